Source: an optimization exercise on an open RTL-to-GDS flow (aim: small area, a short achievable clock period and few clock cycles). Production flows keep margins and buffers that such runs may drop. RTL that was checked went through simulation tests only; none was proved equivalent to the original. The runs stand in the order in which they began. Some may have run side by side, so a run need not build on the results above it, and the first need not be the original design. The series may have gaps, and a smaller design here may also do less where the tests do not look. Only the layout flow was run in runs 2 to 4, 6, 9 to 12 and 16 to 18; the RTL was not checked for function there. Power is estimated from default activity; no workload was simulated.

==> flow/design.v <==
`timescale 1ns / 1ps
module levinson_top(clock, reset, start, done,
	scratch_mem_read_addr, scratch_mem_in,
	scratch_mem_write_addr, scratch_mem_out, scratch_mem_write_en);
	input clock, reset, start;
	output done;
	output [11:0] scratch_mem_read_addr;
	input [31:0] scratch_mem_in;
	output [11:0] scratch_mem_write_addr;
	output [31:0] scratch_mem_out;
	output scratch_mem_write_en;
	localparam [31:0] MAX32 = 32'h7fff_ffff;
	localparam [31:0] MIN32 = 32'h8000_0000;
	localparam [2:0] T_NONE = 3'd0, T_KK = 3'd1, T_AL = 3'd2, T_I1 = 3'd3,
	                 T_I2 = 3'd4, T_FI = 3'd5, T_U = 3'd6, T_S = 3'd7;
	localparam [2:0] C_NONE = 3'd0, C_AL = 3'd2, C_I1 = 3'd3, C_I2 = 3'd4,
	                 C_FI = 3'd5, C_NXT = 3'd6;
	localparam [1:0] M_IDLE = 2'd0, M_RUN = 2'd1, M_RST = 2'd2;
	function [31:0] sadd;    
		input [31:0] a, b;
		reg [31:0] s;
		begin
			s = a + b;
			if (a[31] == b[31] && s[31] != a[31])
				sadd = a[31] ? MIN32 : MAX32;
			else
				sadd = s;
		end
	endfunction
	function [31:0] fmt;     
		input [31:0] x;
		fmt = {x[31:16], 1'b0, x[15:1]};
	endfunction
	function [31:0] comp;    
		input [31:0] x;
		comp = {x[31:16], x[14:0], 1'b0};
	endfunction
	function [4:0] nrm;      
		input [31:0] x;
		reg [30:0] z;
		integer i;
		reg f;
		begin
			z = x[31:1] ^ x[30:0];
			nrm = x[31] ? 5'd31 : 5'd0;
			f = 1'b0;
			for (i = 30; i >= 0; i = i - 1)
				if (!f && z[i]) begin
					nrm = 30 - i;
					f = 1'b1;
				end
		end
	endfunction
	reg [1:0] mode;
	reg [1:0] ph;             
	reg pro;                  
	reg [3:0] it;             
	reg [2:0] jat, jbt, jct, jrt;
	reg [3:0] jak, jbk, jck, jrk;
	reg [2:0] ch;             
	reg [1:0] chw;            
	reg [3:0] nu, ns;         
	reg uf1, uf2, sf1, sf2;   
	reg [2:0] fin;            
	reg [2:0] tl;             
	reg unst;
	reg [2:0] dcnt;           
	reg [15:0] rem;
	reg [5:0] ec;             
	reg [3:0] rcn;            
	reg [3:0] wm;
	reg [31:0] X, Y, H, P, acc, sum, W, K, alp, inv, MI;
	reg [4:0] ex;
	reg [11:0] ra, wa;
	reg [31:0] wd;
	reg we, done_r;
	assign scratch_mem_read_addr = ra;
	assign scratch_mem_write_addr = wa;
	assign scratch_mem_out = wd;
	assign scratch_mem_write_en = we;
	assign done = done_r;
	function [11:0] bufa;
		input b;
		input [3:0] idx;
		bufa = {4'h1, b ? 4'h5 : 4'h3, idx};
	endfunction
	wire signed [15:0] ma = (ph == 2'd2) ? X[15:0] : X[31:16];
	wire signed [15:0] mb = (ph == 2'd1) ? Y[15:0] : Y[31:16];
	wire signed [31:0] mp = ma * mb;
	wire p_big = (P == 32'h4000_0000);
	wire p_small = (P[31:3] == 29'd0) && (P[2:0] != 3'd0);
	wire [15:0] mq = p_small ? P[15:0] : (p_big ? 16'h7fff : P[30:15]);
	wire [31:0] acc_lm = p_big ? MAX32 : {P[30:0], 1'b0};
	wire [31:0] acc_mq = sadd(acc, {{15{mq[15]}}, mq, 1'b0});
	reg [31:0] sh_in;
	reg [4:0] sh_n;
	wire [4:0] sh_norm = nrm(sh_in);
	wire [4:0] sh_s = (sh_n < sh_norm) ? sh_n : sh_norm;
	wire [31:0] sh_out = sh_in << sh_s;
	reg [31:0] ng_in;
	wire [31:0] ng_out = (ng_in == MIN32) ? MAX32 : (~ng_in + 32'd1);
	reg [31:0] oa, ob;
	wire [31:0] o_sum = sadd(oa, ob);
	wire last_it = (it == 4'd10);
	wire acc_neg = acc[31];
	wire sum_neg = sum[31];
	always @(*) begin
		sh_in = acc;
		sh_n = 5'd31;
		ng_in = acc;
		oa = sum;
		ob = acc;
		case (ph)
			2'd1: begin
				if (jrt == T_FI) sh_n = 5'd2;
				if (jrt == T_KK) ng_in = acc;
				else ng_in = sum;        
				if (jrt == T_U) begin
					oa = acc;
					ob = comp(MI);
				end else begin
					oa = (jrk == 4'd0) ? 32'd0 : sum;
					ob = acc;
				end
			end
			2'd2: begin
				ng_in = W;
				if (last_it) begin
					sh_in = {sum[31:1], 1'b0};
					sh_n = 5'd1;
				end else begin
					sh_in = sum;
					sh_n = 5'd4;
				end
				oa = sh_out;
				ob = 32'h0000_8000;
			end
			default: begin
				sh_in = W;
				sh_n = ex;
				oa = sum;
				ob = comp(MI);
			end
		endcase
	end
	wire [3:0] nU = (it == 4'd0) ? 4'd0 : (last_it ? 4'd9 : it - 4'd1);
	wire [3:0] nS = (it == 4'd0 || last_it) ? 4'd0 : it;
	wire [3:0] nu_ok = nu - {3'd0, uf1} - {3'd0, uf2};
	wire s_ready = (ns < nS) && (ns == 4'd0 || ns <= nu_ok);
	wire fin_ok = (ns == nS) && !sf1 && !sf2;
	wire u_avail = (nu < nU);
	reg [2:0] dt;
	reg [3:0] dk;
	always @(*) begin
		dt = T_NONE;
		dk = 4'd0;
		if (ch == C_NXT) begin
			if (chw == 2'd0) begin
				dt = (it == 4'd9) ? T_U : T_KK;
			end
		end else if (ch != C_NONE && chw == 2'd0 && (ch != C_FI || fin_ok)) begin
			dt = ch;
		end else if (u_avail && (nu - ns < 4'd2)) begin
			dt = T_U; dk = nu;
		end else if (s_ready) begin
			dt = T_S; dk = ns;
		end else if (u_avail) begin
			dt = T_U; dk = nu;
		end
	end
	wire signed [15:0] kh = K[31:16];
	wire k_unst = (kh > 16'sd32750) || (kh < -16'sd32750);
	wire [15:0] den = alp[31:16];
	wire [16:0] d1a = {rem, 1'b0};
	wire q1 = (d1a >= {1'b0, den});
	wire [15:0] r1 = q1 ? (d1a - {1'b0, den}) : d1a[15:0];
	wire [16:0] d2a = {r1, 1'b0};
	wire q2 = (d2a >= {1'b0, den});
	wire [15:0] r2 = q2 ? (d2a - {1'b0, den}) : d2a[15:0];
	wire [16:0] d3a = {r2, 1'b0};
	wire q3 = (d3a >= {1'b0, den});
	wire [15:0] r3 = q3 ? (d3a - {1'b0, den}) : d3a[15:0];
	wire [3:0] um = it - 4'd1 - jck;    
	wire [3:0] rm = it - 4'd1 - jrk;    
	always @(posedge clock) begin
		P <= mp;
		MI <= scratch_mem_in;
		if (ph == 2'd1) acc <= acc_lm;
		else acc <= acc_mq;
		we <= 1'b0;
		done_r <= 1'b0;
		if (reset) begin
			mode <= M_IDLE;
			ph <= 2'd0;
			pro <= 1'b0;
			ra <= 12'd272;
			jat <= T_NONE; jbt <= T_NONE; jct <= T_NONE; jrt <= T_NONE;
			ch <= C_NONE;
			chw <= 2'd0;
			fin <= 3'd0;
			tl <= 3'd0;
			dcnt <= 3'd0;
			unst <= 1'b0;
			ec <= 6'd0;
			rcn <= 4'd0;
			it <= 4'd0;
		end else begin
			if (dcnt != 3'd0) begin
				rem <= r3;
				inv[31:16] <= {inv[28:16], q1, q2, q3};
				dcnt <= dcnt - 3'd1;
			end
			case (mode)
			M_IDLE: begin
				ra <= 12'd272;
				if (start) begin
					mode <= M_RUN;
					ph <= 2'd1;
					pro <= 1'b1;
					ra <= 12'd273;            
					it <= 4'd0;
					ch <= C_I1;
					chw <= 2'd0;
					nu <= 4'd0; ns <= 4'd0;
					uf1 <= 1'b0; uf2 <= 1'b0; sf1 <= 1'b0; sf2 <= 1'b0;
					jat <= T_NONE; jbt <= T_NONE; jct <= T_NONE; jrt <= T_NONE;
					fin <= 3'd0;
					tl <= 3'd0;
					ec <= 6'd0;
				end
			end
			M_RST: begin
				rcn <= rcn + 4'd1;
				if (rcn < 4'd10) ra <= 12'd321 + {8'd0, rcn};
				else ra <= 12'd358 + {8'd0, rcn};      
				if (rcn == 4'd0) begin
					we <= 1'b1; wa <= 12'd784; wd <= 32'd4096;
				end else if (rcn >= 4'd3 && rcn <= 4'd12) begin
					we <= 1'b1; wa <= 12'd782 + {8'd0, rcn}; wd <= MI;
				end else if (rcn >= 4'd13) begin
					we <= 1'b1; wa <= 12'd339 + {8'd0, rcn}; wd <= MI;
				end
				if (rcn == 4'd14) done_r <= 1'b1;
				if (rcn == 4'd15) begin
					mode <= M_IDLE;
					ra <= 12'd272;
				end
			end
			default: begin    
				ph <= (ph == 2'd2) ? 2'd0 : ph + 2'd1;
				if (last_it) ec <= ec + 6'd1;
				if (pro) begin
					if (ph == 2'd1) begin
						sum <= 32'd0;
						tl <= 3'd1;
					end else begin
						alp <= MI;           
						ex <= 5'd0;
						dcnt <= 3'd5;
						rem <= 16'h3fff;
						inv <= 32'd0;
						pro <= 1'b0;
					end
				end
				case (ph)
				2'd0: begin
					if (jat == T_S) ra <= 12'd273 + {8'd0, jak};
					else if (jrt == T_S && jrk == it - 4'd1) ra <= 12'd273 + {8'd0, it};
					if (jbt == T_S) H <= MI;
					if (tl == 3'd2) begin
						sum <= o_sum;
						tl <= 3'd3;
					end
					if (fin == 3'd2) begin
						W <= sh_out;
						K <= fmt(sh_out);
						fin <= 3'd3;
					end
					if (last_it && ec >= 6'd10 && ec <= 6'd37) begin
						we <= 1'b1;
						wa <= {4'h3, 4'h1, wm};       
						wd <= {{16{sum[31]}}, sum[31:16]};
					end
					if (last_it && (ec == 6'd10 || ec == 6'd13))
						ra <= (ec == 6'd10) ? 12'd352 : 12'd353;
					if (last_it && (ec == 6'd13 || ec == 6'd16)) H <= MI;
				end
				2'd1: begin
					if (jct == T_U) ra <= bufa(~it[0], um);
					case (jrt)
					T_U: begin
						if (last_it) begin
							sum <= o_sum;
							wm <= 4'd9 - jrk;
						end else begin
							we <= 1'b1;
							wa <= bufa(it[0], rm);
							wd <= fmt(o_sum);
						end
					end
					T_S: begin
						sum <= o_sum;
						if (jrk == it - 4'd1) tl <= 3'd1;
					end
					T_KK: begin
						W <= {1'b0, ~(acc_neg ? ng_out[30:0] : acc[30:0])};
					end
					T_AL: begin
						alp <= fmt(sh_out);
						ex <= ({1'b0, ex} + {1'b0, sh_s} > 6'd31) ? 5'd31 : ex + sh_s;
						dcnt <= 3'd5;
						rem <= 16'h3fff;
						inv <= 32'd0;
					end
					T_I1: begin
						if (acc == MIN32) W <= 32'hffff_ffff;
						else if (acc_neg) W <= MAX32;
						else W <= {1'b0, ~acc[30:0]};
					end
					T_I2: begin
						inv <= fmt(acc);
					end
					T_FI: begin
						W <= sh_out;
						fin <= 3'd1;
					end
					default: ;
					endcase
					if (tl == 3'd3) begin
						H <= fmt(sum_neg ? ng_out : sum);
						tl <= 3'd0;
					end
					if (fin == 3'd3) begin
						we <= 1'b1;
						wa <= bufa(it[0], it);
						wd <= fmt({{4{W[31]}}, W[31:4]});
						unst <= (it >= 4'd2) && k_unst;
						fin <= 3'd4;
					end
					if (last_it && ec == 6'd8) begin
						sum <= {{4{K[31]}}, K[31:16], K[14:4], 1'b0};
						wm <= 4'd10;
					end
					if (last_it && ec >= 6'd11 && ec <= 6'd38) begin
						we <= 1'b1;
						wa <= {4'h1, 4'h4, wm};       
						wd <= {{16{sum[31]}}, sum[31:16]};
					end
					if (last_it && ec == 6'd38) done_r <= 1'b1;
				end
				default: begin    
					if (jat == T_U) ra <= bufa(~it[0], jak + 4'd1);
					else if (jat == T_S) ra <= bufa(it[0], it - jak);
					case (jbt)
					T_KK: begin X <= K; Y <= K; end
					T_AL: begin X <= alp; Y <= fmt(W); end
					T_I1: begin X <= alp; Y <= inv; end
					T_I2: begin X <= fmt(W); Y <= inv; end
					T_FI: begin X <= H; Y <= inv; end
					T_U: begin X <= K; Y <= MI; end
					T_S: begin X <= H; Y <= MI; end
					default: ;
					endcase
					if (tl == 3'd1) begin
						sum <= sh_out;
						tl <= 3'd2;
					end
					if (last_it && ec >= 6'd9)
						sum <= o_sum;
					if (fin == 3'd1) begin
						if (!sum_neg && sum != 32'd0) W <= ng_out;
						fin <= 3'd2;
					end
					if (last_it && (ec == 6'd15 || ec == 6'd18)) begin
						we <= 1'b1;
						wa <= (ec == 6'd15) ? 12'd368 : 12'd369;
						wd <= H;
					end
					if (last_it && ec == 6'd21) begin
						we <= 1'b1;
						wa <= 12'd784;
						wd <= 32'd4096;
					end
					if (last_it && ec == 6'd39) begin
						mode <= M_IDLE;
						ra <= 12'd272;
					end
					if (fin == 3'd4) begin
						we <= 1'b1;
						wa <= 12'd351 + {8'd0, it};
						wd <= {{16{K[31]}}, K[31:16]};
						fin <= 3'd0;
						if (unst) begin
							mode <= M_RST;
							rcn <= 4'd0;
							ec <= 6'd0;
							dcnt <= 3'd0;
						end
					end
					jrt <= jct; jrk <= jck;
					jct <= jbt; jck <= jbk;
					jbt <= jat; jbk <= jak;
					jat <= dt; jak <= dk;
					uf2 <= uf1; uf1 <= (dt == T_U);
					sf2 <= sf1; sf1 <= (dt == T_S);
					if (ch == C_NXT) begin
						if (chw == 2'd0) begin
							it <= it + 4'd1;
							ns <= 4'd0;
							if (it == 4'd9) begin
								nu <= 4'd1;
								ch <= C_NONE;
								ec <= 6'd1;
							end else begin
								nu <= 4'd0;
								ch <= C_AL;
								chw <= 2'd1;
							end
						end else
							chw <= chw - 2'd1;
					end else if (dt == ch && ch != C_NONE) begin
						case (ch)
						C_AL: begin ch <= C_I1; chw <= 2'd3; end
						C_I1: begin ch <= C_I2; chw <= 2'd1; end
						C_I2: begin ch <= C_FI; chw <= 2'd1; end
						default: begin ch <= C_NXT; chw <= 2'd2; end
						endcase
					end else begin
						if (chw != 2'd0) chw <= chw - 2'd1;
						if (dt == T_U) nu <= nu + 4'd1;
						if (dt == T_S) ns <= ns + 4'd1;
					end
				end
				endcase
			end
			endcase
		end
	end
endmodule
==> flow/run.sh <==
#!/bin/bash
# synth_recipe.tcl (not shown) runs the flow's synth.tcl, then flattens the netlist and writes it again
# the make line also repeats each setting of config.mk as NAME=value (left out here)
make -C /OpenROAD-flow-scripts/flow DESIGN_CONFIG=/design/flow/config.mk WORK_HOME=/design/flow/orfs CLKGATE_MAP_FILE= SYNTH_SCRIPT=/design/flow/synth_recipe.tcl finish
==> flow/config.mk <==
export PLATFORM = sky130hd
export DESIGN_NAME = levinson_top
export DESIGN_NICKNAME = levinson_top
export VERILOG_FILES = /design/flow/design.v
export SDC_FILE = /design/flow/constraint.sdc
export NUM_CORES = 8
export LEC_CHECK = 0
export CAP_MARGIN = 20
export CORE_MARGIN = 2
export CORE_UTILIZATION = 30
export PLACE_DENSITY = 0.5
export SLEW_MARGIN = 20
==> flow/constraint.sdc <==
create_clock -name core_clock -period 20.0 [get_ports {clock}]
set_input_delay 4.0000 -clock core_clock [delete_from_list [all_inputs] [get_ports {clock}]]
set_output_delay 4.0000 -clock core_clock [all_outputs]
set_load 0.01 [all_outputs]
==> flow_summary.yaml, run 1 <==
die:
  design.die.area_mm2: 0.1717
  start_util: 0.3021
  placementRows: 150
  die_w_um: 414.4
  core_mm2: 0.1672
  ios: 93
  fp.dieH_um: 414.4
worst_setup_path:
  critPathMaxStageDelay_ps: 730
  worst-setup-path-type: "reg2reg"
  crit_required_ps: 20530
  cp.arrival_ps: 14670
  crit_fanout: 49
  cp_slowest_cell: "mux2_2"
  setup.worst_path.end_class: "flip-flop"
  crit_top_cell: "a21oi_1"
  r2r_slack_ps: 5860
  cp-start-kind: "flip-flop"
yosys:
  synth.most_common_cell: "nor2_1"
  synth_compound_area_frac: 0.2387
  yosys-top-cells-area: "edfxtp_1 21%, fa_1 11%, ha_1 6.3%"
  synth_area_mm2: 0.05052
  synth_cell_types: 108
  yosys.area_share.simple: 0.1614
  synth_xor_area_frac: 0.03173
  yosys.area.top_type_share: 0.2080
  synth-edff-count: 350
  yosys-top-cells-count: "669 x nor2_1, 611 x nand2_1, 476 x a21oi_1, 427 x inv_1, 350 x edfxtp_1"
  syn_inst: 5993
  ys_seq_area_frac: 0.2671
  synth-seq-cells: 499
  synth_top_family_by_area: "compound AO/OA/AOI/OAI gates"
  yosys.area.top_type: "edfxtp_1"
  synth-async-reset-ratio: 0
  synth_mux_area_frac: 0.05929
  synthAdderAreaFrac: 0.1713
  synth.yosys.warnings: 1
  avgSynthCellArea_um2: 8.429
  ys.flop_type: "edfxtp_1"
drt:
  wl_um: 245900
  via_per_inst: 6.078
  drt-pass1-iter-count: 10
  route.detailed.drc: 0
  final_antenna_net_count: 0
  wl_per_cell_um: 30.18
  vias: 49530
  drtIter0Drc: 6827
grt:
  grt_max_degree: 88
  antenna_found_initial: 18
  grt_pass1_wl_um: 349900
  overflow: 0
  grt_pass1_vias: 47180
  grt_usage: 0.2770
sta:
  hold_ws_ps: 418.7
  rsz0062_at_grt: "no"
  period_minus_slack_ps: 14140
  tightest_slew_ps: 1126
  relSlewSlack: 0.2494
  finalMaxSlewViolations: 0
  tns_ps: 0
  setup_viol: 0
  clock-skew-final_ps: 63.54
  fmax_mhz: 70.73
  fin_crit_sh: 0.7069
  hold_violations: 0
layout:
  area_growth_syn_to_layout_pct: 11.11
  design_area_mm2: 0.05613
  post-route-util: 0.3357
  final_layout_size_suffix_gt1_frac: 0.08962
  nFillCells: 17430
  fin_nets: 6448
clock_network:
  post_cts_buffers: 0
  cts_tree: "built"
  clk_transition_reported_paths_ps: 60
  cts-root-buf: "clkbuf_16"
  numCtsBuffers: 67
  htree_levels: 3
  holdBufCountCts: 0
  clock-sinks: 499
  clk_latency_ps: 700
  ctsResizeCount: 0
  clockBufferDepth: 3
placement:
  place_area_mm2: 0.05386
  gp_routability_congestion: 1.026
  port_buffers: 83
  dp_hpwl_um: 183800
power:
  vdd_drop_max_v: 0.0001388
  power.density_mw_per_mm2: 164.9
  p_leak_uw: 0.02169
  total_power_uw: 9258
outcome:
  outcome: "complete, no violations"
hold_path:
  hold_class: "reg2reg"
run:
  maxCapViolCount: 0
[placed cells by master, fill, tap and decap left out, drive strengths merged, types with 41 or more instances in the layout]
cell type        n
o22ai           98
o221ai          83
fa             273
a22o           113
a211oi          61
dfxtp          149
o21a            74
a21o            79
nor2b           51
ha             255
nand2          613
nand2b          41
o21ai          318
clkdlybuf4s50   82
nand3          119
inv            433
a21oi          480
a22oi           78
buf            189
xor2            48
nor2           671
edfxtp         350
clkbuf          82
nor4            58
xnor2          135
a221oi          50
a31oi           99
o211ai          50
mux2           112
mux2i           96
and2            46
nor3           100
[critical path, delay by kind of cell (launching register included)]
| family | cells | cell delay (ps) |
|---|---|---|
| AO/OA/AOI/OAI | 31 | 6760 |
| buffers and inverters | 6 | 2280 |
| AND/OR/NAND/NOR | 9 | 2140 |
| adder cells (fa/ha/maj) | 4 | 1590 |
| multiplexers | 1 | 730 |
| flip-flops | 1 | 380 |
[power by group]
group / internal [uW] / switching [uW]
combinational: 2430 / 4010
clock: 742 / 547
sequential: 1370 / 155
total: 4540 / 4720
[per-stage QoR]
step	worst slack, ps	instances
2_1_floorplan	8600	6000
3_3_place_gp	6410	8019
3_5_place_dp	6295	8019
4_1_cts	6228	8139
5_1_grt	4868	8142
6_report	5862	8148
[area by class of cell]
type	count	area [um2]	area share
multi-input cells	4613	33720	0.6008
flip-flops and latches	499	13500	0.2405
well taps	2204	2758	0.04913
repair buffers	272	2270	0.04044
clock buffers	81	1780	0.03172
inverters	432	1625	0.02896
clock inverters	39	454.2	0.008092
diodes	8	20.02	0.0003567
[flip-flops by register name (all words and copies together), names as in the netlist, 7 cells and up]
signal  cells
inv        32
Y          32
H          32
K          31
ra          7
wd         32
P          32
alp        32
acc        32
MI         32
sum        32
X          32
rem        16
wa          8
W          32
[layer usage]
layer	wire length, um	GRT usage	part of all wire	vias up
li1	-	-	-	21460
met1	100500	0.3662	0.41	24420
met2	106000	0.4162	0.43	2946
met3	23390	0.06080	0.095	693
met4	16020	0.1585	0.065	12
met5	68	0	0.00028	-
[kinds of logic (layout without fill, tap and decap cells)]
logic type / after synthesis / count (layout)
AO/OA/AOI/OAI: 1808 / 1808
XOR/XNOR: 183 / 183
adder cells (fa/ha/maj): 528 / 528
buffers and inverters: 888 / 824
flip-flops: 499 / 499
multiplexers: 242 / 242
other: 2 / 17
AND/OR/NAND/NOR: 1843 / 1843
[path summary, 6_finish.rpt]
check | start | endpoint | depth (start not counted)
setup / recovery | ph[0] | sum[27] | 51
hold / removal | jbk[1] | jck[1] | 0
setup reg to reg | ph[0] | sum[27] | 51
hold reg to reg | jbk[1] | jck[1] | 0
Testbench counts, summed over its fixed seeds: cycles 1,339,200.
==> run 2, diff against run 1 <==
==> flow/design.v (replaced) <==
module bmul16(a, b, s, c);
	input [15:0] a, b;
	output [31:0] s, c;
	wire one0 = b[0] ^ 1'b0;
	wire two0 = (b[1] & ~b[0] & ~1'b0) | (~b[1] & b[0] & 1'b0);
	wire neg0 = b[1];
	wire pp0_0 = ((one0 & a[0]) | (two0 & 1'b0)) ^ neg0;
	wire pp0_1 = ((one0 & a[1]) | (two0 & a[0])) ^ neg0;
	wire pp0_2 = ((one0 & a[2]) | (two0 & a[1])) ^ neg0;
	wire pp0_3 = ((one0 & a[3]) | (two0 & a[2])) ^ neg0;
	wire pp0_4 = ((one0 & a[4]) | (two0 & a[3])) ^ neg0;
	wire pp0_5 = ((one0 & a[5]) | (two0 & a[4])) ^ neg0;
	wire pp0_6 = ((one0 & a[6]) | (two0 & a[5])) ^ neg0;
	wire pp0_7 = ((one0 & a[7]) | (two0 & a[6])) ^ neg0;
	wire pp0_8 = ((one0 & a[8]) | (two0 & a[7])) ^ neg0;
	wire pp0_9 = ((one0 & a[9]) | (two0 & a[8])) ^ neg0;
	wire pp0_10 = ((one0 & a[10]) | (two0 & a[9])) ^ neg0;
	wire pp0_11 = ((one0 & a[11]) | (two0 & a[10])) ^ neg0;
	wire pp0_12 = ((one0 & a[12]) | (two0 & a[11])) ^ neg0;
	wire pp0_13 = ((one0 & a[13]) | (two0 & a[12])) ^ neg0;
	wire pp0_14 = ((one0 & a[14]) | (two0 & a[13])) ^ neg0;
	wire pp0_15 = ((one0 & a[15]) | (two0 & a[14])) ^ neg0;
	wire pp0_16 = ((one0 & a[15]) | (two0 & a[15])) ^ neg0;
	wire ne0 = ~pp0_16;
	wire one1 = b[2] ^ b[1];
	wire two1 = (b[3] & ~b[2] & ~b[1]) | (~b[3] & b[2] & b[1]);
	wire neg1 = b[3];
	wire pp1_0 = ((one1 & a[0]) | (two1 & 1'b0)) ^ neg1;
	wire pp1_1 = ((one1 & a[1]) | (two1 & a[0])) ^ neg1;
	wire pp1_2 = ((one1 & a[2]) | (two1 & a[1])) ^ neg1;
	wire pp1_3 = ((one1 & a[3]) | (two1 & a[2])) ^ neg1;
	wire pp1_4 = ((one1 & a[4]) | (two1 & a[3])) ^ neg1;
	wire pp1_5 = ((one1 & a[5]) | (two1 & a[4])) ^ neg1;
	wire pp1_6 = ((one1 & a[6]) | (two1 & a[5])) ^ neg1;
	wire pp1_7 = ((one1 & a[7]) | (two1 & a[6])) ^ neg1;
	wire pp1_8 = ((one1 & a[8]) | (two1 & a[7])) ^ neg1;
	wire pp1_9 = ((one1 & a[9]) | (two1 & a[8])) ^ neg1;
	wire pp1_10 = ((one1 & a[10]) | (two1 & a[9])) ^ neg1;
	wire pp1_11 = ((one1 & a[11]) | (two1 & a[10])) ^ neg1;
	wire pp1_12 = ((one1 & a[12]) | (two1 & a[11])) ^ neg1;
	wire pp1_13 = ((one1 & a[13]) | (two1 & a[12])) ^ neg1;
	wire pp1_14 = ((one1 & a[14]) | (two1 & a[13])) ^ neg1;
	wire pp1_15 = ((one1 & a[15]) | (two1 & a[14])) ^ neg1;
	wire pp1_16 = ((one1 & a[15]) | (two1 & a[15])) ^ neg1;
	wire ne1 = ~pp1_16;
	wire one2 = b[4] ^ b[3];
	wire two2 = (b[5] & ~b[4] & ~b[3]) | (~b[5] & b[4] & b[3]);
	wire neg2 = b[5];
	wire pp2_0 = ((one2 & a[0]) | (two2 & 1'b0)) ^ neg2;
	wire pp2_1 = ((one2 & a[1]) | (two2 & a[0])) ^ neg2;
	wire pp2_2 = ((one2 & a[2]) | (two2 & a[1])) ^ neg2;
	wire pp2_3 = ((one2 & a[3]) | (two2 & a[2])) ^ neg2;
	wire pp2_4 = ((one2 & a[4]) | (two2 & a[3])) ^ neg2;
	wire pp2_5 = ((one2 & a[5]) | (two2 & a[4])) ^ neg2;
	wire pp2_6 = ((one2 & a[6]) | (two2 & a[5])) ^ neg2;
	wire pp2_7 = ((one2 & a[7]) | (two2 & a[6])) ^ neg2;
	wire pp2_8 = ((one2 & a[8]) | (two2 & a[7])) ^ neg2;
	wire pp2_9 = ((one2 & a[9]) | (two2 & a[8])) ^ neg2;
	wire pp2_10 = ((one2 & a[10]) | (two2 & a[9])) ^ neg2;
	wire pp2_11 = ((one2 & a[11]) | (two2 & a[10])) ^ neg2;
	wire pp2_12 = ((one2 & a[12]) | (two2 & a[11])) ^ neg2;
	wire pp2_13 = ((one2 & a[13]) | (two2 & a[12])) ^ neg2;
	wire pp2_14 = ((one2 & a[14]) | (two2 & a[13])) ^ neg2;
	wire pp2_15 = ((one2 & a[15]) | (two2 & a[14])) ^ neg2;
	wire pp2_16 = ((one2 & a[15]) | (two2 & a[15])) ^ neg2;
	wire ne2 = ~pp2_16;
	wire one3 = b[6] ^ b[5];
	wire two3 = (b[7] & ~b[6] & ~b[5]) | (~b[7] & b[6] & b[5]);
	wire neg3 = b[7];
	wire pp3_0 = ((one3 & a[0]) | (two3 & 1'b0)) ^ neg3;
	wire pp3_1 = ((one3 & a[1]) | (two3 & a[0])) ^ neg3;
	wire pp3_2 = ((one3 & a[2]) | (two3 & a[1])) ^ neg3;
	wire pp3_3 = ((one3 & a[3]) | (two3 & a[2])) ^ neg3;
	wire pp3_4 = ((one3 & a[4]) | (two3 & a[3])) ^ neg3;
	wire pp3_5 = ((one3 & a[5]) | (two3 & a[4])) ^ neg3;
	wire pp3_6 = ((one3 & a[6]) | (two3 & a[5])) ^ neg3;
	wire pp3_7 = ((one3 & a[7]) | (two3 & a[6])) ^ neg3;
	wire pp3_8 = ((one3 & a[8]) | (two3 & a[7])) ^ neg3;
	wire pp3_9 = ((one3 & a[9]) | (two3 & a[8])) ^ neg3;
	wire pp3_10 = ((one3 & a[10]) | (two3 & a[9])) ^ neg3;
	wire pp3_11 = ((one3 & a[11]) | (two3 & a[10])) ^ neg3;
	wire pp3_12 = ((one3 & a[12]) | (two3 & a[11])) ^ neg3;
	wire pp3_13 = ((one3 & a[13]) | (two3 & a[12])) ^ neg3;
	wire pp3_14 = ((one3 & a[14]) | (two3 & a[13])) ^ neg3;
	wire pp3_15 = ((one3 & a[15]) | (two3 & a[14])) ^ neg3;
	wire pp3_16 = ((one3 & a[15]) | (two3 & a[15])) ^ neg3;
	wire ne3 = ~pp3_16;
	wire one4 = b[8] ^ b[7];
	wire two4 = (b[9] & ~b[8] & ~b[7]) | (~b[9] & b[8] & b[7]);
	wire neg4 = b[9];
	wire pp4_0 = ((one4 & a[0]) | (two4 & 1'b0)) ^ neg4;
	wire pp4_1 = ((one4 & a[1]) | (two4 & a[0])) ^ neg4;
	wire pp4_2 = ((one4 & a[2]) | (two4 & a[1])) ^ neg4;
	wire pp4_3 = ((one4 & a[3]) | (two4 & a[2])) ^ neg4;
	wire pp4_4 = ((one4 & a[4]) | (two4 & a[3])) ^ neg4;
	wire pp4_5 = ((one4 & a[5]) | (two4 & a[4])) ^ neg4;
	wire pp4_6 = ((one4 & a[6]) | (two4 & a[5])) ^ neg4;
	wire pp4_7 = ((one4 & a[7]) | (two4 & a[6])) ^ neg4;
	wire pp4_8 = ((one4 & a[8]) | (two4 & a[7])) ^ neg4;
	wire pp4_9 = ((one4 & a[9]) | (two4 & a[8])) ^ neg4;
	wire pp4_10 = ((one4 & a[10]) | (two4 & a[9])) ^ neg4;
	wire pp4_11 = ((one4 & a[11]) | (two4 & a[10])) ^ neg4;
	wire pp4_12 = ((one4 & a[12]) | (two4 & a[11])) ^ neg4;
	wire pp4_13 = ((one4 & a[13]) | (two4 & a[12])) ^ neg4;
	wire pp4_14 = ((one4 & a[14]) | (two4 & a[13])) ^ neg4;
	wire pp4_15 = ((one4 & a[15]) | (two4 & a[14])) ^ neg4;
	wire pp4_16 = ((one4 & a[15]) | (two4 & a[15])) ^ neg4;
	wire ne4 = ~pp4_16;
	wire one5 = b[10] ^ b[9];
	wire two5 = (b[11] & ~b[10] & ~b[9]) | (~b[11] & b[10] & b[9]);
	wire neg5 = b[11];
	wire pp5_0 = ((one5 & a[0]) | (two5 & 1'b0)) ^ neg5;
	wire pp5_1 = ((one5 & a[1]) | (two5 & a[0])) ^ neg5;
	wire pp5_2 = ((one5 & a[2]) | (two5 & a[1])) ^ neg5;
	wire pp5_3 = ((one5 & a[3]) | (two5 & a[2])) ^ neg5;
	wire pp5_4 = ((one5 & a[4]) | (two5 & a[3])) ^ neg5;
	wire pp5_5 = ((one5 & a[5]) | (two5 & a[4])) ^ neg5;
	wire pp5_6 = ((one5 & a[6]) | (two5 & a[5])) ^ neg5;
	wire pp5_7 = ((one5 & a[7]) | (two5 & a[6])) ^ neg5;
	wire pp5_8 = ((one5 & a[8]) | (two5 & a[7])) ^ neg5;
	wire pp5_9 = ((one5 & a[9]) | (two5 & a[8])) ^ neg5;
	wire pp5_10 = ((one5 & a[10]) | (two5 & a[9])) ^ neg5;
	wire pp5_11 = ((one5 & a[11]) | (two5 & a[10])) ^ neg5;
	wire pp5_12 = ((one5 & a[12]) | (two5 & a[11])) ^ neg5;
	wire pp5_13 = ((one5 & a[13]) | (two5 & a[12])) ^ neg5;
	wire pp5_14 = ((one5 & a[14]) | (two5 & a[13])) ^ neg5;
	wire pp5_15 = ((one5 & a[15]) | (two5 & a[14])) ^ neg5;
	wire pp5_16 = ((one5 & a[15]) | (two5 & a[15])) ^ neg5;
	wire ne5 = ~pp5_16;
	wire one6 = b[12] ^ b[11];
	wire two6 = (b[13] & ~b[12] & ~b[11]) | (~b[13] & b[12] & b[11]);
	wire neg6 = b[13];
	wire pp6_0 = ((one6 & a[0]) | (two6 & 1'b0)) ^ neg6;
	wire pp6_1 = ((one6 & a[1]) | (two6 & a[0])) ^ neg6;
	wire pp6_2 = ((one6 & a[2]) | (two6 & a[1])) ^ neg6;
	wire pp6_3 = ((one6 & a[3]) | (two6 & a[2])) ^ neg6;
	wire pp6_4 = ((one6 & a[4]) | (two6 & a[3])) ^ neg6;
	wire pp6_5 = ((one6 & a[5]) | (two6 & a[4])) ^ neg6;
	wire pp6_6 = ((one6 & a[6]) | (two6 & a[5])) ^ neg6;
	wire pp6_7 = ((one6 & a[7]) | (two6 & a[6])) ^ neg6;
	wire pp6_8 = ((one6 & a[8]) | (two6 & a[7])) ^ neg6;
	wire pp6_9 = ((one6 & a[9]) | (two6 & a[8])) ^ neg6;
	wire pp6_10 = ((one6 & a[10]) | (two6 & a[9])) ^ neg6;
	wire pp6_11 = ((one6 & a[11]) | (two6 & a[10])) ^ neg6;
	wire pp6_12 = ((one6 & a[12]) | (two6 & a[11])) ^ neg6;
	wire pp6_13 = ((one6 & a[13]) | (two6 & a[12])) ^ neg6;
	wire pp6_14 = ((one6 & a[14]) | (two6 & a[13])) ^ neg6;
	wire pp6_15 = ((one6 & a[15]) | (two6 & a[14])) ^ neg6;
	wire pp6_16 = ((one6 & a[15]) | (two6 & a[15])) ^ neg6;
	wire ne6 = ~pp6_16;
	wire one7 = b[14] ^ b[13];
	wire two7 = (b[15] & ~b[14] & ~b[13]) | (~b[15] & b[14] & b[13]);
	wire neg7 = b[15];
	wire pp7_0 = ((one7 & a[0]) | (two7 & 1'b0)) ^ neg7;
	wire pp7_1 = ((one7 & a[1]) | (two7 & a[0])) ^ neg7;
	wire pp7_2 = ((one7 & a[2]) | (two7 & a[1])) ^ neg7;
	wire pp7_3 = ((one7 & a[3]) | (two7 & a[2])) ^ neg7;
	wire pp7_4 = ((one7 & a[4]) | (two7 & a[3])) ^ neg7;
	wire pp7_5 = ((one7 & a[5]) | (two7 & a[4])) ^ neg7;
	wire pp7_6 = ((one7 & a[6]) | (two7 & a[5])) ^ neg7;
	wire pp7_7 = ((one7 & a[7]) | (two7 & a[6])) ^ neg7;
	wire pp7_8 = ((one7 & a[8]) | (two7 & a[7])) ^ neg7;
	wire pp7_9 = ((one7 & a[9]) | (two7 & a[8])) ^ neg7;
	wire pp7_10 = ((one7 & a[10]) | (two7 & a[9])) ^ neg7;
	wire pp7_11 = ((one7 & a[11]) | (two7 & a[10])) ^ neg7;
	wire pp7_12 = ((one7 & a[12]) | (two7 & a[11])) ^ neg7;
	wire pp7_13 = ((one7 & a[13]) | (two7 & a[12])) ^ neg7;
	wire pp7_14 = ((one7 & a[14]) | (two7 & a[13])) ^ neg7;
	wire pp7_15 = ((one7 & a[15]) | (two7 & a[14])) ^ neg7;
	wire pp7_16 = ((one7 & a[15]) | (two7 & a[15])) ^ neg7;
	wire ne7 = ~pp7_16;
	wire s1 = pp0_10 ^ pp1_8;
	wire c2 = pp0_10 & pp1_8;
	wire s3 = pp0_11 ^ pp1_9;
	wire c4 = pp0_11 & pp1_9;
	wire s5 = pp0_12 ^ pp1_10 ^ pp2_8;
	wire c6 = (pp0_12 & pp1_10) | (pp0_12 & pp2_8) | (pp1_10 & pp2_8);
	wire s7 = pp3_6 ^ pp4_4;
	wire c8 = pp3_6 & pp4_4;
	wire s9 = pp0_13 ^ pp1_11 ^ pp2_9;
	wire c10 = (pp0_13 & pp1_11) | (pp0_13 & pp2_9) | (pp1_11 & pp2_9);
	wire s11 = pp3_7 ^ pp4_5;
	wire c12 = pp3_7 & pp4_5;
	wire s13 = pp0_14 ^ pp1_12 ^ pp2_10;
	wire c14 = (pp0_14 & pp1_12) | (pp0_14 & pp2_10) | (pp1_12 & pp2_10);
	wire s15 = pp3_8 ^ pp4_6 ^ pp5_4;
	wire c16 = (pp3_8 & pp4_6) | (pp3_8 & pp5_4) | (pp4_6 & pp5_4);
	wire s17 = pp6_2 ^ pp7_0;
	wire c18 = pp6_2 & pp7_0;
	wire s19 = pp0_15 ^ pp1_13 ^ pp2_11;
	wire c20 = (pp0_15 & pp1_13) | (pp0_15 & pp2_11) | (pp1_13 & pp2_11);
	wire s21 = pp3_9 ^ pp4_7 ^ pp5_5;
	wire c22 = (pp3_9 & pp4_7) | (pp3_9 & pp5_5) | (pp4_7 & pp5_5);
	wire s23 = pp6_3 ^ pp7_1;
	wire c24 = pp6_3 & pp7_1;
	wire s25 = ne0 ^ pp1_14 ^ pp2_12;
	wire c26 = (ne0 & pp1_14) | (ne0 & pp2_12) | (pp1_14 & pp2_12);
	wire s27 = pp3_10 ^ pp4_8 ^ pp5_6;
	wire c28 = (pp3_10 & pp4_8) | (pp3_10 & pp5_6) | (pp4_8 & pp5_6);
	wire s29 = pp6_4 ^ pp7_2 ^ 1'b1;
	wire c30 = (pp6_4 & pp7_2) | (pp6_4 & 1'b1) | (pp7_2 & 1'b1);
	wire s31 = pp1_15 ^ pp2_13 ^ pp3_11;
	wire c32 = (pp1_15 & pp2_13) | (pp1_15 & pp3_11) | (pp2_13 & pp3_11);
	wire s33 = pp4_9 ^ pp5_7 ^ pp6_5;
	wire c34 = (pp4_9 & pp5_7) | (pp4_9 & pp6_5) | (pp5_7 & pp6_5);
	wire s35 = pp7_3 ^ 1'b1;
	wire c36 = pp7_3 & 1'b1;
	wire s37 = ne1 ^ pp2_14 ^ pp3_12;
	wire c38 = (ne1 & pp2_14) | (ne1 & pp3_12) | (pp2_14 & pp3_12);
	wire s39 = pp4_10 ^ pp5_8 ^ pp6_6;
	wire c40 = (pp4_10 & pp5_8) | (pp4_10 & pp6_6) | (pp5_8 & pp6_6);
	wire s41 = pp2_15 ^ pp3_13 ^ pp4_11;
	wire c42 = (pp2_15 & pp3_13) | (pp2_15 & pp4_11) | (pp3_13 & pp4_11);
	wire s43 = pp5_9 ^ pp6_7;
	wire c44 = pp5_9 & pp6_7;
	wire s45 = ne2 ^ pp3_14 ^ pp4_12;
	wire c46 = (ne2 & pp3_14) | (ne2 & pp4_12) | (pp3_14 & pp4_12);
	wire s47 = pp3_15 ^ pp4_13;
	wire c48 = pp3_15 & pp4_13;
	wire s49 = pp0_6 ^ pp1_4;
	wire c50 = pp0_6 & pp1_4;
	wire s51 = pp0_7 ^ pp1_5;
	wire c52 = pp0_7 & pp1_5;
	wire s53 = pp0_8 ^ pp1_6 ^ pp2_4;
	wire c54 = (pp0_8 & pp1_6) | (pp0_8 & pp2_4) | (pp1_6 & pp2_4);
	wire s55 = pp3_2 ^ pp4_0;
	wire c56 = pp3_2 & pp4_0;
	wire s57 = pp0_9 ^ pp1_7 ^ pp2_5;
	wire c58 = (pp0_9 & pp1_7) | (pp0_9 & pp2_5) | (pp1_7 & pp2_5);
	wire s59 = pp3_3 ^ pp4_1;
	wire c60 = pp3_3 & pp4_1;
	wire s61 = s1 ^ pp2_6 ^ pp3_4;
	wire c62 = (s1 & pp2_6) | (s1 & pp3_4) | (pp2_6 & pp3_4);
	wire s63 = pp4_2 ^ pp5_0 ^ neg5;
	wire c64 = (pp4_2 & pp5_0) | (pp4_2 & neg5) | (pp5_0 & neg5);
	wire s65 = c2 ^ s3 ^ pp2_7;
	wire c66 = (c2 & s3) | (c2 & pp2_7) | (s3 & pp2_7);
	wire s67 = pp3_5 ^ pp4_3 ^ pp5_1;
	wire c68 = (pp3_5 & pp4_3) | (pp3_5 & pp5_1) | (pp4_3 & pp5_1);
	wire s69 = c4 ^ s5 ^ s7;
	wire c70 = (c4 & s5) | (c4 & s7) | (s5 & s7);
	wire s71 = pp5_2 ^ pp6_0 ^ neg6;
	wire c72 = (pp5_2 & pp6_0) | (pp5_2 & neg6) | (pp6_0 & neg6);
	wire s73 = c6 ^ c8 ^ s9;
	wire c74 = (c6 & c8) | (c6 & s9) | (c8 & s9);
	wire s75 = s11 ^ pp5_3 ^ pp6_1;
	wire c76 = (s11 & pp5_3) | (s11 & pp6_1) | (pp5_3 & pp6_1);
	wire s77 = c10 ^ c12 ^ s13;
	wire c78 = (c10 & c12) | (c10 & s13) | (c12 & s13);
	wire s79 = s15 ^ s17 ^ neg7;
	wire c80 = (s15 & s17) | (s15 & neg7) | (s17 & neg7);
	wire s81 = c14 ^ c16 ^ c18;
	wire c82 = (c14 & c16) | (c14 & c18) | (c16 & c18);
	wire s83 = s19 ^ s21 ^ s23;
	wire c84 = (s19 & s21) | (s19 & s23) | (s21 & s23);
	wire s85 = c20 ^ c22 ^ c24;
	wire c86 = (c20 & c22) | (c20 & c24) | (c22 & c24);
	wire s87 = s25 ^ s27 ^ s29;
	wire c88 = (s25 & s27) | (s25 & s29) | (s27 & s29);
	wire s89 = c26 ^ c28 ^ c30;
	wire c90 = (c26 & c28) | (c26 & c30) | (c28 & c30);
	wire s91 = s31 ^ s33 ^ s35;
	wire c92 = (s31 & s33) | (s31 & s35) | (s33 & s35);
	wire s93 = c32 ^ c34 ^ c36;
	wire c94 = (c32 & c34) | (c32 & c36) | (c34 & c36);
	wire s95 = s37 ^ s39 ^ pp7_4;
	wire c96 = (s37 & s39) | (s37 & pp7_4) | (s39 & pp7_4);
	wire s97 = c38 ^ c40 ^ s41;
	wire c98 = (c38 & c40) | (c38 & s41) | (c40 & s41);
	wire s99 = s43 ^ pp7_5 ^ 1'b1;
	wire c100 = (s43 & pp7_5) | (s43 & 1'b1) | (pp7_5 & 1'b1);
	wire s101 = c42 ^ c44 ^ s45;
	wire c102 = (c42 & c44) | (c42 & s45) | (c44 & s45);
	wire s103 = pp5_10 ^ pp6_8 ^ pp7_6;
	wire c104 = (pp5_10 & pp6_8) | (pp5_10 & pp7_6) | (pp6_8 & pp7_6);
	wire s105 = c46 ^ s47 ^ pp5_11;
	wire c106 = (c46 & s47) | (c46 & pp5_11) | (s47 & pp5_11);
	wire s107 = pp6_9 ^ pp7_7 ^ 1'b1;
	wire c108 = (pp6_9 & pp7_7) | (pp6_9 & 1'b1) | (pp7_7 & 1'b1);
	wire s109 = c48 ^ ne3 ^ pp4_14;
	wire c110 = (c48 & ne3) | (c48 & pp4_14) | (ne3 & pp4_14);
	wire s111 = pp5_12 ^ pp6_10 ^ pp7_8;
	wire c112 = (pp5_12 & pp6_10) | (pp5_12 & pp7_8) | (pp6_10 & pp7_8);
	wire s113 = pp4_15 ^ pp5_13 ^ pp6_11;
	wire c114 = (pp4_15 & pp5_13) | (pp4_15 & pp6_11) | (pp5_13 & pp6_11);
	wire s115 = pp7_9 ^ 1'b1;
	wire c116 = pp7_9 & 1'b1;
	wire s117 = ne4 ^ pp5_14 ^ pp6_12;
	wire c118 = (ne4 & pp5_14) | (ne4 & pp6_12) | (pp5_14 & pp6_12);
	wire s119 = pp5_15 ^ pp6_13;
	wire c120 = pp5_15 & pp6_13;
	wire s121 = pp0_4 ^ pp1_2;
	wire c122 = pp0_4 & pp1_2;
	wire s123 = pp0_5 ^ pp1_3;
	wire c124 = pp0_5 & pp1_3;
	wire s125 = s49 ^ pp2_2 ^ pp3_0;
	wire c126 = (s49 & pp2_2) | (s49 & pp3_0) | (pp2_2 & pp3_0);
	wire s127 = c50 ^ s51 ^ pp2_3;
	wire c128 = (c50 & s51) | (c50 & pp2_3) | (s51 & pp2_3);
	wire s129 = c52 ^ s53 ^ s55;
	wire c130 = (c52 & s53) | (c52 & s55) | (s53 & s55);
	wire s131 = c54 ^ c56 ^ s57;
	wire c132 = (c54 & c56) | (c54 & s57) | (c56 & s57);
	wire s133 = c58 ^ c60 ^ s61;
	wire c134 = (c58 & c60) | (c58 & s61) | (c60 & s61);
	wire s135 = c62 ^ c64 ^ s65;
	wire c136 = (c62 & c64) | (c62 & s65) | (c64 & s65);
	wire s137 = c66 ^ c68 ^ s69;
	wire c138 = (c66 & c68) | (c66 & s69) | (c68 & s69);
	wire s139 = c70 ^ c72 ^ s73;
	wire c140 = (c70 & c72) | (c70 & s73) | (c72 & s73);
	wire s141 = c74 ^ c76 ^ s77;
	wire c142 = (c74 & c76) | (c74 & s77) | (c76 & s77);
	wire s143 = c78 ^ c80 ^ s81;
	wire c144 = (c78 & c80) | (c78 & s81) | (c80 & s81);
	wire s145 = c82 ^ c84 ^ s85;
	wire c146 = (c82 & c84) | (c82 & s85) | (c84 & s85);
	wire s147 = c86 ^ c88 ^ s89;
	wire c148 = (c86 & c88) | (c86 & s89) | (c88 & s89);
	wire s149 = c90 ^ c92 ^ s93;
	wire c150 = (c90 & c92) | (c90 & s93) | (c92 & s93);
	wire s151 = c94 ^ c96 ^ s97;
	wire c152 = (c94 & c96) | (c94 & s97) | (c96 & s97);
	wire s153 = c98 ^ c100 ^ s101;
	wire c154 = (c98 & c100) | (c98 & s101) | (c100 & s101);
	wire s155 = c102 ^ c104 ^ s105;
	wire c156 = (c102 & c104) | (c102 & s105) | (c104 & s105);
	wire s157 = c106 ^ c108 ^ s109;
	wire c158 = (c106 & c108) | (c106 & s109) | (c108 & s109);
	wire s159 = c110 ^ c112 ^ s113;
	wire c160 = (c110 & c112) | (c110 & s113) | (c112 & s113);
	wire s161 = c114 ^ c116 ^ s117;
	wire c162 = (c114 & c116) | (c114 & s117) | (c116 & s117);
	wire s163 = c118 ^ s119 ^ pp7_11;
	wire c164 = (c118 & s119) | (c118 & pp7_11) | (s119 & pp7_11);
	wire s165 = c120 ^ ne5 ^ pp6_14;
	wire c166 = (c120 & ne5) | (c120 & pp6_14) | (ne5 & pp6_14);
	wire s167 = pp6_15 ^ pp7_13;
	wire c168 = pp6_15 & pp7_13;
	wire s169 = pp0_2 ^ pp1_0;
	wire c170 = pp0_2 & pp1_0;
	wire s171 = pp0_3 ^ pp1_1;
	wire c172 = pp0_3 & pp1_1;
	wire s173 = s121 ^ pp2_0 ^ neg2;
	wire c174 = (s121 & pp2_0) | (s121 & neg2) | (pp2_0 & neg2);
	wire s175 = c122 ^ s123 ^ pp2_1;
	wire c176 = (c122 & s123) | (c122 & pp2_1) | (s123 & pp2_1);
	wire s177 = c124 ^ s125 ^ neg3;
	wire c178 = (c124 & s125) | (c124 & neg3) | (s125 & neg3);
	wire s179 = c126 ^ s127 ^ pp3_1;
	wire c180 = (c126 & s127) | (c126 & pp3_1) | (s127 & pp3_1);
	wire s181 = c128 ^ s129 ^ neg4;
	wire c182 = (c128 & s129) | (c128 & neg4) | (s129 & neg4);
	wire s183 = c130 ^ s131 ^ s59;
	wire c184 = (c130 & s131) | (c130 & s59) | (s131 & s59);
	wire s185 = c132 ^ s133 ^ s63;
	wire c186 = (c132 & s133) | (c132 & s63) | (s133 & s63);
	wire s187 = c134 ^ s135 ^ s67;
	wire c188 = (c134 & s135) | (c134 & s67) | (s135 & s67);
	wire s189 = c136 ^ s137 ^ s71;
	wire c190 = (c136 & s137) | (c136 & s71) | (s137 & s71);
	wire s191 = c138 ^ s139 ^ s75;
	wire c192 = (c138 & s139) | (c138 & s75) | (s139 & s75);
	wire s193 = c140 ^ s141 ^ s79;
	wire c194 = (c140 & s141) | (c140 & s79) | (s141 & s79);
	wire s195 = c142 ^ s143 ^ s83;
	wire c196 = (c142 & s143) | (c142 & s83) | (s143 & s83);
	wire s197 = c144 ^ s145 ^ s87;
	wire c198 = (c144 & s145) | (c144 & s87) | (s145 & s87);
	wire s199 = c146 ^ s147 ^ s91;
	wire c200 = (c146 & s147) | (c146 & s91) | (s147 & s91);
	wire s201 = c148 ^ s149 ^ s95;
	wire c202 = (c148 & s149) | (c148 & s95) | (s149 & s95);
	wire s203 = c150 ^ s151 ^ s99;
	wire c204 = (c150 & s151) | (c150 & s99) | (s151 & s99);
	wire s205 = c152 ^ s153 ^ s103;
	wire c206 = (c152 & s153) | (c152 & s103) | (s153 & s103);
	wire s207 = c154 ^ s155 ^ s107;
	wire c208 = (c154 & s155) | (c154 & s107) | (s155 & s107);
	wire s209 = c156 ^ s157 ^ s111;
	wire c210 = (c156 & s157) | (c156 & s111) | (s157 & s111);
	wire s211 = c158 ^ s159 ^ s115;
	wire c212 = (c158 & s159) | (c158 & s115) | (s159 & s115);
	wire s213 = c160 ^ s161 ^ pp7_10;
	wire c214 = (c160 & s161) | (c160 & pp7_10) | (s161 & pp7_10);
	wire s215 = c162 ^ s163 ^ 1'b1;
	wire c216 = (c162 & s163) | (c162 & 1'b1) | (s163 & 1'b1);
	wire s217 = c164 ^ s165 ^ pp7_12;
	wire c218 = (c164 & s165) | (c164 & pp7_12) | (s165 & pp7_12);
	wire s219 = c166 ^ s167 ^ 1'b1;
	wire c220 = (c166 & s167) | (c166 & 1'b1) | (s167 & 1'b1);
	wire s221 = c168 ^ ne6 ^ pp7_14;
	wire c222 = (c168 & ne6) | (c168 & pp7_14) | (ne6 & pp7_14);
	wire s223 = pp7_15 ^ 1'b1;
	wire c224 = pp7_15 & 1'b1;
	assign s = {1'b1, c224, c222, c220, c218, c216, c214, c212, c210, c208, c206, c204, c202, c200, c198, c196, c194, c192, c190, c188, c186, c184, c182, c180, c178, c176, c174, c172, c170, s169, pp0_1, pp0_0};
	assign c = {1'b0, ne7, s223, s221, s219, s217, s215, s213, s211, s209, s207, s205, s203, s201, s199, s197, s195, s193, s191, s189, s187, s185, s183, s181, s179, s177, s175, s173, s171, neg1, 1'b0, neg0};
endmodule
`timescale 1ns / 1ps
module levinson_top(clock, reset, start, done,
	scratch_mem_read_addr, scratch_mem_in,
	scratch_mem_write_addr, scratch_mem_out, scratch_mem_write_en);
	input clock, reset, start;
	output done;
	output [11:0] scratch_mem_read_addr;
	input [31:0] scratch_mem_in;
	output [11:0] scratch_mem_write_addr;
	output [31:0] scratch_mem_out;
	output scratch_mem_write_en;
	localparam [31:0] MAX32 = 32'h7fff_ffff;
	localparam [31:0] MIN32 = 32'h8000_0000;
	localparam [2:0] T_NONE = 3'd0, T_KK = 3'd1, T_AL = 3'd2, T_I1 = 3'd3,
	                 T_I2 = 3'd4, T_FI = 3'd5, T_U = 3'd6, T_S = 3'd7;
	localparam [2:0] C_NONE = 3'd0, C_AL = 3'd2, C_I1 = 3'd3, C_I2 = 3'd4,
	                 C_FI = 3'd5, C_NXT = 3'd6;
	localparam [1:0] M_IDLE = 2'd0, M_RUN = 2'd1, M_RST = 2'd2;
	function [31:0] sadd;    
		input [31:0] a, b;
		reg [31:0] s;
		begin
			s = a + b;
			if (a[31] == b[31] && s[31] != a[31])
				sadd = a[31] ? MIN32 : MAX32;
			else
				sadd = s;
		end
	endfunction
	function [31:0] fmt;     
		input [31:0] x;
		fmt = {x[31:16], 1'b0, x[15:1]};
	endfunction
	function [31:0] comp;    
		input [31:0] x;
		comp = {x[31:16], x[14:0], 1'b0};
	endfunction
	function [4:0] nrm;      
		input [31:0] x;
		reg [30:0] z;
		integer i;
		reg f;
		begin
			z = x[31:1] ^ x[30:0];
			nrm = x[31] ? 5'd31 : 5'd0;
			f = 1'b0;
			for (i = 30; i >= 0; i = i - 1)
				if (!f && z[i]) begin
					nrm = 30 - i;
					f = 1'b1;
				end
		end
	endfunction
	function [31:0] shl4;
		input [31:0] x;
		begin
			if (x[31] != x[30]) shl4 = x;
			else if (x[31] != x[29]) shl4 = {x[30:0], 1'b0};
			else if (x[31] != x[28]) shl4 = {x[29:0], 2'b0};
			else if (x[31] != x[27]) shl4 = {x[28:0], 3'b0};
			else shl4 = {x[27:0], 4'b0};
		end
	endfunction
	function [11:0] bufa;    
		input b;
		input [3:0] idx;
		bufa = {4'h1, b ? 4'h5 : 4'h3, idx};
	endfunction
	reg [1:0] mode;
	reg p0, p1, p2;           
	reg pro;                  
	reg [3:0] it;             
	reg [2:0] jat, jbt, jct, jrt;
	reg [3:0] jak, jbk, jck, jrk;
	reg [2:0] ch;             
	reg [1:0] chw;            
	reg [3:0] nu, ns;         
	reg uf1, uf2, uf3, sf1, sf2;
	reg young;                
	reg f1, f2, f3, f4;       
	reg t1, t2;               
	reg unst;
	reg [2:0] dcnt;           
	reg [15:0] rem;
	reg [5:0] ec;             
	reg [3:0] rcn;            
	reg [3:0] wm;
	reg rnd;
	reg [31:0] X, Y, H, AD, acc, sum, K, alp, inv, MI;
	reg [31:0] ms, mc, T;
	reg [4:0] ex;
	reg [11:0] ra, wa;
	reg [31:0] wd;
	reg we, done_r;
	assign scratch_mem_read_addr = ra;
	assign scratch_mem_write_addr = wa;
	assign scratch_mem_out = wd;
	assign scratch_mem_write_en = we;
	assign done = done_r;
	wire last_it = (it == 4'd10);
	wire [15:0] ma = p2 ? X[15:0] : X[31:16];
	wire [15:0] mb = p1 ? Y[15:0] : Y[31:16];
	wire [31:0] mps, mpc;
	bmul16 i_mul(.a(ma), .b(mb), .s(mps), .c(mpc));
	wire [31:0] P = ms + mc;
	wire p_big = (P == 32'h4000_0000);
	wire p_small = (P[31:3] == 29'd0) && (P[2:0] != 3'd0);
	wire [15:0] mq = p_small ? P[15:0] : (p_big ? 16'h7fff : P[30:15]);
	wire [31:0] t_next = p1 ? (p_big ? MAX32 : {P[30:0], 1'b0}) : {{15{mq[15]}}, mq, 1'b0};
	wire [31:0] acc_next = p2 ? T : sadd(acc, T);
	wire [31:0] sh_in = p1 ? K : acc;
	wire [4:0] sh_n = p1 ? ex : ((jrt == T_FI) ? 5'd2 : 5'd31);
	wire [4:0] sh_norm = nrm(sh_in);
	wire [4:0] sh_s = (sh_n < sh_norm) ? sh_n : sh_norm;
	wire [31:0] sh_out = sh_in << sh_s;
	wire [31:0] ng_in = p0 ? K : (p1 ? sum : acc);
	wire [31:0] ng_out = (ng_in == MIN32) ? MAX32 : (~ng_in + 32'd1);
	reg [31:0] oa, ob;
	always @(*) begin
		if (p2) begin
			if (jrt == T_U) begin
				oa = acc;                      
				ob = comp(AD);
			end else begin
				oa = (jrk == 4'd0) ? 32'd0 : sum;   
				ob = acc;
			end
		end else if (last_it) begin
			oa = (sum[31] == sum[30]) ? {sum[30:1], 2'b00} : {sum[31:1], 1'b0};
			ob = 32'h0000_8000;
		end else begin
			oa = sum;                          
			ob = comp(MI);
		end
	end
	wire [31:0] o_sum = sadd(oa, ob);
	wire [31:0] kk_post = {1'b0, ~(acc[31] ? ng_out[30:0] : acc[30:0])};    
	wire [31:0] i1_post = (acc == MIN32) ? 32'hffff_ffff :
	                      (acc[31] ? MAX32 : {1'b0, ~acc[30:0]});           
	wire [3:0] nU = (it == 4'd0) ? 4'd0 : (last_it ? 4'd9 : it - 4'd1);
	wire [3:0] nS = (it == 4'd0 || last_it) ? 4'd0 : it;
	wire [3:0] nu_ok = nu - {3'd0, uf1} - {3'd0, uf2} - {3'd0, uf3};
	wire s_ready = (ns < nS) && (ns == 4'd0 ? !young : (ns <= nu_ok));
	wire fin_ok = (ns == nS) && !sf1 && !sf2;
	wire u_avail = (nu < nU);
	reg [2:0] dt;
	reg [3:0] dk;
	always @(*) begin
		dt = T_NONE;
		dk = 4'd0;
		if (ch == C_NXT) begin
			if (chw == 2'd0)
				dt = (it == 4'd9) ? T_U : T_KK;
		end else if (ch != C_NONE && chw == 2'd0 && (ch != C_FI || fin_ok)) begin
			dt = ch;
		end else if (u_avail && (nu - ns < 4'd3)) begin
			dt = T_U; dk = nu;
		end else if (s_ready) begin
			dt = T_S; dk = ns;
		end else if (u_avail) begin
			dt = T_U; dk = nu;
		end
	end
	wire signed [15:0] kh = K[31:16];
	wire k_unst = (kh > 16'sd32750) || (kh < -16'sd32750);
	wire [15:0] den = alp[31:16];
	function [16:0] dstep;   
		input [15:0] r;
		input [15:0] d;
		reg [17:0] t;
		begin
			t = {1'b0, r, 1'b0} - {2'b0, d};
			dstep = t[17] ? {1'b0, r[14:0], 1'b0} : {1'b1, t[15:0]};
		end
	endfunction
	wire [16:0] s1 = dstep(rem, den);
	wire [16:0] s2a = dstep({rem[14:0], 1'b0}, den);           
	wire [16:0] s2b = dstep(s1[15:0], den);
	wire [16:0] s2 = s1[16] ? s2b : s2a;
	wire [16:0] s3 = dstep(s2[15:0], den);
	wire [3:0] um = it - 4'd1 - jck;    
	wire [3:0] rm = it - 4'd1 - jrk;    
	always @(posedge clock) begin
		ms <= mps;
		mc <= mpc;
		T <= t_next;
		acc <= acc_next;
		MI <= scratch_mem_in;
		we <= 1'b0;
		done_r <= 1'b0;
		if (dcnt != 3'd0) begin
			rem <= s3[15:0];
			inv[31:16] <= {inv[28:16], s1[16], s2[16], s3[16]};
			dcnt <= dcnt - 3'd1;
		end
		case (mode)
		M_IDLE: begin
			ra <= start ? 12'd273 : 12'd272;    
			mode <= start ? M_RUN : M_IDLE;
			pro <= start;
			p0 <= 1'b0; p1 <= 1'b1; p2 <= 1'b0;
			it <= 4'd0;
			ch <= C_I1;
			chw <= 2'd0;
			nu <= 4'd0; ns <= 4'd0;
			uf1 <= 1'b0; uf2 <= 1'b0; uf3 <= 1'b0; sf1 <= 1'b0; sf2 <= 1'b0;
			young <= 1'b0;
			jat <= T_NONE; jbt <= T_NONE; jct <= T_NONE; jrt <= T_NONE;
			f1 <= 1'b0; f2 <= 1'b0; f3 <= 1'b0; f4 <= 1'b0;
			t1 <= 1'b0; t2 <= 1'b0;
			ec <= 6'd0;
		end
		M_RST: begin
			rcn <= rcn + 4'd1;
			if (rcn < 4'd10) ra <= 12'd321 + {8'd0, rcn};
			else ra <= 12'd358 + {8'd0, rcn};      
			if (rcn == 4'd0) begin
				we <= 1'b1; wa <= 12'd784; wd <= 32'd4096;
			end else if (rcn >= 4'd3 && rcn <= 4'd12) begin
				we <= 1'b1; wa <= 12'd782 + {8'd0, rcn}; wd <= MI;
			end else if (rcn >= 4'd13) begin
				we <= 1'b1; wa <= 12'd339 + {8'd0, rcn}; wd <= MI;
			end
			if (rcn == 4'd14) done_r <= 1'b1;
			if (rcn == 4'd15) begin
				mode <= M_IDLE;
				ra <= 12'd272;
			end
		end
		default: begin    
			p0 <= p2; p1 <= p0; p2 <= p1;
			if (last_it) ec <= ec + 6'd1;
			if (p0) begin
				if (jat == T_S) ra <= 12'd273 + {8'd0, jak};
				if (jrt == T_S && jrk == it - 4'd1) ra <= 12'd273 + {8'd0, it};
				if (jbt == T_S) H <= MI;
				if (f1) begin
					if (!sum[31] && sum != 32'd0) K <= ng_out;
					f1 <= 1'b0;
					f2 <= 1'b1;
				end
				if (t1) begin
					sum <= o_sum;
					t1 <= 1'b0;
					t2 <= 1'b1;
				end
				if (f4) begin
					we <= 1'b1;
					wa <= 12'd351 + {8'd0, it};
					wd <= {{16{K[31]}}, K[31:16]};
					f4 <= 1'b0;
					if (unst) begin
						mode <= M_RST;
						rcn <= 4'd0;
						dcnt <= 3'd0;
					end
				end
				if (last_it) begin
					if (rnd) sum <= o_sum;
					rnd <= 1'b0;
					if (ec == 6'd7) ra <= 12'd352;
					if (ec == 6'd10) ra <= 12'd353;
					if (ec == 6'd10 || ec == 6'd13) begin
						we <= 1'b1;
						wa <= (ec == 6'd10) ? 12'd368 : 12'd369;
						wd <= MI;
					end
					if (ec == 6'd16) begin
						we <= 1'b1;
						wa <= 12'd784;
						wd <= 32'd4096;
					end
				end
			end
			if (p1) begin
				if (jct == T_U) ra <= bufa(~it[0], um);
				if (jrt == T_U) AD <= MI;
				if (t2) begin
					H <= fmt(sum[31] ? ng_out : sum);
					t2 <= 1'b0;
				end
				if (f2) begin
					K <= sh_out;
					f2 <= 1'b0;
					f3 <= 1'b1;
				end
				if (last_it) begin
					if (ec == 6'd8 || (ec >= 6'd14 && ec <= 6'd38)) begin
						we <= 1'b1;
						wa <= {4'h3, 4'h1, wm};       
						wd <= {{16{sum[31]}}, sum[31:16]};
					end
				end
				if (pro) begin
					sum <= 32'd0;
					t1 <= 1'b1;
				end
			end
			if (p2) begin
				if (jat == T_U) ra <= bufa(~it[0], jak + 4'd1);
				else if (jat == T_S) ra <= bufa(it[0], it - jak);
				case (jrt)
				T_U: begin
					if (last_it) begin
						sum <= o_sum;
						rnd <= 1'b1;
						wm <= 4'd9 - jrk;
					end else begin
						we <= 1'b1;
						wa <= bufa(it[0], rm);
						wd <= fmt(o_sum);
					end
				end
				T_S: begin
					if (jrk == it - 4'd1) begin
						sum <= shl4(o_sum);
						t1 <= 1'b1;
					end else
						sum <= o_sum;
				end
				T_AL: begin
					alp <= fmt(sh_out);
					ex <= ({1'b0, ex} + {1'b0, sh_s} > 6'd31) ? 5'd31 : ex + sh_s;
					dcnt <= 3'd5;
					rem <= 16'h3fff;
					inv <= 32'd0;
				end
				T_I2: inv <= fmt(acc);
				T_FI: begin
					K <= sh_out;
					f1 <= 1'b1;
				end
				default: ;
				endcase
				case (jbt)
				T_KK: begin X <= fmt(K); Y <= fmt(K); end
				T_AL: begin X <= alp; Y <= fmt(kk_post); end
				T_I1: begin X <= alp; Y <= inv; end
				T_I2: begin X <= fmt(i1_post); Y <= inv; end
				T_FI: begin X <= H; Y <= (jrt == T_I2) ? fmt(acc) : inv; end
				T_U: begin X <= fmt(K); Y <= MI; end
				T_S: begin X <= H; Y <= MI; end
				default: ;
				endcase
				if (f3) begin
					we <= 1'b1;
					wa <= bufa(it[0], it);
					wd <= fmt({{4{K[31]}}, K[31:4]});
					unst <= (it >= 4'd2) && k_unst;
					f3 <= 1'b0;
					f4 <= 1'b1;
				end
				if (pro) begin
					pro <= 1'b0;
					alp <= MI;           
					ex <= 5'd0;
					dcnt <= 3'd5;
					rem <= 16'h3fff;
					inv <= 32'd0;
				end
				if (last_it) begin
					if (ec == 6'd6) begin
						sum <= {{4{K[31]}}, K[31:5], 1'b0};
						rnd <= 1'b1;
						wm <= 4'd10;
					end
					if (ec == 6'd9 || (ec >= 6'd15 && ec <= 6'd39)) begin
						we <= 1'b1;
						wa <= {4'h1, 4'h4, wm};       
						wd <= {{16{sum[31]}}, sum[31:16]};
					end
					if (ec == 6'd39) done_r <= 1'b1;
				end
				jrt <= jct; jrk <= jck;
				jct <= jbt; jck <= jbk;
				jbt <= jat; jbk <= jak;
				jat <= dt; jak <= dk;
				uf3 <= uf2; uf2 <= uf1; uf1 <= (dt == T_U);
				sf2 <= sf1; sf1 <= (dt == T_S);
				young <= 1'b0;
				if (ch == C_NXT) begin
					if (chw == 2'd0) begin
						it <= it + 4'd1;
						ns <= 4'd0;
						young <= 1'b1;
						if (it == 4'd9) begin
							nu <= 4'd1;
							ch <= C_NONE;
							ec <= 6'd1;
						end else begin
							nu <= 4'd0;
							ch <= C_AL;
							chw <= 2'd1;
						end
					end else
						chw <= chw - 2'd1;
				end else if (dt == ch && ch != C_NONE) begin
					case (ch)
					C_AL: begin ch <= C_I1; chw <= 2'd3; end
					C_I1: begin ch <= C_I2; chw <= 2'd1; end
					C_I2: begin ch <= C_FI; chw <= 2'd1; end
					default: begin ch <= C_NXT; chw <= 2'd2; end
					endcase
				end else begin
					if (chw != 2'd0) chw <= chw - 2'd1;
					if (dt == T_U) nu <= nu + 4'd1;
					if (dt == T_S) ns <= ns + 4'd1;
				end
				if (last_it && ec == 6'd39) begin
					mode <= M_IDLE;
					ra <= 12'd272;
				end
			end
		end
		endcase
		if (reset) begin
			mode <= M_IDLE;
			ra <= 12'd272;
			we <= 1'b0;
			done_r <= 1'b0;
		end
	end
endmodule
==> flow_summary.yaml, run 2 <==
clock_network:
  numCtsBuffers: 74
  post_cts_buffers: 0
  clock-sinks: 572
  clockBufferDepth: 3
  holdBufCountCts: 0
  clk_latency_ps: 710
  cts_tree: "built"
  cts-root-buf: "clkbuf_16"
  ctsResizeCount: 0
  clk_transition_reported_paths_ps: 60
  htree_levels: 3
worst_setup_path:
  crit_top_cell: "a21oi_1"
  path_buf_inv: 2
  path_depth: 37
  r2r_cells: 37
  cp_slowest_cell: "a21boi_0"
  crit_required_ps: 20580
  critPathMaxStageDelay_ps: 720
  worst-setup-path-type: "reg2reg"
  crit_fanout: 27
  cp-start-kind: "flip-flop"
  setup.worst_path.end_class: "flip-flop"
  crit_family: "compound AO/OA/AOI/OAI gates"
  cp.arrival_ps: 9890
sta:
  finalMaxSlewViolations: 0
  tns_ps: 0
  fmax_mhz: 107.4
  period_minus_slack_ps: 9314
  clock-skew-final_ps: 47.56
  worst_slack_ps: 10690
  relSlewSlack: 0.1547
  rsz0062_at_grt: "no"
  tightest_slew_ps: 1266
  hold_violations: 0
  fin_crit_sh: 0.4657
  setup_viol: 0
hold_path:
  hold_class: "reg2reg"
  min_path_cells: 0
yosys:
  syn_inst: 6451
  yosys-top-cells-count: "652 x a21oi_1, 614 x nand2_1, 586 x nor2_1, 525 x o21ai_0, 430 x clkbuf_1"
  ys_seq_area_frac: 0.2859
  synth-seq-cells: 572
  synth_cell_types: 124
  synth-async-reset-ratio: 0
  synth.yosys.warnings: 1
  yosys.area.top_type_share: 0.2074
  synth.most_common_cell: "a21oi_1"
  yosys.area.top_type: "edfxtp_1"
  yosys-top-cells-area: "edfxtp_1 21%, dfxtp_1 7.8%, mux2i_1 6.3%"
  synth_area_mm2: 0.05284
  avgSynthCellArea_um2: 8.191
  ys.flop_type: "edfxtp_1"
  synth-edff-count: 365
power:
  pwr-share-comb: 0.661
  p_sw_frac: 0.5055
  power.density_mw_per_mm2: 161.5
  vdd_drop_max_v: 0.0001238
  p_leak_uw: 0.02252
  switchingPower_uw: 4813
  clkPwrFrac: 0.150
  intPower_uw: 4708
  seqPwrFrac: 0.189
drt:
  vias: 53000
  wl_per_cell_um: 28.15
  via_per_inst: 6.088
  final_antenna_net_count: 0
  route.detailed.drc: 0
  drt-pass1-iter-count: 9
  wl_um: 245000
  drtIter0Drc: 6812
placement:
  dp_hpwl_um: 174900
  dp_slack_ps: 10850
  placed_cells: 8561
  port_buffers: 92
  gp_routability_congestion: 0.9642
die:
  start_util: 0.3010
  design.die.area_mm2: 0.1795
  ios: 93
  die_w_um: 423.7
  placementRows: 154
  fp.dieH_um: 423.7
  core_mm2: 0.1755
layout:
  mostFrequentLayoutCell: "a21oi_1"
  final_cell_mix: "651 x a21oi_1, 613 x nand2_1, 578 x nor2_1, 523 x o21ai_0, 365 x edfxtp_1"
  layout.cells.non_filler: 8705
  fin_nets: 6667
  area_growth_syn_to_layout_pct: 11.58
  final_layout_size_suffix_gt1_frac: 0.09034
grt:
  grt_pass1_vias: 48890
  grt_pass1_wl_um: 350600
  grt_usage: 0.2618
  grt_use_met3: 0.06108
  overflow: 0
  busiest_layer: "met2"
  use_met1: 0.3404
  gr-usage-met2: 0.3962
  antenna_found_initial: 14
  grt_max_degree: 113
run:
  maxCapViolCount: 0
outcome:
  outcome: "complete, no violations"
run 2: changes by cell type after synthesis, moves of 35 or more:
cell	previous run	this run
a21oi_1	476	652
a221oi_1	47	83
a22o_1	112	19
a31oi_1	98	45
clkbuf_1	339	430
dfxtp_1	149	207
fa_1	273	95
inv_1	427	245
mux2i_1	95	330
nor2_1	669	586
o211ai_1	47	82
o21ai_0	263	525
o22ai_1	98	139
run 2: cell type report:
| cell class | instances | area [um2] |
|---|---|---|
| sequential | 572 | 15110 |
| clock buffer | 98 | 2077 |
| fill | 18320 | 116600 |
| timing repair buffer | 306 | 2552 |
| antenna | 11 | 27.53 |
| inverter | 253 | 952.2 |
| multi-input combinational | 5090 | 34880 |
| tap | 2340 | 2928 |
| clock inverter | 35 | 430.4 |
run 2: path summary, 6_finish.rpt:
path | start | endpoint | slack, ps
setup / recovery | alp[26] | rem[1] | 10690
hold reg to reg | jbk[0] | jck[0] | 420
hold / removal | jbk[0] | jck[0] | 420
setup reg to reg | alp[26] | rem[1] | 10690
run 2: stage by stage:
step | hold WS (ps) | total power, uW | util | area, um2
after floorplan | 400.3 | 6006 | - | 52840
after global placement | 400.6 | 7934 | 0.3212 | 56390
after detailed placement | 405.6 | 7945 | 0.3213 | 56400
after CTS | 419.7 | 9411 | 0.3356 | 58900
after global routing | 421.8 | 10120 | 0.3357 | 58930
final | 418.2 | 9521 | 0.3359 | 58960
run 2: cells by family after synthesis:
| family | Yosys count | share of synthesized area |
|---|---|---|
| AO/OA/AOI/OAI | 2244 | 0.2724 |
| XOR/XNOR | 222 | 0.03694 |
| adder cells (fa/ha/maj) | 335 | 0.09283 |
| buffers and inverters | 789 | 0.05970 |
| flip-flops | 572 | 0.2859 |
| multiplexers | 450 | 0.09330 |
| AND/OR/NAND/NOR | 1839 | 0.1589 |
run 2: per-layer routing:
layer  up-vias  part of all wire
li1      23660                 -
met4        10             0.065
met1     25750              0.41
met3       646             0.095
met2      2926              0.43
met5         -           0.00027
run 2: power groups by stage:
stage | combinational, uW | sequential, uW | clock, uW
floorplan | 4340 | 1670 | 0
global placement | 6120 | 1820 | 0
detailed placement | 6130 | 1810 | 0
global route | 6810 | 1820 | 1500
finish | 6290 | 1800 | 1430
CTS | 6170 | 1790 | 1450
==> run 3, diff against run 2 <==
--- a/flow/design.v
+++ b/flow/design.v
@@ -465,21 +465,29 @@
 		bufa = {4'h1, b ? 4'h5 : 4'h3, idx};
 	endfunction
 	reg [1:0] mode;
-	reg p0, p1, p2;           
+	reg p0, p1, p2;
+	reg ma_lo, mb_lo, t_lm, a_ld, sh_k, ng_k, ng_s;
 	reg pro;                  
 	reg [3:0] it;             
-	reg [2:0] jat, jbt, jct, jrt;
+	reg lit;                  
+	reg [2:0] jat, jbt, jct;
 	reg [3:0] jak, jbk, jck, jrk;
+	reg ja_l, jb_l, jc_l;     
+	reg r_u, r_s, r_s0, r_sl, r_al, r_i2, r_fi;
 	reg [2:0] ch;             
-	reg [1:0] chw;            
+	reg [2:0] chw;            
 	reg [3:0] nu, ns;         
+	reg [3:0] ul, sl;         
+	reg [3:0] du;             
+	reg sfirst;
 	reg uf1, uf2, uf3, sf1, sf2;
 	reg young;                
 	reg f1, f2, f3, f4;       
 	reg t1, t2;               
 	reg unst;
-	reg [2:0] dcnt;           
+	reg [3:0] dcnt;           
 	reg [15:0] rem;
+	reg [16:0] d3;            
 	reg [5:0] ec;             
 	reg [3:0] rcn;            
 	reg [3:0] wm;
@@ -495,63 +503,46 @@
 	assign scratch_mem_out = wd;
 	assign scratch_mem_write_en = we;
 	assign done = done_r;
-	wire last_it = (it == 4'd10);
-	wire [15:0] ma = p2 ? X[15:0] : X[31:16];
-	wire [15:0] mb = p1 ? Y[15:0] : Y[31:16];
+	wire [15:0] ma = ma_lo ? X[15:0] : X[31:16];
+	wire [15:0] mb = mb_lo ? Y[15:0] : Y[31:16];
 	wire [31:0] mps, mpc;
 	bmul16 i_mul(.a(ma), .b(mb), .s(mps), .c(mpc));
 	wire [31:0] P = ms + mc;
 	wire p_big = (P == 32'h4000_0000);
 	wire p_small = (P[31:3] == 29'd0) && (P[2:0] != 3'd0);
 	wire [15:0] mq = p_small ? P[15:0] : (p_big ? 16'h7fff : P[30:15]);
-	wire [31:0] t_next = p1 ? (p_big ? MAX32 : {P[30:0], 1'b0}) : {{15{mq[15]}}, mq, 1'b0};
-	wire [31:0] acc_next = p2 ? T : sadd(acc, T);
-	wire [31:0] sh_in = p1 ? K : acc;
-	wire [4:0] sh_n = p1 ? ex : ((jrt == T_FI) ? 5'd2 : 5'd31);
+	wire [31:0] t_next = t_lm ? (p_big ? MAX32 : {P[30:0], 1'b0}) : {{15{mq[15]}}, mq, 1'b0};
+	wire [31:0] acc_next = a_ld ? T : sadd(acc, T);
+	wire [31:0] sh_in = sh_k ? K : acc;
+	wire [4:0] sh_n = sh_k ? ex : (r_fi ? 5'd2 : 5'd31);
 	wire [4:0] sh_norm = nrm(sh_in);
 	wire [4:0] sh_s = (sh_n < sh_norm) ? sh_n : sh_norm;
 	wire [31:0] sh_out = sh_in << sh_s;
-	wire [31:0] ng_in = p0 ? K : (p1 ? sum : acc);
+	wire [31:0] ng_in = ng_k ? K : (ng_s ? sum : acc);
 	wire [31:0] ng_out = (ng_in == MIN32) ? MAX32 : (~ng_in + 32'd1);
-	reg [31:0] oa, ob;
-	always @(*) begin
-		if (p2) begin
-			if (jrt == T_U) begin
-				oa = acc;                      
-				ob = comp(AD);
-			end else begin
-				oa = (jrk == 4'd0) ? 32'd0 : sum;   
-				ob = acc;
-			end
-		end else if (last_it) begin
-			oa = (sum[31] == sum[30]) ? {sum[30:1], 2'b00} : {sum[31:1], 1'b0};
-			ob = 32'h0000_8000;
-		end else begin
-			oa = sum;                          
-			ob = comp(MI);
-		end
-	end
+	wire [31:0] oa = p2 ? (r_u ? acc : (r_s0 ? 32'd0 : sum)) :
+	                 (lit ? ((sum[31] == sum[30]) ? {sum[30:1], 2'b00} : {sum[31:1], 1'b0}) : sum);
+	wire [31:0] ob = p2 ? (r_u ? comp(AD) : acc) : (lit ? 32'h0000_8000 : comp(MI));
 	wire [31:0] o_sum = sadd(oa, ob);
 	wire [31:0] kk_post = {1'b0, ~(acc[31] ? ng_out[30:0] : acc[30:0])};    
 	wire [31:0] i1_post = (acc == MIN32) ? 32'hffff_ffff :
 	                      (acc[31] ? MAX32 : {1'b0, ~acc[30:0]});           
-	wire [3:0] nU = (it == 4'd0) ? 4'd0 : (last_it ? 4'd9 : it - 4'd1);
-	wire [3:0] nS = (it == 4'd0 || last_it) ? 4'd0 : it;
-	wire [3:0] nu_ok = nu - {3'd0, uf1} - {3'd0, uf2} - {3'd0, uf3};
-	wire s_ready = (ns < nS) && (ns == 4'd0 ? !young : (ns <= nu_ok));
-	wire fin_ok = (ns == nS) && !sf1 && !sf2;
-	wire u_avail = (nu < nU);
+	wire u_avail = (ul != 4'd0);
+	wire s_avail = (sl != 4'd0);
+	wire [1:0] recent = {1'b0, uf1} + {1'b0, uf2} + {1'b0, uf3};
+	wire s_ready = s_avail && (sfirst ? !young : (du >= {2'b0, recent}));
+	wire fin_ok = !s_avail && !sf1 && !sf2;
 	reg [2:0] dt;
 	reg [3:0] dk;
 	always @(*) begin
 		dt = T_NONE;
 		dk = 4'd0;
 		if (ch == C_NXT) begin
-			if (chw == 2'd0)
+			if (chw == 3'd0)
 				dt = (it == 4'd9) ? T_U : T_KK;
-		end else if (ch != C_NONE && chw == 2'd0 && (ch != C_FI || fin_ok)) begin
+		end else if (ch != C_NONE && chw == 3'd0 && (ch != C_FI || fin_ok)) begin
 			dt = ch;
-		end else if (u_avail && (nu - ns < 4'd3)) begin
+		end else if (u_avail && du < 4'd3) begin
 			dt = T_U; dk = nu;
 		end else if (s_ready) begin
 			dt = T_S; dk = ns;
@@ -562,20 +553,11 @@
 	wire signed [15:0] kh = K[31:16];
 	wire k_unst = (kh > 16'sd32750) || (kh < -16'sd32750);
 	wire [15:0] den = alp[31:16];
-	function [16:0] dstep;   
-		input [15:0] r;
-		input [15:0] d;
-		reg [17:0] t;
-		begin
-			t = {1'b0, r, 1'b0} - {2'b0, d};
-			dstep = t[17] ? {1'b0, r[14:0], 1'b0} : {1'b1, t[15:0]};
-		end
-	endfunction
-	wire [16:0] s1 = dstep(rem, den);
-	wire [16:0] s2a = dstep({rem[14:0], 1'b0}, den);           
-	wire [16:0] s2b = dstep(s1[15:0], den);
-	wire [16:0] s2 = s1[16] ? s2b : s2a;
-	wire [16:0] s3 = dstep(s2[15:0], den);
+	wire [17:0] rb = {rem, 2'b00};                          
+	wire [18:0] q1t = {1'b0, rb} - {3'b0, den};
+	wire [18:0] q2t = {1'b0, rb} - {2'b0, den, 1'b0};
+	wire [18:0] q3t = {1'b0, rb} - {2'b0, d3};
+	wire [16:0] r2t = {rem, 1'b0} - {1'b0, den};            
 	wire [3:0] um = it - 4'd1 - jck;    
 	wire [3:0] rm = it - 4'd1 - jrk;    
 	always @(posedge clock) begin
@@ -586,10 +568,19 @@
 		MI <= scratch_mem_in;
 		we <= 1'b0;
 		done_r <= 1'b0;
-		if (dcnt != 3'd0) begin
-			rem <= s3[15:0];
-			inv[31:16] <= {inv[28:16], s1[16], s2[16], s3[16]};
-			dcnt <= dcnt - 3'd1;
+		if (dcnt != 4'd0) begin
+			dcnt <= dcnt - 4'd1;
+			if (dcnt == 4'd8) begin
+				d3 <= {1'b0, den} + {den, 1'b0};
+				rem <= r2t[16] ? {rem[14:0], 1'b0} : r2t[15:0];
+				inv <= {15'd0, ~r2t[16], 16'd0};
+			end else begin
+				if (!q3t[18]) rem <= q3t[15:0];
+				else if (!q2t[18]) rem <= q2t[15:0];
+				else if (!q1t[18]) rem <= q1t[15:0];
+				else rem <= rb[15:0];
+				inv[31:16] <= {inv[29:16], !q3t[18] || !q2t[18], !q3t[18] || (q2t[18] && !q1t[18])};
+			end
 		end
 		case (mode)
 		M_IDLE: begin
@@ -597,13 +588,19 @@
 			mode <= start ? M_RUN : M_IDLE;
 			pro <= start;
 			p0 <= 1'b0; p1 <= 1'b1; p2 <= 1'b0;
+			ma_lo <= 1'b0; mb_lo <= 1'b1; t_lm <= 1'b1; a_ld <= 1'b0;
+			sh_k <= 1'b1; ng_k <= 1'b0; ng_s <= 1'b1;
 			it <= 4'd0;
+			lit <= 1'b0;
 			ch <= C_I1;
-			chw <= 2'd0;
-			nu <= 4'd0; ns <= 4'd0;
+			chw <= 3'd1;
+			nu <= 4'd0; ns <= 4'd0; ul <= 4'd0; sl <= 4'd0; du <= 4'd0;
+			sfirst <= 1'b1;
 			uf1 <= 1'b0; uf2 <= 1'b0; uf3 <= 1'b0; sf1 <= 1'b0; sf2 <= 1'b0;
 			young <= 1'b0;
-			jat <= T_NONE; jbt <= T_NONE; jct <= T_NONE; jrt <= T_NONE;
+			jat <= T_NONE; jbt <= T_NONE; jct <= T_NONE;
+			r_u <= 1'b0; r_s <= 1'b0; r_s0 <= 1'b0; r_sl <= 1'b0;
+			r_al <= 1'b0; r_i2 <= 1'b0; r_fi <= 1'b0;
 			f1 <= 1'b0; f2 <= 1'b0; f3 <= 1'b0; f4 <= 1'b0;
 			t1 <= 1'b0; t2 <= 1'b0;
 			ec <= 6'd0;
@@ -627,10 +624,13 @@
 		end
 		default: begin    
 			p0 <= p2; p1 <= p0; p2 <= p1;
-			if (last_it) ec <= ec + 6'd1;
+			ma_lo <= ~(p0 | p2); a_ld <= p1 & ~p0;
+			mb_lo <= ~(p1 | p2); t_lm <= p0 & ~p2; sh_k <= p0 & ~p1;
+			ng_s <= p0 | (p1 & p2); ng_k <= ~(p0 | p1);
+			if (lit) ec <= ec + 6'd1;
 			if (p0) begin
 				if (jat == T_S) ra <= 12'd273 + {8'd0, jak};
-				if (jrt == T_S && jrk == it - 4'd1) ra <= 12'd273 + {8'd0, it};
+				if (r_sl) ra <= 12'd273 + {8'd0, it};
 				if (jbt == T_S) H <= MI;
 				if (f1) begin
 					if (!sum[31] && sum != 32'd0) K <= ng_out;
@@ -650,10 +650,10 @@
 					if (unst) begin
 						mode <= M_RST;
 						rcn <= 4'd0;
-						dcnt <= 3'd0;
+						dcnt <= 4'd0;
 					end
 				end
-				if (last_it) begin
+				if (lit) begin
 					if (rnd) sum <= o_sum;
 					rnd <= 1'b0;
 					if (ec == 6'd7) ra <= 12'd352;
@@ -672,7 +672,7 @@
 			end
 			if (p1) begin
 				if (jct == T_U) ra <= bufa(~it[0], um);
-				if (jrt == T_U) AD <= MI;
+				if (r_u) AD <= MI;
 				if (t2) begin
 					H <= fmt(sum[31] ? ng_out : sum);
 					t2 <= 1'b0;
@@ -682,12 +682,10 @@
 					f2 <= 1'b0;
 					f3 <= 1'b1;
 				end
-				if (last_it) begin
-					if (ec == 6'd8 || (ec >= 6'd14 && ec <= 6'd38)) begin
-						we <= 1'b1;
-						wa <= {4'h3, 4'h1, wm};       
-						wd <= {{16{sum[31]}}, sum[31:16]};
-					end
+				if (lit && (ec == 6'd8 || (ec >= 6'd14 && ec <= 6'd38))) begin
+					we <= 1'b1;
+					wa <= {4'h3, 4'h1, wm};       
+					wd <= {{16{sum[31]}}, sum[31:16]};
 				end
 				if (pro) begin
 					sum <= 32'd0;
@@ -697,9 +695,8 @@
 			if (p2) begin
 				if (jat == T_U) ra <= bufa(~it[0], jak + 4'd1);
 				else if (jat == T_S) ra <= bufa(it[0], it - jak);
-				case (jrt)
-				T_U: begin
-					if (last_it) begin
+				if (r_u) begin
+					if (lit) begin
 						sum <= o_sum;
 						rnd <= 1'b1;
 						wm <= 4'd9 - jrk;
@@ -709,33 +706,30 @@
 						wd <= fmt(o_sum);
 					end
 				end
-				T_S: begin
-					if (jrk == it - 4'd1) begin
+				if (r_s) begin
+					if (r_sl) begin
 						sum <= shl4(o_sum);
 						t1 <= 1'b1;
 					end else
 						sum <= o_sum;
 				end
-				T_AL: begin
+				if (r_al) begin
 					alp <= fmt(sh_out);
 					ex <= ({1'b0, ex} + {1'b0, sh_s} > 6'd31) ? 5'd31 : ex + sh_s;
-					dcnt <= 3'd5;
+					dcnt <= 4'd8;
 					rem <= 16'h3fff;
-					inv <= 32'd0;
 				end
-				T_I2: inv <= fmt(acc);
-				T_FI: begin
+				if (r_i2) inv <= fmt(acc);
+				if (r_fi) begin
 					K <= sh_out;
 					f1 <= 1'b1;
 				end
-				default: ;
-				endcase
 				case (jbt)
 				T_KK: begin X <= fmt(K); Y <= fmt(K); end
 				T_AL: begin X <= alp; Y <= fmt(kk_post); end
 				T_I1: begin X <= alp; Y <= inv; end
 				T_I2: begin X <= fmt(i1_post); Y <= inv; end
-				T_FI: begin X <= H; Y <= (jrt == T_I2) ? fmt(acc) : inv; end
+				T_FI: begin X <= H; Y <= r_i2 ? fmt(acc) : inv; end
 				T_U: begin X <= fmt(K); Y <= MI; end
 				T_S: begin X <= H; Y <= MI; end
 				default: ;
@@ -752,11 +746,10 @@
 					pro <= 1'b0;
 					alp <= MI;           
 					ex <= 5'd0;
-					dcnt <= 3'd5;
+					dcnt <= 4'd8;
 					rem <= 16'h3fff;
-					inv <= 32'd0;
 				end
-				if (last_it) begin
+				if (lit) begin
 					if (ec == 6'd6) begin
 						sum <= {{4{K[31]}}, K[31:5], 1'b0};
 						rnd <= 1'b1;
@@ -769,42 +762,66 @@
 					end
 					if (ec == 6'd39) done_r <= 1'b1;
 				end
-				jrt <= jct; jrk <= jck;
-				jct <= jbt; jck <= jbk;
-				jbt <= jat; jbk <= jak;
-				jat <= dt; jak <= dk;
+				jrk <= jck;
+				r_u <= (jct == T_U);
+				r_s <= (jct == T_S);
+				r_s0 <= (jct == T_S) && (jck == 4'd0);
+				r_sl <= (jct == T_S) && jc_l;
+				r_al <= (jct == T_AL);
+				r_i2 <= (jct == T_I2);
+				r_fi <= (jct == T_FI);
+				jct <= jbt; jck <= jbk; jc_l <= jb_l;
+				jbt <= jat; jbk <= jak; jb_l <= ja_l;
+				jat <= dt; jak <= dk; ja_l <= (dt == T_S) && (sl == 4'd1);
 				uf3 <= uf2; uf2 <= uf1; uf1 <= (dt == T_U);
 				sf2 <= sf1; sf1 <= (dt == T_S);
 				young <= 1'b0;
 				if (ch == C_NXT) begin
-					if (chw == 2'd0) begin
+					if (chw == 3'd0) begin
 						it <= it + 4'd1;
 						ns <= 4'd0;
+						sfirst <= 1'b1;
 						young <= 1'b1;
 						if (it == 4'd9) begin
+							lit <= 1'b1;
 							nu <= 4'd1;
+							ul <= 4'd8;
+							sl <= 4'd0;
+							du <= 4'd1;
 							ch <= C_NONE;
 							ec <= 6'd1;
 						end else begin
 							nu <= 4'd0;
+							ul <= it;
+							sl <= it + 4'd1;
+							du <= 4'd0;
 							ch <= C_AL;
-							chw <= 2'd1;
+							chw <= 3'd1;
 						end
 					end else
-						chw <= chw - 2'd1;
+						chw <= chw - 3'd1;
 				end else if (dt == ch && ch != C_NONE) begin
 					case (ch)
-					C_AL: begin ch <= C_I1; chw <= 2'd3; end
-					C_I1: begin ch <= C_I2; chw <= 2'd1; end
-					C_I2: begin ch <= C_FI; chw <= 2'd1; end
-					default: begin ch <= C_NXT; chw <= 2'd2; end
+					C_AL: begin ch <= C_I1; chw <= 3'd4; end
+					C_I1: begin ch <= C_I2; chw <= 3'd1; end
+					C_I2: begin ch <= C_FI; chw <= 3'd1; end
+					default: begin ch <= C_NXT; chw <= 3'd2; end
 					endcase
 				end else begin
-					if (chw != 2'd0) chw <= chw - 2'd1;
-					if (dt == T_U) nu <= nu + 4'd1;
-					if (dt == T_S) ns <= ns + 4'd1;
+					if (chw != 3'd0) chw <= chw - 3'd1;
+					if (dt == T_U) begin
+						nu <= nu + 4'd1;
+						ul <= ul - 4'd1;
+						du <= du + 4'd1;
+					end
+					if (dt == T_S) begin
+						ns <= ns + 4'd1;
+						sl <= sl - 4'd1;
+						du <= du - 4'd1;
+						sfirst <= 1'b0;
+					end
 				end
-				if (last_it && ec == 6'd39) begin
+				if (lit && ec == 6'd39) begin
 					mode <= M_IDLE;
 					ra <= 12'd272;
 				end
==> flow_summary.yaml, run 3 <==
outcome:
  outcome: "complete, no violations"
worst_setup_path:
  path_buf_inv: 4
  crit_family: "compound AO/OA/AOI/OAI gates"
  cp_slowest_cell: "nor2_1"
  crit_required_ps: 20520
  cp-start-kind: "flip-flop"
  critPathMaxStageDelay_ps: 850
  worst-setup-path-type: "reg2reg"
  setup.worst_path.end_class: "flip-flop"
  cp.arrival_ps: 9520
  crit_fanout: 31
yosys:
  ys.flop_type: "edfxtp_1"
  synth_cell_types: 103
  yosys-top-cells-count: "685 x a21oi_1, 657 x nor2_1, 617 x nand2_1, 614 x o21ai_0, 484 x clkbuf_1"
  yosys.area.top_type: "edfxtp_1"
  synth-seq-cells: 620
  ys_seq_area_frac: 0.3027
  yosys-top-cells-area: "edfxtp_1 22%, dfxtp_1 8.3%, a21oi_1 6.3%"
  synth.most_common_cell: "a21oi_1"
  synth.yosys.warnings: 1
  synth-async-reset-ratio: 0
  synth-edff-count: 396
  yosys.area.top_type_share: 0.2198
  synth_area_mm2: 0.05410
  syn_inst: 6688
  avgSynthCellArea_um2: 8.089
die:
  placementRows: 155
  core_mm2: 0.1788
  die_w_um: 428.7
  fp.dieH_um: 428.7
  start_util: 0.3026
  design.die.area_mm2: 0.1838
  ios: 93
sta:
  worst_slack_ps: 11000
  fmax_mhz: 111.2
  finalMaxSlewViolations: 0
  period_minus_slack_ps: 8996
  fin_crit_sh: 0.4498
  tns_ps: 0
  rsz0062_at_grt: "no"
  clock-skew-final_ps: 39.60
  relSlewSlack: 0.1868
  setup_viol: 0
  tightest_slew_ps: 1215
  hold_violations: 0
grt:
  gr-usage-met2: 0.3972
  grt_usage: 0.2628
  grt_max_degree: 84
  busiest_layer: "met2"
  overflow: 0
  grt_use_met3: 0.06314
  grt_pass1_wl_um: 362800
  use_met1: 0.3436
  grt_pass1_vias: 50910
  antenna_found_initial: 22
clock_network:
  htree_levels: 3
  clock-sinks: 620
  ctsResizeCount: 0
  holdBufCountCts: 0
  clockBufferDepth: 3
  clk_transition_reported_paths_ps: 60
  post_cts_buffers: 0
  clk_latency_ps: 710
  cts_tree: "built"
  numCtsBuffers: 81
  cts-root-buf: "clkbuf_16"
layout:
  final_cell_mix: "683 x a21oi_1, 644 x nor2_1, 616 x nand2_1, 613 x o21ai_0, 396 x edfxtp_1"
  final_layout_size_suffix_gt1_frac: 0.09074
  post-route-util: 0.3389
  fin_nets: 6892
  area_growth_syn_to_layout_pct: 12.01
  mostFrequentLayoutCell: "a21oi_1"
drt:
  wl_per_cell_um: 28.14
  final_antenna_net_count: 0
  route.detailed.drc: 0
  wl_um: 252300
  drt-pass1-iter-count: 10
  via_per_inst: 6.091
  vias: 54610
  drtIter0Drc: 7299
power:
  power.density_mw_per_mm2: 159.4
  switchingPower_uw: 4920
  p_sw_frac: 0.5092
  pwr-share-comb: 0.638
  seqPwrFrac: 0.198
  vdd_drop_max_v: 0.00007555
  clkPwrFrac: 0.164
  intPower_uw: 4742
  p_leak_uw: 0.02344
hold_path:
  hold_class: "reg2reg"
placement:
  port_buffers: 92
  dp_slack_ps: 11170
  dp_hpwl_um: 178800
  gp_routability_congestion: 1.002
run:
  maxCapViolCount: 0
-- run 3: changes by cell type after synthesis, moves of 34 or more --
cell,delta
inv_1,+51
a221oi_1,+34
clkbuf_1,+54
nor2_1,+71
o21ai_0,+89
-- run 3: metrics by stage --
stage / instances / cell area, um2 / hold WS [ps] / total power [uW]
2_1_floorplan: 6688 / 54100 / 400.3 / 5929
6_report: 8966 / 60600 / 418.4 / 9662
3_5_place_dp: 8804 / 57740 / 405.7 / 7915
3_3_place_gp: 8804 / 57730 / 404.3 / 7890
5_1_grt: 8956 / 60580 / 426.2 / 10230
4_1_cts: 8956 / 60570 / 420.5 / 9541
-- run 3: final timing paths --
check                from  cells after the start  slack [ps]       to
setup / recovery  sum[30]                     29       11000  sum[17]
hold reg to reg    jbk[0]                      0         420   jck[0]
setup reg to reg  sum[30]                     29       11000  sum[17]
hold / removal     jbk[0]                      0         420   jck[0]
-- run 3: cells by family after synthesis --
logic type / synth area share
flip-flops: 0.3027
multiplexers: 0.07738
buffers and inverters: 0.06258
AND/OR/NAND/NOR: 0.1559
AO/OA/AOI/OAI: 0.2774
adder cells (fa/ha/maj): 0.08821
XOR/XNOR: 0.03585
-- run 3: cell type report --
cell class | instances | area (um2)
Tap cell | 2355 | 2947
Sequential cell | 620 | 16380
Inverter | 307 | 1154
Antenna cell | 10 | 25.02
Clock inverter | 50 | 560.5
Timing Repair Buffer | 325 | 2670
Fill cell | 18760 | 118200
Multi-Input combinational cell | 5197 | 34590
Clock buffer | 102 | 2272
-- run 3: worst register-to-register path, delay by kind of cell, from the launching register on --
kind,cells,cell delay (ps)
XOR/XNOR,1,210
AND/OR/NAND/NOR,8,2210
AO/OA/AOI/OAI,13,3600
adder cells (fa/ha/maj),3,1150
flip-flops,1,660
buffers and inverters,4,980
-- run 3: per-layer routing --
layer  vias up  share of wire
li1      24380              -
met1     26330           0.41
met2      3157           0.43
met3       727           0.11
met4        12          0.062
met5         -        0.00028
-- run 3: power by group through the flow --
stage	clock, uW	combinational [uW]	sequential, uW
2_1_floorplan	0	4110	1820
6_report	1590	6160	1910
3_5_place_dp	0	5980	1930
4_1_cts	1620	6020	1910
3_3_place_gp	0	5960	1930
5_1_grt	1660	6640	1930
==> run 4, diff against run 3 <==
--- a/flow/design.v
+++ b/flow/design.v
@@ -435,28 +435,42 @@
 	endfunction
 	function [4:0] nrm;      
 		input [31:0] x;
-		reg [30:0] z;
+		reg [31:0] v;
+		reg [15:0] a1;  reg [15:0] c1;         
+		reg [7:0] a2;   reg [15:0] c2;         
+		reg [3:0] a3;   reg [11:0] c3;         
+		reg [1:0] a4;   reg [7:0] c4;          
 		integer i;
-		reg f;
 		begin
-			z = x[31:1] ^ x[30:0];
-			nrm = x[31] ? 5'd31 : 5'd0;
-			f = 1'b0;
-			for (i = 30; i >= 0; i = i - 1)
-				if (!f && z[i]) begin
-					nrm = 30 - i;
-					f = 1'b1;
-				end
+			v = {x[31:1] ^ x[30:0], 1'b1};
+			for (i = 0; i < 16; i = i + 1) begin
+				a1[i] = v[2*i+1] | v[2*i];
+				c1[i] = ~v[2*i+1];
+			end
+			for (i = 0; i < 8; i = i + 1) begin
+				a2[i] = a1[2*i+1] | a1[2*i];
+				c2[2*i +: 2] = a1[2*i+1] ? {1'b0, c1[2*i+1]} : {1'b1, c1[2*i]};
+			end
+			for (i = 0; i < 4; i = i + 1) begin
+				a3[i] = a2[2*i+1] | a2[2*i];
+				c3[3*i +: 3] = a2[2*i+1] ? {1'b0, c2[4*i+2 +: 2]} : {1'b1, c2[4*i +: 2]};
+			end
+			for (i = 0; i < 2; i = i + 1) begin
+				a4[i] = a3[2*i+1] | a3[2*i];
+				c4[4*i +: 4] = a3[2*i+1] ? {1'b0, c3[6*i+3 +: 3]} : {1'b1, c3[6*i +: 3]};
+			end
+			nrm = a4[1] ? {1'b0, c4[7:4]} : {1'b1, c4[3:0]};
+			if (x == 32'd0) nrm = 5'd0;
 		end
 	endfunction
-	function [31:0] shl4;
+	function [4:0] shl4s;    
 		input [31:0] x;
 		begin
-			if (x[31] != x[30]) shl4 = x;
-			else if (x[31] != x[29]) shl4 = {x[30:0], 1'b0};
-			else if (x[31] != x[28]) shl4 = {x[29:0], 2'b0};
-			else if (x[31] != x[27]) shl4 = {x[28:0], 3'b0};
-			else shl4 = {x[27:0], 4'b0};
+			if (x[31] != x[30]) shl4s = 5'b00001;
+			else if (x[31] != x[29]) shl4s = 5'b00010;
+			else if (x[31] != x[28]) shl4s = 5'b00100;
+			else if (x[31] != x[27]) shl4s = 5'b01000;
+			else shl4s = 5'b10000;
 		end
 	endfunction
 	function [11:0] bufa;    
@@ -492,6 +506,8 @@
 	reg [3:0] rcn;            
 	reg [3:0] wm;
 	reg rnd;
+	reg [4:0] s4;
+	reg sa_acc, sa_sum, sa_sh4, sa_r1, sa_r0, sb_ad, sb_acc, sb_mi, sb_r;
 	reg [31:0] X, Y, H, AD, acc, sum, K, alp, inv, MI;
 	reg [31:0] ms, mc, T;
 	reg [4:0] ex;
@@ -520,9 +536,13 @@
 	wire [31:0] sh_out = sh_in << sh_s;
 	wire [31:0] ng_in = ng_k ? K : (ng_s ? sum : acc);
 	wire [31:0] ng_out = (ng_in == MIN32) ? MAX32 : (~ng_in + 32'd1);
-	wire [31:0] oa = p2 ? (r_u ? acc : (r_s0 ? 32'd0 : sum)) :
-	                 (lit ? ((sum[31] == sum[30]) ? {sum[30:1], 2'b00} : {sum[31:1], 1'b0}) : sum);
-	wire [31:0] ob = p2 ? (r_u ? comp(AD) : acc) : (lit ? 32'h0000_8000 : comp(MI));
+	wire [31:0] sh4 = ({32{s4[0]}} & sum) | ({32{s4[1]}} & {sum[30:0], 1'b0}) |
+	                  ({32{s4[2]}} & {sum[29:0], 2'b0}) | ({32{s4[3]}} & {sum[28:0], 3'b0}) |
+	                  ({32{s4[4]}} & {sum[27:0], 4'b0});
+	wire [31:0] oa = ({32{sa_acc}} & acc) | ({32{sa_sum}} & sum) | ({32{sa_sh4}} & sh4) |
+	                 ({32{sa_r1}} & {sum[30:1], 2'b00}) | ({32{sa_r0}} & {sum[31:1], 1'b0});
+	wire [31:0] ob = ({32{sb_ad}} & comp(AD)) | ({32{sb_acc}} & acc) | ({32{sb_mi}} & comp(MI)) |
+	                 {16'd0, sb_r, 15'd0};
 	wire [31:0] o_sum = sadd(oa, ob);
 	wire [31:0] kk_post = {1'b0, ~(acc[31] ? ng_out[30:0] : acc[30:0])};    
 	wire [31:0] i1_post = (acc == MIN32) ? 32'hffff_ffff :
@@ -604,6 +624,8 @@
 			f1 <= 1'b0; f2 <= 1'b0; f3 <= 1'b0; f4 <= 1'b0;
 			t1 <= 1'b0; t2 <= 1'b0;
 			ec <= 6'd0;
+			sa_acc <= 1'b0; sa_sum <= 1'b0; sa_sh4 <= 1'b0; sa_r1 <= 1'b0; sa_r0 <= 1'b0;
+			sb_ad <= 1'b0; sb_acc <= 1'b0; sb_mi <= 1'b0; sb_r <= 1'b0;
 		end
 		M_RST: begin
 			rcn <= rcn + 4'd1;
@@ -628,6 +650,15 @@
 			mb_lo <= ~(p1 | p2); t_lm <= p0 & ~p2; sh_k <= p0 & ~p1;
 			ng_s <= p0 | (p1 & p2); ng_k <= ~(p0 | p1);
 			if (lit) ec <= ec + 6'd1;
+			sa_acc <= p1 & r_u;
+			sa_sum <= p1 & r_s & ~r_s0;
+			sb_ad <= p1 & r_u;
+			sb_acc <= p1 & r_s;
+			sa_sh4 <= p2 & ~lit;
+			sb_mi <= p2 & ~lit;
+			sb_r <= p2 & lit;
+			sa_r1 <= p2 & lit & ((lit && ec == 6'd6) || (r_u ? (o_sum[31] == o_sum[30]) : (sum[31] == sum[30])));
+			sa_r0 <= p2 & lit & ~((lit && ec == 6'd6) || (r_u ? (o_sum[31] == o_sum[30]) : (sum[31] == sum[30])));
 			if (p0) begin
 				if (jat == T_S) ra <= 12'd273 + {8'd0, jak};
 				if (r_sl) ra <= 12'd273 + {8'd0, it};
@@ -689,6 +720,7 @@
 				end
 				if (pro) begin
 					sum <= 32'd0;
+					s4 <= 5'b00001;
 					t1 <= 1'b1;
 				end
 			end
@@ -707,15 +739,13 @@
 					end
 				end
 				if (r_s) begin
-					if (r_sl) begin
-						sum <= shl4(o_sum);
-						t1 <= 1'b1;
-					end else
-						sum <= o_sum;
+					sum <= o_sum;
+					s4 <= shl4s(o_sum);
+					if (r_sl) t1 <= 1'b1;
 				end
 				if (r_al) begin
 					alp <= fmt(sh_out);
-					ex <= ({1'b0, ex} + {1'b0, sh_s} > 6'd31) ? 5'd31 : ex + sh_s;
+					ex <= ({1'b0, ex} + {1'b0, sh_norm} > 6'd31) ? 5'd31 : ex + sh_norm;
 					dcnt <= 4'd8;
 					rem <= 16'h3fff;
 				end
==> flow_summary.yaml, run 4 <==
outcome:
  outcome: "complete, no violations"
die:
  design.die.area_mm2: 0.1766
  placementRows: 152
  fp.dieH_um: 420.3
  core_mm2: 0.1719
  ios: 93
  die_w_um: 420.3
  start_util: 0.3024
yosys:
  synth-async-reset-ratio: 0
  ys.flop_type: "edfxtp_1"
  synth.yosys.warnings: 1
  ys_seq_area_frac: 0.3219
  synth-edff-count: 408
  synth_compound_area_frac: 0.2622
  synth_cell_types: 96
  synth_area_mm2: 0.05198
  synth_mux_area_frac: 0.06835
  yosys.area.top_type_share: 0.2357
  synth-seq-cells: 632
  synth_xor_area_frac: 0.03803
  yosys-top-cells-area: "edfxtp_1 24%, dfxtp_1 8.6%, ha_1 5.9%"
  synthAdderAreaFrac: 0.09493
  syn_inst: 6194
  synth.most_common_cell: "nor2_1"
  yosys.area.top_type: "edfxtp_1"
  synth_top_family_by_area: "compound AO/OA/AOI/OAI gates"
  avgSynthCellArea_um2: 8.393
  yosys-top-cells-count: "614 x nor2_1, 588 x a21oi_1, 520 x nand2_1, 440 x o21ai_0, 418 x clkbuf_1"
  yosys.area_share.simple: 0.1510
power:
  vdd_drop_max_v: 0.00009007
  power.density_mw_per_mm2: 142.0
  p_leak_uw: 0.02300
  total_power_uw: 8268
sta:
  setup_viol: 0
  tightest_slew_ps: 1145
  finalMaxSlewViolations: 0
  fmax_mhz: 127.4
  relSlewSlack: 0.2288
  rsz0062_at_grt: "no"
  clock-skew-final_ps: 39.78
  period_minus_slack_ps: 7847
  fin_crit_sh: 0.3924
  tns_ps: 0
  hold_violations: 0
layout:
  nFillCells: 18050
  area_growth_syn_to_layout_pct: 12.03
  post-route-util: 0.3387
  final_layout_size_suffix_gt1_frac: 0.08318
  fin_nets: 6425
  mostFrequentLayoutCell: "nor2_1"
  final_cell_mix: "606 x nor2_1, 587 x a21oi_1, 519 x nand2_1, 436 x o21ai_0, 408 x edfxtp_1"
drt:
  drtIter0Drc: 6445
  wl_um: 230100
  route.detailed.drc: 0
  wl_per_cell_um: 27.28
  vias: 50590
  final_antenna_net_count: 0
  via_per_inst: 5.998
  drt-pass1-iter-count: 10
hold_path:
  hold_class: "reg2reg"
  min_path_cells: 0
clock_network:
  clockBufferDepth: 3
  clock-sinks: 632
  clk_transition_reported_paths_ps: 60
  cts_tree: "built"
  ctsResizeCount: 0
  post_cts_buffers: 0
  htree_levels: 3
  cts-root-buf: "clkbuf_16"
  clk_latency_ps: 720
  numCtsBuffers: 80
  holdBufCountCts: 0
grt:
  overflow: 0
  grt_pass1_wl_um: 332800
  grt_max_degree: 67
  antenna_found_initial: 9
  grt_usage: 0.2530
  grt_pass1_vias: 47250
worst_setup_path:
  worst-setup-path-type: "reg2reg"
  r2r_cells: 22
  setup.worst_path.end_class: "flip-flop"
  crit_fanout: 30
  cp.arrival_ps: 8310
  cp-start-kind: "flip-flop"
  crit_required_ps: 20460
placement:
  gp_routability_congestion: 1.017
  port_buffers: 92
  dp_hpwl_um: 165500
run:
  maxCapViolCount: 0
run 4: changes by cell type after synthesis, moves of 25 or more:
cell / previous run / this run
a221oi_1: 117 / 75
clkbuf_1: 484 / 418
o21ai_0: 614 / 440
o211ai_1: 92 / 67
a31oi_1: 52 / 77
nand2_1: 617 / 520
a222oi_1: 25 / 117
nor2_1: 657 / 614
a21oi_1: 685 / 588
mux2i_1: 307 / 250
run 4: metal layers:
| metal | routed length, um | track usage | vias up |
|---|---|---|---|
| li1 | - | - | 22680 |
| met1 | 95660 | 0.3395 | 24540 |
| met2 | 98940 | 0.3825 | 2782 |
| met3 | 21170 | 0.04719 | 570 |
| met4 | 14260 | 0.1380 | 12 |
| met5 | 69 | 0 | - |
run 4: layout make-up:
class	count	area, um2	area share
Antenna cell	5	12.51	0.0002148
Tap cell	2310	2890	0.04963
Inverter	328	1231	0.02114
Clock inverter	30	324.1	0.005565
Clock buffer	119	2395	0.04112
Multi-Input combinational cell	4718	32180	0.5526
Sequential cell	632	16740	0.2874
Timing Repair Buffer	292	2464	0.04230
run 4: worst paths after layout:
kind	startpoint	endpoint	slack, ps
max	s4[3]	s4[2]	12150
min	jbk[2]	jck[2]	420
min reg2reg	jbk[2]	jck[2]	420
max reg2reg	s4[3]	s4[2]	12150
run 4: stage by stage:
step	instance area (um2)	hold slack [ps]	instances	setup WS [ps]
after global placement	55430	401.6	8275	12130
after global routing	58220	423.6	8429	11570
after detailed placement	55480	404.5	8279	12310
after CTS	58200	418.3	8428	12260
final	58240	417.1	8434	12150
after floorplan	51980	400.3	6194	13530
run 4: worst max-delay path, stage by stage, from the launching register on:
cell,delay (ps)
edfxtp_1,810
a222oi_1,500
inv_1,70
a222oi_1,320
nand2_1,100
ha_1,360
a21o_1,180
a21o_1,180
a2111oi_0,620
o21bai_1,180
a21oi_1,200
o31a_1,150
and2_1,210
o21ai_0,160
o21a_1,210
o21ai_0,180
nor2b_1,230
fa_1,470
or3_1,720
a311oi_1,1030
or2_2,280
nor2_1,50
a221o_1,350
run 4: power breakdown:
part	internal [uW]	switching (uW)	total [uW]	leakage (uW)
clock network	865	655	1520	0.00133
logic	1770	2990	4760	0.0158
registers	1700	292	1990	0.00582
total	4330	3940	8270	0.0230
run 4: cell families after synthesis:
logic type | Yosys count
compound gates | 2088
simple gates | 1729
buf+inv | 844
flops | 632
mux | 342
fa+ha+maj | 338
xor+xnor | 221
==> run 5, diff against run 4 <==
--- a/flow/design.v
+++ b/flow/design.v
@@ -624,6 +624,7 @@
 			f1 <= 1'b0; f2 <= 1'b0; f3 <= 1'b0; f4 <= 1'b0;
 			t1 <= 1'b0; t2 <= 1'b0;
 			ec <= 6'd0;
+			rnd <= 1'b0;
 			sa_acc <= 1'b0; sa_sum <= 1'b0; sa_sh4 <= 1'b0; sa_r1 <= 1'b0; sa_r0 <= 1'b0;
 			sb_ad <= 1'b0; sb_acc <= 1'b0; sb_mi <= 1'b0; sb_r <= 1'b0;
 		end
==> flow_summary.yaml, run 5 <==
outcome:
  outcome: "complete, no violations"
power:
  pwr-share-comb: 0.574
  power.density_mw_per_mm2: 142.0
  seqPwrFrac: 0.235
  clkPwrFrac: 0.191
  switchingPower_uw: 3926
  intPower_uw: 4348
  p_leak_uw: 0.02283
  p_sw_frac: 0.4745
  vdd_drop_max_v: 0.00009070
clock_network:
  htree_levels: 3
  cts_tree: "built"
  clock-sinks: 632
  post_cts_buffers: 0
  holdBufCountCts: 0
  ctsResizeCount: 0
  clockBufferDepth: 3
  clk_latency_ps: 750
  cts-root-buf: "clkbuf_16"
  numCtsBuffers: 82
  clk_transition_reported_paths_ps: 70
sta:
  tightest_slew_ps: 1183
  clock-skew-final_ps: 67.13
  relSlewSlack: 0.2083
  worst_slack_ps: 11830
  period_minus_slack_ps: 8168
  hold_violations: 0
  finalMaxSlewViolations: 0
  setup_viol: 0
  rsz0062_at_grt: "no"
  fmax_mhz: 122.4
  fin_crit_sh: 0.4084
  tns_ps: 0
drt:
  wl_um: 223100
  final_antenna_net_count: 0
  route.detailed.drc: 0
  drt-pass1-iter-count: 11
  wl_per_cell_um: 26.46
  vias: 50120
  via_per_inst: 5.944
  drtIter0Drc: 7014
worst_setup_path:
  critPathMaxStageDelay_ps: 890
  cp-start-kind: "flip-flop"
  crit_family: "compound AO/OA/AOI/OAI gates"
  path_cells: "buf_4 -> a21o_1 -> or2_2 -> a221o_1 -> ha_1 -> a21o_1 -> a21oi_1 -> a31oi_1 -> o41ai_1 -> o21ai_0 -> a211oi_1 -> o21ai_0 -> a21o_1 -> a21oi_1 -> fa_1 -> or3_1 -> a31o_2 -> a21oi_1 -> xnor2_1 -> a211oi_1 -> nor2b_1"
  setup.worst_path.end_class: "flip-flop"
  path_buf_inv: 1
  crit_fanout: 65
  crit_required_ps: 20500
  worst-setup-path-type: "reg2reg"
  cp_slowest_cell: "o41ai_1"
  cp.arrival_ps: 8670
die:
  die_w_um: 420.7
  placementRows: 152
  start_util: 0.3027
  design.die.area_mm2: 0.1770
  core_mm2: 0.1721
  ios: 93
  fp.dieH_um: 420.7
grt:
  antenna_found_initial: 14
  gr-usage-met2: 0.3718
  grt_usage: 0.2443
  overflow: 0
  use_met1: 0.3338
  grt_max_degree: 75
  grt_pass1_wl_um: 324600
  grt_pass1_vias: 46940
  grt_use_met3: 0.04679
  busiest_layer: "met2"
placement:
  port_buffers: 92
  dp_hpwl_um: 159100
  place_area_mm2: 0.05540
  dp_slack_ps: 11980
  gp_routability_congestion: 0.9678
yosys:
  synth-async-reset-ratio: 0
  avgSynthCellArea_um2: 8.370
  synth-edff-count: 408
  yosys.area.top_type_share: 0.2351
  yosys-top-cells-area: "edfxtp_1 24%, dfxtp_1 8.6%, ha_1 5.9%"
  synth_area_mm2: 0.05210
  ys.flop_type: "edfxtp_1"
  ys_seq_area_frac: 0.3212
  syn_inst: 6225
  yosys.area.top_type: "edfxtp_1"
  synth.yosys.warnings: 1
  synth.most_common_cell: "a21oi_1"
  synth-seq-cells: 632
  synth_cell_types: 95
  yosys-top-cells-count: "571 x a21oi_1, 566 x nor2_1, 539 x o21ai_0, 528 x nand2_1, 450 x clkbuf_1"
hold_path:
  hold_class: "reg2reg"
run:
  maxCapViolCount: 0
layout:
  design_area_mm2: 0.05825
  area_growth_syn_to_layout_pct: 11.80
  final_layout_size_suffix_gt1_frac: 0.08302
  mostFrequentLayoutCell: "a21oi_1"
  post-route-util: 0.3384
  final_cell_mix: "570 x a21oi_1, 559 x nor2_1, 538 x o21ai_0, 527 x nand2_1, 408 x edfxtp_1"
  fin_nets: 6423
run 5: cell count changes in the layout (fill, tap and decap cells not counted), moves of 15 or more:
cell / before / now
o21ai_0: 436 / 538
nor2_1: 606 / 559
buf_4: 196 / 177
mux2i_1: 230 / 211
nand3_1: 98 / 79
xor2_1: 71 / 90
a21oi_1: 587 / 570
mux2_2: 89 / 104
run 5: power groups by stage:
stage / Combinational, uW / Clock, uW / Sequential [uW]
final: 4750 / 1580 / 1940
after global routing: 5160 / 1650 / 1960
after CTS: 4670 / 1610 / 1940
after detailed placement: 4630 / 0 / 1960
after global placement: 4600 / 0 / 1960
after floorplan: 3250 / 0 / 1830
run 5: cells by family after synthesis:
family | synth area share
flops | 0.3212
fa+ha+maj | 0.09471
simple gates | 0.1446
xor+xnor | 0.04102
compound gates | 0.2659
mux | 0.06830
buf+inv | 0.06426
run 5: cell type report:
| class | instances | area [um2] |
|---|---|---|
| Antenna cell | 3 | 7.507 |
| Clock buffer | 102 | 2187 |
| Clock inverter | 51 | 646.9 |
| Fill cell | 17910 | 113900 |
| Inverter | 336 | 1261 |
| Multi-Input combinational cell | 4728 | 32250 |
| Sequential cell | 632 | 16740 |
| Tap cell | 2310 | 2890 |
| Timing Repair Buffer | 270 | 2265 |
run 5: final timing paths:
kind / start / endpoint / slack [ps] / cells after the start
worst max-delay path: sb_mi / sa_r1 / 11830 / 21
worst min-delay path: jbk[3] / jck[3] / 420 / 0
worst max register to register: sb_mi / sa_r1 / 11830 / 21
worst min register to register: jbk[3] / jck[3] / 420 / 0
run 5: metal layers:
metal,wire length (um),vias to the layer above,share of wire
met5,31,-,0.00014
met4,11400,6,0.051
met3,20830,483,0.093
met2,96530,2660,0.43
met1,94300,24370,0.42
li1,-,22600,-
run 5: per-stage QoR:
step                instances  hold WS [ps]  power [uW]
finish                   8432         424.5        8273
global route             8429         436.5        8779
global placement         8275         403.6        6564
floorplan                6225         400.3        5073
CTS                      8428         427.2        8209
detailed placement       8275         413.7        6586
Testbench counts for the RTL of run 5, summed over its fixed seeds: cycles 1,370,400.
==> run 6, diff against run 5 <==
--- a/flow/design.v
+++ b/flow/design.v
@@ -480,7 +480,9 @@
 	endfunction
 	reg [1:0] mode;
 	reg p0, p1, p2;
-	reg ma_lo, mb_lo, t_lm, a_ld, sh_k, ng_k, ng_s;
+	reg ma_lo, mb_lo, t_lm, a_ld, sh_k, ng_k, ng_s, lz_k;
+	reg [4:0] amtk;           
+	reg t0pos;                
 	reg pro;                  
 	reg [3:0] it;             
 	reg lit;                  
@@ -529,11 +531,11 @@
 	wire [15:0] mq = p_small ? P[15:0] : (p_big ? 16'h7fff : P[30:15]);
 	wire [31:0] t_next = t_lm ? (p_big ? MAX32 : {P[30:0], 1'b0}) : {{15{mq[15]}}, mq, 1'b0};
 	wire [31:0] acc_next = a_ld ? T : sadd(acc, T);
-	wire [31:0] sh_in = sh_k ? K : acc;
-	wire [4:0] sh_n = sh_k ? ex : (r_fi ? 5'd2 : 5'd31);
-	wire [4:0] sh_norm = nrm(sh_in);
-	wire [4:0] sh_s = (sh_n < sh_norm) ? sh_n : sh_norm;
-	wire [31:0] sh_out = sh_in << sh_s;
+	wire [31:0] kneg = t0pos ? ng_out : K;
+	wire [4:0] lz = nrm(lz_k ? kneg : acc);
+	wire [31:0] sh_out = (sh_k ? K : acc) << (sh_k ? amtk : lz);
+	wire [31:0] shl2_acc = (acc[31] != acc[30]) ? acc :
+	                       ((acc[31] != acc[29]) ? {acc[30:0], 1'b0} : {acc[29:0], 2'b0});
 	wire [31:0] ng_in = ng_k ? K : (ng_s ? sum : acc);
 	wire [31:0] ng_out = (ng_in == MIN32) ? MAX32 : (~ng_in + 32'd1);
 	wire [31:0] sh4 = ({32{s4[0]}} & sum) | ({32{s4[1]}} & {sum[30:0], 1'b0}) |
@@ -609,7 +611,7 @@
 			pro <= start;
 			p0 <= 1'b0; p1 <= 1'b1; p2 <= 1'b0;
 			ma_lo <= 1'b0; mb_lo <= 1'b1; t_lm <= 1'b1; a_ld <= 1'b0;
-			sh_k <= 1'b1; ng_k <= 1'b0; ng_s <= 1'b1;
+			sh_k <= 1'b1; ng_k <= 1'b0; ng_s <= 1'b1; lz_k <= 1'b0;
 			it <= 4'd0;
 			lit <= 1'b0;
 			ch <= C_I1;
@@ -649,7 +651,7 @@
 			p0 <= p2; p1 <= p0; p2 <= p1;
 			ma_lo <= ~(p0 | p2); a_ld <= p1 & ~p0;
 			mb_lo <= ~(p1 | p2); t_lm <= p0 & ~p2; sh_k <= p0 & ~p1;
-			ng_s <= p0 | (p1 & p2); ng_k <= ~(p0 | p1);
+			ng_s <= p0 | (p1 & p2); ng_k <= ~(p0 | p1); lz_k <= p2 & ~p1;
 			if (lit) ec <= ec + 6'd1;
 			sa_acc <= p1 & r_u;
 			sa_sum <= p1 & r_s & ~r_s0;
@@ -665,12 +667,14 @@
 				if (r_sl) ra <= 12'd273 + {8'd0, it};
 				if (jbt == T_S) H <= MI;
 				if (f1) begin
-					if (!sum[31] && sum != 32'd0) K <= ng_out;
+					K <= kneg;
+					amtk <= (ex < lz) ? ex : lz;
 					f1 <= 1'b0;
 					f2 <= 1'b1;
 				end
 				if (t1) begin
 					sum <= o_sum;
+					t0pos <= !o_sum[31] && (o_sum != 32'd0);
 					t1 <= 1'b0;
 					t2 <= 1'b1;
 				end
@@ -746,13 +750,13 @@
 				end
 				if (r_al) begin
 					alp <= fmt(sh_out);
-					ex <= ({1'b0, ex} + {1'b0, sh_norm} > 6'd31) ? 5'd31 : ex + sh_norm;
+					ex <= ({1'b0, ex} + {1'b0, lz} > 6'd31) ? 5'd31 : ex + lz;
 					dcnt <= 4'd8;
 					rem <= 16'h3fff;
 				end
 				if (r_i2) inv <= fmt(acc);
 				if (r_fi) begin
-					K <= sh_out;
+					K <= shl2_acc;
 					f1 <= 1'b1;
 				end
 				case (jbt)
==> flow_summary.yaml, run 6 <==
worst_setup_path:
  cp-start-kind: "flip-flop"
  critPathMaxStageDelay_ps: 820
  setup.worst_path.end_class: "flip-flop"
  cp_slowest_cell: "a2111oi_1"
  cp.arrival_ps: 9790
  worst-setup-path-type: "reg2reg"
  crit_required_ps: 20480
  crit_fanout: 45
clock_network:
  htree_levels: 3
  clk_transition_reported_paths_ps: 60
  clockBufferDepth: 3
  ctsResizeCount: 0
  clock-sinks: 639
  numCtsBuffers: 86
  post_cts_buffers: 0
  holdBufCountCts: 0
  clk_latency_ps: 730
  cts-root-buf: "clkbuf_16"
  cts_tree: "built"
die:
  core_mm2: 0.1805
  design.die.area_mm2: 0.1848
  placementRows: 156
  ios: 93
  start_util: 0.3014
  die_w_um: 429.9
  fp.dieH_um: 429.9
yosys:
  synth-seq-cells: 639
  yosys.area_share.simple: 0.1565
  syn_inst: 6671
  synth_cell_types: 111
  yosys.area.top_type_share: 0.2290
  ys.flop_type: "edfxtp_1"
  synth_top_family_by_area: "compound AO/OA/AOI/OAI gates"
  yosys.area.top_type: "edfxtp_1"
  synth.most_common_cell: "a21oi_1"
  synth-edff-count: 415
  synth_area_mm2: 0.05441
  yosys-top-cells-area: "edfxtp_1 23%, dfxtp_1 8.2%, a21oi_1 6.1%"
  synth_mux_area_frac: 0.05947
  synth.yosys.warnings: 1
  ys_seq_area_frac: 0.3114
  avgSynthCellArea_um2: 8.156
  synthAdderAreaFrac: 0.09184
  synth_xor_area_frac: 0.03139
  synth-async-reset-ratio: 0
  yosys-top-cells-count: "666 x a21oi_1, 628 x nand2_1, 608 x nor2_1, 555 x o21ai_0, 517 x clkbuf_1"
  synth_compound_area_frac: 0.2825
sta:
  relSlewSlack: 0.2125
  hold_ws_ps: 416.3
  worst_slack_ps: 10690
  fmax_mhz: 107.4
  tightest_slew_ps: 1177
  setup_viol: 0
  clock-skew-final_ps: 33.19
  rsz0062_at_grt: "no"
  finalMaxSlewViolations: 0
  hold_violations: 0
  tns_ps: 0
  period_minus_slack_ps: 9311
  fin_crit_sh: 0.4655
layout:
  fin_nets: 6893
  final_cell_mix: "665 x a21oi_1, 626 x nand2_1, 598 x nor2_1, 554 x o21ai_0, 415 x edfxtp_1"
  area_growth_syn_to_layout_pct: 12.31
  layout.cells.non_filler: 8966
  final_layout_size_suffix_gt1_frac: 0.08986
  multi_input_area_mm2: 0.03411
  mostFrequentLayoutCell: "a21oi_1"
  nFillCells: 18800
  seq_area_mm2: 0.01695
placement:
  placed_cells: 8797
  dp_hpwl_um: 195800
  dp_slack_ps: 10810
  port_buffers: 92
  gp_routability_congestion: 0.9920
grt:
  grt_usage: 0.2872
  antenna_found_initial: 19
  grt_max_degree: 77
  grt_pass1_vias: 51590
  grt_pass1_wl_um: 388800
  overflow: 0
run:
  maxCapViolCount: 0
hold_path:
  hold_class: "reg2reg"
drt:
  drtIter0Drc: 8114
  via_per_inst: 6.207
  route.detailed.drc: 0
  final_antenna_net_count: 0
  wl_um: 275700
  wl_per_cell_um: 30.75
  vias: 55650
  drt-pass1-iter-count: 13
power:
  power.density_mw_per_mm2: 140.6
  p_leak_uw: 0.02386
  total_power_uw: 8590
  vdd_drop_max_v: 0.00009037
outcome:
  outcome: "complete, no violations"
run 6: cell types whose count changed after synthesis, sizes merged, moves of 27 or more:
cell and delta:
nor3 -28, a2bb2oi -27, xor2 -39, nand2 +100, nor2 +44, o22ai +32
a21oi +96, inv +32, a31oi +39, mux2 -30, clkbuf +67
run 6: cell type report:
| type | instances | area share |
|---|---|---|
| Inverter | 366 | 0.02248 |
| Antenna cell | 8 | 0.0003276 |
| Sequential cell | 639 | 0.2774 |
| Tap cell | 2370 | 0.04853 |
| Clock buffer | 112 | 0.03923 |
| Clock inverter | 49 | 0.008559 |
| Multi-Input combinational cell | 5084 | 0.5582 |
| Timing Repair Buffer | 338 | 0.04525 |
run 6: cells by family (layout without fill, tap and decap cells):
group	count (synthesis)	in the layout
other cells	0	8
mux	307	307
xor+xnor	195	195
flops	639	639
fa+ha+maj	343	343
buf+inv	948	865
compound gates	2388	2388
simple gates	1851	1851
run 6: final timing paths:
| path | start | end | slack [ps] | cells after the start |
|---|---|---|---|---|
| worst max register to register | ng_k | K[29] | 10690 | 30 |
| worst max-delay path | ng_k | K[29] | 10690 | 30 |
| worst min-delay path | jbk[3] | jck[3] | 420 | 0 |
| worst min register to register | jbk[3] | jck[3] | 420 | 0 |
run 6: per-layer routing:
layer,global-route usage,part of all wire,wire (um),vias up
li1,-,-,-,24420
met1,0.3772,0.41,112200,27130
met2,0.4255,0.42,116700,3331
met3,0.06433,0.098,27100,760
met4,0.1804,0.071,19630,12
met5,0,0.00024,67,-
run 6: where the power goes:
part	switching, uW	total, uW	internal (uW)
clock	694	1640	946
combinational	3280	4990	1710
sequential	247	1960	1710
total	4220	8590	4370
run 6: worst max-delay path, delay by kind of cell, from the launching register on:
kind                       cells  cell delay, ps
and+or+nand+nor                8            2040
muxes                          2             880
DFF                            1             370
adders and majority gates      2             750
AOI/OAI and AO/OA             13            3460
buffers and inverters          5            1480
run 6: stage by stage:
step	area, um2	util
after floorplan	54410	-
after global placement	58140	0.3220
after detailed placement	58170	0.3222
after CTS	61090	0.3383
after global routing	61090	0.3384
final	61110	0.3385
==> run 7, diff against run 6 <==
--- a/flow/design.v
+++ b/flow/design.v
@@ -507,9 +507,8 @@
 	reg [5:0] ec;             
 	reg [3:0] rcn;            
 	reg [3:0] wm;
-	reg rnd;
 	reg [4:0] s4;
-	reg sa_acc, sa_sum, sa_sh4, sa_r1, sa_r0, sb_ad, sb_acc, sb_mi, sb_r;
+	reg sa_acc, sa_sum, sa_sh4, sb_ad, sb_acc, sb_mi;
 	reg [31:0] X, Y, H, AD, acc, sum, K, alp, inv, MI;
 	reg [31:0] ms, mc, T;
 	reg [4:0] ex;
@@ -531,21 +530,22 @@
 	wire [15:0] mq = p_small ? P[15:0] : (p_big ? 16'h7fff : P[30:15]);
 	wire [31:0] t_next = t_lm ? (p_big ? MAX32 : {P[30:0], 1'b0}) : {{15{mq[15]}}, mq, 1'b0};
 	wire [31:0] acc_next = a_ld ? T : sadd(acc, T);
-	wire [31:0] kneg = t0pos ? ng_out : K;
-	wire [4:0] lz = nrm(lz_k ? kneg : acc);
+	wire [4:0] lz = nrm(lz_k ? K : acc);
 	wire [31:0] sh_out = (sh_k ? K : acc) << (sh_k ? amtk : lz);
 	wire [31:0] shl2_acc = (acc[31] != acc[30]) ? acc :
 	                       ((acc[31] != acc[29]) ? {acc[30:0], 1'b0} : {acc[29:0], 2'b0});
-	wire [31:0] ng_in = ng_k ? K : (ng_s ? sum : acc);
+	wire [31:0] ng_in = ng_s ? sum : (r_fi ? shl2_acc : acc);
 	wire [31:0] ng_out = (ng_in == MIN32) ? MAX32 : (~ng_in + 32'd1);
 	wire [31:0] sh4 = ({32{s4[0]}} & sum) | ({32{s4[1]}} & {sum[30:0], 1'b0}) |
 	                  ({32{s4[2]}} & {sum[29:0], 2'b0}) | ({32{s4[3]}} & {sum[28:0], 3'b0}) |
 	                  ({32{s4[4]}} & {sum[27:0], 4'b0});
-	wire [31:0] oa = ({32{sa_acc}} & acc) | ({32{sa_sum}} & sum) | ({32{sa_sh4}} & sh4) |
-	                 ({32{sa_r1}} & {sum[30:1], 2'b00}) | ({32{sa_r0}} & {sum[31:1], 1'b0});
-	wire [31:0] ob = ({32{sb_ad}} & comp(AD)) | ({32{sb_acc}} & acc) | ({32{sb_mi}} & comp(MI)) |
-	                 {16'd0, sb_r, 15'd0};
-	wire [31:0] o_sum = sadd(oa, ob);
+	wire [31:0] oa = ({32{sa_acc}} & acc) | ({32{sa_sum}} & sum) | ({32{sa_sh4}} & sh4);
+	wire [31:0] ob = ({32{sb_ad}} & comp(AD)) | ({32{sb_acc}} & acc) | ({32{sb_mi}} & comp(MI));
+	wire [31:0] o_raw = oa + ob;
+	wire o_ovf = (oa[31] == ob[31]) && (o_raw[31] != oa[31]);
+	wire [31:0] o_sum = o_ovf ? (oa[31] ? MIN32 : MAX32) : o_raw;
+	wire [16:0] rnd_y = (sum[31] == sum[30]) ? sum[30:14] : sum[31:15];    
+	wire [15:0] rnd_hi = (rnd_y[16:1] == 16'h7fff && rnd_y[0]) ? 16'h7fff : rnd_y[16:1] + {15'd0, rnd_y[0]};
 	wire [31:0] kk_post = {1'b0, ~(acc[31] ? ng_out[30:0] : acc[30:0])};    
 	wire [31:0] i1_post = (acc == MIN32) ? 32'hffff_ffff :
 	                      (acc[31] ? MAX32 : {1'b0, ~acc[30:0]});           
@@ -626,9 +626,8 @@
 			f1 <= 1'b0; f2 <= 1'b0; f3 <= 1'b0; f4 <= 1'b0;
 			t1 <= 1'b0; t2 <= 1'b0;
 			ec <= 6'd0;
-			rnd <= 1'b0;
-			sa_acc <= 1'b0; sa_sum <= 1'b0; sa_sh4 <= 1'b0; sa_r1 <= 1'b0; sa_r0 <= 1'b0;
-			sb_ad <= 1'b0; sb_acc <= 1'b0; sb_mi <= 1'b0; sb_r <= 1'b0;
+			sa_acc <= 1'b0; sa_sum <= 1'b0; sa_sh4 <= 1'b0;
+			sb_ad <= 1'b0; sb_acc <= 1'b0; sb_mi <= 1'b0;
 		end
 		M_RST: begin
 			rcn <= rcn + 4'd1;
@@ -659,22 +658,17 @@
 			sb_acc <= p1 & r_s;
 			sa_sh4 <= p2 & ~lit;
 			sb_mi <= p2 & ~lit;
-			sb_r <= p2 & lit;
-			sa_r1 <= p2 & lit & ((lit && ec == 6'd6) || (r_u ? (o_sum[31] == o_sum[30]) : (sum[31] == sum[30])));
-			sa_r0 <= p2 & lit & ~((lit && ec == 6'd6) || (r_u ? (o_sum[31] == o_sum[30]) : (sum[31] == sum[30])));
 			if (p0) begin
 				if (jat == T_S) ra <= 12'd273 + {8'd0, jak};
 				if (r_sl) ra <= 12'd273 + {8'd0, it};
 				if (jbt == T_S) H <= MI;
 				if (f1) begin
-					K <= kneg;
 					amtk <= (ex < lz) ? ex : lz;
 					f1 <= 1'b0;
 					f2 <= 1'b1;
 				end
 				if (t1) begin
 					sum <= o_sum;
-					t0pos <= !o_sum[31] && (o_sum != 32'd0);
 					t1 <= 1'b0;
 					t2 <= 1'b1;
 				end
@@ -690,8 +684,6 @@
 					end
 				end
 				if (lit) begin
-					if (rnd) sum <= o_sum;
-					rnd <= 1'b0;
 					if (ec == 6'd7) ra <= 12'd352;
 					if (ec == 6'd10) ra <= 12'd353;
 					if (ec == 6'd10 || ec == 6'd13) begin
@@ -711,6 +703,7 @@
 				if (r_u) AD <= MI;
 				if (t2) begin
 					H <= fmt(sum[31] ? ng_out : sum);
+					t0pos <= !sum[31] && (sum != 32'd0);
 					t2 <= 1'b0;
 				end
 				if (f2) begin
@@ -721,7 +714,7 @@
 				if (lit && (ec == 6'd8 || (ec >= 6'd14 && ec <= 6'd38))) begin
 					we <= 1'b1;
 					wa <= {4'h3, 4'h1, wm};       
-					wd <= {{16{sum[31]}}, sum[31:16]};
+					wd <= {{16{rnd_hi[15]}}, rnd_hi};
 				end
 				if (pro) begin
 					sum <= 32'd0;
@@ -735,7 +728,6 @@
 				if (r_u) begin
 					if (lit) begin
 						sum <= o_sum;
-						rnd <= 1'b1;
 						wm <= 4'd9 - jrk;
 					end else begin
 						we <= 1'b1;
@@ -745,7 +737,7 @@
 				end
 				if (r_s) begin
 					sum <= o_sum;
-					s4 <= shl4s(o_sum);
+					s4 <= o_ovf ? 5'b00001 : shl4s(o_raw);
 					if (r_sl) t1 <= 1'b1;
 				end
 				if (r_al) begin
@@ -756,7 +748,7 @@
 				end
 				if (r_i2) inv <= fmt(acc);
 				if (r_fi) begin
-					K <= shl2_acc;
+					K <= t0pos ? ng_out : shl2_acc;
 					f1 <= 1'b1;
 				end
 				case (jbt)
@@ -787,13 +779,12 @@
 				if (lit) begin
 					if (ec == 6'd6) begin
 						sum <= {{4{K[31]}}, K[31:5], 1'b0};
-						rnd <= 1'b1;
 						wm <= 4'd10;
 					end
 					if (ec == 6'd9 || (ec >= 6'd15 && ec <= 6'd39)) begin
 						we <= 1'b1;
 						wa <= {4'h1, 4'h4, wm};       
-						wd <= {{16{sum[31]}}, sum[31:16]};
+						wd <= {{16{rnd_hi[15]}}, rnd_hi};
 					end
 					if (ec == 6'd39) done_r <= 1'b1;
 				end
==> flow_summary.yaml, run 7 <==
clock_network:
  cts_tree: "built"
  clk_latency_ps: 740
  clockBufferDepth: 3
  post_cts_buffers: 0
  holdBufCountCts: 0
  cts-root-buf: "clkbuf_16"
  numCtsBuffers: 82
  ctsResizeCount: 0
  clock-sinks: 634
  htree_levels: 3
  clk_transition_reported_paths_ps: 60
worst_setup_path:
  r2r_cells: 16
  timing.rr.start: "lz_k"
  cp-start-kind: "flip-flop"
  crit_end: "alp[31]"
  crit_required_ps: 20450
  crit_fanout: 63
  setup.worst_path.end_class: "flip-flop"
  crit_start: "lz_k"
  r2r_slack_ps: 13780
  worst-setup-path-type: "reg2reg"
  r2r-end: "alp[31]"
  cp.arrival_ps: 6680
drt:
  final_antenna_net_count: 0
  drt-pass1-iter-count: 9
  wl_per_cell_um: 27.49
  via_per_inst: 6.051
  route.detailed.drc: 0
  drtIter0Drc: 6572
  wl_um: 247200
  vias: 54420
sta:
  tightest_slew_ps: 1198
  period_minus_slack_ps: 6222
  relSlewSlack: 0.2011
  setup_viol: 0
  hold_violations: 0
  clock-skew-final_ps: 81.20
  fmax_mhz: 160.7
  rsz0062_at_grt: "no"
  finalMaxSlewViolations: 0
  tns_ps: 0
  worst_slack_ps: 13780
  hold_ws_ps: 414.7
  fin_crit_sh: 0.3111
die:
  placementRows: 157
  ios: 93
  start_util: 0.3013
  design.die.area_mm2: 0.1869
  fp.dieH_um: 432.3
  core_mm2: 0.1827
  die_w_um: 432.3
layout:
  fin_nets: 6918
  final_cell_mix: "694 x a21oi_1, 650 x nand2_1, 565 x nor2_1, 437 x o21ai_0, 410 x edfxtp_1"
  layout.cells.non_filler: 8993
  nFillCells: 19180
  area_growth_syn_to_layout_pct: 11.53
  post-route-util: 0.3360
  final_layout_size_suffix_gt1_frac: 0.08491
  mostFrequentLayoutCell: "a21oi_1"
grt:
  grt_pass1_wl_um: 358100
  grt_pass1_vias: 50910
  antenna_found_initial: 14
  grt_usage: 0.2557
  grt_max_degree: 68
  overflow: 0
power:
  p_sw_frac: 0.4822
  p_leak_uw: 0.02402
  intPower_uw: 4453
  seqPwrFrac: 0.227
  vdd_drop_max_v: 0.00009015
  pwr-share-comb: 0.588
  clkPwrFrac: 0.185
  power.density_mw_per_mm2: 140.1
  switchingPower_uw: 4147
placement:
  dp_hpwl_um: 177600
  dp_slack_ps: 13850
  port_buffers: 92
  gp_routability_congestion: 0.9615
  placed_cells: 8837
yosys:
  synth-seq-cells: 634
  syn_inst: 6731
  yosys-top-cells-count: "696 x a21oi_1, 651 x nand2_1, 572 x nor2_1, 486 x clkbuf_1, 441 x o21ai_0"
  avgSynthCellArea_um2: 8.178
  yosys.area.top_type_share: 0.2237
  ys_seq_area_frac: 0.3051
  synth-async-reset-ratio: 0
  synth.yosys.warnings: 1
  synth_cell_types: 104
  yosys-top-cells-area: "edfxtp_1 22%, dfxtp_1 8.1%, a21oi_1 6.3%"
  synth.most_common_cell: "a21oi_1"
  synth-edff-count: 410
  ys.flop_type: "edfxtp_1"
  synth_area_mm2: 0.05504
  yosys.area.top_type: "edfxtp_1"
outcome:
  outcome: "complete, no violations"
run:
  maxCapViolCount: 0
hold_path:
  hold_class: "reg2reg"
## run 7: cell type report
type | instances | area (um2) | area share
inverters | 359 | 1348 | 0.02195
multi-input cells | 5159 | 34860 | 0.5678
well taps | 2385 | 2984 | 0.04861
clock buffers | 111 | 2367 | 0.03856
diodes | 1 | 2.502 | 0.00004076
clock inverters | 43 | 519.2 | 0.008459
repair buffers | 301 | 2510 | 0.04089
flip-flops and latches | 634 | 16800 | 0.2737
## run 7: routing by layer
| layer | part of all wire | global-route usage | up-vias | routed length [um] |
|---|---|---|---|---|
| met5 | 0.00033 | 0 | - | 81 |
| met4 | 0.059 | 0.1338 | 12 | 14650 |
| met3 | 0.088 | 0.04933 | 620 | 21740 |
| met2 | 0.43 | 0.3910 | 2908 | 107000 |
| met1 | 0.42 | 0.3407 | 26340 | 103700 |
| li1 | - | - | 24550 | - |
## run 7: per-stage QoR
step / instance area (um2) / power [uW]
final: 61390 / 8600
after global routing: 61390 / 9123
after CTS: 61350 / 8549
after detailed placement: 58460 / 6908
after global placement: 58460 / 6892
after floorplan: 55040 / 5276
## run 7: worst min-delay path by stage
stage	startpoint	to	slack (ps)	cells after the start
6_report	jbk[2]	jck[2]	410	0
3_3_place_gp	jbk[0]	jck[0]	400	0
4_1_cts	jbk[2]	jck[2]	420	0
3_5_place_dp	jb_l	jc_l	410	0
5_1_grt	jbk[2]	jck[2]	430	0
2_1_floorplan	ja_l	jb_l	400	0
## run 7: cell families (layout without fill, tap and decap cells)
group | count (synthesis) | in the layout | share of synthesized area
compound gates | 2408 | 2408 | 0.2859
simple gates | 1833 | 1833 | 0.1514
fa+ha+maj | 346 | 346 | 0.09133
buf+inv | 938 | 814 | 0.06553
xor+xnor | 252 | 252 | 0.04023
flops | 634 | 634 | 0.3051
mux | 320 | 320 | 0.06049
other cells | 0 | 1 | 0
## run 7: power by group through the flow
stage / logic [uW] / clock network [uW] / registers [uW]
floorplan: 3420 / 0 / 1850
global placement: 4920 / 0 / 1970
detailed placement: 4940 / 0 / 1970
CTS: 4980 / 1620 / 1950
global route: 5490 / 1660 / 1980
finish: 5050 / 1590 / 1950
## run 7: critical path, stage by stage (launching register included)
cell and delay, ps:
edfxtp_1 330, buf_4 650, mux2i_1 270, ha_1 340, nor2_1 200, nand4_1 210, a211oi_2 550, o21ai_1 470
a21oi_2 920, inv_2 170, a221o_1 410, a22oi_1 350, a22oi_1 260, mux2i_1 330, o22ai_1 190, nand2_1 170
o21ai_0 90
Testbench counts for the RTL of run 7, summed over its fixed seeds: cycles 1,370,400.
==> run 8, diff against run 7 <==
--- a/flow/config.mk
+++ b/flow/config.mk
@@ -5,8 +5,9 @@
 export SDC_FILE = /design/flow/constraint.sdc
 export NUM_CORES = 8
 export LEC_CHECK = 0
+export ABC_AREA = 1
 export CAP_MARGIN = 20
 export CORE_MARGIN = 2
-export CORE_UTILIZATION = 30
-export PLACE_DENSITY = 0.5
+export CORE_UTILIZATION = 50
+export PLACE_DENSITY = 0.7
 export SLEW_MARGIN = 20
==> flow_summary.yaml, run 8 <==
layout:
  layout.cells.non_filler: 8732
  mostFrequentLayoutCell: "nand2_1"
  area_growth_syn_to_layout_pct: 9.384
  final_layout_size_suffix_gt1_frac: 0.04934
  nFillCells: 10270
  fin_nets: 7652
  final_cell_mix: "1698 x nand2_1, 761 x inv_1, 744 x o21ai_0, 546 x a21oi_1, 460 x nor2_1"
yosys:
  yosys.area.top_type_share: 0.2327
  synth_area_mm2: 0.05290
  avgSynthCellArea_um2: 7.192
  ys.flop_type: "edfxtp_1"
  synth-edff-count: 410
  synth.yosys.warnings: 1
  syn_inst: 7356
  synth-async-reset-ratio: 0
  yosys-top-cells-count: "1699 x nand2_1, 767 x inv_1, 746 x o21ai_0, 550 x a21oi_1, 467 x nor2_1"
  ys_seq_area_frac: 0.3175
  synth.most_common_cell: "nand2_1"
  yosys-top-cells-area: "edfxtp_1 23%, nand2_1 12%, dfxtp_1 8.5%"
  synth-seq-cells: 634
  yosys.area.top_type: "edfxtp_1"
  synth_cell_types: 72
power:
  p_leak_uw: 0.02486
  vdd_drop_max_v: 0.0001337
  total_power_uw: 8868
  p_sw_frac: 0.5061
  clkPwrFrac: 0.180
  intPower_uw: 4380
  pwr-share-comb: 0.592
  seqPwrFrac: 0.228
  switchingPower_uw: 4488
  power.density_mw_per_mm2: 153.2
sta:
  worst_slack_ps: 14100
  relSlewSlack: 0.2045
  tightest_slew_ps: 1186
  clock-skew-final_ps: 32.61
  tns_ps: 0
  setup_viol: 0
  fmax_mhz: 169.4
  period_minus_slack_ps: 5903
  hold_violations: 0
  rsz0062_at_grt: "no"
  fin_crit_sh: 0.2952
  finalMaxSlewViolations: 0
grt:
  grt_max_degree: 73
  grt_pass1_vias: 52560
  grt_usage: 0.4239
  antenna_found_initial: 8
  grt_pass1_wl_um: 344500
  overflow: 0
clock_network:
  clk_transition_reported_paths_ps: 70
  clock-sinks: 634
  clockBufferDepth: 3
  cts-root-buf: "clkbuf_16"
  post_cts_buffers: 0
  numCtsBuffers: 79
  ctsResizeCount: 0
  htree_levels: 3
  clk_latency_ps: 690
  holdBufCountCts: 0
  cts_tree: "built"
drt:
  final_antenna_net_count: 0
  via_per_inst: 6.475
  wl_um: 235600
  drtIter0Drc: 8436
  drt-pass1-iter-count: 12
  vias: 56540
  route.detailed.drc: 0
  wl_per_cell_um: 26.98
die:
  ios: 93
  die_w_um: 329.3
  placementRows: 119
  fp.dieH_um: 329.3
  core_mm2: 0.1051
  start_util: 0.5033
  design.die.area_mm2: 0.1084
worst_setup_path:
  setup.worst_path.end_class: "output pin"
  cp_slowest_cell: "clkdlybuf4s50_1"
  crit_family: "buffers and inverters"
  cp-start-kind: "flip-flop"
  crit_fanout: 2
  path_cells: "clkdlybuf4s50_1"
  cp.arrival_ps: 1900
  worst-setup-path-type: "reg2out"
  path_buf_inv: 1
  crit_required_ps: 16000
  critPathMaxStageDelay_ps: 630
outcome:
  outcome: "complete, no violations"
placement:
  port_buffers: 92
  dp_hpwl_um: 177300
  gp_routability_congestion: 1.078
  dp_slack_ps: 14320
  placed_cells: 8578
hold_path:
  hold_class: "reg2reg"
run:
  maxCapViolCount: 0
-- run 8: changes by cell type after synthesis, moves of 100 or more --
cell and delta:
xor2_1 +156, nor2_1 -105, mux2i_1 -215, a21oi_1 -146
nand3_1 +349, nand2_1 +1048, xnor2_1 -100, a211oi_1 -120
inv_1 +416, o21ai_0 +305, clkbuf_1 -201
-- run 8: stage by stage --
step	area (um2)	utilization	hold WS [ps]
6_report	57870	0.5505	420.1
5_1_grt	57860	0.5504	427.1
4_1_cts	57790	0.5498	421.1
3_5_place_dp	54990	0.5231	407.0
3_3_place_gp	54950	0.5227	401.3
2_1_floorplan	52900	-	400.3
-- run 8: logic make-up after synthesis --
| kind of cell | share of synthesized area |
|---|---|
| compound gates | 0.2233 |
| xor+xnor | 0.05082 |
| fa+ha+maj | 0.09503 |
| buf+inv | 0.08736 |
| flops | 0.3175 |
| mux | 0.001324 |
| simple gates | 0.2247 |
-- run 8: metal layers --
layer | global-route usage | share of wire | vias up
met5 | 0.0008696 | 0.00015 | -
met4 | 0.2625 | 0.072 | 4
met2 | 0.6293 | 0.42 | 4088
met3 | 0.1011 | 0.13 | 796
met1 | 0.5567 | 0.38 | 26520
li1 | - | - | 25130
-- run 8: area by class of cell --
type,instances,area [um2],share of cell area
multi-input cells,5541,31580,0.5457
flip-flops and latches,634,16800,0.2903
inverters,795,2987,0.05161
clock buffers,94,2158,0.03730
repair buffers,220,1949,0.03369
well taps,1391,1740,0.03008
clock inverters,53,643.1,0.01111
diodes,4,10.01,0.0001730
-- run 8: worst paths after layout --
check / start / to / slack [ps] / depth (start not counted)
max: wd[16] / scratch_mem_out[16] / 14100 / 1
min: jb_l / jc_l / 420 / 0
max reg2reg: sum[31] / wd[22] / 14300 / 22
min reg2reg: jb_l / jc_l / 420 / 0
-- run 8: power groups by stage --
| stage | combinational (uW) | sequential, uW | clock [uW] |
|---|---|---|---|
| finish | 5250 | 2020 | 1600 |
| global route | 5780 | 2040 | 1640 |
| CTS | 5110 | 2010 | 1600 |
| detailed placement | 5070 | 2030 | 0 |
| global placement | 4990 | 2030 | 0 |
| floorplan | 3590 | 1920 | 0 |
==> run 9, diff against run 8 <==
--- a/flow/design.v
+++ b/flow/design.v
@@ -480,7 +480,7 @@
 	endfunction
 	reg [1:0] mode;
 	reg p0, p1, p2;
-	reg ma_lo, mb_lo, t_lm, a_ld, sh_k, ng_k, ng_s, lz_k;
+	reg ma_lo, mb_lo, t_lm, a_ld, sh_k, ng_s, lz_k;
 	reg [4:0] amtk;           
 	reg t0pos;                
 	reg pro;                  
@@ -544,6 +544,10 @@
 	wire [31:0] o_raw = oa + ob;
 	wire o_ovf = (oa[31] == ob[31]) && (o_raw[31] != oa[31]);
 	wire [31:0] o_sum = o_ovf ? (oa[31] ? MIN32 : MAX32) : o_raw;
+	wire [31:0] wd_v = f3 ? {{4{K[31]}}, K[31:4]} : o_sum;
+	wire [31:0] wd_f = fmt(wd_v);
+	wire [15:0] wd_hv = lit ? rnd_hi : K[31:16];
+	wire [31:0] wd_h = {{16{wd_hv[15]}}, wd_hv};
 	wire [16:0] rnd_y = (sum[31] == sum[30]) ? sum[30:14] : sum[31:15];    
 	wire [15:0] rnd_hi = (rnd_y[16:1] == 16'h7fff && rnd_y[0]) ? 16'h7fff : rnd_y[16:1] + {15'd0, rnd_y[0]};
 	wire [31:0] kk_post = {1'b0, ~(acc[31] ? ng_out[30:0] : acc[30:0])};    
@@ -611,7 +615,7 @@
 			pro <= start;
 			p0 <= 1'b0; p1 <= 1'b1; p2 <= 1'b0;
 			ma_lo <= 1'b0; mb_lo <= 1'b1; t_lm <= 1'b1; a_ld <= 1'b0;
-			sh_k <= 1'b1; ng_k <= 1'b0; ng_s <= 1'b1; lz_k <= 1'b0;
+			sh_k <= 1'b1; ng_s <= 1'b1; lz_k <= 1'b0;
 			it <= 4'd0;
 			lit <= 1'b0;
 			ch <= C_I1;
@@ -650,7 +654,7 @@
 			p0 <= p2; p1 <= p0; p2 <= p1;
 			ma_lo <= ~(p0 | p2); a_ld <= p1 & ~p0;
 			mb_lo <= ~(p1 | p2); t_lm <= p0 & ~p2; sh_k <= p0 & ~p1;
-			ng_s <= p0 | (p1 & p2); ng_k <= ~(p0 | p1); lz_k <= p2 & ~p1;
+			ng_s <= p0 | (p1 & p2); lz_k <= p2 & ~p1;
 			if (lit) ec <= ec + 6'd1;
 			sa_acc <= p1 & r_u;
 			sa_sum <= p1 & r_s & ~r_s0;
@@ -675,7 +679,7 @@
 				if (f4) begin
 					we <= 1'b1;
 					wa <= 12'd351 + {8'd0, it};
-					wd <= {{16{K[31]}}, K[31:16]};
+					wd <= wd_h;
 					f4 <= 1'b0;
 					if (unst) begin
 						mode <= M_RST;
@@ -714,7 +718,7 @@
 				if (lit && (ec == 6'd8 || (ec >= 6'd14 && ec <= 6'd38))) begin
 					we <= 1'b1;
 					wa <= {4'h3, 4'h1, wm};       
-					wd <= {{16{rnd_hi[15]}}, rnd_hi};
+					wd <= wd_h;
 				end
 				if (pro) begin
 					sum <= 32'd0;
@@ -732,7 +736,7 @@
 					end else begin
 						we <= 1'b1;
 						wa <= bufa(it[0], rm);
-						wd <= fmt(o_sum);
+						wd <= wd_f;
 					end
 				end
 				if (r_s) begin
@@ -764,7 +768,7 @@
 				if (f3) begin
 					we <= 1'b1;
 					wa <= bufa(it[0], it);
-					wd <= fmt({{4{K[31]}}, K[31:4]});
+					wd <= wd_f;
 					unst <= (it >= 4'd2) && k_unst;
 					f3 <= 1'b0;
 					f4 <= 1'b1;
@@ -784,7 +788,7 @@
 					if (ec == 6'd9 || (ec >= 6'd15 && ec <= 6'd39)) begin
 						we <= 1'b1;
 						wa <= {4'h1, 4'h4, wm};       
-						wd <= {{16{rnd_hi[15]}}, rnd_hi};
+						wd <= wd_h;
 					end
 					if (ec == 6'd39) done_r <= 1'b1;
 				end
--- a/flow/config.mk
+++ b/flow/config.mk
@@ -8,6 +8,6 @@
 export ABC_AREA = 1
 export CAP_MARGIN = 20
 export CORE_MARGIN = 2
-export CORE_UTILIZATION = 50
-export PLACE_DENSITY = 0.7
+export CORE_UTILIZATION = 40
+export PLACE_DENSITY = 0.6
 export SLEW_MARGIN = 20
==> flow_summary.yaml, run 9 <==
worst_setup_path:
  worst-setup-path-type: "reg2out"
  critPathMaxStageDelay_ps: 670
  cp_slowest_cell: "clkdlybuf4s50_1"
  r2r-end: "wd[16]"
  path_buf_inv: 1
  path_cells: "clkdlybuf4s50_1"
  crit_fanout: 3
  crit_family: "buffers and inverters"
  cp.arrival_ps: 1830
  r2r_slack_ps: 14220
  crit_required_ps: 16000
  cp-start-kind: "flip-flop"
  r2r_cells: 20
  setup.worst_path.end_class: "output pin"
  timing.rr.start: "s4[2]"
sta:
  worst_slack_ps: 14170
  fin_crit_sh: 0.2913
  finalMaxSlewViolations: 0
  setup_viol: 0
  period_minus_slack_ps: 5827
  hold_violations: 0
  tns_ps: 0
  rsz0062_at_grt: "no"
  relSlewSlack: 0.2483
  fmax_mhz: 171.6
  tightest_slew_ps: 1126
  clock-skew-final_ps: 48.88
yosys:
  synth_area_mm2: 0.05309
  synth_cell_types: 74
  synth.most_common_cell: "nand2_1"
  avgSynthCellArea_um2: 7.192
  synth-edff-count: 410
  synth.yosys.warnings: 1
  synth-async-reset-ratio: 0
  yosys-top-cells-area: "edfxtp_1 23%, nand2_1 12%, dfxtp_1 8.4%"
  yosys.area.top_type_share: 0.2319
  synth-seq-cells: 634
  yosys.area.top_type: "edfxtp_1"
  ys.flop_type: "edfxtp_1"
  ys_seq_area_frac: 0.3164
  syn_inst: 7382
  yosys-top-cells-count: "1665 x nand2_1, 782 x inv_1, 727 x o21ai_0, 622 x a21oi_1, 476 x nand3_1"
grt:
  grt_max_degree: 72
  grt_pass1_vias: 50780
  grt_usage: 0.3286
  grt_pass1_wl_um: 337300
  overflow: 0
  antenna_found_initial: 8
drt:
  via_per_inst: 6.059
  wl_per_cell_um: 25.30
  drtIter0Drc: 7414
  drt-pass1-iter-count: 7
  wl_um: 230500
  route.detailed.drc: 0
  vias: 55190
  final_antenna_net_count: 0
power:
  seqPwrFrac: 0.228
  power.density_mw_per_mm2: 147.2
  p_sw_frac: 0.4956
  intPower_uw: 4345
  vdd_drop_max_v: 0.00007377
  switchingPower_uw: 4269
  p_leak_uw: 0.02550
  clkPwrFrac: 0.190
  pwr-share-comb: 0.583
  total_power_uw: 8614
clock_network:
  clockBufferDepth: 3
  post_cts_buffers: 0
  cts-root-buf: "clkbuf_16"
  clk_transition_reported_paths_ps: 60
  numCtsBuffers: 82
  holdBufCountCts: 0
  htree_levels: 3
  clk_latency_ps: 720
  clock-sinks: 634
  ctsResizeCount: 0
  cts_tree: "built"
die:
  start_util: 0.4034
  placementRows: 133
  design.die.area_mm2: 0.1357
  ios: 93
  core_mm2: 0.1316
  die_w_um: 368.3
  fp.dieH_um: 368.3
layout:
  mostFrequentLayoutCell: "nand2_1"
  layout.cells.non_filler: 9109
  final_layout_size_suffix_gt1_frac: 0.05076
  final_cell_mix: "1664 x nand2_1, 778 x inv_1, 726 x o21ai_0, 619 x a21oi_1, 475 x nand3_1"
  fin_nets: 7659
  design_area_mm2: 0.05852
  area_growth_syn_to_layout_pct: 10.22
hold_path:
  min_path_cells: 0
  min_from: "jbk[3]"
  hold_path_end: "jck[3]"
  hold_class: "reg2reg"
placement:
  gp_routability_congestion: 1.024
  port_buffers: 92
  place_area_mm2: 0.05549
  placed_cells: 8946
  dp_slack_ps: 13990
  dp_hpwl_um: 177100
run:
  maxCapViolCount: 0
outcome:
  outcome: "complete, no violations"
-- run 9: changes by cell type in the layout (fill, tap and decap cells not counted), sizes merged, moves of 14 or more --
cell / change
clkbuf: +22
o21bai: -21
nand2: -30
a221oi: +32
a21oi: +73
o2111ai: -24
inv: +17
nand3: +24
o221ai: -14
nor2: -45
-- run 9: area by class of cell --
type	count	area (um2)
Fill cell	13570	73110
Antenna cell	6	15.01
Tap cell	1755	2196
Clock buffer	116	2415
Clock inverter	38	535.5
Multi-Input combinational cell	5529	31600
Timing Repair Buffer	218	1902
Inverter	813	3057
Sequential cell	634	16800
-- run 9: cells by family (layout without fill, tap and decap cells) --
logic type               count (synthesis)  count (layout)  share of synthesized area
XOR/XNOR                               303             303                    0.04998
multiplexers                             7               7                   0.001320
buffers and inverters                 1219            1185                    0.09012
AO/OA/AOI/OAI                         2070            2070                     0.2260
AND/OR/NAND/NOR                       2803            2803                     0.2216
adder cells (fa/ha/maj)                346             346                    0.09469
flip-flops                             634             634                     0.3164
other                                    0               6                          0
-- run 9: worst max-delay path by stage --
| stage | startpoint | endpoint | slack (ps) | cells after the start |
|---|---|---|---|---|
| 6_report | wd[6] | scratch_mem_out[6] | 14170 | 1 |
| 5_1_grt | s4[2] | wd[17] | 14140 | 20 |
| 4_1_cts | wd[1] | scratch_mem_out[1] | 14160 | 1 |
| 3_5_place_dp | reset | ra[8] | 13990 | 5 |
| 3_3_place_gp | reset | ra[8] | 14020 | 5 |
| 2_1_floorplan | reset | ra[8] | 14760 | 4 |
-- run 9: through the flow --
step	util	hold slack, ps
finish	0.4446	420.8
global route	0.4445	441.0
CTS	0.4440	424.3
detailed placement	0.4216	406.3
global placement	0.4216	403.4
floorplan	-	400.3
-- run 9: power groups by stage --
stage               registers [uW]  logic, uW  clock network (uW)
detailed placement            1970       4910                   0
global route                  1980       5560                1700
global placement              1980       4870                   0
finish                        1960       5020                1630
floorplan                     1880       3460                   0
CTS                           1950       4930                1650
-- run 9: per-layer routing --
| layer | global-route usage | part of all wire |
|---|---|---|
| met1 | 0.4409 | 0.41 |
| met2 | 0.4973 | 0.43 |
| met3 | 0.06367 | 0.095 |
| met4 | 0.1771 | 0.063 |
| met5 | 0 | 0.00018 |
==> run 10, diff against run 9 <==
--- a/flow/design.v
+++ b/flow/design.v
@@ -505,6 +505,8 @@
 	reg [15:0] rem;
 	reg [16:0] d3;            
 	reg [5:0] ec;             
+	wire [5:0] ecn = ec + 6'd1;
+	reg e6, e7, e10, e13, e16, e39, ew1, ew2;
 	reg [3:0] rcn;            
 	reg [3:0] wm;
 	reg [4:0] s4;
@@ -546,7 +548,7 @@
 	wire [31:0] o_sum = o_ovf ? (oa[31] ? MIN32 : MAX32) : o_raw;
 	wire [31:0] wd_v = f3 ? {{4{K[31]}}, K[31:4]} : o_sum;
 	wire [31:0] wd_f = fmt(wd_v);
-	wire [15:0] wd_hv = lit ? rnd_hi : K[31:16];
+	wire [15:0] wd_hv = lit ? inv[15:0] : K[31:16];
 	wire [31:0] wd_h = {{16{wd_hv[15]}}, wd_hv};
 	wire [16:0] rnd_y = (sum[31] == sum[30]) ? sum[30:14] : sum[31:15];    
 	wire [15:0] rnd_hi = (rnd_y[16:1] == 16'h7fff && rnd_y[0]) ? 16'h7fff : rnd_y[16:1] + {15'd0, rnd_y[0]};
@@ -592,19 +594,23 @@
 		T <= t_next;
 		acc <= acc_next;
 		MI <= scratch_mem_in;
+		AD <= MI;                 
 		we <= 1'b0;
 		done_r <= 1'b0;
+		wd <= wd_f;
+		wa <= bufa(it[0], rm);
+		ra <= bufa(~it[0], um);
+		if (dcnt == 4'd8) rem <= r2t[16] ? {rem[14:0], 1'b0} : r2t[15:0];
+		else if (!q3t[18]) rem <= q3t[15:0];
+		else if (!q2t[18]) rem <= q2t[15:0];
+		else if (!q1t[18]) rem <= q1t[15:0];
+		else rem <= rb[15:0];
 		if (dcnt != 4'd0) begin
 			dcnt <= dcnt - 4'd1;
 			if (dcnt == 4'd8) begin
 				d3 <= {1'b0, den} + {den, 1'b0};
-				rem <= r2t[16] ? {rem[14:0], 1'b0} : r2t[15:0];
 				inv <= {15'd0, ~r2t[16], 16'd0};
 			end else begin
-				if (!q3t[18]) rem <= q3t[15:0];
-				else if (!q2t[18]) rem <= q2t[15:0];
-				else if (!q1t[18]) rem <= q1t[15:0];
-				else rem <= rb[15:0];
 				inv[31:16] <= {inv[29:16], !q3t[18] || !q2t[18], !q3t[18] || (q2t[18] && !q1t[18])};
 			end
 		end
@@ -630,6 +636,8 @@
 			f1 <= 1'b0; f2 <= 1'b0; f3 <= 1'b0; f4 <= 1'b0;
 			t1 <= 1'b0; t2 <= 1'b0;
 			ec <= 6'd0;
+			e6 <= 1'b0; e7 <= 1'b0; e10 <= 1'b0; e13 <= 1'b0; e16 <= 1'b0; e39 <= 1'b0;
+			ew1 <= 1'b0; ew2 <= 1'b0;
 			sa_acc <= 1'b0; sa_sum <= 1'b0; sa_sh4 <= 1'b0;
 			sb_ad <= 1'b0; sb_acc <= 1'b0; sb_mi <= 1'b0;
 		end
@@ -655,7 +663,15 @@
 			ma_lo <= ~(p0 | p2); a_ld <= p1 & ~p0;
 			mb_lo <= ~(p1 | p2); t_lm <= p0 & ~p2; sh_k <= p0 & ~p1;
 			ng_s <= p0 | (p1 & p2); lz_k <= p2 & ~p1;
-			if (lit) ec <= ec + 6'd1;
+			if (lit) ec <= ecn;
+			e6 <= lit && ecn == 6'd6;
+			e7 <= lit && ecn == 6'd7;
+			e10 <= lit && ecn == 6'd10;
+			e13 <= lit && ecn == 6'd13;
+			e16 <= lit && ecn == 6'd16;
+			e39 <= lit && ecn == 6'd39;
+			ew1 <= lit && (ecn == 6'd8 || (ecn >= 6'd14 && ecn <= 6'd38));
+			ew2 <= lit && (ecn == 6'd9 || (ecn >= 6'd15 && ecn <= 6'd39));
 			sa_acc <= p1 & r_u;
 			sa_sum <= p1 & r_s & ~r_s0;
 			sb_ad <= p1 & r_u;
@@ -688,14 +704,15 @@
 					end
 				end
 				if (lit) begin
-					if (ec == 6'd7) ra <= 12'd352;
-					if (ec == 6'd10) ra <= 12'd353;
-					if (ec == 6'd10 || ec == 6'd13) begin
+					inv[15:0] <= rnd_hi;     
+					if (e7) ra <= 12'd352;
+					if (e10) ra <= 12'd353;
+					if (e10 || e13) begin
 						we <= 1'b1;
-						wa <= (ec == 6'd10) ? 12'd368 : 12'd369;
+						wa <= e10 ? 12'd368 : 12'd369;
 						wd <= MI;
 					end
-					if (ec == 6'd16) begin
+					if (e16) begin
 						we <= 1'b1;
 						wa <= 12'd784;
 						wd <= 32'd4096;
@@ -704,9 +721,8 @@
 			end
 			if (p1) begin
 				if (jct == T_U) ra <= bufa(~it[0], um);
-				if (r_u) AD <= MI;
 				if (t2) begin
-					H <= fmt(sum[31] ? ng_out : sum);
+					sum <= fmt(sum[31] ? ng_out : sum);
 					t0pos <= !sum[31] && (sum != 32'd0);
 					t2 <= 1'b0;
 				end
@@ -715,7 +731,7 @@
 					f2 <= 1'b0;
 					f3 <= 1'b1;
 				end
-				if (lit && (ec == 6'd8 || (ec >= 6'd14 && ec <= 6'd38))) begin
+				if (lit && ew1) begin
 					we <= 1'b1;
 					wa <= {4'h3, 4'h1, wm};       
 					wd <= wd_h;
@@ -760,7 +776,7 @@
 				T_AL: begin X <= alp; Y <= fmt(kk_post); end
 				T_I1: begin X <= alp; Y <= inv; end
 				T_I2: begin X <= fmt(i1_post); Y <= inv; end
-				T_FI: begin X <= H; Y <= r_i2 ? fmt(acc) : inv; end
+				T_FI: begin X <= sum; Y <= r_i2 ? fmt(acc) : inv; end
 				T_U: begin X <= fmt(K); Y <= MI; end
 				T_S: begin X <= H; Y <= MI; end
 				default: ;
@@ -781,16 +797,16 @@
 					rem <= 16'h3fff;
 				end
 				if (lit) begin
-					if (ec == 6'd6) begin
+					if (e6) begin
 						sum <= {{4{K[31]}}, K[31:5], 1'b0};
 						wm <= 4'd10;
 					end
-					if (ec == 6'd9 || (ec >= 6'd15 && ec <= 6'd39)) begin
+					if (ew2) begin
 						we <= 1'b1;
 						wa <= {4'h1, 4'h4, wm};       
 						wd <= wd_h;
 					end
-					if (ec == 6'd39) done_r <= 1'b1;
+					if (e39) done_r <= 1'b1;
 				end
 				jrk <= jck;
 				r_u <= (jct == T_U);
@@ -851,7 +867,7 @@
 						sfirst <= 1'b0;
 					end
 				end
-				if (lit && ec == 6'd39) begin
+				if (lit && e39) begin
 					mode <= M_IDLE;
 					ra <= 12'd272;
 				end
--- a/flow/config.mk
+++ b/flow/config.mk
@@ -9,5 +9,7 @@
 export CAP_MARGIN = 20
 export CORE_MARGIN = 2
 export CORE_UTILIZATION = 40
+export CTS_CLUSTER_DIAMETER = 120
+export CTS_CLUSTER_SIZE = 20
 export PLACE_DENSITY = 0.6
 export SLEW_MARGIN = 20
==> flow_summary.yaml, run 10 <==
die:
  ios: 93
  die_w_um: 370.7
  fp.dieH_um: 370.7
  design.die.area_mm2: 0.1374
  start_util: 0.4030
  core_mm2: 0.1335
  placementRows: 134
sta:
  rsz0062_at_grt: "no"
  tightest_slew_ps: 1416
  fmax_mhz: 155.5
  setup_viol: 0
  fin_crit_sh: 0.3215
  clock-skew-final_ps: 44.38
  tns_ps: 0
  period_minus_slack_ps: 6431
  relSlewSlack: 0.05592
  hold_violations: 0
  finalMaxSlewViolations: 0
drt:
  wl_per_cell_um: 30.43
  drtIter0Drc: 9449
  via_per_inst: 6.287
  route.detailed.drc: 0
  vias: 59310
  drt-pass1-iter-count: 9
  wl_um: 287100
  final_antenna_net_count: 0
worst_setup_path:
  crit_fanout: 24
  cp.arrival_ps: 6840
  r2r_slack_ps: 13570
  critPathMaxStageDelay_ps: 1040
  worst-setup-path-type: "reg2reg"
  path_cells: "buf_4 -> inv_2 -> ha_1 -> nand2_1 -> clkinv_1 -> o221ai_1 -> o21ai_0 -> ha_1 -> inv_1 -> nor2_1 -> nand2_2 -> nor2_2 -> nand3_2 -> buf_4 -> nand3_1 -> a221oi_1 -> a21oi_1"
  r2r-end: "K[16]"
  setup.worst_path.end_class: "flip-flop"
  cp_slowest_cell: "a221oi_1"
  timing.rr.start: "acc[30]"
  cp-start-kind: "flip-flop"
  r2r_cells: 17
  crit_required_ps: 20410
clock_network:
  cts-root-buf: "clkbuf_16"
  clk_latency_ps: 700
  cts_tree: "built"
  clk_transition_reported_paths_ps: 100
  numCtsBuffers: 42
  clock-sinks: 633
  holdBufCountCts: 0
  clockBufferDepth: 3
  ctsResizeCount: 0
  htree_levels: 2
  post_cts_buffers: 0
power:
  intPower_uw: 3841
  p_leak_uw: 0.02567
  switchingPower_uw: 4780
  p_sw_frac: 0.5545
  clkPwrFrac: 0.113
  power.density_mw_per_mm2: 149.2
  vdd_drop_max_v: 0.00009107
  seqPwrFrac: 0.230
  pwr-share-comb: 0.657
grt:
  grt_max_degree: 98
  grt_pass1_wl_um: 401700
  grt_usage: 0.4054
  grt_pass1_vias: 54520
  antenna_found_initial: 29
  overflow: 0
layout:
  fin_nets: 7986
  nFillCells: 14130
  area_growth_syn_to_layout_pct: 7.464
  final_cell_mix: "1903 x nand2_1, 758 x inv_1, 664 x o21ai_0, 611 x a21oi_1, 533 x nand3_1"
  design_area_mm2: 0.05779
  mostFrequentLayoutCell: "nand2_1"
  final_layout_size_suffix_gt1_frac: 0.04885
yosys:
  yosys-top-cells-count: "1904 x nand2_1, 759 x inv_1, 665 x o21ai_0, 615 x a21oi_1, 533 x nand3_1"
  syn_inst: 7728
  ys_seq_area_frac: 0.2995
  synth-edff-count: 343
  yosys-top-cells-area: "edfxtp_1 19%, nand2_1 13%, dfxtp_1 11%"
  synth_cell_types: 76
  avgSynthCellArea_um2: 6.959
  ys.flop_type: "edfxtp_1"
  synth.yosys.warnings: 1
  synth-seq-cells: 633
  synth-async-reset-ratio: 0
  synth_area_mm2: 0.05378
  yosys.area.top_type: "edfxtp_1"
  yosys.area.top_type_share: 0.1915
  synth.most_common_cell: "nand2_1"
placement:
  gp_routability_congestion: 1.122
  dp_hpwl_um: 213400
  port_buffers: 83
  place_area_mm2: 0.05634
hold_path:
  min_from: "jbk[1]"
  hold_path_end: "jck[1]"
  hold_class: "reg2reg"
  min_path_cells: 0
outcome:
  outcome: "complete, no violations"
run:
  maxCapViolCount: 0
-- run 10: cell count changes after synthesis, moves of 57 or more --
cell | before | now
o21ai_0 | 727 | 665
dfxtp_1 | 224 | 290
o22ai_1 | 178 | 238
edfxtp_1 | 410 | 343
nand2_1 | 1665 | 1904
nand3_1 | 476 | 533
-- run 10: area by class of cell --
| type | instances | area, um2 | area share |
|---|---|---|---|
| sequential | 633 | 16110 | 0.2788 |
| inverter | 813 | 3052 | 0.05280 |
| clock inverter | 12 | 132.6 | 0.002295 |
| tap | 1768 | 2212 | 0.03828 |
| multi-input combinational | 5859 | 32880 | 0.5689 |
| clock buffer | 63 | 1162 | 0.02011 |
| timing repair buffer | 255 | 2167 | 0.03750 |
| antenna | 31 | 77.57 | 0.001342 |
-- run 10: power by group through the flow --
stage                     combinational [uW]  clock, uW  sequential [uW]
after detailed placement                5440          0             1990
after floorplan                         3580          0             1880
final                                   5660        971             1990
after global routing                    6140       1020             2000
after global placement                  5410          0             2000
after CTS                               5470        979             1970
-- run 10: how the worst max path moves through the flow --
| stage | from | to |
|---|---|---|
| global route | lz_k | K[30] |
| detailed placement | lz_k | K[30] |
| global placement | sb_ad | wd[16] |
| CTS | lz_k | K[30] |
| finish | acc[30] | K[16] |
| floorplan | reset | ra[1] |
-- run 10: worst max-delay path, delay by kind of cell (launching register included) --
family,cells,cell delay (ps)
flops,1,320
buf+inv,5,1540
compound gates,4,1670
fa+ha+maj,2,920
simple gates,6,1690
-- run 10: per-layer routing --
metal / routed length [um] / vias to the layer above / global-route usage
met5: 148 / - / 0
met4: 23700 / 18 / 0.2769
met3: 36720 / 1003 / 0.1397
met2: 117500 / 4106 / 0.5855
met1: 109000 / 28050 / 0.5064
li1: - / 26130 / -
-- run 10: logic make-up (layout without fill, tap and decap cells) --
family	count (synthesis)	in the layout	synth area share
compound gates	2013	2013	0.2160
xor+xnor	307	307	0.05000
fa+ha+maj	347	347	0.09371
buf+inv	1243	1143	0.09171
flops	633	633	0.2995
mux	11	11	0.002047
other cells	2	40	0.0001396
simple gates	3172	3172	0.2469
-- run 10: per-stage QoR --
| step | util | std cells | setup WS (ps) | total power, uW | hold WS (ps) |
|---|---|---|---|---|---|
| 2_1_floorplan | - | 7735 | 15560 | 5463 | 360.9 |
| 3_3_place_gp | 0.4220 | 9321 | 14100 | 7402 | 401.0 |
| 3_5_place_dp | 0.4221 | 9322 | 14060 | 7434 | 406.2 |
| 4_1_cts | 0.4319 | 9397 | 14050 | 8417 | 428.9 |
| 5_1_grt | 0.4325 | 9403 | 13330 | 9160 | 435.0 |
| 6_report | 0.4330 | 9434 | 13570 | 8621 | 428.0 |
==> run 11, diff against run 10 <==
--- a/flow/config.mk
+++ b/flow/config.mk
@@ -9,7 +9,5 @@
 export CAP_MARGIN = 20
 export CORE_MARGIN = 2
 export CORE_UTILIZATION = 40
-export CTS_CLUSTER_DIAMETER = 120
-export CTS_CLUSTER_SIZE = 20
 export PLACE_DENSITY = 0.6
 export SLEW_MARGIN = 20
==> flow_summary.yaml, run 11 <==
worst_setup_path:
  worst-setup-path-type: "reg2reg"
  cp-start-kind: "flip-flop"
  crit_required_ps: 20580
  crit_top_cell: "nand2_1"
  crit_fanout: 33
  path_cells: "inv_1 -> nand2_1 -> inv_1 -> o221ai_1 -> ha_1 -> a21oi_1 -> nand2_1 -> nand2_1 -> nand3_1 -> a21oi_1 -> nand2_1 -> nand4_1 -> buf_4 -> inv_1 -> a21oi_1 -> o21ai_1 -> inv_1 -> o21ai_1 -> nand2_1 -> nand2_1 -> nand2_1 -> nand2_1 -> nand2_1 -> nand2_1"
  path_buf_inv: 5
  cp.arrival_ps: 7030
  critPathMaxStageDelay_ps: 1070
  setup.worst_path.end_class: "flip-flop"
  cp_slowest_cell: "a21oi_1"
  crit_family: "compound AO/OA/AOI/OAI gates"
die:
  design.die.area_mm2: 0.1374
  die_w_um: 370.7
  start_util: 0.4030
  ios: 93
  placementRows: 134
  fp.dieH_um: 370.7
  core_mm2: 0.1335
layout:
  design_area_mm2: 0.05935
  final_layout_size_suffix_gt1_frac: 0.05837
  mostFrequentLayoutCell: "nand2_1"
  area_growth_syn_to_layout_pct: 10.36
  fin_nets: 8025
  final_cell_mix: "1903 x nand2_1, 758 x inv_1, 664 x o21ai_0, 611 x a21oi_1, 533 x nand3_1"
  layout.cells.non_filler: 9507
run:
  maxCapViolCount: 0
grt:
  grt_pass1_vias: 55000
  antenna_found_initial: 25
  grt_usage: 0.4080
  grt_max_degree: 98
  busiest_layer: "met2"
  overflow: 0
  use_met1: 0.5067
  gr-usage-met2: 0.5844
  grt_pass1_wl_um: 403700
  grt_use_met3: 0.1454
clock_network:
  clock-sinks: 633
  clk_transition_reported_paths_ps: 60
  ctsResizeCount: 0
  cts-root-buf: "clkbuf_16"
  clk_latency_ps: 740
  clockBufferDepth: 3
  htree_levels: 3
  holdBufCountCts: 0
  cts_tree: "built"
  numCtsBuffers: 81
  post_cts_buffers: 0
sta:
  period_minus_slack_ps: 6447
  clock-skew-final_ps: 54.91
  rsz0062_at_grt: "no"
  hold_violations: 0
  fin_crit_sh: 0.3224
  relSlewSlack: 0.1130
  finalMaxSlewViolations: 0
  tightest_slew_ps: 1330
  fmax_mhz: 155.1
  tns_ps: 0
  hold_ws_ps: 417.4
  setup_viol: 0
yosys:
  synth-async-reset-ratio: 0
  yosys-top-cells-count: "1904 x nand2_1, 759 x inv_1, 665 x o21ai_0, 615 x a21oi_1, 533 x nand3_1"
  yosys.area.top_type_share: 0.1915
  synth_cell_types: 76
  yosys-top-cells-area: "edfxtp_1 19%, nand2_1 13%, dfxtp_1 11%"
  avgSynthCellArea_um2: 6.959
  synth_area_mm2: 0.05378
  synth.most_common_cell: "nand2_1"
  ys.flop_type: "edfxtp_1"
  synth.yosys.warnings: 1
  synth-seq-cells: 633
  syn_inst: 7728
  synth-edff-count: 343
  ys_seq_area_frac: 0.2995
  yosys.area.top_type: "edfxtp_1"
power:
  clkPwrFrac: 0.172
  total_power_uw: 9255
  intPower_uw: 4339
  p_sw_frac: 0.5312
  seqPwrFrac: 0.215
  pwr-share-comb: 0.613
  switchingPower_uw: 4917
  p_leak_uw: 0.02645
  vdd_drop_max_v: 0.0001091
  power.density_mw_per_mm2: 155.9
placement:
  gp_routability_congestion: 1.122
  dp_hpwl_um: 213400
  port_buffers: 83
  place_area_mm2: 0.05634
  placed_cells: 9322
drt:
  vias: 59850
  wl_per_cell_um: 30.38
  drt-pass1-iter-count: 9
  wl_um: 288800
  drtIter0Drc: 9185
  route.detailed.drc: 0
  final_antenna_net_count: 0
  via_per_inst: 6.295
hold_path:
  hold_class: "reg2reg"
outcome:
  outcome: "complete, no violations"
==> run 11: cell count changes in the layout (fill, tap and decap cells not counted), moves of 2 or more <==
cell       delta
clkbuf_16    +49
clkbuf_8     +15
clkinv_2      +5
inv_4         +5
clkbuf_1      -4
clkinv_4      +3
clkinv_1      +2
clkinv_16     +2
clkinv_8      +2
diode_2       -2
inv_8         -2
==> run 11: path summary, 6_finish.rpt <==
path	start	end	slack, ps	cells after the start
setup / recovery	sa_sum	wd[16]	13550	24
hold / removal	jbk[1]	jck[1]	420	0
setup reg to reg	sa_sum	wd[16]	13550	24
hold reg to reg	jbk[1]	jck[1]	420	0
==> run 11: final cells by class <==
type / instances / area, um2
repair buffers: 255 / 2167
clock inverters: 27 / 277.8
multi-input cells: 5859 / 32880
inverters: 813 / 3052
flip-flops and latches: 633 / 16110
clock buffers: 123 / 2580
well taps: 1768 / 2212
fillers: 14000 / 74110
diodes: 29 / 72.57
==> run 11: cell families (layout without fill, tap and decap cells) <==
logic type | Yosys count | after routing | synth area share
xor+xnor | 307 | 307 | 0.05000
mux | 11 | 11 | 0.002047
flops | 633 | 633 | 0.2995
fa+ha+maj | 347 | 347 | 0.09371
other cells | 2 | 38 | 0.0001396
buf+inv | 1243 | 1218 | 0.09171
simple gates | 3172 | 3172 | 0.2469
compound gates | 2013 | 2013 | 0.2160
==> run 11: power groups by stage <==
| stage | combinational (uW) | sequential, uW | clock [uW] |
|---|---|---|---|
| after floorplan | 3580 | 1880 | 0 |
| after global placement | 5410 | 2000 | 0 |
| after detailed placement | 5440 | 1990 | 0 |
| after CTS | 5470 | 1970 | 1600 |
| after global routing | 6140 | 2000 | 1650 |
| final | 5670 | 1990 | 1590 |
==> run 11: stage by stage <==
step	util	worst slack, ps
final	0.4447	13550
after global routing	0.4442	13330
after CTS	0.4436	14060
after detailed placement	0.4221	14060
after global placement	0.4220	14100
after floorplan	-	15560
==> run 11: per-layer routing <==
layer	routed length, um	vias up	share of wire
li1	-	26240	-
met1	109000	28230	0.38
met2	117200	4350	0.41
met3	38040	1012	0.13
met4	24450	13	0.085
met5	164	-	0.00057
==> run 11: worst reg2reg max path, cell delays in order (launching register included) <==
cell,delay (ps)
edfxtp_1,480
inv_1,140
nand2_1,120
inv_1,760
o221ai_1,470
ha_1,510
a21oi_1,210
nand2_1,120
nand2_1,70
nand3_1,100
a21oi_1,300
nand2_1,150
nand4_1,100
buf_4,410
inv_1,290
a21oi_1,1070
o21ai_1,330
inv_1,180
o21ai_1,70
nand2_1,90
nand2_1,50
nand2_1,50
nand2_1,50
nand2_1,60
nand2_1,90
==> run 12, diff against run 11 <==
--- a/flow/design.v
+++ b/flow/design.v
@@ -503,7 +503,6 @@
 	reg unst;
 	reg [3:0] dcnt;           
 	reg [15:0] rem;
-	reg [16:0] d3;            
 	reg [5:0] ec;             
 	wire [5:0] ecn = ec + 6'd1;
 	reg e6, e7, e10, e13, e16, e39, ew1, ew2;
@@ -584,7 +583,7 @@
 	wire [17:0] rb = {rem, 2'b00};                          
 	wire [18:0] q1t = {1'b0, rb} - {3'b0, den};
 	wire [18:0] q2t = {1'b0, rb} - {2'b0, den, 1'b0};
-	wire [18:0] q3t = {1'b0, rb} - {2'b0, d3};
+	wire [18:0] q3t = q1t - {2'b0, den, 1'b0};             
 	wire [16:0] r2t = {rem, 1'b0} - {1'b0, den};            
 	wire [3:0] um = it - 4'd1 - jck;    
 	wire [3:0] rm = it - 4'd1 - jrk;    
@@ -608,7 +607,6 @@
 		if (dcnt != 4'd0) begin
 			dcnt <= dcnt - 4'd1;
 			if (dcnt == 4'd8) begin
-				d3 <= {1'b0, den} + {den, 1'b0};
 				inv <= {15'd0, ~r2t[16], 16'd0};
 			end else begin
 				inv[31:16] <= {inv[29:16], !q3t[18] || !q2t[18], !q3t[18] || (q2t[18] && !q1t[18])};
==> flow_summary.yaml, run 12 <==
layout:
  final_layout_size_suffix_gt1_frac: 0.05991
  area_growth_syn_to_layout_pct: 10.37
  mostFrequentLayoutCell: "nand2_1"
  final_cell_mix: "1882 x nand2_1, 811 x inv_1, 641 x o21ai_0, 566 x a21oi_1, 552 x nand3_1"
  design_area_mm2: 0.05865
  nFillCells: 13740
  fin_nets: 7979
  post-route-util: 0.4456
placement:
  gp_routability_congestion: 1.082
  place_area_mm2: 0.05582
  dp_hpwl_um: 212000
  port_buffers: 83
  dp_slack_ps: 14110
sta:
  tightest_slew_ps: 1258
  rsz0062_at_grt: "no"
  worst_slack_ps: 13760
  period_minus_slack_ps: 6242
  clock-skew-final_ps: 34.54
  tns_ps: 0
  setup_viol: 0
  finalMaxSlewViolations: 0
  fmax_mhz: 160.2
  hold_violations: 0
  fin_crit_sh: 0.3121
  relSlewSlack: 0.1616
die:
  design.die.area_mm2: 0.1358
  fp.dieH_um: 368.5
  core_mm2: 0.1316
  ios: 93
  placementRows: 133
  start_util: 0.4037
  die_w_um: 368.5
clock_network:
  clk_latency_ps: 730
  cts_tree: "built"
  clk_transition_reported_paths_ps: 70
  post_cts_buffers: 0
  htree_levels: 3
  cts-root-buf: "clkbuf_16"
  clock-sinks: 616
  ctsResizeCount: 0
  holdBufCountCts: 0
  numCtsBuffers: 81
  clockBufferDepth: 3
yosys:
  avgSynthCellArea_um2: 6.916
  yosys.area.top_type_share: 0.1842
  synth-edff-count: 326
  synth-async-reset-ratio: 0
  ys_seq_area_frac: 0.2935
  ys.flop_type: "edfxtp_1"
  yosys-top-cells-area: "edfxtp_1 18%, nand2_1 13%, dfxtp_1 11%"
  synth_cell_types: 75
  synth.yosys.warnings: 1
  synth.most_common_cell: "nand2_1"
  syn_inst: 7683
  synth-seq-cells: 616
  yosys-top-cells-count: "1886 x nand2_1, 814 x inv_1, 643 x o21ai_0, 571 x a21oi_1, 552 x nand3_1"
  synth_area_mm2: 0.05314
  yosys.area.top_type: "edfxtp_1"
power:
  seqPwrFrac: 0.204
  total_power_uw: 9430
  power.density_mw_per_mm2: 160.8
  vdd_drop_max_v: 0.00009713
  clkPwrFrac: 0.162
  p_leak_uw: 0.02621
  intPower_uw: 4363
  p_sw_frac: 0.5374
  pwr-share-comb: 0.633
  switchingPower_uw: 5067
drt:
  vias: 59650
  drt-pass1-iter-count: 9
  via_per_inst: 6.310
  final_antenna_net_count: 0
  wl_um: 290400
  drtIter0Drc: 9829
  wl_per_cell_um: 30.72
  route.detailed.drc: 0
worst_setup_path:
  r2r_slack_ps: 13760
  worst-setup-path-type: "reg2reg"
  path_cells: "buf_4 -> nand2_1 -> nand2_1 -> inv_1 -> o221ai_1 -> ha_1 -> a21oi_1 -> a21boi_0 -> nand2_1 -> a21oi_1 -> nand2_1 -> nand2_1 -> nand2_1 -> nand2_1 -> buf_4 -> inv_1 -> a21oi_1 -> inv_1 -> a21oi_1 -> o21ai_0 -> nand3_1 -> o21ai_1 -> nand2_1 -> nand2_1"
  cp_slowest_cell: "inv_1"
  crit_top_cell: "nand2_1"
  critPathMaxStageDelay_ps: 800
  setup.worst_path.end_class: "flip-flop"
  cp.arrival_ps: 6700
  cp-start-kind: "flip-flop"
  crit_required_ps: 20460
  path_buf_inv: 5
  crit_fanout: 64
  crit_family: "compound AO/OA/AOI/OAI gates"
grt:
  grt_pass1_vias: 54010
  grt_usage: 0.4129
  antenna_found_initial: 24
  grt_pass1_wl_um: 404100
  overflow: 0
  grt_max_degree: 103
outcome:
  outcome: "complete, no violations"
run:
  maxCapViolCount: 0
hold_path:
  hold_class: "reg2reg"
==> run 12: cell count changes after synthesis, sizes merged, moves of 14 or more <==
cell / before / now
a21oi: 618 / 572
a221oi: 52 / 94
clkbuf: 321 / 300
edfxtp: 343 / 326
ha: 254 / 239
inv: 786 / 833
nand2: 1914 / 1900
nand3: 549 / 580
nor2: 484 / 466
o211ai: 83 / 115
o21ai: 750 / 728
o22ai: 238 / 173
or2: 38 / 53
xor2: 235 / 217
==> run 12: path summary, 6_finish.rpt <==
check	startpoint	endpoint	depth (start not counted)
min	jbk[3]	jck[3]	0
max	sb_mi	sum[11]	24
min reg2reg	jbk[3]	jck[3]	0
max reg2reg	sb_mi	sum[11]	24
==> run 12: cell type report <==
type | instances | area, um2 | area share
antenna | 21 | 52.55 | 0.0008960
clock buffer | 104 | 2183 | 0.03723
clock inverter | 45 | 511.7 | 0.008725
inverter | 855 | 3214 | 0.05480
multi-input combinational | 5798 | 32680 | 0.5572
sequential | 616 | 15600 | 0.2660
tap | 1755 | 2196 | 0.03744
timing repair buffer | 260 | 2215 | 0.03776
==> run 12: layer usage <==
metal | GRT usage | up-vias | part of all wire
met5 | 0.002493 | - | 0.00063
met4 | 0.2729 | 20 | 0.081
met3 | 0.1332 | 1042 | 0.13
met2 | 0.6022 | 4344 | 0.41
met1 | 0.5199 | 28170 | 0.38
li1 | - | 26080 | -
==> run 12: power by group through the flow <==
stage | clock network, uW | logic (uW) | registers [uW]
global placement | 0 | 5690 | 1940
CTS | 1540 | 5750 | 1910
floorplan | 0 | 3760 | 1850
finish | 1530 | 5970 | 1930
detailed placement | 0 | 5720 | 1930
global route | 1580 | 6460 | 1940
==> run 12: logic make-up after synthesis <==
logic type      share of synthesized area
compound gates                     0.2153
xor+xnor                          0.04780
fa+ha+maj                         0.09131
buf+inv                           0.09484
flops                              0.2935
mux                              0.001319
other cells                     0.0001413
simple gates                       0.2558
==> run 12: metrics by stage <==
step | hold WS, ps | instances
after floorplan | 360.9 | 7690
after global placement | 405.7 | 9277
after detailed placement | 411.5 | 9278
after CTS | 429.1 | 9427
after global routing | 429.8 | 9433
final | 426.1 | 9454
==> run 13, diff against run 12 <==
==> flow/design.v: back to that of run 7 <==
==> flow_summary.yaml, run 13 <==
worst_setup_path:
  path_cells: "clkdlybuf4s50_1"
  crit_start: "wd[1]"
  cp_slowest_cell: "clkdlybuf4s50_1"
  crit_family: "buffers and inverters"
  worst-setup-path-type: "reg2out"
  cp.arrival_ps: 1880
  crit_required_ps: 16000
  setup.worst_path.end_class: "output pin"
  cp-start-kind: "flip-flop"
  timing.rr.start: "sum[31]"
  r2r_cells: 21
  crit_fanout: 2
  path_buf_inv: 1
  path_depth: 1
  critPathMaxStageDelay_ps: 620
drt:
  via_per_inst: 6.096
  route.detailed.drc: 0
  drtIter0Drc: 7458
  wl_per_cell_um: 26.46
  wl_um: 241400
  drt-pass1-iter-count: 7
  final_antenna_net_count: 0
  vias: 55620
grt:
  grt_pass1_vias: 52020
  grt_pass1_wl_um: 350700
  grt_usage: 0.3450
  antenna_found_initial: 10
  grt_max_degree: 72
  overflow: 0
sta:
  rsz0062_at_grt: "no"
  finalMaxSlewViolations: 0
  period_minus_slack_ps: 5880
  fmax_mhz: 170.1
  relSlewSlack: 0.2566
  hold_ws_ps: 422.3
  fin_crit_sh: 0.2940
  tns_ps: 0
  clock-skew-final_ps: 67.27
  setup_viol: 0
  hold_violations: 0
  tightest_slew_ps: 1114
layout:
  layout.cells.non_filler: 9123
  final_layout_size_suffix_gt1_frac: 0.05217
  fin_nets: 7672
  mostFrequentLayoutCell: "nand2_1"
  area_growth_syn_to_layout_pct: 10.49
  final_cell_mix: "1698 x nand2_1, 763 x inv_1, 744 x o21ai_0, 545 x a21oi_1, 460 x nor2_1"
yosys:
  ys.flop_type: "edfxtp_1"
  yosys-top-cells-area: "edfxtp_1 23%, nand2_1 12%, dfxtp_1 8.5%"
  synth.most_common_cell: "nand2_1"
  syn_inst: 7356
  synth.yosys.warnings: 1
  yosys.area.top_type: "edfxtp_1"
  synth_cell_types: 72
  synth_area_mm2: 0.05290
  ys_seq_area_frac: 0.3175
  avgSynthCellArea_um2: 7.192
  yosys.area.top_type_share: 0.2327
  synth-async-reset-ratio: 0
  yosys-top-cells-count: "1699 x nand2_1, 767 x inv_1, 746 x o21ai_0, 550 x a21oi_1, 467 x nor2_1"
  synth-edff-count: 410
  synth-seq-cells: 634
clock_network:
  cts_tree: "built"
  clk_transition_reported_paths_ps: 60
  htree_levels: 3
  clockBufferDepth: 3
  post_cts_buffers: 0
  numCtsBuffers: 82
  clk_latency_ps: 730
  ctsResizeCount: 0
  clock-sinks: 634
  holdBufCountCts: 0
  cts-root-buf: "clkbuf_16"
power:
  seqPwrFrac: 0.225
  switchingPower_uw: 4514
  power.density_mw_per_mm2: 152.3
  clkPwrFrac: 0.179
  vdd_drop_max_v: 0.00007865
  intPower_uw: 4386
  p_leak_uw: 0.02497
  pwr-share-comb: 0.596
  p_sw_frac: 0.5072
  total_power_uw: 8901
outcome:
  outcome: "complete, no violations"
hold_path:
  min_from: "jb_l"
  min_path_cells: 0
  hold_class: "reg2reg"
die:
  design.die.area_mm2: 0.1352
  fp.dieH_um: 367.7
  die_w_um: 367.7
  placementRows: 133
  core_mm2: 0.1313
  ios: 93
  start_util: 0.4029
placement:
  dp_hpwl_um: 184100
  gp_routability_congestion: 1.023
  placed_cells: 8961
  port_buffers: 92
run:
  maxCapViolCount: 0
==> run 13: changes by cell type after synthesis, moves of 27 or more <==
cell       change
dfxtp_1       -66
o2111ai_1     +27
nand2_1      -187
nand4_1       -29
o21ai_0      +103
edfxtp_1      +84
o21ai_1       -50
inv_1         -47
o221ai_1      +49
a221oi_1      -71
nand3_1       -97
==> run 13: final cells by class <==
cell class | count | area [um2]
Fill cell | 13540 | 72840
Multi-Input combinational cell | 5541 | 31600
Sequential cell | 634 | 16800
Inverter | 795 | 2987
Clock buffer | 111 | 2356
Tap cell | 1755 | 2196
Timing Repair Buffer | 237 | 2017
Clock inverter | 42 | 476.7
Antenna cell | 8 | 20.02
==> run 13: per-stage QoR <==
step / util / setup WS, ps / area, um2
finish: 0.4452 / 14120 / 58450
global route: 0.4451 / 14010 / 58440
CTS: 0.4449 / 14100 / 58410
detailed placement: 0.4233 / 14330 / 55580
global placement: 0.4232 / 14400 / 55570
floorplan: - / 15120 / 52900
==> run 13: power groups by stage <==
stage	Combinational, uW	Clock, uW	Sequential, uW
final	5310	1590	2000
after global routing	5880	1650	2010
after CTS	5220	1610	1990
after detailed placement	5190	0	2010
after global placement	5160	0	2010
after floorplan	3590	0	1920
==> run 13: cell families after synthesis <==
group                    share of synthesized area
buffers and inverters                      0.08736
adder cells (fa/ha/maj)                    0.09503
AO/OA/AOI/OAI                               0.2233
flip-flops                                  0.3175
AND/OR/NAND/NOR                             0.2247
multiplexers                              0.001324
XOR/XNOR                                   0.05082
==> run 13: path summary, 6_finish.rpt <==
| kind | to | slack [ps] |
|---|---|---|
| max | scratch_mem_out[1] | 14120 |
| min | jc_l | 420 |
| max reg2reg | wd[29] | 14410 |
| min reg2reg | jc_l | 420 |
==> run 13: routing by layer <==
metal	GRT usage	share of wire	wire, um
met1	0.4510	0.40	96960
met3	0.07688	0.10	24620
met2	0.5297	0.44	105100
met4	0.1838	0.061	14630
met5	0	0.00039	93
Testbench counts for the RTL of run 13, summed over its fixed seeds: cycles 1,370,400.
==> run 14, diff against run 13 <==
--- a/flow/design.v
+++ b/flow/design.v
@@ -480,7 +480,7 @@
 	endfunction
 	reg [1:0] mode;
 	reg p0, p1, p2;
-	reg ma_lo, mb_lo, t_lm, a_ld, sh_k, ng_k, ng_s, lz_k;
+	reg ma_lo, mb_lo, t_lm, a_ld, sh_k, ng_s;
 	reg [4:0] amtk;           
 	reg t0pos;                
 	reg pro;                  
@@ -503,8 +503,9 @@
 	reg unst;
 	reg [3:0] dcnt;           
 	reg [15:0] rem;
-	reg [16:0] d3;            
 	reg [5:0] ec;             
+	wire [5:0] ecn = ec + 6'd1;
+	reg e6, e7, e10, e13, e16, e39, ew1, ew2;
 	reg [3:0] rcn;            
 	reg [3:0] wm;
 	reg [4:0] s4;
@@ -530,7 +531,8 @@
 	wire [15:0] mq = p_small ? P[15:0] : (p_big ? 16'h7fff : P[30:15]);
 	wire [31:0] t_next = t_lm ? (p_big ? MAX32 : {P[30:0], 1'b0}) : {{15{mq[15]}}, mq, 1'b0};
 	wire [31:0] acc_next = a_ld ? T : sadd(acc, T);
-	wire [4:0] lz = nrm(lz_k ? K : acc);
+	wire [4:0] lz = nrm(acc);
+	wire [4:0] lzk = nrm(K);
 	wire [31:0] sh_out = (sh_k ? K : acc) << (sh_k ? amtk : lz);
 	wire [31:0] shl2_acc = (acc[31] != acc[30]) ? acc :
 	                       ((acc[31] != acc[29]) ? {acc[30:0], 1'b0} : {acc[29:0], 2'b0});
@@ -578,29 +580,74 @@
 	wire [17:0] rb = {rem, 2'b00};                          
 	wire [18:0] q1t = {1'b0, rb} - {3'b0, den};
 	wire [18:0] q2t = {1'b0, rb} - {2'b0, den, 1'b0};
-	wire [18:0] q3t = {1'b0, rb} - {2'b0, d3};
+	wire [18:0] q3t = q1t - {2'b0, den, 1'b0};             
 	wire [16:0] r2t = {rem, 1'b0} - {1'b0, den};            
 	wire [3:0] um = it - 4'd1 - jck;    
 	wire [3:0] rm = it - 4'd1 - jrk;    
+	wire run = (mode == M_RUN);
+	wire rst_m = (mode == M_RST);
+	wire w_u = run & p2 & r_u & ~lit;                    
+	wire w_f3 = run & p2 & f3;                           
+	wire w_f4 = run & p0 & f4;                           
+	wire w_lw = run & lit & ((p1 & ew1) | (p2 & ew2));   
+	wire w_mi = (run & p0 & lit & (e10 | e13)) | (rst_m & rcn >= 4'd3);
+	wire w_4k = (run & p0 & lit & e16) | (rst_m & rcn == 4'd0);
+	always @(posedge clock)
+		wd <= ({32{w_u}} & fmt(o_sum)) | ({32{w_f3}} & fmt({{4{K[31]}}, K[31:4]})) |
+		      ({32{w_f4}} & {{16{K[31]}}, K[31:16]}) | ({32{w_lw}} & {{16{inv[15]}}, inv[15:0]}) |
+		      ({32{w_mi}} & MI) | {19'd0, w_4k, 12'd0};
+	wire s_os = run & ((p2 & r_s) | (p0 & t1) | (p2 & r_u & lit));
+	wire s_ab = run & p1 & t2;
+	wire s_10 = run & p2 & lit & e6;
+	wire s_0 = run & p1 & pro;
+	always @(posedge clock)
+		if (s_os | s_ab | s_10 | s_0)
+			sum <= ({32{s_os}} & o_sum) | ({32{s_ab}} & fmt(sum[31] ? ng_out : sum)) |
+			       ({32{s_10}} & {{4{K[31]}}, K[31:5], 1'b0});
+	wire k_fi = run & p2 & r_fi;
+	wire k_f2 = run & p1 & f2;
+	always @(posedge clock)
+		if (k_fi | k_f2)
+			K <= ({32{k_fi}} & (t0pos ? ng_out : shl2_acc)) | ({32{k_f2}} & sh_out);
+	wire ld = run & p2;
+	wire x_k = (jbt == T_KK) | (jbt == T_U);
+	wire x_a = (jbt == T_AL) | (jbt == T_I1);
+	wire x_i = (jbt == T_I2);
+	wire x_s = (jbt == T_FI);
+	wire x_h = (jbt == T_S);
+	wire y_k = (jbt == T_KK);
+	wire y_kk = (jbt == T_AL);
+	wire y_i = (jbt == T_I1) | (jbt == T_I2) | ((jbt == T_FI) & ~r_i2);
+	wire y_a = (jbt == T_FI) & r_i2;
+	wire y_m = (jbt == T_U) | (jbt == T_S);
+	always @(posedge clock)
+		if (ld & (jbt != T_NONE)) begin
+			X <= ({32{x_k}} & fmt(K)) | ({32{x_a}} & alp) | ({32{x_i}} & fmt(i1_post)) |
+			     ({32{x_s}} & sum) | ({32{x_h}} & H);
+			Y <= ({32{y_k}} & fmt(K)) | ({32{y_kk}} & fmt(kk_post)) | ({32{y_i}} & inv) |
+			     ({32{y_a}} & fmt(acc)) | ({32{y_m}} & MI);
+		end
 	always @(posedge clock) begin
 		ms <= mps;
 		mc <= mpc;
 		T <= t_next;
 		acc <= acc_next;
 		MI <= scratch_mem_in;
+		AD <= MI;                 
 		we <= 1'b0;
 		done_r <= 1'b0;
+		wa <= bufa(it[0], rm);
+		ra <= bufa(~it[0], um);
+		if (dcnt == 4'd8) rem <= r2t[16] ? {rem[14:0], 1'b0} : r2t[15:0];
+		else if (!q3t[18]) rem <= q3t[15:0];
+		else if (!q2t[18]) rem <= q2t[15:0];
+		else if (!q1t[18]) rem <= q1t[15:0];
+		else rem <= rb[15:0];
 		if (dcnt != 4'd0) begin
 			dcnt <= dcnt - 4'd1;
 			if (dcnt == 4'd8) begin
-				d3 <= {1'b0, den} + {den, 1'b0};
-				rem <= r2t[16] ? {rem[14:0], 1'b0} : r2t[15:0];
 				inv <= {15'd0, ~r2t[16], 16'd0};
 			end else begin
-				if (!q3t[18]) rem <= q3t[15:0];
-				else if (!q2t[18]) rem <= q2t[15:0];
-				else if (!q1t[18]) rem <= q1t[15:0];
-				else rem <= rb[15:0];
 				inv[31:16] <= {inv[29:16], !q3t[18] || !q2t[18], !q3t[18] || (q2t[18] && !q1t[18])};
 			end
 		end
@@ -611,7 +658,7 @@
 			pro <= start;
 			p0 <= 1'b0; p1 <= 1'b1; p2 <= 1'b0;
 			ma_lo <= 1'b0; mb_lo <= 1'b1; t_lm <= 1'b1; a_ld <= 1'b0;
-			sh_k <= 1'b1; ng_k <= 1'b0; ng_s <= 1'b1; lz_k <= 1'b0;
+			sh_k <= 1'b1; ng_s <= 1'b1;
 			it <= 4'd0;
 			lit <= 1'b0;
 			ch <= C_I1;
@@ -626,6 +673,8 @@
 			f1 <= 1'b0; f2 <= 1'b0; f3 <= 1'b0; f4 <= 1'b0;
 			t1 <= 1'b0; t2 <= 1'b0;
 			ec <= 6'd0;
+			e6 <= 1'b0; e7 <= 1'b0; e10 <= 1'b0; e13 <= 1'b0; e16 <= 1'b0; e39 <= 1'b0;
+			ew1 <= 1'b0; ew2 <= 1'b0;
 			sa_acc <= 1'b0; sa_sum <= 1'b0; sa_sh4 <= 1'b0;
 			sb_ad <= 1'b0; sb_acc <= 1'b0; sb_mi <= 1'b0;
 		end
@@ -634,11 +683,11 @@
 			if (rcn < 4'd10) ra <= 12'd321 + {8'd0, rcn};
 			else ra <= 12'd358 + {8'd0, rcn};      
 			if (rcn == 4'd0) begin
-				we <= 1'b1; wa <= 12'd784; wd <= 32'd4096;
+				we <= 1'b1; wa <= 12'd784;
 			end else if (rcn >= 4'd3 && rcn <= 4'd12) begin
-				we <= 1'b1; wa <= 12'd782 + {8'd0, rcn}; wd <= MI;
+				we <= 1'b1; wa <= 12'd782 + {8'd0, rcn};
 			end else if (rcn >= 4'd13) begin
-				we <= 1'b1; wa <= 12'd339 + {8'd0, rcn}; wd <= MI;
+				we <= 1'b1; wa <= 12'd339 + {8'd0, rcn};
 			end
 			if (rcn == 4'd14) done_r <= 1'b1;
 			if (rcn == 4'd15) begin
@@ -650,8 +699,16 @@
 			p0 <= p2; p1 <= p0; p2 <= p1;
 			ma_lo <= ~(p0 | p2); a_ld <= p1 & ~p0;
 			mb_lo <= ~(p1 | p2); t_lm <= p0 & ~p2; sh_k <= p0 & ~p1;
-			ng_s <= p0 | (p1 & p2); ng_k <= ~(p0 | p1); lz_k <= p2 & ~p1;
-			if (lit) ec <= ec + 6'd1;
+			ng_s <= p0 | (p1 & p2);
+			if (lit) ec <= ecn;
+			e6 <= lit && ecn == 6'd6;
+			e7 <= lit && ecn == 6'd7;
+			e10 <= lit && ecn == 6'd10;
+			e13 <= lit && ecn == 6'd13;
+			e16 <= lit && ecn == 6'd16;
+			e39 <= lit && ecn == 6'd39;
+			ew1 <= lit && (ecn == 6'd8 || (ecn >= 6'd14 && ecn <= 6'd38));
+			ew2 <= lit && (ecn == 6'd9 || (ecn >= 6'd15 && ecn <= 6'd39));
 			sa_acc <= p1 & r_u;
 			sa_sum <= p1 & r_s & ~r_s0;
 			sb_ad <= p1 & r_u;
@@ -663,19 +720,17 @@
 				if (r_sl) ra <= 12'd273 + {8'd0, it};
 				if (jbt == T_S) H <= MI;
 				if (f1) begin
-					amtk <= (ex < lz) ? ex : lz;
+					amtk <= (ex < lzk) ? ex : lzk;
 					f1 <= 1'b0;
 					f2 <= 1'b1;
 				end
 				if (t1) begin
-					sum <= o_sum;
 					t1 <= 1'b0;
 					t2 <= 1'b1;
 				end
 				if (f4) begin
 					we <= 1'b1;
 					wa <= 12'd351 + {8'd0, it};
-					wd <= {{16{K[31]}}, K[31:16]};
 					f4 <= 1'b0;
 					if (unst) begin
 						mode <= M_RST;
@@ -684,40 +739,34 @@
 					end
 				end
 				if (lit) begin
-					if (ec == 6'd7) ra <= 12'd352;
-					if (ec == 6'd10) ra <= 12'd353;
-					if (ec == 6'd10 || ec == 6'd13) begin
+					inv[15:0] <= rnd_hi;     
+					if (e7) ra <= 12'd352;
+					if (e10) ra <= 12'd353;
+					if (e10 || e13) begin
 						we <= 1'b1;
-						wa <= (ec == 6'd10) ? 12'd368 : 12'd369;
-						wd <= MI;
+						wa <= e10 ? 12'd368 : 12'd369;
 					end
-					if (ec == 6'd16) begin
+					if (e16) begin
 						we <= 1'b1;
 						wa <= 12'd784;
-						wd <= 32'd4096;
 					end
 				end
 			end
 			if (p1) begin
 				if (jct == T_U) ra <= bufa(~it[0], um);
-				if (r_u) AD <= MI;
 				if (t2) begin
-					H <= fmt(sum[31] ? ng_out : sum);
 					t0pos <= !sum[31] && (sum != 32'd0);
 					t2 <= 1'b0;
 				end
 				if (f2) begin
-					K <= sh_out;
 					f2 <= 1'b0;
 					f3 <= 1'b1;
 				end
-				if (lit && (ec == 6'd8 || (ec >= 6'd14 && ec <= 6'd38))) begin
+				if (lit && ew1) begin
 					we <= 1'b1;
 					wa <= {4'h3, 4'h1, wm};       
-					wd <= {{16{rnd_hi[15]}}, rnd_hi};
 				end
 				if (pro) begin
-					sum <= 32'd0;
 					s4 <= 5'b00001;
 					t1 <= 1'b1;
 				end
@@ -727,16 +776,13 @@
 				else if (jat == T_S) ra <= bufa(it[0], it - jak);
 				if (r_u) begin
 					if (lit) begin
-						sum <= o_sum;
 						wm <= 4'd9 - jrk;
 					end else begin
 						we <= 1'b1;
 						wa <= bufa(it[0], rm);
-						wd <= fmt(o_sum);
 					end
 				end
 				if (r_s) begin
-					sum <= o_sum;
 					s4 <= o_ovf ? 5'b00001 : shl4s(o_raw);
 					if (r_sl) t1 <= 1'b1;
 				end
@@ -748,23 +794,11 @@
 				end
 				if (r_i2) inv <= fmt(acc);
 				if (r_fi) begin
-					K <= t0pos ? ng_out : shl2_acc;
 					f1 <= 1'b1;
 				end
-				case (jbt)
-				T_KK: begin X <= fmt(K); Y <= fmt(K); end
-				T_AL: begin X <= alp; Y <= fmt(kk_post); end
-				T_I1: begin X <= alp; Y <= inv; end
-				T_I2: begin X <= fmt(i1_post); Y <= inv; end
-				T_FI: begin X <= H; Y <= r_i2 ? fmt(acc) : inv; end
-				T_U: begin X <= fmt(K); Y <= MI; end
-				T_S: begin X <= H; Y <= MI; end
-				default: ;
-				endcase
 				if (f3) begin
 					we <= 1'b1;
 					wa <= bufa(it[0], it);
-					wd <= fmt({{4{K[31]}}, K[31:4]});
 					unst <= (it >= 4'd2) && k_unst;
 					f3 <= 1'b0;
 					f4 <= 1'b1;
@@ -777,16 +811,14 @@
 					rem <= 16'h3fff;
 				end
 				if (lit) begin
-					if (ec == 6'd6) begin
-						sum <= {{4{K[31]}}, K[31:5], 1'b0};
+					if (e6) begin
 						wm <= 4'd10;
 					end
-					if (ec == 6'd9 || (ec >= 6'd15 && ec <= 6'd39)) begin
+					if (ew2) begin
 						we <= 1'b1;
 						wa <= {4'h1, 4'h4, wm};       
-						wd <= {{16{rnd_hi[15]}}, rnd_hi};
 					end
-					if (ec == 6'd39) done_r <= 1'b1;
+					if (e39) done_r <= 1'b1;
 				end
 				jrk <= jck;
 				r_u <= (jct == T_U);
@@ -847,7 +879,7 @@
 						sfirst <= 1'b0;
 					end
 				end
-				if (lit && ec == 6'd39) begin
+				if (lit && e39) begin
 					mode <= M_IDLE;
 					ra <= 12'd272;
 				end
==> flow_summary.yaml, run 14 <==
clock_network:
  cts_tree: "built"
  clk_transition_reported_paths_ps: 60
  clock-sinks: 615
  post_cts_buffers: 0
  cts-root-buf: "clkbuf_16"
  numCtsBuffers: 76
  clk_latency_ps: 710
  htree_levels: 3
  clockBufferDepth: 3
  holdBufCountCts: 0
  ctsResizeCount: 0
sta:
  hold_violations: 0
  tns_ps: 0
  period_minus_slack_ps: 6605
  fmax_mhz: 151.4
  finalMaxSlewViolations: 0
  hold_ws_ps: 402.2
  fin_crit_sh: 0.3303
  rsz0062_at_grt: "no"
  tightest_slew_ps: 1260
  setup_viol: 0
  clock-skew-final_ps: 32.21
  worst_slack_ps: 13390
  relSlewSlack: 0.1582
placement:
  dp_hpwl_um: 183300
  place_area_mm2: 0.05171
  port_buffers: 83
  gp_routability_congestion: 1.127
  dp_slack_ps: 13550
yosys:
  synthAdderAreaFrac: 0.1069
  synth_top_family_by_area: "simple AND/OR/NAND/NOR gates"
  ys.flop_type: "edfxtp_1"
  yosys-top-cells-count: "1588 x nand2_1, 696 x inv_1, 527 x nor2_1, 499 x o21ai_0, 488 x nand3_1"
  ys_seq_area_frac: 0.3171
  synth-edff-count: 325
  synth-seq-cells: 615
  syn_inst: 6782
  yosys-top-cells-area: "edfxtp_1 20%, nand2_1 12%, dfxtp_1 12%"
  synth_compound_area_frac: 0.1963
  synth-async-reset-ratio: 0
  synth.yosys.warnings: 1
  yosys.area.top_type_share: 0.1988
  avgSynthCellArea_um2: 7.238
  yosys.area_share.simple: 0.2429
  synth_area_mm2: 0.04909
  synth_cell_types: 66
  synth.most_common_cell: "nand2_1"
  yosys.area.top_type: "edfxtp_1"
  synth_xor_area_frac: 0.05139
  synth_mux_area_frac: 0.001427
run:
  maxCapViolCount: 0
worst_setup_path:
  r2r-end: "wd[10]"
  cp.arrival_ps: 7180
  crit_start: "sb_ad"
  crit_fanout: 33
  r2r_slack_ps: 13390
  timing.rr.start: "sb_ad"
  cp-start-kind: "flip-flop"
  setup.worst_path.end_class: "flip-flop"
  crit_required_ps: 20570
  worst-setup-path-type: "reg2reg"
  r2r_cells: 23
hold_path:
  min_path_cells: 0
  hold_path_end: "AD[3]"
  hold_class: "reg2reg"
  min_from: "MI[3]"
outcome:
  outcome: "complete, no violations"
drt:
  drtIter0Drc: 7137
  drt-pass1-iter-count: 12
  final_antenna_net_count: 0
  route.detailed.drc: 0
  wl_per_cell_um: 28.25
  via_per_inst: 6.129
  vias: 51980
  wl_um: 239500
die:
  die_w_um: 354.3
  placementRows: 128
  design.die.area_mm2: 0.1255
  core_mm2: 0.1217
  ios: 93
  start_util: 0.4033
  fp.dieH_um: 354.3
layout:
  area_growth_syn_to_layout_pct: 10.65
  final_layout_size_suffix_gt1_frac: 0.05615
  fin_nets: 7175
  design_area_mm2: 0.05432
  mostFrequentLayoutCell: "nand2_1"
  final_cell_mix: "1585 x nand2_1, 692 x inv_1, 522 x nor2_1, 496 x o21ai_0, 488 x nand3_1"
power:
  power.density_mw_per_mm2: 159.2
  p_leak_uw: 0.02387
  vdd_drop_max_v: 0.00009953
grt:
  grt_max_degree: 73
  grt_pass1_wl_um: 339500
  grt_usage: 0.3698
  grt_pass1_vias: 47810
  overflow: 0
  antenna_found_initial: 25
==> run 14: logic make-up (layout without fill, tap and decap cells) <==
kind of cell,Yosys count,count (layout)
multiplexers,7,7
buffers and inverters,1054,1104
AND/OR/NAND/NOR,2848,2848
adder cells (fa/ha/maj),363,363
flip-flops,615,615
XOR/XNOR,288,288
AO/OA/AOI/OAI,1605,1605
other,2,26
==> run 14: routing by layer <==
| metal | global-route usage | wire [um] | part of all wire |
|---|---|---|---|
| met5 | 0 | 91 | 0.00038 |
| met2 | 0.5243 | 96520 | 0.40 |
| met1 | 0.4867 | 94780 | 0.40 |
| met4 | 0.2271 | 17680 | 0.074 |
| met3 | 0.1178 | 30460 | 0.13 |
==> run 14: through the flow <==
stage | utilization | instances | power, uW
floorplan | - | 6789 | 5306
global placement | 0.4248 | 8323 | 6985
detailed placement | 0.4248 | 8323 | 7032
CTS | 0.4458 | 8463 | 8491
global route | 0.4459 | 8464 | 9200
finish | 0.4462 | 8481 | 8648
==> run 14: worst max-delay path by stage <==
stage,cells past startpoint,slack (ps),end
finish,23,13390,wd[10]
global route,23,12930,wd[10]
CTS,23,13550,wd[10]
detailed placement,23,13550,wd[10]
global placement,23,13520,wd[10]
floorplan,22,15450,sum[22]
==> run 14: final cells by class <==
type / instances / area (um2)
flip-flops and latches: 615 / 15560
clock buffers: 99 / 2103
repair buffers: 207 / 1769
fillers: 12590 / 67400
multi-input cells: 5120 / 29520
clock inverters: 41 / 445.4
diodes: 17 / 42.54
inverters: 757 / 2841
well taps: 1625 / 2033
==> run 14: critical path, cell delays in order (launching register included) <==
cell,delay [ps]
edfxtp_1,360
buf_4,280
inv_1,770
o221ai_1,330
ha_1,350
nand3_1,70
nand2_1,120
a21oi_1,120
o21ai_0,470
nand3_1,130
nand3_1,190
nand2_1,80
o211ai_1,130
a21oi_1,150
fa_1,730
nor2_1,80
nand2_1,600
nand2_1,410
inv_1,420
nand3_1,190
nand2_1,100
o221ai_1,110
a21oi_1,150
o21ai_0,100
==> run 14: power breakdown <==
group | switching (uW) | internal [uW]
sequential | 222 | 1640
combinational | 3680 | 1660
clock | 628 | 818
Testbench counts for the RTL of run 14, summed over its fixed seeds: cycles 1,370,400.
==> run 15, diff against run 14 <==
==> flow/flow/run.sh (new file) <==
#!/bin/bash
set -euo pipefail
bash standard.sh SETUP_SLACK_MARGIN=15 finish > standard.log 2>&1
==> flow/standard.sh (new file) <==
#!/bin/bash
# synth_recipe.tcl (not shown) runs the flow's synth.tcl, then flattens the netlist and writes it again
# the make line also repeats each setting of config.mk as NAME=value (left out here)
make -C /OpenROAD-flow-scripts/flow DESIGN_CONFIG=/design/flow/config.mk WORK_HOME=/design/flow/orfs CLKGATE_MAP_FILE= SYNTH_SCRIPT=/design/flow/synth_recipe.tcl "${@:-finish}"
removed: flow/run.sh
==> flow_summary.yaml, run 15 <==
worst_setup_path:
  crit_fanout: 1
  path_cells: "buf_6"
  cp_slowest_cell: "dfxtp_4"
  critPathMaxStageDelay_ps: 400
  cp-start-kind: "flip-flop"
  crit_required_ps: 16000
  crit_family: "flip-flops"
  worst-setup-path-type: "reg2out"
  path_buf_inv: 1
  setup.worst_path.end_class: "output pin"
  cp.arrival_ps: 1210
sta:
  hold_violations: 0
  rsz0062_at_grt: "yes"
  relSlewSlack: 0.1824
  tightest_slew_ps: 1223
  period_minus_slack_ps: 5210
  fmax_mhz: 191.9
  clock-skew-final_ps: 32.28
  tns_ps: 0
  setup_viol: 0
  fin_crit_sh: 0.2605
  finalMaxSlewViolations: 0
drt:
  vias: 52150
  wl_um: 241000
  wl_per_cell_um: 28.27
  via_per_inst: 6.118
  final_antenna_net_count: 0
  route.detailed.drc: 0
  drtIter0Drc: 7108
  drt-pass1-iter-count: 8
yosys:
  synth-async-reset-ratio: 0
  avgSynthCellArea_um2: 7.238
  synth_area_mm2: 0.04909
  syn_inst: 6782
  yosys-top-cells-area: "edfxtp_1 20%, nand2_1 12%, dfxtp_1 12%"
  yosys.area.top_type_share: 0.1988
  synth.yosys.warnings: 1
  ys_seq_area_frac: 0.3171
  synth_cell_types: 66
  synth-edff-count: 325
  ys.flop_type: "edfxtp_1"
  yosys-top-cells-count: "1588 x nand2_1, 696 x inv_1, 527 x nor2_1, 499 x o21ai_0, 488 x nand3_1"
  synth-seq-cells: 615
  synth.most_common_cell: "nand2_1"
  yosys.area.top_type: "edfxtp_1"
grt:
  overflow: 0
  antenna_found_initial: 28
  grt_pass1_wl_um: 340500
  grt_max_degree: 73
  grt_pass1_vias: 47920
  grt_usage: 0.3708
layout:
  final_layout_size_suffix_gt1_frac: 0.08112
  multi_input_area_mm2: 0.02971
  design_area_mm2: 0.05506
  area_growth_syn_to_layout_pct: 12.17
  post-route-util: 0.4524
  mostFrequentLayoutCell: "nand2_1"
  fin_nets: 7215
  nFillCells: 12560
  final_cell_mix: "1579 x nand2_1, 678 x inv_1, 517 x nor2_1, 485 x nand3_1, 484 x o21ai_0"
  seq_area_mm2: 0.01567
clock_network:
  holdBufCountCts: 0
  cts-root-buf: "clkbuf_16"
  numCtsBuffers: 76
  clockBufferDepth: 3
  clk_transition_reported_paths_ps: 60
  clock-sinks: 615
  cts_tree: "built"
  clk_latency_ps: 700
  htree_levels: 3
die:
  die_w_um: 354.3
  core_mm2: 0.1217
  placementRows: 128
  fp.dieH_um: 354.3
  start_util: 0.4033
  design.die.area_mm2: 0.1255
  ios: 93
hold_path:
  hold_class: "reg2reg"
placement:
  gp_routability_congestion: 1.127
  port_buffers: 83
  dp_hpwl_um: 183300
  place_area_mm2: 0.05171
power:
  power.density_mw_per_mm2: 157.8
  p_leak_uw: 0.02416
  vdd_drop_max_v: 0.00009893
run:
  maxCapViolCount: 0
outcome:
  outcome: "complete, no violations"
run 15: cell count changes in the layout (fill, tap and decap cells not counted), moves of 7 or more:
| cell | change |
|---|---|
| buf_6 | +41 |
| dfxtp_4 | +22 |
| dfxtp_1 | -41 |
| clkinvlp_4 | +19 |
| buf_4 | +27 |
| inv_1 | -14 |
| buf_2 | +10 |
| dfxtp_2 | +19 |
| clkdlybuf4s50_1 | -49 |
| o21ai_0 | -12 |
| o21ai_1 | +7 |
run 15: worst paths after layout:
check                                      endpoint  slack, ps  cells past startpoint    start
worst min-delay path                          AD[3]        400                      0    MI[3]
worst max-delay path            scratch_mem_out[27]      14790                      1   wd[27]
worst max register to register                K[28]      14850                     17  acc[31]
worst min register to register                AD[3]        400                      0    MI[3]
run 15: report_power, final:
part | internal (uW) | switching [uW]
Clock | 818 | 624
Combinational | 1680 | 3710
Sequential | 1640 | 220
Total | 4140 | 4550
run 15: layer usage:
metal	vias to the layer above	track usage	share of wire
met1	24650	0.4842	0.40
li1	23310	-	-
met5	-	0	0.00048
met4	18	0.2227	0.074
met2	3424	0.5300	0.41
met3	742	0.1215	0.12
run 15: area by class of cell:
type / instances / share of cell area
flip-flops and latches: 615 / 0.2846
diodes: 19 / 0.0008635
inverters: 757 / 0.05319
repair inverters: 3 / 0.0004090
multi-input cells: 5122 / 0.5396
well taps: 1625 / 0.03692
repair buffers: 242 / 0.03815
clock buffers: 99 / 0.03820
clock inverters: 41 / 0.008089
run 15: cells by family after synthesis:
logic type	after synthesis	synth area share
simple gates	2848	0.2429
compound gates	1605	0.1963
buf+inv	1054	0.08393
flops	615	0.3171
fa+ha+maj	363	0.1069
xor+xnor	288	0.05139
mux	7	0.001427
other cells	2	0.0001530
run 15: timing repair:
action / 4_1_cts / 5_1_grt
gates cloned: 3 / 2
endpoints found under the setup margin: 219 / 189
gates resized for setup: 330 / 74
pin swaps: 0 / 9
endpoints found under the hold margin: 0 / 0
setup buffers: 8 / 27
run 15: metrics by stage:
step	cells	total power (uW)	setup WS (ps)	hold slack, ps
after floorplan	6789	5306	15450	360.9
after global placement	8323	6985	13520	397.3
after detailed placement	8323	7032	13550	404.5
after CTS	8474	8504	14740	411.3
after global routing	8504	9250	14740	422.1
final	8523	8691	14790	401.6
==> run 16, diff against run 15 <==
--- a/flow/design.v
+++ b/flow/design.v
@@ -577,11 +577,10 @@
 	wire signed [15:0] kh = K[31:16];
 	wire k_unst = (kh > 16'sd32750) || (kh < -16'sd32750);
 	wire [15:0] den = alp[31:16];
-	wire [17:0] rb = {rem, 2'b00};                          
-	wire [18:0] q1t = {1'b0, rb} - {3'b0, den};
-	wire [18:0] q2t = {1'b0, rb} - {2'b0, den, 1'b0};
-	wire [18:0] q3t = q1t - {2'b0, den, 1'b0};             
-	wire [16:0] r2t = {rem, 1'b0} - {1'b0, den};            
+	wire [16:0] s1t = {rem, 1'b0} - {1'b0, den};
+	wire [15:0] s1r = s1t[16] ? {rem[14:0], 1'b0} : s1t[15:0];
+	wire [16:0] s2t = {s1r, 1'b0} - {1'b0, den};
+	wire [15:0] s2r = s2t[16] ? {s1r[14:0], 1'b0} : s2t[15:0];
 	wire [3:0] um = it - 4'd1 - jck;    
 	wire [3:0] rm = it - 4'd1 - jrk;    
 	wire run = (mode == M_RUN);
@@ -638,17 +637,13 @@
 		done_r <= 1'b0;
 		wa <= bufa(it[0], rm);
 		ra <= bufa(~it[0], um);
-		if (dcnt == 4'd8) rem <= r2t[16] ? {rem[14:0], 1'b0} : r2t[15:0];
-		else if (!q3t[18]) rem <= q3t[15:0];
-		else if (!q2t[18]) rem <= q2t[15:0];
-		else if (!q1t[18]) rem <= q1t[15:0];
-		else rem <= rb[15:0];
+		rem <= (dcnt == 4'd8) ? s1r : s2r;
 		if (dcnt != 4'd0) begin
 			dcnt <= dcnt - 4'd1;
 			if (dcnt == 4'd8) begin
-				inv <= {15'd0, ~r2t[16], 16'd0};
+				inv <= {15'd0, ~s1t[16], 16'd0};
 			end else begin
-				inv[31:16] <= {inv[29:16], !q3t[18] || !q2t[18], !q3t[18] || (q2t[18] && !q1t[18])};
+				inv[31:16] <= {inv[29:16], ~s1t[16], ~s2t[16]};
 			end
 		end
 		case (mode)
--- a/flow/config.mk
+++ b/flow/config.mk
@@ -9,5 +9,7 @@
 export CAP_MARGIN = 20
 export CORE_MARGIN = 2
 export CORE_UTILIZATION = 40
+export CTS_CLUSTER_DIAMETER = 120
+export CTS_CLUSTER_SIZE = 20
 export PLACE_DENSITY = 0.6
 export SLEW_MARGIN = 20
==> flow_summary.yaml, run 16 <==
worst_setup_path:
  path_cells: "buf_6"
  worst-setup-path-type: "reg2out"
  r2r_slack_ps: 15020
  crit_family: "flip-flops"
  cp_slowest_cell: "dfxtp_4"
  crit_fanout: 1
  cp-start-kind: "flip-flop"
  critPathMaxStageDelay_ps: 420
  path_buf_inv: 1
  cp.arrival_ps: 1230
  setup.worst_path.end_class: "output pin"
  crit_required_ps: 16000
sta:
  setup_viol: 0
  hold_violations: 0
  finalMaxSlewViolations: 0
  fin_crit_sh: 0.2615
  clock-skew-final_ps: 47.02
  rsz0062_at_grt: "yes"
  relSlewSlack: 0.1991
  tns_ps: 0
  tightest_slew_ps: 1201
  period_minus_slack_ps: 5230
  fmax_mhz: 191.2
grt:
  grt_pass1_vias: 45750
  grt_max_degree: 66
  grt_usage: 0.3820
  grt_pass1_wl_um: 337500
  overflow: 0
  antenna_found_initial: 20
yosys:
  synth_area_mm2: 0.04813
  synth.yosys.warnings: 1
  synth-seq-cells: 615
  synth-edff-count: 325
  ys_seq_area_frac: 0.3234
  synth_cell_types: 81
  yosys-top-cells-count: "1509 x nand2_1, 651 x inv_1, 547 x nor2_1, 442 x o21ai_0, 432 x nand3_1"
  ys.flop_type: "edfxtp_1"
  yosys.area.top_type_share: 0.2028
  synth.most_common_cell: "nand2_1"
  syn_inst: 6554
  avgSynthCellArea_um2: 7.344
  synth-async-reset-ratio: 0
  yosys-top-cells-area: "edfxtp_1 20%, dfxtp_1 12%, nand2_1 12%"
  yosys.area.top_type: "edfxtp_1"
clock_network:
  clock-sinks: 615
  cts_tree: "built"
  clk_latency_ps: 680
  clk_transition_reported_paths_ps: 120
  numCtsBuffers: 39
  holdBufCountCts: 0
  cts-root-buf: "clkbuf_16"
  clockBufferDepth: 3
  htree_levels: 2
layout:
  mostFrequentLayoutCell: "nand2_1"
  final_cell_mix: "1501 x nand2_1, 642 x inv_1, 537 x nor2_1, 421 x nand3_1, 418 x o21ai_0"
  final_layout_size_suffix_gt1_frac: 0.07582
  area_growth_syn_to_layout_pct: 9.805
  fin_nets: 6932
outcome:
  outcome: "complete, no violations"
drt:
  top_layer: "met5"
  drtIter0Drc: 6818
  wl_per_cell_um: 29.60
  drt-met1-wl_um: 98900
  final_antenna_net_count: 0
  via_per_inst: 6.114
  drt-pass1-iter-count: 9
  route.detailed.drc: 0
  vias: 50140
  dr_wl_met2_um: 97650
  wl_um: 242700
  met3WireLength_um: 32530
power:
  p_leak_uw: 0.02302
  total_power_uw: 8137
  power.density_mw_per_mm2: 154.0
  vdd_drop_max_v: 0.0001377
die:
  placementRows: 127
  core_mm2: 0.1197
  die_w_um: 350.9
  ios: 93
  start_util: 0.4023
  fp.dieH_um: 350.9
  design.die.area_mm2: 0.1231
placement:
  dp_hpwl_um: 187000
  gp_routability_congestion: 1.074
  port_buffers: 83
run:
  maxCapViolCount: 0
hold_path:
  hold_class: "reg2reg"
[run 16: path summary, 6_finish.rpt]
| check | from | to | cells after the start |
|---|---|---|---|
| worst min-delay path | MI[2] | AD[2] | 0 |
| worst max register to register | acc[1] | alp[11] | 14 |
| worst max-delay path | wd[12] | scratch_mem_out[12] | 1 |
| worst min register to register | MI[2] | AD[2] | 0 |
[run 16: timing repair]
action                     CTS  global route
pin swaps                    4            10
resized for setup          339            79
cloned                       5             3
setup buffers               11            17
setup endpoints to repair  230           217
[run 16: area by class of cell]
type	count	area [um2]
multi-input cells	4938	29040
fillers	12410	66800
inverters	718	2733
clock buffers	61	1090
repair inverters	3	23.77
diodes	8	20.02
flip-flops and latches	615	15650
clock inverters	10	157.7
repair buffers	236	2122
well taps	1612	2017
[run 16: metal layers]
layer	vias to the layer above	global-route usage
li1	22450	-
met3	528	0.1507
met2	3058	0.5418
met5	-	0.01531
met4	21	0.1681
met1	24080	0.5077
[run 16: cell families (layout without fill, tap and decap cells)]
group                    count (synthesis)  count (layout)  share of synthesized area
buffers and inverters                 1012            1028                    0.08321
AO/OA/AOI/OAI                         1565            1566                     0.1975
XOR/XNOR                               284             284                    0.05183
multiplexers                             8               8                   0.001664
AND/OR/NAND/NOR                       2722            2725                     0.2378
adder cells (fa/ha/maj)                346             346                     0.1044
other                                    2              17                  0.0001560
flip-flops                             615             615                     0.3234
[run 16: report_power, final]
| part | switching, uW | total [uW] | internal, uW |
|---|---|---|---|
| clock network | 525 | 928 | 403 |
| registers | 187 | 1820 | 1640 |
| logic | 3680 | 5390 | 1700 |
| total | 4390 | 8140 | 3740 |
[run 16: per-stage QoR]
step | instances | utilization | worst slack (ps) | instance area (um2) | hold WS (ps)
floorplan | 6561 | - | 15560 | 48160 | 346.7
global placement | 8084 | 0.4238 | 13160 | 50710 | 361.5
detailed placement | 8084 | 0.4238 | 13370 | 50710 | 369.2
CTS | 8171 | 0.4375 | 14780 | 52350 | 388.9
global route | 8195 | 0.4416 | 14770 | 52840 | 395.3
finish | 8201 | 0.4417 | 14770 | 52850 | 390.7
==> run 17, diff against run 16 <==
--- a/flow/config.mk
+++ b/flow/config.mk
@@ -9,7 +9,7 @@
 export CAP_MARGIN = 20
 export CORE_MARGIN = 2
 export CORE_UTILIZATION = 40
-export CTS_CLUSTER_DIAMETER = 120
-export CTS_CLUSTER_SIZE = 20
+export CTS_CLUSTER_DIAMETER = 110
+export CTS_CLUSTER_SIZE = 18
 export PLACE_DENSITY = 0.6
 export SLEW_MARGIN = 20
==> flow_summary.yaml, run 17 <==
outcome:
  outcome: "complete, no violations"
sta:
  hold_violations: 0
  finalMaxSlewViolations: 0
  fin_crit_sh: 0.2623
  hold_ws_ps: 381.5
  fmax_mhz: 190.7
  period_minus_slack_ps: 5245
  setup_viol: 0
  tns_ps: 0
  rsz0062_at_grt: "yes"
  clock-skew-final_ps: 53.76
  relSlewSlack: 0.1948
  tightest_slew_ps: 1208
clock_network:
  clockBufferDepth: 3
  cts-root-buf: "clkbuf_16"
  clk_latency_ps: 690
  clk_transition_reported_paths_ps: 110
  cts_tree: "built"
  numCtsBuffers: 43
  htree_levels: 2
  holdBufCountCts: 0
  clock-sinks: 615
yosys:
  syn_inst: 6554
  ys.flop_type: "edfxtp_1"
  synth.most_common_cell: "nand2_1"
  yosys-top-cells-count: "1509 x nand2_1, 651 x inv_1, 547 x nor2_1, 442 x o21ai_0, 432 x nand3_1"
  yosys-top-cells-area: "edfxtp_1 20%, dfxtp_1 12%, nand2_1 12%"
  synth_cell_types: 81
  synth-seq-cells: 615
  synth-edff-count: 325
  ys_seq_area_frac: 0.3234
  yosys.area.top_type_share: 0.2028
  synth.yosys.warnings: 1
  avgSynthCellArea_um2: 7.344
  synth-async-reset-ratio: 0
  synth_area_mm2: 0.04813
  yosys.area.top_type: "edfxtp_1"
drt:
  wl_um: 242600
  final_antenna_net_count: 0
  drtIter0Drc: 6805
  route.detailed.drc: 0
  drt-pass1-iter-count: 9
  vias: 50170
  via_per_inst: 6.108
  wl_per_cell_um: 29.54
layout:
  fin_nets: 6940
  layout.cells.non_filler: 8213
  mostFrequentLayoutCell: "nand2_1"
  area_growth_syn_to_layout_pct: 10.02
  final_layout_size_suffix_gt1_frac: 0.07797
  post-route-util: 0.4426
  final_cell_mix: "1500 x nand2_1, 642 x inv_1, 537 x nor2_1, 422 x o21ai_0, 420 x nand3_1"
grt:
  gr-usage-met2: 0.5435
  antenna_found_initial: 17
  grt_max_degree: 66
  grt_pass1_wl_um: 338100
  grt_pass1_vias: 45850
  busiest_layer: "met2"
  use_met1: 0.5088
  grt_usage: 0.3824
  overflow: 0
  grt_use_met3: 0.1493
worst_setup_path:
  setup.worst_path.end_class: "output pin"
  cp_slowest_cell: "dfxtp_4"
  worst-setup-path-type: "reg2out"
  path_buf_inv: 1
  critPathMaxStageDelay_ps: 430
  cp.arrival_ps: 1250
  crit_family: "flip-flops"
  crit_start: "wd[13]"
  crit_fanout: 1
  timing.rr.start: "acc[1]"
  cp-start-kind: "flip-flop"
  crit_required_ps: 16000
  path_cells: "buf_6"
power:
  power.density_mw_per_mm2: 153.8
  vdd_drop_max_v: 0.0001356
  total_power_uw: 8145
  p_leak_uw: 0.02308
hold_path:
  hold_class: "reg2reg"
  min_from: "MI[2]"
die:
  placementRows: 127
  die_w_um: 350.9
  ios: 93
  start_util: 0.4023
  core_mm2: 0.1197
  fp.dieH_um: 350.9
  design.die.area_mm2: 0.1231
run:
  maxCapViolCount: 0
placement:
  placed_cells: 8084
  dp_hpwl_um: 187000
  port_buffers: 83
  gp_routability_congestion: 1.074
==> run 17: cell counts after synthesis <==
Identical to the previous run, type by type.
==> run 17: cell type report <==
| cell class | count | area [um2] |
|---|---|---|
| Fill cell | 12400 | 66700 |
| Clock buffer | 67 | 1167 |
| Clock inverter | 11 | 140.1 |
| Timing Repair Buffer | 240 | 2157 |
| Multi-Input combinational cell | 4938 | 29040 |
| Timing Repair inverter | 3 | 23.77 |
| Antenna cell | 9 | 22.52 |
| Tap cell | 1612 | 2017 |
| Inverter | 718 | 2734 |
| Sequential cell | 615 | 15650 |
==> run 17: layer usage <==
metal	part of all wire	wire length, um
met5	0.00050	121
met4	0.055	13390
met1	0.41	98770
met3	0.14	32780
met2	0.40	97570
==> run 17: repair_timing <==
| item | in CTS | in global routing |
|---|---|---|
| gates cloned | 5 | 3 |
| resized for setup | 341 | 77 |
| endpoints found under the setup margin | 231 | 224 |
| pin swaps | 4 | 12 |
| endpoints found under the hold margin | 0 | 0 |
| setup buffers | 14 | 18 |
==> run 17: through the flow <==
step	setup slack (ps)	cell area, um2
global placement	13160	50710
global route	14760	52940
floorplan	15560	48160
detailed placement	13370	50710
CTS	14760	52440
finish	14750	52960
==> run 17: power breakdown <==
part / internal, uW / switching (uW)
clock: 417 / 536
sequential: 1640 / 187
combinational: 1700 / 3670
total: 3750 / 4390
==> run 17: cells by family (layout without fill, tap and decap cells) <==
group           Yosys count  in the layout  synth area share
other cells               2             18         0.0001560
flops                   615            615            0.3234
mux                       8              8          0.001664
simple gates           2722           2725            0.2378
xor+xnor                284            284           0.05183
buf+inv                1012           1039           0.08321
compound gates         1565           1566            0.1975
fa+ha+maj               346            346            0.1044
==> run 17: final timing paths <==
path                         endpoint  slack, ps  cells past startpoint
setup reg to reg               alp[8]      15020                     14
setup / recovery  scratch_mem_out[13]      14750                      1
hold / removal                  AD[2]        380                      0
hold reg to reg                 AD[2]        380                      0
==> run 17: worst reg2reg max path, delay by kind of cell, from the launching register on <==
kind	cells	cell delay (ps)
AOI/OAI and AO/OA	2	620
adders and majority gates	1	250
buffers and inverters	4	1250
DFF	1	300
and+or+nand+nor	7	2260
==> run 18, diff against run 17 <==
--- a/flow/config.mk
+++ b/flow/config.mk
@@ -9,7 +9,7 @@
 export CAP_MARGIN = 20
 export CORE_MARGIN = 2
 export CORE_UTILIZATION = 40
-export CTS_CLUSTER_DIAMETER = 110
-export CTS_CLUSTER_SIZE = 18
+export CTS_CLUSTER_DIAMETER = 100
+export CTS_CLUSTER_SIZE = 16
 export PLACE_DENSITY = 0.6
 export SLEW_MARGIN = 20
==> flow_summary.yaml, run 18 <==
power:
  total_power_uw: 8228
  p_leak_uw: 0.02314
  power.density_mw_per_mm2: 155.0
  vdd_drop_max_v: 0.0001377
sta:
  setup_viol: 0
  clock-skew-final_ps: 41.04
  period_minus_slack_ps: 5227
  fin_crit_sh: 0.2614
  relSlewSlack: 0.1953
  hold_violations: 0
  fmax_mhz: 191.3
  tightest_slew_ps: 1206
  tns_ps: 0
  rsz0062_at_grt: "yes"
  hold_ws_ps: 382.8
  finalMaxSlewViolations: 0
worst_setup_path:
  path_depth: 1
  cp_slowest_cell: "dfxtp_4"
  cp-start-kind: "flip-flop"
  crit_required_ps: 16000
  crit_family: "flip-flops"
  r2r_cells: 14
  setup.worst_path.end_class: "output pin"
  path_buf_inv: 1
  cp.arrival_ps: 1230
  path_cells: "buf_6"
  crit_fanout: 1
  critPathMaxStageDelay_ps: 410
  worst-setup-path-type: "reg2out"
  r2r_slack_ps: 14920
layout:
  mostFrequentLayoutCell: "nand2_1"
  final_layout_size_suffix_gt1_frac: 0.07758
  seq_area_mm2: 0.01565
  multi_input_area_mm2: 0.02902
  nFillCells: 12400
  design_area_mm2: 0.05310
  fin_nets: 6943
  post-route-util: 0.4438
  area_growth_syn_to_layout_pct: 10.31
  final_cell_mix: "1502 x nand2_1, 643 x inv_1, 537 x nor2_1, 422 x nand3_1, 419 x o21ai_0"
yosys:
  synth-edff-count: 325
  avgSynthCellArea_um2: 7.344
  yosys.area.top_type_share: 0.2028
  synth-async-reset-ratio: 0
  synth_area_mm2: 0.04813
  ys.flop_type: "edfxtp_1"
  synth-seq-cells: 615
  synth_cell_types: 81
  synth.yosys.warnings: 1
  syn_inst: 6554
  yosys-top-cells-count: "1509 x nand2_1, 651 x inv_1, 547 x nor2_1, 442 x o21ai_0, 432 x nand3_1"
  synth.most_common_cell: "nand2_1"
  yosys.area.top_type: "edfxtp_1"
  yosys-top-cells-area: "edfxtp_1 20%, dfxtp_1 12%, nand2_1 12%"
  ys_seq_area_frac: 0.3234
die:
  core_mm2: 0.1197
  placementRows: 127
  fp.dieH_um: 350.9
  start_util: 0.4023
  ios: 93
  design.die.area_mm2: 0.1231
  die_w_um: 350.9
grt:
  grt_pass1_wl_um: 338100
  grt_usage: 0.3827
  antenna_found_initial: 15
  overflow: 0
  grt_pass1_vias: 45800
  grt_max_degree: 66
clock_network:
  clk_transition_reported_paths_ps: 90
  clk_latency_ps: 700
  cts_tree: "built"
  htree_levels: 2
  numCtsBuffers: 48
  cts-root-buf: "clkbuf_16"
  clock-sinks: 615
  clockBufferDepth: 3
drt:
  drt-pass1-iter-count: 8
  wl_um: 242600
  vias: 50120
  route.detailed.drc: 0
  via_per_inst: 6.094
  wl_per_cell_um: 29.50
  drtIter0Drc: 6530
  final_antenna_net_count: 0
placement:
  gp_routability_congestion: 1.074
  port_buffers: 83
  dp_hpwl_um: 187000
  place_area_mm2: 0.05071
run:
  maxCapViolCount: 0
hold_path:
  hold_class: "reg2reg"
  min_path_cells: 0
outcome:
  outcome: "complete, no violations"
-- run 18: worst paths after layout --
path                from                  end
hold reg to reg    MI[2]                AD[2]
hold / removal     MI[2]                AD[2]
setup / recovery  wd[12]  scratch_mem_out[12]
setup reg to reg  acc[1]              alp[10]
-- run 18: metal layers --
layer  part of all wire  vias to the layer above  global-route usage  wire, um
li1                   -                    22480                   -         -
met4              0.055                       12              0.1753     13310
met5             0.0012                        -            0.005887       298
met1               0.41                    24120              0.5080     99300
met3               0.13                      537              0.1530     32310
met2               0.40                     2967              0.5399     97360
-- run 18: what timing repair did --
item,4_1_cts,5_1_grt
pin swaps,4,9
cloned,6,2
setup endpoints to repair,229,225
setup buffers,16,13
gates resized for setup,340,75
hold buffers,0,0
hold endpoints to repair,0,0
-- run 18: where the power goes --
group / internal (uW) / leakage, uW / switching (uW)
clock network: 480 / 0.000715 / 545
logic: 1700 / 0.0169 / 3680
registers: 1640 / 0.00557 / 187
-- run 18: layout make-up --
type / instances / share of cell area
multi-input combinational: 4938 / 0.5466
sequential: 615 / 0.2948
inverter: 718 / 0.05149
timing repair buffer: 238 / 0.04025
tap: 1612 / 0.03799
clock buffer: 75 / 0.02491
clock inverter: 13 / 0.003016
antenna: 12 / 0.0005655
timing repair inverter: 3 / 0.0004477
-- run 18: cells by family after synthesis --
group	share of synthesized area
xor+xnor	0.05183
fa+ha+maj	0.1044
buf+inv	0.08321
mux	0.001664
compound gates	0.1975
simple gates	0.2378
other cells	0.0001560
flops	0.3234
-- run 18: metrics by stage --
stage | worst slack [ps] | std cells
after floorplan | 15560 | 6561
after global placement | 13160 | 8084
after detailed placement | 13370 | 8084
after CTS | 14780 | 8194
after global routing | 14770 | 8214
final | 14770 | 8224
==> run 19, diff against run 18 <==
--- a/flow/design.v
+++ b/flow/design.v
@@ -536,8 +536,12 @@
 	wire [31:0] sh_out = (sh_k ? K : acc) << (sh_k ? amtk : lz);
 	wire [31:0] shl2_acc = (acc[31] != acc[30]) ? acc :
 	                       ((acc[31] != acc[29]) ? {acc[30:0], 1'b0} : {acc[29:0], 2'b0});
-	wire [31:0] ng_in = ng_s ? sum : (r_fi ? shl2_acc : acc);
-	wire [31:0] ng_out = (ng_in == MIN32) ? MAX32 : (~ng_in + 32'd1);
+	wire [31:0] ng_in = ng_s ? sum : acc;
+	wire [31:0] ng_raw = ~ng_in + 32'd1;
+	wire [31:0] ng_out = (ng_in == MIN32) ? MAX32 : ng_raw;
+	wire [1:0] s2 = (acc[31] != acc[30]) ? 2'd0 : ((acc[31] != acc[29]) ? 2'd1 : 2'd2);
+	wire [31:0] neg_shl2 = (shl2_acc == MIN32) ? MAX32 :
+	                       ((s2 == 2'd0) ? ng_raw : ((s2 == 2'd1) ? {ng_raw[30:0], 1'b0} : {ng_raw[29:0], 2'b0}));
 	wire [31:0] sh4 = ({32{s4[0]}} & sum) | ({32{s4[1]}} & {sum[30:0], 1'b0}) |
 	                  ({32{s4[2]}} & {sum[29:0], 2'b0}) | ({32{s4[3]}} & {sum[28:0], 3'b0}) |
 	                  ({32{s4[4]}} & {sum[27:0], 4'b0});
@@ -607,7 +611,7 @@
 	wire k_f2 = run & p1 & f2;
 	always @(posedge clock)
 		if (k_fi | k_f2)
-			K <= ({32{k_fi}} & (t0pos ? ng_out : shl2_acc)) | ({32{k_f2}} & sh_out);
+			K <= ({32{k_fi}} & (t0pos ? neg_shl2 : shl2_acc)) | ({32{k_f2}} & sh_out);
 	wire ld = run & p2;
 	wire x_k = (jbt == T_KK) | (jbt == T_U);
 	wire x_a = (jbt == T_AL) | (jbt == T_I1);
==> flow/flow/run.sh (replaced) <==
#!/bin/bash
set -euo pipefail
bash standard.sh SETUP_SLACK_MARGIN=14.8 finish > standard.log 2>&1
==> flow_summary.yaml, run 19 <==
outcome:
  outcome: "complete, no violations"
sta:
  tns_ps: 0
  tightest_slew_ps: 1325
  hold_ws_ps: 377.5
  fin_crit_sh: 0.2618
  hold_violations: 0
  finalMaxSlewViolations: 0
  relSlewSlack: 0.1164
  setup_viol: 0
  rsz0062_at_grt: "yes"
  period_minus_slack_ps: 5236
  clock-skew-final_ps: 40.81
  fmax_mhz: 191.0
drt:
  via_per_inst: 6.127
  vias: 50430
  wl_per_cell_um: 31.15
  wl_um: 256400
  drt-pass1-iter-count: 6
  final_antenna_net_count: 0
  route.detailed.drc: 0
  drtIter0Drc: 6570
power:
  power.density_mw_per_mm2: 157.3
  p_leak_uw: 0.02324
  vdd_drop_max_v: 0.00009596
worst_setup_path:
  path_cells: "inv_1 -> ha_1 -> inv_1 -> nand3_1 -> nor2_1 -> nand2_1 -> nor2_4 -> nand3_2 -> nand3_4 -> nand2_8 -> nor2_1 -> nand2_1 -> nand3_1 -> nand3_1 -> nand2_1 -> nand3_1 -> nand2_1"
  r2r_slack_ps: 14760
  setup.worst_path.end_class: "flip-flop"
  timing.rr.start: "acc[21]"
  worst-setup-path-type: "reg2reg"
  r2r-end: "K[22]"
  critPathMaxStageDelay_ps: 820
  cp.arrival_ps: 5780
  cp-start-kind: "flip-flop"
  cp_slowest_cell: "dfxtp_1"
  crit_fanout: 35
  crit_family: "simple AND/OR/NAND/NOR gates"
  crit_required_ps: 20550
  path_buf_inv: 2
  r2r_cells: 17
placement:
  placed_cells: 8100
  dp_hpwl_um: 198600
  port_buffers: 83
  gp_routability_congestion: 1.094
  place_area_mm2: 0.05085
layout:
  layout.cells.non_filler: 8231
  area_growth_syn_to_layout_pct: 9.634
  fin_nets: 6950
  final_cell_mix: "1490 x nand2_1, 691 x inv_1, 537 x nor2_1, 461 x nand3_1, 371 x o21ai_0"
  design_area_mm2: 0.05271
  final_layout_size_suffix_gt1_frac: 0.06798
  mostFrequentLayoutCell: "nand2_1"
die:
  ios: 93
  design.die.area_mm2: 0.1230
  core_mm2: 0.1197
  fp.dieH_um: 350.7
  die_w_um: 350.7
  start_util: 0.4018
  placementRows: 127
clock_network:
  clk_transition_reported_paths_ps: 90
  numCtsBuffers: 48
  clockBufferDepth: 3
  cts-root-buf: "clkbuf_16"
  htree_levels: 2
  holdBufCountCts: 0
  cts_tree: "built"
  clk_latency_ps: 700
  clock-sinks: 615
grt:
  grt_pass1_wl_um: 354600
  grt_pass1_vias: 46580
  grt_usage: 0.4069
  overflow: 0
  antenna_found_initial: 19
  grt_max_degree: 71
yosys:
  synth-seq-cells: 615
  ys_seq_area_frac: 0.3237
  synth-edff-count: 325
  synth.yosys.warnings: 1
  yosys.area.top_type_share: 0.2030
  yosys.area_share.simple: 0.2372
  synth_cell_types: 76
  syn_inst: 6549
  synth_top_family_by_area: "simple AND/OR/NAND/NOR gates"
  synth_mux_area_frac: 0.002290
  synth_xor_area_frac: 0.05374
  synthAdderAreaFrac: 0.1046
  synth.most_common_cell: "nand2_1"
  ys.flop_type: "edfxtp_1"
  yosys.area.top_type: "edfxtp_1"
  synth_compound_area_frac: 0.1930
  avgSynthCellArea_um2: 7.342
  synth_area_mm2: 0.04808
  synth-async-reset-ratio: 0
  yosys-top-cells-count: "1494 x nand2_1, 702 x inv_1, 545 x nor2_1, 464 x nand3_1, 386 x o21ai_0"
  yosys-top-cells-area: "edfxtp_1 20%, dfxtp_1 12%, nand2_1 12%"
hold_path:
  min_from: "MI[3]"
  min_path_cells: 0
  hold_path_end: "AD[3]"
  hold_class: "reg2reg"
run:
  maxCapViolCount: 0
[run 19: cell types whose count changed after synthesis, moves of 13 or more]
cell      previous run  this run
a21oi_1            374       345
nand3_1            432       464
o221ai_1            64        80
xor2_1             216       230
inv_2               41        26
o22ai_1            219       244
a221oi_1            46        63
o211ai_1           124       105
nor3_1              43        56
o21ai_1             47        60
nand2_1           1509      1494
inv_1              651       702
o21ai_0            442       386
[run 19: cell type report]
cell class	count	area, um2
timing repair buffer	258	2026
timing repair inverter	1	7.507
multi-input combinational	4899	28690
fill	12450	66940
clock inverter	13	180.2
antenna	14	35.03
clock buffer	73	1316
inverter	746	2853
sequential	615	15590
tap	1612	2017
[run 19: what timing repair did]
action                                  CTS  global route
cloned                                    1             1
gates resized for setup                 253            39
hold endpoints to repair                  0             0
pin swaps                                 3             6
endpoints found under the setup margin  139            93
setup buffers                            11            16
[run 19: worst max path at each step]
stage            start       to  slack [ps]  depth (start not counted)
4_1_cts          sb_ad  sum[21]       14790                         23
3_5_place_dp     s4[1]  sum[21]       12700                         23
3_3_place_gp     s4[1]  sum[21]       12530                         23
6_report       acc[21]    K[22]       14760                         17
2_1_floorplan    sb_ad   sum[7]       15550                         22
5_1_grt        sum[21]  sum[23]       14730                         20
[run 19: stage by stage]
step / power [uW] / utilization / setup slack (ps)
6_report: 8291 / 0.4405 / 14760
5_1_grt: 8828 / 0.4403 / 14730
4_1_cts: 8103 / 0.4378 / 14790
3_5_place_dp: 7072 / 0.4250 / 12700
3_3_place_gp: 7050 / 0.4250 / 12530
2_1_floorplan: 5296 / - / 15550
[run 19: metal layers]
metal  track usage  share of wire  vias up
met2        0.6133           0.43     3003
met1        0.5063           0.38    24240
met3       0.08593          0.095      716
met5             0        0.00018        -
met4        0.3197          0.095        6
li1              -              -    22470
[run 19: worst reg2reg max path: stages (launching register included)]
cell and delay [ps]:
dfxtp_1 820, inv_1 410, ha_1 380, inv_1 80
nand3_1 90, nor2_1 150, nand2_1 300, nor2_4 230
nand3_2 310, nand3_4 420, nand2_8 260, nor2_1 300
nand2_1 130, nand3_1 150, nand3_1 460, nand2_1 240
nand3_1 230, nand2_1 150
[run 19: cell families after synthesis]
family	Yosys count
XOR/XNOR	295
buffers and inverters	1043
flip-flops	615
AO/OA/AOI/OAI	1513
adder cells (fa/ha/maj)	346
AND/OR/NAND/NOR	2724
other	2
multiplexers	11
[run 19: where the power goes]
group / leakage, uW / switching, uW / internal (uW) / total [uW]
Sequential: 0.00556 / 168 / 1630 / 1800
Clock: 0.000722 / 540 / 479 / 1020
Combinational: 0.0170 / 3790 / 1690 / 5470
Total: 0.0232 / 4500 / 3800 / 8290
Testbench counts for the RTL of run 19, summed over its fixed seeds: cycles 1,370,400.
==> run 20, diff against run 19 <==
==> flow/flow/run.sh (replaced) <==
#!/bin/bash
set -euo pipefail
bash standard.sh SETUP_SLACK_MARGIN=15 finish > standard.log 2>&1
==> flow_summary.yaml, run 20 <==
yosys:
  yosys.area_share.simple: 0.2372
  ys.flop_type: "edfxtp_1"
  synth.most_common_cell: "nand2_1"
  synth_mux_area_frac: 0.002290
  syn_inst: 6549
  yosys-top-cells-area: "edfxtp_1 20%, dfxtp_1 12%, nand2_1 12%"
  synth-edff-count: 325
  yosys.area.top_type: "edfxtp_1"
  synthAdderAreaFrac: 0.1046
  avgSynthCellArea_um2: 7.342
  synth_area_mm2: 0.04808
  synth-seq-cells: 615
  synth_cell_types: 76
  synth_compound_area_frac: 0.1930
  ys_seq_area_frac: 0.3237
  yosys-top-cells-count: "1494 x nand2_1, 702 x inv_1, 545 x nor2_1, 464 x nand3_1, 386 x o21ai_0"
  synth_top_family_by_area: "simple AND/OR/NAND/NOR gates"
  synth_xor_area_frac: 0.05374
  yosys.area.top_type_share: 0.2030
  synth.yosys.warnings: 1
  synth-async-reset-ratio: 0
worst_setup_path:
  cp.arrival_ps: 1180
  timing.rr.start: "acc[30]"
  worst-setup-path-type: "reg2out"
  cp_slowest_cell: "dfxtp_4"
  path_cells: "buf_6"
  crit_fanout: 1
  crit_family: "flip-flops"
  cp-start-kind: "flip-flop"
  setup.worst_path.end_class: "output pin"
  crit_start: "wd[9]"
  critPathMaxStageDelay_ps: 390
  crit_required_ps: 16000
  path_buf_inv: 1
layout:
  seq_area_mm2: 0.01562
  final_layout_size_suffix_gt1_frac: 0.07621
  final_cell_mix: "1488 x nand2_1, 685 x inv_1, 537 x nor2_1, 456 x nand3_1, 365 x o21ai_0"
  nFillCells: 12400
  fin_nets: 6958
  design_area_mm2: 0.05304
  area_growth_syn_to_layout_pct: 10.31
  mostFrequentLayoutCell: "nand2_1"
  multi_input_area_mm2: 0.02874
sta:
  setup_viol: 0
  worst_slack_ps: 14820
  hold_ws_ps: 376.0
  tightest_slew_ps: 1294
  relSlewSlack: 0.1373
  rsz0062_at_grt: "yes"
  finalMaxSlewViolations: 0
  clock-skew-final_ps: 41.65
  fmax_mhz: 192.9
  period_minus_slack_ps: 5184
  hold_violations: 0
  fin_crit_sh: 0.2592
  tns_ps: 0
die:
  die_w_um: 350.7
  start_util: 0.4018
  core_mm2: 0.1197
  fp.dieH_um: 350.7
  ios: 93
  design.die.area_mm2: 0.1230
  placementRows: 127
power:
  vdd_drop_max_v: 0.00009566
  power.density_mw_per_mm2: 156.8
  p_leak_uw: 0.02332
  total_power_uw: 8317
clock_network:
  htree_levels: 2
  clk_transition_reported_paths_ps: 80
  clock-sinks: 615
  numCtsBuffers: 48
  cts-root-buf: "clkbuf_16"
  clockBufferDepth: 3
  holdBufCountCts: 0
  cts_tree: "built"
  clk_latency_ps: 710
grt:
  grt_pass1_wl_um: 355800
  grt_pass1_vias: 46620
  antenna_found_initial: 17
  grt_usage: 0.4082
  grt_max_degree: 71
  overflow: 0
placement:
  port_buffers: 83
  place_area_mm2: 0.05085
  gp_routability_congestion: 1.094
  dp_slack_ps: 12700
  dp_hpwl_um: 198600
drt:
  drtIter0Drc: 6634
  drt-pass1-iter-count: 6
  vias: 50470
  route.detailed.drc: 0
  wl_um: 257200
  wl_per_cell_um: 31.22
  via_per_inst: 6.128
  final_antenna_net_count: 0
run:
  maxCapViolCount: 0
hold_path:
  hold_class: "reg2reg"
  min_from: "MI[3]"
outcome:
  outcome: "complete, no violations"
==> run 20: cell types whose count changed in the layout (fill, tap and decap cells not counted), sizes merged <==
cell    previous run  this run
buf              224       231
diode             14        11
clkinv            24        26
bufinv             2         1
==> run 20: worst reg2reg max path: cells and delay by family, from the launching register on <==
family                     cells  cell delay [ps]
and+or+nand+nor                5              680
DFF                            1              310
AOI/OAI and AO/OA              3             1390
adders and majority gates      1              320
buffers and inverters          6             1920
==> run 20: stage by stage <==
| step | utilization | cells |
|---|---|---|
| floorplan | - | 6556 |
| global placement | 0.4250 | 8100 |
| detailed placement | 0.4250 | 8100 |
| CTS | 0.4395 | 8201 |
| global route | 0.4430 | 8226 |
| finish | 0.4432 | 8236 |
==> run 20: timing repair <==
item,4_1_cts,5_1_grt
gates resized for setup,310,74
pin swaps,4,7
cloned,2,1
setup buffers,13,21
endpoints found under the setup margin,156,176
==> run 20: power breakdown <==
part / total [uW] / leakage (uW) / internal, uW / switching (uW)
logic: 5500 / 0.0170 / 1700 / 3800
clock network: 1020 / 0.000722 / 479 / 538
registers: 1800 / 0.00557 / 1630 / 170
==> run 20: logic make-up after synthesis <==
logic type / count (synthesis)
and+or+nand+nor: 2724
AOI/OAI and AO/OA: 1513
buffers and inverters: 1043
DFF: 615
adders and majority gates: 346
xor gates and xnor gates: 295
muxes: 11
other: 2
==> run 20: layout make-up <==
cell class | instances | share of cell area
clock buffer | 73 | 0.02482
timing repair inverter | 2 | 0.0002595
multi-input combinational | 4899 | 0.5418
antenna | 11 | 0.0005190
inverter | 746 | 0.05339
sequential | 615 | 0.2946
tap | 1612 | 0.03803
clock inverter | 13 | 0.003397
timing repair buffer | 265 | 0.04320
==> run 20: worst paths after layout <==
check	cells past startpoint	endpoint	slack (ps)
max	1	scratch_mem_out[9]	14820
min reg2reg	0	AD[3]	380
max reg2reg	15	K[8]	15100
min	0	AD[3]	380
==> run 20: metal layers <==
| metal | wire, um | up-vias | global-route usage |
|---|---|---|---|
| met5 | 24 | - | 0 |
| met4 | 24330 | 4 | 0.3257 |
| met3 | 24640 | 717 | 0.09021 |
| met2 | 109600 | 3027 | 0.6124 |
| met1 | 98560 | 24250 | 0.5058 |
| li1 | - | 22470 | - |
==> run 21, diff against run 20 <==
--- a/flow/config.mk
+++ b/flow/config.mk
@@ -8,8 +8,8 @@
 export ABC_AREA = 1
 export CAP_MARGIN = 20
 export CORE_MARGIN = 2
-export CORE_UTILIZATION = 40
+export CORE_UTILIZATION = 45
 export CTS_CLUSTER_DIAMETER = 100
 export CTS_CLUSTER_SIZE = 16
-export PLACE_DENSITY = 0.6
+export PLACE_DENSITY = 0.65
 export SLEW_MARGIN = 20
==> flow_summary.yaml, run 21 <==
layout:
  final_cell_mix: "1485 x nand2_1, 686 x inv_1, 536 x nor2_1, 458 x nand3_1, 370 x o21ai_0"
  layout.cells.non_filler: 8038
  area_growth_syn_to_layout_pct: 10.36
  design_area_mm2: 0.05306
  final_layout_size_suffix_gt1_frac: 0.07931
  fin_nets: 6964
  mostFrequentLayoutCell: "nand2_1"
  post-route-util: 0.5026
grt:
  antenna_found_initial: 36
  overflow: 0
  grt_max_degree: 71
  grt_pass1_vias: 46830
  grt_pass1_wl_um: 349800
  grt_usage: 0.4507
yosys:
  synth-edff-count: 325
  synth_compound_area_frac: 0.1930
  synth_area_mm2: 0.04808
  synth-seq-cells: 615
  synth-async-reset-ratio: 0
  ys_seq_area_frac: 0.3237
  synth_top_family_by_area: "simple AND/OR/NAND/NOR gates"
  synth.most_common_cell: "nand2_1"
  yosys-top-cells-area: "edfxtp_1 20%, dfxtp_1 12%, nand2_1 12%"
  avgSynthCellArea_um2: 7.342
  yosys.area.top_type: "edfxtp_1"
  syn_inst: 6549
  yosys.area.top_type_share: 0.2030
  synth.yosys.warnings: 1
  yosys.area_share.simple: 0.2372
  yosys-top-cells-count: "1494 x nand2_1, 702 x inv_1, 545 x nor2_1, 464 x nand3_1, 386 x o21ai_0"
  synthAdderAreaFrac: 0.1046
  synth_cell_types: 76
  synth_xor_area_frac: 0.05374
  ys.flop_type: "edfxtp_1"
  synth_mux_area_frac: 0.002290
power:
  power.density_mw_per_mm2: 161.7
  vdd_drop_max_v: 0.0001253
  p_leak_uw: 0.02337
die:
  fp.dieH_um: 330.9
  ios: 93
  start_util: 0.4555
  die_w_um: 330.9
  placementRows: 119
  core_mm2: 0.1056
  design.die.area_mm2: 0.1095
drt:
  vias: 51960
  route.detailed.drc: 0
  wl_um: 254200
  final_antenna_net_count: 0
  wl_per_cell_um: 31.63
  drtIter0Drc: 7800
  via_per_inst: 6.464
  drt-pass1-iter-count: 7
worst_setup_path:
  crit_start: "wd[23]"
  cp-start-kind: "flip-flop"
  critPathMaxStageDelay_ps: 410
  setup.worst_path.end_class: "output pin"
  path_buf_inv: 1
  timing.rr.start: "acc[16]"
  crit_required_ps: 16000
  cp.arrival_ps: 1220
  crit_fanout: 1
  crit_family: "flip-flops"
  cp_slowest_cell: "dfxtp_4"
  r2r_cells: 18
  path_cells: "buf_6"
  worst-setup-path-type: "reg2out"
  path_depth: 1
sta:
  clock-skew-final_ps: 52.69
  relSlewSlack: 0.1022
  tns_ps: 0
  fin_crit_sh: 0.2611
  period_minus_slack_ps: 5223
  hold_violations: 0
  finalMaxSlewViolations: 0
  setup_viol: 0
  fmax_mhz: 191.5
  tightest_slew_ps: 1335
  rsz0062_at_grt: "yes"
  hold_ws_ps: 355.2
clock_network:
  clockBufferDepth: 3
  cts_tree: "built"
  numCtsBuffers: 50
  clock-sinks: 615
  clk_transition_reported_paths_ps: 90
  cts-root-buf: "clkbuf_16"
  htree_levels: 2
  clk_latency_ps: 700
run:
  maxCapViolCount: 0
placement:
  place_area_mm2: 0.05048
  gp_routability_congestion: 1.119
  placed_cells: 7866
  port_buffers: 83
  dp_hpwl_um: 190800
outcome:
  outcome: "complete, no violations"
hold_path:
  min_from: "MI[2]"
  hold_class: "reg2reg"
  min_path_cells: 0
-- run 21: cell counts after synthesis --
No cell type changed its count.
-- run 21: repair_timing --
item	in CTS	in global routing
gates resized for setup	376	62
pin swaps	4	24
setup endpoints to repair	198	179
hold buffers	0	0
cloned	7	2
setup buffers	16	29
-- run 21: path summary, 6_finish.rpt --
path | to | slack, ps
worst min-delay path | AD[2] | 360
worst min register to register | AD[2] | 360
worst max-delay path | scratch_mem_out[23] | 14780
worst max register to register | K[18] | 14960
-- run 21: area by class of cell --
class | count | area, um2
clock buffer | 74 | 1341
inverter | 746 | 2858
antenna | 27 | 67.56
timing repair inverter | 5 | 35.03
timing repair buffer | 264 | 2356
tap | 1391 | 1740
fill | 10600 | 52500
multi-input combinational | 4901 | 28790
clock inverter | 15 | 215.2
sequential | 615 | 15660
-- run 21: report_power, final --
group          internal [uW]  switching [uW]  total (uW)  leakage [uW]
registers               1630             175        1810       0.00557
logic                   1770            3960        5730        0.0170
clock network            503             539        1040      0.000746
total                   3900            4680        8580        0.0234
-- run 21: per-stage QoR --
| step | total power (uW) | setup WS [ps] |
|---|---|---|
| after global routing | 9059 | 14780 |
| after CTS | 8258 | 14780 |
| after floorplan | 5296 | 15550 |
| after detailed placement | 7156 | 12950 |
| after global placement | 7137 | 12930 |
| final | 8578 | 14780 |
-- run 21: metal layers --
| layer | GRT usage | wire [um] | up-vias |
|---|---|---|---|
| met5 | 0.006087 | 255 | - |
| met4 | 0.2807 | 19530 | 26 |
| met3 | 0.1834 | 35920 | 867 |
| met2 | 0.6271 | 101300 | 3734 |
| met1 | 0.5767 | 97230 | 24810 |
| li1 | - | - | 22520 |
-- run 21: kinds of logic after synthesis --
logic type,count (synthesis)
and+or+nand+nor,2724
buffers and inverters,1043
adders and majority gates,346
DFF,615
AOI/OAI and AO/OA,1513
muxes,11
other,2
xor gates and xnor gates,295
==> run 22, diff against run 21 <==
--- a/flow/config.mk
+++ b/flow/config.mk
@@ -8,8 +8,9 @@
 export ABC_AREA = 1
 export CAP_MARGIN = 20
 export CORE_MARGIN = 2
-export CORE_UTILIZATION = 45
+export CORE_UTILIZATION = 40
 export CTS_CLUSTER_DIAMETER = 100
 export CTS_CLUSTER_SIZE = 16
-export PLACE_DENSITY = 0.65
+export PLACE_DENSITY = 0.6
 export SLEW_MARGIN = 20
+export TNS_END_PERCENT = 20
==> flow_summary.yaml, run 22 <==
worst_setup_path:
  setup.worst_path.end_class: "output pin"
  crit_family: "flip-flops"
  timing.rr.start: "acc[30]"
  cp-start-kind: "flip-flop"
  path_buf_inv: 1
  path_depth: 1
  crit_fanout: 1
  crit_required_ps: 16000
  cp.arrival_ps: 1180
  crit_start: "wd[9]"
  path_cells: "buf_6"
  r2r_slack_ps: 14840
  r2r_cells: 17
  worst-setup-path-type: "reg2out"
  cp_slowest_cell: "dfxtp_4"
  r2r-end: "K[29]"
  critPathMaxStageDelay_ps: 380
yosys:
  ys_seq_area_frac: 0.3237
  yosys.area.top_type: "edfxtp_1"
  synth_cell_types: 76
  syn_inst: 6549
  synth_area_mm2: 0.04808
  yosys.area.top_type_share: 0.2030
  synth-async-reset-ratio: 0
  ys.flop_type: "edfxtp_1"
  synth.yosys.warnings: 1
  synth-seq-cells: 615
  yosys-top-cells-area: "edfxtp_1 20%, dfxtp_1 12%, nand2_1 12%"
  avgSynthCellArea_um2: 7.342
  yosys-top-cells-count: "1494 x nand2_1, 702 x inv_1, 545 x nor2_1, 464 x nand3_1, 386 x o21ai_0"
  synth-edff-count: 325
  synth.most_common_cell: "nand2_1"
drt:
  wl_um: 257200
  final_antenna_net_count: 0
  drtIter0Drc: 6458
  route.detailed.drc: 0
  vias: 50390
  wl_per_cell_um: 31.20
  via_per_inst: 6.113
  drt-pass1-iter-count: 14
hold_path:
  hold_path_end: "AD[3]"
  min_path_cells: 0
  min_from: "MI[3]"
  hold_class: "reg2reg"
grt:
  overflow: 0
  grt_usage: 0.4073
  grt_pass1_vias: 46580
  grt_pass1_wl_um: 355000
  antenna_found_initial: 17
  grt_max_degree: 71
layout:
  nFillCells: 12440
  multi_input_area_mm2: 0.02872
  final_layout_size_suffix_gt1_frac: 0.07238
  mostFrequentLayoutCell: "nand2_1"
  seq_area_mm2: 0.01559
  area_growth_syn_to_layout_pct: 9.949
  fin_nets: 6963
  final_cell_mix: "1489 x nand2_1, 686 x inv_1, 537 x nor2_1, 457 x nand3_1, 365 x o21ai_0"
sta:
  tns_ps: 0
  fin_crit_sh: 0.2590
  period_minus_slack_ps: 5180
  fmax_mhz: 193.1
  setup_viol: 0
  rsz0062_at_grt: "yes"
  hold_ws_ps: 378.8
  relSlewSlack: 0.1467
  hold_violations: 0
  clock-skew-final_ps: 34.74
  finalMaxSlewViolations: 0
  tightest_slew_ps: 1280
placement:
  dp_hpwl_um: 198600
  port_buffers: 83
  gp_routability_congestion: 1.094
clock_network:
  clockBufferDepth: 3
  numCtsBuffers: 48
  holdBufCountCts: 0
  cts_tree: "built"
  htree_levels: 2
  cts-root-buf: "clkbuf_16"
  clk_latency_ps: 690
  clock-sinks: 615
  clk_transition_reported_paths_ps: 80
die:
  die_w_um: 350.7
  core_mm2: 0.1197
  ios: 93
  fp.dieH_um: 350.7
  placementRows: 127
  start_util: 0.4018
  design.die.area_mm2: 0.1230
run:
  maxCapViolCount: 0
power:
  vdd_drop_max_v: 0.00009541
  power.density_mw_per_mm2: 157.3
  p_leak_uw: 0.02330
outcome:
  outcome: "complete, no violations"
[run 22: cell counts after synthesis]
No cell type changed its count.
[run 22: layout make-up]
type	count	area share
repair inverters	2	0.0003077
flip-flops and latches	615	0.2950
clock inverters	13	0.003408
repair buffers	270	0.04078
diodes	12	0.0005680
clock buffers	73	0.02490
multi-input cells	4899	0.5434
inverters	746	0.05356
well taps	1612	0.03815
[run 22: power by group]
| group | switching (uW) | leakage (uW) | internal (uW) | total, uW |
|---|---|---|---|---|
| logic | 3800 | 0.0170 | 1700 | 5500 |
| registers | 169 | 0.00556 | 1630 | 1800 |
| clock network | 534 | 0.000722 | 479 | 1010 |
| total | 4510 | 0.0233 | 3810 | 8310 |
[run 22: what timing repair did]
| action | 4_1_cts | 5_1_grt |
|---|---|---|
| buffers inserted | 12 | 27 |
| setup endpoints to repair | 156 | 178 |
| pin swaps | 3 | 9 |
| gates resized for setup | 256 | 64 |
| hold endpoints to repair | 0 | 0 |
| cloned | 1 | 2 |
[run 22: through the flow]
step	utilization	area, um2	power [uW]	cells	setup WS (ps)
floorplan	-	48110	5296	6556	15550
global placement	0.4250	50850	7050	8100	12530
detailed placement	0.4250	50850	7072	8100	12700
CTS	0.4379	52400	8104	8199	14800
global route	0.4416	52840	8853	8231	14820
finish	0.4418	52860	8314	8242	14820
[run 22: how the worst max path moves through the flow]
stage	end	slack, ps
after CTS	scratch_mem_out[9]	14800
final	scratch_mem_out[9]	14820
after global placement	sum[21]	12530
after floorplan	sum[7]	15550
after global routing	scratch_mem_out[14]	14820
after detailed placement	sum[21]	12700
[run 22: worst reg2reg max path, delay by kind of cell (launching register included)]
family | cells | cell delay (ps)
adders and majority gates | 1 | 310
DFF | 1 | 310
buffers and inverters | 7 | 2250
and+or+nand+nor | 6 | 840
AOI/OAI and AO/OA | 3 | 1220
[run 22: metal layers]
metal,vias to the layer above,GRT usage,wire (um)
met2,2773,0.6101,108600
met5,-,0,11
met4,2,0.3286,25020
met3,710,0.08889,23780
met1,24400,0.5048,99710
li1,22500,-,-
[run 22: cell families (layout without fill, tap and decap cells)]
group           Yosys count  after routing  share of synthesized area
xor+xnor                295            295                    0.05374
mux                      11             11                   0.002290
fa+ha+maj               346            346                     0.1046
simple gates           2724           2725                     0.2372
other cells               2             21                  0.0001562
buf+inv                1043           1104                    0.08538
compound gates         1513           1513                     0.1930
flops                   615            615                     0.3237
==> run 23, diff against run 22 <==
--- a/flow/design.v
+++ b/flow/design.v
@@ -560,6 +560,7 @@
 	wire [1:0] recent = {1'b0, uf1} + {1'b0, uf2} + {1'b0, uf3};
 	wire s_ready = s_avail && (sfirst ? !young : (du >= {2'b0, recent}));
 	wire fin_ok = !s_avail && !sf1 && !sf2;
+	wire few_left = (ul == 4'd0 && sl <= 4'd1) || (ul == 4'd1 && sl == 4'd0);
 	reg [2:0] dt;
 	reg [3:0] dk;
 	always @(*) begin
@@ -568,7 +569,7 @@
 		if (ch == C_NXT) begin
 			if (chw == 3'd0)
 				dt = (it == 4'd9) ? T_U : T_KK;
-		end else if (ch != C_NONE && chw == 3'd0 && (ch != C_FI || fin_ok)) begin
+		end else if (ch != C_NONE && chw == 3'd0 && (ch != C_FI || fin_ok) && (ch != C_I1 || few_left)) begin
 			dt = ch;
 		end else if (u_avail && du < 4'd3) begin
 			dt = T_U; dk = nu;
--- a/flow/config.mk
+++ b/flow/config.mk
@@ -13,4 +13,3 @@
 export CTS_CLUSTER_SIZE = 16
 export PLACE_DENSITY = 0.6
 export SLEW_MARGIN = 20
-export TNS_END_PERCENT = 20
==> flow_summary.yaml, run 23 <==
outcome:
  outcome: "complete, no violations"
grt:
  grt_usage: 0.3987
  use_met1: 0.5004
  antenna_found_initial: 16
  grt_pass1_wl_um: 348100
  gr-usage-met2: 0.5673
  grt_use_met3: 0.1529
  overflow: 0
  grt_pass1_vias: 46540
  busiest_layer: "met2"
  grt_max_degree: 69
worst_setup_path:
  path_buf_inv: 1
  cp.arrival_ps: 1220
  critPathMaxStageDelay_ps: 410
  setup.worst_path.end_class: "output pin"
  cp-start-kind: "flip-flop"
  cp_slowest_cell: "dfxtp_4"
  r2r_cells: 14
  worst-setup-path-type: "reg2out"
  crit_required_ps: 16000
  path_cells: "buf_6"
  crit_family: "flip-flops"
  timing.rr.start: "sum[30]"
  crit_fanout: 1
  crit_start: "wd[22]"
  path_depth: 1
layout:
  layout.cells.non_filler: 8222
  design_area_mm2: 0.05312
  mostFrequentLayoutCell: "nand2_1"
  final_cell_mix: "1443 x nand2_1, 687 x inv_1, 548 x nor2_1, 437 x o21ai_0, 422 x nand3_1"
  area_growth_syn_to_layout_pct: 10.74
  final_layout_size_suffix_gt1_frac: 0.07532
  fin_nets: 6926
sta:
  finalMaxSlewViolations: 0
  tightest_slew_ps: 1349
  fin_crit_sh: 0.2610
  setup_viol: 0
  hold_violations: 0
  clock-skew-final_ps: 36.75
  tns_ps: 0
  fmax_mhz: 191.6
  hold_ws_ps: 393.1
  relSlewSlack: 0.09088
  worst_slack_ps: 14780
  period_minus_slack_ps: 5220
  rsz0062_at_grt: "yes"
yosys:
  synth.yosys.warnings: 1
  synth_cell_types: 67
  synth.most_common_cell: "nand2_1"
  ys.flop_type: "edfxtp_1"
  syn_inst: 6526
  synth-seq-cells: 615
  synth-async-reset-ratio: 0
  yosys-top-cells-count: "1453 x nand2_1, 695 x inv_1, 559 x nor2_1, 457 x o21ai_0, 427 x nand3_1"
  avgSynthCellArea_um2: 7.350
  synth_area_mm2: 0.04797
  synth-edff-count: 325
  yosys.area.top_type: "edfxtp_1"
  ys_seq_area_frac: 0.3245
  yosys-top-cells-area: "edfxtp_1 20%, dfxtp_1 12%, nand2_1 11%"
  yosys.area.top_type_share: 0.2035
drt:
  vias: 51030
  via_per_inst: 6.206
  drt-pass1-iter-count: 7
  route.detailed.drc: 0
  final_antenna_net_count: 0
  wl_um: 251800
  drtIter0Drc: 7359
  wl_per_cell_um: 30.63
power:
  intPower_uw: 3923
  pwr-share-comb: 0.662
  p_sw_frac: 0.5445
  power.density_mw_per_mm2: 162.1
  p_leak_uw: 0.02320
  vdd_drop_max_v: 0.0001889
  switchingPower_uw: 4689
  seqPwrFrac: 0.212
  clkPwrFrac: 0.126
clock_network:
  clock-sinks: 615
  numCtsBuffers: 51
  clk_latency_ps: 710
  cts_tree: "built"
  htree_levels: 2
  cts-root-buf: "clkbuf_16"
  clk_transition_reported_paths_ps: 80
  clockBufferDepth: 3
  holdBufCountCts: 0
placement:
  placed_cells: 8073
  port_buffers: 83
  dp_slack_ps: 13460
  gp_routability_congestion: 1.118
  place_area_mm2: 0.05073
  dp_hpwl_um: 194000
run:
  maxCapViolCount: 0
hold_path:
  min_path_cells: 0
  min_from: "MI[11]"
  hold_class: "reg2reg"
die:
  design.die.area_mm2: 0.1227
  start_util: 0.4014
  die_w_um: 350.3
  core_mm2: 0.1195
  fp.dieH_um: 350.3
  placementRows: 127
  ios: 93
-- run 23: kinds of logic after synthesis --
kind of cell	share of synthesized area
AOI/OAI and AO/OA	0.1989
xor gates and xnor gates	0.05514
adders and majority gates	0.1048
buffers and inverters	0.08459
DFF	0.3245
muxes	0.001669
other	0.0001566
and+or+nand+nor	0.2302
-- run 23: final timing paths --
check / end / slack (ps)
worst max-delay path: scratch_mem_out[22] / 14780
worst min-delay path: AD[11] / 390
worst max register to register: inv[14] / 14980
worst min register to register: AD[11] / 390
-- run 23: layout make-up --
type	count	area, um2
multi-input cells	4879	28710
clock inverters	19	260.3
diodes	25	62.56
inverters	748	2858
repair buffers	249	2171
repair inverters	1	7.507
fillers	12370	66370
clock buffers	74	1384
well taps	1612	2017
flip-flops and latches	615	15660
-- run 23: timing repair --
item | CTS | global route
pin swaps | 2 | 8
gates cloned | 2 | 0
setup buffers | 12 | 14
endpoints found under the hold margin | 0 | 0
setup endpoints to repair | 196 | 220
resized for setup | 333 | 75
-- run 23: metrics by stage --
stage	utilization	total power [uW]
after floorplan	-	5290
after global placement	0.4244	7242
after detailed placement	0.4245	7248
after CTS	0.4409	8366
after global routing	0.4440	9118
final	0.4445	8613
-- run 23: power by group through the flow --
| stage | Sequential [uW] | Clock, uW | Combinational (uW) |
|---|---|---|---|
| after detailed placement | 1840 | 0 | 5410 |
| after global routing | 1840 | 1130 | 6150 |
| final | 1820 | 1080 | 5700 |
| after CTS | 1810 | 1080 | 5470 |
| after global placement | 1840 | 0 | 5400 |
| after floorplan | 1790 | 0 | 3500 |
-- run 23: layer usage --
layer,routed length [um],vias to the layer above,part of all wire
met5,574,-,0.0023
met4,19670,21,0.078
met3,32850,773,0.13
met2,101600,3359,0.40
met1,97120,24430,0.39
li1,-,22440,-
Testbench counts for the RTL of run 23, summed over its fixed seeds: cycles 1,327,200.
==> run 24, diff against run 23 <==
==> flow/flow/run.sh (replaced) <==
#!/bin/bash
set -euo pipefail
bash standard.sh SETUP_SLACK_MARGIN=15.2 finish > standard.log 2>&1
==> flow_summary.yaml, run 24 <==
outcome:
  outcome: "complete, no violations"
yosys:
  ys_seq_area_frac: 0.3245
  yosys.area.top_type_share: 0.2035
  synth_top_family_by_area: "simple AND/OR/NAND/NOR gates"
  synth.most_common_cell: "nand2_1"
  synth_compound_area_frac: 0.1989
  yosys-top-cells-area: "edfxtp_1 20%, dfxtp_1 12%, nand2_1 11%"
  synth_xor_area_frac: 0.05514
  syn_inst: 6526
  synth_mux_area_frac: 0.001669
  synth-async-reset-ratio: 0
  synthAdderAreaFrac: 0.1048
  synth-seq-cells: 615
  synth-edff-count: 325
  yosys.area_share.simple: 0.2302
  avgSynthCellArea_um2: 7.350
  yosys.area.top_type: "edfxtp_1"
  synth_cell_types: 67
  yosys-top-cells-count: "1453 x nand2_1, 695 x inv_1, 559 x nor2_1, 457 x o21ai_0, 427 x nand3_1"
  ys.flop_type: "edfxtp_1"
  synth.yosys.warnings: 1
  synth_area_mm2: 0.04797
hold_path:
  hold_class: "reg2reg"
  min_path_cells: 0
grt:
  gr-usage-met2: 0.5635
  grt_pass1_wl_um: 347700
  antenna_found_initial: 19
  grt_use_met3: 0.1456
  grt_usage: 0.3981
  use_met1: 0.5016
  grt_max_degree: 69
  overflow: 0
  grt_pass1_vias: 46590
  busiest_layer: "met2"
sta:
  relSlewSlack: 0.06066
  finalMaxSlewViolations: 0
  tightest_slew_ps: 1397
  rsz0062_at_grt: "yes"
  hold_violations: 0
  tns_ps: 0
  period_minus_slack_ps: 5220
  fin_crit_sh: 0.2610
  fmax_mhz: 191.6
  setup_viol: 0
  clock-skew-final_ps: 45.21
die:
  placementRows: 127
  start_util: 0.4014
  design.die.area_mm2: 0.1227
  ios: 93
  core_mm2: 0.1195
  fp.dieH_um: 350.3
  die_w_um: 350.3
drt:
  wl_um: 252600
  route.detailed.drc: 0
  drt-pass1-iter-count: 10
  drtIter0Drc: 7622
  via_per_inst: 6.241
  final_antenna_net_count: 0
  wl_per_cell_um: 30.61
  vias: 51510
worst_setup_path:
  r2r_cells: 17
  crit_family: "flip-flops"
  path_cells: "buf_6"
  crit_fanout: 1
  path_buf_inv: 1
  cp.arrival_ps: 1220
  crit_start: "wd[19]"
  r2r_slack_ps: 15240
  crit_end: "scratch_mem_out[19]"
  path_depth: 1
  r2r-end: "K[12]"
  cp-start-kind: "flip-flop"
  critPathMaxStageDelay_ps: 410
  worst-setup-path-type: "reg2out"
  setup.worst_path.end_class: "output pin"
  crit_required_ps: 16000
  cp_slowest_cell: "dfxtp_4"
  timing.rr.start: "acc[1]"
layout:
  final_cell_mix: "1433 x nand2_1, 682 x inv_1, 547 x nor2_1, 433 x o21ai_0, 421 x nand3_1"
  area_growth_syn_to_layout_pct: 11.66
  fin_nets: 6963
  final_layout_size_suffix_gt1_frac: 0.08426
  nFillCells: 12350
  mostFrequentLayoutCell: "nand2_1"
clock_network:
  cts-root-buf: "clkbuf_16"
  clk_latency_ps: 710
  cts_tree: "built"
  clk_transition_reported_paths_ps: 80
  clockBufferDepth: 3
  clock-sinks: 615
  numCtsBuffers: 51
  htree_levels: 2
power:
  p_leak_uw: 0.02341
  power.density_mw_per_mm2: 161.3
  total_power_uw: 8637
  vdd_drop_max_v: 0.0001568
placement:
  port_buffers: 83
  dp_hpwl_um: 194000
  gp_routability_congestion: 1.118
run:
  maxCapViolCount: 0
## run 24: cell counts after synthesis
Identical to the previous run, type by type.
## run 24: kinds of logic after synthesis
| group | Yosys count |
|---|---|
| AND/OR/NAND/NOR | 2652 |
| AO/OA/AOI/OAI | 1561 |
| buffers and inverters | 1040 |
| flip-flops | 615 |
| adder cells (fa/ha/maj) | 346 |
| XOR/XNOR | 302 |
| multiplexers | 8 |
| other | 2 |
## run 24: through the flow
| stage | instance area, um2 | instances | utilization | hold WS [ps] | worst slack [ps] |
|---|---|---|---|---|---|
| 4_1_cts | 52800 | 8184 | 0.4418 | 390.4 | 14780 |
| 3_3_place_gp | 50720 | 8072 | 0.4244 | 379.5 | 13420 |
| 2_1_floorplan | 47990 | 6533 | - | 346.7 | 15560 |
| 3_5_place_dp | 50730 | 8073 | 0.4245 | 381.0 | 13460 |
| 6_report | 53560 | 8253 | 0.4482 | 393.0 | 14780 |
| 5_1_grt | 53520 | 8236 | 0.4479 | 401.0 | 14760 |
## run 24: how the worst min path moves through the flow
stage,start,end,slack (ps)
after floorplan,MI[0],AD[0],350
after global placement,MI[2],AD[2],380
after detailed placement,MI[2],AD[2],380
after CTS,MI[2],AD[2],390
after global routing,MI[2],AD[2],400
final,MI[11],AD[11],390
## run 24: routing by layer
layer | routed length, um | part of all wire
met4 | 20520 | 0.081
met3 | 32900 | 0.13
met1 | 97270 | 0.39
met2 | 101400 | 0.40
met5 | 511 | 0.0020
## run 24: worst register-to-register path, cell delays in order (launching register included)
cell	delay (ps)
dfxtp_1	310
buf_4	220
clkinvlp_4	230
buf_4	290
ha_1	210
nand4_1	140
nor2_2	400
inv_1	100
nor3_1	400
or2_1	280
nor2_4	110
inv_1	90
o21ai_0	90
o21ai_2	460
nand2_2	490
inv_1	400
nand3_1	150
o21ai_0	170
## run 24: area by class of cell
cell class / instances / area (um2) / share of cell area
Antenna cell: 19 / 47.55 / 0.0008877
Multi-Input combinational cell: 4880 / 28830 / 0.5383
Clock inverter: 19 / 260.3 / 0.004859
Inverter: 748 / 2880 / 0.05378
Tap cell: 1612 / 2017 / 0.03766
Clock buffer: 74 / 1384 / 0.02584
Timing Repair Buffer: 285 / 2476 / 0.04623
Sequential cell: 615 / 15660 / 0.2923
Timing Repair inverter: 1 / 7.507 / 0.0001402
## run 24: where the power goes
group / leakage [uW] / internal [uW] / total [uW] / switching, uW
combinational: 0.0170 / 1770 / 5730 / 3960
clock: 0.000793 / 531 / 1080 / 551
sequential: 0.00557 / 1640 / 1830 / 187
## run 24: repair_timing
item / CTS / global route
buffers inserted: 16 / 46
gates cloned: 2 / 2
hold buffers: 0 / 0
pin swaps: 3 / 24
endpoints found under the setup margin: 215 / 216
resized for setup: 356 / 100
==> run 25, diff against run 24 <==
==> flow/run.sh (new file) <==
#!/bin/bash
# synth_recipe.tcl (not shown) runs the flow's synth.tcl, then flattens the netlist and writes it again
# the make line also repeats each setting of config.mk as NAME=value (left out here)
make -C /OpenROAD-flow-scripts/flow DESIGN_CONFIG=/design/flow/config.mk WORK_HOME=/design/flow/orfs CLKGATE_MAP_FILE= SYNTH_SCRIPT=/design/flow/synth_recipe.tcl finish
==> flow/config.mk (replaced) <==
export PLATFORM = sky130hd
export DESIGN_NAME = levinson_top
export DESIGN_NICKNAME = levinson_top
export VERILOG_FILES = /design/flow/design.v
export SDC_FILE = /design/flow/constraint.sdc
export NUM_CORES = 8
export LEC_CHECK = 0
export CAP_MARGIN = 20
export CORE_MARGIN = 2
export CORE_UTILIZATION = 40
export PLACE_DENSITY = 0.6
export SLEW_MARGIN = 20
removed: flow/flow/run.sh
removed: flow/standard.sh
==> flow_summary.yaml, run 25 <==
power:
  vdd_drop_max_v: 0.0001407
  clkPwrFrac: 0.171
  power.density_mw_per_mm2: 159.2
  total_power_uw: 8733
  pwr-share-comb: 0.618
  intPower_uw: 4391
  seqPwrFrac: 0.211
  p_leak_uw: 0.02203
  p_sw_frac: 0.4972
  switchingPower_uw: 4342
clock_network:
  htree_levels: 3
  clk_latency_ps: 740
  numCtsBuffers: 76
  clk_transition_reported_paths_ps: 70
  clockBufferDepth: 3
  clock-sinks: 615
  ctsResizeCount: 0
  holdBufCountCts: 0
  post_cts_buffers: 0
  cts-root-buf: "clkbuf_16"
  cts_tree: "built"
drt:
  wl_um: 224400
  vias: 49770
  final_antenna_net_count: 0
  wl_per_cell_um: 29.82
  drt-pass1-iter-count: 10
  route.detailed.drc: 0
  drtIter0Drc: 7915
  via_per_inst: 6.615
sta:
  finalMaxSlewViolations: 0
  worst_slack_ps: 13020
  clock-skew-final_ps: 81.30
  hold_ws_ps: 412.6
  fin_crit_sh: 0.3488
  tns_ps: 0
  period_minus_slack_ps: 6976
  setup_viol: 0
  fmax_mhz: 143.4
  hold_violations: 0
  relSlewSlack: 0.2222
  tightest_slew_ps: 1167
  rsz0062_at_grt: "no"
worst_setup_path:
  crit_top_cell: "nand2_1"
  r2r_cells: 20
  cp_slowest_cell: "inv_1"
  crit_required_ps: 20490
  cp.arrival_ps: 7470
  crit_fanout: 36
  path_cells: "buf_4 -> inv_1 -> a21oi_1 -> a221oi_1 -> inv_1 -> ha_1 -> o21ai_0 -> nand2b_1 -> a2111oi_1 -> nor3_1 -> o2111ai_1 -> nand3_1 -> nand2_1 -> nand2_1 -> a21o_1 -> a21oi_1 -> fa_1 -> nand3_1 -> nand2_1 -> o221ai_1"
  setup.worst_path.end_class: "flip-flop"
  worst-setup-path-type: "reg2reg"
  cp-start-kind: "flip-flop"
  critPathMaxStageDelay_ps: 750
yosys:
  synth-seq-cells: 615
  synth.yosys.warnings: 1
  yosys.area.top_type: "edfxtp_1"
  synth-async-reset-ratio: 0
  synth_area_mm2: 0.04975
  synth.most_common_cell: "nand2_1"
  ys.flop_type: "edfxtp_1"
  ys_seq_area_frac: 0.3129
  yosys-top-cells-count: "544 x nand2_1, 513 x a21oi_1, 474 x nor2_1, 457 x o21ai_0, 432 x clkbuf_1"
  avgSynthCellArea_um2: 8.325
  synth-edff-count: 325
  synth_cell_types: 121
  syn_inst: 5976
  yosys-top-cells-area: "edfxtp_1 20%, dfxtp_1 12%, ha_1 6.4%"
  yosys.area.top_type_share: 0.1962
die:
  ios: 93
  core_mm2: 0.1236
  placementRows: 129
  fp.dieH_um: 356.7
  design.die.area_mm2: 0.1272
  start_util: 0.4024
  die_w_um: 356.7
layout:
  area_growth_syn_to_layout_pct: 10.24
  final_layout_size_suffix_gt1_frac: 0.07928
  fin_nets: 6197
  final_cell_mix: "544 x nand2_1, 513 x a21oi_1, 471 x nor2_1, 455 x o21ai_0, 364 x inv_1"
  design_area_mm2: 0.05485
  mostFrequentLayoutCell: "nand2_1"
grt:
  antenna_found_initial: 21
  grt_pass1_wl_um: 320100
  grt_max_degree: 75
  grt_pass1_vias: 45510
  overflow: 0
  grt_usage: 0.3400
run:
  maxCapViolCount: 0
placement:
  port_buffers: 83
  place_area_mm2: 0.05211
  gp_routability_congestion: 1.049
  dp_slack_ps: 13390
  dp_hpwl_um: 166500
outcome:
  outcome: "complete, no violations"
hold_path:
  hold_class: "reg2reg"
  min_path_cells: 0
[run 25: logic make-up after synthesis]
kind of cell / Yosys count / share of synthesized area
other: 2 / 0.0001510
adder cells (fa/ha/maj): 346 / 0.1011
flip-flops: 615 / 0.3129
AO/OA/AOI/OAI: 2091 / 0.2793
multiplexers: 225 / 0.04708
buffers and inverters: 873 / 0.06833
AND/OR/NAND/NOR: 1575 / 0.1471
XOR/XNOR: 249 / 0.04414
[run 25: critical path, delay by kind of cell (launching register included)]
kind / cells / cell delay (ps)
buf+inv: 3 / 1110
simple gates: 7 / 1920
flops: 1 / 360
fa+ha+maj: 2 / 850
compound gates: 8 / 2460
[run 25: final timing paths]
path	from	endpoint	slack, ps
max	sb_mi	sum[14]	13020
min	jbk[1]	jck[1]	410
max reg2reg	sb_mi	sum[14]	13020
min reg2reg	jbk[1]	jck[1]	410
[run 25: layer usage]
metal / global-route usage / share of wire / vias to the layer above
li1: - / - / 21800
met1: 0.4256 / 0.38 / 23850
met2: 0.5016 / 0.42 / 3289
met3: 0.1075 / 0.12 / 817
met4: 0.2235 / 0.081 / 20
met5: 0.005926 / 0.0010 / -
[run 25: cell type report]
| cell class | count | area, um2 |
|---|---|---|
| fill | 12240 | 68790 |
| multi-input combinational | 4495 | 30980 |
| sequential | 615 | 15570 |
| timing repair buffer | 256 | 2130 |
| clock buffer | 98 | 2127 |
| tap | 1637 | 2048 |
| inverter | 372 | 1396 |
| clock inverter | 42 | 576.8 |
| antenna | 9 | 22.52 |
[run 25: metrics by stage]
step	utilization	instances
after floorplan	-	5983
after global placement	0.4215	7375
after detailed placement	0.4215	7375
after CTS	0.4433	7515
after global routing	0.4435	7518
final	0.4436	7524
[run 25: power groups by stage]
stage	Clock, uW	Sequential, uW	Combinational [uW]
detailed placement	0	1850	5190
CTS	1510	1830	5230
finish	1490	1840	5400
global route	1560	1860	5780
global placement	0	1850	5150
floorplan	0	1760	3620
==> run 26, diff against run 25 <==
--- a/flow/config.mk
+++ b/flow/config.mk
@@ -5,6 +5,7 @@
 export SDC_FILE = /design/flow/constraint.sdc
 export NUM_CORES = 8
 export LEC_CHECK = 0
+export ABC_AREA = 1
 export CAP_MARGIN = 20
 export CORE_MARGIN = 2
 export CORE_UTILIZATION = 40
==> flow_summary.yaml, run 26 <==
clock_network:
  post_cts_buffers: 0
  holdBufCountCts: 0
  clk_transition_reported_paths_ps: 60
  cts-root-buf: "clkbuf_16"
  htree_levels: 3
  ctsResizeCount: 0
  clk_latency_ps: 730
  clock-sinks: 615
  clockBufferDepth: 3
  cts_tree: "built"
  numCtsBuffers: 77
sta:
  finalMaxSlewViolations: 0
  period_minus_slack_ps: 6793
  clock-skew-final_ps: 54.04
  fin_crit_sh: 0.3396
  setup_viol: 0
  tns_ps: 0
  fmax_mhz: 147.2
  tightest_slew_ps: 1283
  rsz0062_at_grt: "no"
  hold_violations: 0
  relSlewSlack: 0.1359
placement:
  gp_routability_congestion: 1.118
  dp_hpwl_um: 194000
  port_buffers: 83
yosys:
  yosys.area.top_type_share: 0.2035
  synth_cell_types: 67
  ys_seq_area_frac: 0.3245
  ys.flop_type: "edfxtp_1"
  synth_area_mm2: 0.04797
  yosys-top-cells-area: "edfxtp_1 20%, dfxtp_1 12%, nand2_1 11%"
  synth-edff-count: 325
  yosys.area.top_type: "edfxtp_1"
  avgSynthCellArea_um2: 7.350
  yosys-top-cells-count: "1453 x nand2_1, 695 x inv_1, 559 x nor2_1, 457 x o21ai_0, 427 x nand3_1"
  synth-async-reset-ratio: 0
  synth.most_common_cell: "nand2_1"
  synth-seq-cells: 615
  syn_inst: 6526
  synth.yosys.warnings: 1
worst_setup_path:
  worst-setup-path-type: "reg2reg"
  setup.worst_path.end_class: "flip-flop"
  crit_required_ps: 20440
  cp.arrival_ps: 7230
  crit_fanout: 37
  cp-start-kind: "flip-flop"
  r2r_slack_ps: 13210
layout:
  mostFrequentLayoutCell: "nand2_1"
  final_cell_mix: "1451 x nand2_1, 694 x inv_1, 554 x nor2_1, 453 x o21ai_0, 427 x nand3_1"
  final_layout_size_suffix_gt1_frac: 0.05783
  area_growth_syn_to_layout_pct: 11.78
  fin_nets: 6925
grt:
  antenna_found_initial: 26
  overflow: 0
  grt_max_degree: 69
  grt_pass1_wl_um: 348400
  grt_pass1_vias: 46720
  grt_usage: 0.3993
power:
  p_sw_frac: 0.5264
  total_power_uw: 9026
  clkPwrFrac: 0.171
  intPower_uw: 4275
  power.density_mw_per_mm2: 168.3
  seqPwrFrac: 0.202
  pwr-share-comb: 0.627
  p_leak_uw: 0.02346
  vdd_drop_max_v: 0.0001716
  switchingPower_uw: 4752
outcome:
  outcome: "complete, no violations"
die:
  design.die.area_mm2: 0.1227
  core_mm2: 0.1195
  start_util: 0.4014
  die_w_um: 350.3
  ios: 93
  fp.dieH_um: 350.3
  placementRows: 127
drt:
  route.detailed.drc: 0
  drt-pass1-iter-count: 10
  vias: 51260
  via_per_inst: 6.215
  final_antenna_net_count: 0
  wl_per_cell_um: 30.50
  drtIter0Drc: 7380
  wl_um: 251600
run:
  maxCapViolCount: 0
hold_path:
  hold_class: "reg2reg"
==> run 26: cells by family (layout without fill, tap and decap cells) <==
group	Yosys count	in the layout	synth area share
simple gates	2652	2652	0.2302
other cells	2	39	0.0001566
compound gates	1561	1561	0.1989
fa+ha+maj	346	346	0.1048
buf+inv	1040	1113	0.08459
xor+xnor	302	302	0.05514
mux	8	8	0.001669
flops	615	615	0.3245
==> run 26: power by group through the flow <==
stage               Combinational (uW)  Sequential (uW)  Clock (uW)
finish                            5660             1830        1540
detailed placement                5410             1840           0
floorplan                         3500             1790           0
global route                      6090             1840        1600
CTS                               5450             1820        1550
global placement                  5400             1840           0
==> run 26: worst paths after layout <==
path	from	to	depth (start not counted)
min reg2reg	MI[2]	AD[2]	0
max	sb_mi	sum[14]	18
max reg2reg	sb_mi	sum[14]	18
min	MI[2]	AD[2]	0
==> run 26: stage by stage <==
stage / cell area [um2] / utilization / cells / setup WS, ps / hold WS (ps)
after detailed placement: 50730 / 0.4245 / 8073 / 13460 / 381.0
after CTS: 53500 / 0.4477 / 8214 / 13410 / 387.8
after global routing: 53560 / 0.4482 / 8223 / 12840 / 399.3
final: 53620 / 0.4487 / 8248 / 13210 / 381.0
after floorplan: 47990 / - / 6533 / 15560 / 346.7
after global placement: 50720 / 0.4244 / 8072 / 13420 / 379.5
==> run 26: routing by layer <==
metal / GRT usage / vias up / share of wire
met4: 0.2721 / 28 / 0.082
met5: 0.01295 / - / 0.0017
li1: - / 22450 / -
met1: 0.5007 / 24420 / 0.39
met2: 0.5659 / 3460 / 0.40
met3: 0.1486 / 906 / 0.13
==> run 26: cell type report <==
| type | count | area, um2 |
|---|---|---|
| fillers | 12300 | 65880 |
| inverters | 748 | 2808 |
| clock buffers | 105 | 2336 |
| repair buffers | 224 | 1904 |
| multi-input cells | 4878 | 28480 |
| well taps | 1612 | 2017 |
| flip-flops and latches | 615 | 15560 |
| clock inverters | 36 | 434.2 |
| diodes | 30 | 75.07 |
==> run 26: critical path: stages (launching register included) <==
cell and delay (ps):
edfxtp_1 350, buf_4 270, a21oi_4 810, o221ai_1 390, ha_1 390, nand3_1 70, nand2_1 120, a21oi_1 160
o21ai_0 620, nand3_1 140, nand3_1 170, a21o_1 180, a21oi_1 140, fa_1 690, nand3_1 590, inv_1 770
nor2_1 290, a22oi_1 230, o21ai_0 100
==> run 27, diff against run 26 <==
==> flow/flow/run.sh (new file) <==
#!/bin/bash
set -euo pipefail
bash standard.sh SETUP_SLACK_MARGIN=15 finish > standard.log 2>&1
==> flow/standard.sh (new file) <==
#!/bin/bash
# synth_recipe.tcl (not shown) runs the flow's synth.tcl, then flattens the netlist and writes it again
# the make line also repeats each setting of config.mk as NAME=value (left out here)
make -C /OpenROAD-flow-scripts/flow DESIGN_CONFIG=/design/flow/config.mk WORK_HOME=/design/flow/orfs CLKGATE_MAP_FILE= SYNTH_SCRIPT=/design/flow/synth_recipe.tcl "${@:-finish}"
--- a/flow/config.mk
+++ b/flow/config.mk
@@ -8,6 +8,8 @@
 export ABC_AREA = 1
 export CAP_MARGIN = 20
 export CORE_MARGIN = 2
-export CORE_UTILIZATION = 40
-export PLACE_DENSITY = 0.6
+export CORE_UTILIZATION = 35
+export CTS_CLUSTER_DIAMETER = 100
+export CTS_CLUSTER_SIZE = 16
+export PLACE_DENSITY = 0.55
 export SLEW_MARGIN = 20
removed: flow/run.sh
==> flow_summary.yaml, run 27 <==
outcome:
  outcome: "complete, no violations"
power:
  total_power_uw: 8634
  power.density_mw_per_mm2: 161.6
  pwr-share-comb: 0.663
  seqPwrFrac: 0.214
  clkPwrFrac: 0.123
  p_leak_uw: 0.02327
  switchingPower_uw: 4775
  intPower_uw: 3859
  p_sw_frac: 0.5531
  vdd_drop_max_v: 0.0001223
clock_network:
  cts_tree: "built"
  cts-root-buf: "clkbuf_16"
  clockBufferDepth: 3
  clk_latency_ps: 710
  numCtsBuffers: 49
  clock-sinks: 615
  htree_levels: 2
  clk_transition_reported_paths_ps: 90
  holdBufCountCts: 0
layout:
  fin_nets: 6937
  final_layout_size_suffix_gt1_frac: 0.07854
  nFillCells: 14440
  final_cell_mix: "1438 x nand2_1, 684 x inv_1, 549 x nor2_1, 446 x o21ai_0, 422 x nand3_1"
  area_growth_syn_to_layout_pct: 11.37
  mostFrequentLayoutCell: "nand2_1"
  design_area_mm2: 0.05342
drt:
  final_antenna_net_count: 0
  via_per_inst: 6.131
  drt-pass1-iter-count: 9
  wl_per_cell_um: 33.80
  drtIter0Drc: 7316
  vias: 51440
  wl_um: 283600
  route.detailed.drc: 0
yosys:
  ys.flop_type: "edfxtp_1"
  yosys-top-cells-area: "edfxtp_1 20%, dfxtp_1 12%, nand2_1 11%"
  synth-async-reset-ratio: 0
  synth_area_mm2: 0.04797
  synth_top_family_by_area: "simple AND/OR/NAND/NOR gates"
  synthAdderAreaFrac: 0.1048
  yosys.area_share.simple: 0.2302
  synth_compound_area_frac: 0.1989
  synth.most_common_cell: "nand2_1"
  synth_mux_area_frac: 0.001669
  synth-seq-cells: 615
  synth_xor_area_frac: 0.05514
  ys_seq_area_frac: 0.3245
  yosys.area.top_type: "edfxtp_1"
  syn_inst: 6526
  yosys.area.top_type_share: 0.2035
  synth.yosys.warnings: 1
  avgSynthCellArea_um2: 7.350
  synth_cell_types: 67
  synth-edff-count: 325
  yosys-top-cells-count: "1453 x nand2_1, 695 x inv_1, 559 x nor2_1, 457 x o21ai_0, 427 x nand3_1"
worst_setup_path:
  r2r-end: "sum[30]"
  cp_slowest_cell: "dfxtp_4"
  r2r_cells: 16
  setup.worst_path.end_class: "output pin"
  cp-start-kind: "flip-flop"
  worst-setup-path-type: "reg2out"
  crit_family: "flip-flops"
  r2r_slack_ps: 14940
  timing.rr.start: "ng_s"
  cp.arrival_ps: 1250
  path_buf_inv: 1
  path_cells: "buf_6"
  critPathMaxStageDelay_ps: 410
  crit_required_ps: 16000
  crit_fanout: 1
hold_path:
  min_from: "MI[3]"
  min_path_cells: 0
  hold_path_end: "AD[3]"
  hold_class: "reg2reg"
grt:
  antenna_found_initial: 35
  overflow: 0
  grt_pass1_wl_um: 385100
  grt_max_degree: 65
  grt_usage: 0.3912
  grt_pass1_vias: 47050
sta:
  relSlewSlack: 0.1140
  fin_crit_sh: 0.2626
  tightest_slew_ps: 1320
  clock-skew-final_ps: 64.57
  period_minus_slack_ps: 5252
  tns_ps: 0
  rsz0062_at_grt: "yes"
  fmax_mhz: 190.4
  finalMaxSlewViolations: 0
  hold_violations: 0
  setup_viol: 0
run:
  maxCapViolCount: 0
placement:
  place_area_mm2: 0.05102
  port_buffers: 83
  gp_routability_congestion: 1.073
  dp_hpwl_um: 219400
die:
  fp.dieH_um: 374.2
  die_w_um: 374.2
  core_mm2: 0.1358
  placementRows: 135
  design.die.area_mm2: 0.1400
  start_util: 0.3532
  ios: 93
-- run 27: area by class of cell --
cell class | count | area (um2) | area share
Antenna cell | 14 | 35.03 | 0.0006558
Clock buffer | 76 | 1379 | 0.02581
Clock inverter | 14 | 193.9 | 0.003630
Inverter | 748 | 2853 | 0.05340
Multi-Input combinational cell | 4878 | 28760 | 0.5383
Sequential cell | 615 | 15660 | 0.2932
Tap cell | 1781 | 2228 | 0.04171
Timing Repair Buffer | 262 | 2298 | 0.04303
Timing Repair inverter | 2 | 12.51 | 0.0002342
-- run 27: power by group through the flow --
stage	Sequential, uW	Clock (uW)	Combinational (uW)
final	1850	1060	5720
after global placement	1870	0	5480
after global routing	1870	1110	6210
after CTS	1840	1070	5530
after detailed placement	1870	0	5470
after floorplan	1790	0	3500
-- run 27: how the worst max path moves through the flow --
stage	startpoint	to	depth (start not counted)
after global routing	wd[26]	scratch_mem_out[26]	1
after floorplan	reset	done_r	2
final	wd[8]	scratch_mem_out[8]	1
after CTS	wd[26]	scratch_mem_out[26]	1
after global placement	s4[2]	sum[21]	21
after detailed placement	s4[1]	sum[14]	19
-- run 27: repair_timing --
action / CTS / global route
pin swaps: 1 / 12
buffers inserted: 10 / 24
resized for setup: 353 / 75
setup endpoints to repair: 222 / 189
gates cloned: 1 / 1
-- run 27: cells by family (layout without fill, tap and decap cells) --
| group | count (synthesis) | after routing |
|---|---|---|
| XOR/XNOR | 302 | 302 |
| multiplexers | 8 | 8 |
| adder cells (fa/ha/maj) | 346 | 346 |
| flip-flops | 615 | 615 |
| other | 2 | 23 |
| AND/OR/NAND/NOR | 2652 | 2652 |
| AO/OA/AOI/OAI | 1561 | 1561 |
| buffers and inverters | 1040 | 1102 |
-- run 27: metal layers --
metal,share of wire,vias to the layer above,GRT usage
li1,-,22410,-
met1,0.41,25050,0.5261
met2,0.40,3225,0.5545
met3,0.11,733,0.1014
met4,0.077,26,0.2467
met5,0.00063,-,0
-- run 27: through the flow --
stage                     instances    util  hold slack, ps  setup slack (ps)
final                          8390  0.3934           364.9             14750
after global routing           8377  0.3931           383.7             14760
after detailed placement       8248  0.3757           359.1             13540
after global placement         8246  0.3754           358.1             13010
after CTS                      8349  0.3896           370.1             14720
after floorplan                6533       -           346.7             15560
==> run 28, diff against run 27 <==
--- a/flow/config.mk
+++ b/flow/config.mk
@@ -8,8 +8,8 @@
 export ABC_AREA = 1
 export CAP_MARGIN = 20
 export CORE_MARGIN = 2
-export CORE_UTILIZATION = 35
-export CTS_CLUSTER_DIAMETER = 100
-export CTS_CLUSTER_SIZE = 16
-export PLACE_DENSITY = 0.55
+export CORE_UTILIZATION = 40
+export CTS_CLUSTER_DIAMETER = 110
+export CTS_CLUSTER_SIZE = 18
+export PLACE_DENSITY = 0.6
 export SLEW_MARGIN = 20
==> flow_summary.yaml, run 28 <==
outcome:
  outcome: "complete, no violations"
drt:
  wl_per_cell_um: 30.69
  wl_um: 252100
  drt-pass1-iter-count: 7
  final_antenna_net_count: 0
  drtIter0Drc: 7200
  via_per_inst: 6.219
  drt-met1-wl_um: 97980
  route.detailed.drc: 0
  top_layer: "met5"
  met3WireLength_um: 32070
  vias: 51100
  dr_wl_met2_um: 101100
yosys:
  yosys.area_share.simple: 0.2302
  yosys.area.top_type_share: 0.2035
  synth_cell_types: 67
  yosys-top-cells-count: "1453 x nand2_1, 695 x inv_1, 559 x nor2_1, 457 x o21ai_0, 427 x nand3_1"
  synth-edff-count: 325
  synth_area_mm2: 0.04797
  ys_seq_area_frac: 0.3245
  synth_compound_area_frac: 0.1989
  yosys-top-cells-area: "edfxtp_1 20%, dfxtp_1 12%, nand2_1 11%"
  synth.yosys.warnings: 1
  synthAdderAreaFrac: 0.1048
  synth-seq-cells: 615
  synth.most_common_cell: "nand2_1"
  synth_mux_area_frac: 0.001669
  yosys.area.top_type: "edfxtp_1"
  syn_inst: 6526
  synth-async-reset-ratio: 0
  ys.flop_type: "edfxtp_1"
  synth_top_family_by_area: "simple AND/OR/NAND/NOR gates"
  synth_xor_area_frac: 0.05514
  avgSynthCellArea_um2: 7.350
worst_setup_path:
  path_cells: "buf_6"
  worst-setup-path-type: "reg2out"
  setup.worst_path.end_class: "output pin"
  crit_family: "flip-flops"
  cp_slowest_cell: "dfxtp_4"
  critPathMaxStageDelay_ps: 410
  cp-start-kind: "flip-flop"
  cp.arrival_ps: 1210
  path_buf_inv: 1
  crit_fanout: 1
  crit_required_ps: 16000
power:
  vdd_drop_max_v: 0.0001797
  power.density_mw_per_mm2: 160.8
  p_leak_uw: 0.02316
layout:
  fin_nets: 6940
  area_growth_syn_to_layout_pct: 10.34
  multi_input_area_mm2: 0.02871
  mostFrequentLayoutCell: "nand2_1"
  final_layout_size_suffix_gt1_frac: 0.07648
  seq_area_mm2: 0.01566
  nFillCells: 12380
  final_cell_mix: "1444 x nand2_1, 686 x inv_1, 547 x nor2_1, 436 x o21ai_0, 422 x nand3_1"
  layout.cells.non_filler: 8216
  design_area_mm2: 0.05293
clock_network:
  holdBufCountCts: 0
  cts_tree: "built"
  clock-sinks: 615
  htree_levels: 2
  cts-root-buf: "clkbuf_16"
  clk_transition_reported_paths_ps: 80
  clk_latency_ps: 690
  numCtsBuffers: 43
  clockBufferDepth: 3
placement:
  port_buffers: 83
  dp_hpwl_um: 194000
  placed_cells: 8073
  place_area_mm2: 0.05073
  gp_routability_congestion: 1.118
die:
  fp.dieH_um: 350.3
  die_w_um: 350.3
  ios: 93
  placementRows: 127
  start_util: 0.4014
  core_mm2: 0.1195
  design.die.area_mm2: 0.1227
sta:
  setup_viol: 0
  hold_violations: 0
  tns_ps: 0
  relSlewSlack: 0.08297
  rsz0062_at_grt: "yes"
  hold_ws_ps: 387.3
  clock-skew-final_ps: 60.10
  tightest_slew_ps: 1361
  period_minus_slack_ps: 5212
  fin_crit_sh: 0.2606
  finalMaxSlewViolations: 0
  fmax_mhz: 191.9
grt:
  antenna_found_initial: 17
  grt_usage: 0.3980
  grt_pass1_wl_um: 347800
  overflow: 0
  grt_max_degree: 69
  grt_pass1_vias: 46520
hold_path:
  hold_class: "reg2reg"
run:
  maxCapViolCount: 0
[run 28: worst paths after layout]
| kind | startpoint | to | slack (ps) | cells after the start |
|---|---|---|---|---|
| max | wd[22] | scratch_mem_out[22] | 14790 | 1 |
| min | MI[11] | AD[11] | 390 | 0 |
| max reg2reg | sum[25] | sum[21] | 15040 | 18 |
| min reg2reg | MI[11] | AD[11] | 390 | 0 |
[run 28: logic make-up (layout without fill, tap and decap cells)]
kind of cell | count (synthesis) | in the layout
and+or+nand+nor | 2652 | 2652
buffers and inverters | 1040 | 1096
DFF | 615 | 615
muxes | 8 | 8
other | 2 | 23
xor gates and xnor gates | 302 | 302
adders and majority gates | 346 | 346
AOI/OAI and AO/OA | 1561 | 1562
[run 28: cell type report]
class	instances	share of cell area
flip-flops and latches	615	0.2958
repair inverters	2	0.0002837
clock buffers	65	0.02227
well taps	1612	0.03811
repair buffers	270	0.04362
inverters	748	0.05385
multi-input cells	4879	0.5425
diodes	14	0.0006619
clock inverters	11	0.002931
[run 28: timing repair]
action | 4_1_cts | 5_1_grt
pin swaps | 2 | 12
buffers inserted | 10 | 35
endpoints found under the hold margin | 0 | 0
resized for setup | 337 | 73
setup endpoints to repair | 196 | 212
cloned | 2 | 1
[run 28: report_power, final]
part           total, uW  internal (uW)  leakage (uW)  switching (uW)
combinational       5730           1760        0.0169            3970
sequential          1820           1640       0.00557             186
clock                960            438      0.000643             522
[run 28: worst reg2reg max path, stage by stage, from the launching register on]
cell and delay (ps):
edfxtp_1 640, inv_1 560, o21ai_0 130, o21ai_0 170
o221ai_1 220, ha_1 420, a21oi_1 220, o21ai_0 180
a21o_1 230, a21oi_2 230, fa_2 520, inv_1 180
nand3b_1 200, nand2_4 190, clkinvlp_4 220, nand3_1 150
nand2_1 80, nand2_1 80, o211ai_1 80
[run 28: metrics by stage]
step	setup WS (ps)	power (uW)	utilization
3_3_place_gp	13420	7242	0.4244
4_1_cts	14780	8248	0.4383
2_1_floorplan	15560	5290	-
3_5_place_dp	13460	7248	0.4245
6_report	14790	8510	0.4429
5_1_grt	14800	8997	0.4426
[run 28: metal layers]
metal / up-vias / global-route usage
li1: 22440 / -
met2: 3407 / 0.5640
met3: 819 / 0.1417
met1: 24420 / 0.5042
met4: 20 / 0.2688
met5: - / 0.01177

==> afterwards: timing with drivers on the ports <==
The results above use ideal ports. As a check the final layouts listed here were re-extracted and re-timed, cells and wires unchanged.
Step 1: set_driving_cell puts a clkbuf_16 on clock and a buf_2 on each other input, an assumption about the parent block.
Step 2 moves the port delays by t, midway between the first and last clock arrival at a register: inputs arrive t later, outputs are due t later. That takes back most of the time a late clock gives input paths.
a / b / c = ideal ports / drivers / drivers and shift; a / b = the first two.
run | t (ns) | setup WS [ns] | pins driven straight from the clock port
run 1 | 0.742 | 5.862 / 5.862 / 5.862 | 1
run 2 | 0.769 | 10.686 / 10.686 / 10.686 | 1
run 3 | 0.780 | 11.004 / 11.004 / 11.004 | 1
run 4 | 0.785 | 12.153 / 12.153 / 12.153 | 1
run 5 | 0.802 | 11.832 / 11.832 / 11.832 | 1
run 6 | 0.803 | 10.689 / 10.689 / 10.689 | 1
run 7 | 0.793 | 13.778 / 13.778 / 13.778 | 1
run 8 | 0.760 | 14.097 / 14.018 / 14.270 | 1
run 9 | 0.779 | 14.173 / 14.089 / 13.912 | 1
run 10 | 0.762 | 13.569 / 13.569 / 13.569 | 1
run 11 | 0.795 | 13.553 / 13.553 / 13.553 | 1
run 12 | 0.799 | 13.758 / 13.758 / 13.758 | 1
run 13 | 0.785 | 14.120 / 14.033 / 14.252 | 1
run 14 | 0.776 | 13.395 / 13.395 / 13.395 | 1
run 15 | 0.761 | 14.790 / 14.712 / 14.742 | 1
run 16 | 0.752 | 14.770 / 14.682 / 14.853 | 1
run 17 | 0.746 | 14.755 / 14.676 / 14.868 | 1
run 18 | 0.765 | 14.773 / 14.688 / 14.829 | 1
run 19 | 0.762 | 14.764 / 14.727 / 14.718 | 1
run 20 | 0.764 | 14.816 / 14.735 / 14.710 | 1
run 21 | 0.754 | 14.777 / 14.696 / 14.742 | 1
run 22 | 0.758 | 14.820 / 14.740 / 14.705 | 1
run 23 | 0.770 | 14.780 / 14.697 / 14.610 | 1
run 24 | 0.770 | 14.780 / 14.702 / 14.598 | 1
run 25 | 0.781 | 13.024 / 13.024 / 13.024 | 1
run 26 | 0.782 | 13.207 / 13.207 / 13.207 | 1
run 27 | 0.764 | 14.749 / 14.662 / 14.473 | 1
run 28 | 0.738 | 14.788 / 14.709 / 14.626 | 1
After both steps setup and hold are still met in every run listed. The setup slack of run 27, which loses most, moves by -0.087 ns with the drivers and by -0.276 ns with both steps.
